From an optimization exercise on the open Yosys and OpenROAD flow, aimed at small area and a short achievable clock period; shortcuts taken in it are not production practice. The RTL was checked by simulation tests, not by an equivalence proof against the original design. Order is by start time. A run may have started before the one above it ended, and the first run may already hold edits. Not every run is shown, and edits may drop behaviour that the tests do not exercise.

==> flow/design.v <==
module abr_adder #(
    parameter RADIX          = 8
)
(
    input  wire [RADIX-1:0]  a_i,
    input  wire [RADIX-1:0]  b_i,
    input  wire              cin_i,
    output wire [RADIX-1:0]  s_o,
    output wire              cout_o
);
    logic [RADIX : 0]   s_full;
    always_comb begin
        s_full = a_i + b_i + cin_i;
    end
    assign s_o = s_full[RADIX-1 : 0];
    assign cout_o = s_full[RADIX];
endmodule
module abr_ntt_add_sub_mod 
    #(
    parameter REG_SIZE      = 384
    )
    (
    input wire           clk,
    input wire           reset_n,
    input wire           zeroize,
    input  wire                 add_en_i,
    input  wire                 sub_i,
    input  wire  [REG_SIZE-1:0] opa_i,
    input  wire  [REG_SIZE-1:0] opb_i,
    input  wire  [REG_SIZE-1:0] prime_i,
    input  wire                 mlkem,
    output logic [REG_SIZE-1:0] res_o,
    output logic                ready_o
);
    localparam MLKEM_REG_SIZE = 12;
    logic [REG_SIZE-1 : 0] opb0;
    logic [REG_SIZE-1 : 0] opb1;
    logic [REG_SIZE-1 : 0] r0;
    logic [REG_SIZE-1 : 0] r1;
    logic                  carry0; 
    logic                  carry0_int; 
    logic                  sub_n;
    logic [REG_SIZE-1 : 0] r0_reg;
    logic                  carry0_reg;
    logic                  carry1;
    logic                  carry1_int;
    logic [1 : 0]          push_result_reg;
    abr_adder #(
        .RADIX(REG_SIZE)
        ) 
        adder_inst_0(
        .a_i(opa_i),
        .b_i(mlkem ? {{(REG_SIZE-MLKEM_REG_SIZE){1'b0}}, opb0[MLKEM_REG_SIZE-1:0]} : opb0),
        .cin_i(sub_i),
        .s_o(r0),
        .cout_o(carry0_int)
    );
    abr_adder #(
        .RADIX(REG_SIZE)
        ) 
        adder_inst_1(
        .a_i(mlkem ? {{(REG_SIZE-MLKEM_REG_SIZE){1'b0}}, r0_reg[MLKEM_REG_SIZE-1:0]} : r0_reg),  
        .b_i(mlkem ? {{(REG_SIZE-MLKEM_REG_SIZE){1'b0}}, opb1[MLKEM_REG_SIZE-1:0]} : opb1),
        .cin_i(sub_n),
        .s_o(r1),
        .cout_o(carry1_int)
    );
    assign carry0 = mlkem ? r0[MLKEM_REG_SIZE] : carry0_int;
    assign carry1 = mlkem ? r1[MLKEM_REG_SIZE] : carry1_int;
    assign opb0 = sub_i ? ~opb_i : opb_i;
    always_ff @(posedge clk or negedge reset_n) 
    begin
        if(!reset_n) begin
            r0_reg <= '0;
            carry0_reg <= '0;
            sub_n <= '0;
            opb1 <= '0;
        end
        else if (zeroize) begin
            r0_reg <= '0;
            carry0_reg <= '0;
            sub_n <= '0;
            opb1 <= '0;
        end
        else if (add_en_i) begin 
            r0_reg <= r0;
            carry0_reg <= carry0;
            sub_n <= !sub_i;
            if (sub_i)
                opb1 <= prime_i;
            else
                opb1 <= ~prime_i;
        end
    end
    always_ff @(posedge clk or negedge reset_n) begin
        if (!reset_n)
            push_result_reg <= 2'b0;
        else if (zeroize)
            push_result_reg <= 2'b0;
        else
            push_result_reg <= {add_en_i, push_result_reg[1]};
    end
    assign ready_o = push_result_reg[0];
    always_comb begin
        if (mlkem)
            res_o = sub_n ? (carry0_reg ^ carry1)? {{(REG_SIZE-MLKEM_REG_SIZE){1'b0}}, r1[MLKEM_REG_SIZE-1:0]} : {{(REG_SIZE-MLKEM_REG_SIZE){1'b0}}, r0_reg[MLKEM_REG_SIZE-1:0]} : (carry0_reg) ? {{(REG_SIZE-MLKEM_REG_SIZE){1'b0}}, r0_reg[MLKEM_REG_SIZE-1:0]} : {{(REG_SIZE-MLKEM_REG_SIZE){1'b0}}, r1[MLKEM_REG_SIZE-1:0]};
        else
            res_o = sub_n ? (carry0_reg ^ carry1)? r1 : r0_reg : (carry0_reg) ? r0_reg : r1;
    end
endmodule
module ntt_mult_dsp #(
    parameter RADIX = 32
)
(
    input  wire  [RADIX-1 : 0]        A_i,
    input  wire  [RADIX-1 : 0]        B_i,
    output logic [(2*RADIX)-1 : 0]    P_o
);
    always_comb begin
        P_o = A_i * B_i;
    end
endmodule
module barrett_reduction #(
    parameter int prime = 3329,
    parameter int REG_SIZE = $clog2(prime)
)(
    input  logic [2*REG_SIZE-1:0]   x,
    output logic [REG_SIZE-1:0]     inv,  
    output logic [REG_SIZE-1:0]     r     
);
    localparam int K = 2*REG_SIZE;
    localparam logic [2*REG_SIZE:0] pow2K = (2*REG_SIZE+1)'(1) << K;
    localparam logic [REG_SIZE:0] m = pow2K / prime;
    logic [3*REG_SIZE:0]   mult_full;
    logic [REG_SIZE:0]     u_est, u_plus_one;
    logic [2*REG_SIZE:0]   u_prime, r_est, r_sub_prime;
    logic additional_reduction;
    assign mult_full = x * m;
    assign u_est = mult_full >> K;
    assign u_prime = u_est * prime;
    assign r_est = {1'b0, x} - u_prime;
    assign r_sub_prime = r_est - prime;
    assign u_plus_one = u_est + 1;
    assign additional_reduction = (r_est >= prime);
    assign r   = additional_reduction? r_sub_prime[REG_SIZE-1 : 0] : r_est[REG_SIZE-1 : 0];
    assign inv = additional_reduction? u_plus_one[REG_SIZE-1 : 0] : u_est[REG_SIZE-1 : 0];
endmodule
module ntt_div2
    #(
        parameter REG_SIZE      = 23,
        parameter PRIME   = 23'd8380417,
        parameter PRIME_DIV2_ODD = (PRIME + 1) / 2
    )
    (
        input  wire  [REG_SIZE-1:0] op_i,
        output logic [REG_SIZE-1:0] res_o
    );
    always_comb res_o = op_i[0] ? REG_SIZE'((op_i >> 1) + PRIME_DIV2_ODD)
                                             : REG_SIZE'(op_i >> 1);
endmodule
module ntt_butterfly 
#(
    parameter REG_SIZE  = 23,
    parameter MLDSA_Q     = 23'd8380417,
    parameter MLDSA_Q_DIV2_ODD = (MLDSA_Q + 1) / 2,
    parameter MLKEM_Q = 12'd3329,
    parameter MLKEM_Q_DIV2_ODD = (MLKEM_Q + 1) / 2
)
(
    input wire clk,
    input wire reset_n,
    input wire zeroize,
    input wire [2:0] mode,
    input wire accumulate,
    input wire mlkem,
    input wire   [REG_SIZE-1:0] opu_i,
    input wire   [REG_SIZE-1:0] opv_i,
    input wire   [REG_SIZE-1:0] opw_i,
    output logic [REG_SIZE-1:0]   u_o,
    output logic [REG_SIZE-1:0]   v_o,
    output logic [REG_SIZE-1:0]   pwm_res_o,
    output logic [REG_SIZE-1:0]   pairwm_mul_red_o
);
    localparam MLKEM_REG_SIZE = 12;
    localparam [2:0] ct     = 3'd0,
                     gs     = 3'd1,
                     pwm    = 3'd2,
                     pwa    = 3'd3,
                     pws    = 3'd4,
                     pairwm = 3'd5;
    logic [REG_SIZE-1:0] u_reg, u_reg_d2;
    logic [REG_SIZE-1:0] w_reg, w_reg_d2;  
    logic [(2*REG_SIZE)-1:0] vw, vw_reg, mul_res; 
    logic [(2*MLKEM_REG_SIZE)-1:0] mul_res_reg;  
    logic [MLKEM_REG_SIZE-1:0] mlkem_mul_res_reduced;
    logic [45:0] mldsa_mul_res_reg;
    logic [22:0] mldsa_mul_res_reduced_comb;
    logic [22:0] mldsa_mul_res_reduced;
    logic [MLKEM_REG_SIZE-1:0] mlkem_mul_res_reduced_reg;  
    logic [REG_SIZE-1:0] mul_opa, mul_opb;
    logic [REG_SIZE-1:0] u_minus_v, mldsa_u_minus_v_div2;
    logic [MLKEM_REG_SIZE-1:0] mlkem_u_minus_v_div2;
    logic [REG_SIZE-1:0] add_opa, add_opb;
    logic [REG_SIZE-1:0] add_res, add_res_d1, add_res_d2, sub_res;
    logic [REG_SIZE-1:0] mldsa_add_res_div2, sub_res_div2, mul_res_reduced_div2;
    logic [MLKEM_REG_SIZE-1:0] mlkem_add_res_div2;
    always_ff @(posedge clk or negedge reset_n) begin
        if (!reset_n) begin
            u_reg    <= 'h0;
            u_reg_d2 <= 'h0;
            w_reg    <= 'h0; 
            w_reg_d2 <= 'h0; 
            mul_res_reg <= '0;
            mlkem_mul_res_reduced_reg <= '0;
            mldsa_mul_res_reg <= '0;
            mldsa_mul_res_reduced <= '0;
        end
        else if (zeroize) begin
            u_reg    <= 'h0;
            u_reg_d2 <= 'h0;
            w_reg    <= 'h0; 
            w_reg_d2 <= 'h0; 
            mul_res_reg <= '0;
            mlkem_mul_res_reduced_reg <= '0;
            mldsa_mul_res_reg <= '0;
            mldsa_mul_res_reduced <= '0;
        end
        else begin
            u_reg    <= opu_i;
            u_reg_d2 <= u_reg;
            w_reg    <= opw_i; 
            w_reg_d2 <= w_reg; 
            mul_res_reg <= (2*MLKEM_REG_SIZE)'(mul_res);
            mlkem_mul_res_reduced_reg <= mlkem_mul_res_reduced;
            mldsa_mul_res_reg <= mlkem ? '0 : 46'(mul_res);
            mldsa_mul_res_reduced <= mldsa_mul_res_reduced_comb;
        end
    end
    always_ff @(posedge clk or negedge reset_n) begin
        if (!reset_n) begin
            add_res_d1 <= 'h0;
            add_res_d2 <= 'h0;
        end
        else if (zeroize) begin
            add_res_d1 <= 'h0;
            add_res_d2 <= 'h0;
        end
        else begin
            add_res_d1 <= add_res;
            add_res_d2 <= add_res_d1;
        end
    end
    always_comb begin
        unique case(mode)
            ct: begin
                u_o = add_res;
                v_o = sub_res;
                pwm_res_o = 'h0;
            end
            gs: begin
                u_o = mlkem ? REG_SIZE'(mlkem_add_res_div2) : mldsa_add_res_div2;
                v_o = mlkem ? REG_SIZE'(mlkem_mul_res_reduced_reg) : mldsa_mul_res_reduced[REG_SIZE-1:0];  
                pwm_res_o = 'h0;
            end
            pwm:begin
                u_o = 'h0;  
                v_o = 'h0;
                pwm_res_o = mlkem ? 'h0 : accumulate ? add_res : mldsa_mul_res_reduced[REG_SIZE-1:0];
            end
            pwa:begin
                u_o = 'h0;  
                v_o = 'h0;
                pwm_res_o = add_res;
            end
            pws:begin
                u_o = 'h0;  
                v_o = 'h0;
                pwm_res_o = u_minus_v;
            end
            pairwm: begin
                u_o = 'h0;
                v_o = 'h0;
                pwm_res_o = 'h0;
            end
            default: begin
                u_o = 'h0;
                v_o = 'h0;
                pwm_res_o = 'h0;
            end
        endcase
    end
    always_comb begin
        unique case(mode)
            ct: begin
                add_opa = u_reg_d2;
                add_opb = mlkem ? REG_SIZE'(mlkem_mul_res_reduced_reg) : mldsa_mul_res_reduced[REG_SIZE-1:0];
                mul_opa = opv_i;
                mul_opb = opw_i;
            end
            gs: begin
                add_opa = opu_i;
                add_opb = opv_i;
                mul_opa = mlkem ? REG_SIZE'(mlkem_u_minus_v_div2) : mldsa_u_minus_v_div2;  
                mul_opb = w_reg;
            end
            pwm:begin
                add_opa = mlkem ? 'h0 : w_reg_d2;
                add_opb = mlkem ? 'h0 : mldsa_mul_res_reduced[REG_SIZE-1:0];
                mul_opa = opu_i;
                mul_opb = opv_i;
            end
            pwa:begin
                add_opa = opu_i;
                add_opb = opv_i;
                mul_opa = 'h0;
                mul_opb = 'h0;
            end
            pairwm: begin  
                add_opa = 'h0;
                add_opb = 'h0;
                mul_opa = mlkem ? opu_i : 'h0;
                mul_opb = mlkem ? opv_i : 'h0;
            end
            default: begin
                add_opa = 'h0;
                add_opb = 'h0;
                mul_opa = 'h0;
                mul_opb = 'h0;
            end
        endcase
    end
    abr_ntt_add_sub_mod #(
        .REG_SIZE(REG_SIZE)
        )
        sub_inst_0(
        .clk(clk),
        .reset_n(reset_n),
        .zeroize(zeroize),
        .add_en_i(1'b1),
        .sub_i(1'b1),
        .opa_i(opu_i),
        .opb_i(opv_i),
        .prime_i(mlkem ? REG_SIZE'(MLKEM_Q) : REG_SIZE'(MLDSA_Q)),
        .mlkem(mlkem),
        .res_o(u_minus_v),
        .ready_o()
    );
    abr_ntt_add_sub_mod #(
        .REG_SIZE(REG_SIZE)
        )
        sub_inst_1(
        .clk(clk),
        .reset_n(reset_n),
        .zeroize(zeroize),
        .add_en_i(1'b1),
        .sub_i(1'b1),
        .opa_i(u_reg_d2),
        .opb_i(mlkem ? REG_SIZE'(mlkem_mul_res_reduced_reg) : mldsa_mul_res_reduced[REG_SIZE-1:0]),
        .prime_i(mlkem ? REG_SIZE'(MLKEM_Q) : REG_SIZE'(MLDSA_Q)),
        .mlkem(mlkem),
        .res_o(sub_res),
        .ready_o()
    );
    abr_ntt_add_sub_mod #(
        .REG_SIZE(REG_SIZE)
        )
        add_inst_0(
        .clk(clk),
        .reset_n(reset_n),
        .zeroize(zeroize),
        .add_en_i(1'b1),
        .sub_i(1'b0),
        .opa_i(add_opa),
        .opb_i(add_opb),
        .prime_i(mlkem ? REG_SIZE'(MLKEM_Q) : REG_SIZE'(MLDSA_Q)),
        .mlkem(mlkem),
        .res_o(add_res),
        .ready_o()
    );
    ntt_mult_dsp #(
        .RADIX(REG_SIZE)
        )
        mul_inst_0 (
        .A_i(mul_opa),
        .B_i(mul_opb),
        .P_o(mul_res)
    );
    barrett_reduction #(
        .REG_SIZE(23),
        .prime(MLDSA_Q)
        )
        mldsa_mul_redux_inst_0 (
        .x(mldsa_mul_res_reg),
        .inv(),
        .r(mldsa_mul_res_reduced_comb)
    );
    barrett_reduction #(
        .REG_SIZE(MLKEM_REG_SIZE),
        .prime(MLKEM_Q)
        )
        mlkem_mul_redux_inst_0 (
        .x(mlkem ? mul_res_reg : '0),
        .inv(),
        .r(mlkem_mul_res_reduced)
    );
    ntt_div2 #(
        .REG_SIZE(REG_SIZE),
        .PRIME(MLDSA_Q)
    )
    mldsa_div2_inst_0 (
        .op_i (add_res_d2),
        .res_o (mldsa_add_res_div2)
    );
    ntt_div2 #(
        .REG_SIZE(REG_SIZE),
        .PRIME(MLDSA_Q)
    )
    mldsa_div2_inst_2 (
        .op_i (u_minus_v),
        .res_o (mldsa_u_minus_v_div2)
    );
    ntt_div2 #(
        .REG_SIZE(MLKEM_REG_SIZE),
        .PRIME(MLKEM_Q)
    )
    mlkem_div2_inst_0 (
        .op_i (add_res_d2[MLKEM_REG_SIZE-1:0]),
        .res_o (mlkem_add_res_div2)
    );
    ntt_div2 #(
        .REG_SIZE(MLKEM_REG_SIZE),
        .PRIME(MLKEM_Q)
    )
    mlkem_div2_inst_2 (
        .op_i (u_minus_v[MLKEM_REG_SIZE-1:0]),
        .res_o (mlkem_u_minus_v_div2)
    );
    assign pairwm_mul_red_o = ((mode == pairwm) & mlkem)
                              ? REG_SIZE'(mlkem_mul_res_reduced_reg)
                              : 'h0;
endmodule
==> flow/run.sh <==
#!/bin/bash
# synth_recipe.tcl (not shown) runs the flow's synth.tcl, then flattens the netlist and writes it again
# the make line also repeats each setting of config.mk as NAME=value (left out here)
make -C /OpenROAD-flow-scripts/flow DESIGN_CONFIG=/design/flow/config.mk WORK_HOME=/design/flow/orfs CLKGATE_MAP_FILE= SYNTH_SCRIPT=/design/flow/synth_recipe.tcl finish
==> flow/config.mk <==
export PLATFORM = sky130hd
export DESIGN_NAME = ntt_butterfly
export DESIGN_NICKNAME = ntt_butterfly
export VERILOG_FILES = /design/flow/design.v
export SDC_FILE = /design/flow/constraint.sdc
export NUM_CORES = 4
export LEC_CHECK = 0
export CAP_MARGIN = 20
export CORE_MARGIN = 2
export CORE_UTILIZATION = 40
export SLEW_MARGIN = 20
==> flow/constraint.sdc <==
create_clock -name core_clock -period 13.0 [get_ports {clk}]
set_input_delay 2.6000 -clock core_clock [delete_from_list [all_inputs] [get_ports {clk}]]
set_output_delay 2.6000 -clock core_clock [all_outputs]
set_load 0.01 [all_outputs]
==> flow_summary.yaml, run 1 <==
clock_network:
  cts_tree: "done"
  clk_pin_slew_ps: 60
  htreeDepth: 2
  clock-sinks: 318
  cts_buffers: 42
  root_buffer: "clkbuf_16"
  clk_latency_ps: 620
  cts.path.max_buffers: 3
  cts_hold_buf: 0
synth:
  yosysWarnings: 6
  async_reset_ff_frac: 1.000
  ys_ff_latch: 318
  synthTopCellsByArea: "fa_1, ha_1, dfrtp_1"
  synth_area_per_cell_sq_um: 9.029
  ys_types: 100
  synth_most_common_cell: "inv_1"
  netlist_area_sq_um: 61200
  synthTopCellsByCount: "inv_1, ha_1, fa_1"
  yosys.area.top_type_share: 0.2875
  yosysSeqAreaShare: 0.1300
  synth_area_leader_cell: "fa_1"
  synthCells: 6778
  synth_edf_count: 0
  ys.flop_type: "dfrtp_1"
sta:
  rsz0062_at_grt: "yes"
  fmax_mhz: 79.58
  finClkSkew_ps: 36.11
  slew_headroom: 0.2328
  worst_slew_pin_slew_ps: 1151
  fin_crit_sh: 0.9667
  fin_setup_tns_ps: 0
  setup_violations: 0
  slew_viol_final: 0
  period_minus_slack_ps: 12570
  hold_viol: 0
setup_path:
  cp_top_family: "adder cells"
  cp.arrival_ps: 13080
  slowest_stage: "fa_1"
  path_class: "reg2reg"
  cp.required_ps: 13510
  reg2reg_depth: 49
  critical_path_depth: 49
  slowest_delay_ps: 550
  cp_num_buf_inv: 7
  critPathMostFrequentCell: "fa_1"
  endpoint_kind: "register"
  start_kind: "register"
  path_max_fanout: 19
global_route:
  grtUsageMet2: 0.3882
  grt_pass1_wl_microns: 301300
  grt_use_total: 0.2513
  grt_pass1_vias: 49720
  use_met3: 0.04255
  grt-ovfl-total: 0
  use_met1: 0.3539
  grt_antenna_before_repair: 8
  busiest_layer: "met2"
  grt_max_degree: 144
run:
  maxCapViolations: 0
hold_path:
  hp-class: "reg2reg"
  min_path_cells: 1
final_layout:
  finalNetCount: 8827
  fillCellCount: 14791
  area_delta_synth_final_pct: 10.93
  largest_register_ffs: 46
  final_core_util: 0.4469
  layout-drive-gt1-share: 0.06019
drt:
  vias: 48912
  drtIter0Drc: 4150
  ant_nets: 0
  route.detailed.drc: 0
  wire_per_inst_microns: 21.83
  routed_wl_microns: 197200
  dr.pass1.iters: 6
  drt-vias-per-instance: 5.415
run_status:
  status: "no timing/DRC/antenna violations"
placement:
  port_buffers: 157
  hpwl_microns: 166600
  place.gp.congestion: 0.9930
floorplanning:
  io_pins: 169
  design.core.area_sq_um: 151900
  dieArea_sq_um: 156100
  die_w_microns: 395.2
  die_h_microns: 395.2
  rows: 143
  start_util: 0.4029
stage by stage:
| stage | setup WS [ps] | instances | cell area (sq um) | hold WS (ps) |
|---|---|---|---|---|
| CTS | 8.666 | 9009 | 67520 | 458.6 |
| detailed placement | -362.2 | 8939 | 66050 | 446.3 |
| finish | 433.5 | 9032 | 67890 | 457.1 |
| global placement | -252.4 | 8939 | 66050 | 439.9 |
| floorplan | 15.68 | 6788 | 61290 | 438.5 |
| global route | -92.46 | 9025 | 67870 | 470.8 |
cells in the final DEF (no fill, tap or decap), types with 28 or more instances in the layout:
cell type / count
fa_1: 877
nor3_1: 89
a22oi_1: 46
o21ai_0: 151
nor2_1: 425
clkbuf_16: 42
xnor2_1: 188
and2_1: 95
a211oi_1: 32
buf_4: 207
a222oi_1: 28
dfrtp_1: 312
nand2_1: 675
mux2i_1: 56
o21a_1: 47
a21o_1: 106
and3_1: 51
xor2_1: 120
nand2b_1: 45
o21bai_1: 35
clkdlybuf4s50_1: 154
inv_1: 1182
nand3_1: 77
nand4_1: 34
nor2b_1: 217
ha_1: 896
o22ai_1: 35
a21oi_1: 267
cell type report:
type                       instances  area [sq um]  share of cell area
multi-input combinational       5033         48170              0.7095
sequential                       318          7965              0.1173
inverter                        1205          4529             0.06672
timing repair buffer             368          3224             0.04749
tap                             2030          2540             0.03741
clock buffer                      55          1180             0.01738
clock inverter                    15         260.3            0.003833
antenna                            8         20.02           0.0002949
timing repair:
action | CTS | global route
resized for setup | 6 | 63
pin swaps | 1 | 15
setup endpoints to repair | 23 | 31
buffers inserted | 0 | 15
metal layers:
| layer | wire (microns) | vias to the layer above |
|---|---|---|
| met5 | 13 | - |
| met1 | 86370 | 24335 |
| met3 | 15890 | 362 |
| met2 | 86900 | 1868 |
| li1 | - | 22345 |
| met4 | 8038 | 2 |
worst register-to-register path: cells and delay by family (launching register included):
kind	cells	cell delay, ps
fa+ha+maj	13	5610
compound gates	22	4330
simple gates	4	830
xor+xnor	3	740
buf+inv	7	560
flops	1	410
worst paths after layout:
path / start / to / slack, ps
max: mldsa_mul_res_reg[14] / mldsa_mul_res_reduced[3] / 430
min: add_res_d1[3] / add_res_d2[3] / 460
max reg2reg: mldsa_mul_res_reg[14] / mldsa_mul_res_reduced[3] / 430
min reg2reg: add_res_d1[3] / add_res_d2[3] / 460
max in group asynchronous: reset_n / mldsa_mul_res_reg[42] / 8930
min in group asynchronous: reset_n / add_res_d1[5] / 1990
logic make-up (layout without fill, tap and decap cells):
group,Yosys count,after routing,share of synthesized area
adders and majority gates,1785,1785,0.4726
xor gates and xnor gates,313,313,0.04479
AOI/OAI and AO/OA,1016,1016,0.1106
muxes,61,61,0.01008
other,1,19,0.00006127
buffers and inverters,1437,1643,0.08916
and+or+nand+nor,1847,1847,0.1427
DFF,318,318,0.1300
Power of run 1 is left out: the tool's default activity adds up to more than one toggle a clock period on the data nets, which glitch-free logic cannot reach.
==> run 2: too many edits to list; what changed since run 1 <==
flow/design.v: 441 -> 2053 lines; modules unchanged: 0
  ntt_butterfly: edited, 281 -> 2053 lines, shown in part
  removed: abr_adder, abr_ntt_add_sub_mod, ntt_mult_dsp, barrett_reduction, ntt_div2
==> module ntt_butterfly, changes in run 2, first 50 of 2315 lines <==
@@ -1,281 +1,2053 @@
-module ntt_butterfly 
+module ntt_butterfly
 #(
-    parameter REG_SIZE  = 23,
-    parameter MLDSA_Q     = 23'd8380417,
-    parameter MLDSA_Q_DIV2_ODD = (MLDSA_Q + 1) / 2,
-    parameter MLKEM_Q = 12'd3329,
-    parameter MLKEM_Q_DIV2_ODD = (MLKEM_Q + 1) / 2
+    parameter REG_SIZE = 23
 )
 (
-    input wire clk,
-    input wire reset_n,
-    input wire zeroize,
-    input wire [2:0] mode,
-    input wire accumulate,
-    input wire mlkem,
-    input wire   [REG_SIZE-1:0] opu_i,
-    input wire   [REG_SIZE-1:0] opv_i,
-    input wire   [REG_SIZE-1:0] opw_i,
-    output logic [REG_SIZE-1:0]   u_o,
-    output logic [REG_SIZE-1:0]   v_o,
-    output logic [REG_SIZE-1:0]   pwm_res_o,
-    output logic [REG_SIZE-1:0]   pairwm_mul_red_o
+    input  wire                 clk,
+    input  wire                 reset_n,
+    input  wire                 zeroize,
+    input  wire [2:0]           mode,
+    input  wire                 accumulate,
+    input  wire                 mlkem,
+    input  wire  [REG_SIZE-1:0] opu_i,
+    input  wire  [REG_SIZE-1:0] opv_i,
+    input  wire  [REG_SIZE-1:0] opw_i,
+    output logic [REG_SIZE-1:0] u_o,
+    output logic [REG_SIZE-1:0] v_o,
+    output logic [REG_SIZE-1:0] pwm_res_o,
+    output logic [REG_SIZE-1:0] pairwm_mul_red_o
 );
-    localparam MLKEM_REG_SIZE = 12;
-    localparam [2:0] ct     = 3'd0,
-                     gs     = 3'd1,
-                     pwm    = 3'd2,
-                     pwa    = 3'd3,
-                     pws    = 3'd4,
-                     pairwm = 3'd5;
-    logic [REG_SIZE-1:0] u_reg, u_reg_d2;
-    logic [REG_SIZE-1:0] w_reg, w_reg_d2;  
-    logic [(2*REG_SIZE)-1:0] vw, vw_reg, mul_res; 
-    logic [(2*MLKEM_REG_SIZE)-1:0] mul_res_reg;  
==> run 2 against run 1 <==
Net effect:
- still clean on timing, DRC and antenna
- critical path depth is 16 lower
- global-route usage is 5.0 points higher
- maximum frequency is 9.8% higher
- highest routed layer unchanged
==> flow_summary.yaml, run 2 <==
setup_path:
  cp.required_ps: 13430
  rr_startpoint: "mlkem_r"
  slowest_delay_ps: 920
  endpoint_kind: "register"
  start_kind: "register"
  path_max_fanout: 32
  slowest_stage: "dfrtp_4"
  cp-startpoint: "mlkem_r"
  cp.arrival_ps: 11870
  path_class: "reg2reg"
sta:
  slew_headroom: 0.1940
  setup_violations: 0
  fin_crit_sh: 0.8802
  fin_setup_tns_ps: 0
  worst_slew_pin_slew_ps: 1209
  hold_viol: 0
  period_minus_slack_ps: 11440
  slew_viol_final: 0
  finClkSkew_ps: 53.94
  fmax_mhz: 87.39
  rsz0062_at_grt: "no"
global_route:
  grt_pass1_wl_microns: 224400
  grt_pass1_vias: 34446
  grt_antenna_before_repair: 10
  grt_use_total: 0.3017
  grt-ovfl-total: 0
  grt_max_degree: 75
synth:
  netlist_area_sq_um: 37790
  ys.flop_type: "dfrtp_1"
  yosysSeqAreaShare: 0.1351
  ys_types: 98
  synth_edf_count: 0
  yosys.area.top_type_share: 0.1669
  ys_ff_latch: 204
  synthCells: 4638
  synth_area_per_cell_sq_um: 8.148
  synthTopCellsByArea: "fa_1, dfrtp_1, ha_1"
  synthTopCellsByCount: "inv_1, xnor2_1, nand2_1"
  yosysWarnings: 2
  synth_most_common_cell: "inv_1"
  synth_area_leader_cell: "fa_1"
  async_reset_ff_frac: 1.000
floorplanning:
  die_h_microns: 311.4
  start_util: 0.4043
  die_w_microns: 311.4
  rows: 112
  dieArea_sq_um: 96950
  io_pins: 169
  design.core.area_sq_um: 93470
clock_network:
  cts_resized: 0
  clock-sinks: 204
  root_buffer: "clkbuf_16"
  cts.path.max_buffers: 3
  clk_pin_slew_ps: 80
  cts_buffers: 25
  htreeDepth: 1
  cts_tree: "done"
  clk_latency_ps: 610
  cts_setup_buffers: 0
  cts_hold_buf: 0
run:
  maxCapViolations: 0
final_layout:
  finalNetCount: 5377
  fillCellCount: 9413
  layout_common_cells: "inv_1, xnor2_1, nand2_1, ha_1, nor2_1"
  area_delta_synth_final_pct: 9.916
  ff_latch_area_sq_um: 5110
  layout-drive-gt1-share: 0.05061
  layout_commonest_cell: "inv_1"
  multi_input_area_sq_um: 29560
drt:
  dr.pass1.iters: 6
  route.detailed.drc: 0
  ant_nets: 0
  routed_wl_microns: 151000
  wire_per_inst_microns: 25.50
  drtIter0Drc: 4100
  highest_layer: "met5"
  m1WireLength_microns: 64720
  drt-vias-per-instance: 6.055
  dr_wl_met2_microns: 65750
  vias: 35848
  dr_wl_met3_microns: 13880
placement:
  hpwl_microns: 117200
  place.gp.congestion: 0.9883
  port_buffers: 168
hold_path:
  hp-class: "reg2reg"
  min_from: "c_r[1]"
run_status:
  status: "no timing/DRC/antenna violations"
==> run 2: cell count changes after synthesis, moves of 91 or more <==
cell     previous run  this run
dfrtp_1           318       204
ha_1              903       339
fa_1              879       315
nand2_1           675       340
a22oi_1            46       268
inv_1            1202       531
nor2b_1           221        68
nor2_1            428       337
xnor2_1           191       398
==> run 2: cells by family (layout without fill, tap and decap cells) <==
family,Yosys count,in the layout,synth area share
buffers and inverters,833,858,0.08386
AO/OA/AOI/OAI,1281,1281,0.2290
flip-flops,204,204,0.1351
XOR/XNOR,495,495,0.1149
other,0,3,0
multiplexers,81,81,0.02238
adder cells (fa/ha/maj),658,658,0.2802
AND/OR/NAND/NOR,1086,1086,0.1346
==> run 2: critical path: cells and delay by family (launching register included) <==
family	cells	cell delay, ps
AOI/OAI and AO/OA	17	5230
and+or+nand+nor	7	2120
adders and majority gates	4	1830
DFF	1	920
buffers and inverters	3	760
muxes	1	200
xor gates and xnor gates	1	170
==> run 2: worst paths after layout <==
path / end / slack (ps) / cells after the start
setup / recovery: c_r[5] / 1560 / 33
hold / removal: c_d[1] / 500 / 1
setup reg to reg: c_r[5] / 1560 / 33
hold reg to reg: c_d[1] / 500 / 1
max in group asynchronous: mlkem_r / 9470 / 2
min in group asynchronous: c_d[13] / 2010 / 1
==> run 2: per-layer routing <==
metal | vias up | GRT usage
met5 | - | 0
met4 | 8 | 0.1112
met3 | 324 | 0.05797
met2 | 1832 | 0.4610
met1 | 17748 | 0.4215
li1 | 15936 | -
==> run 2: per-stage QoR <==
| step | hold WS [ps] | instance area (sq um) | worst slack (ps) | utilization | instances |
|---|---|---|---|---|---|
| final | 498.7 | 41540 | 1557 | 0.4444 | 5920 |
| after global routing | 535.4 | 41530 | 701.0 | 0.4443 | 5917 |
| after CTS | 501.8 | 41500 | 1791 | 0.4440 | 5916 |
| after detailed placement | 483.9 | 40720 | 1795 | 0.4356 | 5872 |
| after global placement | 475.7 | 40720 | 1952 | 0.4356 | 5871 |
| after floorplan | 464.2 | 37790 | 1989 | - | 4638 |
==> run 2: cell type report <==
class,instances,area share
well taps,1254,0.03777
clock inverters,15,0.003313
repair buffers,271,0.05952
diodes,3,0.0001807
multi-input cells,3601,0.7117
clock buffers,29,0.01542
flip-flops and latches,204,0.1230
inverters,543,0.04907
Power of run 2 is left out for the same reason.
==> run 3: changes to the inputs <==
--- a/flow/config.mk
+++ b/flow/config.mk
@@ -6,6 +6,8 @@
 export NUM_CORES = 4
 export LEC_CHECK = 0
+export ABC_CLOCK_PERIOD_IN_PS = 5000
 export CAP_MARGIN = 20
 export CORE_MARGIN = 2
 export CORE_UTILIZATION = 40
+export SETUP_SLACK_MARGIN = 5
 export SLEW_MARGIN = 20
==> run 3 against run 2 <==
Net effect:
- still clean on timing, DRC and antenna
- via count increased by 5.8%
- setup slack gained 3100 ps
- sequential share of layout area shrank 1.6 points
- core utilization is 7.0 points higher
- non-clock buffer count grew 282
- highest routed layer unchanged
==> flow_summary.yaml, run 3 <==
run_status:
  status: "no timing/DRC/antenna violations"
sta:
  setup_violations: 0
  slew_headroom: 0.1131
  period_minus_slack_ps: 8314
  finClkSkew_ps: 71.53
  fmax_mhz: 120.3
  hold_viol: 0
  rsz0062_at_grt: "yes"
  fin_crit_sh: 0.6395
  slew_viol_final: 0
  worst_slew_pin_slew_ps: 1319
  fin_setup_tns_ps: 0
global_route:
  grt_pass1_wl_microns: 235000
  grt-ovfl-total: 0
  grt_use_total: 0.3187
  grt_antenna_before_repair: 11
  grt_pass1_vias: 35959
  grt_max_degree: 77
clock_network:
  cts_buffers: 26
  clk_pin_slew_ps: 70
  clock-sinks: 204
  cts_hold_buf: 0
  cts.path.max_buffers: 3
  root_buffer: "clkbuf_16"
  clk_latency_ps: 630
  htreeDepth: 1
  cts_tree: "done"
floorplanning:
  io_pins: 169
  start_util: 0.4043
  die_w_microns: 311.4
  rows: 112
  design.core.area_sq_um: 93470
  die_h_microns: 311.4
  dieArea_sq_um: 96950
setup_path:
  reg2reg_slack_ps: 4690
  cp.arrival_ps: 8820
  start_kind: "register"
  slowest_delay_ps: 610
  path_class: "reg2reg"
  cp_num_buf_inv: 5
  cp_top_family: "compound AO/OA/AOI/OAI gates"
  path_max_fanout: 8
  slowest_stage: "dfrtp_4"
  endpoint_kind: "register"
  cp.required_ps: 13500
synth:
  yosysWarnings: 2
  synth_area_leader_cell: "fa_1"
  ys_ff_latch: 204
  synthTopCellsByCount: "inv_1, xnor2_1, nand2_1"
  synth_area_per_cell_sq_um: 8.148
  yosysSeqAreaShare: 0.1351
  ys_types: 98
  ys.flop_type: "dfrtp_1"
  synth_edf_count: 0
  synth_most_common_cell: "inv_1"
  netlist_area_sq_um: 37790
  synthCells: 4638
  async_reset_ff_frac: 1.000
  synthTopCellsByArea: "fa_1, dfrtp_1, ha_1"
  yosys.area.top_type_share: 0.1669
placement:
  port_buffers: 168
  hpwl_microns: 118900
  place.gp.congestion: 1.013
final_layout:
  layout-drive-gt1-share: 0.2082
  ff_latch_area_sq_um: 5146
  finalNetCount: 5667
  layout_common_cells: "inv_1, xnor2_1, nand2_1"
  area_delta_synth_final_pct: 27.28
  layout_commonest_cell: "inv_1"
  multi_input_area_sq_um: 32990
  fillCellCount: 8794
hold_path:
  hp-class: "reg2reg"
drt:
  drtIter0Drc: 3849
  wire_per_inst_microns: 26.36
  drt-vias-per-instance: 6.105
  route.detailed.drc: 0
  vias: 37943
  routed_wl_microns: 163800
  dr.pass1.iters: 8
  ant_nets: 0
run:
  maxCapViolations: 0
run 3: cell counts after synthesis:
No cell type changed its count.
run 3: kinds of logic (layout without fill, tap and decap cells):
| group | after synthesis | in the layout | synth area share |
|---|---|---|---|
| compound gates | 1281 | 1282 | 0.2290 |
| simple gates | 1086 | 1090 | 0.1346 |
| buf+inv | 833 | 1146 | 0.08386 |
| fa+ha+maj | 658 | 658 | 0.2802 |
| xor+xnor | 495 | 495 | 0.1149 |
| flops | 204 | 204 | 0.1351 |
| mux | 81 | 81 | 0.02238 |
| other cells | 0 | 5 | 0 |
run 3: worst paths after layout:
path | start | to | cells after the start
worst max-delay path | mlkem_r | c_r[17] | 35
worst min-delay path | c_d[5] | uo_r[5] | 2
worst max register to register | mlkem_r | c_r[17] | 35
worst min register to register | c_d[5] | uo_r[5] | 2
max in group asynchronous | reset_n | bone_r[0] | 2
min in group asynchronous | reset_n | vo_r[22] | 1
run 3: area by class of cell:
| type | instances | share of cell area |
|---|---|---|
| clock inverters | 17 | 0.004032 |
| repair buffers | 553 | 0.1112 |
| multi-input cells | 3606 | 0.6859 |
| repair inverters | 2 | 0.0003642 |
| flip-flops and latches | 204 | 0.1070 |
| well taps | 1254 | 0.03262 |
| diodes | 5 | 0.0002601 |
| clock buffers | 31 | 0.01433 |
| inverters | 543 | 0.04427 |
run 3: stage by stage:
step	util	hold slack, ps	worst slack [ps]	instance area, sq um	cells
3_3_place_gp	0.4384	475.1	2109	40980	5868
6_report	0.5146	497.9	4686	48100	6215
5_1_grt	0.5145	513.1	4525	48090	6211
2_1_floorplan	-	464.2	4688	38200	4638
4_1_cts	0.4805	502.2	4877	44910	6069
3_5_place_dp	0.4384	488.0	1995	40980	5868
run 3: what timing repair did:
action / in CTS / in global routing
setup endpoints to repair: 186 / 140
hold endpoints to repair: 0 / 0
cloned: 9 / 7
setup buffers: 144 / 134
pin swaps: 124 / 212
resized for setup: 404 / 437
run 3: layer usage:
metal,share of wire,up-vias,wire (microns),track usage
met5,0.00026,-,42,0.001976
met2,0.43,2169,70100,0.4729
met1,0.41,18726,66650,0.4388
li1,-,16562,-,-
met4,0.057,6,9396,0.1478
met3,0.11,480,17640,0.07194
run 3: worst reg2reg max path: cells and delay by family (launching register included):
family | cells | cell delay (ps)
XOR/XNOR | 1 | 150
adder cells (fa/ha/maj) | 4 | 1330
flip-flops | 1 | 610
AND/OR/NAND/NOR | 6 | 1210
AO/OA/AOI/OAI | 17 | 3760
buffers and inverters | 5 | 640
multiplexers | 2 | 500
Power of run 3 is left out for the same reason.
==> run 4: changes to the inputs <==
--- a/flow/config.mk
+++ b/flow/config.mk
@@ -10,4 +10,3 @@
 export CORE_MARGIN = 2
 export CORE_UTILIZATION = 40
-export SETUP_SLACK_MARGIN = 5
 export SLEW_MARGIN = 20
==> run 4 against run 3 <==
Net effect:
- cell count down 4.7%
- clock skew decreased by 18 ps
- register-to-register slack worse by 3100 ps
- highest routed layer unchanged
- critical path depth is 2 lower
- synthesized area stayed put
- maximum frequency is 27% lower
- wire length fell by 7.8%
- die area stayed put
==> flow_summary.yaml, run 4 <==
drt:
  wire_per_inst_microns: 25.50
  highest_layer: "met5"
  drt-vias-per-instance: 6.055
  drtIter0Drc: 4100
  m1WireLength_microns: 64720
  dr.pass1.iters: 6
  routed_wl_microns: 151000
  route.detailed.drc: 0
  vias: 35848
  dr_wl_met3_microns: 13880
  ant_nets: 0
  dr_wl_met2_microns: 65750
sta:
  slew_viol_final: 0
  slew_headroom: 0.1940
  setup_violations: 0
  period_minus_slack_ps: 11440
  rsz0062_at_grt: "no"
  hold_viol: 0
  worst_slew_pin_slew_ps: 1209
  fmax_mhz: 87.39
  fin_crit_sh: 0.8802
  fin_setup_tns_ps: 0
  finClkSkew_ps: 53.94
global_route:
  grt_max_degree: 75
  grt_pass1_vias: 34446
  grt_antenna_before_repair: 10
  grt-ovfl-total: 0
  grt_pass1_wl_microns: 224400
  grt_use_total: 0.3017
clock_network:
  root_buffer: "clkbuf_16"
  cts_setup_buffers: 0
  cts_buffers: 25
  cts.path.max_buffers: 3
  cts_hold_buf: 0
  clock-sinks: 204
  clk_latency_ps: 610
  htreeDepth: 1
  cts_tree: "done"
  clk_pin_slew_ps: 80
  cts_resized: 0
floorplanning:
  die_w_microns: 311.4
  start_util: 0.4043
  dieArea_sq_um: 96950
  io_pins: 169
  die_h_microns: 311.4
  rows: 112
  design.core.area_sq_um: 93470
final_layout:
  layout_common_cells: "inv_1, xnor2_1, nand2_1, ha_1, nor2_1"
  layout_commonest_cell: "inv_1"
  layout-drive-gt1-share: 0.05061
  area_delta_synth_final_pct: 9.916
  finalNetCount: 5377
setup_path:
  endpoint_kind: "register"
  cp.arrival_ps: 11870
  path_class: "reg2reg"
  cp.required_ps: 13430
  rr_startpoint: "mlkem_r"
  cp-startpoint: "mlkem_r"
  path_max_fanout: 32
  slowest_delay_ps: 920
  slowest_stage: "dfrtp_4"
  start_kind: "register"
synth:
  synth_area_leader_cell: "fa_1"
  synth_edf_count: 0
  ys_ff_latch: 204
  netlist_area_sq_um: 37790
  synthCells: 4638
  yosysWarnings: 2
  ys_types: 98
  async_reset_ff_frac: 1.000
  synth_area_per_cell_sq_um: 8.148
  synthTopCellsByCount: "inv_1, xnor2_1, nand2_1"
  yosys.area.top_type_share: 0.1669
  synth_most_common_cell: "inv_1"
  ys.flop_type: "dfrtp_1"
  yosysSeqAreaShare: 0.1351
  synthTopCellsByArea: "fa_1, dfrtp_1, ha_1"
hold_path:
  hp-class: "reg2reg"
  min_from: "c_r[1]"
placement:
  hpwl_microns: 117200
  port_buffers: 168
  place.gp.congestion: 0.9883
run_status:
  status: "no timing/DRC/antenna violations"
run:
  maxCapViolations: 0
## run 4: logic make-up (layout without fill, tap and decap cells)
family / after synthesis / in the layout / synth area share
AOI/OAI and AO/OA: 1281 / 1281 / 0.2290
xor gates and xnor gates: 495 / 495 / 0.1149
adders and majority gates: 658 / 658 / 0.2802
buffers and inverters: 833 / 858 / 0.08386
DFF: 204 / 204 / 0.1351
muxes: 81 / 81 / 0.02238
other: 0 / 3 / 0
and+or+nand+nor: 1086 / 1086 / 0.1346
## run 4: cell type report
type                            instances  area (sq um)
Multi-Input combinational cell       3601         29560
Clock inverter                         15         137.6
Clock buffer                           29         640.6
Inverter                              543          2038
Timing Repair Buffer                  271          2472
Fill cell                            9413         51930
Tap cell                             1254          1569
Antenna cell                            3         7.507
Sequential cell                       204          5110
## run 4: per-layer routing
layer | vias to the layer above | track usage
met4 | 8 | 0.1112
met2 | 1832 | 0.4610
met3 | 324 | 0.05797
met5 | - | 0
met1 | 17748 | 0.4215
li1 | 15936 | -
## run 4: stage by stage
stage	instances	hold WS (ps)	area, sq um	setup WS, ps	utilization
detailed placement	5872	483.9	40720	1795	0.4356
global placement	5871	475.7	40720	1952	0.4356
CTS	5916	501.8	41500	1791	0.4440
floorplan	4638	464.2	37790	1989	-
global route	5917	535.4	41530	701.0	0.4443
finish	5920	498.7	41540	1557	0.4444
## run 4: worst paths after layout
| check | endpoint | slack (ps) | cells after the start |
|---|---|---|---|
| setup / recovery | c_r[5] | 1560 | 33 |
| hold / removal | c_d[1] | 500 | 1 |
| setup reg to reg | c_r[5] | 1560 | 33 |
| hold reg to reg | c_d[1] | 500 | 1 |
| max in group asynchronous | mlkem_r | 9470 | 2 |
| min in group asynchronous | c_d[13] | 2010 | 1 |
## run 4: worst max-delay path, delay by kind of cell (launching register included)
kind	cells	cell delay, ps
AO/OA/AOI/OAI	17	5230
buffers and inverters	3	760
adder cells (fa/ha/maj)	4	1830
multiplexers	1	200
AND/OR/NAND/NOR	7	2120
flip-flops	1	920
XOR/XNOR	1	170
Power of run 4 is left out for the same reason.
==> run 5: changes to the inputs <==
==> flow/flow/run.sh (new file) <==
#!/bin/bash
# Standard layout, with repair_timing aiming for a larger setup slack margin.
set -euo pipefail
bash standard.sh SETUP_SLACK_MARGIN=7 finish > standard.log 2>&1
==> flow/standard.sh (new file) <==
#!/bin/bash
# synth_recipe.tcl (not shown) runs the flow's synth.tcl, then flattens the netlist and writes it again
# the make line also repeats each setting of config.mk as NAME=value (left out here)
make -C /OpenROAD-flow-scripts/flow DESIGN_CONFIG=/design/flow/config.mk WORK_HOME=/design/flow/orfs CLKGATE_MAP_FILE= SYNTH_SCRIPT=/design/flow/synth_recipe.tcl "${@:-finish}"
--- a/flow/config.mk
+++ b/flow/config.mk
@@ -6,5 +6,4 @@
 export NUM_CORES = 4
 export LEC_CHECK = 0
-export ABC_CLOCK_PERIOD_IN_PS = 5000
 export CAP_MARGIN = 20
 export CORE_MARGIN = 2
removed: flow/run.sh
==> run 5 against run 4 <==
Net effect:
- sequential cell count unchanged
- clock skew is 16 ps higher
- synthesized cell count unchanged
- wire length increased by 15%
- first-iteration DRC count rose by 9.1%
- via count rose by 11%
- sequential share of layout area shrank 2.7 points
- highest routed layer unchanged
==> flow_summary.yaml, run 5 <==
sta:
  slew_viol_final: 0
  fin_crit_sh: 0.6251
  setup_violations: 0
  fmax_mhz: 123.1
  worst_slew_pin_slew_ps: 1236
  slew_headroom: 0.1701
  period_minus_slack_ps: 8126
  rsz0062_at_grt: "yes"
  finClkSkew_ps: 70.40
  fin_setup_tns_ps: 0
  hold_viol: 0
floorplanning:
  die_h_microns: 311.4
  design.core.area_sq_um: 93470
  io_pins: 169
  die_w_microns: 311.4
  start_util: 0.4043
  rows: 112
  dieArea_sq_um: 96950
clock_network:
  clock-sinks: 204
  root_buffer: "clkbuf_16"
  cts_hold_buf: 0
  clk_pin_slew_ps: 70
  clk_latency_ps: 620
  cts_buffers: 26
  cts.path.max_buffers: 3
  htreeDepth: 1
  cts_tree: "done"
setup_path:
  path_class: "reg2reg"
  reg2reg_to: "c_r[11]"
  cp.required_ps: 13530
  path_max_fanout: 6
  rr_startpoint: "mlkem_r"
  start_kind: "register"
  endpoint: "c_r[11]"
  endpoint_kind: "register"
  reg2reg_depth: 40
  cp_top_family: "compound AO/OA/AOI/OAI gates"
  slowest_delay_ps: 620
  cp_num_buf_inv: 11
  cp-startpoint: "mlkem_r"
  cp.arrival_ps: 8660
  slowest_stage: "fa_2"
  critical_path_depth: 40
  reg2reg_slack_ps: 4870
final_layout:
  fillCellCount: 8057
  finalNetCount: 5947
  area_delta_synth_final_pct: 42.91
  layout_commonest_cell: "inv_1"
  layout-drive-gt1-share: 0.3657
  layout_common_cells: "inv_1, buf_4, xnor2_1"
placement:
  hpwl_microns: 118200
  port_buffers: 168
  place.gp.congestion: 0.9710
synth:
  synth_area_leader_cell: "fa_1"
  netlist_area_sq_um: 37790
  yosysSeqAreaShare: 0.1351
  yosysWarnings: 2
  synth_edf_count: 0
  synthCells: 4638
  ys_types: 98
  yosys.area.top_type_share: 0.1669
  synthTopCellsByCount: "inv_1, xnor2_1, nand2_1"
  ys_ff_latch: 204
  synthTopCellsByArea: "fa_1, dfrtp_1, ha_1"
  ys.flop_type: "dfrtp_1"
  synth_area_per_cell_sq_um: 8.148
  async_reset_ff_frac: 1.000
  synth_most_common_cell: "inv_1"
global_route:
  grt_antenna_before_repair: 10
  grt_use_total: 0.3375
  grt-ovfl-total: 0
  grt_pass1_vias: 38245
  grt_pass1_wl_microns: 248300
  grt_max_degree: 76
hold_path:
  hp-class: "reg2reg"
  min_path_cells: 2
  min_from: "c_d[5]"
drt:
  drt-vias-per-instance: 6.122
  routed_wl_microns: 174300
  route.detailed.drc: 0
  vias: 39732
  ant_nets: 0
  drtIter0Drc: 4474
  wire_per_inst_microns: 26.85
  dr.pass1.iters: 8
run_status:
  status: "no timing/DRC/antenna violations"
run:
  maxCapViolations: 0
run 5: changes by cell type in the layout (fill, tap and decap cells not counted), sizes merged, moves of 5 or more:
| cell | change |
|---|---|
| buf | +638 |
| clkbuf | +14 |
| clkdlybuf4s50 | -95 |
| clkinv | -5 |
| clkinvlp | +14 |
| inv | -10 |
run 5: layout make-up:
class                           instances  area, sq um  area share
Sequential cell                       204         5201     0.09630
Clock buffer                           31        699.4     0.01295
Inverter                              543         2145     0.03971
Tap cell                             1254         1569     0.02905
Timing Repair inverter                  3        26.28   0.0004865
Multi-Input combinational cell       3605        36030      0.6672
Clock inverter                         12        166.4    0.003081
Timing Repair Buffer                  833         8157      0.1510
Antenna cell                            5        12.51   0.0002317
run 5: worst min path at each step:
stage	to
after floorplan	c_d[10]
after global placement	c_d[3]
after detailed placement	c_d[1]
after CTS	uo_r[5]
after global routing	c_d[6]
final	uo_r[5]
run 5: repair_timing:
item / CTS / global route
resized for setup: 1383 / 458
gates cloned: 20 / 1
buffers inserted: 403 / 167
pin swaps: 337 / 330
setup endpoints to repair: 232 / 219
run 5: metal layers:
layer  up-vias  track usage  wire length (microns)
met5         -            0                     18
met4         2       0.1660                  10970
met3       583      0.07334                  18800
met2      2363       0.5080                  75020
met1     19700       0.4572                  69480
li1      17084            -                      -
run 5: per-stage QoR:
step / hold WS, ps / instance area [sq um] / cells / util / setup slack, ps
after floorplan: 464.2 / 39570 / 4638 / - / 4690
after global placement: 475.4 / 41820 / 5850 / 0.4474 / 2279
after detailed placement: 484.9 / 41820 / 5850 / 0.4474 / 2172
after CTS: 488.0 / 50760 / 6316 / 0.5431 / 4993
after global routing: 518.5 / 54000 / 6485 / 0.5777 / 4592
final: 498.1 / 54010 / 6490 / 0.5778 / 4874
run 5: cells by family after synthesis:
logic type / after synthesis / share of synthesized area
fa+ha+maj: 658 / 0.2802
buf+inv: 833 / 0.08386
simple gates: 1086 / 0.1346
mux: 81 / 0.02238
flops: 204 / 0.1351
compound gates: 1281 / 0.2290
xor+xnor: 495 / 0.1149
run 5: worst reg2reg max path, delay by kind of cell, from the launching register on:
kind / cells / cell delay [ps]
adder cells (fa/ha/maj): 4 / 1510
AO/OA/AOI/OAI: 16 / 2850
AND/OR/NAND/NOR: 8 / 1610
XOR/XNOR: 1 / 210
buffers and inverters: 11 / 1370
flip-flops: 1 / 540
Power of run 5 is left out for the same reason.
==> run 6: changes to the inputs <==
--- a/flow/design.v
+++ b/flow/design.v
@@ -36,5 +36,4 @@
     wire m_pws = (mode_r == PWS);
     wire [24:0] q1  = mlkem_r ? 25'd3329 : 25'd8380417;
-    wire [24:0] q2  = mlkem_r ? 25'd6658 : 25'd16760834;
     wire [24:0] qn  = mlkem_r ? (25'h1000000 - 25'd3329 + 25'h1000000) : (25'h1000000 - 25'd8380417 + 25'h1000000);
     logic [22:0] c_d, red;
@@ -42,15 +41,15 @@
     wire [22:0]  ax = share ? c_d : opu_i;
     wire [22:0]  ay = share ? red : opv_i;
-    wire [24:0] s_a = {2'b0, ax} + {2'b0, ay};                  
-    wire [24:0] s_m = {2'b0, ax} + {2'b0, ay} + qn;             
-    wire [24:0] s_p = {2'b0, ax} + {2'b0, ay} + q1;             
-    wire [24:0] d_a = {2'b0, ax} + {2'b11, ~ay} + 25'd1;        
-    wire [24:0] d_p = {2'b0, ax} + {2'b11, ~ay} + 25'd1 + q1;   
-    wire [24:0] d_2 = {2'b0, ax} + {2'b11, ~ay} + 25'd1 + q2;   
-    wire [22:0] addm = s_m[24] ? s_a[22:0] : s_m[22:0];        
-    wire [22:0] subm = d_a[24] ? d_p[22:0] : d_a[22:0];        
-    wire [22:0] addh = !s_a[0] ? s_a[23:1] : (s_m[24] ? s_p[23:1] : s_m[23:1]);
-    wire [22:0] subh = d_a[0] ? d_p[23:1] : (d_a[24] ? d_2[23:1] : d_a[23:1]);
-    wire [22:0] a_n = m_ct ? opv_i : m_gs ? subh : opu_i;
+    wire        p_odd = m_gs & (ax[0] ^ ay[0]);
+    wire [24:0] kq    = p_odd ? q1 : 25'd0;
+    wire [24:0] s_a   = {2'b0, ax} + {2'b0, ay} + kq;               
+    wire [24:0] s_x   = m_gs ? {1'b0, s_a[24:1]} : s_a;             
+    wire [24:0] s_m   = s_x + qn;                                   
+    wire [24:0] d_a   = {2'b0, ax} + {2'b11, ~ay} + 25'd1 + kq;     
+    wire [24:0] d_x   = m_gs ? {d_a[24], d_a[24:1]} : d_a;          
+    wire [22:0] d_p   = d_x[22:0] + q1[22:0];                       
+    wire [22:0] addm = s_m[24] ? s_x[22:0] : s_m[22:0];             
+    wire [22:0] subm = d_x[24] ? d_p : d_x[22:0];                   
+    wire [22:0] a_n = m_ct ? opv_i : m_gs ? subm : opu_i;
     wire [22:0] b_n = (m_ct | m_gs) ? opw_i : opv_i;
     logic [22:0] c_n;
@@ -58,5 +57,5 @@
         case (mode_r)
             CT:      c_n = opu_i;
-            GS:      c_n = addh;
+            GS:      c_n = addm;
             PWM:     c_n = opw_i;
             PWA:     c_n = addm;
@@ -98,23 +97,23 @@
     wire [45:0] mul_s, mul_c;
     wire [26:0] dsa_s, dsa_c, kem_s, kem_c;
-    logic [11:0] kt0;
+    logic [12:0] kt0;
     always_comb begin
         case (prod[15:12])
-            4'd0: kt0 = 12'd2056;
-            4'd1: kt0 = 12'd2823;
-            4'd2: kt0 = 12'd261;
-            4'd3: kt0 = 12'd1028;
-            4'd4: kt0 = 12'd1795;
-            4'd5: kt0 = 12'd2562;
-            4'd6: kt0 = 12'd0;
-            4'd7: kt0 = 12'd767;
-            4'd8: kt0 = 12'd1534;
-            4'd9: kt0 = 12'd2301;
-            4'd10: kt0 = 12'd3068;
-            4'd11: kt0 = 12'd506;
-            4'd12: kt0 = 12'd1273;
-            4'd13: kt0 = 12'd2040;
-            4'd14: kt0 = 12'd2807;
-            4'd15: kt0 = 12'd245;
+            4'd0: kt0 = 13'd7307;
+            4'd1: kt0 = 13'd8074;
+            4'd2: kt0 = 13'd5512;
+            4'd3: kt0 = 13'd6279;
+            4'd4: kt0 = 13'd7046;
+            4'd5: kt0 = 13'd7813;
+            4'd6: kt0 = 13'd5251;
+            4'd7: kt0 = 13'd6018;
+            4'd8: kt0 = 13'd6785;
+            4'd9: kt0 = 13'd7552;
+            4'd10: kt0 = 13'd127;
+            4'd11: kt0 = 13'd5757;
+            4'd12: kt0 = 13'd6524;
+            4'd13: kt0 = 13'd7291;
+            4'd14: kt0 = 13'd8058;
+            4'd15: kt0 = 13'd5496;
         endcase
     end
@@ -1587,104 +1586,56 @@
     wire fk_48;
     wire fk_49;
-    wire fk_50;
-    wire fk_51;
-    wire fk_52;
-    wire fk_53;
-    wire fk_54;
-    wire fk_55;
-    wire fk_56;
-    wire fk_57;
-    wire fk_58;
-    wire fk_59;
-    wire fk_60;
-    wire fk_61;
-    wire fk_62;
-    wire fk_63;
-    wire fk_64;
-    wire fk_65;
-    wire fk_66;
-    wire fk_67;
-    wire fk_68;
-    wire fk_69;
-    wire fk_70;
-    wire fk_71;
-    wire fk_72;
-    wire fk_73;
     assign fk_0 = prod[0] ^ kt0[0];
     assign fk_1 = prod[0] & kt0[0];
     assign fk_2 = prod[1] ^ kt0[1] ^ kt1[1];
     assign fk_3 = (prod[1] & kt0[1]) | (prod[1] & kt1[1]) | (kt0[1] & kt1[1]);
-    assign fk_4 = prod[2] ^ kt0[2];
-    assign fk_5 = prod[2] & kt0[2];
-    assign fk_6 = prod[3] ^ kt0[3];
-    assign fk_7 = prod[3] & kt0[3];
-    assign fk_8 = prod[4] ^ kt0[4];
-    assign fk_9 = prod[4] & kt0[4];
-    assign fk_10 = prod[5] ^ kt0[5];
-    assign fk_11 = prod[5] & kt0[5];
-    assign fk_12 = prod[6] ^ kt0[6];
-    assign fk_13 = prod[6] & kt0[6];
+    assign fk_4 = prod[2] ^ kt0[2] ^ kt1[2];
+    assign fk_5 = (prod[2] & kt0[2]) | (prod[2] & kt1[2]) | (kt0[2] & kt1[2]);
+    assign fk_6 = prod[3] ^ kt0[3] ^ kt1[3];
+    assign fk_7 = (prod[3] & kt0[3]) | (prod[3] & kt1[3]) | (kt0[3] & kt1[3]);
+    assign fk_8 = prod[4] ^ kt0[4] ^ kt1[4];
+    assign fk_9 = (prod[4] & kt0[4]) | (prod[4] & kt1[4]) | (kt0[4] & kt1[4]);
+    assign fk_10 = prod[5] ^ kt0[5] ^ kt1[5];
+    assign fk_11 = (prod[5] & kt0[5]) | (prod[5] & kt1[5]) | (kt0[5] & kt1[5]);
+    assign fk_12 = prod[6] ^ kt0[6] ^ kt1[6];
+    assign fk_13 = (prod[6] & kt0[6]) | (prod[6] & kt1[6]) | (kt0[6] & kt1[6]);
     assign fk_14 = prod[7] ^ kt0[7] ^ kt1[7];
     assign fk_15 = (prod[7] & kt0[7]) | (prod[7] & kt1[7]) | (kt0[7] & kt1[7]);
-    assign fk_16 = prod[8] ^ kt0[8];
-    assign fk_17 = prod[8] & kt0[8];
-    assign fk_18 = prod[9] ^ kt0[9];
-    assign fk_19 = prod[9] & kt0[9];
+    assign fk_16 = prod[8] ^ kt0[8] ^ kt1[8];
+    assign fk_17 = (prod[8] & kt0[8]) | (prod[8] & kt1[8]) | (kt0[8] & kt1[8]);
+    assign fk_18 = prod[9] ^ kt0[9] ^ kt1[9];
+    assign fk_19 = (prod[9] & kt0[9]) | (prod[9] & kt1[9]) | (kt0[9] & kt1[9]);
     assign fk_20 = prod[10] ^ kt0[10] ^ kt1[10];
     assign fk_21 = (prod[10] & kt0[10]) | (prod[10] & kt1[10]) | (kt0[10] & kt1[10]);
-    assign fk_22 = prod[11] ^ kt0[11];
-    assign fk_23 = prod[11] & kt0[11];
+    assign fk_22 = prod[11] ^ kt0[11] ^ kt1[11];
+    assign fk_23 = (prod[11] & kt0[11]) | (prod[11] & kt1[11]) | (kt0[11] & kt1[11]);
     assign fk_24 = fk_0 ^ kt1[0];
     assign fk_25 = fk_0 & kt1[0];
     assign fk_26 = fk_1 ^ fk_2 ^ kt2[1];
     assign fk_27 = (fk_1 & fk_2) | (fk_1 & kt2[1]) | (fk_2 & kt2[1]);
-    assign fk_28 = fk_3 ^ fk_4 ^ kt1[2];
-    assign fk_29 = (fk_3 & fk_4) | (fk_3 & kt1[2]) | (fk_4 & kt1[2]);
-    assign fk_30 = fk_5 ^ fk_6 ^ kt1[3];
-    assign fk_31 = (fk_5 & fk_6) | (fk_5 & kt1[3]) | (fk_6 & kt1[3]);
-    assign fk_32 = fk_7 ^ fk_8 ^ kt1[4];
-    assign fk_33 = (fk_7 & fk_8) | (fk_7 & kt1[4]) | (fk_8 & kt1[4]);
-    assign fk_34 = fk_9 ^ fk_10 ^ kt1[5];
-    assign fk_35 = (fk_9 & fk_10) | (fk_9 & kt1[5]) | (fk_10 & kt1[5]);
-    assign fk_36 = fk_11 ^ fk_12 ^ kt1[6];
-    assign fk_37 = (fk_11 & fk_12) | (fk_11 & kt1[6]) | (fk_12 & kt1[6]);
+    assign fk_28 = fk_3 ^ fk_4 ^ kt2[2];
+    assign fk_29 = (fk_3 & fk_4) | (fk_3 & kt2[2]) | (fk_4 & kt2[2]);
+    assign fk_30 = fk_5 ^ fk_6 ^ kt2[3];
+    assign fk_31 = (fk_5 & fk_6) | (fk_5 & kt2[3]) | (fk_6 & kt2[3]);
+    assign fk_32 = fk_7 ^ fk_8 ^ kt2[4];
+    assign fk_33 = (fk_7 & fk_8) | (fk_7 & kt2[4]) | (fk_8 & kt2[4]);
+    assign fk_34 = fk_9 ^ fk_10 ^ kt2[5];
+    assign fk_35 = (fk_9 & fk_10) | (fk_9 & kt2[5]) | (fk_10 & kt2[5]);
+    assign fk_36 = fk_11 ^ fk_12 ^ kt2[6];
+    assign fk_37 = (fk_11 & fk_12) | (fk_11 & kt2[6]) | (fk_12 & kt2[6]);
     assign fk_38 = fk_13 ^ fk_14 ^ kt2[7];
     assign fk_39 = (fk_13 & fk_14) | (fk_13 & kt2[7]) | (fk_14 & kt2[7]);
-    assign fk_40 = fk_15 ^ fk_16 ^ kt1[8];
-    assign fk_41 = (fk_15 & fk_16) | (fk_15 & kt1[8]) | (fk_16 & kt1[8]);
-    assign fk_42 = fk_17 ^ fk_18 ^ kt1[9];
-    assign fk_43 = (fk_17 & fk_18) | (fk_17 & kt1[9]) | (fk_18 & kt1[9]);
+    assign fk_40 = fk_15 ^ fk_16 ^ kt2[8];
+    assign fk_41 = (fk_15 & fk_16) | (fk_15 & kt2[8]) | (fk_16 & kt2[8]);
+    assign fk_42 = fk_17 ^ fk_18 ^ kt2[9];
+    assign fk_43 = (fk_17 & fk_18) | (fk_17 & kt2[9]) | (fk_18 & kt2[9]);
     assign fk_44 = fk_19 ^ fk_20 ^ kt2[10];
     assign fk_45 = (fk_19 & fk_20) | (fk_19 & kt2[10]) | (fk_20 & kt2[10]);
-    assign fk_46 = fk_21 ^ fk_22 ^ kt1[11];
-    assign fk_47 = (fk_21 & fk_22) | (fk_21 & kt1[11]) | (fk_22 & kt1[11]);
-    assign fk_48 = fk_24 ^ kt2[0];
-    assign fk_49 = fk_24 & kt2[0];
-    assign fk_50 = fk_25 ^ fk_26 ^ 1'b1;
-    assign fk_51 = (fk_25 & fk_26) | (fk_25 & 1'b1) | (fk_26 & 1'b1);
-    assign fk_52 = fk_27 ^ fk_28 ^ kt2[2];
-    assign fk_53 = (fk_27 & fk_28) | (fk_27 & kt2[2]) | (fk_28 & kt2[2]);
-    assign fk_54 = fk_29 ^ fk_30 ^ kt2[3];
-    assign fk_55 = (fk_29 & fk_30) | (fk_29 & kt2[3]) | (fk_30 & kt2[3]);
-    assign fk_56 = fk_31 ^ fk_32 ^ kt2[4];
-    assign fk_57 = (fk_31 & fk_32) | (fk_31 & kt2[4]) | (fk_32 & kt2[4]);
-    assign fk_58 = fk_33 ^ fk_34 ^ kt2[5];
-    assign fk_59 = (fk_33 & fk_34) | (fk_33 & kt2[5]) | (fk_34 & kt2[5]);
-    assign fk_60 = fk_35 ^ fk_36 ^ kt2[6];
-    assign fk_61 = (fk_35 & fk_36) | (fk_35 & kt2[6]) | (fk_36 & kt2[6]);
-    assign fk_62 = fk_37 ^ fk_38 ^ 1'b1;
-    assign fk_63 = (fk_37 & fk_38) | (fk_37 & 1'b1) | (fk_38 & 1'b1);
-    assign fk_64 = fk_39 ^ fk_40 ^ kt2[8];
-    assign fk_65 = (fk_39 & fk_40) | (fk_39 & kt2[8]) | (fk_40 & kt2[8]);
-    assign fk_66 = fk_41 ^ fk_42 ^ kt2[9];
-    assign fk_67 = (fk_41 & fk_42) | (fk_41 & kt2[9]) | (fk_42 & kt2[9]);
-    assign fk_68 = fk_43 ^ fk_44 ^ 1'b1;
-    assign fk_69 = (fk_43 & fk_44) | (fk_43 & 1'b1) | (fk_44 & 1'b1);
-    assign fk_70 = fk_45 ^ fk_46 ^ kt2[11];
-    assign fk_71 = (fk_45 & fk_46) | (fk_45 & kt2[11]) | (fk_46 & kt2[11]);
-    assign fk_72 = fk_47 ^ fk_23 ^ 1'b1;
-    assign fk_73 = (fk_47 & fk_23) | (fk_47 & 1'b1) | (fk_23 & 1'b1);
-    assign kem_s = {1'b1, 1'b1, 1'b1, 1'b1, 1'b1, 1'b1, 1'b1, 1'b1, 1'b1, 1'b1, 1'b1, 1'b1, 1'b1, fk_73, fk_71, fk_69, fk_67, fk_65, fk_63, fk_61, fk_59, fk_57, fk_55, fk_53, fk_51, fk_49, fk_48};
-    assign kem_c = {1'b0, 1'b0, 1'b0, 1'b0, 1'b0, 1'b0, 1'b0, 1'b0, 1'b0, 1'b0, 1'b0, 1'b0, 1'b0, 1'b1, fk_72, fk_70, fk_68, fk_66, fk_64, fk_62, fk_60, fk_58, fk_56, fk_54, fk_52, fk_50, 1'b1};
+    assign fk_46 = fk_21 ^ fk_22 ^ kt2[11];
+    assign fk_47 = (fk_21 & fk_22) | (fk_21 & kt2[11]) | (fk_22 & kt2[11]);
+    assign fk_48 = fk_23 ^ kt0[12];
+    assign fk_49 = fk_23 & kt0[12];
+    assign kem_s = {kt0[12], kt0[12], kt0[12], kt0[12], kt0[12], kt0[12], kt0[12], kt0[12], kt0[12], kt0[12], kt0[12], kt0[12], kt0[12], fk_49, fk_47, fk_45, fk_43, fk_41, fk_39, fk_37, fk_35, fk_33, fk_31, fk_29, fk_27, fk_25, fk_24};
+    assign kem_c = {1'b0, 1'b0, 1'b0, 1'b0, 1'b0, 1'b0, 1'b0, 1'b0, 1'b0, 1'b0, 1'b0, 1'b0, 1'b0, kt0[12], fk_48, fk_46, fk_44, fk_42, fk_40, fk_38, fk_36, fk_34, fk_32, fk_30, fk_28, fk_26, kt2[0]};
     wire [45:0] prod = mul_s + mul_c;
     logic [26:0] t_s, t_c;
@@ -1700,332 +1651,8 @@
         end
     end
-    wire cp1_0;
-    wire cp1_1;
-    wire cp1_2;
-    wire cp1_3;
-    wire cp1_4;
-    wire cp1_5;
-    wire cp1_6;
-    wire cp1_7;
-    wire cp1_8;
-    wire cp1_9;
-    wire cp1_10;
-    wire cp1_11;
-    wire cp1_12;
-    wire cp1_13;
-    wire cp1_14;
-    wire cp1_15;
-    wire cp1_16;
-    wire cp1_17;
-    wire cp1_18;
-    wire cp1_19;
-    wire cp1_20;
-    wire cp1_21;
-    wire cp1_22;
-    wire cp1_23;
-    wire cp1_24;
-    wire cp1_25;
-    wire cp1_26;
-    wire cp1_27;
-    wire cp1_28;
-    wire cp1_29;
-    wire cp1_30;
-    wire cp1_31;
-    wire cp1_32;
-    wire cp1_33;
-    wire cp1_34;
-    wire cp1_35;
-    wire cp1_36;
-    wire cp1_37;
-    wire cp1_38;
-    wire cp1_39;
-    wire cp1_40;
-    wire cp1_41;
-    wire cp1_42;
-    wire cp1_43;
-    wire cp1_44;
-    wire cp1_45;
-    wire cp1_46;
-    wire cp1_47;
-    wire cp1_48;
-    wire cp1_49;
-    wire cp1_50;
-    wire cp1_51;
-    wire cp1_52;
-    wire cp1_53;
-    assign cp1_0 = t_s[0] ^ t_c[0] ^ 1'b1;
-    assign cp1_1 = (t_s[0] & t_c[0]) | (t_s[0] & 1'b1) | (t_c[0] & 1'b1);
-    assign cp1_2 = t_s[1] ^ t_c[1] ^ 1'b0;
-    assign cp1_3 = (t_s[1] & t_c[1]) | (t_s[1] & 1'b0) | (t_c[1] & 1'b0);
-    assign cp1_4 = t_s[2] ^ t_c[2] ^ 1'b0;
-    assign cp1_5 = (t_s[2] & t_c[2]) | (t_s[2] & 1'b0) | (t_c[2] & 1'b0);
-    assign cp1_6 = t_s[3] ^ t_c[3] ^ 1'b0;
-    assign cp1_7 = (t_s[3] & t_c[3]) | (t_s[3] & 1'b0) | (t_c[3] & 1'b0);
-    assign cp1_8 = t_s[4] ^ t_c[4] ^ 1'b0;
-    assign cp1_9 = (t_s[4] & t_c[4]) | (t_s[4] & 1'b0) | (t_c[4] & 1'b0);
-    assign cp1_10 = t_s[5] ^ t_c[5] ^ 1'b0;
-    assign cp1_11 = (t_s[5] & t_c[5]) | (t_s[5] & 1'b0) | (t_c[5] & 1'b0);
-    assign cp1_12 = t_s[6] ^ t_c[6] ^ 1'b0;
-    assign cp1_13 = (t_s[6] & t_c[6]) | (t_s[6] & 1'b0) | (t_c[6] & 1'b0);
-    assign cp1_14 = t_s[7] ^ t_c[7] ^ 1'b0;
-    assign cp1_15 = (t_s[7] & t_c[7]) | (t_s[7] & 1'b0) | (t_c[7] & 1'b0);
-    assign cp1_16 = t_s[8] ^ t_c[8] ^ mlkem_r;
-    assign cp1_17 = (t_s[8] & t_c[8]) | (t_s[8] & mlkem_r) | (t_c[8] & mlkem_r);
-    assign cp1_18 = t_s[9] ^ t_c[9] ^ 1'b0;
-    assign cp1_19 = (t_s[9] & t_c[9]) | (t_s[9] & 1'b0) | (t_c[9] & 1'b0);
-    assign cp1_20 = t_s[10] ^ t_c[10] ^ mlkem_r;
-    assign cp1_21 = (t_s[10] & t_c[10]) | (t_s[10] & mlkem_r) | (t_c[10] & mlkem_r);
-    assign cp1_22 = t_s[11] ^ t_c[11] ^ mlkem_r;
-    assign cp1_23 = (t_s[11] & t_c[11]) | (t_s[11] & mlkem_r) | (t_c[11] & mlkem_r);
-    assign cp1_24 = t_s[12] ^ t_c[12] ^ 1'b0;
-    assign cp1_25 = (t_s[12] & t_c[12]) | (t_s[12] & 1'b0) | (t_c[12] & 1'b0);
-    assign cp1_26 = t_s[13] ^ t_c[13] ^ ~mlkem_r;
-    assign cp1_27 = (t_s[13] & t_c[13]) | (t_s[13] & ~mlkem_r) | (t_c[13] & ~mlkem_r);
-    assign cp1_28 = t_s[14] ^ t_c[14] ^ ~mlkem_r;
-    assign cp1_29 = (t_s[14] & t_c[14]) | (t_s[14] & ~mlkem_r) | (t_c[14] & ~mlkem_r);
-    assign cp1_30 = t_s[15] ^ t_c[15] ^ ~mlkem_r;
-    assign cp1_31 = (t_s[15] & t_c[15]) | (t_s[15] & ~mlkem_r) | (t_c[15] & ~mlkem_r);
-    assign cp1_32 = t_s[16] ^ t_c[16] ^ ~mlkem_r;
-    assign cp1_33 = (t_s[16] & t_c[16]) | (t_s[16] & ~mlkem_r) | (t_c[16] & ~mlkem_r);
-    assign cp1_34 = t_s[17] ^ t_c[17] ^ ~mlkem_r;
-    assign cp1_35 = (t_s[17] & t_c[17]) | (t_s[17] & ~mlkem_r) | (t_c[17] & ~mlkem_r);
-    assign cp1_36 = t_s[18] ^ t_c[18] ^ ~mlkem_r;
-    assign cp1_37 = (t_s[18] & t_c[18]) | (t_s[18] & ~mlkem_r) | (t_c[18] & ~mlkem_r);
-    assign cp1_38 = t_s[19] ^ t_c[19] ^ ~mlkem_r;
-    assign cp1_39 = (t_s[19] & t_c[19]) | (t_s[19] & ~mlkem_r) | (t_c[19] & ~mlkem_r);
-    assign cp1_40 = t_s[20] ^ t_c[20] ^ ~mlkem_r;
-    assign cp1_41 = (t_s[20] & t_c[20]) | (t_s[20] & ~mlkem_r) | (t_c[20] & ~mlkem_r);
-    assign cp1_42 = t_s[21] ^ t_c[21] ^ ~mlkem_r;
-    assign cp1_43 = (t_s[21] & t_c[21]) | (t_s[21] & ~mlkem_r) | (t_c[21] & ~mlkem_r);
-    assign cp1_44 = t_s[22] ^ t_c[22] ^ ~mlkem_r;
-    assign cp1_45 = (t_s[22] & t_c[22]) | (t_s[22] & ~mlkem_r) | (t_c[22] & ~mlkem_r);
-    assign cp1_46 = t_s[23] ^ t_c[23] ^ 1'b0;
-    assign cp1_47 = (t_s[23] & t_c[23]) | (t_s[23] & 1'b0) | (t_c[23] & 1'b0);
-    assign cp1_48 = t_s[24] ^ t_c[24] ^ 1'b0;
-    assign cp1_49 = (t_s[24] & t_c[24]) | (t_s[24] & 1'b0) | (t_c[24] & 1'b0);
-    assign cp1_50 = t_s[25] ^ t_c[25] ^ 1'b0;
-    assign cp1_51 = (t_s[25] & t_c[25]) | (t_s[25] & 1'b0) | (t_c[25] & 1'b0);
-    assign cp1_52 = t_s[26] ^ t_c[26] ^ 1'b0;
-    assign cp1_53 = (t_s[26] & t_c[26]) | (t_s[26] & 1'b0) | (t_c[26] & 1'b0);
-    wire [26:0] cp1 = {cp1_52, cp1_50, cp1_48, cp1_46, cp1_44, cp1_42, cp1_40, cp1_38, cp1_36, cp1_34, cp1_32, cp1_30, cp1_28, cp1_26, cp1_24, cp1_22, cp1_20, cp1_18, cp1_16, cp1_14, cp1_12, cp1_10, cp1_8, cp1_6, cp1_4, cp1_2, cp1_0} + {cp1_51, cp1_49, cp1_47, cp1_45, cp1_43, cp1_41, cp1_39, cp1_37, cp1_35, cp1_33, cp1_31, cp1_29, cp1_27, cp1_25, cp1_23, cp1_21, cp1_19, cp1_17, cp1_15, cp1_13, cp1_11, cp1_9, cp1_7, cp1_5, cp1_3, cp1_1, 1'b0};
-    wire cm1_0;
-    wire cm1_1;
-    wire cm1_2;
-    wire cm1_3;
-    wire cm1_4;
-    wire cm1_5;
-    wire cm1_6;
-    wire cm1_7;
-    wire cm1_8;
-    wire cm1_9;
-    wire cm1_10;
-    wire cm1_11;
-    wire cm1_12;
-    wire cm1_13;
-    wire cm1_14;
-    wire cm1_15;
-    wire cm1_16;
-    wire cm1_17;
-    wire cm1_18;
-    wire cm1_19;
-    wire cm1_20;
-    wire cm1_21;
-    wire cm1_22;
-    wire cm1_23;
-    wire cm1_24;
-    wire cm1_25;
-    wire cm1_26;
-    wire cm1_27;
-    wire cm1_28;
-    wire cm1_29;
-    wire cm1_30;
-    wire cm1_31;
-    wire cm1_32;
-    wire cm1_33;
-    wire cm1_34;
-    wire cm1_35;
-    wire cm1_36;
-    wire cm1_37;
-    wire cm1_38;
-    wire cm1_39;
-    wire cm1_40;
-    wire cm1_41;
-    wire cm1_42;
-    wire cm1_43;
-    wire cm1_44;
-    wire cm1_45;
-    wire cm1_46;
-    wire cm1_47;
-    wire cm1_48;
-    wire cm1_49;
-    wire cm1_50;
-    wire cm1_51;
-    wire cm1_52;
-    wire cm1_53;
-    assign cm1_0 = t_s[0] ^ t_c[0] ^ 1'b1;
-    assign cm1_1 = (t_s[0] & t_c[0]) | (t_s[0] & 1'b1) | (t_c[0] & 1'b1);
-    assign cm1_2 = t_s[1] ^ t_c[1] ^ 1'b1;
-    assign cm1_3 = (t_s[1] & t_c[1]) | (t_s[1] & 1'b1) | (t_c[1] & 1'b1);
-    assign cm1_4 = t_s[2] ^ t_c[2] ^ 1'b1;
-    assign cm1_5 = (t_s[2] & t_c[2]) | (t_s[2] & 1'b1) | (t_c[2] & 1'b1);
-    assign cm1_6 = t_s[3] ^ t_c[3] ^ 1'b1;
-    assign cm1_7 = (t_s[3] & t_c[3]) | (t_s[3] & 1'b1) | (t_c[3] & 1'b1);
-    assign cm1_8 = t_s[4] ^ t_c[4] ^ 1'b1;
-    assign cm1_9 = (t_s[4] & t_c[4]) | (t_s[4] & 1'b1) | (t_c[4] & 1'b1);
-    assign cm1_10 = t_s[5] ^ t_c[5] ^ 1'b1;
-    assign cm1_11 = (t_s[5] & t_c[5]) | (t_s[5] & 1'b1) | (t_c[5] & 1'b1);
-    assign cm1_12 = t_s[6] ^ t_c[6] ^ 1'b1;
-    assign cm1_13 = (t_s[6] & t_c[6]) | (t_s[6] & 1'b1) | (t_c[6] & 1'b1);
-    assign cm1_14 = t_s[7] ^ t_c[7] ^ 1'b1;
-    assign cm1_15 = (t_s[7] & t_c[7]) | (t_s[7] & 1'b1) | (t_c[7] & 1'b1);
-    assign cm1_16 = t_s[8] ^ t_c[8] ^ ~mlkem_r;
-    assign cm1_17 = (t_s[8] & t_c[8]) | (t_s[8] & ~mlkem_r) | (t_c[8] & ~mlkem_r);
-    assign cm1_18 = t_s[9] ^ t_c[9] ^ 1'b1;
-    assign cm1_19 = (t_s[9] & t_c[9]) | (t_s[9] & 1'b1) | (t_c[9] & 1'b1);
-    assign cm1_20 = t_s[10] ^ t_c[10] ^ ~mlkem_r;
-    assign cm1_21 = (t_s[10] & t_c[10]) | (t_s[10] & ~mlkem_r) | (t_c[10] & ~mlkem_r);
-    assign cm1_22 = t_s[11] ^ t_c[11] ^ ~mlkem_r;
-    assign cm1_23 = (t_s[11] & t_c[11]) | (t_s[11] & ~mlkem_r) | (t_c[11] & ~mlkem_r);
-    assign cm1_24 = t_s[12] ^ t_c[12] ^ 1'b1;
-    assign cm1_25 = (t_s[12] & t_c[12]) | (t_s[12] & 1'b1) | (t_c[12] & 1'b1);
-    assign cm1_26 = t_s[13] ^ t_c[13] ^ mlkem_r;
-    assign cm1_27 = (t_s[13] & t_c[13]) | (t_s[13] & mlkem_r) | (t_c[13] & mlkem_r);
-    assign cm1_28 = t_s[14] ^ t_c[14] ^ mlkem_r;
-    assign cm1_29 = (t_s[14] & t_c[14]) | (t_s[14] & mlkem_r) | (t_c[14] & mlkem_r);
-    assign cm1_30 = t_s[15] ^ t_c[15] ^ mlkem_r;
-    assign cm1_31 = (t_s[15] & t_c[15]) | (t_s[15] & mlkem_r) | (t_c[15] & mlkem_r);
-    assign cm1_32 = t_s[16] ^ t_c[16] ^ mlkem_r;
-    assign cm1_33 = (t_s[16] & t_c[16]) | (t_s[16] & mlkem_r) | (t_c[16] & mlkem_r);
-    assign cm1_34 = t_s[17] ^ t_c[17] ^ mlkem_r;
-    assign cm1_35 = (t_s[17] & t_c[17]) | (t_s[17] & mlkem_r) | (t_c[17] & mlkem_r);
-    assign cm1_36 = t_s[18] ^ t_c[18] ^ mlkem_r;
-    assign cm1_37 = (t_s[18] & t_c[18]) | (t_s[18] & mlkem_r) | (t_c[18] & mlkem_r);
-    assign cm1_38 = t_s[19] ^ t_c[19] ^ mlkem_r;
-    assign cm1_39 = (t_s[19] & t_c[19]) | (t_s[19] & mlkem_r) | (t_c[19] & mlkem_r);
-    assign cm1_40 = t_s[20] ^ t_c[20] ^ mlkem_r;
-    assign cm1_41 = (t_s[20] & t_c[20]) | (t_s[20] & mlkem_r) | (t_c[20] & mlkem_r);
-    assign cm1_42 = t_s[21] ^ t_c[21] ^ mlkem_r;
-    assign cm1_43 = (t_s[21] & t_c[21]) | (t_s[21] & mlkem_r) | (t_c[21] & mlkem_r);
-    assign cm1_44 = t_s[22] ^ t_c[22] ^ mlkem_r;
-    assign cm1_45 = (t_s[22] & t_c[22]) | (t_s[22] & mlkem_r) | (t_c[22] & mlkem_r);
-    assign cm1_46 = t_s[23] ^ t_c[23] ^ 1'b1;
-    assign cm1_47 = (t_s[23] & t_c[23]) | (t_s[23] & 1'b1) | (t_c[23] & 1'b1);
-    assign cm1_48 = t_s[24] ^ t_c[24] ^ 1'b1;
-    assign cm1_49 = (t_s[24] & t_c[24]) | (t_s[24] & 1'b1) | (t_c[24] & 1'b1);
-    assign cm1_50 = t_s[25] ^ t_c[25] ^ 1'b1;
-    assign cm1_51 = (t_s[25] & t_c[25]) | (t_s[25] & 1'b1) | (t_c[25] & 1'b1);
-    assign cm1_52 = t_s[26] ^ t_c[26] ^ 1'b1;
-    assign cm1_53 = (t_s[26] & t_c[26]) | (t_s[26] & 1'b1) | (t_c[26] & 1'b1);
-    wire [26:0] cm1 = {cm1_52, cm1_50, cm1_48, cm1_46, cm1_44, cm1_42, cm1_40, cm1_38, cm1_36, cm1_34, cm1_32, cm1_30, cm1_28, cm1_26, cm1_24, cm1_22, cm1_20, cm1_18, cm1_16, cm1_14, cm1_12, cm1_10, cm1_8, cm1_6, cm1_4, cm1_2, cm1_0} + {cm1_51, cm1_49, cm1_47, cm1_45, cm1_43, cm1_41, cm1_39, cm1_37, cm1_35, cm1_33, cm1_31, cm1_29, cm1_27, cm1_25, cm1_23, cm1_21, cm1_19, cm1_17, cm1_15, cm1_13, cm1_11, cm1_9, cm1_7, cm1_5, cm1_3, cm1_1, 1'b0};
-    wire cm2_0;
-    wire cm2_1;
-    wire cm2_2;
-    wire cm2_3;
-    wire cm2_4;
-    wire cm2_5;
-    wire cm2_6;
-    wire cm2_7;
-    wire cm2_8;
-    wire cm2_9;
-    wire cm2_10;
-    wire cm2_11;
-    wire cm2_12;
-    wire cm2_13;
-    wire cm2_14;
-    wire cm2_15;
-    wire cm2_16;
-    wire cm2_17;
-    wire cm2_18;
-    wire cm2_19;
-    wire cm2_20;
-    wire cm2_21;
-    wire cm2_22;
-    wire cm2_23;
-    wire cm2_24;
-    wire cm2_25;
-    wire cm2_26;
-    wire cm2_27;
-    wire cm2_28;
-    wire cm2_29;
-    wire cm2_30;
-    wire cm2_31;
-    wire cm2_32;
-    wire cm2_33;
-    wire cm2_34;
-    wire cm2_35;
-    wire cm2_36;
-    wire cm2_37;
-    wire cm2_38;
-    wire cm2_39;
-    wire cm2_40;
-    wire cm2_41;
-    wire cm2_42;
-    wire cm2_43;
-    wire cm2_44;
-    wire cm2_45;
-    wire cm2_46;
-    wire cm2_47;
-    wire cm2_48;
-    wire cm2_49;
-    wire cm2_50;
-    wire cm2_51;
-    wire cm2_52;
-    wire cm2_53;
-    assign cm2_0 = t_s[0] ^ t_c[0] ^ 1'b0;
-    assign cm2_1 = (t_s[0] & t_c[0]) | (t_s[0] & 1'b0) | (t_c[0] & 1'b0);
-    assign cm2_2 = t_s[1] ^ t_c[1] ^ 1'b1;
-    assign cm2_3 = (t_s[1] & t_c[1]) | (t_s[1] & 1'b1) | (t_c[1] & 1'b1);
-    assign cm2_4 = t_s[2] ^ t_c[2] ^ 1'b1;
-    assign cm2_5 = (t_s[2] & t_c[2]) | (t_s[2] & 1'b1) | (t_c[2] & 1'b1);
-    assign cm2_6 = t_s[3] ^ t_c[3] ^ 1'b1;
-    assign cm2_7 = (t_s[3] & t_c[3]) | (t_s[3] & 1'b1) | (t_c[3] & 1'b1);
-    assign cm2_8 = t_s[4] ^ t_c[4] ^ 1'b1;
-    assign cm2_9 = (t_s[4] & t_c[4]) | (t_s[4] & 1'b1) | (t_c[4] & 1'b1);
-    assign cm2_10 = t_s[5] ^ t_c[5] ^ 1'b1;
-    assign cm2_11 = (t_s[5] & t_c[5]) | (t_s[5] & 1'b1) | (t_c[5] & 1'b1);
-    assign cm2_12 = t_s[6] ^ t_c[6] ^ 1'b1;
-    assign cm2_13 = (t_s[6] & t_c[6]) | (t_s[6] & 1'b1) | (t_c[6] & 1'b1);
-    assign cm2_14 = t_s[7] ^ t_c[7] ^ 1'b1;
-    assign cm2_15 = (t_s[7] & t_c[7]) | (t_s[7] & 1'b1) | (t_c[7] & 1'b1);
-    assign cm2_16 = t_s[8] ^ t_c[8] ^ 1'b1;
-    assign cm2_17 = (t_s[8] & t_c[8]) | (t_s[8] & 1'b1) | (t_c[8] & 1'b1);
-    assign cm2_18 = t_s[9] ^ t_c[9] ^ ~mlkem_r;
-    assign cm2_19 = (t_s[9] & t_c[9]) | (t_s[9] & ~mlkem_r) | (t_c[9] & ~mlkem_r);
-    assign cm2_20 = t_s[10] ^ t_c[10] ^ 1'b1;
-    assign cm2_21 = (t_s[10] & t_c[10]) | (t_s[10] & 1'b1) | (t_c[10] & 1'b1);
-    assign cm2_22 = t_s[11] ^ t_c[11] ^ ~mlkem_r;
-    assign cm2_23 = (t_s[11] & t_c[11]) | (t_s[11] & ~mlkem_r) | (t_c[11] & ~mlkem_r);
-    assign cm2_24 = t_s[12] ^ t_c[12] ^ ~mlkem_r;
-    assign cm2_25 = (t_s[12] & t_c[12]) | (t_s[12] & ~mlkem_r) | (t_c[12] & ~mlkem_r);
-    assign cm2_26 = t_s[13] ^ t_c[13] ^ 1'b1;
-    assign cm2_27 = (t_s[13] & t_c[13]) | (t_s[13] & 1'b1) | (t_c[13] & 1'b1);
-    assign cm2_28 = t_s[14] ^ t_c[14] ^ mlkem_r;
-    assign cm2_29 = (t_s[14] & t_c[14]) | (t_s[14] & mlkem_r) | (t_c[14] & mlkem_r);
-    assign cm2_30 = t_s[15] ^ t_c[15] ^ mlkem_r;
-    assign cm2_31 = (t_s[15] & t_c[15]) | (t_s[15] & mlkem_r) | (t_c[15] & mlkem_r);
-    assign cm2_32 = t_s[16] ^ t_c[16] ^ mlkem_r;
-    assign cm2_33 = (t_s[16] & t_c[16]) | (t_s[16] & mlkem_r) | (t_c[16] & mlkem_r);
-    assign cm2_34 = t_s[17] ^ t_c[17] ^ mlkem_r;
-    assign cm2_35 = (t_s[17] & t_c[17]) | (t_s[17] & mlkem_r) | (t_c[17] & mlkem_r);
-    assign cm2_36 = t_s[18] ^ t_c[18] ^ mlkem_r;
-    assign cm2_37 = (t_s[18] & t_c[18]) | (t_s[18] & mlkem_r) | (t_c[18] & mlkem_r);
-    assign cm2_38 = t_s[19] ^ t_c[19] ^ mlkem_r;
-    assign cm2_39 = (t_s[19] & t_c[19]) | (t_s[19] & mlkem_r) | (t_c[19] & mlkem_r);
-    assign cm2_40 = t_s[20] ^ t_c[20] ^ mlkem_r;
-    assign cm2_41 = (t_s[20] & t_c[20]) | (t_s[20] & mlkem_r) | (t_c[20] & mlkem_r);
-    assign cm2_42 = t_s[21] ^ t_c[21] ^ mlkem_r;
-    assign cm2_43 = (t_s[21] & t_c[21]) | (t_s[21] & mlkem_r) | (t_c[21] & mlkem_r);
-    assign cm2_44 = t_s[22] ^ t_c[22] ^ mlkem_r;
-    assign cm2_45 = (t_s[22] & t_c[22]) | (t_s[22] & mlkem_r) | (t_c[22] & mlkem_r);
-    assign cm2_46 = t_s[23] ^ t_c[23] ^ mlkem_r;
-    assign cm2_47 = (t_s[23] & t_c[23]) | (t_s[23] & mlkem_r) | (t_c[23] & mlkem_r);
-    assign cm2_48 = t_s[24] ^ t_c[24] ^ 1'b1;
-    assign cm2_49 = (t_s[24] & t_c[24]) | (t_s[24] & 1'b1) | (t_c[24] & 1'b1);
-    assign cm2_50 = t_s[25] ^ t_c[25] ^ 1'b1;
-    assign cm2_51 = (t_s[25] & t_c[25]) | (t_s[25] & 1'b1) | (t_c[25] & 1'b1);
-    assign cm2_52 = t_s[26] ^ t_c[26] ^ 1'b1;
-    assign cm2_53 = (t_s[26] & t_c[26]) | (t_s[26] & 1'b1) | (t_c[26] & 1'b1);
-    wire [26:0] cm2 = {cm2_52, cm2_50, cm2_48, cm2_46, cm2_44, cm2_42, cm2_40, cm2_38, cm2_36, cm2_34, cm2_32, cm2_30, cm2_28, cm2_26, cm2_24, cm2_22, cm2_20, cm2_18, cm2_16, cm2_14, cm2_12, cm2_10, cm2_8, cm2_6, cm2_4, cm2_2, cm2_0} + {cm2_51, cm2_49, cm2_47, cm2_45, cm2_43, cm2_41, cm2_39, cm2_37, cm2_35, cm2_33, cm2_31, cm2_29, cm2_27, cm2_25, cm2_23, cm2_21, cm2_19, cm2_17, cm2_15, cm2_13, cm2_11, cm2_9, cm2_7, cm2_5, cm2_3, cm2_1, 1'b0};
     wire [26:0] c00 = t_s + t_c;
+    wire [26:0] cp1 = c00 + {2'b0, q1};
+    wire [26:0] cm1 = c00 + {2'b11, qn};
+    wire [26:0] cm2 = c00 + (mlkem_r ? 27'h7FFE5FE : 27'h7003FFE);
     assign red = !cm2[26] ? cm2[22:0] :
                  !cm1[26] ? cm1[22:0] :
==> flow/run.sh (new file) <==
#!/bin/bash
# synth_recipe.tcl (not shown) runs the flow's synth.tcl, then flattens the netlist and writes it again
# the make line also repeats each setting of config.mk as NAME=value (left out here)
make -C /OpenROAD-flow-scripts/flow DESIGN_CONFIG=/design/flow/config.mk WORK_HOME=/design/flow/orfs CLKGATE_MAP_FILE= SYNTH_SCRIPT=/design/flow/synth_recipe.tcl finish
--- a/flow/config.mk
+++ b/flow/config.mk
@@ -9,3 +9,4 @@
 export CORE_MARGIN = 2
 export CORE_UTILIZATION = 40
+export SETUP_SLACK_MARGIN = 5
 export SLEW_MARGIN = 20
removed: flow/flow/run.sh
removed: flow/standard.sh
==> run 6 against run 5 <==
Net effect:
- still clean on timing, DRC and antenna
- critical endpoint is now c_r[21]
- via count decreased by 10%
- highest routed layer is now met4
- non-clock buffer count decreased by 324
- register-to-register slack got worse by 2600 ps
- critical path depth increased by 11
- count of clock-buffer cells in the layout decreased by 2
==> flow_summary.yaml, run 6 <==
final_layout:
  final_cells: 5830
  area_delta_synth_final_pct: 25.24
  finalNetCount: 5300
  multi_input_area_sq_um: 31000
  largest_register_ffs: 26
  layout_commonest_cell: "inv_1"
  layout_common_cells: "inv_1, xnor2_1, nor2_1"
  layout-drive-gt1-share: 0.2002
  fillCellCount: 8366
  ff_latch_area_sq_um: 5175
global_route:
  busiest_layer: "met2"
  grt_pass1_vias: 33572
  grtUsageMet2: 0.4609
  grt_max_degree: 82
  use_met1: 0.4212
  use_met3: 0.07215
  grt_antenna_before_repair: 8
  grt_use_total: 0.3064
  grt-ovfl-total: 0
  grt_pass1_wl_microns: 216800
sta:
  rsz0062_at_grt: "yes"
  period_minus_slack_ps: 10680
  hold_viol: 0
  fin_crit_sh: 0.8212
  slew_viol_final: 0
  fmax_mhz: 93.67
  worst_slew_pin_slew_ps: 1277
  fin_setup_tns_ps: 0
  slew_headroom: 0.1486
  postLayoutSetupSlackWorst_ps: 2324
  finClkSkew_ps: 58.02
  setup_violations: 0
drt:
  dr.pass1.iters: 8
  route.detailed.drc: 0
  ant_nets: 0
  vias: 35577
  drtIter0Drc: 3909
  wire_per_inst_microns: 25.66
  routed_wl_microns: 149600
  drt-vias-per-instance: 6.102
synth:
  synthCells: 4360
  ys.flop_type: "dfrtp_1"
  synth_edf_count: 0
  yosysWarnings: 2
  netlist_area_sq_um: 36050
  async_reset_ff_frac: 1.000
  synth_area_per_cell_sq_um: 8.267
  synthTopCellsByArea: "fa_1, dfrtp_1, ha_1"
  yosysSeqAreaShare: 0.1423
  synthTopCellsByCount: "inv_1, xnor2_1, nor2_1"
  yosys.area.top_type_share: 0.1672
  synth_area_leader_cell: "fa_1"
  synth_most_common_cell: "inv_1"
  ys_types: 106
  ys_ff_latch: 205
setup_path:
  path_max_fanout: 6
  slowest_stage: "fa_1"
  cp.arrival_ps: 11190
  slowest_delay_ps: 630
  start_kind: "register"
  cp.required_ps: 13510
  endpoint_kind: "register"
  path_class: "reg2reg"
clock_network:
  clock-sinks: 205
  htreeDepth: 1
  clk_pin_slew_ps: 70
  cts_buffers: 25
  clk_latency_ps: 590
  root_buffer: "clkbuf_16"
  cts_hold_buf: 0
  cts_tree: "done"
  cts.path.max_buffers: 3
placement:
  place.gp.congestion: 0.9533
  hpwl_microns: 107200
  port_buffers: 168
  dp_cells: 5540
  pre_cts_slack_ps: 660.6
run_status:
  status: "no timing/DRC/antenna violations"
floorplanning:
  die_w_microns: 304.2
  rows: 110
  design.core.area_sq_um: 89600
  io_pins: 169
  die_h_microns: 304.2
  start_util: 0.4023
  dieArea_sq_um: 92530
run:
  maxCapViolations: 0
hold_path:
  hp-class: "reg2reg"
## run 6: changes by cell type after synthesis, sizes merged, moves of 18 or more
cell    previous run  this run
a31oi             49        31
inv              539       475
o21ai            192       165
ha               339       291
xnor2            399       378
a21oi            301       242
nand2            340       269
clkbuf           245       219
o21a              23        48
## run 6: layer usage
layer / vias up / wire length, microns
met3: 412 / 16200
met2: 2087 / 64250
met4: 0 / 7850
li1: 15603 / -
met5: - / 0
met1: 17475 / 61270
## run 6: cells by family (layout without fill, tap and decap cells)
group / count (synthesis) / after routing / synth area share
AOI/OAI and AO/OA: 1195 / 1195 / 0.2308
xor gates and xnor gates: 462 / 462 / 0.1127
and+or+nand+nor: 1073 / 1075 / 0.1426
muxes: 84 / 84 / 0.02405
other: 0 / 4 / 0
buffers and inverters: 747 / 1035 / 0.07883
adders and majority gates: 594 / 594 / 0.2687
DFF: 205 / 205 / 0.1423
## run 6: cell type report
type                            count  area share
Antenna cell                        4   0.0002217
Multi-Input combinational cell   3410      0.6867
Timing Repair Buffer              509      0.1051
Clock buffer                       29     0.01508
Clock inverter                     17    0.004462
Sequential cell                   205      0.1146
Inverter                          480     0.04116
Tap cell                         1176     0.03259
## run 6: final timing paths
| kind | from | to | slack [ps] | cells after the start |
|---|---|---|---|---|
| worst max-delay path | t_c[0] | c_r[21] | 2320 | 51 |
| worst min-delay path | c_r[5] | c_d[5] | 500 | 1 |
| worst max register to register | t_c[0] | c_r[21] | 2320 | 51 |
| worst min register to register | c_r[5] | c_d[5] | 500 | 1 |
| max in group asynchronous | reset_n | bneg_r[3] | 9550 | 2 |
| min in group asynchronous | reset_n | c_d[1] | 1980 | 1 |
## run 6: metrics by stage
| step | hold slack [ps] | utilization | area [sq um] |
|---|---|---|---|
| 3_5_place_dp | 491.8 | 0.4381 | 39260 |
| 3_3_place_gp | 474.3 | 0.4381 | 39260 |
| 4_1_cts | 496.7 | 0.4778 | 42810 |
| 6_report | 499.6 | 0.5039 | 45140 |
| 5_1_grt | 515.7 | 0.5038 | 45140 |
| 2_1_floorplan | 464.2 | - | 36410 |
## run 6: timing repair
| item | in CTS | in global routing |
|---|---|---|
| buffers inserted | 139 | 97 |
| resized for setup | 496 | 377 |
| cloned | 3 | 1 |
| pin swaps | 117 | 134 |
| setup endpoints to repair | 186 | 184 |
## run 6: critical path, delay by kind of cell, from the launching register on
family	cells	cell delay, ps
AOI/OAI and AO/OA	21	4090
xor gates and xnor gates	3	520
adders and majority gates	7	2450
buffers and inverters	7	710
DFF	1	360
muxes	2	310
and+or+nand+nor	11	2180
Power of run 6 is left out for the same reason.
==> run 7: changes to the inputs <==
--- a/flow/config.mk
+++ b/flow/config.mk
@@ -9,4 +9,4 @@
 export CORE_MARGIN = 2
 export CORE_UTILIZATION = 40
-export SETUP_SLACK_MARGIN = 5
+export SETUP_SLACK_MARGIN = 3.5
 export SLEW_MARGIN = 20
==> run 7 against run 6 <==
Net effect:
- hold slack better by 5.0 ps
- setup slack better by 170 ps
- cell area is 6.4% lower
- first-iteration DRC count is 6.3% lower
- register-to-register slack better by 170 ps
- sequential share of layout area is 0.70 points higher
- critical path depth is 1 lower
- clock skew is 1.6 ps lower
- synthesized area stayed put
- wire length is 4.3% lower
- global-route usage is 0.64 points lower
- core utilization is 3.2 points lower
- critical endpoint is now c_r[5]
- largest cell class unchanged
- highest routed layer is now met5
==> flow_summary.yaml, run 7 <==
run_status:
  status: "no timing/DRC/antenna violations"
hold_path:
  hold_path_end: "c_d[12]"
  min_path_cells: 1
  min_from: "c_r[12]"
  hp-class: "reg2reg"
setup_path:
  reg2reg_slack_ps: 2490
  rr_startpoint: "t_s[0]"
  slowest_delay_ps: 450
  cp.required_ps: 13420
  endpoint_kind: "register"
  start_kind: "register"
  cp.arrival_ps: 10930
  path_class: "reg2reg"
  reg2reg_to: "c_r[5]"
  path_max_fanout: 7
  cp-startpoint: "t_s[0]"
  slowest_stage: "or4_4"
  reg2reg_depth: 50
global_route:
  grt_antenna_before_repair: 3
  grt_use_total: 0.3000
  grt-ovfl-total: 0
  grt_pass1_vias: 33365
  grt_pass1_wl_microns: 213000
  grt_max_degree: 78
clock_network:
  cts.path.max_buffers: 3
  clk_pin_slew_ps: 60
  root_buffer: "clkbuf_16"
  cts_buffers: 26
  clock-sinks: 205
  htreeDepth: 1
  cts_hold_buf: 0
  cts_tree: "done"
  clk_latency_ps: 590
final_layout:
  layout_commonest_cell: "inv_1"
  layout_common_cells: "inv_1, xnor2_1, nor2_1"
  largest_register_ffs: 26
  layout-drive-gt1-share: 0.1196
  finalNetCount: 5158
  area_delta_synth_final_pct: 17.19
synth:
  synthCells: 4360
  ys_types: 106
  synthTopCellsByCount: "inv_1, xnor2_1, nor2_1"
  synth_edf_count: 0
  synth_area_per_cell_sq_um: 8.267
  netlist_area_sq_um: 36050
  synth_most_common_cell: "inv_1"
  yosys.area.top_type_share: 0.1672
  ys_ff_latch: 205
  yosysSeqAreaShare: 0.1423
  synthTopCellsByArea: "fa_1, dfrtp_1, ha_1"
  ys.flop_type: "dfrtp_1"
  synth_area_leader_cell: "fa_1"
  async_reset_ff_frac: 1.000
  yosysWarnings: 2
drt:
  route.detailed.drc: 0
  dr.pass1.iters: 8
  wire_per_inst_microns: 25.17
  drtIter0Drc: 3662
  routed_wl_microns: 143100
  drt-vias-per-instance: 6.065
  vias: 34478
  ant_nets: 0
sta:
  fmax_mhz: 95.17
  period_minus_slack_ps: 10510
  slew_viol_final: 0
  setup_violations: 0
  fin_setup_tns_ps: 0
  rsz0062_at_grt: "yes"
  finClkSkew_ps: 56.47
  worst_slew_pin_slew_ps: 1091
  hold_viol: 0
  slew_headroom: 0.2721
  fin_crit_sh: 0.8083
floorplanning:
  start_util: 0.4023
  io_pins: 169
  dieArea_sq_um: 92530
  design.core.area_sq_um: 89600
  die_h_microns: 304.2
  rows: 110
  die_w_microns: 304.2
placement:
  hpwl_microns: 107200
  place.gp.congestion: 0.9450
  port_buffers: 168
run:
  maxCapViolations: 0
[run 7: layer usage]
metal	up-vias	global-route usage	wire (microns)
met5	-	0	11
met4	2	0.1244	6882
met3	335	0.06630	14590
met2	1815	0.4507	61890
met1	17002	0.4160	59750
li1	15324	-	-
[run 7: logic make-up (layout without fill, tap and decap cells)]
family	count (synthesis)	in the layout	share of synthesized area
buffers and inverters	747	893	0.07883
flip-flops	205	205	0.1423
AND/OR/NAND/NOR	1073	1074	0.1426
adder cells (fa/ha/maj)	594	594	0.2687
AO/OA/AOI/OAI	1195	1195	0.2308
multiplexers	84	84	0.02405
other	0	2	0
XOR/XNOR	462	462	0.1127
[run 7: layout make-up]
cell class / instances / area, sq um
multi-input combinational: 3409 / 29630
fill: 8648 / 47360
antenna: 2 / 5.005
sequential: 205 / 5137
inverter: 480 / 1814
timing repair buffer: 367 / 3321
clock inverter: 8 / 122.6
clock buffer: 38 / 735.7
tap: 1176 / 1471
[run 7: critical path: cells and delay by family, from the launching register on]
kind / cells / cell delay, ps
AOI/OAI and AO/OA: 19 / 3360
xor gates and xnor gates: 3 / 400
adders and majority gates: 6 / 1880
buffers and inverters: 5 / 610
DFF: 1 / 360
muxes: 3 / 880
and+or+nand+nor: 14 / 2900
[run 7: metrics by stage]
step / std cells / hold slack [ps] / area [sq um] / util / setup WS, ps
floorplan: 4360 / 464.2 / 36290 / - / 2625
global placement: 5542 / 482.2 / 39220 / 0.4377 / 984.5
detailed placement: 5543 / 489.3 / 39230 / 0.4378 / 582.1
CTS: 5659 / 503.5 / 41450 / 0.4627 / 2623
global route: 5685 / 518.7 / 42240 / 0.4715 / 2081
finish: 5685 / 504.7 / 42240 / 0.4715 / 2492
[run 7: repair_timing]
action / 4_1_cts / 5_1_grt
setup buffers: 68 / 21
gates resized for setup: 159 / 111
pin swaps: 80 / 76
gates cloned: 2 / 0
endpoints found under the setup margin: 129 / 118
[run 7: worst max-delay path by stage]
| stage | end | slack, ps | cells past startpoint |
|---|---|---|---|
| after floorplan | c_r[3] | 2620 | 53 |
| after global placement | c_r[10] | 980 | 48 |
| after detailed placement | c_r[13] | 580 | 48 |
| after CTS | c_r[10] | 2620 | 53 |
| after global routing | c_r[0] | 2080 | 55 |
| final | c_r[5] | 2490 | 50 |
Power of run 7 is left out for the same reason.
==> run 8: changes to the inputs <==
--- a/flow/design.v
+++ b/flow/design.v
@@ -38,13 +38,23 @@
     wire [24:0] qn  = mlkem_r ? (25'h1000000 - 25'd3329 + 25'h1000000) : (25'h1000000 - 25'd8380417 + 25'h1000000);
     logic [22:0] c_d, red;
+    logic [26:0] t_s, t_c;
+    wire  [26:0] c00 = t_s + t_c;           
+    wire        t_neg = c00[26];
+    wire        t_ge1 = !t_neg && (c00[25:0] >= {1'b0, q1});
+    wire        t_ge2 = !t_neg && (c00[25:0] >= (mlkem_r ? 26'd6658 : 26'd16760834));
+    wire [24:0] nkq = t_neg ? q1 : t_ge2 ? (mlkem_r ? 25'h1FFE5FE : 25'h1003FFE) :
+                      t_ge1 ? qn : 25'd0;
+    wire [24:0] pkq = t_neg ? qn : t_ge2 ? (mlkem_r ? 25'd6658 : 25'd16760834) :
+                      t_ge1 ? q1 : 25'd0;
     wire         share = m_ct | m_pwm;
     wire [22:0]  ax = share ? c_d : opu_i;
-    wire [22:0]  ay = share ? red : opv_i;
+    wire [24:0]  ay = share ? c00[24:0] : {2'b0, opv_i};
     wire        p_odd = m_gs & (ax[0] ^ ay[0]);
-    wire [24:0] kq    = p_odd ? q1 : 25'd0;
-    wire [24:0] s_a   = {2'b0, ax} + {2'b0, ay} + kq;               
+    wire [24:0] kqa   = share ? nkq : (p_odd ? q1 : 25'd0);
+    wire [24:0] kqs   = share ? pkq : (p_odd ? q1 : 25'd0);
+    wire [24:0] s_a   = {2'b0, ax} + ay + kqa;                      
     wire [24:0] s_x   = m_gs ? {1'b0, s_a[24:1]} : s_a;             
     wire [24:0] s_m   = s_x + qn;                                   
-    wire [24:0] d_a   = {2'b0, ax} + {2'b11, ~ay} + 25'd1 + kq;     
+    wire [24:0] d_a   = {2'b0, ax} + ~ay + 25'd1 + kqs;             
     wire [24:0] d_x   = m_gs ? {d_a[24], d_a[24:1]} : d_a;          
     wire [22:0] d_p   = d_x[22:0] + q1[22:0];                       
@@ -1639,5 +1649,4 @@
     assign kem_c = {1'b0, 1'b0, 1'b0, 1'b0, 1'b0, 1'b0, 1'b0, 1'b0, 1'b0, 1'b0, 1'b0, 1'b0, 1'b0, kt0[12], fk_48, fk_46, fk_44, fk_42, fk_40, fk_38, fk_36, fk_34, fk_32, fk_30, fk_28, fk_26, kt2[0]};
     wire [45:0] prod = mul_s + mul_c;
-    logic [26:0] t_s, t_c;
     always_ff @(posedge clk or negedge reset_n) begin
         if (!reset_n) begin
@@ -1651,11 +1660,9 @@
         end
     end
-    wire [26:0] c00 = t_s + t_c;
-    wire [26:0] cp1 = c00 + {2'b0, q1};
-    wire [26:0] cm1 = c00 + {2'b11, qn};
-    wire [26:0] cm2 = c00 + (mlkem_r ? 27'h7FFE5FE : 27'h7003FFE);
-    assign red = !cm2[26] ? cm2[22:0] :
-                 !cm1[26] ? cm1[22:0] :
-                 !c00[26] ? c00[22:0] : cp1[22:0];
+    wire [22:0] qa_p1 = mlkem_r ? 23'd3329      : 23'h7FE001;
+    wire [22:0] qa_m1 = mlkem_r ? 23'h7FF2FF    : 23'h001FFF;
+    wire [22:0] qa_m2 = mlkem_r ? 23'h7FE5FE    : 23'h003FFE;
+    wire [22:0] kadd  = t_neg ? qa_p1 : t_ge2 ? qa_m2 : t_ge1 ? qa_m1 : 23'd0;
+    assign red = c00[22:0] + kadd;
     logic [22:0] uo_r, vo_r;
     always_ff @(posedge clk or negedge reset_n) begin
--- a/flow/config.mk
+++ b/flow/config.mk
@@ -9,4 +9,4 @@
 export CORE_MARGIN = 2
 export CORE_UTILIZATION = 40
-export SETUP_SLACK_MARGIN = 3.5
+export SETUP_SLACK_MARGIN = 5
 export SLEW_MARGIN = 20
==> run 8 against run 7 <==
Net effect:
- synthesized cell count decreased by 4.2%
- critical endpoint is now pwm_res_o[22]
- sequential cell count unchanged
- via count shrank 3.1%
- global-route usage shrank 0.16 points
- critical path type is now reg2out
- largest cell class unchanged
- clock skew is 16 ps lower
- register-to-register slack is essentially flat
- still clean
- cell area is 5.9% higher
==> flow_summary.yaml, run 8 <==
run_status:
  status: "no timing/DRC/antenna violations"
floorplanning:
  io_pins: 169
  dieArea_sq_um: 89400
  rows: 108
  die_h_microns: 299
  die_w_microns: 299
  design.core.area_sq_um: 86480
  start_util: 0.4025
clock_network:
  cts_buffers: 25
  htreeDepth: 1
  cts.path.max_buffers: 3
  clk_pin_slew_ps: 60
  cts_tree: "done"
  cts_hold_buf: 0
  root_buffer: "clkbuf_16"
  clk_latency_ps: 580
  clock-sinks: 205
synth:
  synthTopCellsByCount: "inv_1, xnor2_1, nor2_1"
  yosysWarnings: 2
  yosysSeqAreaShare: 0.1474
  synthCells: 4179
  yosys.area.top_type_share: 0.1863
  ys_types: 96
  synth_area_leader_cell: "fa_1"
  ys_ff_latch: 205
  async_reset_ff_frac: 1.000
  synth_most_common_cell: "inv_1"
  ys.flop_type: "dfrtp_1"
  netlist_area_sq_um: 34810
  synth_area_per_cell_sq_um: 8.330
  synthTopCellsByArea: "fa_1, dfrtp_1, ha_1"
  synth_edf_count: 0
drt:
  drt-vias-per-instance: 5.896
  drtIter0Drc: 3480
  vias: 33420
  routed_wl_microns: 140000
  ant_nets: 0
  dr.pass1.iters: 7
  wire_per_inst_microns: 24.70
  route.detailed.drc: 0
final_layout:
  layout_commonest_cell: "inv_1"
  layout-drive-gt1-share: 0.2266
  layout_common_cells: "inv_1, xnor2_1, nor2_1"
  finalNetCount: 5171
  largest_register_ffs: 26
  area_delta_synth_final_pct: 28.56
  fillCellCount: 7994
global_route:
  grt_max_degree: 76
  grt_pass1_wl_microns: 203000
  grt-ovfl-total: 0
  grt_pass1_vias: 31826
  grt_use_total: 0.2984
  grt_antenna_before_repair: 5
setup_path:
  cp_num_buf_inv: 3
  reg2reg_to: "uo_r[11]"
  cp_top_family: "compound AO/OA/AOI/OAI gates"
  reg2reg_slack_ps: 2500
  critical_path_depth: 40
  reg2reg_depth: 53
  rr_startpoint: "t_c[1]"
  path_max_fanout: 3
  cp.required_ps: 10400
  slowest_delay_ps: 400
  slowest_stage: "dfrtp_1"
  start_kind: "register"
  path_class: "reg2out"
  cp.arrival_ps: 7950
  endpoint_kind: "output pin"
sta:
  setup_violations: 0
  worst_slew_pin_slew_ps: 1243
  fin_setup_tns_ps: 0
  slew_headroom: 0.1667
  fmax_mhz: 94.80
  finClkSkew_ps: 39.99
  hold_viol: 0
  period_minus_slack_ps: 10550
  slew_viol_final: 0
  fin_crit_sh: 0.8114
  rsz0062_at_grt: "yes"
hold_path:
  hold_path_end: "c_d[0]"
  hp-class: "reg2reg"
  min_path_cells: 1
  min_from: "c_r[0]"
placement:
  hpwl_microns: 102300
  place.gp.congestion: 0.9816
  port_buffers: 168
run:
  maxCapViolations: 0
## run 8: changes by cell type in the layout (fill, tap and decap cells not counted), sizes merged, moves of 15 or more
cell | previous run | this run
buf | 201 | 398
nand2 | 270 | 318
clkdlybuf4s50 | 166 | 120
a21o | 89 | 63
fa | 301 | 324
and3 | 34 | 12
nor3 | 64 | 42
or3 | 33 | 14
o211ai | 33 | 15
nor2 | 349 | 365
a32oi | 18 | 3
nand4 | 26 | 11
## run 8: cell type report
| cell class | count | area [sq um] | area share |
|---|---|---|---|
| diodes | 3 | 7.507 | 0.0001677 |
| well taps | 1155 | 1445 | 0.03229 |
| repair buffers | 524 | 4773 | 0.1067 |
| flip-flops and latches | 205 | 5169 | 0.1155 |
| multi-input cells | 3250 | 30640 | 0.6847 |
| inverters | 485 | 1883 | 0.04208 |
| clock buffers | 34 | 699.4 | 0.01563 |
| clock inverters | 12 | 133.9 | 0.002991 |
## run 8: worst max path at each step
| stage | start | slack, ps | endpoint |
|---|---|---|---|
| global route | t_c[1] | 2030 | pwm_res_o[20] |
| global placement | t_c[1] | 1930 | pwm_res_o[22] |
| floorplan | t_c[1] | 3380 | c_r[7] |
| CTS | t_c[1] | 2680 | pairwm_mul_red_o[19] |
| finish | t_c[1] | 2450 | pwm_res_o[22] |
| detailed placement | t_s[0] | 1840 | pwm_res_o[22] |
## run 8: logic make-up (layout without fill, tap and decap cells)
logic type,after synthesis,after routing,share of synthesized area
muxes,91,94,0.02703
AOI/OAI and AO/OA,1058,1058,0.2065
adders and majority gates,605,605,0.2872
xor gates and xnor gates,459,459,0.1159
and+or+nand+nor,1033,1034,0.1369
buffers and inverters,728,1055,0.07908
other,0,3,0
DFF,205,205,0.1474
## run 8: metal layers
layer | share of wire | up-vias | global-route usage
li1 | - | 14794 | -
met1 | 0.41 | 16500 | 0.4154
met2 | 0.44 | 1797 | 0.4507
met3 | 0.11 | 323 | 0.06783
met4 | 0.045 | 6 | 0.1126
met5 | 0.00031 | - | 0
## run 8: per-stage QoR
step                      hold slack, ps  instance area (sq um)  std cells  utilization  setup slack, ps
after floorplan                    464.2                  35030       4179            -             3375
after global placement             472.4                  37880       5341       0.4381             1933
after detailed placement           480.1                  37900       5342       0.4382             1842
after CTS                          494.9                  41670       5547       0.4818             2678
after global routing               536.7                  44750       5665       0.5174             2031
final                              493.3                  44750       5668       0.5175             2452
## run 8: repair_timing
item / in CTS / in global routing
cloned: 6 / 0
pin swaps: 103 / 197
buffers inserted: 153 / 118
resized for setup: 548 / 467
setup endpoints to repair: 186 / 184
Power of run 8 is left out for the same reason.
==> run 9: changes to the inputs <==
--- a/flow/design.v
+++ b/flow/design.v
@@ -36,29 +36,18 @@
     wire m_pws = (mode_r == PWS);
     wire [24:0] q1  = mlkem_r ? 25'd3329 : 25'd8380417;
+    wire [22:0] hq  = mlkem_r ? 23'd1665 : 23'd4190209;        
     wire [24:0] qn  = mlkem_r ? (25'h1000000 - 25'd3329 + 25'h1000000) : (25'h1000000 - 25'd8380417 + 25'h1000000);
     logic [22:0] c_d, red;
-    logic [26:0] t_s, t_c;
-    wire  [26:0] c00 = t_s + t_c;           
-    wire        t_neg = c00[26];
-    wire        t_ge1 = !t_neg && (c00[25:0] >= {1'b0, q1});
-    wire        t_ge2 = !t_neg && (c00[25:0] >= (mlkem_r ? 26'd6658 : 26'd16760834));
-    wire [24:0] nkq = t_neg ? q1 : t_ge2 ? (mlkem_r ? 25'h1FFE5FE : 25'h1003FFE) :
-                      t_ge1 ? qn : 25'd0;
-    wire [24:0] pkq = t_neg ? qn : t_ge2 ? (mlkem_r ? 25'd6658 : 25'd16760834) :
-                      t_ge1 ? q1 : 25'd0;
     wire         share = m_ct | m_pwm;
-    wire [22:0]  ax = share ? c_d : opu_i;
-    wire [24:0]  ay = share ? c00[24:0] : {2'b0, opv_i};
-    wire        p_odd = m_gs & (ax[0] ^ ay[0]);
-    wire [24:0] kqa   = share ? nkq : (p_odd ? q1 : 25'd0);
-    wire [24:0] kqs   = share ? pkq : (p_odd ? q1 : 25'd0);
-    wire [24:0] s_a   = {2'b0, ax} + ay + kqa;                      
-    wire [24:0] s_x   = m_gs ? {1'b0, s_a[24:1]} : s_a;             
-    wire [24:0] s_m   = s_x + qn;                                   
-    wire [24:0] d_a   = {2'b0, ax} + ~ay + 25'd1 + kqs;             
-    wire [24:0] d_x   = m_gs ? {d_a[24], d_a[24:1]} : d_a;          
-    wire [22:0] d_p   = d_x[22:0] + q1[22:0];                       
-    wire [22:0] addm = s_m[24] ? s_x[22:0] : s_m[22:0];             
-    wire [22:0] subm = d_x[24] ? d_p : d_x[22:0];                   
+    wire [22:0]  hu = {1'b0, opu_i[22:1]} + (opu_i[0] ? hq : 23'd0);
+    wire [22:0]  hv = {1'b0, opv_i[22:1]} + (opv_i[0] ? hq : 23'd0);
+    wire [22:0]  ax = share ? c_d : m_gs ? hu : opu_i;
+    wire [22:0]  ay = share ? red : m_gs ? hv : opv_i;
+    wire [24:0] s_a = {2'b0, ax} + {2'b0, ay};                  
+    wire [24:0] s_m = {2'b0, ax} + {2'b0, ay} + qn;             
+    wire [24:0] d_a = {2'b0, ax} + {2'b11, ~ay} + 25'd1;        
+    wire [24:0] d_p = {2'b0, ax} + {2'b11, ~ay} + 25'd1 + q1;   
+    wire [22:0] addm = s_m[24] ? s_a[22:0] : s_m[22:0];        
+    wire [22:0] subm = d_a[24] ? d_p[22:0] : d_a[22:0];        
     wire [22:0] a_n = m_ct ? opv_i : m_gs ? subm : opu_i;
     wire [22:0] b_n = (m_ct | m_gs) ? opw_i : opv_i;
@@ -1649,4 +1638,5 @@
     assign kem_c = {1'b0, 1'b0, 1'b0, 1'b0, 1'b0, 1'b0, 1'b0, 1'b0, 1'b0, 1'b0, 1'b0, 1'b0, 1'b0, kt0[12], fk_48, fk_46, fk_44, fk_42, fk_40, fk_38, fk_36, fk_34, fk_32, fk_30, fk_28, fk_26, kt2[0]};
     wire [45:0] prod = mul_s + mul_c;
+    logic [26:0] t_s, t_c;
     always_ff @(posedge clk or negedge reset_n) begin
         if (!reset_n) begin
@@ -1660,9 +1650,335 @@
         end
     end
-    wire [22:0] qa_p1 = mlkem_r ? 23'd3329      : 23'h7FE001;
-    wire [22:0] qa_m1 = mlkem_r ? 23'h7FF2FF    : 23'h001FFF;
-    wire [22:0] qa_m2 = mlkem_r ? 23'h7FE5FE    : 23'h003FFE;
-    wire [22:0] kadd  = t_neg ? qa_p1 : t_ge2 ? qa_m2 : t_ge1 ? qa_m1 : 23'd0;
-    assign red = c00[22:0] + kadd;
+    wire cp1_0;
+    wire cp1_1;
+    wire cp1_2;
+    wire cp1_3;
+    wire cp1_4;
+    wire cp1_5;
+    wire cp1_6;
+    wire cp1_7;
+    wire cp1_8;
+    wire cp1_9;
+    wire cp1_10;
+    wire cp1_11;
+    wire cp1_12;
+    wire cp1_13;
+    wire cp1_14;
+    wire cp1_15;
+    wire cp1_16;
+    wire cp1_17;
+    wire cp1_18;
+    wire cp1_19;
+    wire cp1_20;
+    wire cp1_21;
+    wire cp1_22;
+    wire cp1_23;
+    wire cp1_24;
+    wire cp1_25;
+    wire cp1_26;
+    wire cp1_27;
+    wire cp1_28;
+    wire cp1_29;
+    wire cp1_30;
+    wire cp1_31;
+    wire cp1_32;
+    wire cp1_33;
+    wire cp1_34;
+    wire cp1_35;
+    wire cp1_36;
+    wire cp1_37;
+    wire cp1_38;
+    wire cp1_39;
+    wire cp1_40;
+    wire cp1_41;
+    wire cp1_42;
+    wire cp1_43;
+    wire cp1_44;
+    wire cp1_45;
+    wire cp1_46;
+    wire cp1_47;
+    wire cp1_48;
+    wire cp1_49;
+    wire cp1_50;
+    wire cp1_51;
+    wire cp1_52;
+    wire cp1_53;
+    assign cp1_0 = t_s[0] ^ t_c[0] ^ 1'b1;
+    assign cp1_1 = (t_s[0] & t_c[0]) | (t_s[0] & 1'b1) | (t_c[0] & 1'b1);
+    assign cp1_2 = t_s[1] ^ t_c[1] ^ 1'b0;
+    assign cp1_3 = (t_s[1] & t_c[1]) | (t_s[1] & 1'b0) | (t_c[1] & 1'b0);
+    assign cp1_4 = t_s[2] ^ t_c[2] ^ 1'b0;
+    assign cp1_5 = (t_s[2] & t_c[2]) | (t_s[2] & 1'b0) | (t_c[2] & 1'b0);
+    assign cp1_6 = t_s[3] ^ t_c[3] ^ 1'b0;
+    assign cp1_7 = (t_s[3] & t_c[3]) | (t_s[3] & 1'b0) | (t_c[3] & 1'b0);
+    assign cp1_8 = t_s[4] ^ t_c[4] ^ 1'b0;
+    assign cp1_9 = (t_s[4] & t_c[4]) | (t_s[4] & 1'b0) | (t_c[4] & 1'b0);
+    assign cp1_10 = t_s[5] ^ t_c[5] ^ 1'b0;
+    assign cp1_11 = (t_s[5] & t_c[5]) | (t_s[5] & 1'b0) | (t_c[5] & 1'b0);
+    assign cp1_12 = t_s[6] ^ t_c[6] ^ 1'b0;
+    assign cp1_13 = (t_s[6] & t_c[6]) | (t_s[6] & 1'b0) | (t_c[6] & 1'b0);
+    assign cp1_14 = t_s[7] ^ t_c[7] ^ 1'b0;
+    assign cp1_15 = (t_s[7] & t_c[7]) | (t_s[7] & 1'b0) | (t_c[7] & 1'b0);
+    assign cp1_16 = t_s[8] ^ t_c[8] ^ mlkem_r;
+    assign cp1_17 = (t_s[8] & t_c[8]) | (t_s[8] & mlkem_r) | (t_c[8] & mlkem_r);
+    assign cp1_18 = t_s[9] ^ t_c[9] ^ 1'b0;
+    assign cp1_19 = (t_s[9] & t_c[9]) | (t_s[9] & 1'b0) | (t_c[9] & 1'b0);
+    assign cp1_20 = t_s[10] ^ t_c[10] ^ mlkem_r;
+    assign cp1_21 = (t_s[10] & t_c[10]) | (t_s[10] & mlkem_r) | (t_c[10] & mlkem_r);
+    assign cp1_22 = t_s[11] ^ t_c[11] ^ mlkem_r;
+    assign cp1_23 = (t_s[11] & t_c[11]) | (t_s[11] & mlkem_r) | (t_c[11] & mlkem_r);
+    assign cp1_24 = t_s[12] ^ t_c[12] ^ 1'b0;
+    assign cp1_25 = (t_s[12] & t_c[12]) | (t_s[12] & 1'b0) | (t_c[12] & 1'b0);
+    assign cp1_26 = t_s[13] ^ t_c[13] ^ ~mlkem_r;
+    assign cp1_27 = (t_s[13] & t_c[13]) | (t_s[13] & ~mlkem_r) | (t_c[13] & ~mlkem_r);
+    assign cp1_28 = t_s[14] ^ t_c[14] ^ ~mlkem_r;
+    assign cp1_29 = (t_s[14] & t_c[14]) | (t_s[14] & ~mlkem_r) | (t_c[14] & ~mlkem_r);
+    assign cp1_30 = t_s[15] ^ t_c[15] ^ ~mlkem_r;
+    assign cp1_31 = (t_s[15] & t_c[15]) | (t_s[15] & ~mlkem_r) | (t_c[15] & ~mlkem_r);
+    assign cp1_32 = t_s[16] ^ t_c[16] ^ ~mlkem_r;
+    assign cp1_33 = (t_s[16] & t_c[16]) | (t_s[16] & ~mlkem_r) | (t_c[16] & ~mlkem_r);
+    assign cp1_34 = t_s[17] ^ t_c[17] ^ ~mlkem_r;
+    assign cp1_35 = (t_s[17] & t_c[17]) | (t_s[17] & ~mlkem_r) | (t_c[17] & ~mlkem_r);
+    assign cp1_36 = t_s[18] ^ t_c[18] ^ ~mlkem_r;
+    assign cp1_37 = (t_s[18] & t_c[18]) | (t_s[18] & ~mlkem_r) | (t_c[18] & ~mlkem_r);
+    assign cp1_38 = t_s[19] ^ t_c[19] ^ ~mlkem_r;
+    assign cp1_39 = (t_s[19] & t_c[19]) | (t_s[19] & ~mlkem_r) | (t_c[19] & ~mlkem_r);
+    assign cp1_40 = t_s[20] ^ t_c[20] ^ ~mlkem_r;
+    assign cp1_41 = (t_s[20] & t_c[20]) | (t_s[20] & ~mlkem_r) | (t_c[20] & ~mlkem_r);
+    assign cp1_42 = t_s[21] ^ t_c[21] ^ ~mlkem_r;
+    assign cp1_43 = (t_s[21] & t_c[21]) | (t_s[21] & ~mlkem_r) | (t_c[21] & ~mlkem_r);
+    assign cp1_44 = t_s[22] ^ t_c[22] ^ ~mlkem_r;
+    assign cp1_45 = (t_s[22] & t_c[22]) | (t_s[22] & ~mlkem_r) | (t_c[22] & ~mlkem_r);
+    assign cp1_46 = t_s[23] ^ t_c[23] ^ 1'b0;
+    assign cp1_47 = (t_s[23] & t_c[23]) | (t_s[23] & 1'b0) | (t_c[23] & 1'b0);
+    assign cp1_48 = t_s[24] ^ t_c[24] ^ 1'b0;
+    assign cp1_49 = (t_s[24] & t_c[24]) | (t_s[24] & 1'b0) | (t_c[24] & 1'b0);
+    assign cp1_50 = t_s[25] ^ t_c[25] ^ 1'b0;
+    assign cp1_51 = (t_s[25] & t_c[25]) | (t_s[25] & 1'b0) | (t_c[25] & 1'b0);
+    assign cp1_52 = t_s[26] ^ t_c[26] ^ 1'b0;
+    assign cp1_53 = (t_s[26] & t_c[26]) | (t_s[26] & 1'b0) | (t_c[26] & 1'b0);
+    wire [26:0] cp1 = {cp1_52, cp1_50, cp1_48, cp1_46, cp1_44, cp1_42, cp1_40, cp1_38, cp1_36, cp1_34, cp1_32, cp1_30, cp1_28, cp1_26, cp1_24, cp1_22, cp1_20, cp1_18, cp1_16, cp1_14, cp1_12, cp1_10, cp1_8, cp1_6, cp1_4, cp1_2, cp1_0} + {cp1_51, cp1_49, cp1_47, cp1_45, cp1_43, cp1_41, cp1_39, cp1_37, cp1_35, cp1_33, cp1_31, cp1_29, cp1_27, cp1_25, cp1_23, cp1_21, cp1_19, cp1_17, cp1_15, cp1_13, cp1_11, cp1_9, cp1_7, cp1_5, cp1_3, cp1_1, 1'b0};
+    wire cm1_0;
+    wire cm1_1;
+    wire cm1_2;
+    wire cm1_3;
+    wire cm1_4;
+    wire cm1_5;
+    wire cm1_6;
+    wire cm1_7;
+    wire cm1_8;
+    wire cm1_9;
+    wire cm1_10;
+    wire cm1_11;
+    wire cm1_12;
+    wire cm1_13;
+    wire cm1_14;
+    wire cm1_15;
+    wire cm1_16;
+    wire cm1_17;
+    wire cm1_18;
+    wire cm1_19;
+    wire cm1_20;
+    wire cm1_21;
+    wire cm1_22;
+    wire cm1_23;
+    wire cm1_24;
+    wire cm1_25;
+    wire cm1_26;
+    wire cm1_27;
+    wire cm1_28;
+    wire cm1_29;
+    wire cm1_30;
+    wire cm1_31;
+    wire cm1_32;
+    wire cm1_33;
+    wire cm1_34;
+    wire cm1_35;
+    wire cm1_36;
+    wire cm1_37;
+    wire cm1_38;
+    wire cm1_39;
+    wire cm1_40;
+    wire cm1_41;
+    wire cm1_42;
+    wire cm1_43;
+    wire cm1_44;
+    wire cm1_45;
+    wire cm1_46;
+    wire cm1_47;
+    wire cm1_48;
+    wire cm1_49;
+    wire cm1_50;
+    wire cm1_51;
+    wire cm1_52;
+    wire cm1_53;
+    assign cm1_0 = t_s[0] ^ t_c[0] ^ 1'b1;
+    assign cm1_1 = (t_s[0] & t_c[0]) | (t_s[0] & 1'b1) | (t_c[0] & 1'b1);
+    assign cm1_2 = t_s[1] ^ t_c[1] ^ 1'b1;
+    assign cm1_3 = (t_s[1] & t_c[1]) | (t_s[1] & 1'b1) | (t_c[1] & 1'b1);
+    assign cm1_4 = t_s[2] ^ t_c[2] ^ 1'b1;
+    assign cm1_5 = (t_s[2] & t_c[2]) | (t_s[2] & 1'b1) | (t_c[2] & 1'b1);
+    assign cm1_6 = t_s[3] ^ t_c[3] ^ 1'b1;
+    assign cm1_7 = (t_s[3] & t_c[3]) | (t_s[3] & 1'b1) | (t_c[3] & 1'b1);
+    assign cm1_8 = t_s[4] ^ t_c[4] ^ 1'b1;
+    assign cm1_9 = (t_s[4] & t_c[4]) | (t_s[4] & 1'b1) | (t_c[4] & 1'b1);
+    assign cm1_10 = t_s[5] ^ t_c[5] ^ 1'b1;
+    assign cm1_11 = (t_s[5] & t_c[5]) | (t_s[5] & 1'b1) | (t_c[5] & 1'b1);
+    assign cm1_12 = t_s[6] ^ t_c[6] ^ 1'b1;
+    assign cm1_13 = (t_s[6] & t_c[6]) | (t_s[6] & 1'b1) | (t_c[6] & 1'b1);
+    assign cm1_14 = t_s[7] ^ t_c[7] ^ 1'b1;
+    assign cm1_15 = (t_s[7] & t_c[7]) | (t_s[7] & 1'b1) | (t_c[7] & 1'b1);
+    assign cm1_16 = t_s[8] ^ t_c[8] ^ ~mlkem_r;
+    assign cm1_17 = (t_s[8] & t_c[8]) | (t_s[8] & ~mlkem_r) | (t_c[8] & ~mlkem_r);
+    assign cm1_18 = t_s[9] ^ t_c[9] ^ 1'b1;
+    assign cm1_19 = (t_s[9] & t_c[9]) | (t_s[9] & 1'b1) | (t_c[9] & 1'b1);
+    assign cm1_20 = t_s[10] ^ t_c[10] ^ ~mlkem_r;
+    assign cm1_21 = (t_s[10] & t_c[10]) | (t_s[10] & ~mlkem_r) | (t_c[10] & ~mlkem_r);
+    assign cm1_22 = t_s[11] ^ t_c[11] ^ ~mlkem_r;
+    assign cm1_23 = (t_s[11] & t_c[11]) | (t_s[11] & ~mlkem_r) | (t_c[11] & ~mlkem_r);
+    assign cm1_24 = t_s[12] ^ t_c[12] ^ 1'b1;
+    assign cm1_25 = (t_s[12] & t_c[12]) | (t_s[12] & 1'b1) | (t_c[12] & 1'b1);
+    assign cm1_26 = t_s[13] ^ t_c[13] ^ mlkem_r;
+    assign cm1_27 = (t_s[13] & t_c[13]) | (t_s[13] & mlkem_r) | (t_c[13] & mlkem_r);
+    assign cm1_28 = t_s[14] ^ t_c[14] ^ mlkem_r;
+    assign cm1_29 = (t_s[14] & t_c[14]) | (t_s[14] & mlkem_r) | (t_c[14] & mlkem_r);
+    assign cm1_30 = t_s[15] ^ t_c[15] ^ mlkem_r;
+    assign cm1_31 = (t_s[15] & t_c[15]) | (t_s[15] & mlkem_r) | (t_c[15] & mlkem_r);
+    assign cm1_32 = t_s[16] ^ t_c[16] ^ mlkem_r;
+    assign cm1_33 = (t_s[16] & t_c[16]) | (t_s[16] & mlkem_r) | (t_c[16] & mlkem_r);
+    assign cm1_34 = t_s[17] ^ t_c[17] ^ mlkem_r;
+    assign cm1_35 = (t_s[17] & t_c[17]) | (t_s[17] & mlkem_r) | (t_c[17] & mlkem_r);
+    assign cm1_36 = t_s[18] ^ t_c[18] ^ mlkem_r;
+    assign cm1_37 = (t_s[18] & t_c[18]) | (t_s[18] & mlkem_r) | (t_c[18] & mlkem_r);
+    assign cm1_38 = t_s[19] ^ t_c[19] ^ mlkem_r;
+    assign cm1_39 = (t_s[19] & t_c[19]) | (t_s[19] & mlkem_r) | (t_c[19] & mlkem_r);
+    assign cm1_40 = t_s[20] ^ t_c[20] ^ mlkem_r;
+    assign cm1_41 = (t_s[20] & t_c[20]) | (t_s[20] & mlkem_r) | (t_c[20] & mlkem_r);
+    assign cm1_42 = t_s[21] ^ t_c[21] ^ mlkem_r;
+    assign cm1_43 = (t_s[21] & t_c[21]) | (t_s[21] & mlkem_r) | (t_c[21] & mlkem_r);
+    assign cm1_44 = t_s[22] ^ t_c[22] ^ mlkem_r;
+    assign cm1_45 = (t_s[22] & t_c[22]) | (t_s[22] & mlkem_r) | (t_c[22] & mlkem_r);
+    assign cm1_46 = t_s[23] ^ t_c[23] ^ 1'b1;
+    assign cm1_47 = (t_s[23] & t_c[23]) | (t_s[23] & 1'b1) | (t_c[23] & 1'b1);
+    assign cm1_48 = t_s[24] ^ t_c[24] ^ 1'b1;
+    assign cm1_49 = (t_s[24] & t_c[24]) | (t_s[24] & 1'b1) | (t_c[24] & 1'b1);
+    assign cm1_50 = t_s[25] ^ t_c[25] ^ 1'b1;
+    assign cm1_51 = (t_s[25] & t_c[25]) | (t_s[25] & 1'b1) | (t_c[25] & 1'b1);
+    assign cm1_52 = t_s[26] ^ t_c[26] ^ 1'b1;
+    assign cm1_53 = (t_s[26] & t_c[26]) | (t_s[26] & 1'b1) | (t_c[26] & 1'b1);
+    wire [26:0] cm1 = {cm1_52, cm1_50, cm1_48, cm1_46, cm1_44, cm1_42, cm1_40, cm1_38, cm1_36, cm1_34, cm1_32, cm1_30, cm1_28, cm1_26, cm1_24, cm1_22, cm1_20, cm1_18, cm1_16, cm1_14, cm1_12, cm1_10, cm1_8, cm1_6, cm1_4, cm1_2, cm1_0} + {cm1_51, cm1_49, cm1_47, cm1_45, cm1_43, cm1_41, cm1_39, cm1_37, cm1_35, cm1_33, cm1_31, cm1_29, cm1_27, cm1_25, cm1_23, cm1_21, cm1_19, cm1_17, cm1_15, cm1_13, cm1_11, cm1_9, cm1_7, cm1_5, cm1_3, cm1_1, 1'b0};
+    wire cm2_0;
+    wire cm2_1;
+    wire cm2_2;
+    wire cm2_3;
+    wire cm2_4;
+    wire cm2_5;
+    wire cm2_6;
+    wire cm2_7;
+    wire cm2_8;
+    wire cm2_9;
+    wire cm2_10;
+    wire cm2_11;
+    wire cm2_12;
+    wire cm2_13;
+    wire cm2_14;
+    wire cm2_15;
+    wire cm2_16;
+    wire cm2_17;
+    wire cm2_18;
+    wire cm2_19;
+    wire cm2_20;
+    wire cm2_21;
+    wire cm2_22;
+    wire cm2_23;
+    wire cm2_24;
+    wire cm2_25;
+    wire cm2_26;
+    wire cm2_27;
+    wire cm2_28;
+    wire cm2_29;
+    wire cm2_30;
+    wire cm2_31;
+    wire cm2_32;
+    wire cm2_33;
+    wire cm2_34;
+    wire cm2_35;
+    wire cm2_36;
+    wire cm2_37;
+    wire cm2_38;
+    wire cm2_39;
+    wire cm2_40;
+    wire cm2_41;
+    wire cm2_42;
+    wire cm2_43;
+    wire cm2_44;
+    wire cm2_45;
+    wire cm2_46;
+    wire cm2_47;
+    wire cm2_48;
+    wire cm2_49;
+    wire cm2_50;
+    wire cm2_51;
+    wire cm2_52;
+    wire cm2_53;
+    assign cm2_0 = t_s[0] ^ t_c[0] ^ 1'b0;
+    assign cm2_1 = (t_s[0] & t_c[0]) | (t_s[0] & 1'b0) | (t_c[0] & 1'b0);
+    assign cm2_2 = t_s[1] ^ t_c[1] ^ 1'b1;
+    assign cm2_3 = (t_s[1] & t_c[1]) | (t_s[1] & 1'b1) | (t_c[1] & 1'b1);
+    assign cm2_4 = t_s[2] ^ t_c[2] ^ 1'b1;
+    assign cm2_5 = (t_s[2] & t_c[2]) | (t_s[2] & 1'b1) | (t_c[2] & 1'b1);
+    assign cm2_6 = t_s[3] ^ t_c[3] ^ 1'b1;
+    assign cm2_7 = (t_s[3] & t_c[3]) | (t_s[3] & 1'b1) | (t_c[3] & 1'b1);
+    assign cm2_8 = t_s[4] ^ t_c[4] ^ 1'b1;
+    assign cm2_9 = (t_s[4] & t_c[4]) | (t_s[4] & 1'b1) | (t_c[4] & 1'b1);
+    assign cm2_10 = t_s[5] ^ t_c[5] ^ 1'b1;
+    assign cm2_11 = (t_s[5] & t_c[5]) | (t_s[5] & 1'b1) | (t_c[5] & 1'b1);
+    assign cm2_12 = t_s[6] ^ t_c[6] ^ 1'b1;
+    assign cm2_13 = (t_s[6] & t_c[6]) | (t_s[6] & 1'b1) | (t_c[6] & 1'b1);
+    assign cm2_14 = t_s[7] ^ t_c[7] ^ 1'b1;
+    assign cm2_15 = (t_s[7] & t_c[7]) | (t_s[7] & 1'b1) | (t_c[7] & 1'b1);
+    assign cm2_16 = t_s[8] ^ t_c[8] ^ 1'b1;
+    assign cm2_17 = (t_s[8] & t_c[8]) | (t_s[8] & 1'b1) | (t_c[8] & 1'b1);
+    assign cm2_18 = t_s[9] ^ t_c[9] ^ ~mlkem_r;
+    assign cm2_19 = (t_s[9] & t_c[9]) | (t_s[9] & ~mlkem_r) | (t_c[9] & ~mlkem_r);
+    assign cm2_20 = t_s[10] ^ t_c[10] ^ 1'b1;
+    assign cm2_21 = (t_s[10] & t_c[10]) | (t_s[10] & 1'b1) | (t_c[10] & 1'b1);
+    assign cm2_22 = t_s[11] ^ t_c[11] ^ ~mlkem_r;
+    assign cm2_23 = (t_s[11] & t_c[11]) | (t_s[11] & ~mlkem_r) | (t_c[11] & ~mlkem_r);
+    assign cm2_24 = t_s[12] ^ t_c[12] ^ ~mlkem_r;
+    assign cm2_25 = (t_s[12] & t_c[12]) | (t_s[12] & ~mlkem_r) | (t_c[12] & ~mlkem_r);
+    assign cm2_26 = t_s[13] ^ t_c[13] ^ 1'b1;
+    assign cm2_27 = (t_s[13] & t_c[13]) | (t_s[13] & 1'b1) | (t_c[13] & 1'b1);
+    assign cm2_28 = t_s[14] ^ t_c[14] ^ mlkem_r;
+    assign cm2_29 = (t_s[14] & t_c[14]) | (t_s[14] & mlkem_r) | (t_c[14] & mlkem_r);
+    assign cm2_30 = t_s[15] ^ t_c[15] ^ mlkem_r;
+    assign cm2_31 = (t_s[15] & t_c[15]) | (t_s[15] & mlkem_r) | (t_c[15] & mlkem_r);
+    assign cm2_32 = t_s[16] ^ t_c[16] ^ mlkem_r;
+    assign cm2_33 = (t_s[16] & t_c[16]) | (t_s[16] & mlkem_r) | (t_c[16] & mlkem_r);
+    assign cm2_34 = t_s[17] ^ t_c[17] ^ mlkem_r;
+    assign cm2_35 = (t_s[17] & t_c[17]) | (t_s[17] & mlkem_r) | (t_c[17] & mlkem_r);
+    assign cm2_36 = t_s[18] ^ t_c[18] ^ mlkem_r;
+    assign cm2_37 = (t_s[18] & t_c[18]) | (t_s[18] & mlkem_r) | (t_c[18] & mlkem_r);
+    assign cm2_38 = t_s[19] ^ t_c[19] ^ mlkem_r;
+    assign cm2_39 = (t_s[19] & t_c[19]) | (t_s[19] & mlkem_r) | (t_c[19] & mlkem_r);
+    assign cm2_40 = t_s[20] ^ t_c[20] ^ mlkem_r;
+    assign cm2_41 = (t_s[20] & t_c[20]) | (t_s[20] & mlkem_r) | (t_c[20] & mlkem_r);
+    assign cm2_42 = t_s[21] ^ t_c[21] ^ mlkem_r;
+    assign cm2_43 = (t_s[21] & t_c[21]) | (t_s[21] & mlkem_r) | (t_c[21] & mlkem_r);
+    assign cm2_44 = t_s[22] ^ t_c[22] ^ mlkem_r;
+    assign cm2_45 = (t_s[22] & t_c[22]) | (t_s[22] & mlkem_r) | (t_c[22] & mlkem_r);
+    assign cm2_46 = t_s[23] ^ t_c[23] ^ mlkem_r;
+    assign cm2_47 = (t_s[23] & t_c[23]) | (t_s[23] & mlkem_r) | (t_c[23] & mlkem_r);
+    assign cm2_48 = t_s[24] ^ t_c[24] ^ 1'b1;
+    assign cm2_49 = (t_s[24] & t_c[24]) | (t_s[24] & 1'b1) | (t_c[24] & 1'b1);
+    assign cm2_50 = t_s[25] ^ t_c[25] ^ 1'b1;
+    assign cm2_51 = (t_s[25] & t_c[25]) | (t_s[25] & 1'b1) | (t_c[25] & 1'b1);
+    assign cm2_52 = t_s[26] ^ t_c[26] ^ 1'b1;
+    assign cm2_53 = (t_s[26] & t_c[26]) | (t_s[26] & 1'b1) | (t_c[26] & 1'b1);
+    wire [26:0] cm2 = {cm2_52, cm2_50, cm2_48, cm2_46, cm2_44, cm2_42, cm2_40, cm2_38, cm2_36, cm2_34, cm2_32, cm2_30, cm2_28, cm2_26, cm2_24, cm2_22, cm2_20, cm2_18, cm2_16, cm2_14, cm2_12, cm2_10, cm2_8, cm2_6, cm2_4, cm2_2, cm2_0} + {cm2_51, cm2_49, cm2_47, cm2_45, cm2_43, cm2_41, cm2_39, cm2_37, cm2_35, cm2_33, cm2_31, cm2_29, cm2_27, cm2_25, cm2_23, cm2_21, cm2_19, cm2_17, cm2_15, cm2_13, cm2_11, cm2_9, cm2_7, cm2_5, cm2_3, cm2_1, 1'b0};
+    wire [26:0] c00 = t_s + t_c;
+    assign red = !cm2[26] ? cm2[22:0] :
+                 !cm1[26] ? cm1[22:0] :
+                 !c00[26] ? c00[22:0] : cp1[22:0];
     logic [22:0] uo_r, vo_r;
     always_ff @(posedge clk or negedge reset_n) begin
==> run 9 against run 8 <==
Net effect:
- non-clock buffer count decreased by 63
- cell count is 8.5% higher
- via count rose by 11%
- critical endpoint is now c_r[9]
- critical path depth decreased by 10
==> flow_summary.yaml, run 9 <==
synth:
  synth_most_common_cell: "inv_1"
  synth_top_family_by_area: "adder cells"
  yosys.area_share.simple: 0.1391
  yosysSeqAreaShare: 0.1346
  netlist_area_sq_um: 38110
  ys_ff_latch: 205
  synth_edf_count: 0
  synth_area_leader_cell: "fa_1"
  synthCells: 4648
  synthAdderAreaFrac: 0.2775
  synth_area_per_cell_sq_um: 8.200
  async_reset_ff_frac: 1.000
  ys_types: 103
  synth_compound_area_frac: 0.2307
  muxShareOfSynthArea: 0.02741
  synthTopCellsByArea: "fa_1, dfrtp_1, ha_1"
  synthTopCellsByCount: "inv_1, xnor2_1, nor2_1"
  yosysWarnings: 2
  yosys.area_share.xor_xnor: 0.1094
  yosys.area.top_type_share: 0.1655
  ys.flop_type: "dfrtp_1"
final_layout:
  layout_common_cells: "inv_1, xnor2_1, nor2_1"
  finalNetCount: 5593
  largest_register_ffs: 26
  layout_commonest_cell: "inv_1"
  area_delta_synth_final_pct: 22.34
  layout-drive-gt1-share: 0.1722
setup_path:
  cp-startpoint: "opv_i[11]"
  start_kind: "input port"
  cp_top_family: "compound AO/OA/AOI/OAI gates"
  reg2reg_to: "c_r[9]"
  reg2reg_depth: 39
  rr_startpoint: "mlkem_r"
  cp.arrival_ps: 8620
  path_class: "in2reg"
  path_max_fanout: 7
  reg2reg_slack_ps: 4870
  critPathMostFrequentCell: "ha_4"
  cp_num_buf_inv: 4
  slowest_delay_ps: 470
  slowest_stage: "dlygate4sd2_1"
  endpoint_kind: "register"
  cp.required_ps: 13450
drt:
  wire_per_inst_microns: 25.65
  vias: 37044
  ant_nets: 0
  routed_wl_microns: 157800
  dr.pass1.iters: 6
  route.detailed.drc: 0
  drtIter0Drc: 4073
  drt-vias-per-instance: 6.022
clock_network:
  clock-sinks: 205
  cts.path.max_buffers: 3
  clk_latency_ps: 620
  root_buffer: "clkbuf_16"
  cts_tree: "done"
  htreeDepth: 1
  cts_buffers: 27
  clk_pin_slew_ps: 70
sta:
  slew_viol_final: 0
  worst_slew_pin_slew_ps: 1140
  rsz0062_at_grt: "yes"
  fin_crit_sh: 0.6283
  period_minus_slack_ps: 8168
  fin_setup_tns_ps: 0
  slew_headroom: 0.2371
  hold_viol: 0
  finClkSkew_ps: 38.13
  setup_violations: 0
  fmax_mhz: 122.4
hold_path:
  hold_path_end: "c_d[8]"
  min_path_cells: 1
  hp-class: "reg2reg"
  min_from: "c_r[8]"
global_route:
  grtUsageMet2: 0.4696
  grt-ovfl-total: 0
  grt_use_total: 0.3087
  grt_pass1_wl_microns: 230000
  use_met1: 0.3987
  grt_pass1_vias: 36126
  grt_max_degree: 83
  use_met3: 0.05988
  grt_antenna_before_repair: 2
  busiest_layer: "met2"
floorplanning:
  die_w_microns: 312.7
  die_h_microns: 312.7
  design.core.area_sq_um: 94730
  rows: 113
  dieArea_sq_um: 97770
  io_pins: 169
  start_util: 0.4023
run:
  maxCapViolations: 0
placement:
  place.gp.congestion: 0.9578
  hpwl_microns: 114700
  port_buffers: 168
run_status:
  status: "no timing/DRC/antenna violations"
[run 9: changes by cell type in the layout (fill, tap and decap cells not counted), sizes merged, moves of 18 or more]
cell / previous run / this run
buf: 398 / 304
ha: 279 / 338
a21oi: 231 / 288
inv: 484 / 532
o21ai: 151 / 186
a31oi: 22 / 55
xor2: 87 / 120
nand2: 318 / 292
nand3: 37 / 61
nor3: 42 / 66
and3: 12 / 35
o21bai: 24 / 43
a2111oi: 30 / 12
[run 9: how the worst max path moves through the flow]
stage / endpoint / slack, ps / cells after the start
after detailed placement: c_r[3] / 2830 / 35
after global routing: c_r[4] / 4680 / 39
after global placement: c_r[3] / 2930 / 35
after CTS: c_r[17] / 4930 / 30
final: c_r[9] / 4830 / 30
after floorplan: c_r[14] / 5000 / 31
[run 9: kinds of logic (layout without fill, tap and decap cells)]
family | Yosys count | after routing
other | 0 | 2
adders and majority gates | 657 | 657
muxes | 102 | 102
buffers and inverters | 812 | 1044
xor gates and xnor gates | 475 | 475
DFF | 205 | 205
AOI/OAI and AO/OA | 1284 | 1287
and+or+nand+nor | 1113 | 1114
[run 9: metrics by stage]
step / hold slack (ps) / instances / instance area (sq um) / setup slack [ps] / utilization
after floorplan: 464.2 / 4648 / 38290 / 5002 / -
after global placement: 483.3 / 5904 / 41240 / 2933 / 0.4354
after detailed placement: 500.9 / 5904 / 41240 / 2828 / 0.4354
after CTS: 497.1 / 6082 / 44540 / 4928 / 0.4701
after global routing: 522.8 / 6150 / 46630 / 4685 / 0.4922
final: 489.4 / 6151 / 46630 / 4832 / 0.4922
[run 9: layout make-up]
cell class,count,area [sq um]
diodes,2,5.005
clock buffers,33,748.2
clock inverters,17,229.0
fillers,9100,48100
inverters,531,2032
multi-input cells,3635,32590
flip-flops and latches,205,5169
well taps,1265,1583
repair buffers,461,4243
repair inverters,2,32.53
[run 9: per-layer routing]
metal  routed length, microns  part of all wire  vias up
met1                    62310              0.39    18174
met2                    68930              0.44     1897
li1                         -                 -    16465
met4                    12490             0.079        0
met5                        0                 0        -
met3                    14040             0.089      508
[run 9: repair_timing]
action / 4_1_cts / 5_1_grt
hold buffers: 0 / 0
setup buffers: 121 / 63
resized for setup: 315 / 323
cloned: 7 / 3
endpoints found under the setup margin: 184 / 131
pin swaps: 82 / 152
Power of run 9 is left out for the same reason.
==> run 10: changes to the inputs <==
--- a/flow/config.mk
+++ b/flow/config.mk
@@ -8,5 +8,5 @@
 export CAP_MARGIN = 20
 export CORE_MARGIN = 2
-export CORE_UTILIZATION = 40
+export CORE_UTILIZATION = 65
 export SETUP_SLACK_MARGIN = 5
 export SLEW_MARGIN = 20
==> run 10 against run 9 <==
Net effect:
- still clean on timing, DRC and antenna
- count of clock-buffer cells in the layout down 6
- setup slack worse by 98 ps
- sequential share of layout area up 0.16 points
- sequential cell count unchanged
- global-route usage up 17 points
- die area down 38%
- synthesized cell count unchanged
- core utilization up 30 points
- non-clock buffer count up 2
- maximum frequency down 1.2%
- clock skew down 6.1 ps
- largest cell class unchanged
- highest routed layer is now met5
==> flow_summary.yaml, run 10 <==
clock_network:
  cts_buffers: 23
  clk_pin_slew_ps: 80
  clock-sinks: 205
  cts.path.max_buffers: 3
  root_buffer: "clkbuf_16"
  clk_latency_ps: 570
  htreeDepth: 1
  cts_tree: "done"
  cts_hold_buf: 0
sta:
  slew_headroom: 0.2101
  setup_violations: 0
  hold_viol: 0
  whs_ps: 492.0
  fin_setup_tns_ps: 0
  fmax_mhz: 121.0
  worst_slew_pin_slew_ps: 1185
  period_minus_slack_ps: 8266
  rsz0062_at_grt: "yes"
  finClkSkew_ps: 32.06
  fin_crit_sh: 0.6358
  slew_viol_final: 0
floorplanning:
  die_h_microns: 246.1
  start_util: 0.6593
  rows: 88
  dieArea_sq_um: 60590
  die_w_microns: 246.1
  io_pins: 169
  design.core.area_sq_um: 57810
synth:
  synthTopCellsByCount: "inv_1, xnor2_1, nor2_1"
  ys.flop_type: "dfrtp_1"
  synthCells: 4648
  netlist_area_sq_um: 38110
  async_reset_ff_frac: 1.000
  synth_edf_count: 0
  yosys.area.top_type_share: 0.1655
  ys_types: 103
  yosysSeqAreaShare: 0.1346
  yosysWarnings: 2
  synth_area_leader_cell: "fa_1"
  synthTopCellsByArea: "fa_1, dfrtp_1, ha_1"
  ys_ff_latch: 205
  synth_most_common_cell: "inv_1"
  synth_area_per_cell_sq_um: 8.200
setup_path:
  path_class: "in2reg"
  path_max_fanout: 8
  start_kind: "input port"
  endpoint_kind: "register"
  cp.required_ps: 13480
  cp.arrival_ps: 8740
  slowest_delay_ps: 450
  slowest_stage: "a311oi_4"
final_layout:
  ff_latch_area_sq_um: 5147
  fillCellCount: 3968
  finalNetCount: 5589
  fin_area_sq_um: 45780
  layout_commonest_cell: "inv_1"
  multi_input_area_sq_um: 32510
  layout_common_cells: "inv_1, nor2_1, xnor2_1"
  largest_register_ffs: 26
  layout-drive-gt1-share: 0.1708
  final_cells: 5644
  area_delta_synth_final_pct: 20.11
global_route:
  grt-ovfl-total: 0
  grt_pass1_wl_microns: 218200
  grt_antenna_before_repair: 2
  grt_pass1_vias: 35844
  grt_use_total: 0.4752
  grt_max_degree: 132
hold_path:
  hp-class: "reg2reg"
drt:
  drtIter0Drc: 5552
  ant_nets: 0
  m1WireLength_microns: 55620
  highest_layer: "met5"
  drt-vias-per-instance: 6.915
  vias: 39028
  wire_per_inst_microns: 27.09
  route.detailed.drc: 0
  dr_wl_met3_microns: 22450
  routed_wl_microns: 152900
  dr_wl_met2_microns: 63150
  dr.pass1.iters: 10
placement:
  dp_cells: 5394
  place.gp.congestion: 1.042
  place_area_sq_um: 40530
  hpwl_microns: 108300
  port_buffers: 168
run:
  maxCapViolations: 0
run_status:
  status: "no timing/DRC/antenna violations"
[run 10: cell counts after synthesis]
No cell type changed its count.
[run 10: path summary, 6_finish.rpt]
kind                               start  cells after the start        end  slack [ps]
worst max-delay path            opv_i[0]                     30     c_r[5]        4730
worst min register to register   c_r[19]                      1    c_d[19]         490
worst min-delay path             c_r[19]                      1    c_d[19]         490
worst max register to register   mlkem_r                     34     c_r[5]        4750
max in group asynchronous        reset_n                      4  bone_r[0]        9590
min in group asynchronous        reset_n                      1    t_s[15]        1890
[run 10: logic make-up (layout without fill, tap and decap cells)]
logic type | Yosys count | after routing | synth area share
AOI/OAI and AO/OA | 1284 | 1286 | 0.2307
and+or+nand+nor | 1113 | 1113 | 0.1391
buffers and inverters | 812 | 1038 | 0.08138
adders and majority gates | 657 | 657 | 0.2775
xor gates and xnor gates | 475 | 475 | 0.1094
DFF | 205 | 205 | 0.1346
muxes | 102 | 102 | 0.02741
other | 0 | 3 | 0
[run 10: cell type report]
type	instances	share of cell area
Clock buffer	27	0.01334
Inverter	531	0.04466
Tap cell	765	0.02091
Antenna cell	3	0.0001640
Timing Repair Buffer	463	0.09301
Clock inverter	15	0.004455
Sequential cell	205	0.1124
Timing Repair inverter	2	0.0007107
Multi-Input combinational cell	3633	0.7103
[run 10: metrics by stage]
step,utilization,setup slack (ps)
4_1_cts,0.7444,4982
6_report,0.7919,4734
5_1_grt,0.7918,4563
2_1_floorplan,-,5002
3_5_place_dp,0.7011,2941
3_3_place_gp,0.7011,2985
[run 10: repair_timing]
action,in CTS,in global routing
cloned,4,5
setup endpoints to repair,184,143
pin swaps,63,139
setup buffers,79,115
gates resized for setup,259,391
[run 10: worst max-delay path, delay by kind of cell]
family | cells | cell delay [ps]
AOI/OAI and AO/OA | 16 | 3580
and+or+nand+nor | 8 | 1190
muxes | 1 | 290
adders and majority gates | 3 | 810
buffers and inverters | 2 | 280
[run 10: per-layer routing]
| metal | track usage | vias to the layer above |
|---|---|---|
| li1 | - | 16474 |
| met1 | 0.6288 | 18649 |
| met2 | 0.6932 | 3089 |
| met3 | 0.1639 | 810 |
| met4 | 0.2283 | 6 |
| met5 | 0 | - |
Power of run 10 is left out for the same reason.
==> run 11: changes to the inputs <==
==> flow/flow/run.sh (new file) <==
#!/bin/bash
# Standard layout, with repair_timing aiming for a larger setup slack margin.
set -euo pipefail
bash standard.sh SETUP_SLACK_MARGIN=6 finish > standard.log 2>&1
==> flow/standard.sh (new file) <==
#!/bin/bash
# synth_recipe.tcl (not shown) runs the flow's synth.tcl, then flattens the netlist and writes it again
# the make line also repeats each setting of config.mk as NAME=value (left out here)
make -C /OpenROAD-flow-scripts/flow DESIGN_CONFIG=/design/flow/config.mk WORK_HOME=/design/flow/orfs CLKGATE_MAP_FILE= SYNTH_SCRIPT=/design/flow/synth_recipe.tcl "${@:-finish}"
--- a/flow/config.mk
+++ b/flow/config.mk
@@ -8,5 +8,4 @@
 export CAP_MARGIN = 20
 export CORE_MARGIN = 2
-export CORE_UTILIZATION = 65
-export SETUP_SLACK_MARGIN = 5
+export CORE_UTILIZATION = 40
 export SLEW_MARGIN = 20
removed: flow/run.sh
==> run 11 against run 10 <==
Net effect:
- first-iteration DRC count is 29% lower
- core utilization down 23 points
- cell area up 16%
- setup slack gained 170 ps
- critical path type unchanged
- sequential share of layout area decreased by 1.5 points
- still clean
- synthesized cell count did not move
- count of clock-buffer cells in the layout up 5
- sequential cell count is the same
- cell count rose by 15%
- non-clock buffer count grew 335
==> flow_summary.yaml, run 11 <==
global_route:
  grt-ovfl-total: 0
  grt_use_total: 0.3242
  grt_max_degree: 76
  grt_pass1_wl_microns: 241100
  grt_antenna_before_repair: 8
  grt_pass1_vias: 37847
synth:
  async_reset_ff_frac: 1.000
  ys.flop_type: "dfrtp_1"
  synthTopCellsByCount: "inv_1, xnor2_1, nor2_1"
  synth_most_common_cell: "inv_1"
  synthCells: 4648
  ys_ff_latch: 205
  synth_area_leader_cell: "fa_1"
  synth_area_per_cell_sq_um: 8.200
  yosysWarnings: 2
  synth_edf_count: 0
  yosysSeqAreaShare: 0.1346
  yosys.area.top_type_share: 0.1655
  ys_types: 103
  synthTopCellsByArea: "fa_1, dfrtp_1, ha_1"
  netlist_area_sq_um: 38110
drt:
  drt-vias-per-instance: 6.009
  route.detailed.drc: 0
  drtIter0Drc: 3933
  vias: 39034
  routed_wl_microns: 167900
  dr.pass1.iters: 7
  wire_per_inst_microns: 25.85
  ant_nets: 0
setup_path:
  path_max_fanout: 7
  critPathMostFrequentCell: "ha_4"
  cp_top_family: "compound AO/OA/AOI/OAI gates"
  cp.arrival_ps: 8560
  cp.required_ps: 13470
  start_kind: "input port"
  slowest_delay_ps: 430
  path_class: "in2reg"
  slowest_stage: "a311oi_4"
  endpoint_kind: "register"
  cp_num_buf_inv: 4
clock_network:
  cts_buffers: 28
  root_buffer: "clkbuf_16"
  clk_latency_ps: 620
  clk_pin_slew_ps: 70
  htreeDepth: 1
  cts_hold_buf: 0
  cts_tree: "done"
  clock-sinks: 205
  cts.path.max_buffers: 3
final_layout:
  layout_common_cells: "inv_1, buf_4, xnor2_1"
  final_cells: 6496
  finalNetCount: 5935
  fin_area_sq_um: 52910
  layout_commonest_cell: "inv_1"
  layout-drive-gt1-share: 0.3189
  largest_register_ffs: 26
  area_delta_synth_final_pct: 38.82
sta:
  rsz0062_at_grt: "yes"
  fin_crit_sh: 0.6225
  setup_violations: 0
  worst_slew_pin_slew_ps: 1144
  period_minus_slack_ps: 8093
  whs_ps: 507.7
  fin_setup_tns_ps: 0
  slew_headroom: 0.2374
  hold_viol: 0
  slew_viol_final: 0
  finClkSkew_ps: 38.07
  fmax_mhz: 123.6
run:
  maxCapViolations: 0
floorplanning:
  design.core.area_sq_um: 94730
  io_pins: 169
  rows: 113
  die_w_microns: 312.7
  start_util: 0.4023
  die_h_microns: 312.7
  dieArea_sq_um: 97770
run_status:
  status: "no timing/DRC/antenna violations"
placement:
  place.gp.congestion: 0.9371
  dp_cells: 5904
  port_buffers: 168
  place_area_sq_um: 41700
  hpwl_microns: 115700
hold_path:
  hp-class: "reg2reg"
[run 11: worst register-to-register path, delay by kind of cell (launching register included)]
| kind | cells | cell delay, ps |
|---|---|---|
| adders and majority gates | 4 | 1330 |
| AOI/OAI and AO/OA | 18 | 3670 |
| and+or+nand+nor | 9 | 1330 |
| DFF | 1 | 610 |
| xor gates and xnor gates | 1 | 150 |
| buffers and inverters | 6 | 860 |
[run 11: final timing paths]
path | depth (start not counted) | from | slack, ps | endpoint
max in group asynchronous | 2 | reset_n | 9560 | t_s[6]
worst max register to register | 38 | mlkem_r | 4920 | c_r[3]
worst max-delay path | 32 | opv_i[1] | 4910 | c_r[3]
min in group asynchronous | 1 | reset_n | 1960 | c_r[21]
worst min register to register | 1 | c_r[6] | 510 | c_d[6]
worst min-delay path | 1 | c_r[6] | 510 | c_d[6]
[run 11: kinds of logic after synthesis]
family / after synthesis / synth area share
AOI/OAI and AO/OA: 1284 / 0.2307
and+or+nand+nor: 1113 / 0.1391
buffers and inverters: 812 / 0.08138
adders and majority gates: 657 / 0.2775
xor gates and xnor gates: 475 / 0.1094
DFF: 205 / 0.1346
muxes: 102 / 0.02741
[run 11: layout make-up]
type | instances | area, sq um
clock buffer | 32 | 745.7
antenna | 4 | 10.01
sequential | 205 | 5167
clock inverter | 20 | 246.5
inverter | 531 | 2091
fill | 8454 | 41820
multi-input combinational | 3639 | 35510
timing repair buffer | 798 | 7518
timing repair inverter | 2 | 32.53
tap | 1265 | 1583
[run 11: per-stage QoR]
| step | utilization | setup slack, ps |
|---|---|---|
| floorplan | - | 5075 |
| global placement | 0.4402 | 3127 |
| detailed placement | 0.4402 | 3105 |
| CTS | 0.5245 | 5103 |
| global route | 0.5585 | 4735 |
| finish | 0.5585 | 4907 |
[run 11: timing repair]
action / CTS / global route
gates resized for setup: 1104 / 449
setup endpoints to repair: 233 / 191
gates cloned: 19 / 4
pin swaps: 339 / 272
setup buffers: 343 / 170
[run 11: layer usage]
layer,global-route usage,up-vias,share of wire
li1,-,17173,-
met1,0.4143,19163,0.39
met2,0.5005,2089,0.44
met3,0.05942,603,0.091
met4,0.2177,6,0.085
met5,0,-,0.00024
Power of run 11 is left out for the same reason.
==> run 12: changes to the inputs <==
--- a/flow/design.v
+++ b/flow/design.v
@@ -40,8 +40,6 @@
     logic [22:0] c_d, red;
     wire         share = m_ct | m_pwm;
-    wire [22:0]  hu = {1'b0, opu_i[22:1]} + (opu_i[0] ? hq : 23'd0);
-    wire [22:0]  hv = {1'b0, opv_i[22:1]} + (opv_i[0] ? hq : 23'd0);
-    wire [22:0]  ax = share ? c_d : m_gs ? hu : opu_i;
-    wire [22:0]  ay = share ? red : m_gs ? hv : opv_i;
+    wire [22:0]  ax = share ? c_d : opu_i;
+    wire [22:0]  ay = share ? red : opv_i;
     wire [24:0] s_a = {2'b0, ax} + {2'b0, ay};                  
     wire [24:0] s_m = {2'b0, ax} + {2'b0, ay} + qn;             
@@ -1981,4 +1979,6 @@
                  !cm1[26] ? cm1[22:0] :
                  !c00[26] ? c00[22:0] : cp1[22:0];
+    wire [22:0] hc = {1'b0, c_d[22:1]} + (c_d[0] ? hq : 23'd0);
+    wire [22:0] hr = {1'b0, red[22:1]} + (red[0] ? hq : 23'd0);
     logic [22:0] uo_r, vo_r;
     always_ff @(posedge clk or negedge reset_n) begin
@@ -1988,6 +1988,6 @@
             uo_r <= '0; vo_r <= '0;
         end else begin
-            uo_r <= m_gs ? c_d : addm;
-            vo_r <= m_gs ? red : subm;
+            uo_r <= m_gs ? hc : addm;
+            vo_r <= m_gs ? hr : subm;
         end
     end
==> flow/run.sh (new file) <==
#!/bin/bash
# synth_recipe.tcl (not shown) runs the flow's synth.tcl, then flattens the netlist and writes it again
# the make line also repeats each setting of config.mk as NAME=value (left out here)
make -C /OpenROAD-flow-scripts/flow DESIGN_CONFIG=/design/flow/config.mk WORK_HOME=/design/flow/orfs CLKGATE_MAP_FILE= SYNTH_SCRIPT=/design/flow/synth_recipe.tcl finish
--- a/flow/config.mk
+++ b/flow/config.mk
@@ -9,3 +9,4 @@
 export CORE_MARGIN = 2
 export CORE_UTILIZATION = 40
+export SETUP_SLACK_MARGIN = 5
 export SLEW_MARGIN = 20
removed: flow/flow/run.sh
removed: flow/standard.sh
==> run 12 against run 11 <==
Net effect:
- global-route usage down 3.4 points
- clock skew down 13 ps
- die area down 0.69%
- the layout now fails its checks (capacitance limit, slew limit)
- largest cell class unchanged
==> flow_summary.yaml, run 12 <==
drt:
  routed_wl_microns: 149500
  vias: 36433
  wire_per_inst_microns: 24.54
  drt-vias-per-instance: 5.979
  drtIter0Drc: 4213
  route.detailed.drc: 0
  dr.pass1.iters: 6
  ant_nets: 0
setup_path:
  rr_startpoint: "mlkem_r"
  cp.required_ps: 13410
  slowest_stage: "fa_1"
  reg2reg_slack_ps: 4750
  slowest_delay_ps: 580
  start_kind: "register"
  critPathMostFrequentCell: "ha_4"
  endpoint_kind: "register"
  path_max_fanout: 6
  reg2reg_to: "c_r[7]"
  path_class: "reg2reg"
  reg2reg_depth: 35
  cp-startpoint: "mlkem_r"
  cp.arrival_ps: 8660
clock_network:
  clk_pin_slew_ps: 70
  cts_buffers: 25
  cts.path.max_buffers: 3
  clock-sinks: 205
  root_buffer: "clkbuf_16"
  cts_hold_buf: 0
  clk_latency_ps: 600
  htreeDepth: 1
  cts_tree: "done"
hold_path:
  hold_path_end: "c_d[1]"
  min_from: "c_r[1]"
  hp-class: "reg2reg"
  min_path_cells: 1
final_layout:
  finalNetCount: 5550
  layout-drive-gt1-share: 0.1625
  largest_register_ffs: 26
  layout_common_cells: "inv_1, xnor2_1, fa_1"
  area_delta_synth_final_pct: 22.26
  layout_commonest_cell: "inv_1"
global_route:
  grt_pass1_vias: 34432
  grt_max_degree: 83
  grt_pass1_wl_microns: 217100
  grt_use_total: 0.2904
  grt-ovfl-total: 0
  grt_antenna_before_repair: 7
synth:
  synthTopCellsByCount: "inv_1, xnor2_1, ha_1"
  ys_ff_latch: 205
  synth_most_common_cell: "inv_1"
  synthTopCellsByArea: "fa_1, dfrtp_1, ha_1"
  async_reset_ff_frac: 1.000
  ys_types: 116
  synth_area_leader_cell: "fa_1"
  synthCells: 4590
  yosysWarnings: 2
  synth_edf_count: 0
  netlist_area_sq_um: 37850
  synth_area_per_cell_sq_um: 8.245
  yosysSeqAreaShare: 0.1356
  yosys.area.top_type_share: 0.1666
  ys.flop_type: "dfrtp_1"
sta:
  fin_crit_sh: 0.6346
  slew_viol_final: 10
  rsz0062_at_grt: "yes"
  fmax_mhz: 121.2
  slew_headroom: -0.01738
  fin_setup_tns_ps: 0
  hold_viol: 0
  setup_violations: 0
  worst_slew_pin_slew_ps: 1520
  period_minus_slack_ps: 8250
  finClkSkew_ps: 24.60
floorplanning:
  die_h_microns: 311.6
  io_pins: 169
  design.core.area_sq_um: 93610
  dieArea_sq_um: 97090
  start_util: 0.4043
  die_w_microns: 311.6
  rows: 112
run:
  maxCapViolations: 1
placement:
  hpwl_microns: 108200
  port_buffers: 168
  place.gp.congestion: 0.9761
run_status:
  violations: "capacitance limit, slew limit"
  status: "finished with violations"
run 12: how the worst max path moves through the flow:
| stage | slack [ps] | to |
|---|---|---|
| CTS | 4970 | t_c[22] |
| floorplan | 4680 | a_r[22] |
| finish | 4750 | c_r[7] |
| global route | 4570 | uo_r[1] |
| detailed placement | 3160 | c_r[19] |
| global placement | 3370 | c_r[21] |
run 12: layout make-up:
cell class,instances,area (sq um)
repair buffers,466,4449
flip-flops and latches,205,5145
inverters,562,2136
clock inverters,14,161.4
diodes,2,5.005
fillers,8979,47340
well taps,1254,1569
repair inverters,1,5.005
clock buffers,31,698.2
multi-input cells,3558,32100
run 12: timing repair:
action,4_1_cts,5_1_grt
buffers inserted,51,147
resized for setup,204,329
pin swaps,52,148
gates cloned,10,6
endpoints found under the setup margin,186,144
run 12: per-stage QoR:
stage,util,setup slack (ps),area [sq um],hold slack (ps),std cells
floorplan,-,4677,38200,464.2,4590
global placement,0.4386,3373,41050,473.2,5832
detailed placement,0.4386,3163,41050,476.3,5832
CTS,0.4634,4971,43380,484.9,5938
global route,0.4943,4574,46270,519.5,6093
finish,0.4943,4750,46270,487.2,6093
run 12: cell families (layout without fill, tap and decap cells):
group	after synthesis	count (layout)	synth area share
and+or+nand+nor	1102	1104	0.1410
xor gates and xnor gates	470	470	0.1088
buffers and inverters	836	1074	0.08414
DFF	205	205	0.1356
AOI/OAI and AO/OA	1245	1252	0.2309
muxes	74	74	0.01990
other	0	2	0
adders and majority gates	658	658	0.2798
run 12: critical path, delay by kind of cell, from the launching register on:
family / cells / cell delay (ps)
xor gates and xnor gates: 2 / 420
DFF: 1 / 460
buffers and inverters: 7 / 1050
AOI/OAI and AO/OA: 16 / 3580
and+or+nand+nor: 6 / 1090
adders and majority gates: 4 / 1450
run 12: routing by layer:
layer,up-vias,global-route usage,part of all wire
li1,16300,-,-
met1,17846,0.4028,0.42
met2,1898,0.4393,0.43
met3,383,0.05837,0.098
met4,6,0.1217,0.052
met5,-,0,0.00024
Power of run 12 is left out for the same reason.
==> run 13: changes to the inputs <==
--- a/flow/config.mk
+++ b/flow/config.mk
@@ -6,7 +6,7 @@
 export NUM_CORES = 4
 export LEC_CHECK = 0
-export CAP_MARGIN = 20
+export CAP_MARGIN = 25
 export CORE_MARGIN = 2
 export CORE_UTILIZATION = 40
 export SETUP_SLACK_MARGIN = 5
-export SLEW_MARGIN = 20
+export SLEW_MARGIN = 30
==> run 13 against run 12 <==
Net effect:
- the run now finishes clean
- register-to-register slack improved by 70 ps
- wire length decreased by 1.1%
- core utilization decreased by 0.49 points
- sequential share of layout area increased by 0.11 points
- highest routed layer is now met4
==> flow_summary.yaml, run 13 <==
floorplanning:
  die_h_microns: 311.6
  rows: 112
  die_w_microns: 311.6
  design.core.area_sq_um: 93610
  io_pins: 169
  start_util: 0.4043
  dieArea_sq_um: 97090
synth:
  yosysWarnings: 2
  synth_area_per_cell_sq_um: 8.245
  yosysSeqAreaShare: 0.1356
  ys_types: 116
  synth_edf_count: 0
  yosys.area.top_type_share: 0.1666
  synth_area_leader_cell: "fa_1"
  synth_most_common_cell: "inv_1"
  ys_ff_latch: 205
  synthTopCellsByArea: "fa_1, dfrtp_1, ha_1"
  synthCells: 4590
  synthTopCellsByCount: "inv_1, xnor2_1, ha_1"
  async_reset_ff_frac: 1.000
  ys.flop_type: "dfrtp_1"
  netlist_area_sq_um: 37850
placement:
  place_area_sq_um: 41070
  port_buffers: 168
  hpwl_microns: 108300
  pre_cts_slack_ps: 3223
  place.gp.congestion: 0.9761
drt:
  wire_per_inst_microns: 24.36
  drtIter0Drc: 3966
  ant_nets: 0
  drt-vias-per-instance: 5.969
  vias: 36223
  routed_wl_microns: 147800
  dr.pass1.iters: 6
  route.detailed.drc: 0
sta:
  postLayoutSetupSlackWorst_ps: 4823
  period_minus_slack_ps: 8177
  whs_ps: 491.6
  hold_viol: 0
  fin_crit_sh: 0.6290
  slew_headroom: 0.1602
  slew_viol_final: 0
  worst_slew_pin_slew_ps: 1255
  fmax_mhz: 122.3
  fin_setup_tns_ps: 0
  rsz0062_at_grt: "yes"
  finClkSkew_ps: 49.80
  setup_violations: 0
clock_network:
  clk_latency_ps: 610
  clock-sinks: 205
  clk_pin_slew_ps: 70
  htreeDepth: 1
  root_buffer: "clkbuf_16"
  cts_tree: "done"
  cts_buffers: 25
  cts.path.max_buffers: 3
global_route:
  grt_pass1_vias: 34220
  grt-ovfl-total: 0
  grt_max_degree: 83
  grt_use_total: 0.2886
  grt_pass1_wl_microns: 216400
  grt_antenna_before_repair: 5
setup_path:
  cp.required_ps: 13460
  endpoint_kind: "register"
  path_max_fanout: 7
  critPathMostFrequentCell: "a21oi_4"
  path_class: "reg2reg"
  slowest_delay_ps: 520
  slowest_stage: "fa_1"
  start_kind: "register"
  cp.arrival_ps: 8630
hold_path:
  hp-class: "reg2reg"
run:
  maxCapViolations: 0
final_layout:
  fin_area_sq_um: 45820
  layout_commonest_cell: "inv_1"
  fillCellCount: 9063
  finalNetCount: 5528
  largest_register_ffs: 26
  area_delta_synth_final_pct: 21.06
  layout_common_cells: "inv_1, xnor2_1, fa_1"
  layout-drive-gt1-share: 0.1558
run_status:
  status: "no timing/DRC/antenna violations"
run 13: timing repair:
item                                    CTS  global route
cloned                                    8             5
resized for setup                       183           293
endpoints found under the setup margin  186           140
hold buffers                              0             0
buffers inserted                         39           139
pin swaps                                35           169
run 13: cells by family (layout without fill, tap and decap cells):
kind of cell,Yosys count,in the layout,synth area share
XOR/XNOR,470,470,0.1088
buffers and inverters,836,1054,0.08414
other,0,1,0
multiplexers,74,74,0.01990
AND/OR/NAND/NOR,1102,1103,0.1410
adder cells (fa/ha/maj),658,658,0.2798
flip-flops,205,205,0.1356
AO/OA/AOI/OAI,1245,1250,0.2309
run 13: through the flow:
stage | instances | utilization
3_3_place_gp | 5832 | 0.4386
3_5_place_dp | 5832 | 0.4387
6_report | 6069 | 0.4894
4_1_cts | 5923 | 0.4605
2_1_floorplan | 4590 | -
5_1_grt | 6069 | 0.4894
run 13: cell type report:
type | instances | area (sq um) | area share
flip-flops and latches | 205 | 5145 | 0.1123
multi-input cells | 3555 | 31800 | 0.6942
repair inverters | 1 | 5.005 | 0.0001092
clock inverters | 15 | 163.9 | 0.003578
repair buffers | 447 | 4330 | 0.09452
inverters | 562 | 2136 | 0.04662
clock buffers | 29 | 660.6 | 0.01442
diodes | 1 | 2.502 | 0.00005462
well taps | 1254 | 1569 | 0.03425
run 13: critical path, delay by kind of cell (launching register included):
family | cells | cell delay, ps
flops | 1 | 450
compound gates | 16 | 3680
xor+xnor | 2 | 380
simple gates | 6 | 1130
buf+inv | 6 | 960
fa+ha+maj | 4 | 1430
run 13: worst paths after layout:
check | depth (start not counted) | slack, ps | end | start
worst max-delay path | 34 | 4820 | c_r[7] | mlkem_r
worst min-delay path | 1 | 490 | c_d[1] | c_r[1]
worst max register to register | 34 | 4820 | c_r[7] | mlkem_r
worst min register to register | 1 | 490 | c_d[1] | c_r[1]
max in group asynchronous | 3 | 9160 | bone_r[0] | reset_n
min in group asynchronous | 1 | 1940 | c_d[21] | reset_n
run 13: layer usage:
| layer | routed length (microns) | GRT usage | part of all wire |
|---|---|---|---|
| met2 | 64350 | 0.4402 | 0.44 |
| met4 | 6713 | 0.1092 | 0.045 |
| met1 | 62810 | 0.4049 | 0.42 |
| met5 | 0 | 0 | 0 |
| met3 | 13970 | 0.05357 | 0.095 |
Power of run 13 is left out for the same reason.
==> run 14: changes to the inputs <==
--- a/flow/config.mk
+++ b/flow/config.mk
@@ -6,4 +6,5 @@
 export NUM_CORES = 4
 export LEC_CHECK = 0
+export ABC_AREA = 1
 export CAP_MARGIN = 25
 export CORE_MARGIN = 2
==> run 14 against run 13 <==
Net effect:
- sequential share of layout area is 0.14 points higher
- wire length is 17% higher
- critical endpoint is now pwm_res_o[18]
- setup slack better by 350 ps
- critical path depth is 16 lower
- clock skew is 4.8 ps lower
- register-to-register slack better by 450 ps
- synthesized area is 5.0% higher
- highest routed layer is now met5
- critical path type is now reg2out
==> flow_summary.yaml, run 14 <==
setup_path:
  cp.arrival_ps: 5230
  slowest_stage: "clkdlybuf4s50_1"
  cp_num_buf_inv: 4
  endpoint_kind: "output pin"
  cp.required_ps: 10400
  reg2reg_depth: 30
  start_kind: "register"
  path_cells: "clkinv_8 > buf_16 > fa_1 > inv_1 > ha_1 > nand2_1 > nor2_1 > nand3_1 > nand3_1 > nand3_1 > nand2_1 > a21oi_1 > or2_2 > and3_1 > o221ai_1 > nand2_1 > o21bai_1 > clkdlybuf4s50_1"
  slowest_delay_ps: 630
  reg2reg_slack_ps: 5270
  path_max_fanout: 17
  critical_path_depth: 18
  path_class: "reg2out"
  cp_top_family: "simple AND/OR/NAND/NOR gates"
global_route:
  grt_pass1_wl_microns: 252200
  grt-ovfl-total: 0
  grt_use_total: 0.3283
  grt_pass1_vias: 38723
  grt_antenna_before_repair: 7
  grt_max_degree: 80
drt:
  drt-vias-per-instance: 5.651
  route.detailed.drc: 0
  dr.pass1.iters: 6
  wire_per_inst_microns: 24.07
  ant_nets: 0
  routed_wl_microns: 173200
  vias: 40677
  drtIter0Drc: 4580
synth:
  yosys.area.top_type_share: 0.1587
  synth_area_per_cell_sq_um: 6.928
  synth_area_leader_cell: "fa_1"
  ys_types: 71
  yosysSeqAreaShare: 0.1291
  async_reset_ff_frac: 1.000
  synth_edf_count: 0
  ys.flop_type: "dfrtp_1"
  netlist_area_sq_um: 39730
  yosysWarnings: 2
  synthTopCellsByArea: "fa_1, dfrtp_1, ha_1"
  ys_ff_latch: 205
  synthTopCellsByCount: "inv_1, nand2_1, nor2_1"
  synth_most_common_cell: "inv_1"
  synthCells: 5735
sta:
  finClkSkew_ps: 45.04
  slew_headroom: 0.3013
  period_minus_slack_ps: 7825
  fmax_mhz: 127.8
  hold_viol: 0
  fin_setup_tns_ps: 0
  fin_crit_sh: 0.6019
  rsz0062_at_grt: "yes"
  whs_ps: 481.2
  slew_viol_final: 0
  worst_slew_pin_slew_ps: 1044
  setup_violations: 0
clock_network:
  clk_pin_slew_ps: 60
  root_buffer: "clkbuf_16"
  htreeDepth: 1
  clk_latency_ps: 610
  cts_hold_buf: 0
  cts_buffers: 25
  cts.path.max_buffers: 3
  cts_tree: "done"
  clock-sinks: 205
hold_path:
  hp-class: "reg2reg"
  min_path_cells: 2
floorplanning:
  die_h_microns: 319.2
  dieArea_sq_um: 101900
  io_pins: 169
  start_util: 0.4037
  die_w_microns: 319.2
  design.core.area_sq_um: 98420
  rows: 115
run_status:
  status: "no timing/DRC/antenna violations"
placement:
  place.gp.congestion: 0.9894
  port_buffers: 168
  place_area_sq_um: 42570
  hpwl_microns: 136800
run:
  maxCapViolations: 0
final_layout:
  ff_latch_area_sq_um: 5161
  largest_register_ffs: 26
  fillCellCount: 10254
  layout-drive-gt1-share: 0.09479
  layout_common_cells: "inv_1, nand2_1, nor2_1"
  fin_area_sq_um: 45400
  area_delta_synth_final_pct: 14.27
  finalNetCount: 6620
  layout_commonest_cell: "inv_1"
  multi_input_area_sq_um: 30120
## run 14: logic make-up after synthesis
kind of cell,Yosys count,share of synthesized area
buffers and inverters,1367,0.1316
AO/OA/AOI/OAI,1089,0.1615
flip-flops,205,0.1291
AND/OR/NAND/NOR,1975,0.2112
XOR/XNOR,440,0.09982
adder cells (fa/ha/maj),657,0.2662
multiplexers,2,0.0005353
## run 14: through the flow
step	setup WS, ps	std cells	util
after floorplan	5206	5735	-
after global placement	3581	7020	0.4324
after detailed placement	3574	7020	0.4326
after CTS	5001	7126	0.4483
after global routing	4959	7195	0.4612
final	5175	7198	0.4613
## run 14: repair_timing
item,4_1_cts,5_1_grt
buffers inserted,46,63
endpoints found under the setup margin,177,133
cloned,14,6
resized for setup,73,174
pin swaps,7,17
## run 14: area by class of cell
class / instances / area share
Inverter: 1133 / 0.09626
Timing Repair Buffer: 343 / 0.07104
Timing Repair inverter: 13 / 0.001709
Multi-Input combinational cell: 4168 / 0.6634
Sequential cell: 205 / 0.1137
Tap cell: 1287 / 0.03547
Clock buffer: 34 / 0.01540
Antenna cell: 3 / 0.0001653
Clock inverter: 12 / 0.002894
## run 14: path summary, 6_finish.rpt
check,startpoint,to
max in group asynchronous,reset_n,a_r[22]
max reg2reg,t_s[1],vo_r[7]
max,mlkem_r,pwm_res_o[18]
min reg2reg,c_r[5],c_d[5]
min,c_r[5],c_d[5]
min in group asynchronous,reset_n,mode_r[0]
## run 14: routing by layer
layer,track usage,part of all wire,vias up
met4,0.09560,0.039,4
met5,0,0.00018,-
met3,0.06357,0.094,362
li1,-,-,18615
met1,0.4632,0.44,19616
met2,0.5075,0.43,2080
## run 14: tightest hold or removal path, delay by kind of cell (launching register included)
| kind | cells | cell delay, ps |
|---|---|---|
| flip-flops | 1 | 320 |
| AND/OR/NAND/NOR | 1 | 70 |
| buffers and inverters | 1 | 50 |
Power of run 14 is left out for the same reason.
==> run 15: changes to the inputs <==
--- a/flow/config.mk
+++ b/flow/config.mk
@@ -7,7 +7,7 @@
 export LEC_CHECK = 0
 export ABC_AREA = 1
-export CAP_MARGIN = 25
+export CAP_MARGIN = 20
 export CORE_MARGIN = 2
 export CORE_UTILIZATION = 40
 export SETUP_SLACK_MARGIN = 5
-export SLEW_MARGIN = 30
+export SLEW_MARGIN = 20
==> run 15 against run 14 <==
Net effect:
- cell count about the same
- cell area fell by 0.44%
- sequential share of layout area hardly changed
- non-clock buffer count shrank 2
- first-iteration DRC count is 3.3% lower
- via count about the same
- global-route usage increased by 0.13 points
- critical path depth increased by 7
- critical path type is now reg2reg
==> flow_summary.yaml, run 15 <==
run_status:
  status: "no timing/DRC/antenna violations"
drt:
  drtIter0Drc: 4428
  ant_nets: 0
  vias: 40651
  drt-vias-per-instance: 5.651
  routed_wl_microns: 173000
  wire_per_inst_microns: 24.06
  route.detailed.drc: 0
  dr.pass1.iters: 6
synth:
  synth_edf_count: 0
  synthCells: 5735
  synthTopCellsByCount: "inv_1, nand2_1, nor2_1"
  ys_types: 71
  ys_ff_latch: 205
  synth_most_common_cell: "inv_1"
  netlist_area_sq_um: 39730
  synthTopCellsByArea: "fa_1, dfrtp_1, ha_1"
  synth_area_leader_cell: "fa_1"
  async_reset_ff_frac: 1.000
  yosys.area.top_type_share: 0.1587
  synth_area_per_cell_sq_um: 6.928
  yosysSeqAreaShare: 0.1291
  ys.flop_type: "dfrtp_1"
  yosysWarnings: 2
sta:
  fmax_mhz: 127.8
  fin_setup_tns_ps: 0
  setup_violations: 0
  hold_viol: 0
  whs_ps: 483.1
  slew_viol_final: 0
  worst_slew_pin_slew_ps: 1174
  slew_headroom: 0.1948
  finClkSkew_ps: 55.33
  rsz0062_at_grt: "yes"
  period_minus_slack_ps: 7823
  fin_crit_sh: 0.6017
global_route:
  grt_pass1_wl_microns: 253200
  grt_use_total: 0.3296
  grt-ovfl-total: 0
  grt_max_degree: 80
  grt_pass1_vias: 38805
  grt_antenna_before_repair: 5
setup_path:
  endpoint_kind: "register"
  critPathMostFrequentCell: "fa_1"
  cp.arrival_ps: 8250
  start_kind: "register"
  slowest_stage: "dfrtp_1"
  path_max_fanout: 17
  path_class: "reg2reg"
  slowest_delay_ps: 930
  cp.required_ps: 13430
placement:
  place.gp.congestion: 0.9894
  port_buffers: 168
  hpwl_microns: 136800
clock_network:
  clk_pin_slew_ps: 60
  cts_hold_buf: 0
  cts_buffers: 25
  clock-sinks: 205
  cts.path.max_buffers: 3
  htreeDepth: 1
  clk_latency_ps: 620
  root_buffer: "clkbuf_16"
  cts_tree: "done"
final_layout:
  fillCellCount: 10285
  finalNetCount: 6617
  layout_commonest_cell: "inv_1"
  multi_input_area_sq_um: 29940
  layout-drive-gt1-share: 0.09180
  layout_common_cells: "inv_1, nand2_1, nor2_1"
  largest_register_ffs: 26
  ff_latch_area_sq_um: 5160
  final_core_util: 0.4593
  area_delta_synth_final_pct: 13.76
floorplanning:
  die_h_microns: 319.2
  io_pins: 169
  die_w_microns: 319.2
  start_util: 0.4037
  design.core.area_sq_um: 98420
  dieArea_sq_um: 101900
  rows: 115
hold_path:
  hp-class: "reg2reg"
run:
  maxCapViolations: 0
## run 15: cell counts after synthesis
Identical to the previous run, type by type.
## run 15: metal layers
| layer | vias up | global-route usage | wire length, microns |
|---|---|---|---|
| met5 | - | 0 | 32 |
| met4 | 4 | 0.1102 | 7230 |
| met3 | 364 | 0.06503 | 16250 |
| met2 | 2040 | 0.5014 | 74430 |
| met1 | 19648 | 0.4655 | 75100 |
| li1 | 18595 | - | - |
## run 15: area by class of cell
cell class                      count  area share
Tap cell                         1287     0.03563
Sequential cell                   205      0.1142
Antenna cell                        2   0.0001107
Timing Repair inverter             14    0.001772
Clock buffer                       29     0.01484
Multi-Input combinational cell   4166      0.6623
Inverter                         1133     0.09666
Timing Repair Buffer              341     0.06967
Clock inverter                     16    0.004872
## run 15: path summary, 6_finish.rpt
check	start	endpoint	slack, ps	cells after the start
setup / recovery	bneg_r[10]	t_s[20]	5180	25
hold / removal	c_r[5]	c_d[5]	480	2
setup reg to reg	bneg_r[10]	t_s[20]	5180	25
hold reg to reg	c_r[5]	c_d[5]	480	2
max in group asynchronous	reset_n	bneg_r[3]	9550	2
min in group asynchronous	reset_n	mode_r[0]	1950	1
## run 15: what timing repair did
item                                    4_1_cts  5_1_grt
cloned                                       14        5
pin swaps                                     5       19
endpoints found under the setup margin      178      136
buffers inserted                             51       55
resized for setup                            76      136
## run 15: worst max-delay path, delay by kind of cell (launching register included)
kind / cells / cell delay [ps]
buffers and inverters: 6 / 610
XOR/XNOR: 2 / 400
adder cells (fa/ha/maj): 9 / 4190
AO/OA/AOI/OAI: 4 / 910
flip-flops: 1 / 930
AND/OR/NAND/NOR: 4 / 570
## run 15: through the flow
step / setup slack, ps / cell area, sq um / std cells
2_1_floorplan: 5206 / 39740 / 5735
3_3_place_gp: 3581 / 42560 / 7020
6_report: 5177 / 45200 / 7193
3_5_place_dp: 3452 / 42560 / 7020
4_1_cts: 4985 / 44220 / 7130
5_1_grt: 4953 / 45200 / 7191
## run 15: cells by family (layout without fill, tap and decap cells)
family / count (synthesis) / after routing / synth area share
AND/OR/NAND/NOR: 1975 / 1978 / 0.2112
buffers and inverters: 1367 / 1533 / 0.1316
AO/OA/AOI/OAI: 1089 / 1089 / 0.1615
adder cells (fa/ha/maj): 657 / 657 / 0.2662
XOR/XNOR: 440 / 440 / 0.09982
flip-flops: 205 / 205 / 0.1291
multiplexers: 2 / 2 / 0.0005353
other: 0 / 2 / 0
Power of run 15 is left out for the same reason.
==> run 16: changes to the inputs <==
--- a/flow/design.v
+++ b/flow/design.v
@@ -94,65 +94,113 @@
     wire [45:0] mul_s, mul_c;
     wire [26:0] dsa_s, dsa_c, kem_s, kem_c;
-    logic [12:0] kt0;
+    wire [3:0] fe = {2'b0, prod[22:21]} + {2'b0, prod[32:31]} + {2'b0, prod[42:41]};
+    wire [1:0] e4 = fe[3] ? 2'd2 : fe[2] ? 2'd1 : 2'd0;
+    logic [24:0] dtab;
     always_comb begin
-        case (prod[15:12])
-            4'd0: kt0 = 13'd7307;
-            4'd1: kt0 = 13'd8074;
-            4'd2: kt0 = 13'd5512;
-            4'd3: kt0 = 13'd6279;
-            4'd4: kt0 = 13'd7046;
-            4'd5: kt0 = 13'd7813;
-            4'd6: kt0 = 13'd5251;
-            4'd7: kt0 = 13'd6018;
-            4'd8: kt0 = 13'd6785;
-            4'd9: kt0 = 13'd7552;
-            4'd10: kt0 = 13'd127;
-            4'd11: kt0 = 13'd5757;
-            4'd12: kt0 = 13'd6524;
-            4'd13: kt0 = 13'd7291;
-            4'd14: kt0 = 13'd8058;
-            4'd15: kt0 = 13'd5496;
+        case ({e4, prod[45:43]})
+            5'd0: dtab = 25'd16760834;
+            5'd1: dtab = 25'd16769025;
+            5'd2: dtab = 25'd16777216;
+            5'd3: dtab = 25'd16785407;
+            5'd4: dtab = 25'd16793598;
+            5'd5: dtab = 25'd16801789;
+            5'd6: dtab = 25'd16809980;
+            5'd7: dtab = 25'd16818171;
+            5'd8: dtab = 25'd8380417;
+            5'd9: dtab = 25'd8388608;
+            5'd10: dtab = 25'd8396799;
+            5'd11: dtab = 25'd8404990;
+            5'd12: dtab = 25'd8413181;
+            5'd13: dtab = 25'd8421372;
+            5'd14: dtab = 25'd8429563;
+            5'd15: dtab = 25'd8437754;
+            5'd16: dtab = 25'd0;
+            5'd17: dtab = 25'd8191;
+            5'd18: dtab = 25'd16382;
+            5'd19: dtab = 25'd24573;
+            5'd20: dtab = 25'd32764;
+            5'd21: dtab = 25'd40955;
+            5'd22: dtab = 25'd49146;
+            5'd23: dtab = 25'd57337;
+            5'd24: dtab = 25'd0;
+            5'd25: dtab = 25'd8191;
+            5'd26: dtab = 25'd16382;
+            5'd27: dtab = 25'd24573;
+            5'd28: dtab = 25'd32764;
+            5'd29: dtab = 25'd40955;
+            5'd30: dtab = 25'd49146;
+            5'd31: dtab = 25'd57337;
         endcase
     end
-    logic [11:0] kt1;
+    logic [11:0] kt0;
+    always_comb begin
+        case (prod[13:10])
+            4'd0: kt0 = 12'd771;
+            4'd1: kt0 = 12'd1795;
+            4'd2: kt0 = 12'd2819;
+            4'd3: kt0 = 12'd514;
+            4'd4: kt0 = 12'd1538;
+            4'd5: kt0 = 12'd2562;
+            4'd6: kt0 = 12'd257;
+            4'd7: kt0 = 12'd1281;
+            4'd8: kt0 = 12'd2305;
+            4'd9: kt0 = 12'd0;
+            4'd10: kt0 = 12'd1024;
+            4'd11: kt0 = 12'd2048;
+            4'd12: kt0 = 12'd3072;
+            4'd13: kt0 = 12'd767;
+            4'd14: kt0 = 12'd1791;
+            4'd15: kt0 = 12'd2815;
+        endcase
+    end
+    logic [9:0] kt1;
+    always_comb begin
+        case (prod[15:14])
+            2'd0: kt1 = 10'd783;
+            2'd1: kt1 = 10'd522;
+            2'd2: kt1 = 10'd261;
+            2'd3: kt1 = 10'd0;
+        endcase
+    end
+    logic [12:0] kt2;
     always_comb begin
         case (prod[19:16])
-            4'd0: kt1 = 12'd0;
-            4'd1: kt1 = 12'd2285;
-            4'd2: kt1 = 12'd1241;
-            4'd3: kt1 = 12'd197;
-            4'd4: kt1 = 12'd2482;
-            4'd5: kt1 = 12'd1438;
-            4'd6: kt1 = 12'd394;
-            4'd7: kt1 = 12'd2679;
-            4'd8: kt1 = 12'd1635;
-            4'd9: kt1 = 12'd591;
-            4'd10: kt1 = 12'd2876;
-            4'd11: kt1 = 12'd1832;
-            4'd12: kt1 = 12'd788;
-            4'd13: kt1 = 12'd3073;
-            4'd14: kt1 = 12'd2029;
-            4'd15: kt1 = 12'd985;
+            4'd0: kt2 = 13'd5753;
+            4'd1: kt2 = 13'd4709;
+            4'd2: kt2 = 13'd6994;
+            4'd3: kt2 = 13'd5950;
+            4'd4: kt2 = 13'd4906;
+            4'd5: kt2 = 13'd7191;
+            4'd6: kt2 = 13'd6147;
+            4'd7: kt2 = 13'd5103;
+            4'd8: kt2 = 13'd7388;
+            4'd9: kt2 = 13'd6344;
+            4'd10: kt2 = 13'd5300;
+            4'd11: kt2 = 13'd7585;
+            4'd12: kt2 = 13'd6541;
+            4'd13: kt2 = 13'd5497;
+            4'd14: kt2 = 13'd7782;
+            4'd15: kt2 = 13'd6738;
         endcase
     end
-    logic [11:0] kt2;
+    logic [9:0] kt3;
     always_comb begin
         case (prod[23:20])
-            4'd0: kt2 = 12'd885;
-            4'd1: kt2 = 12'd826;
-            4'd2: kt2 = 12'd767;
-            4'd3: kt2 = 12'd708;
-            4'd4: kt2 = 12'd649;
-            4'd5: kt2 = 12'd590;
-            4'd6: kt2 = 12'd531;
-            4'd7: kt2 = 12'd472;
-            4'd8: kt2 = 12'd413;
-            4'd9: kt2 = 12'd354;
-            4'd10: kt2 = 12'd295;
-            4'd11: kt2 = 12'd236;
-            4'd12: kt2 = 12'd177;
-            4'd13: kt2 = 12'd118;
-            4'd14: kt2 = 12'd59;
-            4'd15: kt2 = 12'd0;
+            4'd0: kt3 = 10'd885;
+            4'd1: kt3 = 10'd826;
+            4'd2: kt3 = 10'd767;
+            4'd3: kt3 = 10'd708;
+            4'd4: kt3 = 10'd649;
+            4'd5: kt3 = 10'd590;
+            4'd6: kt3 = 10'd531;
+            4'd7: kt3 = 10'd472;
+            4'd8: kt3 = 10'd413;
+            4'd9: kt3 = 10'd354;
+            4'd10: kt3 = 10'd295;
+            4'd11: kt3 = 10'd236;
+            4'd12: kt3 = 10'd177;
+            4'd13: kt3 = 10'd118;
+            4'd14: kt3 = 10'd59;
+            4'd15: kt3 = 10'd0;
         endcase
     end
@@ -1333,204 +1381,124 @@
     wire fd_116;
     wire fd_117;
-    wire fd_118;
-    wire fd_119;
-    wire fd_120;
-    wire fd_121;
-    wire fd_122;
-    wire fd_123;
-    wire fd_124;
-    wire fd_125;
-    wire fd_126;
-    wire fd_127;
-    wire fd_128;
-    wire fd_129;
-    wire fd_130;
-    wire fd_131;
-    wire fd_132;
-    wire fd_133;
-    wire fd_134;
-    wire fd_135;
-    wire fd_136;
-    wire fd_137;
-    wire fd_138;
-    wire fd_139;
-    wire fd_140;
-    wire fd_141;
-    wire fd_142;
-    wire fd_143;
-    wire fd_144;
-    wire fd_145;
-    wire fd_146;
-    wire fd_147;
-    wire fd_148;
-    wire fd_149;
-    wire fd_150;
-    wire fd_151;
-    wire fd_152;
-    wire fd_153;
-    wire fd_154;
-    wire fd_155;
-    wire fd_156;
-    wire fd_157;
-    assign fd_0 = prod[0] ^ ~prod[23];
-    assign fd_1 = prod[0] & ~prod[23];
-    assign fd_2 = prod[1] ^ ~prod[24] ^ ~prod[34];
-    assign fd_3 = (prod[1] & ~prod[24]) | (prod[1] & ~prod[34]) | (~prod[24] & ~prod[34]);
-    assign fd_4 = prod[2] ^ ~prod[25];
-    assign fd_5 = prod[2] & ~prod[25];
-    assign fd_6 = prod[3] ^ ~prod[26];
-    assign fd_7 = prod[3] & ~prod[26];
-    assign fd_8 = prod[4] ^ ~prod[27];
-    assign fd_9 = prod[4] & ~prod[27];
-    assign fd_10 = prod[5] ^ ~prod[28];
-    assign fd_11 = prod[5] & ~prod[28];
-    assign fd_12 = prod[6] ^ ~prod[29];
-    assign fd_13 = prod[6] & ~prod[29];
-    assign fd_14 = prod[7] ^ ~prod[30];
-    assign fd_15 = prod[7] & ~prod[30];
-    assign fd_16 = prod[8] ^ ~prod[31];
-    assign fd_17 = prod[8] & ~prod[31];
-    assign fd_18 = prod[9] ^ ~prod[32];
-    assign fd_19 = prod[9] & ~prod[32];
-    assign fd_20 = prod[10] ^ ~prod[33];
-    assign fd_21 = prod[10] & ~prod[33];
-    assign fd_22 = prod[11] ^ ~prod[34];
-    assign fd_23 = prod[11] & ~prod[34];
-    assign fd_24 = prod[12] ^ ~prod[35];
-    assign fd_25 = prod[12] & ~prod[35];
-    assign fd_26 = prod[13] ^ prod[23] ^ prod[33];
-    assign fd_27 = (prod[13] & prod[23]) | (prod[13] & prod[33]) | (prod[23] & prod[33]);
-    assign fd_28 = prod[14] ^ prod[24] ^ prod[34];
-    assign fd_29 = (prod[14] & prod[24]) | (prod[14] & prod[34]) | (prod[24] & prod[34]);
-    assign fd_30 = prod[44] ^ ~prod[37];
-    assign fd_31 = prod[44] & ~prod[37];
-    assign fd_32 = prod[15] ^ prod[25] ^ prod[35];
-    assign fd_33 = (prod[15] & prod[25]) | (prod[15] & prod[35]) | (prod[25] & prod[35]);
-    assign fd_34 = prod[45] ^ ~prod[38] ^ 1'b1;
-    assign fd_35 = (prod[45] & ~prod[38]) | (prod[45] & 1'b1) | (~prod[38] & 1'b1);
-    assign fd_36 = prod[16] ^ prod[26] ^ prod[36];
-    assign fd_37 = (prod[16] & prod[26]) | (prod[16] & prod[36]) | (prod[26] & prod[36]);
-    assign fd_38 = ~prod[39] ^ 1'b1;
-    assign fd_39 = ~prod[39] & 1'b1;
-    assign fd_40 = prod[17] ^ prod[27] ^ prod[37];
-    assign fd_41 = (prod[17] & prod[27]) | (prod[17] & prod[37]) | (prod[27] & prod[37]);
-    assign fd_42 = ~prod[40] ^ 1'b1;
-    assign fd_43 = ~prod[40] & 1'b1;
-    assign fd_44 = prod[18] ^ prod[28] ^ prod[38];
-    assign fd_45 = (prod[18] & prod[28]) | (prod[18] & prod[38]) | (prod[28] & prod[38]);
-    assign fd_46 = ~prod[41] ^ 1'b1;
-    assign fd_47 = ~prod[41] & 1'b1;
-    assign fd_48 = prod[19] ^ prod[29] ^ prod[39];
-    assign fd_49 = (prod[19] & prod[29]) | (prod[19] & prod[39]) | (prod[29] & prod[39]);
-    assign fd_50 = ~prod[42] ^ 1'b1;
-    assign fd_51 = ~prod[42] & 1'b1;
-    assign fd_52 = prod[20] ^ prod[30] ^ prod[40];
-    assign fd_53 = (prod[20] & prod[30]) | (prod[20] & prod[40]) | (prod[30] & prod[40]);
-    assign fd_54 = ~prod[43] ^ 1'b1;
-    assign fd_55 = ~prod[43] & 1'b1;
-    assign fd_56 = prod[21] ^ prod[31] ^ prod[41];
-    assign fd_57 = (prod[21] & prod[31]) | (prod[21] & prod[41]) | (prod[31] & prod[41]);
-    assign fd_58 = ~prod[44] ^ 1'b1;
-    assign fd_59 = ~prod[44] & 1'b1;
-    assign fd_60 = prod[22] ^ prod[32] ^ prod[42];
-    assign fd_61 = (prod[22] & prod[32]) | (prod[22] & prod[42]) | (prod[32] & prod[42]);
-    assign fd_62 = ~prod[45] ^ 1'b1;
-    assign fd_63 = ~prod[45] & 1'b1;
-    assign fd_64 = fd_0 ^ ~prod[33];
-    assign fd_65 = fd_0 & ~prod[33];
-    assign fd_66 = fd_1 ^ fd_2 ^ ~prod[44];
-    assign fd_67 = (fd_1 & fd_2) | (fd_1 & ~prod[44]) | (fd_2 & ~prod[44]);
-    assign fd_68 = fd_3 ^ fd_4 ^ ~prod[35];
-    assign fd_69 = (fd_3 & fd_4) | (fd_3 & ~prod[35]) | (fd_4 & ~prod[35]);
-    assign fd_70 = fd_5 ^ fd_6 ^ ~prod[36];
-    assign fd_71 = (fd_5 & fd_6) | (fd_5 & ~prod[36]) | (fd_6 & ~prod[36]);
-    assign fd_72 = fd_7 ^ fd_8 ^ ~prod[37];
-    assign fd_73 = (fd_7 & fd_8) | (fd_7 & ~prod[37]) | (fd_8 & ~prod[37]);
-    assign fd_74 = fd_9 ^ fd_10 ^ ~prod[38];
-    assign fd_75 = (fd_9 & fd_10) | (fd_9 & ~prod[38]) | (fd_10 & ~prod[38]);
-    assign fd_76 = fd_11 ^ fd_12 ^ ~prod[39];
-    assign fd_77 = (fd_11 & fd_12) | (fd_11 & ~prod[39]) | (fd_12 & ~prod[39]);
-    assign fd_78 = fd_13 ^ fd_14 ^ ~prod[40];
-    assign fd_79 = (fd_13 & fd_14) | (fd_13 & ~prod[40]) | (fd_14 & ~prod[40]);
-    assign fd_80 = fd_15 ^ fd_16 ^ ~prod[41];
-    assign fd_81 = (fd_15 & fd_16) | (fd_15 & ~prod[41]) | (fd_16 & ~prod[41]);
-    assign fd_82 = fd_17 ^ fd_18 ^ ~prod[42];
-    assign fd_83 = (fd_17 & fd_18) | (fd_17 & ~prod[42]) | (fd_18 & ~prod[42]);
-    assign fd_84 = fd_19 ^ fd_20 ^ ~prod[43];
-    assign fd_85 = (fd_19 & fd_20) | (fd_19 & ~prod[43]) | (fd_20 & ~prod[43]);
-    assign fd_86 = fd_21 ^ fd_22 ^ ~prod[44];
-    assign fd_87 = (fd_21 & fd_22) | (fd_21 & ~prod[44]) | (fd_22 & ~prod[44]);
-    assign fd_88 = fd_23 ^ fd_24 ^ ~prod[45];
-    assign fd_89 = (fd_23 & fd_24) | (fd_23 & ~prod[45]) | (fd_24 & ~prod[45]);
-    assign fd_90 = fd_25 ^ fd_26 ^ prod[43];
-    assign fd_91 = (fd_25 & fd_26) | (fd_25 & prod[43]) | (fd_26 & prod[43]);
-    assign fd_92 = fd_27 ^ fd_28 ^ fd_30;
-    assign fd_93 = (fd_27 & fd_28) | (fd_27 & fd_30) | (fd_28 & fd_30);
-    assign fd_94 = fd_29 ^ fd_31 ^ fd_32;
-    assign fd_95 = (fd_29 & fd_31) | (fd_29 & fd_32) | (fd_31 & fd_32);
-    assign fd_96 = fd_33 ^ fd_35 ^ fd_36;
-    assign fd_97 = (fd_33 & fd_35) | (fd_33 & fd_36) | (fd_35 & fd_36);
-    assign fd_98 = fd_37 ^ fd_39 ^ fd_40;
-    assign fd_99 = (fd_37 & fd_39) | (fd_37 & fd_40) | (fd_39 & fd_40);
-    assign fd_100 = fd_41 ^ fd_43 ^ fd_44;
-    assign fd_101 = (fd_41 & fd_43) | (fd_41 & fd_44) | (fd_43 & fd_44);
-    assign fd_102 = fd_45 ^ fd_47 ^ fd_48;
-    assign fd_103 = (fd_45 & fd_47) | (fd_45 & fd_48) | (fd_47 & fd_48);
-    assign fd_104 = fd_49 ^ fd_51 ^ fd_52;
-    assign fd_105 = (fd_49 & fd_51) | (fd_49 & fd_52) | (fd_51 & fd_52);
-    assign fd_106 = fd_53 ^ fd_55 ^ fd_56;
-    assign fd_107 = (fd_53 & fd_55) | (fd_53 & fd_56) | (fd_55 & fd_56);
-    assign fd_108 = fd_57 ^ fd_59 ^ fd_60;
-    assign fd_109 = (fd_57 & fd_59) | (fd_57 & fd_60) | (fd_59 & fd_60);
-    assign fd_110 = fd_64 ^ ~prod[43];
-    assign fd_111 = fd_64 & ~prod[43];
-    assign fd_112 = fd_65 ^ fd_66 ^ 1'b1;
-    assign fd_113 = (fd_65 & fd_66) | (fd_65 & 1'b1) | (fd_66 & 1'b1);
-    assign fd_114 = fd_67 ^ fd_68 ^ ~prod[45];
-    assign fd_115 = (fd_67 & fd_68) | (fd_67 & ~prod[45]) | (fd_68 & ~prod[45]);
-    assign fd_116 = fd_69 ^ fd_70 ^ 1'b1;
-    assign fd_117 = (fd_69 & fd_70) | (fd_69 & 1'b1) | (fd_70 & 1'b1);
-    assign fd_118 = fd_71 ^ fd_72 ^ 1'b1;
-    assign fd_119 = (fd_71 & fd_72) | (fd_71 & 1'b1) | (fd_72 & 1'b1);
-    assign fd_120 = fd_73 ^ fd_74 ^ 1'b1;
-    assign fd_121 = (fd_73 & fd_74) | (fd_73 & 1'b1) | (fd_74 & 1'b1);
-    assign fd_122 = fd_75 ^ fd_76 ^ 1'b1;
-    assign fd_123 = (fd_75 & fd_76) | (fd_75 & 1'b1) | (fd_76 & 1'b1);
-    assign fd_124 = fd_77 ^ fd_78 ^ 1'b1;
-    assign fd_125 = (fd_77 & fd_78) | (fd_77 & 1'b1) | (fd_78 & 1'b1);
-    assign fd_126 = fd_79 ^ fd_80 ^ 1'b1;
-    assign fd_127 = (fd_79 & fd_80) | (fd_79 & 1'b1) | (fd_80 & 1'b1);
-    assign fd_128 = fd_81 ^ fd_82 ^ 1'b1;
-    assign fd_129 = (fd_81 & fd_82) | (fd_81 & 1'b1) | (fd_82 & 1'b1);
-    assign fd_130 = fd_83 ^ fd_84 ^ 1'b1;
-    assign fd_131 = (fd_83 & fd_84) | (fd_83 & 1'b1) | (fd_84 & 1'b1);
-    assign fd_132 = fd_85 ^ fd_86 ^ 1'b1;
-    assign fd_133 = (fd_85 & fd_86) | (fd_85 & 1'b1) | (fd_86 & 1'b1);
-    assign fd_134 = fd_87 ^ fd_88 ^ 1'b1;
-    assign fd_135 = (fd_87 & fd_88) | (fd_87 & 1'b1) | (fd_88 & 1'b1);
-    assign fd_136 = fd_89 ^ fd_90 ^ ~prod[36];
-    assign fd_137 = (fd_89 & fd_90) | (fd_89 & ~prod[36]) | (fd_90 & ~prod[36]);
-    assign fd_138 = fd_91 ^ fd_92 ^ 1'b1;
-    assign fd_139 = (fd_91 & fd_92) | (fd_91 & 1'b1) | (fd_92 & 1'b1);
-    assign fd_140 = fd_93 ^ fd_94 ^ fd_34;
-    assign fd_141 = (fd_93 & fd_94) | (fd_93 & fd_34) | (fd_94 & fd_34);
-    assign fd_142 = fd_95 ^ fd_96 ^ fd_38;
-    assign fd_143 = (fd_95 & fd_96) | (fd_95 & fd_38) | (fd_96 & fd_38);
-    assign fd_144 = fd_97 ^ fd_98 ^ fd_42;
-    assign fd_145 = (fd_97 & fd_98) | (fd_97 & fd_42) | (fd_98 & fd_42);
-    assign fd_146 = fd_99 ^ fd_100 ^ fd_46;
-    assign fd_147 = (fd_99 & fd_100) | (fd_99 & fd_46) | (fd_100 & fd_46);
-    assign fd_148 = fd_101 ^ fd_102 ^ fd_50;
-    assign fd_149 = (fd_101 & fd_102) | (fd_101 & fd_50) | (fd_102 & fd_50);
-    assign fd_150 = fd_103 ^ fd_104 ^ fd_54;
-    assign fd_151 = (fd_103 & fd_104) | (fd_103 & fd_54) | (fd_104 & fd_54);
-    assign fd_152 = fd_105 ^ fd_106 ^ fd_58;
-    assign fd_153 = (fd_105 & fd_106) | (fd_105 & fd_58) | (fd_106 & fd_58);
-    assign fd_154 = fd_107 ^ fd_108 ^ fd_62;
-    assign fd_155 = (fd_107 & fd_108) | (fd_107 & fd_62) | (fd_108 & fd_62);
-    assign fd_156 = fd_109 ^ fd_61 ^ fd_63;
-    assign fd_157 = (fd_109 & fd_61) | (fd_109 & fd_63) | (fd_61 & fd_63);
-    assign dsa_s = {1'b1, 1'b1, fd_157, fd_155, fd_153, fd_151, fd_149, fd_147, fd_145, fd_143, fd_141, fd_139, fd_137, fd_135, fd_133, fd_131, fd_129, fd_127, fd_125, fd_123, fd_121, fd_119, fd_117, fd_115, fd_113, fd_111, fd_110};
-    assign dsa_c = {1'b0, 1'b0, 1'b1, fd_156, fd_154, fd_152, fd_150, fd_148, fd_146, fd_144, fd_142, fd_140, fd_138, fd_136, fd_134, fd_132, fd_130, fd_128, fd_126, fd_124, fd_122, fd_120, fd_118, fd_116, fd_114, fd_112, 1'b1};
+    assign fd_0 = prod[13] ^ prod[23] ^ prod[33];
+    assign fd_1 = (prod[13] & prod[23]) | (prod[13] & prod[33]) | (prod[23] & prod[33]);
+    assign fd_2 = prod[14] ^ prod[24] ^ prod[34];
+    assign fd_3 = (prod[14] & prod[24]) | (prod[14] & prod[34]) | (prod[24] & prod[34]);
+    assign fd_4 = prod[15] ^ prod[25] ^ prod[35];
+    assign fd_5 = (prod[15] & prod[25]) | (prod[15] & prod[35]) | (prod[25] & prod[35]);
+    assign fd_6 = prod[16] ^ prod[26] ^ prod[36];
+    assign fd_7 = (prod[16] & prod[26]) | (prod[16] & prod[36]) | (prod[26] & prod[36]);
+    assign fd_8 = prod[17] ^ prod[27] ^ prod[37];
+    assign fd_9 = (prod[17] & prod[27]) | (prod[17] & prod[37]) | (prod[27] & prod[37]);
+    assign fd_10 = prod[18] ^ prod[28] ^ prod[38];
+    assign fd_11 = (prod[18] & prod[28]) | (prod[18] & prod[38]) | (prod[28] & prod[38]);
+    assign fd_12 = prod[19] ^ prod[29] ^ prod[39];
+    assign fd_13 = (prod[19] & prod[29]) | (prod[19] & prod[39]) | (prod[29] & prod[39]);
+    assign fd_14 = prod[20] ^ prod[30] ^ prod[40];
+    assign fd_15 = (prod[20] & prod[30]) | (prod[20] & prod[40]) | (prod[30] & prod[40]);
+    assign fd_16 = prod[21] ^ prod[31] ^ prod[41];
+    assign fd_17 = (prod[21] & prod[31]) | (prod[21] & prod[41]) | (prod[31] & prod[41]);
+    assign fd_18 = prod[22] ^ prod[32] ^ prod[42];
+    assign fd_19 = (prod[22] & prod[32]) | (prod[22] & prod[42]) | (prod[32] & prod[42]);
+    assign fd_20 = prod[0] ^ ~prod[23];
+    assign fd_21 = prod[0] & ~prod[23];
+    assign fd_22 = prod[1] ^ ~prod[24] ^ ~prod[34];
+    assign fd_23 = (prod[1] & ~prod[24]) | (prod[1] & ~prod[34]) | (~prod[24] & ~prod[34]);
+    assign fd_24 = prod[2] ^ ~prod[25] ^ ~prod[35];
+    assign fd_25 = (prod[2] & ~prod[25]) | (prod[2] & ~prod[35]) | (~prod[25] & ~prod[35]);
+    assign fd_26 = prod[3] ^ ~prod[26] ^ ~prod[36];
+    assign fd_27 = (prod[3] & ~prod[26]) | (prod[3] & ~prod[36]) | (~prod[26] & ~prod[36]);
+    assign fd_28 = prod[4] ^ ~prod[27] ^ ~prod[37];
+    assign fd_29 = (prod[4] & ~prod[27]) | (prod[4] & ~prod[37]) | (~prod[27] & ~prod[37]);
+    assign fd_30 = prod[5] ^ ~prod[28] ^ ~prod[38];
+    assign fd_31 = (prod[5] & ~prod[28]) | (prod[5] & ~prod[38]) | (~prod[28] & ~prod[38]);
+    assign fd_32 = prod[6] ^ ~prod[29] ^ ~prod[39];
+    assign fd_33 = (prod[6] & ~prod[29]) | (prod[6] & ~prod[39]) | (~prod[29] & ~prod[39]);
+    assign fd_34 = prod[7] ^ ~prod[30] ^ ~prod[40];
+    assign fd_35 = (prod[7] & ~prod[30]) | (prod[7] & ~prod[40]) | (~prod[30] & ~prod[40]);
+    assign fd_36 = prod[8] ^ ~prod[31] ^ ~prod[41];
+    assign fd_37 = (prod[8] & ~prod[31]) | (prod[8] & ~prod[41]) | (~prod[31] & ~prod[41]);
+    assign fd_38 = prod[9] ^ ~prod[32] ^ ~prod[42];
+    assign fd_39 = (prod[9] & ~prod[32]) | (prod[9] & ~prod[42]) | (~prod[32] & ~prod[42]);
+    assign fd_40 = prod[10] ^ ~prod[33] ^ ~prod[43];
+    assign fd_41 = (prod[10] & ~prod[33]) | (prod[10] & ~prod[43]) | (~prod[33] & ~prod[43]);
+    assign fd_42 = prod[11] ^ ~prod[34] ^ ~prod[44];
+    assign fd_43 = (prod[11] & ~prod[34]) | (prod[11] & ~prod[44]) | (~prod[34] & ~prod[44]);
+    assign fd_44 = prod[12] ^ ~prod[35] ^ ~prod[45];
+    assign fd_45 = (prod[12] & ~prod[35]) | (prod[12] & ~prod[45]) | (~prod[35] & ~prod[45]);
+    assign fd_46 = fd_0 ^ ~prod[36] ^ dtab[13];
+    assign fd_47 = (fd_0 & ~prod[36]) | (fd_0 & dtab[13]) | (~prod[36] & dtab[13]);
+    assign fd_48 = fd_1 ^ fd_2 ^ ~prod[37];
+    assign fd_49 = (fd_1 & fd_2) | (fd_1 & ~prod[37]) | (fd_2 & ~prod[37]);
+    assign fd_50 = fd_3 ^ fd_4 ^ ~prod[38];
+    assign fd_51 = (fd_3 & fd_4) | (fd_3 & ~prod[38]) | (fd_4 & ~prod[38]);
+    assign fd_52 = fd_5 ^ fd_6 ^ ~prod[39];
+    assign fd_53 = (fd_5 & fd_6) | (fd_5 & ~prod[39]) | (fd_6 & ~prod[39]);
+    assign fd_54 = fd_7 ^ fd_8 ^ ~prod[40];
+    assign fd_55 = (fd_7 & fd_8) | (fd_7 & ~prod[40]) | (fd_8 & ~prod[40]);
+    assign fd_56 = fd_9 ^ fd_10 ^ ~prod[41];
+    assign fd_57 = (fd_9 & fd_10) | (fd_9 & ~prod[41]) | (fd_10 & ~prod[41]);
+    assign fd_58 = fd_11 ^ fd_12 ^ ~prod[42];
+    assign fd_59 = (fd_11 & fd_12) | (fd_11 & ~prod[42]) | (fd_12 & ~prod[42]);
+    assign fd_60 = fd_13 ^ fd_14 ^ ~prod[43];
+    assign fd_61 = (fd_13 & fd_14) | (fd_13 & ~prod[43]) | (fd_14 & ~prod[43]);
+    assign fd_62 = fd_15 ^ fd_16 ^ ~prod[44];
+    assign fd_63 = (fd_15 & fd_16) | (fd_15 & ~prod[44]) | (fd_16 & ~prod[44]);
+    assign fd_64 = fd_17 ^ fd_18 ^ ~prod[45];
+    assign fd_65 = (fd_17 & fd_18) | (fd_17 & ~prod[45]) | (fd_18 & ~prod[45]);
+    assign fd_66 = fd_19 ^ dtab[23];
+    assign fd_67 = fd_19 & dtab[23];
+    assign fd_68 = fd_20 ^ ~prod[33];
+    assign fd_69 = fd_20 & ~prod[33];
+    assign fd_70 = fd_21 ^ fd_22 ^ dtab[1];
+    assign fd_71 = (fd_21 & fd_22) | (fd_21 & dtab[1]) | (fd_22 & dtab[1]);
+    assign fd_72 = fd_23 ^ fd_24 ^ dtab[2];
+    assign fd_73 = (fd_23 & fd_24) | (fd_23 & dtab[2]) | (fd_24 & dtab[2]);
+    assign fd_74 = fd_25 ^ fd_26 ^ dtab[3];
+    assign fd_75 = (fd_25 & fd_26) | (fd_25 & dtab[3]) | (fd_26 & dtab[3]);
+    assign fd_76 = fd_27 ^ fd_28 ^ dtab[4];
+    assign fd_77 = (fd_27 & fd_28) | (fd_27 & dtab[4]) | (fd_28 & dtab[4]);
+    assign fd_78 = fd_29 ^ fd_30 ^ dtab[5];
+    assign fd_79 = (fd_29 & fd_30) | (fd_29 & dtab[5]) | (fd_30 & dtab[5]);
+    assign fd_80 = fd_31 ^ fd_32 ^ dtab[6];
+    assign fd_81 = (fd_31 & fd_32) | (fd_31 & dtab[6]) | (fd_32 & dtab[6]);
+    assign fd_82 = fd_33 ^ fd_34 ^ dtab[7];
+    assign fd_83 = (fd_33 & fd_34) | (fd_33 & dtab[7]) | (fd_34 & dtab[7]);
+    assign fd_84 = fd_35 ^ fd_36 ^ dtab[8];
+    assign fd_85 = (fd_35 & fd_36) | (fd_35 & dtab[8]) | (fd_36 & dtab[8]);
+    assign fd_86 = fd_37 ^ fd_38 ^ dtab[9];
+    assign fd_87 = (fd_37 & fd_38) | (fd_37 & dtab[9]) | (fd_38 & dtab[9]);
+    assign fd_88 = fd_39 ^ fd_40 ^ dtab[10];
+    assign fd_89 = (fd_39 & fd_40) | (fd_39 & dtab[10]) | (fd_40 & dtab[10]);
+    assign fd_90 = fd_41 ^ fd_42 ^ dtab[11];
+    assign fd_91 = (fd_41 & fd_42) | (fd_41 & dtab[11]) | (fd_42 & dtab[11]);
+    assign fd_92 = fd_43 ^ fd_44 ^ dtab[12];
+    assign fd_93 = (fd_43 & fd_44) | (fd_43 & dtab[12]) | (fd_44 & dtab[12]);
+    assign fd_94 = fd_45 ^ fd_46 ^ 1'b1;
+    assign fd_95 = (fd_45 & fd_46) | (fd_45 & 1'b1) | (fd_46 & 1'b1);
+    assign fd_96 = fd_47 ^ fd_48 ^ dtab[14];
+    assign fd_97 = (fd_47 & fd_48) | (fd_47 & dtab[14]) | (fd_48 & dtab[14]);
+    assign fd_98 = fd_49 ^ fd_50 ^ dtab[15];
+    assign fd_99 = (fd_49 & fd_50) | (fd_49 & dtab[15]) | (fd_50 & dtab[15]);
+    assign fd_100 = fd_51 ^ fd_52 ^ dtab[16];
+    assign fd_101 = (fd_51 & fd_52) | (fd_51 & dtab[16]) | (fd_52 & dtab[16]);
+    assign fd_102 = fd_53 ^ fd_54 ^ dtab[17];
+    assign fd_103 = (fd_53 & fd_54) | (fd_53 & dtab[17]) | (fd_54 & dtab[17]);
+    assign fd_104 = fd_55 ^ fd_56 ^ dtab[18];
+    assign fd_105 = (fd_55 & fd_56) | (fd_55 & dtab[18]) | (fd_56 & dtab[18]);
+    assign fd_106 = fd_57 ^ fd_58 ^ dtab[19];
+    assign fd_107 = (fd_57 & fd_58) | (fd_57 & dtab[19]) | (fd_58 & dtab[19]);
+    assign fd_108 = fd_59 ^ fd_60 ^ dtab[20];
+    assign fd_109 = (fd_59 & fd_60) | (fd_59 & dtab[20]) | (fd_60 & dtab[20]);
+    assign fd_110 = fd_61 ^ fd_62 ^ dtab[21];
+    assign fd_111 = (fd_61 & fd_62) | (fd_61 & dtab[21]) | (fd_62 & dtab[21]);
+    assign fd_112 = fd_63 ^ fd_64 ^ dtab[22];
+    assign fd_113 = (fd_63 & fd_64) | (fd_63 & dtab[22]) | (fd_64 & dtab[22]);
+    assign fd_114 = fd_65 ^ fd_66 ^ 1'b1;
+    assign fd_115 = (fd_65 & fd_66) | (fd_65 & 1'b1) | (fd_66 & 1'b1);
+    assign fd_116 = fd_67 ^ dtab[24];
+    assign fd_117 = fd_67 & dtab[24];
+    assign dsa_s = {1'b1, fd_117, fd_115, fd_113, fd_111, fd_109, fd_107, fd_105, fd_103, fd_101, fd_99, fd_97, fd_95, fd_93, fd_91, fd_89, fd_87, fd_85, fd_83, fd_81, fd_79, fd_77, fd_75, fd_73, fd_71, fd_69, fd_68};
+    assign dsa_c = {1'b0, 1'b1, fd_116, fd_114, fd_112, fd_110, fd_108, fd_106, fd_104, fd_102, fd_100, fd_98, fd_96, fd_94, fd_92, fd_90, fd_88, fd_86, fd_84, fd_82, fd_80, fd_78, fd_76, fd_74, fd_72, fd_70, dtab[0]};
     wire fk_0;
     wire fk_1;
@@ -1583,4 +1551,20 @@
     wire fk_48;
     wire fk_49;
+    wire fk_50;
+    wire fk_51;
+    wire fk_52;
+    wire fk_53;
+    wire fk_54;
+    wire fk_55;
+    wire fk_56;
+    wire fk_57;
+    wire fk_58;
+    wire fk_59;
+    wire fk_60;
+    wire fk_61;
+    wire fk_62;
+    wire fk_63;
+    wire fk_64;
+    wire fk_65;
     assign fk_0 = prod[0] ^ kt0[0];
     assign fk_1 = prod[0] & kt0[0];
@@ -1603,36 +1587,52 @@
     assign fk_18 = prod[9] ^ kt0[9] ^ kt1[9];
     assign fk_19 = (prod[9] & kt0[9]) | (prod[9] & kt1[9]) | (kt0[9] & kt1[9]);
-    assign fk_20 = prod[10] ^ kt0[10] ^ kt1[10];
-    assign fk_21 = (prod[10] & kt0[10]) | (prod[10] & kt1[10]) | (kt0[10] & kt1[10]);
-    assign fk_22 = prod[11] ^ kt0[11] ^ kt1[11];
-    assign fk_23 = (prod[11] & kt0[11]) | (prod[11] & kt1[11]) | (kt0[11] & kt1[11]);
-    assign fk_24 = fk_0 ^ kt1[0];
-    assign fk_25 = fk_0 & kt1[0];
-    assign fk_26 = fk_1 ^ fk_2 ^ kt2[1];
-    assign fk_27 = (fk_1 & fk_2) | (fk_1 & kt2[1]) | (fk_2 & kt2[1]);
-    assign fk_28 = fk_3 ^ fk_4 ^ kt2[2];
-    assign fk_29 = (fk_3 & fk_4) | (fk_3 & kt2[2]) | (fk_4 & kt2[2]);
-    assign fk_30 = fk_5 ^ fk_6 ^ kt2[3];
-    assign fk_31 = (fk_5 & fk_6) | (fk_5 & kt2[3]) | (fk_6 & kt2[3]);
-    assign fk_32 = fk_7 ^ fk_8 ^ kt2[4];
-    assign fk_33 = (fk_7 & fk_8) | (fk_7 & kt2[4]) | (fk_8 & kt2[4]);
-    assign fk_34 = fk_9 ^ fk_10 ^ kt2[5];
-    assign fk_35 = (fk_9 & fk_10) | (fk_9 & kt2[5]) | (fk_10 & kt2[5]);
-    assign fk_36 = fk_11 ^ fk_12 ^ kt2[6];
-    assign fk_37 = (fk_11 & fk_12) | (fk_11 & kt2[6]) | (fk_12 & kt2[6]);
-    assign fk_38 = fk_13 ^ fk_14 ^ kt2[7];
-    assign fk_39 = (fk_13 & fk_14) | (fk_13 & kt2[7]) | (fk_14 & kt2[7]);
-    assign fk_40 = fk_15 ^ fk_16 ^ kt2[8];
-    assign fk_41 = (fk_15 & fk_16) | (fk_15 & kt2[8]) | (fk_16 & kt2[8]);
-    assign fk_42 = fk_17 ^ fk_18 ^ kt2[9];
-    assign fk_43 = (fk_17 & fk_18) | (fk_17 & kt2[9]) | (fk_18 & kt2[9]);
-    assign fk_44 = fk_19 ^ fk_20 ^ kt2[10];
-    assign fk_45 = (fk_19 & fk_20) | (fk_19 & kt2[10]) | (fk_20 & kt2[10]);
-    assign fk_46 = fk_21 ^ fk_22 ^ kt2[11];
-    assign fk_47 = (fk_21 & fk_22) | (fk_21 & kt2[11]) | (fk_22 & kt2[11]);
-    assign fk_48 = fk_23 ^ kt0[12];
-    assign fk_49 = fk_23 & kt0[12];
-    assign kem_s = {kt0[12], kt0[12], kt0[12], kt0[12], kt0[12], kt0[12], kt0[12], kt0[12], kt0[12], kt0[12], kt0[12], kt0[12], kt0[12], fk_49, fk_47, fk_45, fk_43, fk_41, fk_39, fk_37, fk_35, fk_33, fk_31, fk_29, fk_27, fk_25, fk_24};
-    assign kem_c = {1'b0, 1'b0, 1'b0, 1'b0, 1'b0, 1'b0, 1'b0, 1'b0, 1'b0, 1'b0, 1'b0, 1'b0, 1'b0, kt0[12], fk_48, fk_46, fk_44, fk_42, fk_40, fk_38, fk_36, fk_34, fk_32, fk_30, fk_28, fk_26, kt2[0]};
+    assign fk_20 = fk_0 ^ kt1[0];
+    assign fk_21 = fk_0 & kt1[0];
+    assign fk_22 = fk_1 ^ fk_2 ^ kt2[1];
+    assign fk_23 = (fk_1 & fk_2) | (fk_1 & kt2[1]) | (fk_2 & kt2[1]);
+    assign fk_24 = fk_3 ^ fk_4 ^ kt2[2];
+    assign fk_25 = (fk_3 & fk_4) | (fk_3 & kt2[2]) | (fk_4 & kt2[2]);
+    assign fk_26 = fk_5 ^ fk_6 ^ kt2[3];
+    assign fk_27 = (fk_5 & fk_6) | (fk_5 & kt2[3]) | (fk_6 & kt2[3]);
+    assign fk_28 = fk_7 ^ fk_8 ^ kt2[4];
+    assign fk_29 = (fk_7 & fk_8) | (fk_7 & kt2[4]) | (fk_8 & kt2[4]);
+    assign fk_30 = fk_9 ^ fk_10 ^ kt2[5];
+    assign fk_31 = (fk_9 & fk_10) | (fk_9 & kt2[5]) | (fk_10 & kt2[5]);
+    assign fk_32 = fk_11 ^ fk_12 ^ kt2[6];
+    assign fk_33 = (fk_11 & fk_12) | (fk_11 & kt2[6]) | (fk_12 & kt2[6]);
+    assign fk_34 = fk_13 ^ fk_14 ^ kt2[7];
+    assign fk_35 = (fk_13 & fk_14) | (fk_13 & kt2[7]) | (fk_14 & kt2[7]);
+    assign fk_36 = fk_15 ^ fk_16 ^ kt2[8];
+    assign fk_37 = (fk_15 & fk_16) | (fk_15 & kt2[8]) | (fk_16 & kt2[8]);
+    assign fk_38 = fk_17 ^ fk_18 ^ kt2[9];
+    assign fk_39 = (fk_17 & fk_18) | (fk_17 & kt2[9]) | (fk_18 & kt2[9]);
+    assign fk_40 = fk_19 ^ kt0[10];
+    assign fk_41 = fk_19 & kt0[10];
+    assign fk_42 = fk_20 ^ kt2[0];
+    assign fk_43 = fk_20 & kt2[0];
+    assign fk_44 = fk_21 ^ fk_22 ^ kt3[1];
+    assign fk_45 = (fk_21 & fk_22) | (fk_21 & kt3[1]) | (fk_22 & kt3[1]);
+    assign fk_46 = fk_23 ^ fk_24 ^ kt3[2];
+    assign fk_47 = (fk_23 & fk_24) | (fk_23 & kt3[2]) | (fk_24 & kt3[2]);
+    assign fk_48 = fk_25 ^ fk_26 ^ kt3[3];
+    assign fk_49 = (fk_25 & fk_26) | (fk_25 & kt3[3]) | (fk_26 & kt3[3]);
+    assign fk_50 = fk_27 ^ fk_28 ^ kt3[4];
+    assign fk_51 = (fk_27 & fk_28) | (fk_27 & kt3[4]) | (fk_28 & kt3[4]);
+    assign fk_52 = fk_29 ^ fk_30 ^ kt3[5];
+    assign fk_53 = (fk_29 & fk_30) | (fk_29 & kt3[5]) | (fk_30 & kt3[5]);
+    assign fk_54 = fk_31 ^ fk_32 ^ kt3[6];
+    assign fk_55 = (fk_31 & fk_32) | (fk_31 & kt3[6]) | (fk_32 & kt3[6]);
+    assign fk_56 = fk_33 ^ fk_34 ^ kt3[7];
+    assign fk_57 = (fk_33 & fk_34) | (fk_33 & kt3[7]) | (fk_34 & kt3[7]);
+    assign fk_58 = fk_35 ^ fk_36 ^ kt3[8];
+    assign fk_59 = (fk_35 & fk_36) | (fk_35 & kt3[8]) | (fk_36 & kt3[8]);
+    assign fk_60 = fk_37 ^ fk_38 ^ kt3[9];
+    assign fk_61 = (fk_37 & fk_38) | (fk_37 & kt3[9]) | (fk_38 & kt3[9]);
+    assign fk_62 = fk_39 ^ fk_40 ^ kt2[10];
+    assign fk_63 = (fk_39 & fk_40) | (fk_39 & kt2[10]) | (fk_40 & kt2[10]);
+    assign fk_64 = fk_41 ^ kt0[11] ^ kt2[11];
+    assign fk_65 = (fk_41 & kt0[11]) | (fk_41 & kt2[11]) | (kt0[11] & kt2[11]);
+    assign kem_s = {kt2[12], kt2[12], kt2[12], kt2[12], kt2[12], kt2[12], kt2[12], kt2[12], kt2[12], kt2[12], kt2[12], kt2[12], kt2[12], kt2[12], fk_65, fk_63, fk_61, fk_59, fk_57, fk_55, fk_53, fk_51, fk_49, fk_47, fk_45, fk_43, fk_42};
+    assign kem_c = {1'b0, 1'b0, 1'b0, 1'b0, 1'b0, 1'b0, 1'b0, 1'b0, 1'b0, 1'b0, 1'b0, 1'b0, 1'b0, 1'b0, kt2[12], fk_64, fk_62, fk_60, fk_58, fk_56, fk_54, fk_52, fk_50, fk_48, fk_46, fk_44, kt3[0]};
     wire [45:0] prod = mul_s + mul_c;
     logic [26:0] t_s, t_c;
@@ -1866,116 +1866,6 @@
     assign cm1_53 = (t_s[26] & t_c[26]) | (t_s[26] & 1'b1) | (t_c[26] & 1'b1);
     wire [26:0] cm1 = {cm1_52, cm1_50, cm1_48, cm1_46, cm1_44, cm1_42, cm1_40, cm1_38, cm1_36, cm1_34, cm1_32, cm1_30, cm1_28, cm1_26, cm1_24, cm1_22, cm1_20, cm1_18, cm1_16, cm1_14, cm1_12, cm1_10, cm1_8, cm1_6, cm1_4, cm1_2, cm1_0} + {cm1_51, cm1_49, cm1_47, cm1_45, cm1_43, cm1_41, cm1_39, cm1_37, cm1_35, cm1_33, cm1_31, cm1_29, cm1_27, cm1_25, cm1_23, cm1_21, cm1_19, cm1_17, cm1_15, cm1_13, cm1_11, cm1_9, cm1_7, cm1_5, cm1_3, cm1_1, 1'b0};
-    wire cm2_0;
-    wire cm2_1;
-    wire cm2_2;
-    wire cm2_3;
-    wire cm2_4;
-    wire cm2_5;
-    wire cm2_6;
-    wire cm2_7;
-    wire cm2_8;
-    wire cm2_9;
-    wire cm2_10;
-    wire cm2_11;
-    wire cm2_12;
-    wire cm2_13;
-    wire cm2_14;
-    wire cm2_15;
-    wire cm2_16;
-    wire cm2_17;
-    wire cm2_18;
-    wire cm2_19;
-    wire cm2_20;
-    wire cm2_21;
-    wire cm2_22;
-    wire cm2_23;
-    wire cm2_24;
-    wire cm2_25;
-    wire cm2_26;
-    wire cm2_27;
-    wire cm2_28;
-    wire cm2_29;
-    wire cm2_30;
-    wire cm2_31;
-    wire cm2_32;
-    wire cm2_33;
-    wire cm2_34;
-    wire cm2_35;
-    wire cm2_36;
-    wire cm2_37;
-    wire cm2_38;
-    wire cm2_39;
-    wire cm2_40;
-    wire cm2_41;
-    wire cm2_42;
-    wire cm2_43;
-    wire cm2_44;
-    wire cm2_45;
-    wire cm2_46;
-    wire cm2_47;
-    wire cm2_48;
-    wire cm2_49;
-    wire cm2_50;
-    wire cm2_51;
-    wire cm2_52;
-    wire cm2_53;
-    assign cm2_0 = t_s[0] ^ t_c[0] ^ 1'b0;
-    assign cm2_1 = (t_s[0] & t_c[0]) | (t_s[0] & 1'b0) | (t_c[0] & 1'b0);
-    assign cm2_2 = t_s[1] ^ t_c[1] ^ 1'b1;
-    assign cm2_3 = (t_s[1] & t_c[1]) | (t_s[1] & 1'b1) | (t_c[1] & 1'b1);
-    assign cm2_4 = t_s[2] ^ t_c[2] ^ 1'b1;
-    assign cm2_5 = (t_s[2] & t_c[2]) | (t_s[2] & 1'b1) | (t_c[2] & 1'b1);
-    assign cm2_6 = t_s[3] ^ t_c[3] ^ 1'b1;
-    assign cm2_7 = (t_s[3] & t_c[3]) | (t_s[3] & 1'b1) | (t_c[3] & 1'b1);
-    assign cm2_8 = t_s[4] ^ t_c[4] ^ 1'b1;
-    assign cm2_9 = (t_s[4] & t_c[4]) | (t_s[4] & 1'b1) | (t_c[4] & 1'b1);
-    assign cm2_10 = t_s[5] ^ t_c[5] ^ 1'b1;
-    assign cm2_11 = (t_s[5] & t_c[5]) | (t_s[5] & 1'b1) | (t_c[5] & 1'b1);
-    assign cm2_12 = t_s[6] ^ t_c[6] ^ 1'b1;
-    assign cm2_13 = (t_s[6] & t_c[6]) | (t_s[6] & 1'b1) | (t_c[6] & 1'b1);
-    assign cm2_14 = t_s[7] ^ t_c[7] ^ 1'b1;
-    assign cm2_15 = (t_s[7] & t_c[7]) | (t_s[7] & 1'b1) | (t_c[7] & 1'b1);
-    assign cm2_16 = t_s[8] ^ t_c[8] ^ 1'b1;
-    assign cm2_17 = (t_s[8] & t_c[8]) | (t_s[8] & 1'b1) | (t_c[8] & 1'b1);
-    assign cm2_18 = t_s[9] ^ t_c[9] ^ ~mlkem_r;
-    assign cm2_19 = (t_s[9] & t_c[9]) | (t_s[9] & ~mlkem_r) | (t_c[9] & ~mlkem_r);
-    assign cm2_20 = t_s[10] ^ t_c[10] ^ 1'b1;
-    assign cm2_21 = (t_s[10] & t_c[10]) | (t_s[10] & 1'b1) | (t_c[10] & 1'b1);
-    assign cm2_22 = t_s[11] ^ t_c[11] ^ ~mlkem_r;
-    assign cm2_23 = (t_s[11] & t_c[11]) | (t_s[11] & ~mlkem_r) | (t_c[11] & ~mlkem_r);
-    assign cm2_24 = t_s[12] ^ t_c[12] ^ ~mlkem_r;
-    assign cm2_25 = (t_s[12] & t_c[12]) | (t_s[12] & ~mlkem_r) | (t_c[12] & ~mlkem_r);
-    assign cm2_26 = t_s[13] ^ t_c[13] ^ 1'b1;
-    assign cm2_27 = (t_s[13] & t_c[13]) | (t_s[13] & 1'b1) | (t_c[13] & 1'b1);
-    assign cm2_28 = t_s[14] ^ t_c[14] ^ mlkem_r;
-    assign cm2_29 = (t_s[14] & t_c[14]) | (t_s[14] & mlkem_r) | (t_c[14] & mlkem_r);
-    assign cm2_30 = t_s[15] ^ t_c[15] ^ mlkem_r;
-    assign cm2_31 = (t_s[15] & t_c[15]) | (t_s[15] & mlkem_r) | (t_c[15] & mlkem_r);
-    assign cm2_32 = t_s[16] ^ t_c[16] ^ mlkem_r;
-    assign cm2_33 = (t_s[16] & t_c[16]) | (t_s[16] & mlkem_r) | (t_c[16] & mlkem_r);
-    assign cm2_34 = t_s[17] ^ t_c[17] ^ mlkem_r;
-    assign cm2_35 = (t_s[17] & t_c[17]) | (t_s[17] & mlkem_r) | (t_c[17] & mlkem_r);
-    assign cm2_36 = t_s[18] ^ t_c[18] ^ mlkem_r;
-    assign cm2_37 = (t_s[18] & t_c[18]) | (t_s[18] & mlkem_r) | (t_c[18] & mlkem_r);
-    assign cm2_38 = t_s[19] ^ t_c[19] ^ mlkem_r;
-    assign cm2_39 = (t_s[19] & t_c[19]) | (t_s[19] & mlkem_r) | (t_c[19] & mlkem_r);
-    assign cm2_40 = t_s[20] ^ t_c[20] ^ mlkem_r;
-    assign cm2_41 = (t_s[20] & t_c[20]) | (t_s[20] & mlkem_r) | (t_c[20] & mlkem_r);
-    assign cm2_42 = t_s[21] ^ t_c[21] ^ mlkem_r;
-    assign cm2_43 = (t_s[21] & t_c[21]) | (t_s[21] & mlkem_r) | (t_c[21] & mlkem_r);
-    assign cm2_44 = t_s[22] ^ t_c[22] ^ mlkem_r;
-    assign cm2_45 = (t_s[22] & t_c[22]) | (t_s[22] & mlkem_r) | (t_c[22] & mlkem_r);
-    assign cm2_46 = t_s[23] ^ t_c[23] ^ mlkem_r;
-    assign cm2_47 = (t_s[23] & t_c[23]) | (t_s[23] & mlkem_r) | (t_c[23] & mlkem_r);
-    assign cm2_48 = t_s[24] ^ t_c[24] ^ 1'b1;
-    assign cm2_49 = (t_s[24] & t_c[24]) | (t_s[24] & 1'b1) | (t_c[24] & 1'b1);
-    assign cm2_50 = t_s[25] ^ t_c[25] ^ 1'b1;
-    assign cm2_51 = (t_s[25] & t_c[25]) | (t_s[25] & 1'b1) | (t_c[25] & 1'b1);
-    assign cm2_52 = t_s[26] ^ t_c[26] ^ 1'b1;
-    assign cm2_53 = (t_s[26] & t_c[26]) | (t_s[26] & 1'b1) | (t_c[26] & 1'b1);
-    wire [26:0] cm2 = {cm2_52, cm2_50, cm2_48, cm2_46, cm2_44, cm2_42, cm2_40, cm2_38, cm2_36, cm2_34, cm2_32, cm2_30, cm2_28, cm2_26, cm2_24, cm2_22, cm2_20, cm2_18, cm2_16, cm2_14, cm2_12, cm2_10, cm2_8, cm2_6, cm2_4, cm2_2, cm2_0} + {cm2_51, cm2_49, cm2_47, cm2_45, cm2_43, cm2_41, cm2_39, cm2_37, cm2_35, cm2_33, cm2_31, cm2_29, cm2_27, cm2_25, cm2_23, cm2_21, cm2_19, cm2_17, cm2_15, cm2_13, cm2_11, cm2_9, cm2_7, cm2_5, cm2_3, cm2_1, 1'b0};
     wire [26:0] c00 = t_s + t_c;
-    assign red = !cm2[26] ? cm2[22:0] :
-                 !cm1[26] ? cm1[22:0] :
+    assign red = !cm1[26] ? cm1[22:0] :
                  !c00[26] ? c00[22:0] : cp1[22:0];
     wire [22:0] hc = {1'b0, c_d[22:1]} + (c_d[0] ? hq : 23'd0);
==> run 16 against run 15 <==
Net effect:
- still clean on timing, DRC and antenna
- maximum frequency shrank 0.77%
- non-clock buffer count is 24 lower
- via count fell by 1.7%
- first-iteration DRC count decreased by 3.8%
- cell area shrank 1.7%
- critical path type unchanged
- critical endpoint is now uo_r[8]
- highest routed layer unchanged
==> flow_summary.yaml, run 16 <==
global_route:
  grt_antenna_before_repair: 4
  grt-ovfl-total: 0
  grt_max_degree: 100
  grt_use_total: 0.3352
  grt_pass1_vias: 38301
  grt_pass1_wl_microns: 248500
clock_network:
  clk_latency_ps: 620
  clock-sinks: 207
  cts.path.max_buffers: 3
  cts_hold_buf: 0
  root_buffer: "clkbuf_16"
  cts_tree: "done"
  cts_buffers: 27
  htreeDepth: 1
  clk_pin_slew_ps: 60
placement:
  place.gp.congestion: 1.010
  port_buffers: 168
  hpwl_microns: 135000
hold_path:
  min_path_cells: 2
  min_from: "c_r[0]"
  hold_path_end: "c_d[0]"
  hp-class: "reg2reg"
sta:
  fmax_mhz: 126.9
  slew_viol_final: 0
  rsz0062_at_grt: "yes"
  setup_violations: 0
  fin_setup_tns_ps: 0
  period_minus_slack_ps: 7883
  fin_crit_sh: 0.6064
  hold_viol: 0
  finClkSkew_ps: 49.95
  slew_headroom: 0.2680
  worst_slew_pin_slew_ps: 1094
drt:
  drt-vias-per-instance: 5.705
  wire_per_inst_microns: 24.59
  drtIter0Drc: 4260
  vias: 39955
  routed_wl_microns: 172200
  route.detailed.drc: 0
  dr.pass1.iters: 8
  ant_nets: 0
final_layout:
  layout_common_cells: "inv_1, nand2_1, nor2_1"
  ff_latch_area_sq_um: 5215
  area_delta_synth_final_pct: 14.16
  fillCellCount: 9946
  final_core_util: 0.4601
  layout-drive-gt1-share: 0.08610
  finalNetCount: 6421
  layout_commonest_cell: "inv_1"
  multi_input_area_sq_um: 29290
  largest_register_ffs: 27
synth:
  ys.flop_type: "dfrtp_1"
  synthTopCellsByCount: "inv_1, nand2_1, nor2_1"
  yosysWarnings: 2
  netlist_area_sq_um: 38920
  synthAdderAreaFrac: 0.2670
  yosys.area.top_type_share: 0.1656
  synth_area_per_cell_sq_um: 6.970
  synthTopCellsByArea: "fa_1, dfrtp_1, inv_1"
  muxShareOfSynthArea: 0.0005787
  synth_compound_area_frac: 0.1617
  async_reset_ff_frac: 1.000
  synth_edf_count: 0
  synth_most_common_cell: "inv_1"
  synthCells: 5584
  ys_ff_latch: 207
  synth_area_leader_cell: "fa_1"
  synth_top_family_by_area: "adder cells"
  yosysSeqAreaShare: 0.1331
  yosys.area_share.xor_xnor: 0.09892
  yosys.area_share.simple: 0.2052
  ys_types: 69
setup_path:
  reg2reg_to: "uo_r[8]"
  path_class: "reg2reg"
  endpoint_kind: "register"
  slowest_delay_ps: 570
  cp.required_ps: 13510
  start_kind: "register"
  path_max_fanout: 31
  reg2reg_slack_ps: 5120
  rr_startpoint: "mlkem_r"
  cp.arrival_ps: 8390
  reg2reg_depth: 37
  slowest_stage: "fa_1"
floorplanning:
  dieArea_sq_um: 99810
  die_w_microns: 315.9
  die_h_microns: 315.9
  rows: 114
  design.core.area_sq_um: 96570
  io_pins: 169
  start_util: 0.4030
run_status:
  status: "no timing/DRC/antenna violations"
run:
  maxCapViolations: 0
==> run 16: changes by cell type after synthesis, sizes merged, moves of 11 or more <==
cell and delta:
a21oi -28, nor2 -27, ha -26, inv -25, nand3 -24, xor2 -23, nand2 -19, xnor2 +11
==> run 16: repair_timing <==
| item | CTS | global route |
|---|---|---|
| resized for setup | 85 | 165 |
| buffers inserted | 29 | 50 |
| cloned | 11 | 5 |
| setup endpoints to repair | 130 | 124 |
| pin swaps | 1 | 22 |
==> run 16: worst max-delay path by stage <==
stage	from	end	slack, ps	depth (start not counted)
2_1_floorplan	bone_r[5]	t_c[12]	5060	37
3_3_place_gp	bneg_r[2]	t_c[12]	3510	28
3_5_place_dp	bneg_r[2]	t_c[12]	3440	28
4_1_cts	a_r[14]	t_c[14]	5000	31
5_1_grt	mlkem_r	uo_r[8]	4890	37
6_report	mlkem_r	uo_r[8]	5120	37
==> run 16: layout make-up <==
| class | instances | area share |
|---|---|---|
| timing repair inverter | 9 | 0.001464 |
| multi-input combinational | 4035 | 0.6593 |
| clock inverter | 14 | 0.004027 |
| timing repair buffer | 317 | 0.06987 |
| inverter | 1112 | 0.09609 |
| clock buffer | 32 | 0.01586 |
| tap | 1276 | 0.03593 |
| sequential | 207 | 0.1174 |
| antenna | 1 | 0.00005632 |
==> run 16: per-layer routing <==
metal | share of wire | global-route usage | up-vias | wire (microns)
met3 | 0.11 | 0.09019 | 376 | 19300
met2 | 0.42 | 0.4986 | 2179 | 73060
li1 | - | - | 18038 | -
met1 | 0.42 | 0.4638 | 19358 | 72400
met5 | 0.00013 | 0 | - | 23
met4 | 0.043 | 0.1243 | 4 | 7394
==> run 16: cell families (layout without fill, tap and decap cells) <==
| family | Yosys count | in the layout |
|---|---|---|
| adders and majority gates | 638 | 638 |
| muxes | 2 | 2 |
| other | 0 | 1 |
| and+or+nand+nor | 1897 | 1903 |
| AOI/OAI and AO/OA | 1064 | 1064 |
| buffers and inverters | 1348 | 1484 |
| DFF | 207 | 207 |
| xor gates and xnor gates | 428 | 428 |
==> run 16: critical path, delay by kind of cell, from the launching register on <==
family,cells,cell delay [ps]
AOI/OAI and AO/OA,7,1470
adders and majority gates,4,1680
buffers and inverters,9,970
and+or+nand+nor,16,2960
xor gates and xnor gates,1,240
DFF,1,450
==> run 16: stage by stage <==
stage	hold slack (ps)	setup slack, ps	cell area [sq um]	cells
after global placement	457.6	3506	41730	6861
after CTS	479.4	5004	43210	6947
after detailed placement	469.1	3442	41730	6861
after global routing	505.5	4893	44430	7002
after floorplan	445.2	5057	38940	5584
final	477.1	5117	44430	7003
Power of run 16 is left out for the same reason.
==> run 17: changes to the inputs <==
--- a/flow/design.v
+++ b/flow/design.v
@@ -93,5 +93,5 @@
     end
     wire [45:0] mul_s, mul_c;
-    wire [26:0] dsa_s, dsa_c, kem_s, kem_c;
+    wire [24:0] dsa_s, dsa_c, kem_s, kem_c;
     wire [3:0] fe = {2'b0, prod[22:21]} + {2'b0, prod[32:31]} + {2'b0, prod[42:41]};
     wire [1:0] e4 = fe[3] ? 2'd2 : fe[2] ? 2'd1 : 2'd0;
@@ -1499,6 +1499,6 @@
     assign fd_116 = fd_67 ^ dtab[24];
     assign fd_117 = fd_67 & dtab[24];
-    assign dsa_s = {1'b1, fd_117, fd_115, fd_113, fd_111, fd_109, fd_107, fd_105, fd_103, fd_101, fd_99, fd_97, fd_95, fd_93, fd_91, fd_89, fd_87, fd_85, fd_83, fd_81, fd_79, fd_77, fd_75, fd_73, fd_71, fd_69, fd_68};
-    assign dsa_c = {1'b0, 1'b1, fd_116, fd_114, fd_112, fd_110, fd_108, fd_106, fd_104, fd_102, fd_100, fd_98, fd_96, fd_94, fd_92, fd_90, fd_88, fd_86, fd_84, fd_82, fd_80, fd_78, fd_76, fd_74, fd_72, fd_70, dtab[0]};
+    assign dsa_s = {fd_115, fd_113, fd_111, fd_109, fd_107, fd_105, fd_103, fd_101, fd_99, fd_97, fd_95, fd_93, fd_91, fd_89, fd_87, fd_85, fd_83, fd_81, fd_79, fd_77, fd_75, fd_73, fd_71, fd_69, fd_68};
+    assign dsa_c = {fd_116, fd_114, fd_112, fd_110, fd_108, fd_106, fd_104, fd_102, fd_100, fd_98, fd_96, fd_94, fd_92, fd_90, fd_88, fd_86, fd_84, fd_82, fd_80, fd_78, fd_76, fd_74, fd_72, fd_70, dtab[0]};
     wire fk_0;
     wire fk_1;
@@ -1633,8 +1633,8 @@
     assign fk_64 = fk_41 ^ kt0[11] ^ kt2[11];
     assign fk_65 = (fk_41 & kt0[11]) | (fk_41 & kt2[11]) | (kt0[11] & kt2[11]);
-    assign kem_s = {kt2[12], kt2[12], kt2[12], kt2[12], kt2[12], kt2[12], kt2[12], kt2[12], kt2[12], kt2[12], kt2[12], kt2[12], kt2[12], kt2[12], fk_65, fk_63, fk_61, fk_59, fk_57, fk_55, fk_53, fk_51, fk_49, fk_47, fk_45, fk_43, fk_42};
-    assign kem_c = {1'b0, 1'b0, 1'b0, 1'b0, 1'b0, 1'b0, 1'b0, 1'b0, 1'b0, 1'b0, 1'b0, 1'b0, 1'b0, 1'b0, kt2[12], fk_64, fk_62, fk_60, fk_58, fk_56, fk_54, fk_52, fk_50, fk_48, fk_46, fk_44, kt3[0]};
+    assign kem_s = {kt2[12], kt2[12], kt2[12], kt2[12], kt2[12], kt2[12], kt2[12], kt2[12], kt2[12], kt2[12], kt2[12], kt2[12], fk_65, fk_63, fk_61, fk_59, fk_57, fk_55, fk_53, fk_51, fk_49, fk_47, fk_45, fk_43, fk_42};
+    assign kem_c = {1'b0, 1'b0, 1'b0, 1'b0, 1'b0, 1'b0, 1'b0, 1'b0, 1'b0, 1'b0, 1'b0, 1'b0, kt2[12], fk_64, fk_62, fk_60, fk_58, fk_56, fk_54, fk_52, fk_50, fk_48, fk_46, fk_44, kt3[0]};
     wire [45:0] prod = mul_s + mul_c;
-    logic [26:0] t_s, t_c;
+    logic [24:0] t_s, t_c;
     always_ff @(posedge clk or negedge reset_n) begin
         if (!reset_n) begin
@@ -1698,8 +1698,4 @@
     wire cp1_48;
     wire cp1_49;
-    wire cp1_50;
-    wire cp1_51;
-    wire cp1_52;
-    wire cp1_53;
     assign cp1_0 = t_s[0] ^ t_c[0] ^ 1'b1;
     assign cp1_1 = (t_s[0] & t_c[0]) | (t_s[0] & 1'b1) | (t_c[0] & 1'b1);
@@ -1752,9 +1748,5 @@
     assign cp1_48 = t_s[24] ^ t_c[24] ^ 1'b0;
     assign cp1_49 = (t_s[24] & t_c[24]) | (t_s[24] & 1'b0) | (t_c[24] & 1'b0);
-    assign cp1_50 = t_s[25] ^ t_c[25] ^ 1'b0;
-    assign cp1_51 = (t_s[25] & t_c[25]) | (t_s[25] & 1'b0) | (t_c[25] & 1'b0);
-    assign cp1_52 = t_s[26] ^ t_c[26] ^ 1'b0;
-    assign cp1_53 = (t_s[26] & t_c[26]) | (t_s[26] & 1'b0) | (t_c[26] & 1'b0);
-    wire [26:0] cp1 = {cp1_52, cp1_50, cp1_48, cp1_46, cp1_44, cp1_42, cp1_40, cp1_38, cp1_36, cp1_34, cp1_32, cp1_30, cp1_28, cp1_26, cp1_24, cp1_22, cp1_20, cp1_18, cp1_16, cp1_14, cp1_12, cp1_10, cp1_8, cp1_6, cp1_4, cp1_2, cp1_0} + {cp1_51, cp1_49, cp1_47, cp1_45, cp1_43, cp1_41, cp1_39, cp1_37, cp1_35, cp1_33, cp1_31, cp1_29, cp1_27, cp1_25, cp1_23, cp1_21, cp1_19, cp1_17, cp1_15, cp1_13, cp1_11, cp1_9, cp1_7, cp1_5, cp1_3, cp1_1, 1'b0};
+    wire [24:0] cp1 = {cp1_48, cp1_46, cp1_44, cp1_42, cp1_40, cp1_38, cp1_36, cp1_34, cp1_32, cp1_30, cp1_28, cp1_26, cp1_24, cp1_22, cp1_20, cp1_18, cp1_16, cp1_14, cp1_12, cp1_10, cp1_8, cp1_6, cp1_4, cp1_2, cp1_0} + {cp1_47, cp1_45, cp1_43, cp1_41, cp1_39, cp1_37, cp1_35, cp1_33, cp1_31, cp1_29, cp1_27, cp1_25, cp1_23, cp1_21, cp1_19, cp1_17, cp1_15, cp1_13, cp1_11, cp1_9, cp1_7, cp1_5, cp1_3, cp1_1, 1'b0};
     wire cm1_0;
     wire cm1_1;
@@ -1807,8 +1799,4 @@
     wire cm1_48;
     wire cm1_49;
-    wire cm1_50;
-    wire cm1_51;
-    wire cm1_52;
-    wire cm1_53;
     assign cm1_0 = t_s[0] ^ t_c[0] ^ 1'b1;
     assign cm1_1 = (t_s[0] & t_c[0]) | (t_s[0] & 1'b1) | (t_c[0] & 1'b1);
@@ -1861,13 +1849,57 @@
     assign cm1_48 = t_s[24] ^ t_c[24] ^ 1'b1;
     assign cm1_49 = (t_s[24] & t_c[24]) | (t_s[24] & 1'b1) | (t_c[24] & 1'b1);
-    assign cm1_50 = t_s[25] ^ t_c[25] ^ 1'b1;
-    assign cm1_51 = (t_s[25] & t_c[25]) | (t_s[25] & 1'b1) | (t_c[25] & 1'b1);
-    assign cm1_52 = t_s[26] ^ t_c[26] ^ 1'b1;
-    assign cm1_53 = (t_s[26] & t_c[26]) | (t_s[26] & 1'b1) | (t_c[26] & 1'b1);
-    wire [26:0] cm1 = {cm1_52, cm1_50, cm1_48, cm1_46, cm1_44, cm1_42, cm1_40, cm1_38, cm1_36, cm1_34, cm1_32, cm1_30, cm1_28, cm1_26, cm1_24, cm1_22, cm1_20, cm1_18, cm1_16, cm1_14, cm1_12, cm1_10, cm1_8, cm1_6, cm1_4, cm1_2, cm1_0} + {cm1_51, cm1_49, cm1_47, cm1_45, cm1_43, cm1_41, cm1_39, cm1_37, cm1_35, cm1_33, cm1_31, cm1_29, cm1_27, cm1_25, cm1_23, cm1_21, cm1_19, cm1_17, cm1_15, cm1_13, cm1_11, cm1_9, cm1_7, cm1_5, cm1_3, cm1_1, 1'b0};
-    wire [26:0] c00 = t_s + t_c;
-    assign red = !cm1[26] ? cm1[22:0] :
-                 !c00[26] ? c00[22:0] : cp1[22:0];
-    wire [22:0] hc = {1'b0, c_d[22:1]} + (c_d[0] ? hq : 23'd0);
+    wire [24:0] cm1 = {cm1_48, cm1_46, cm1_44, cm1_42, cm1_40, cm1_38, cm1_36, cm1_34, cm1_32, cm1_30, cm1_28, cm1_26, cm1_24, cm1_22, cm1_20, cm1_18, cm1_16, cm1_14, cm1_12, cm1_10, cm1_8, cm1_6, cm1_4, cm1_2, cm1_0} + {cm1_47, cm1_45, cm1_43, cm1_41, cm1_39, cm1_37, cm1_35, cm1_33, cm1_31, cm1_29, cm1_27, cm1_25, cm1_23, cm1_21, cm1_19, cm1_17, cm1_15, cm1_13, cm1_11, cm1_9, cm1_7, cm1_5, cm1_3, cm1_1, 1'b0};
+    wire [24:0] c00 = t_s + t_c;
+    assign red = !cm1[24] ? cm1[22:0] :
+                 !c00[24] ? c00[22:0] : cp1[22:0];
+    wire [22:0] hc;
+    wire [22:0] hck = c_d[0] ? hq : 23'd0;
+    wire [22:0] hcc;
+    assign hc[0] = c_d[1] ^ hck[0];
+    assign hcc[0] = c_d[1] & hck[0];
+    assign hc[1] = c_d[2] ^ hck[1] ^ hcc[0];
+    assign hcc[1] = (c_d[2] & hck[1]) | (c_d[2] & hcc[0]) | (hck[1] & hcc[0]);
+    assign hc[2] = c_d[3] ^ hck[2] ^ hcc[1];
+    assign hcc[2] = (c_d[3] & hck[2]) | (c_d[3] & hcc[1]) | (hck[2] & hcc[1]);
+    assign hc[3] = c_d[4] ^ hck[3] ^ hcc[2];
+    assign hcc[3] = (c_d[4] & hck[3]) | (c_d[4] & hcc[2]) | (hck[3] & hcc[2]);
+    assign hc[4] = c_d[5] ^ hck[4] ^ hcc[3];
+    assign hcc[4] = (c_d[5] & hck[4]) | (c_d[5] & hcc[3]) | (hck[4] & hcc[3]);
+    assign hc[5] = c_d[6] ^ hck[5] ^ hcc[4];
+    assign hcc[5] = (c_d[6] & hck[5]) | (c_d[6] & hcc[4]) | (hck[5] & hcc[4]);
+    assign hc[6] = c_d[7] ^ hck[6] ^ hcc[5];
+    assign hcc[6] = (c_d[7] & hck[6]) | (c_d[7] & hcc[5]) | (hck[6] & hcc[5]);
+    assign hc[7] = c_d[8] ^ hck[7] ^ hcc[6];
+    assign hcc[7] = (c_d[8] & hck[7]) | (c_d[8] & hcc[6]) | (hck[7] & hcc[6]);
+    assign hc[8] = c_d[9] ^ hck[8] ^ hcc[7];
+    assign hcc[8] = (c_d[9] & hck[8]) | (c_d[9] & hcc[7]) | (hck[8] & hcc[7]);
+    assign hc[9] = c_d[10] ^ hck[9] ^ hcc[8];
+    assign hcc[9] = (c_d[10] & hck[9]) | (c_d[10] & hcc[8]) | (hck[9] & hcc[8]);
+    assign hc[10] = c_d[11] ^ hck[10] ^ hcc[9];
+    assign hcc[10] = (c_d[11] & hck[10]) | (c_d[11] & hcc[9]) | (hck[10] & hcc[9]);
+    assign hc[11] = c_d[12] ^ hck[11] ^ hcc[10];
+    assign hcc[11] = (c_d[12] & hck[11]) | (c_d[12] & hcc[10]) | (hck[11] & hcc[10]);
+    assign hc[12] = c_d[13] ^ hck[12] ^ hcc[11];
+    assign hcc[12] = (c_d[13] & hck[12]) | (c_d[13] & hcc[11]) | (hck[12] & hcc[11]);
+    assign hc[13] = c_d[14] ^ hck[13] ^ hcc[12];
+    assign hcc[13] = (c_d[14] & hck[13]) | (c_d[14] & hcc[12]) | (hck[13] & hcc[12]);
+    assign hc[14] = c_d[15] ^ hck[14] ^ hcc[13];
+    assign hcc[14] = (c_d[15] & hck[14]) | (c_d[15] & hcc[13]) | (hck[14] & hcc[13]);
+    assign hc[15] = c_d[16] ^ hck[15] ^ hcc[14];
+    assign hcc[15] = (c_d[16] & hck[15]) | (c_d[16] & hcc[14]) | (hck[15] & hcc[14]);
+    assign hc[16] = c_d[17] ^ hck[16] ^ hcc[15];
+    assign hcc[16] = (c_d[17] & hck[16]) | (c_d[17] & hcc[15]) | (hck[16] & hcc[15]);
+    assign hc[17] = c_d[18] ^ hck[17] ^ hcc[16];
+    assign hcc[17] = (c_d[18] & hck[17]) | (c_d[18] & hcc[16]) | (hck[17] & hcc[16]);
+    assign hc[18] = c_d[19] ^ hck[18] ^ hcc[17];
+    assign hcc[18] = (c_d[19] & hck[18]) | (c_d[19] & hcc[17]) | (hck[18] & hcc[17]);
+    assign hc[19] = c_d[20] ^ hck[19] ^ hcc[18];
+    assign hcc[19] = (c_d[20] & hck[19]) | (c_d[20] & hcc[18]) | (hck[19] & hcc[18]);
+    assign hc[20] = c_d[21] ^ hck[20] ^ hcc[19];
+    assign hcc[20] = (c_d[21] & hck[20]) | (c_d[21] & hcc[19]) | (hck[20] & hcc[19]);
+    assign hc[21] = c_d[22] ^ hck[21] ^ hcc[20];
+    assign hcc[21] = (c_d[22] & hck[21]) | (c_d[22] & hcc[20]) | (hck[21] & hcc[20]);
+    assign hc[22] = hck[22] ^ hcc[21];
+    assign hcc[22] = 1'b0;
     wire [22:0] hr = {1'b0, red[22:1]} + (red[0] ? hq : 23'd0);
     logic [22:0] uo_r, vo_r;
==> run 17 against run 16 <==
Net effect:
- still clean on timing, DRC and antenna
- register-to-register slack better by 70 ps
- via count down 0.92%
- critical path type unchanged
- critical path depth down 8
- critical endpoint is now t_c[16]
- cell count down 0.93%
- synthesized cell count down 1.7%
- non-clock buffer count up 29
- sequential cell count down 3
==> flow_summary.yaml, run 17 <==
synth:
  synthTopCellsByCount: "inv_1, nand2_1, nor2_1"
  synth_edf_count: 0
  yosys.area.top_type_share: 0.1762
  synthTopCellsByArea: "fa_1, dfrtp_1, inv_1"
  synth_area_per_cell_sq_um: 6.999
  yosysSeqAreaShare: 0.1329
  async_reset_ff_frac: 1.000
  synth_most_common_cell: "inv_1"
  synthCells: 5487
  netlist_area_sq_um: 38400
  ys_ff_latch: 204
  yosysWarnings: 2
  ys_types: 61
  synth_area_leader_cell: "fa_1"
  ys.flop_type: "dfrtp_1"
clock_network:
  clk_pin_slew_ps: 60
  cts_buffers: 27
  clock-sinks: 204
  cts_tree: "done"
  cts_hold_buf: 0
  cts.path.max_buffers: 3
  clk_latency_ps: 610
  root_buffer: "clkbuf_16"
  htreeDepth: 1
placement:
  port_buffers: 168
  place.gp.congestion: 1.030
  hpwl_microns: 132700
setup_path:
  cp_num_buf_inv: 9
  rr_startpoint: "btwo_r[3]"
  reg2reg_slack_ps: 5190
  reg2reg_to: "t_c[16]"
  cp-startpoint: "btwo_r[3]"
  slowest_stage: "xnor2_1"
  cp_top_family: "adder cells"
  cp.required_ps: 13450
  slowest_delay_ps: 780
  endpoint_kind: "register"
  path_class: "reg2reg"
  reg2reg_depth: 29
  critPathMostFrequentCell: "fa_1"
  cp.arrival_ps: 8270
  critical_path_depth: 29
  start_kind: "register"
  path_max_fanout: 7
drt:
  ant_nets: 0
  route.detailed.drc: 0
  vias: 39589
  drtIter0Drc: 4487
  wire_per_inst_microns: 24.61
  drt-vias-per-instance: 5.706
  dr.pass1.iters: 7
  routed_wl_microns: 170700
run_status:
  status: "no timing/DRC/antenna violations"
sta:
  period_minus_slack_ps: 7813
  hold_viol: 0
  slew_viol_final: 0
  fmax_mhz: 128.0
  rsz0062_at_grt: "yes"
  slew_headroom: 0.3083
  worst_slew_pin_slew_ps: 1038
  setup_violations: 0
  fin_crit_sh: 0.6010
  fin_setup_tns_ps: 0
  finClkSkew_ps: 44.03
global_route:
  grt_pass1_wl_microns: 246300
  grt_antenna_before_repair: 6
  grt_pass1_vias: 37341
  grt_max_degree: 82
  grt_use_total: 0.3349
  grt-ovfl-total: 0
final_layout:
  layout-drive-gt1-share: 0.1014
  layout_commonest_cell: "inv_1"
  area_delta_synth_final_pct: 15.57
  layout_common_cells: "inv_1, nand2_1, nor2_1"
  finalNetCount: 6362
floorplanning:
  io_pins: 169
  dieArea_sq_um: 98500
  start_util: 0.4042
  design.core.area_sq_um: 95010
  die_w_microns: 313.8
  rows: 113
  die_h_microns: 313.8
run:
  maxCapViolations: 0
hold_path:
  hp-class: "reg2reg"
  hold_path_end: "c_d[17]"
  min_from: "c_r[17]"
  min_path_cells: 2
run 17: changes by cell type in the layout (fill, tap and decap cells not counted), sizes merged, moves of 16 or more:
cell | before | now
buf | 150 | 179
fa | 322 | 338
ha | 313 | 296
inv | 1098 | 1122
nand2 | 1032 | 988
nor2 | 463 | 445
o21ai | 280 | 264
run 17: worst max-delay path by stage:
stage          endpoint  slack [ps]
3_3_place_gp    c_r[21]        3400
5_1_grt         c_r[21]        4890
3_5_place_dp     c_r[4]        3230
4_1_cts          c_r[4]        4980
2_1_floorplan   t_c[12]        5040
6_report        t_c[16]        5190
run 17: metal layers:
layer / global-route usage / wire [microns]
met1: 0.4654 / 71330
met2: 0.4959 / 72230
met3: 0.08735 / 19270
met4: 0.1293 / 7791
met5: 0 / 103
run 17: cell type report:
class,instances,area (sq um)
fillers,9814,50630
multi-input cells,3918,28910
flip-flops and latches,204,5155
inverters,1139,4433
repair buffers,346,3282
well taps,1265,1583
clock buffers,33,718.2
clock inverters,17,191.4
repair inverters,15,107.6
diodes,1,2.502
run 17: cell families (layout without fill, tap and decap cells):
logic type	after synthesis	in the layout	synth area share
XOR/XNOR	408	408	0.09520
flip-flops	204	204	0.1329
AND/OR/NAND/NOR	1835	1838	0.2034
buffers and inverters	1368	1550	0.1358
AO/OA/AOI/OAI	1033	1033	0.1586
adder cells (fa/ha/maj)	637	637	0.2734
other	0	1	0
multiplexers	2	2	0.0005864
run 17: timing repair:
action,in CTS,in global routing
pin swaps,7,20
setup buffers,68,44
gates resized for setup,153,160
gates cloned,15,4
setup endpoints to repair,183,110
run 17: worst reg2reg max path: cells and delay by family (launching register included):
| family | cells | cell delay (ps) |
|---|---|---|
| and+or+nand+nor | 6 | 630 |
| DFF | 1 | 410 |
| adders and majority gates | 9 | 4270 |
| xor gates and xnor gates | 2 | 1030 |
| buffers and inverters | 9 | 870 |
| AOI/OAI and AO/OA | 3 | 460 |
run 17: per-stage QoR:
step | setup WS (ps) | util | hold WS [ps] | std cells | cell area (sq um)
4_1_cts | 4979 | 0.4550 | 473.1 | 6889 | 43230
2_1_floorplan | 5041 | - | 445.2 | 5487 | 38400
3_3_place_gp | 3400 | 0.4341 | 458.9 | 6756 | 41240
3_5_place_dp | 3227 | 0.4341 | 460.4 | 6756 | 41240
5_1_grt | 4894 | 0.4671 | 512.4 | 6937 | 44380
6_report | 5187 | 0.4671 | 466.6 | 6938 | 44380
Power of run 17 is left out for the same reason.
==> run 18: changes to the inputs <==
==> flow/flow/run.sh (new file) <==
#!/bin/bash
# Standard layout, with repair_timing aiming for a larger setup slack margin.
set -euo pipefail
bash standard.sh SETUP_SLACK_MARGIN=6.5 finish > standard.log 2>&1
==> flow/standard.sh (new file) <==
#!/bin/bash
# synth_recipe.tcl (not shown) runs the flow's synth.tcl, then flattens the netlist and writes it again
# the make line also repeats each setting of config.mk as NAME=value (left out here)
make -C /OpenROAD-flow-scripts/flow DESIGN_CONFIG=/design/flow/config.mk WORK_HOME=/design/flow/orfs CLKGATE_MAP_FILE= SYNTH_SCRIPT=/design/flow/synth_recipe.tcl "${@:-finish}"
--- a/flow/config.mk
+++ b/flow/config.mk
@@ -10,4 +10,3 @@
 export CORE_MARGIN = 2
 export CORE_UTILIZATION = 40
-export SETUP_SLACK_MARGIN = 5
 export SLEW_MARGIN = 20
removed: flow/run.sh
==> run 18 against run 17 <==
Net effect:
- clock skew up 12 ps
- sequential cell count unchanged
- wire length grew 2.7%
- hold slack improved by 40 ps
- core utilization grew 9.3 points
- maximum frequency increased by 1.5%
==> flow_summary.yaml, run 18 <==
setup_path:
  slowest_stage: "fa_2"
  cp.arrival_ps: 8110
  reg2reg_depth: 30
  reg2reg_to: "t_c[7]"
  endpoint_kind: "register"
  critPathMostFrequentCell: "fa_1"
  cp_num_buf_inv: 5
  path_class: "reg2reg"
  reg2reg_slack_ps: 5300
  rr_startpoint: "bneg_r[8]"
  cp.required_ps: 13410
  slowest_delay_ps: 670
  path_max_fanout: 20
  start_kind: "register"
  cp_top_family: "adder cells"
synth:
  synthAdderAreaFrac: 0.2734
  yosys.area.top_type_share: 0.1762
  yosysSeqAreaShare: 0.1329
  synthCells: 5487
  synth_most_common_cell: "inv_1"
  yosys.area_share.simple: 0.2034
  synth_edf_count: 0
  ys.flop_type: "dfrtp_1"
  netlist_area_sq_um: 38400
  synth_area_leader_cell: "fa_1"
  muxShareOfSynthArea: 0.0005865
  ys_types: 61
  ys_ff_latch: 204
  synth_area_per_cell_sq_um: 6.999
  yosys.area_share.xor_xnor: 0.09520
  synthTopCellsByCount: "inv_1, nand2_1, nor2_1"
  yosysWarnings: 2
  synthTopCellsByArea: "fa_1, dfrtp_1, inv_1"
  async_reset_ff_frac: 1.000
  synth_top_family_by_area: "adder cells"
  synth_compound_area_frac: 0.1586
global_route:
  grt_pass1_vias: 39711
  grt_pass1_wl_microns: 251600
  grt-ovfl-total: 0
  grt_use_total: 0.3385
  grt_max_degree: 91
  grt_antenna_before_repair: 1
placement:
  place.gp.congestion: 1.034
  port_buffers: 168
  hpwl_microns: 127500
clock_network:
  cts_buffers: 25
  clk_pin_slew_ps: 60
  cts.path.max_buffers: 3
  htreeDepth: 1
  clk_latency_ps: 590
  root_buffer: "clkbuf_16"
  clock-sinks: 204
  cts_tree: "done"
final_layout:
  ff_latch_area_sq_um: 5160
  final_core_util: 0.5604
  fillCellCount: 8792
  layout_commonest_cell: "inv_1"
  layout-drive-gt1-share: 0.3004
  area_delta_synth_final_pct: 38.66
  finalNetCount: 6745
  layout_common_cells: "inv_1, nand2_1, buf_4"
  multi_input_area_sq_um: 33960
  diodes: 0
hold_path:
  min_path_cells: 2
  hp-class: "reg2reg"
  hold_path_end: "c_d[5]"
  min_from: "c_r[5]"
sta:
  period_minus_slack_ps: 7698
  hold_viol: 0
  rsz0062_at_grt: "yes"
  fmax_mhz: 129.9
  slew_viol_final: 0
  finClkSkew_ps: 56.06
  fin_crit_sh: 0.5922
  worst_slew_pin_slew_ps: 1034
  setup_violations: 0
  slew_headroom: 0.3108
  fin_setup_tns_ps: 0
drt:
  drtIter0Drc: 4466
  route.detailed.drc: 0
  ant_nets: 0
  wire_per_inst_microns: 23.97
  vias: 41566
  routed_wl_microns: 175300
  drt-vias-per-instance: 5.682
  dr.pass1.iters: 6
floorplanning:
  die_w_microns: 313.8
  io_pins: 169
  die_h_microns: 313.8
  rows: 113
  start_util: 0.4042
  dieArea_sq_um: 98500
  design.core.area_sq_um: 95010
run:
  maxCapViolations: 0
run_status:
  status: "no timing/DRC/antenna violations"
run 18: cell counts after synthesis:
Identical to the previous run, type by type.
run 18: logic make-up after synthesis:
| group | count (synthesis) |
|---|---|
| compound gates | 1033 |
| xor+xnor | 408 |
| fa+ha+maj | 637 |
| buf+inv | 1368 |
| flops | 204 |
| mux | 2 |
| simple gates | 1835 |
run 18: how the worst max path moves through the flow:
stage | startpoint | endpoint | slack, ps | cells past startpoint
2_1_floorplan | a_r[21] | t_c[12] | 6010 | 34
3_3_place_gp | mlkem_r | c_r[22] | 3520 | 43
3_5_place_dp | mlkem_r | c_r[18] | 3480 | 44
4_1_cts | bone_r[1] | t_c[14] | 5320 | 37
5_1_grt | a_r[16] | t_c[14] | 5110 | 36
6_report | bneg_r[8] | t_c[7] | 5300 | 30
run 18: cell type report:
| cell class | count | area share |
|---|---|---|
| clock inverter | 10 | 0.001621 |
| timing repair buffer | 728 | 0.1326 |
| clock buffer | 34 | 0.01314 |
| inverter | 1139 | 0.08567 |
| tap | 1265 | 0.02972 |
| multi-input combinational | 3919 | 0.6377 |
| timing repair inverter | 17 | 0.002608 |
| sequential | 204 | 0.09691 |
run 18: routing by layer:
metal	vias up	global-route usage	wire length, microns
met2	2427	0.5088	74890
li1	18495	-	-
met5	-	0	13
met1	20153	0.4650	71140
met4	2	0.1418	9434
met3	489	0.08055	19870
run 18: metrics by stage:
step	worst slack (ps)	hold WS [ps]	instances	cell area [sq um]
2_1_floorplan	6009	445.2	5487	39490
3_3_place_gp	3521	463.9	6741	41760
3_5_place_dp	3477	463.0	6741	41760
4_1_cts	5320	487.5	7156	49260
5_1_grt	5107	523.1	7316	53250
6_report	5302	506.3	7316	53250
run 18: timing repair:
item	in CTS	in global routing
pin swaps	290	293
hold buffers	0	0
gates cloned	28	1
buffers inserted	343	159
gates resized for setup	1197	659
setup endpoints to repair	234	216
run 18: worst reg2reg max path, delay by kind of cell (launching register included):
family	cells	cell delay, ps
and+or+nand+nor	5	370
AOI/OAI and AO/OA	9	1190
DFF	1	570
buffers and inverters	5	800
adders and majority gates	9	4180
xor gates and xnor gates	2	440
Power of run 18 is left out for the same reason.
==> run 19: changes to the inputs <==
==> flow/run.sh (new file) <==
#!/bin/bash
# synth_recipe.tcl (not shown) runs the flow's synth.tcl, then flattens the netlist and writes it again
# the make line also repeats each setting of config.mk as NAME=value (left out here)
make -C /OpenROAD-flow-scripts/flow DESIGN_CONFIG=/design/flow/config.mk WORK_HOME=/design/flow/orfs CLKGATE_MAP_FILE= SYNTH_SCRIPT=/design/flow/synth_recipe.tcl finish
--- a/flow/config.mk
+++ b/flow/config.mk
@@ -10,3 +10,4 @@
 export CORE_MARGIN = 2
 export CORE_UTILIZATION = 40
+export SETUP_SLACK_MARGIN = 4.5
 export SLEW_MARGIN = 20
removed: flow/flow/run.sh
removed: flow/standard.sh
==> run 19 against run 18 <==
Net effect:
- via count decreased by 5.8%
- still clean
- first-iteration DRC count increased by 0.13%
- highest routed layer unchanged
- core utilization decreased by 10 points
- critical path depth increased by 6
- largest cell class unchanged
==> flow_summary.yaml, run 19 <==
synth:
  synth_most_common_cell: "inv_1"
  ys_ff_latch: 204
  synthTopCellsByCount: "inv_1, nand2_1, nor2_1"
  synth_area_per_cell_sq_um: 6.999
  ys_types: 61
  synthTopCellsByArea: "fa_1, dfrtp_1, inv_1"
  synth_area_leader_cell: "fa_1"
  synth_edf_count: 0
  synthCells: 5487
  yosysSeqAreaShare: 0.1329
  async_reset_ff_frac: 1.000
  ys.flop_type: "dfrtp_1"
  yosys.area.top_type_share: 0.1762
  netlist_area_sq_um: 38400
  yosysWarnings: 2
floorplanning:
  dieArea_sq_um: 98500
  io_pins: 169
  die_h_microns: 313.8
  rows: 113
  design.core.area_sq_um: 95010
  die_w_microns: 313.8
  start_util: 0.4042
drt:
  ant_nets: 0
  route.detailed.drc: 0
  routed_wl_microns: 165800
  wire_per_inst_microns: 24.03
  vias: 39160
  drt-vias-per-instance: 5.676
  dr.pass1.iters: 6
  drtIter0Drc: 4472
setup_path:
  cp_top_family: "adder cells"
  cp.required_ps: 13440
  slowest_stage: "fa_1"
  path_max_fanout: 24
  path_class: "reg2reg"
  critPathMostFrequentCell: "fa_1"
  slowest_delay_ps: 560
  cp_num_buf_inv: 7
  start_kind: "register"
  endpoint_kind: "register"
  reg2reg_slack_ps: 4820
  cp.arrival_ps: 8620
clock_network:
  cts_buffers: 26
  root_buffer: "clkbuf_16"
  htreeDepth: 1
  cts_hold_buf: 0
  clk_pin_slew_ps: 70
  cts.path.max_buffers: 3
  clock-sinks: 204
  cts_tree: "done"
  clk_latency_ps: 610
global_route:
  grt_pass1_vias: 37260
  grt-ovfl-total: 0
  grt_use_total: 0.3268
  grt_max_degree: 77
  grt_antenna_before_repair: 6
  grt_pass1_wl_microns: 241900
final_layout:
  layout-drive-gt1-share: 0.08079
  area_delta_synth_final_pct: 13.41
  finalNetCount: 6324
  final_core_util: 0.4584
  layout_commonest_cell: "inv_1"
  layout_common_cells: "inv_1, nand2_1, nor2_1"
sta:
  hold_viol: 0
  fin_crit_sh: 0.6292
  fmax_mhz: 122.3
  slew_viol_final: 0
  period_minus_slack_ps: 8180
  fin_setup_tns_ps: 0
  worst_slew_pin_slew_ps: 1100
  setup_violations: 0
  slew_headroom: 0.2642
  finClkSkew_ps: 54.53
  rsz0062_at_grt: "yes"
run_status:
  status: "no timing/DRC/antenna violations"
placement:
  port_buffers: 168
  place.gp.congestion: 1.070
  hpwl_microns: 129400
hold_path:
  hp-class: "reg2reg"
run:
  maxCapViolations: 0
run 19: cell counts after synthesis:
Identical to the previous run, type by type.
run 19: cells by family after synthesis:
family                     after synthesis  synth area share
muxes                                    2         0.0005864
DFF                                    204            0.1329
buffers and inverters                 1368            0.1358
xor gates and xnor gates               408           0.09520
AOI/OAI and AO/OA                     1033            0.1586
and+or+nand+nor                       1835            0.2034
adders and majority gates              637            0.2734
run 19: final cells by class:
type,count,area (sq um)
antenna,2,5.005
inverter,1139,4387
multi-input combinational,3918,28390
tap,1265,1583
timing repair buffer,311,2990
timing repair inverter,13,95.09
clock inverter,17,254.0
clock buffer,30,705.7
sequential,204,5145
fill,9888,51460
run 19: what timing repair did:
| action | CTS | global route |
|---|---|---|
| setup endpoints to repair | 104 | 104 |
| cloned | 13 | 3 |
| buffers inserted | 40 | 38 |
| pin swaps | 1 | 5 |
| gates resized for setup | 69 | 98 |
run 19: path summary, 6_finish.rpt:
path / from / to / depth (start not counted)
min in group asynchronous: reset_n / c_d[15] / 1
worst max-delay path: a_r[14] / t_c[14] / 36
worst min-delay path: c_r[0] / c_d[0] / 2
worst max register to register: a_r[14] / t_c[14] / 36
max in group asynchronous: reset_n / bneg_r[2] / 2
worst min register to register: c_r[0] / c_d[0] / 2
run 19: worst register-to-register path: cells and delay by family, from the launching register on:
family                     cells  cell delay (ps)
adders and majority gates     10             4700
AOI/OAI and AO/OA              8             1240
and+or+nand+nor                9              670
buffers and inverters          7              660
DFF                            1              390
xor gates and xnor gates       2              380
run 19: routing by layer:
layer,wire [microns],vias to the layer above,share of wire,track usage
li1,-,17649,-,-
met1,69580,18890,0.42,0.4544
met2,71640,2204,0.43,0.4989
met3,18000,403,0.11,0.07930
met4,6403,14,0.039,0.1020
met5,162,-,0.00098,0.001934
run 19: metrics by stage:
step | cell area [sq um] | hold WS, ps | worst slack, ps | cells
3_3_place_gp | 41240 | 454.4 | 3454 | 6756
3_5_place_dp | 41250 | 462.9 | 3447 | 6756
6_report | 43550 | 472.3 | 4820 | 6899
2_1_floorplan | 38400 | 445.2 | 4568 | 5487
5_1_grt | 43550 | 484.8 | 4391 | 6897
4_1_cts | 42810 | 472.1 | 4479 | 6856
Power of run 19 is left out for the same reason.
==> run 20: changes to the inputs <==
--- a/flow/config.mk
+++ b/flow/config.mk
@@ -10,4 +10,4 @@
 export CORE_MARGIN = 2
 export CORE_UTILIZATION = 40
-export SETUP_SLACK_MARGIN = 4.5
+export SETUP_SLACK_MARGIN = 4
 export SLEW_MARGIN = 20
==> run 20 against run 19 <==
Net effect:
- synthesized area did not move
- critical path depth fell by 3
- sequential cell count did not move
- first-iteration DRC count fell by 4.5%
- highest routed layer unchanged
- sequential share of layout area rose by 0.15 points
- maximum frequency fell by 5.3%
- global-route usage fell by 0.62 points
- hold slack got worse by 0.63 ps
- largest cell class unchanged
==> flow_summary.yaml, run 20 <==
run_status:
  status: "no timing/DRC/antenna violations"
sta:
  postLayoutSetupSlackWorst_ps: 4363
  rsz0062_at_grt: "no"
  fin_setup_tns_ps: 0
  hold_viol: 0
  whs_ps: 471.7
  worst_slew_pin_slew_ps: 1065
  fmax_mhz: 115.8
  fin_crit_sh: 0.6644
  setup_violations: 0
  slew_viol_final: 0
  period_minus_slack_ps: 8637
  slew_headroom: 0.2894
  finClkSkew_ps: 53.50
synth:
  synth_edf_count: 0
  ys.flop_type: "dfrtp_1"
  netlist_area_sq_um: 38400
  synth_most_common_cell: "inv_1"
  synthTopCellsByArea: "fa_1, dfrtp_1, inv_1"
  async_reset_ff_frac: 1.000
  synthCells: 5487
  yosysWarnings: 2
  synth_area_per_cell_sq_um: 6.999
  synthTopCellsByCount: "inv_1, nand2_1, nor2_1"
  ys_ff_latch: 204
  yosysSeqAreaShare: 0.1329
  ys_types: 61
  yosys.area.top_type_share: 0.1762
  synth_area_leader_cell: "fa_1"
floorplanning:
  io_pins: 169
  start_util: 0.4042
  dieArea_sq_um: 98500
  die_w_microns: 313.8
  die_h_microns: 313.8
  rows: 113
  design.core.area_sq_um: 95010
setup_path:
  start_kind: "register"
  slowest_stage: "dfrtp_1"
  slowest_delay_ps: 580
  cp.arrival_ps: 9080
  critPathMostFrequentCell: "fa_1"
  path_class: "reg2reg"
  cp.required_ps: 13440
  path_max_fanout: 12
  endpoint_kind: "register"
drt:
  drt-vias-per-instance: 5.680
  vias: 38975
  route.detailed.drc: 0
  ant_nets: 0
  drtIter0Drc: 4269
  routed_wl_microns: 164700
  dr.pass1.iters: 14
  wire_per_inst_microns: 24.00
global_route:
  grt_antenna_before_repair: 6
  grt_max_degree: 77
  grt_pass1_wl_microns: 238200
  grt-ovfl-total: 0
  grt_use_total: 0.3206
  grt_pass1_vias: 36824
clock_network:
  root_buffer: "clkbuf_16"
  clk_pin_slew_ps: 70
  cts_buffers: 26
  clock-sinks: 204
  htreeDepth: 1
  cts_hold_buf: 0
  cts_tree: "done"
  clk_latency_ps: 610
  cts.path.max_buffers: 3
placement:
  hpwl_microns: 129400
  dp_cells: 6756
  place.gp.congestion: 1.070
  pre_cts_slack_ps: 3447
  port_buffers: 168
final_layout:
  final_cells: 6862
  finalNetCount: 6287
  layout_commonest_cell: "inv_1"
  area_delta_synth_final_pct: 11.67
  fillCellCount: 9929
  layout_common_cells: "inv_1, nand2_1, nor2_1"
  layout-drive-gt1-share: 0.06738
run:
  maxCapViolations: 0
hold_path:
  hp-class: "reg2reg"
[run 20: cell counts after synthesis]
No cell type changed its count.
[run 20: area by class of cell]
class	instances	area [sq um]	share of cell area
antenna	2	5.005	0.0001167
clock buffer	30	705.7	0.01646
clock inverter	17	254.0	0.005923
inverter	1139	4369	0.1019
multi-input combinational	3917	28190	0.6575
sequential	204	5129	0.1196
tap	1265	1583	0.03691
timing repair buffer	275	2554	0.05955
timing repair inverter	13	90.09	0.002101
[run 20: worst max-delay path, delay by kind of cell (launching register included)]
family,cells,cell delay (ps)
xor gates and xnor gates,2,340
AOI/OAI and AO/OA,5,1090
buffers and inverters,6,930
DFF,1,580
adders and majority gates,10,4360
and+or+nand+nor,10,1170
[run 20: logic make-up after synthesis]
group | synth area share
xor+xnor | 0.09520
fa+ha+maj | 0.2734
flops | 0.1329
buf+inv | 0.1358
simple gates | 0.2034
mux | 0.0005864
compound gates | 0.1586
[run 20: worst paths after layout]
path	from	to	slack, ps	cells after the start
setup / recovery	a_r[10]	t_c[14]	4360	33
hold / removal	c_r[0]	c_d[0]	470	2
setup reg to reg	a_r[10]	t_c[14]	4360	33
hold reg to reg	c_r[0]	c_d[0]	470	2
max in group asynchronous	reset_n	a_r[22]	9610	2
min in group asynchronous	reset_n	c_d[15]	1980	1
[run 20: what timing repair did]
action | CTS | global route
pin swaps | 0 | 3
buffers inserted | 0 | 42
setup endpoints to repair | 80 | 99
cloned | 0 | 15
gates resized for setup | 16 | 62
[run 20: per-stage QoR]
| stage | util | cell area (sq um) |
|---|---|---|
| 2_1_floorplan | - | 38400 |
| 3_3_place_gp | 0.4341 | 41240 |
| 3_5_place_dp | 0.4341 | 41250 |
| 4_1_cts | 0.4447 | 42250 |
| 5_1_grt | 0.4513 | 42880 |
| 6_report | 0.4514 | 42880 |
[run 20: layer usage]
layer	GRT usage	share of wire
met1	0.4470	0.42
met2	0.4936	0.43
met3	0.07211	0.11
met4	0.09830	0.039
met5	0	0.00099
Power of run 20 is left out for the same reason.
==> run 21: changes to the inputs <==
==> flow/flow/run.sh (new file) <==
#!/bin/bash
# Standard layout; the port buffers use the smallest buffer cell (the resizer
# still upsizes any that timing or slew needs).
set -euo pipefail
bash standard.sh SETUP_SLACK_MARGIN=6 "BUFFER_PORTS_ARGS=-buffer_cell sky130_fd_sc_hd__buf_1" finish > standard.log 2>&1
==> flow/standard.sh (new file) <==
#!/bin/bash
# synth_recipe.tcl (not shown) runs the flow's synth.tcl, then flattens the netlist and writes it again
# the make line also repeats each setting of config.mk as NAME=value (left out here)
make -C /OpenROAD-flow-scripts/flow DESIGN_CONFIG=/design/flow/config.mk WORK_HOME=/design/flow/orfs CLKGATE_MAP_FILE= SYNTH_SCRIPT=/design/flow/synth_recipe.tcl "${@:-finish}"
--- a/flow/config.mk
+++ b/flow/config.mk
@@ -10,4 +10,4 @@
 export CORE_MARGIN = 2
 export CORE_UTILIZATION = 40
-export SETUP_SLACK_MARGIN = 4
+export SETUP_SLACK_MARGIN = 5
 export SLEW_MARGIN = 20
removed: flow/run.sh
==> run 21 against run 20 <==
Net effect:
- global-route usage increased by 1.9 points
- setup slack improved by 940 ps
- critical path depth decreased by 3
- synthesized cell count unchanged
- synthesized area unchanged
- hold slack improved by 6.1 ps
- maximum frequency increased by 12%
- sequential share of layout area decreased by 1.3 points
- clock skew increased by 25 ps
- core utilization increased by 5.6 points
- count of clock-buffer cells in the layout increased by 2
==> flow_summary.yaml, run 21 <==
final_layout:
  layout_common_cells: "inv_1, nand2_1, nor2_1"
  layout-drive-gt1-share: 0.2236
  fillCellCount: 9430
  area_delta_synth_final_pct: 25.52
  finalNetCount: 6541
  multi_input_area_sq_um: 31890
  layout_commonest_cell: "inv_1"
  ff_latch_area_sq_um: 5160
synth:
  muxShareOfSynthArea: 0.0005865
  yosysSeqAreaShare: 0.1329
  async_reset_ff_frac: 1.000
  synth_top_family_by_area: "adder cells"
  yosys.area_share.xor_xnor: 0.09520
  ys_types: 61
  ys.flop_type: "dfrtp_1"
  synth_area_leader_cell: "fa_1"
  netlist_area_sq_um: 38400
  synthTopCellsByArea: "fa_1, dfrtp_1, inv_1"
  synthCells: 5487
  synth_compound_area_frac: 0.1586
  synthTopCellsByCount: "inv_1, nand2_1, nor2_1"
  synth_most_common_cell: "inv_1"
  ys_ff_latch: 204
  synth_area_per_cell_sq_um: 6.999
  yosys.area.top_type_share: 0.1762
  synthAdderAreaFrac: 0.2734
  synth_edf_count: 0
  yosys.area_share.simple: 0.2034
  yosysWarnings: 2
drt:
  vias: 40356
  drt-vias-per-instance: 5.670
  ant_nets: 0
  routed_wl_microns: 174500
  drtIter0Drc: 4527
  dr.pass1.iters: 6
  wire_per_inst_microns: 24.51
  route.detailed.drc: 0
placement:
  port_buffers: 168
  hpwl_microns: 129100
  place.gp.congestion: 1.019
setup_path:
  cp_top_family: "adder cells"
  start_kind: "register"
  slowest_delay_ps: 690
  cp_num_buf_inv: 8
  slowest_stage: "fa_1"
  endpoint_kind: "register"
  cp.required_ps: 13440
  critical_path_depth: 30
  path_max_fanout: 5
  reg2reg_depth: 30
  cp.arrival_ps: 8140
  path_class: "reg2reg"
  critPathMostFrequentCell: "fa_1"
global_route:
  use_met3: 0.08148
  use_met1: 0.4658
  grt_pass1_wl_microns: 248900
  grt_max_degree: 67
  grt_pass1_vias: 38151
  grt_antenna_before_repair: 4
  busiest_layer: "met2"
  grtUsageMet2: 0.5035
  grt-ovfl-total: 0
  grt_use_total: 0.3393
clock_network:
  clk_pin_slew_ps: 70
  clk_latency_ps: 640
  cts.path.max_buffers: 3
  htreeDepth: 1
  cts_buffers: 25
  root_buffer: "clkbuf_16"
  cts_tree: "done"
  cts_hold_buf: 0
  clock-sinks: 204
floorplanning:
  rows: 113
  design.core.area_sq_um: 95010
  die_h_microns: 313.8
  start_util: 0.4042
  io_pins: 169
  dieArea_sq_um: 98500
  die_w_microns: 313.8
run:
  maxCapViolations: 0
sta:
  fin_setup_tns_ps: 0
  fmax_mhz: 129.9
  setup_violations: 0
  slew_viol_final: 0
  fin_crit_sh: 0.5922
  hold_viol: 0
  rsz0062_at_grt: "yes"
  slew_headroom: 0.2074
  worst_slew_pin_slew_ps: 1185
  period_minus_slack_ps: 7699
  finClkSkew_ps: 78.20
hold_path:
  min_path_cells: 2
  hp-class: "reg2reg"
run_status:
  status: "no timing/DRC/antenna violations"
-- run 21: cell type report --
class,count,area share
repair inverters,21,0.003063
repair buffers,521,0.08348
flip-flops and latches,204,0.1070
multi-input cells,3918,0.6615
diodes,3,0.0001557
well taps,1265,0.03284
clock buffers,32,0.01394
clock inverters,14,0.003790
inverters,1139,0.09415
-- run 21: what timing repair did --
action,4_1_cts,5_1_grt
setup buffers,163,129
pin swaps,143,221
gates resized for setup,503,533
cloned,28,2
endpoints found under the setup margin,188,154
-- run 21: metal layers --
layer / wire [microns] / share of wire
met4: 10280 / 0.059
met1: 71720 / 0.41
met2: 73790 / 0.42
met5: 30 / 0.00017
met3: 18650 / 0.11
-- run 21: worst min-delay path, cell delays in order, from the launching register on --
cell and delay [ps]:
dfrtp_1 320, inv_1 50, nor2_1 80
-- run 21: through the flow --
step	cell area (sq um)	util	instances	hold slack, ps	worst slack, ps
after floorplan	39160	-	5487	445.2	5993
after global placement	40450	0.4258	6746	454.9	3579
after detailed placement	40450	0.4258	6746	462.5	3630
after CTS	45000	0.4737	6983	478.9	5573
after global routing	48200	0.5073	7114	512.8	5148
final	48200	0.5073	7117	477.8	5301
-- run 21: cells by family after synthesis --
kind of cell,count (synthesis)
fa+ha+maj,637
flops,204
mux,2
compound gates,1033
simple gates,1835
xor+xnor,408
buf+inv,1368
-- run 21: worst paths after layout --
path                       endpoint    start  slack [ps]
max                         t_c[14]  a_r[19]        5300
min                         c_d[18]  c_r[18]         480
max reg2reg                 t_c[14]  a_r[19]        5300
min reg2reg                 c_d[18]  c_r[18]         480
max in group asynchronous    t_s[1]  reset_n        9140
min in group asynchronous   a_r[17]  reset_n        1960
Power of run 21 is left out for the same reason.
==> run 22: changes to the inputs <==
==> flow/flow/run.sh (replaced) <==
#!/bin/bash
# Standard layout; the port buffers use the smallest buffer cell (the resizer
# still upsizes any that timing or slew needs).
set -euo pipefail
bash standard.sh SETUP_SLACK_MARGIN=5.5 "BUFFER_PORTS_ARGS=-buffer_cell sky130_fd_sc_hd__buf_1" finish > standard.log 2>&1
--- a/flow/config.mk
+++ b/flow/config.mk
@@ -10,4 +10,5 @@
 export CORE_MARGIN = 2
 export CORE_UTILIZATION = 40
+export CTS_BUF_LIST = sky130_fd_sc_hd__clkbuf_4 sky130_fd_sc_hd__clkbuf_8
 export SETUP_SLACK_MARGIN = 5
 export SLEW_MARGIN = 20
==> run 22 against run 21 <==
Net effect:
- register-to-register slack improved by 140 ps
- cell count fell by 0.97%
- critical path type unchanged
- setup slack improved by 140 ps
- clock skew fell by 15 ps
==> flow_summary.yaml, run 22 <==
final_layout:
  layout-drive-gt1-share: 0.1595
  layout_commonest_cell: "inv_1"
  finalNetCount: 6459
  area_delta_synth_final_pct: 19.35
  layout_common_cells: "inv_1, nand2_1, nor2_1"
floorplanning:
  die_h_microns: 313.8
  die_w_microns: 313.8
  design.core.area_sq_um: 95010
  rows: 113
  dieArea_sq_um: 98500
  start_util: 0.4042
  io_pins: 169
synth:
  yosysSeqAreaShare: 0.1329
  ys_ff_latch: 204
  synth_edf_count: 0
  ys.flop_type: "dfrtp_1"
  ys_types: 61
  synthTopCellsByCount: "inv_1, nand2_1, nor2_1"
  synth_most_common_cell: "inv_1"
  synthTopCellsByArea: "fa_1, dfrtp_1, inv_1"
  synthCells: 5487
  netlist_area_sq_um: 38400
  yosysWarnings: 2
  synth_area_leader_cell: "fa_1"
  synth_area_per_cell_sq_um: 6.999
  yosys.area.top_type_share: 0.1762
  async_reset_ff_frac: 1.000
sta:
  rsz0062_at_grt: "yes"
  fin_crit_sh: 0.5815
  fmax_mhz: 132.3
  finClkSkew_ps: 63.31
  hold_viol: 0
  worst_slew_pin_slew_ps: 1283
  slew_headroom: 0.1447
  setup_violations: 0
  period_minus_slack_ps: 7560
  slew_viol_final: 0
  fin_setup_tns_ps: 0
clock_network:
  cts_tree: "done"
  clock-sinks: 204
  root_buffer: "clkbuf_8"
  htreeDepth: 2
  cts.path.max_buffers: 3
  clk_latency_ps: 690
  clk_pin_slew_ps: 60
  cts_buffers: 42
drt:
  routed_wl_microns: 173800
  vias: 40351
  dr.pass1.iters: 7
  drt-vias-per-instance: 5.725
  route.detailed.drc: 0
  wire_per_inst_microns: 24.66
  drtIter0Drc: 4359
  ant_nets: 0
setup_path:
  reg2reg_depth: 35
  endpoint_kind: "register"
  slowest_stage: "fa_2"
  cp.required_ps: 13510
  cp.arrival_ps: 8070
  slowest_delay_ps: 590
  start_kind: "register"
  path_max_fanout: 6
  path_class: "reg2reg"
global_route:
  grt-ovfl-total: 0
  grt_pass1_wl_microns: 248000
  grt_use_total: 0.3384
  grt_pass1_vias: 37866
  grt_antenna_before_repair: 7
  grt_max_degree: 71
hold_path:
  hp-class: "reg2reg"
  min_path_cells: 2
placement:
  port_buffers: 168
  hpwl_microns: 129300
  place.gp.congestion: 1.056
run_status:
  status: "no timing/DRC/antenna violations"
run:
  maxCapViolations: 0
==> run 22: final timing paths <==
path                           start         to  slack [ps]
max                        bone_r[2]    t_c[14]        5440
min                          c_r[17]    c_d[17]         470
max reg2reg                bone_r[2]    t_c[14]        5440
min reg2reg                  c_r[17]    c_d[17]         470
max in group asynchronous    reset_n  bneg_r[6]        9080
min in group asynchronous    reset_n   uo_r[14]        2200
==> run 22: critical path: cells and delay by family (launching register included) <==
family	cells	cell delay, ps
compound gates	4	660
xor+xnor	2	380
fa+ha+maj	10	4480
buf+inv	10	860
flops	1	430
simple gates	9	620
==> run 22: logic make-up (layout without fill, tap and decap cells) <==
family                     after synthesis  count (layout)  share of synthesized area
muxes                                    2               2                  0.0005864
adders and majority gates              637             637                     0.2734
xor gates and xnor gates               408             408                    0.09520
AOI/OAI and AO/OA                     1033            1033                     0.1586
buffers and inverters                 1368            1655                     0.1358
and+or+nand+nor                       1835            1842                     0.2034
other                                    0               2                          0
DFF                                    204             204                     0.1329
==> run 22: what timing repair did <==
action                                  4_1_cts  5_1_grt
gates resized for setup                     297      370
buffers inserted                            117       68
pin swaps                                    60      118
gates cloned                                 28        3
endpoints found under the setup margin      171      132
hold buffers                                  0        0
==> run 22: area by class of cell <==
cell class / instances / area [sq um]
inverter: 1139 / 4454
clock buffer: 55 / 725.7
sequential: 204 / 5152
timing repair inverter: 15 / 111.4
clock inverter: 22 / 289.0
tap: 1265 / 1583
multi-input combinational: 3922 / 30310
fill: 9624 / 49180
timing repair buffer: 424 / 3198
antenna: 2 / 5.005
==> run 22: stage by stage <==
step / cell area, sq um / util / setup slack, ps / instances / hold WS (ps)
3_5_place_dp: 40190 / 0.4230 / 3659 / 6753 / 460.6
5_1_grt: 45830 / 0.4824 / 5177 / 7047 / 495.2
6_report: 45830 / 0.4824 / 5440 / 7048 / 469.0
4_1_cts: 43690 / 0.4598 / 5478 / 6975 / 471.9
2_1_floorplan: 38470 / - / 5506 / 5487 / 445.2
3_3_place_gp: 40180 / 0.4229 / 3685 / 6752 / 453.0
==> run 22: metal layers <==
layer | up-vias | share of wire | global-route usage
met1 | 19433 | 0.41 | 0.4679
met5 | - | 0.00019 | 0.003868
met4 | 4 | 0.052 | 0.1420
li1 | 17953 | - | -
met2 | 2455 | 0.42 | 0.5013
met3 | 506 | 0.12 | 0.08438
Power of run 22 is left out for the same reason.
==> run 23: changes to the inputs <==
==> flow/flow/run.sh (replaced) <==
#!/bin/bash
# Standard layout; the port buffers use the smallest buffer cell (the resizer
# still upsizes any that timing or slew needs).
set -euo pipefail
bash standard.sh "BUFFER_PORTS_ARGS=-buffer_cell sky130_fd_sc_hd__buf_1" finish > standard.log 2>&1
--- a/flow/config.mk
+++ b/flow/config.mk
@@ -10,5 +10,4 @@
 export CORE_MARGIN = 2
 export CORE_UTILIZATION = 40
-export CTS_BUF_LIST = sky130_fd_sc_hd__clkbuf_4 sky130_fd_sc_hd__clkbuf_8
 export SETUP_SLACK_MARGIN = 5
 export SLEW_MARGIN = 20
==> run 23 against run 22 <==
Net effect:
- still clean
- non-clock buffer count down 84
- setup slack worse by 300 ps
- cell count down 1.7%
- die area unchanged
- synthesized area unchanged
- sequential cell count unchanged
- count of clock-buffer cells in the layout down 19
- critical path depth down 1
- via count down 2.2%
==> flow_summary.yaml, run 23 <==
run_status:
  status: "no timing/DRC/antenna violations"
sta:
  rsz0062_at_grt: "no"
  hold_viol: 0
  fin_crit_sh: 0.6042
  fmax_mhz: 127.3
  worst_slew_pin_slew_ps: 1259
  slew_viol_final: 0
  slew_headroom: 0.1577
  setup_violations: 0
  period_minus_slack_ps: 7855
  whs_ps: 476.0
  fin_setup_tns_ps: 0
  finClkSkew_ps: 78.05
global_route:
  grt_use_total: 0.3318
  grt_max_degree: 70
  grt-ovfl-total: 0
  use_met1: 0.4573
  use_met3: 0.08161
  grt_antenna_before_repair: 10
  busiest_layer: "met2"
  grt_pass1_wl_microns: 244400
  grtUsageMet2: 0.4937
  grt_pass1_vias: 37647
synth:
  synthTopCellsByArea: "fa_1, dfrtp_1, inv_1"
  netlist_area_sq_um: 38400
  synth_area_per_cell_sq_um: 6.999
  yosysWarnings: 2
  synth_most_common_cell: "inv_1"
  synth_area_leader_cell: "fa_1"
  ys.flop_type: "dfrtp_1"
  synth_edf_count: 0
  ys_types: 61
  yosysSeqAreaShare: 0.1329
  async_reset_ff_frac: 1.000
  yosys.area.top_type_share: 0.1762
  ys_ff_latch: 204
  synthTopCellsByCount: "inv_1, nand2_1, nor2_1"
  synthCells: 5487
floorplanning:
  start_util: 0.4042
  io_pins: 169
  design.core.area_sq_um: 95010
  die_h_microns: 313.8
  rows: 113
  die_w_microns: 313.8
  dieArea_sq_um: 98500
setup_path:
  path_max_fanout: 7
  cp.arrival_ps: 8300
  endpoint: "t_c[14]"
  rr_startpoint: "bone_r[3]"
  critPathMostFrequentCell: "fa_1"
  cp-startpoint: "bone_r[3]"
  reg2reg_slack_ps: 5150
  path_class: "reg2reg"
  slowest_delay_ps: 610
  slowest_stage: "fa_1"
  cp.required_ps: 13450
  start_kind: "register"
  endpoint_kind: "register"
  reg2reg_to: "t_c[14]"
  reg2reg_depth: 34
clock_network:
  clk_pin_slew_ps: 60
  cts.path.max_buffers: 3
  cts_tree: "done"
  clock-sinks: 204
  root_buffer: "clkbuf_16"
  cts_buffers: 28
  htreeDepth: 1
  clk_latency_ps: 640
final_layout:
  layout_commonest_cell: "inv_1"
  finalNetCount: 6355
  area_delta_synth_final_pct: 13.07
  fillCellCount: 9908
  layout-drive-gt1-share: 0.1037
  fin_area_sq_um: 43420
  layout_common_cells: "inv_1, nand2_1, nor2_1"
  final_core_util: 0.4570
hold_path:
  hp-class: "reg2reg"
  min_path_cells: 2
drt:
  wire_per_inst_microns: 24.59
  route.detailed.drc: 0
  dr.pass1.iters: 8
  vias: 39463
  drtIter0Drc: 4222
  ant_nets: 0
  drt-vias-per-instance: 5.696
  routed_wl_microns: 170400
placement:
  port_buffers: 168
  place.gp.congestion: 1.035
  place_area_sq_um: 40220
  hpwl_microns: 131800
run:
  maxCapViolations: 0
[run 23: cell counts after synthesis]
Identical to the previous run, type by type.
[run 23: how the worst min path moves through the flow]
stage / startpoint / endpoint / slack, ps
after floorplan: c_r[0] / c_d[0] / 450
after global placement: c_r[18] / c_d[18] / 460
after detailed placement: c_r[21] / c_d[21] / 470
after CTS: c_r[21] / c_d[21] / 480
after global routing: c_r[21] / c_d[21] / 500
final: c_r[17] / c_d[17] / 480
[run 23: worst max-delay path: cells and delay by family (launching register included)]
kind	cells	cell delay, ps
xor gates and xnor gates	2	420
buffers and inverters	5	640
adders and majority gates	10	4480
and+or+nand+nor	9	590
AOI/OAI and AO/OA	8	1100
DFF	1	430
[run 23: layout make-up]
class / count / area (sq um) / share of cell area
Tap cell: 1265 / 1583 / 0.03645
Inverter: 1139 / 4410 / 0.1016
Clock inverter: 11 / 111.4 / 0.002565
Clock buffer: 36 / 790.8 / 0.01821
Timing Repair Buffer: 340 / 2350 / 0.05412
Multi-Input combinational cell: 3920 / 28950 / 0.6666
Timing Repair inverter: 11 / 80.08 / 0.001844
Antenna cell: 2 / 5.005 / 0.0001153
Sequential cell: 204 / 5144 / 0.1185
[run 23: cell families after synthesis]
group,Yosys count,synth area share
AOI/OAI and AO/OA,1033,0.1586
xor gates and xnor gates,408,0.09520
muxes,2,0.0005864
adders and majority gates,637,0.2734
DFF,204,0.1329
and+or+nand+nor,1835,0.2034
buffers and inverters,1368,0.1358
[run 23: through the flow]
step,worst slack [ps],instances
after CTS,5004,6868
after global routing,4956,6926
after detailed placement,3665,6759
final,5145,6928
after floorplan,5041,5487
after global placement,3677,6759
[run 23: what timing repair did]
| action | 4_1_cts | 5_1_grt |
|---|---|---|
| endpoints found under the hold margin | 0 | 0 |
| hold buffers | 0 | 0 |
| endpoints found under the setup margin | 112 | 110 |
| buffers inserted | 49 | 52 |
| pin swaps | 7 | 47 |
| gates resized for setup | 132 | 214 |
| gates cloned | 13 | 6 |
[run 23: per-layer routing]
metal	vias to the layer above	part of all wire	wire length (microns)
met5	-	0.00032	54
met3	466	0.11	18490
met2	2153	0.42	72140
met4	8	0.050	8511
met1	19104	0.42	71160
li1	17732	-	-
Power of run 23 is left out for the same reason.
==> run 24: changes to the inputs <==
==> flow/flow/run.sh (replaced) <==
#!/bin/bash
# Standard layout; the port buffers use the smallest buffer cell (the resizer
# still upsizes any that timing or slew needs).
set -euo pipefail
bash standard.sh SETUP_SLACK_MARGIN=5.5 "BUFFER_PORTS_ARGS=-buffer_cell sky130_fd_sc_hd__buf_1" finish > standard.log 2>&1
==> run 24 against run 23 <==
Net effect:
- die area unchanged
- critical endpoint is now t_c[9]
- first-iteration DRC count increased by 8.5%
- register-to-register slack improved by 360 ps
- sequential share of layout area decreased by 0.48 points
- cell area increased by 4.4%
==> flow_summary.yaml, run 24 <==
synth:
  synth_edf_count: 0
  async_reset_ff_frac: 1.000
  synthTopCellsByCount: "inv_1, nand2_1, nor2_1"
  synthCells: 5487
  synth_area_per_cell_sq_um: 6.999
  yosysSeqAreaShare: 0.1329
  ys_types: 61
  ys.flop_type: "dfrtp_1"
  ys_ff_latch: 204
  yosysWarnings: 2
  synth_area_leader_cell: "fa_1"
  yosys.area.top_type_share: 0.1762
  netlist_area_sq_um: 38400
  synthTopCellsByArea: "fa_1, dfrtp_1, inv_1"
  synth_most_common_cell: "inv_1"
floorplanning:
  die_w_microns: 313.8
  io_pins: 169
  dieArea_sq_um: 98500
  die_h_microns: 313.8
  rows: 113
  design.core.area_sq_um: 95010
  start_util: 0.4042
final_layout:
  layout_common_cells: "inv_1, nand2_1, nor2_1"
  finalNetCount: 6432
  layout-drive-gt1-share: 0.1479
  layout_commonest_cell: "inv_1"
  fillCellCount: 9661
  final_core_util: 0.4769
  area_delta_synth_final_pct: 17.99
drt:
  ant_nets: 0
  route.detailed.drc: 0
  drt-vias-per-instance: 5.724
  routed_wl_microns: 171400
  wire_per_inst_microns: 24.46
  drtIter0Drc: 4580
  vias: 40122
  dr.pass1.iters: 6
global_route:
  grt-ovfl-total: 0
  grt_pass1_wl_microns: 246300
  grt_max_degree: 71
  grt_use_total: 0.3346
  grt_antenna_before_repair: 7
  grt_pass1_vias: 37489
setup_path:
  path_max_fanout: 9
  slowest_delay_ps: 600
  start_kind: "register"
  slowest_stage: "fa_2"
  cp.arrival_ps: 7900
  critPathMostFrequentCell: "fa_1"
  path_class: "reg2reg"
  endpoint_kind: "register"
  cp.required_ps: 13400
placement:
  place.gp.congestion: 1.056
  hpwl_microns: 129300
  port_buffers: 168
  pre_cts_slack_ps: 3659
sta:
  fin_crit_sh: 0.5765
  postLayoutSetupSlackWorst_ps: 5505
  fmax_mhz: 133.4
  fin_setup_tns_ps: 0
  hold_viol: 0
  period_minus_slack_ps: 7495
  slew_headroom: 0.3028
  setup_violations: 0
  finClkSkew_ps: 78.58
  slew_viol_final: 0
  rsz0062_at_grt: "yes"
  worst_slew_pin_slew_ps: 1045
clock_network:
  cts.path.max_buffers: 3
  cts_hold_buf: 0
  root_buffer: "clkbuf_16"
  cts_tree: "done"
  clock-sinks: 204
  cts_buffers: 28
  htreeDepth: 1
  clk_pin_slew_ps: 60
  clk_latency_ps: 630
hold_path:
  hp-class: "reg2reg"
run_status:
  status: "no timing/DRC/antenna violations"
run:
  maxCapViolations: 0
==> run 24: logic make-up after synthesis <==
kind of cell / Yosys count / synth area share
adders and majority gates: 637 / 0.2734
muxes: 2 / 0.0005864
xor gates and xnor gates: 408 / 0.09520
DFF: 204 / 0.1329
buffers and inverters: 1368 / 0.1358
AOI/OAI and AO/OA: 1033 / 0.1586
and+or+nand+nor: 1835 / 0.2034
==> run 24: area by class of cell <==
| cell class | instances | area [sq um] | area share |
|---|---|---|---|
| Sequential cell | 204 | 5151 | 0.1137 |
| Clock buffer | 32 | 735.7 | 0.01624 |
| Antenna cell | 5 | 12.51 | 0.0002761 |
| Tap cell | 1265 | 1583 | 0.03493 |
| Multi-Input combinational cell | 3921 | 30070 | 0.6635 |
| Timing Repair inverter | 15 | 111.4 | 0.002458 |
| Timing Repair Buffer | 412 | 2977 | 0.06569 |
| Inverter | 1139 | 4461 | 0.09844 |
| Clock inverter | 16 | 215.2 | 0.004749 |
==> run 24: worst paths after layout <==
| kind | from | end | slack, ps | cells past startpoint |
|---|---|---|---|---|
| max reg2reg | bone_r[7] | t_c[9] | 5510 | 31 |
| max | bone_r[7] | t_c[9] | 5510 | 31 |
| max in group asynchronous | reset_n | bneg_r[6] | 9070 | 3 |
| min in group asynchronous | reset_n | c_r[13] | 2250 | 2 |
| min | c_r[1] | c_d[1] | 470 | 2 |
| min reg2reg | c_r[1] | c_d[1] | 470 | 2 |
==> run 24: repair_timing <==
action	4_1_cts	5_1_grt
setup buffers	123	54
cloned	21	4
resized for setup	324	289
endpoints found under the setup margin	160	126
pin swaps	65	96
==> run 24: stage by stage <==
stage	std cells	hold slack, ps	cell area [sq um]
floorplan	5487	445.2	38470
global placement	6752	453.0	40180
detailed placement	6753	460.6	40190
CTS	6945	472.6	43600
global route	7004	493.9	45300
finish	7009	468.3	45310
==> run 24: routing by layer <==
| metal | up-vias | global-route usage | part of all wire |
|---|---|---|---|
| met3 | 468 | 0.07831 | 0.11 |
| met1 | 19411 | 0.4661 | 0.42 |
| met5 | - | 0.003868 | 0.00047 |
| met2 | 2350 | 0.5042 | 0.43 |
| li1 | 17883 | - | - |
| met4 | 10 | 0.1215 | 0.047 |
==> run 24: worst max-delay path, delay by kind of cell (launching register included) <==
family          cells  cell delay (ps)
compound gates      9             1290
xor+xnor            2              380
fa+ha+maj           9             4060
buf+inv             7              810
flops               1              410
simple gates        4              290
Power of run 24 is left out for the same reason.
==> run 25: changes to the inputs <==
--- a/flow/design.v
+++ b/flow/design.v
@@ -48,6 +48,6 @@
     wire [22:0] addm = s_m[24] ? s_a[22:0] : s_m[22:0];        
     wire [22:0] subm = d_a[24] ? d_p[22:0] : d_a[22:0];        
-    wire [22:0] a_n = m_ct ? opv_i : m_gs ? subm : opu_i;
-    wire [22:0] b_n = (m_ct | m_gs) ? opw_i : opv_i;
+    wire [22:0] a_n = m_gs ? subm : opv_i;
+    wire [22:0] b_n = (m_ct | m_gs) ? opw_i : opu_i;
     logic [22:0] c_n;
     always_comb begin
@@ -58,5 +58,5 @@
             PWA:     c_n = addm;
             PWS:     c_n = subm;
-            default: c_n = '0;
+            default: c_n = addm;           
         endcase
     end
==> flow/flow/run.sh (replaced) <==
#!/bin/bash
# Standard layout; the port buffers use the smallest buffer cell (the resizer
# still upsizes any that timing or slew needs).
set -euo pipefail
bash standard.sh "BUFFER_PORTS_ARGS=-buffer_cell sky130_fd_sc_hd__buf_1" finish > standard.log 2>&1
==> run 25 against run 24 <==
Net effect:
- cell area decreased by 5.0%
- global-route usage decreased by 2.6 points
- cell count decreased by 2.5%
- non-clock buffer count decreased by 56
- core utilization decreased by 1.7 points
- die area decreased by 1.3%
- critical path type unchanged
- hold slack improved by 6.1 ps
- register-to-register slack got worse by 350 ps
- synthesized cell count decreased by 1.9%
- wire length decreased by 7.4%
- via count decreased by 4.5%
- setup slack got worse by 350 ps
==> flow_summary.yaml, run 25 <==
global_route:
  grt_antenna_before_repair: 6
  grt_pass1_wl_microns: 228500
  grt_pass1_vias: 36302
  grt_max_degree: 70
  grt-ovfl-total: 0
  grt_use_total: 0.3091
sta:
  rsz0062_at_grt: "yes"
  slew_headroom: 0.2180
  fin_setup_tns_ps: 0
  setup_violations: 0
  worst_slew_pin_slew_ps: 1169
  fin_crit_sh: 0.6033
  period_minus_slack_ps: 7842
  postLayoutSetupSlackWorst_ps: 5158
  finClkSkew_ps: 22.49
  slew_viol_final: 0
  fmax_mhz: 127.5
  hold_viol: 0
placement:
  port_buffers: 168
  pre_cts_slack_ps: 3617
  hpwl_microns: 122400
  place.gp.congestion: 0.9982
drt:
  vias: 38325
  drt-vias-per-instance: 5.608
  drtIter0Drc: 4169
  routed_wl_microns: 158800
  wire_per_inst_microns: 23.23
  route.detailed.drc: 0
  ant_nets: 0
  dr.pass1.iters: 7
clock_network:
  cts_buffers: 27
  cts.path.max_buffers: 3
  clock-sinks: 204
  htreeDepth: 1
  clk_pin_slew_ps: 60
  clk_latency_ps: 600
  root_buffer: "clkbuf_16"
  cts_tree: "done"
synth:
  synthTopCellsByCount: "inv_1, nand2_1, nor2_1"
  async_reset_ff_frac: 1.000
  netlist_area_sq_um: 37880
  synth_area_leader_cell: "fa_1"
  yosysWarnings: 2
  synthTopCellsByArea: "fa_1, dfrtp_1, inv_1"
  synth_most_common_cell: "inv_1"
  synth_area_per_cell_sq_um: 7.034
  synthCells: 5385
  ys_types: 64
  synth_edf_count: 0
  yosysSeqAreaShare: 0.1348
  yosys.area.top_type_share: 0.1786
  ys_ff_latch: 204
  ys.flop_type: "dfrtp_1"
setup_path:
  cp.arrival_ps: 8300
  path_max_fanout: 4
  critPathMostFrequentCell: "fa_1"
  endpoint_kind: "register"
  cp.required_ps: 13460
  path_class: "reg2reg"
  slowest_stage: "fa_1"
  reg2reg_slack_ps: 5160
  start_kind: "register"
  slowest_delay_ps: 600
run:
  maxCapViolations: 0
final_layout:
  layout_commonest_cell: "inv_1"
  layout-drive-gt1-share: 0.1050
  layout_common_cells: "inv_1, nand2_1, nor2_1"
  area_delta_synth_final_pct: 13.62
  finalNetCount: 6269
floorplanning:
  die_w_microns: 311.7
  die_h_microns: 311.7
  dieArea_sq_um: 97180
  io_pins: 169
  design.core.area_sq_um: 93610
  start_util: 0.4047
  rows: 112
run_status:
  status: "no timing/DRC/antenna violations"
hold_path:
  hp-class: "reg2reg"
-- run 25: final timing paths --
kind | start | endpoint | cells after the start
max | a_r[22] | t_c[14] | 35
min | c_r[16] | c_d[16] | 2
max reg2reg | a_r[22] | t_c[14] | 35
min reg2reg | c_r[16] | c_d[16] | 2
max in group asynchronous | reset_n | mlkem_r | 3
min in group asynchronous | reset_n | bneg_r[3] | 1
-- run 25: repair_timing --
action	CTS	global route
resized for setup	126	191
pin swaps	6	44
cloned	13	14
setup endpoints to repair	119	117
hold buffers	0	0
setup buffers	56	60
-- run 25: worst max-delay path, delay by kind of cell, from the launching register on --
family | cells | cell delay [ps]
compound gates | 4 | 690
xor+xnor | 2 | 310
fa+ha+maj | 10 | 4570
buf+inv | 8 | 910
flops | 1 | 430
simple gates | 11 | 740
-- run 25: area by class of cell --
cell class	instances	area, sq um
sequential	204	5147
clock buffer	36	769.5
tap	1254	1569
multi-input combinational	3857	28460
timing repair inverter	13	87.58
clock inverter	14	181.4
fill	9823	50570
antenna	1	2.502
timing repair buffer	356	2555
inverter	1099	4262
-- run 25: per-layer routing --
layer | part of all wire | routed length, microns | track usage | up-vias
met3 | 0.10 | 16570 | 0.05996 | 426
met5 | 0.00038 | 60 | 0 | -
li1 | - | - | - | 17460
met4 | 0.054 | 8496 | 0.1361 | 8
met1 | 0.40 | 63900 | 0.4147 | 18377
met2 | 0.44 | 69730 | 0.4827 | 2054
-- run 25: stage by stage --
stage	utilization	instances	area [sq um]	hold WS, ps
after floorplan	-	5385	37890	445.2
after global placement	0.4233	6639	39620	456.8
after detailed placement	0.4233	6639	39620	462.5
after CTS	0.4437	6758	41540	468.3
after global routing	0.4597	6833	43040	501.0
final	0.4598	6834	43040	474.4
-- run 25: cell families (layout without fill, tap and decap cells) --
family | after synthesis | count (layout) | share of synthesized area
xor gates and xnor gates | 408 | 408 | 0.09612
buffers and inverters | 1327 | 1518 | 0.1339
adders and majority gates | 637 | 637 | 0.2772
and+or+nand+nor | 1797 | 1799 | 0.2014
other | 0 | 1 | 0
DFF | 204 | 204 | 0.1348
AOI/OAI and AO/OA | 1010 | 1011 | 0.1561
muxes | 2 | 2 | 0.0005945
Power of run 25 is left out for the same reason.
==> run 26: changes to the inputs <==
==> flow/flow/run.sh (replaced) <==
#!/bin/bash
# Standard layout; the port buffers use the smallest buffer cell (the resizer
# still upsizes any that timing or slew needs).
set -euo pipefail
bash standard.sh SETUP_SLACK_MARGIN=5.5 "BUFFER_PORTS_ARGS=-buffer_cell sky130_fd_sc_hd__buf_1" finish > standard.log 2>&1
==> run 26 against run 25 <==
Net effect:
- hold slack lost 2.0 ps
- maximum frequency grew 5.5%
- critical endpoint is now t_c[8]
- still clean
- via count grew 0.82%
- highest routed layer unchanged
==> flow_summary.yaml, run 26 <==
drt:
  ant_nets: 0
  dr.pass1.iters: 7
  dr_wl_met3_microns: 15940
  wire_per_inst_microns: 22.81
  route.detailed.drc: 0
  drt-vias-per-instance: 5.596
  vias: 38640
  routed_wl_microns: 157500
  m1WireLength_microns: 62980
  highest_layer: "met5"
  dr_wl_met2_microns: 69340
  drtIter0Drc: 4204
synth:
  synth_edf_count: 0
  yosysWarnings: 2
  synth_area_leader_cell: "fa_1"
  synthCells: 5385
  yosys.area.top_type_share: 0.1786
  synth_area_per_cell_sq_um: 7.034
  synth_most_common_cell: "inv_1"
  synthTopCellsByArea: "fa_1, dfrtp_1, inv_1"
  netlist_area_sq_um: 37880
  yosysSeqAreaShare: 0.1348
  async_reset_ff_frac: 1.000
  synthTopCellsByCount: "inv_1, nand2_1, nor2_1"
  ys.flop_type: "dfrtp_1"
  ys_types: 64
  ys_ff_latch: 204
hold_path:
  min_path_cells: 2
  hold_path_end: "c_d[18]"
  min_from: "c_r[18]"
  hp-class: "reg2reg"
clock_network:
  clock-sinks: 204
  cts_tree: "done"
  cts_buffers: 27
  clk_pin_slew_ps: 60
  cts.path.max_buffers: 3
  root_buffer: "clkbuf_16"
  htreeDepth: 1
  clk_latency_ps: 590
sta:
  finClkSkew_ps: 19.47
  period_minus_slack_ps: 7431
  fin_setup_tns_ps: 0
  slew_headroom: 0.3568
  setup_violations: 0
  slew_viol_final: 0
  rsz0062_at_grt: "yes"
  hold_viol: 0
  fmax_mhz: 134.6
  worst_slew_pin_slew_ps: 964.8
  fin_crit_sh: 0.5716
setup_path:
  reg2reg_depth: 34
  path_max_fanout: 6
  reg2reg_slack_ps: 5570
  start_kind: "register"
  cp.arrival_ps: 7870
  cp.required_ps: 13440
  reg2reg_to: "t_c[8]"
  path_class: "reg2reg"
  critPathMostFrequentCell: "fa_1"
  rr_startpoint: "bone_r[2]"
  endpoint_kind: "register"
  slowest_stage: "fa_2"
  slowest_delay_ps: 590
run:
  maxCapViolations: 0
run_status:
  status: "no timing/DRC/antenna violations"
global_route:
  grt_pass1_vias: 36728
  grt_antenna_before_repair: 3
  grt_pass1_wl_microns: 228200
  grt_max_degree: 72
  grt-ovfl-total: 0
  grt_use_total: 0.3079
floorplanning:
  io_pins: 169
  rows: 112
  dieArea_sq_um: 97180
  die_h_microns: 311.7
  start_util: 0.4047
  design.core.area_sq_um: 93610
  die_w_microns: 311.7
placement:
  place_area_sq_um: 39680
  hpwl_microns: 119600
  dp_cells: 6643
  place.gp.congestion: 1.042
  port_buffers: 168
final_layout:
  fillCellCount: 9436
  final_cells: 6905
  area_delta_synth_final_pct: 19.62
  multi_input_area_sq_um: 29810
  fin_area_sq_um: 45310
  layout-drive-gt1-share: 0.1584
  layout_common_cells: "inv_1, nand2_1, nor2_1"
  final_core_util: 0.4841
  layout_commonest_cell: "inv_1"
  finalNetCount: 6341
  ff_latch_area_sq_um: 5150
run 26: cell counts after synthesis:
No cell type changed its count.
run 26: metrics by stage:
| stage | setup slack [ps] | hold WS, ps |
|---|---|---|
| 2_1_floorplan | 5489 | 445.2 |
| 3_3_place_gp | 4033 | 453.0 |
| 3_5_place_dp | 3910 | 461.4 |
| 4_1_cts | 5466 | 472.0 |
| 5_1_grt | 5348 | 502.0 |
| 6_report | 5569 | 472.4 |
run 26: worst max path at each step:
stage              start       to  slack [ps]  cells past startpoint
6_report       bone_r[2]   t_c[8]        5570                     34
5_1_grt        bone_r[3]   t_c[8]        5350                     33
4_1_cts          mlkem_r  c_r[20]        5470                     37
3_5_place_dp   bneg_r[3]  t_c[12]        3910                     36
3_3_place_gp   bneg_r[3]  t_c[12]        4030                     36
2_1_floorplan  bone_r[5]  t_c[12]        5490                     36
run 26: repair_timing:
action,4_1_cts,5_1_grt
setup endpoints to repair,167,119
gates resized for setup,345,340
hold buffers,0,0
buffers inserted,87,94
pin swaps,79,131
cloned,22,8
run 26: cell type report:
| class | instances | area share |
|---|---|---|
| diodes | 1 | 0.00005522 |
| clock buffers | 31 | 0.01546 |
| clock inverters | 18 | 0.004832 |
| inverters | 1099 | 0.09454 |
| multi-input cells | 3860 | 0.6580 |
| flip-flops and latches | 204 | 0.1137 |
| well taps | 1254 | 0.03463 |
| repair buffers | 426 | 0.07698 |
| repair inverters | 12 | 0.001878 |
run 26: logic make-up after synthesis:
group	count (synthesis)	share of synthesized area
multiplexers	2	0.0005945
buffers and inverters	1327	0.1339
adder cells (fa/ha/maj)	637	0.2772
AO/OA/AOI/OAI	1010	0.1561
XOR/XNOR	408	0.09612
AND/OR/NAND/NOR	1797	0.2014
flip-flops	204	0.1348
run 26: worst max-delay path: cells and delay by family, from the launching register on:
kind                       cells  cell delay, ps
adders and majority gates      9            4080
AOI/OAI and AO/OA              8            1080
buffers and inverters          9             920
and+or+nand+nor                6             440
DFF                            1             390
xor gates and xnor gates       2             390
run 26: per-layer routing:
layer,global-route usage,vias to the layer above
met1,0.4091,18571
met5,0.005929,-
li1,-,17564
met4,0.1407,6
met2,0.4807,2067
met3,0.06236,432
Power of run 26 is left out for the same reason.
==> run 27: changes to the inputs <==
==> flow/flow/run.sh (replaced) <==
#!/bin/bash
# Standard synthesis, then a netlist pass that re-balances the inverters around
# the full-adder cells (flow/fixfa.py, logic unchanged), then the standard
# layout with port buffers of the smallest buffer cell and a larger setup
# slack margin for repair_timing. Each tool's output goes to its own log here.
set -euo pipefail
R=orfs/results/sky130hd/ntt_butterfly/base
ARGS=(SETUP_SLACK_MARGIN=5.5 "BUFFER_PORTS_ARGS=-buffer_cell sky130_fd_sc_hd__buf_1")
bash standard.sh "${ARGS[@]}" synth > synth.log 2>&1
cp "$R/1_2_yosys.v" "$R/1_2_yosys.std.v"
python3 flow/fixfa.py "$R/1_2_yosys.std.v" "$R/1_2_yosys.v" > fixfa.log 2>&1
rm -f "$R/1_synth.odb" "$R/1_synth.sdc"
bash standard.sh "${ARGS[@]}" finish > standard.log 2>&1
==> flow/flow/fixfa.py (new file) <==
#!/usr/bin/env python3
"""Re-balance inverters around full-adder cells in a Yosys structural netlist.

A full adder is self-dual: FA(~a, ~b, ~c) = (~sum, ~cout). Yosys' adder
extraction picks the polarity of each extracted full adder arbitrarily, which
leaves inverters between chained full adders. This script chooses, per full
adder, whether it works on complemented signals so that as few inverters as
possible are needed, then rewires the netlist (sharing one inverter per net
that is needed in complemented form). The logic function is unchanged.

usage: fixfa.py IN.v OUT.v
"""
import re, sys, collections

OUTPINS = {"X", "Y", "Q", "Q_N", "SUM", "COUT", "HI", "LO"}
INV = "sky130_fd_sc_hd__inv_1"

src = open(sys.argv[1]).read()
inst_re = re.compile(r"^(\s*)(sky130_fd_sc_hd__\w+)\s+(\S+)\s*\((.*?)\);\n", re.S | re.M)
pin_re = re.compile(r"\.(\w+)\(\s*([^()]*?)\s*\)")

cells = []  # dict(type, name, pins: list of [pin, net])
pieces = []  # text pieces: str or cell index
pos = 0
for m in inst_re.finditer(src):
    pieces.append(src[pos:m.start()])
    pins = [[p, n] for p, n in pin_re.findall(m.group(4))]
    cells.append({"type": m.group(2), "name": m.group(3), "pins": pins, "indent": m.group(1)})
    pieces.append(len(cells) - 1)
    pos = m.end()
pieces.append(src[pos:])

# ports
ports = set()
for m in re.finditer(r"^\s*(input|output)\s+(\[\d+:\d+\]\s+)?(\S+)\s*;", src, re.M):
    ports.add(m.group(3))
def is_port(net):
    base = re.sub(r"\[\d+\]$", "", net)
    return base in ports or net in ports

driver = {}
loads = collections.defaultdict(list)
for ci, c in enumerate(cells):
    for k, (p, n) in enumerate(c["pins"]):
        if p in OUTPINS:
            driver[n] = (ci, k)
        else:
            loads[n].append((ci, k))

def is_inv(ci): return cells[ci]["type"] == INV
def is_fa(ci): return cells[ci]["type"].startswith("sky130_fd_sc_hd__fa_")

# inverters that can be absorbed: input net not driven by an inverter, output not a port
absorb = {}
for ci, c in enumerate(cells):
    if not is_inv(ci): continue
    a = [n for p, n in c["pins"] if p == "A"][0]
    y = [n for p, n in c["pins"] if p == "Y"][0]
    if is_port(y): continue
    if a in driver and is_inv(driver[a][0]): continue
    if y in driver and False: pass
    absorb[ci] = (a, y)

# connections: (root, parity, load pin) for every load pin of absorbed-inverter outputs and of roots
inv_out = {y: (ci, a) for ci, (a, y) in absorb.items()}
conns = collections.defaultdict(list)  # root -> list of (parity, ci, k)
for n, ls in loads.items():
    if n in inv_out:
        ci_inv, r = inv_out[n]
        for (ci, k) in ls: conns[r].append((1, ci, k))
    else:
        for (ci, k) in ls:
            if ci in absorb: continue  # the absorbed inverter itself
            conns[n].append((0, ci, k))

fas = [ci for ci in range(len(cells)) if is_fa(ci)]
flip = {ci: 0 for ci in fas}

def drv_flip(r):
    d = driver.get(r)
    return flip.get(d[0], 0) if d else 0

def need_inv(r):
    fr = drv_flip(r)
    for p, ci, k in conns[r]:
        if p ^ fr ^ (flip.get(ci, 0) if is_fa(ci) else 0):
            return 1
    return 0

# roots touched by each FA
fa_roots = collections.defaultdict(set)
for r, lst in conns.items():
    d = driver.get(r)
    if d and is_fa(d[0]): fa_roots[d[0]].add(r)
    for p, ci, k in lst:
        if is_fa(ci): fa_roots[ci].add(r)

before = sum(need_inv(r) for r in conns)
for it in range(20):
    changed = 0
    for ci in fas:
        rs = fa_roots[ci]
        cur = sum(need_inv(r) for r in rs)
        flip[ci] ^= 1
        new = sum(need_inv(r) for r in rs)
        if new < cur: changed += 1
        else: flip[ci] ^= 1
    if not changed: break
after = sum(need_inv(r) for r in conns)
print(f"fixfa: {len(fas)} full adders, {sum(flip.values())} flipped, "
      f"{len(absorb)} absorbable inverters, complemented nets {before} -> {after}", file=sys.stderr)

# rebuild: keep one inverter per root that needs it (reuse an absorbed one when available)
inv_for_root = {}
for ci, (a, y) in absorb.items():
    inv_for_root.setdefault(a, ci)
used_inv = set()
new_cells = []
newnet = 0
for r, lst in conns.items():
    fr = drv_flip(r)
    neg = None
    for p, ci, k in lst:
        want_neg = p ^ fr ^ (flip.get(ci, 0) if is_fa(ci) else 0)
        if want_neg:
            if neg is None:
                if r in inv_for_root:
                    ii = inv_for_root[r]; used_inv.add(ii)
                    neg = absorb[ii][1]
                else:
                    neg = f"_fixfa_n{newnet}_"; newnet += 1
                    new_cells.append((r, neg))
            cells[ci]["pins"][k][1] = neg
        else:
            cells[ci]["pins"][k][1] = r
drop = set(absorb) - used_inv

def esc(n):
    return n + " " if n.startswith("\\") else n

out = []
for pc in pieces:
    if isinstance(pc, str):
        out.append(pc); continue
    if pc in drop: continue
    c = cells[pc]
    ind = c["indent"]
    pl = (",\n").join(f"{ind}  .{p}({esc(n)})" for p, n in c["pins"])
    out.append(f"{ind}{c['type']} {c['name']} (\n{pl}\n{ind});\n")
text = "".join(out)
# declare new nets and cells before endmodule
decl = "".join(f"  wire {n};\n" for r, n in new_cells)
insts = "".join(f"  {INV} _fixfa_i{i}_ (\n    .A({esc(r)}),\n    .Y({n})\n  );\n" for i, (r, n) in enumerate(new_cells))
k = text.rindex("endmodule")
text = text[:k] + decl + insts + text[k:]
open(sys.argv[2], "w").write(text)
print(f"fixfa: inverters removed {len(drop)}, added {len(new_cells)}", file=sys.stderr)
==> run 27 against run 26 <==
Net effect:
- hold slack got worse by 4.1 ps
- wire length grew 5.0%
- critical endpoint is now t_c[10]
- still clean on timing, DRC and antenna
- clock skew rose by 17 ps
==> flow_summary.yaml, run 27 <==
run_status:
  status: "no timing/DRC/antenna violations"
placement:
  port_buffers: 168
  place.gp.congestion: 1.045
  hpwl_microns: 125000
drt:
  ant_nets: 0
  m1WireLength_microns: 67080
  drt-vias-per-instance: 5.739
  routed_wl_microns: 165400
  dr_wl_met2_microns: 71180
  vias: 38435
  wire_per_inst_microns: 24.69
  dr_wl_met3_microns: 17830
  drtIter0Drc: 4379
  dr.pass1.iters: 8
  highest_layer: "met5"
  route.detailed.drc: 0
clock_network:
  htreeDepth: 1
  root_buffer: "clkbuf_16"
  clk_latency_ps: 590
  clock-sinks: 204
  cts_hold_buf: 0
  cts.path.max_buffers: 3
  clk_pin_slew_ps: 60
  cts_buffers: 25
  cts_tree: "done"
sta:
  fin_setup_tns_ps: 0
  slew_headroom: 0.2733
  whs_ps: 468.3
  finClkSkew_ps: 36.39
  rsz0062_at_grt: "yes"
  fmax_mhz: 130.4
  worst_slew_pin_slew_ps: 1089
  setup_violations: 0
  fin_crit_sh: 0.5900
  hold_viol: 0
  slew_viol_final: 0
  period_minus_slack_ps: 7670
synth:
  yosysWarnings: 2
  synth_area_per_cell_sq_um: 7.160
  netlist_area_sq_um: 37140
  synthCells: 5187
setup_path:
  path_max_fanout: 24
  cp.arrival_ps: 8070
  cp.required_ps: 13400
  path_class: "reg2reg"
  reg2reg_depth: 30
  start_kind: "register"
  endpoint_kind: "register"
  slowest_stage: "fa_1"
  slowest_delay_ps: 590
global_route:
  grt_pass1_wl_microns: 237400
  grt_antenna_before_repair: 6
  grt_max_degree: 73
  grt_use_total: 0.3346
  grt-ovfl-total: 0
  grt_pass1_vias: 36330
final_layout:
  finalNetCount: 6143
  layout_common_cells: "nand2_1, inv_1, nor2_1"
  fillCellCount: 9256
  area_delta_synth_final_pct: 19.88
  layout_commonest_cell: "nand2_1"
  layout-drive-gt1-share: 0.1671
run:
  maxCapViolations: 0
floorplanning:
  rows: 111
  io_pins: 169
  die_h_microns: 308.7
  design.core.area_sq_um: 91800
  die_w_microns: 308.7
  start_util: 0.4045
  dieArea_sq_um: 95300
hold_path:
  min_path_cells: 2
  hp-class: "reg2reg"
[run 27: changes by cell type in the layout (fill, tap and decap cells not counted), moves of 21 or more]
cell,before,now
inv_1,1008,827
inv_2,59,33
ha_1,249,228
o22ai_1,219,244
o22ai_2,40,19
[run 27: layout make-up]
type,instances,area (sq um),share of cell area
Antenna cell,3,7.507,0.0001686
Clock buffer,32,701.9,0.01577
Clock inverter,14,190.2,0.004272
Inverter,901,3551,0.07976
Multi-Input combinational cell,3859,30080,0.6756
Sequential cell,204,5146,0.1156
Tap cell,1243,1555,0.03493
Timing Repair Buffer,424,3169,0.07119
Timing Repair inverter,17,120.1,0.002698
[run 27: path summary, 6_finish.rpt]
kind,from,to,slack [ps]
worst max register to register,a_r[17],t_c[10],5330
worst min-delay path,c_r[9],c_d[9],470
max in group asynchronous,reset_n,bneg_r[2],9050
worst max-delay path,a_r[17],t_c[10],5330
worst min register to register,c_r[9],c_d[9],470
min in group asynchronous,reset_n,btwo_r[8],2010
[run 27: what timing repair did]
item,4_1_cts,5_1_grt
setup buffers,79,112
pin swaps,82,124
cloned,24,3
endpoints found under the setup margin,188,151
gates resized for setup,333,336
[run 27: worst max-delay path: cells and delay by family (launching register included)]
| kind | cells | cell delay, ps |
|---|---|---|
| simple gates | 4 | 350 |
| flops | 1 | 360 |
| fa+ha+maj | 9 | 4140 |
| xor+xnor | 2 | 700 |
| compound gates | 5 | 770 |
| buf+inv | 10 | 1170 |
[run 27: through the flow]
stage / setup WS, ps / utilization / instances / instance area, sq um
after CTS: 5295 / 0.4569 / 6579 / 41950
after floorplan: 5467 / - / 5187 / 37200
after detailed placement: 3364 / 0.4235 / 6430 / 38880
after global routing: 5071 / 0.4849 / 6694 / 44510
after global placement: 3385 / 0.4235 / 6430 / 38880
final: 5330 / 0.4850 / 6697 / 44520
[run 27: metal layers]
layer	GRT usage	up-vias
li1	-	17165
met1	0.4555	18606
met2	0.5072	2165
met3	0.07790	491
met4	0.1441	8
met5	0	-
Power of run 27 is left out for the same reason.
==> run 28: changes to the inputs <==
--- a/flow/flow/run.sh
+++ b/flow/flow/run.sh
@@ -6,5 +6,5 @@
 set -euo pipefail
 R=orfs/results/sky130hd/ntt_butterfly/base
-ARGS=(SETUP_SLACK_MARGIN=5.5 "BUFFER_PORTS_ARGS=-buffer_cell sky130_fd_sc_hd__buf_1")
+ARGS=("BUFFER_PORTS_ARGS=-buffer_cell sky130_fd_sc_hd__buf_1")
 bash standard.sh "${ARGS[@]}" synth > synth.log 2>&1
 cp "$R/1_2_yosys.v" "$R/1_2_yosys.std.v"
==> run 28 against run 27 <==
Net effect:
- still clean
- cell area decreased by 3.7%
- setup slack worse by 170 ps
- cell count is 0.70% lower
- sequential share of layout area is 0.47 points higher
- critical path depth is 2 lower
- count of clock-buffer cells in the layout increased by 1
- clock skew grew 20 ps
- maximum frequency is 2.2% lower
- register-to-register slack got worse by 170 ps
- first-iteration DRC count rose by 0.66%
- core utilization decreased by 1.8 points
- sequential cell count unchanged
- critical endpoint unchanged
==> flow_summary.yaml, run 28 <==
final_layout:
  fillCellCount: 9376
  final_cells: 6650
  layout_commonest_cell: "nand2_1"
  finalNetCount: 6098
  area_delta_synth_final_pct: 15.40
  layout-drive-gt1-share: 0.1330
  ff_latch_area_sq_um: 5156
  layout_common_cells: "nand2_1, inv_1, nor2_1"
  multi_input_area_sq_um: 29020
placement:
  place.gp.congestion: 1.044
  hpwl_microns: 125300
  port_buffers: 168
  dp_cells: 6420
  pre_cts_slack_ps: 3024
drt:
  route.detailed.drc: 0
  vias: 38311
  routed_wl_microns: 164500
  ant_nets: 0
  dr.pass1.iters: 7
  drt-vias-per-instance: 5.761
  drtIter0Drc: 4408
  highest_layer: "met4"
  m1WireLength_microns: 67330
  dr_wl_met2_microns: 71020
  wire_per_inst_microns: 24.74
  dr_wl_met3_microns: 17190
setup_path:
  cp.arrival_ps: 8250
  slowest_delay_ps: 610
  path_class: "reg2reg"
  cp_num_buf_inv: 6
  reg2reg_depth: 28
  start_kind: "register"
  path_max_fanout: 10
  slowest_stage: "fa_1"
  cp.required_ps: 13410
  critPathMostFrequentCell: "fa_1"
  endpoint_kind: "register"
  reg2reg_slack_ps: 5160
  reg2reg_to: "t_c[10]"
  rr_startpoint: "bone_r[5]"
  cp_top_family: "adder cells"
clock_network:
  htreeDepth: 1
  clk_pin_slew_ps: 60
  clock-sinks: 204
  cts.path.max_buffers: 3
  cts_tree: "done"
  cts_buffers: 25
  cts_hold_buf: 0
  root_buffer: "clkbuf_16"
  clk_latency_ps: 610
global_route:
  grt-ovfl-total: 0
  grt_pass1_wl_microns: 235600
  grt_antenna_before_repair: 2
  grt_use_total: 0.3326
  grt_pass1_vias: 36253
  grt_max_degree: 82
floorplanning:
  rows: 111
  design.core.area_sq_um: 91800
  die_h_microns: 308.7
  start_util: 0.4045
  dieArea_sq_um: 95300
  io_pins: 169
  die_w_microns: 308.7
sta:
  finClkSkew_ps: 56.31
  rsz0062_at_grt: "yes"
  slew_viol_final: 0
  slew_headroom: 0.2869
  hold_viol: 0
  period_minus_slack_ps: 7839
  postLayoutSetupSlackWorst_ps: 5161
  fmax_mhz: 127.6
  fin_setup_tns_ps: 0
  fin_crit_sh: 0.6030
  setup_violations: 0
  worst_slew_pin_slew_ps: 1066
run:
  maxCapViolations: 0
hold_path:
  hp-class: "reg2reg"
  hold_path_end: "c_d[9]"
  min_from: "c_r[9]"
  min_path_cells: 2
synth:
  synthCells: 5187
  synth_area_per_cell_sq_um: 7.160
  yosysWarnings: 2
  netlist_area_sq_um: 37140
run_status:
  status: "no timing/DRC/antenna violations"
run 28: changes by cell type in the layout (fill, tap and decap cells not counted), sizes merged:
cell | before | now
bufinv | 3 | 2
inv | 881 | 877
clkinvlp | 40 | 50
clkinv | 8 | 6
nand2 | 954 | 952
bufbuf | 1 | 0
buf | 417 | 372
diode | 3 | 1
run 28: worst max path at each step:
stage / end / slack, ps / from / cells after the start
5_1_grt: t_c[5] / 4930 / bone_r[5] / 32
6_report: t_c[10] / 5160 / bone_r[5] / 28
3_5_place_dp: t_c[10] / 3020 / bneg_r[3] / 32
2_1_floorplan: t_c[12] / 5120 / bneg_r[8] / 34
3_3_place_gp: t_c[12] / 3080 / bneg_r[3] / 34
4_1_cts: c_r[10] / 5000 / mlkem_r / 42
run 28: what timing repair did:
item / 4_1_cts / 5_1_grt
pin swaps: 13 / 88
buffers inserted: 95 / 61
endpoints found under the setup margin: 180 / 137
gates resized for setup: 194 / 249
endpoints found under the hold margin: 0 / 0
cloned: 23 / 4
run 28: layout make-up:
type                       instances  share of cell area
antenna                            1          0.00005839
clock buffer                      33             0.01647
clock inverter                    13            0.003650
inverter                         901             0.08271
multi-input combinational       3857              0.6771
sequential                       204              0.1203
tap                             1243             0.03629
timing repair buffer             377             0.05988
timing repair inverter            21            0.003504
run 28: worst min-delay path: stages (launching register included):
cell,delay [ps]
dfrtp_1,320
inv_1,40
nor2_1,70
run 28: through the flow:
| stage | util | hold WS, ps | cell area, sq um |
|---|---|---|---|
| 5_1_grt | 0.4668 | 484.1 | 42850 |
| 3_5_place_dp | 0.4228 | 461.5 | 38810 |
| 4_1_cts | 0.4492 | 471.4 | 41240 |
| 6_report | 0.4668 | 467.4 | 42850 |
| 2_1_floorplan | - | 445.2 | 37150 |
| 3_3_place_gp | 0.4225 | 456.9 | 38790 |
run 28: metal layers:
layer,up-vias,global-route usage
li1,17091,-
met1,18424,0.4540
met2,2259,0.5109
met3,537,0.06885
met4,0,0.1395
met5,-,0
Power of run 28 is left out for the same reason.
==> run 29: changes to the inputs <==
--- a/flow/config.mk
+++ b/flow/config.mk
@@ -12,2 +12,3 @@
 export SETUP_SLACK_MARGIN = 5
 export SLEW_MARGIN = 20
+export TNS_END_PERCENT = 10
==> run 29 against run 28 <==
Net effect:
- setup slack worse by 6.5 ps
- critical path type unchanged
- core utilization up 0.097 points
- highest routed layer unchanged
- clock skew up 0.58 ps
- critical endpoint unchanged
- synthesized area unchanged
- critical path depth unchanged
- cell area up 0.21%
- still clean
- first-iteration DRC count up 8.6%
- maximum frequency about the same
- die area unchanged
- non-clock buffer count up 5
==> flow_summary.yaml, run 29 <==
run:
  maxCapViolations: 0
final_layout:
  final_cells: 6656
  area_delta_synth_final_pct: 15.64
  fillCellCount: 9362
  layout-drive-gt1-share: 0.1345
  multi_input_area_sq_um: 29060
  layout_common_cells: "nand2_1, inv_1, nor2_1"
  finalNetCount: 6103
  layout_commonest_cell: "nand2_1"
  final_core_util: 0.4678
  ff_latch_area_sq_um: 5156
setup_path:
  cp_top_family: "adder cells"
  slowest_stage: "fa_1"
  cp_num_buf_inv: 6
  reg2reg_slack_ps: 5150
  cp.arrival_ps: 8250
  cp.required_ps: 13410
  path_max_fanout: 10
  path_class: "reg2reg"
  critPathMostFrequentCell: "fa_1"
  start_kind: "register"
  endpoint_kind: "register"
  slowest_delay_ps: 610
clock_network:
  clock-sinks: 204
  root_buffer: "clkbuf_16"
  cts_buffers: 25
  htreeDepth: 1
  cts_hold_buf: 0
  cts_tree: "done"
  cts.path.max_buffers: 3
  clk_pin_slew_ps: 60
  clk_latency_ps: 610
sta:
  worst_slew_pin_slew_ps: 1065
  slew_viol_final: 0
  slew_headroom: 0.2872
  fmax_mhz: 127.5
  fin_setup_tns_ps: 0
  fin_crit_sh: 0.6035
  whs_ps: 467.3
  period_minus_slack_ps: 7846
  hold_viol: 0
  rsz0062_at_grt: "yes"
  finClkSkew_ps: 56.90
  setup_violations: 0
drt:
  vias: 38228
  wire_per_inst_microns: 24.75
  dr.pass1.iters: 7
  drt-vias-per-instance: 5.743
  routed_wl_microns: 164800
  ant_nets: 0
  drtIter0Drc: 4786
  route.detailed.drc: 0
floorplanning:
  start_util: 0.4045
  die_w_microns: 308.7
  design.core.area_sq_um: 91800
  io_pins: 169
  die_h_microns: 308.7
  rows: 111
  dieArea_sq_um: 95300
global_route:
  grt_antenna_before_repair: 1
  grt_pass1_vias: 36276
  grt-ovfl-total: 0
  grt_max_degree: 82
  grt_use_total: 0.3323
  grt_pass1_wl_microns: 235300
placement:
  place.gp.congestion: 1.044
  dp_cells: 6420
  hpwl_microns: 125300
  port_buffers: 168
synth:
  netlist_area_sq_um: 37140
  synth_area_per_cell_sq_um: 7.160
  synthCells: 5187
  yosysWarnings: 2
hold_path:
  hp-class: "reg2reg"
run_status:
  status: "no timing/DRC/antenna violations"
## run 29: timing repair
action | CTS | global route
resized for setup | 177 | 271
gates cloned | 23 | 5
endpoints found under the setup margin | 180 | 138
pin swaps | 10 | 89
setup buffers | 89 | 71
## run 29: path summary, 6_finish.rpt
kind	startpoint	to	cells past startpoint
hold reg to reg	c_r[9]	c_d[9]	2
setup reg to reg	bone_r[5]	t_c[10]	28
setup / recovery	bone_r[5]	t_c[10]	28
hold / removal	c_r[9]	c_d[9]	2
min in group asynchronous	reset_n	bone_r[4]	1
max in group asynchronous	reset_n	c_d[5]	3
## run 29: worst register-to-register path, delay by kind of cell (launching register included)
kind / cells / cell delay (ps)
buf+inv: 6 / 810
flops: 1 / 420
xor+xnor: 2 / 410
fa+ha+maj: 9 / 4410
simple gates: 5 / 410
compound gates: 6 / 1200
## run 29: area by class of cell
cell class / count / share of cell area
Sequential cell: 204 / 0.1201
Inverter: 901 / 0.08248
Timing Repair Buffer: 382 / 0.06075
Clock buffer: 33 / 0.01643
Multi-Input combinational cell: 3857 / 0.6768
Antenna cell: 2 / 0.0001165
Timing Repair inverter: 21 / 0.003496
Tap cell: 1243 / 0.03622
Clock inverter: 13 / 0.003642
## run 29: layer usage
layer / GRT usage / up-vias / wire length [microns]
met1: 0.4538 / 18405 / 67410
met2: 0.5089 / 2206 / 70740
met5: 0 / - / 0
met3: 0.06817 / 522 / 17190
li1: - / 17095 / -
met4: 0.1434 / 0 / 9412
## run 29: through the flow
stage | cell area [sq um] | setup slack, ps
after global routing | 42940 | 4902
after global placement | 38790 | 3080
after CTS | 41120 | 4959
after detailed placement | 38810 | 3024
after floorplan | 37150 | 5115
final | 42940 | 5154
Power of run 29 is left out for the same reason.
==> run 30: changes to the inputs <==
--- a/flow/config.mk
+++ b/flow/config.mk
@@ -12,3 +12,3 @@
 export SETUP_SLACK_MARGIN = 5
 export SLEW_MARGIN = 20
-export TNS_END_PERCENT = 10
+export TNS_END_PERCENT = 40
==> run 30 against run 29 <==
Net effect:
- maximum frequency shrank 1.2%
- cell area decreased by 1.3%
- die area did not move
- hold slack lost 2.3 ps
- setup slack got worse by 96 ps
- core utilization is 0.62 points lower
- cell count shrank 0.39%
- sequential share of layout area rose by 0.16 points
- sequential cell count unchanged
- first-iteration DRC count shrank 7.1%
- highest routed layer unchanged
- synthesized cell count unchanged
- still clean on timing, DRC and antenna
- count of clock-buffer cells in the layout did not move
==> flow_summary.yaml, run 30 <==
synth:
  yosysWarnings: 2
  netlist_area_sq_um: 37140
  synthCells: 5187
  synth_area_per_cell_sq_um: 7.160
drt:
  drtIter0Drc: 4444
  routed_wl_microns: 163500
  drt-vias-per-instance: 5.738
  route.detailed.drc: 0
  vias: 38046
  dr.pass1.iters: 7
  wire_per_inst_microns: 24.67
  ant_nets: 0
final_layout:
  area_delta_synth_final_pct: 14.11
  layout_commonest_cell: "nand2_1"
  layout-drive-gt1-share: 0.1209
  finalNetCount: 6078
  layout_common_cells: "nand2_1, inv_1, nor2_1"
  fillCellCount: 9435
  fin_area_sq_um: 42380
clock_network:
  htreeDepth: 1
  clock-sinks: 204
  root_buffer: "clkbuf_16"
  cts_buffers: 25
  clk_latency_ps: 620
  cts_tree: "done"
  cts_hold_buf: 0
  cts.path.max_buffers: 3
  clk_pin_slew_ps: 60
global_route:
  grt_pass1_vias: 36262
  grt_use_total: 0.3326
  grt_pass1_wl_microns: 235600
  grt_antenna_before_repair: 1
  grt-ovfl-total: 0
  grt_max_degree: 82
floorplanning:
  die_w_microns: 308.7
  dieArea_sq_um: 95300
  design.core.area_sq_um: 91800
  die_h_microns: 308.7
  io_pins: 169
  start_util: 0.4045
  rows: 111
placement:
  port_buffers: 168
  pre_cts_slack_ps: 3024
  hpwl_microns: 125300
  place_area_sq_um: 38810
  place.gp.congestion: 1.044
sta:
  setup_violations: 0
  fmax_mhz: 125.9
  fin_setup_tns_ps: 0
  whs_ps: 465.0
  slew_viol_final: 0
  postLayoutSetupSlackWorst_ps: 5058
  finClkSkew_ps: 60.83
  slew_headroom: 0.2744
  fin_crit_sh: 0.6109
  hold_viol: 0
  rsz0062_at_grt: "yes"
  worst_slew_pin_slew_ps: 1084
  period_minus_slack_ps: 7942
setup_path:
  cp.required_ps: 13410
  cp.arrival_ps: 8350
  reg2reg_to: "t_c[10]"
  critPathMostFrequentCell: "fa_1"
  reg2reg_depth: 28
  slowest_delay_ps: 560
  start_kind: "register"
  cp-startpoint: "btwo_r[5]"
  endpoint_kind: "register"
  rr_startpoint: "btwo_r[5]"
  reg2reg_slack_ps: 5060
  path_max_fanout: 11
  slowest_stage: "fa_2"
  path_class: "reg2reg"
hold_path:
  hp-class: "reg2reg"
  min_path_cells: 2
  min_from: "c_r[9]"
  hold_path_end: "c_d[9]"
run:
  maxCapViolations: 0
run_status:
  status: "no timing/DRC/antenna violations"
==> run 30: worst max-delay path by stage <==
stage / cells past startpoint / end / slack [ps]
2_1_floorplan: 34 / t_c[12] / 5120
3_3_place_gp: 34 / t_c[12] / 3080
3_5_place_dp: 32 / t_c[10] / 3020
4_1_cts: 35 / c_r[9] / 4980
5_1_grt: 33 / t_c[14] / 4850
6_report: 28 / t_c[10] / 5060
==> run 30: final cells by class <==
cell class              instances  area, sq um  share of cell area
clock inverters                13        156.4            0.003691
flip-flops and latches        204         5156              0.1217
inverters                     901         3540             0.08353
repair buffers                357         2335             0.05509
multi-input cells            3857        28780              0.6791
diodes                          1        2.502          0.00005905
well taps                    1243         1555             0.03670
repair inverters               21        150.1            0.003543
clock buffers                  33        705.7             0.01665
==> run 30: timing repair <==
action,4_1_cts,5_1_grt
endpoints found under the setup margin,180,137
gates resized for setup,192,180
pin swaps,12,51
setup buffers,94,43
gates cloned,23,3
==> run 30: routing by layer <==
layer	global-route usage	wire, microns
met2	0.5112	70600
met1	0.4534	67130
met4	0.1394	8895
met3	0.06954	16920
met5	0	0
==> run 30: critical path: cells and delay by family, from the launching register on <==
| family | cells | cell delay (ps) |
|---|---|---|
| simple gates | 5 | 430 |
| fa+ha+maj | 9 | 4340 |
| flops | 1 | 400 |
| buf+inv | 6 | 880 |
| compound gates | 6 | 1280 |
| xor+xnor | 2 | 410 |
==> run 30: metrics by stage <==
step / utilization / cells
after floorplan: - / 5187
after global placement: 0.4225 / 6419
after detailed placement: 0.4228 / 6420
after CTS: 0.4490 / 6583
after global routing: 0.4616 / 6629
final: 0.4616 / 6630
Power of run 30 is left out for the same reason.
==> run 31: changes to the inputs <==
--- a/flow/config.mk
+++ b/flow/config.mk
@@ -6,5 +6,4 @@
 export NUM_CORES = 4
 export LEC_CHECK = 0
-export ABC_AREA = 1
 export CAP_MARGIN = 20
 export CORE_MARGIN = 2
@@ -12,3 +11,2 @@
 export SETUP_SLACK_MARGIN = 5
 export SLEW_MARGIN = 20
-export TNS_END_PERCENT = 40
==> run 31 against run 30 <==
Net effect:
- wire length decreased by 11%
- largest cell class unchanged
- via count decreased by 9.3%
- still clean on timing, DRC and antenna
- sequential cell count unchanged
==> flow_summary.yaml, run 31 <==
placement:
  port_buffers: 168
  place.gp.congestion: 1.020
  hpwl_microns: 104800
floorplanning:
  io_pins: 169
  dieArea_sq_um: 92770
  die_h_microns: 304.6
  rows: 110
  start_util: 0.4027
  die_w_microns: 304.6
  design.core.area_sq_um: 89740
setup_path:
  path_class: "reg2reg"
  reg2reg_to: "t_c[14]"
  reg2reg_slack_ps: 4760
  critPathMostFrequentCell: "fa_2"
  endpoint_kind: "register"
  cp_top_family: "adder cells"
  slowest_delay_ps: 560
  path_max_fanout: 6
  start_kind: "register"
  reg2reg_depth: 30
  cp.required_ps: 13490
  cp_num_buf_inv: 2
  rr_startpoint: "bone_r[5]"
  slowest_stage: "dfrtp_4"
  cp.arrival_ps: 8720
clock_network:
  root_buffer: "clkbuf_16"
  clk_latency_ps: 620
  cts_tree: "done"
  clock-sinks: 204
  htreeDepth: 1
  cts_buffers: 28
  cts.path.max_buffers: 3
  cts_hold_buf: 0
  clk_pin_slew_ps: 60
sta:
  finClkSkew_ps: 40.07
  worst_slew_pin_slew_ps: 1099
  hold_viol: 0
  fin_setup_tns_ps: 0
  period_minus_slack_ps: 8237
  setup_violations: 0
  slew_headroom: 0.2466
  fmax_mhz: 121.4
  slew_viol_final: 0
  rsz0062_at_grt: "yes"
  fin_crit_sh: 0.6336
global_route:
  grt_pass1_wl_microns: 213900
  grt_use_total: 0.2992
  grt-ovfl-total: 0
  grt_pass1_vias: 33608
  grt_max_degree: 156
  grt_antenna_before_repair: 3
final_layout:
  area_delta_synth_final_pct: 19.86
  finalNetCount: 5211
  diodes: 0
  layout-drive-gt1-share: 0.1810
  fillCellCount: 8572
  layout_commonest_cell: "inv_1"
  layout_common_cells: "inv_1, xnor2_1, nor2_1"
hold_path:
  min_from: "c_r[13]"
  hold_path_end: "c_d[13]"
  min_path_cells: 1
  hp-class: "reg2reg"
drt:
  ant_nets: 0
  dr.pass1.iters: 8
  wire_per_inst_microns: 25.60
  routed_wl_microns: 145800
  drt-vias-per-instance: 6.059
  drtIter0Drc: 3479
  vias: 34505
  route.detailed.drc: 0
run_status:
  status: "no timing/DRC/antenna violations"
synth:
  synthCells: 4313
  netlist_area_sq_um: 36140
  yosysWarnings: 2
  synth_area_per_cell_sq_um: 8.379
run:
  maxCapViolations: 0
[run 31: cell type report]
cell class	count	area, sq um	share of cell area
flip-flops and latches	204	5201	0.1201
repair inverters	2	17.52	0.0004044
multi-input cells	3435	30780	0.7107
clock inverters	13	227.7	0.005257
clock buffers	36	780.7	0.01802
repair buffers	426	3188	0.07360
inverters	403	1645	0.03798
well taps	1176	1471	0.03397
[run 31: worst max-delay path by stage]
stage	from	to	slack [ps]	cells past startpoint
after detailed placement	bneg_r[3]	t_c[22]	2750	30
after global placement	bneg_r[3]	t_c[14]	2720	32
after CTS	bone_r[5]	t_c[14]	4840	30
final	bone_r[5]	t_c[14]	4760	30
after floorplan	mlkem_r	c_r[21]	5000	38
after global routing	a_r[22]	t_c[14]	4490	30
[run 31: per-stage QoR]
step	std cells	util	setup WS [ps]	hold WS, ps	instance area [sq um]
detailed placement	5462	0.4254	2749	478.5	38180
CTS	5628	0.4623	4840	497.0	41480
finish	5695	0.4827	4763	495.5	43320
global route	5695	0.4827	4492	534.8	43320
global placement	5462	0.4254	2717	488.1	38180
floorplan	4313	-	5004	464.2	36640
[run 31: worst register-to-register path, delay by kind of cell (launching register included)]
family          cells  cell delay, ps
compound gates     11            2060
xor+xnor            1             150
fa+ha+maj          10            4260
buf+inv             2             200
flops               1             560
mux                 1             240
simple gates        5             680
[run 31: what timing repair did]
item,in CTS,in global routing
pin swaps,100,141
resized for setup,308,270
cloned,6,4
endpoints found under the hold margin,0,0
setup buffers,111,63
endpoints found under the setup margin,178,125
[run 31: per-layer routing]
metal | routed length [microns] | share of wire | vias up | track usage
met5 | 30 | 0.00021 | - | 0
met4 | 9225 | 0.063 | 4 | 0.1506
met3 | 12250 | 0.084 | 459 | 0.05201
met2 | 66880 | 0.46 | 1770 | 0.4856
met1 | 57380 | 0.39 | 17113 | 0.3836
li1 | - | - | 15159 | -
Power of run 31 is left out for the same reason.
==> run 32: changes to the inputs <==
--- a/flow/flow/run.sh
+++ b/flow/flow/run.sh
@@ -6,5 +6,5 @@
 set -euo pipefail
 R=orfs/results/sky130hd/ntt_butterfly/base
-ARGS=("BUFFER_PORTS_ARGS=-buffer_cell sky130_fd_sc_hd__buf_1")
+ARGS=(SETUP_SLACK_MARGIN=5.5 "BUFFER_PORTS_ARGS=-buffer_cell sky130_fd_sc_hd__buf_1")
 bash standard.sh "${ARGS[@]}" synth > synth.log 2>&1
 cp "$R/1_2_yosys.v" "$R/1_2_yosys.std.v"
==> run 32 against run 31 <==
Net effect:
- non-clock buffer count up 97
- first-iteration DRC count up 5.6%
- setup slack worse by 30 ps
- critical path type unchanged
==> flow_summary.yaml, run 32 <==
global_route:
  use_met1: 0.3896
  grt_pass1_vias: 34124
  grt_max_degree: 163
  busiest_layer: "met2"
  grt-ovfl-total: 0
  grt_antenna_before_repair: 0
  grt_pass1_wl_microns: 214300
  grt_use_total: 0.2997
  grtUsageMet2: 0.4770
  use_met3: 0.04409
final_layout:
  area_delta_synth_final_pct: 25.41
  layout_commonest_cell: "inv_1"
  diodes: 0
  layout-drive-gt1-share: 0.2298
  finalNetCount: 5308
  layout_common_cells: "inv_1, xnor2_1, nand2_1"
setup_path:
  cp.arrival_ps: 8800
  cp_top_family: "compound AO/OA/AOI/OAI gates"
  path_class: "reg2reg"
  slowest_delay_ps: 610
  path_max_fanout: 8
  cp.required_ps: 13530
  endpoint_kind: "register"
  cp_num_buf_inv: 11
  slowest_stage: "fa_2"
  start_kind: "register"
sta:
  setup_violations: 0
  fmax_mhz: 121.0
  hold_viol: 0
  finClkSkew_ps: 45.37
  rsz0062_at_grt: "yes"
  period_minus_slack_ps: 8267
  slew_viol_final: 0
  fin_setup_tns_ps: 0
  slew_headroom: 0.1158
  worst_slew_pin_slew_ps: 1326
  postLayoutSetupSlackWorst_ps: 4733
  fin_crit_sh: 0.6359
floorplanning:
  die_h_microns: 304.6
  design.core.area_sq_um: 89740
  io_pins: 169
  die_w_microns: 304.6
  start_util: 0.4027
  dieArea_sq_um: 92770
  rows: 110
clock_network:
  cts_buffers: 28
  cts_tree: "done"
  clock-sinks: 204
  htreeDepth: 1
  clk_pin_slew_ps: 70
  root_buffer: "clkbuf_16"
  cts.path.max_buffers: 3
  clk_latency_ps: 610
synth:
  yosysWarnings: 2
  synth_area_per_cell_sq_um: 8.379
  synthCells: 4313
  netlist_area_sq_um: 36140
drt:
  ant_nets: 0
  dr.pass1.iters: 6
  route.detailed.drc: 0
  vias: 34934
  drtIter0Drc: 3673
  drt-vias-per-instance: 6.029
  routed_wl_microns: 146400
  wire_per_inst_microns: 25.27
placement:
  port_buffers: 168
  pre_cts_slack_ps: 3021
  hpwl_microns: 105000
  place.gp.congestion: 0.9705
run:
  maxCapViolations: 0
run_status:
  status: "no timing/DRC/antenna violations"
hold_path:
  hp-class: "reg2reg"
## run 32: cell type report
| type | instances | area [sq um] |
|---|---|---|
| repair buffers | 523 | 4238 |
| inverters | 403 | 1630 |
| clock buffers | 40 | 797.0 |
| clock inverters | 11 | 150.1 |
| repair inverters | 2 | 16.27 |
| well taps | 1176 | 1471 |
| multi-input cells | 3435 | 31850 |
| fillers | 8361 | 44410 |
| flip-flops and latches | 204 | 5169 |
## run 32: worst paths after layout
path | startpoint | end | slack [ps] | cells after the start
worst max register to register | mlkem_r | c_r[13] | 4730 | 42
worst max-delay path | mlkem_r | c_r[13] | 4730 | 42
worst min register to register | c_r[12] | c_d[12] | 500 | 1
max in group asynchronous | reset_n | bneg_r[1] | 8690 | 3
worst min-delay path | c_r[12] | c_d[12] | 500 | 1
min in group asynchronous | reset_n | vo_r[21] | 2110 | 1
## run 32: what timing repair did
item / 4_1_cts / 5_1_grt
gates cloned: 10 / 2
gates resized for setup: 442 / 377
hold buffers: 0 / 0
pin swaps: 152 / 202
setup endpoints to repair: 188 / 173
setup buffers: 163 / 101
## run 32: metrics by stage
step,utilization,hold slack (ps),instance area (sq um),std cells
after detailed placement,0.4287,482.4,38470,5467
after floorplan,-,464.2,37030,4313
after CTS,0.4777,503.7,42860,5691
final,0.5051,501.6,45320,5794
after global routing,0.5051,543.5,45320,5794
after global placement,0.4286,494.5,38460,5467
## run 32: routing by layer
metal	part of all wire	wire length [microns]
met1	0.40	58520
met2	0.45	66070
met3	0.079	11590
met4	0.070	10250
met5	0	0
Power of run 32 is left out for the same reason.

static timing again, ports no longer ideal:
How much do the figures lean on ideal ports? The routed layouts below were timed once more, with nothing changed but the port constraints.
Step 1 assumes that a clkbuf_16 drives the clock port and a buf_2 every other input.
Step 2 also shifts input and output timing later by t, the mid clock arrival at the registers, as if the neighbouring blocks saw the same clock.
a / b / c = ideal / step 1 / step 2; a / b = the first two.
run	shift t [ns]	setup slack, ns	hold WS [ns]	clock arrival spread, ns
run 1	0.660	0.433 / 0.433 / 0.014	0.457 / 0.457 / 0.457	0.038 / 0.038
run 2	0.641	1.557 / 1.557 / 1.557	0.499 / 0.499 / 0.499	0.054 / 0.054
run 3	0.659	4.686 / 4.686 / 4.617	0.498 / 0.498 / 0.498	0.072 / 0.071
run 4	0.641	1.557 / 1.557 / 1.557	0.499 / 0.499 / 0.499	0.054 / 0.054
run 5	0.653	4.874 / 4.874 / 4.626	0.498 / 0.498 / 0.498	0.070 / 0.071
run 6	0.639	2.324 / 2.324 / 2.324	0.500 / 0.500 / 0.500	0.060 / 0.060
run 7	0.633	2.492 / 2.492 / 2.492	0.505 / 0.505 / 0.505	0.056 / 0.057
run 8	0.631	2.452 / 2.384 / 2.500	0.493 / 0.493 / 0.493	0.040 / 0.040
run 9	0.677	4.832 / 4.843 / 4.165	0.489 / 0.489 / 0.489	0.038 / 0.039
run 10	0.617	4.734 / 4.749 / 4.139	0.492 / 0.492 / 0.492	0.032 / 0.032
run 11	0.674	4.907 / 4.868 / 4.193	0.508 / 0.508 / 0.508	0.046 / 0.047
run 12	0.647	4.750 / 4.750 / 4.520	0.487 / 0.487 / 0.487	0.025 / 0.025
run 13	0.640	4.823 / 4.823 / 4.595	0.492 / 0.492 / 0.492	0.050 / 0.050
run 14	0.648	5.175 / 5.112 / 5.272	0.481 / 0.481 / 0.481	0.046 / 0.046
run 15	0.650	5.177 / 5.135 / 5.177	0.483 / 0.483 / 0.483	0.055 / 0.056
run 16	0.674	5.117 / 5.117 / 4.991	0.477 / 0.477 / 0.477	0.050 / 0.050
run 17	0.664	5.187 / 5.187 / 4.921	0.467 / 0.467 / 0.467	0.046 / 0.046
run 18	0.629	5.302 / 5.302 / 5.302	0.506 / 0.506 / 0.506	0.056 / 0.057
run 19	0.660	4.820 / 4.820 / 4.704	0.472 / 0.472 / 0.472	0.059 / 0.059
run 20	0.660	4.363 / 4.363 / 4.363	0.472 / 0.472 / 0.472	0.059 / 0.059
run 21	0.674	5.301 / 5.301 / 5.301	0.478 / 0.478 / 0.478	0.079 / 0.078
run 22	0.722	5.440 / 5.440 / 5.440	0.469 / 0.469 / 0.469	0.071 / 0.072
run 23	0.672	5.145 / 5.145 / 5.145	0.476 / 0.476 / 0.476	0.082 / 0.083
run 24	0.655	5.505 / 5.505 / 5.505	0.468 / 0.468 / 0.468	0.079 / 0.079
run 25	0.652	5.158 / 5.158 / 5.158	0.474 / 0.474 / 0.474	0.024 / 0.024
run 26	0.653	5.569 / 5.569 / 5.569	0.472 / 0.472 / 0.472	0.020 / 0.019
run 27	0.641	5.330 / 5.330 / 5.330	0.468 / 0.468 / 0.468	0.037 / 0.036
run 28	0.657	5.161 / 5.161 / 5.161	0.467 / 0.467 / 0.467	0.056 / 0.056
run 29	0.657	5.154 / 5.154 / 5.154	0.467 / 0.467 / 0.467	0.057 / 0.057
run 30	0.658	5.058 / 4.991 / 5.058	0.465 / 0.465 / 0.465	0.060 / 0.060
run 31	0.662	4.763 / 4.763 / 4.763	0.496 / 0.496 / 0.496	0.043 / 0.044
run 32	0.646	4.733 / 4.733 / 4.733	0.502 / 0.502 / 0.502	0.046 / 0.046
The setup slack of run 11, which loses most, moves by -0.039 ns with the drivers and by -0.714 ns with both steps.
